This design comes from an exercise in tuning for small area and a short achievable clock period on the open sky130 flow, not from production work.
Where RTL was checked, it was by simulation tests only, not by an equivalence proof against the original.
Runs are listed by start time; runs that overlapped did not see each other's results, and the first one shown may already differ from the original design.
The series may have gaps, and a smaller design here may also do less where the tests do not look.
The RTL of runs 1 to 5, 10 to 12, 14, 18, 21, 22, 25, 29 and 30 was laid out without a check of its function.
No activity file was given, so power comes from the tool's default toggle rates.

==> design/flow/design.v <==
module fp_multiplier(input [31:0] a, input [31:0] b, output [31:0] out, input clk,
	input rst, input in_valid, output out_valid);
	wire [7:0] ea = a[30:23], eb = b[30:23];
	wire za = ~|ea, zb = ~|eb, ia = &ea, ib = &eb;
	wire fn_s0 = (ia & zb) | (za & ib);         
	wire fo_s0 = ia | ib;                       
	wire fz_s0 = (za | zb) & ~fo_s0;            
	wire nz_s0 = ~(za | zb | fo_s0);            
	wire sg_s0 = (a[31] ^ b[31]) & ~fz_s0 & ~fn_s0;
	wire [7:0] es = ea + eb + 8'd129;           
	wire [7:0] es1 = ea + eb + 8'd130;
	wire [7:0] e_s0 = fo_s0 ? 8'hff : fz_s0 ? 8'h00 : es;     
	wire [7:0] e1_s0 = fo_s0 ? 8'hff : fz_s0 ? 8'h00 : es1;   
	reg b0_r1, a0_r1, b1_r1, a1_r1, n84_r1, a2_r1, a3_r1, a4_r1, a5_r1, a6_r1, a7_r1, a8_r1, a9_r1, a10_r1, a11_r1, a13_r1, a12_r1, a15_r1, a14_r1, a16_r1, a17_r1, n115_r1, n114_r1, n116_r1, a20_r1, a19_r1, a22_r1, n147_r1, n146_r1, n148_r1, a18_r1, a21_r1, n179_r1, n178_r1, n180_r1, n211_r1, n210_r1, n212_r1, n243_r1, n242_r1, n244_r1, n275_r1, n274_r1, n276_r1, n307_r1, n306_r1, n308_r1, n339_r1, n338_r1, n340_r1, n371_r1, n370_r1, n372_r1, n403_r1, n402_r1, n404_r1, n435_r1, n436_r1, n434_r1, n493_r2, n498_r2, n500_r2, n495_r2, n497_r2, n508_r2, n501_r2, n510_r2, n518_r2, n511_r2, n520_r2, n98_r1, n530_r2, n521_r2, n532_r2, n533_r2, n542_r2, n544_r2, n100_r1, n556_r2, n545_r2, n558_r2, n570_r2, n559_r2, n572_r2, n569_r2, n571_r2, n584_r2, n586_r2, n573_r2, n585_r2, n587_r2, n600_r2, n602_r2, n104_r1, n616_r2, n603_r2, n618_r2, n620_r2, n628_r1, n630_r1, n634_r2, n636_r2, n621_r2, n638_r2, n106_r1, n629_r1, n631_r1, n648_r1, n650_r1, n654_r2, n656_r2, n639_r2, n658_r2, n649_r1, n651_r1, n666_r1, n668_r1, n670_r1, n674_r2, n676_r2, n659_r2, n678_r2, n686_r1, n667_r1, n669_r1, n671_r1, n696_r2, n698_r2, n679_r2, n700_r2, n111_r1, n687_r1, n708_r1, n710_r1, n697_r2, n716_r2, n718_r2, n699_r2, n701_r2, n720_r2, n440_r1, n709_r1, n711_r1, n732_r1, n734_r1, n736_r1, n740_r2, n742_r2, n721_r2, n744_r2, n752_r1, n733_r1, n735_r1, n737_r1, n764_r2, n745_r2, n766_r2, n768_r2, n753_r1, n442_r1, n780_r1, n782_r1, n765_r2, n786_r2, n788_r2, n767_r2, n769_r2, n790_r2, n781_r1, n783_r1, n810_r2, n812_r2, n791_r2, n814_r2, n444_r1, n204_r1, n811_r2, n813_r2, n830_r2, n832_r2, n834_r2, n815_r2, n852_r2, n854_r2, n835_r2, n856_r2, n851_r2, n853_r2, n855_r2, n872_r2, n874_r2, n857_r2, n875_r2, n890_r2, n892_r2, n894_r2, n908_r2, n910_r2, n895_r2, n912_r2, n909_r2, n911_r2, n926_r2, n928_r2, n913_r2, n927_r2, n929_r2, n942_r2, n944_r2, n945_r2, n958_r2, n960_r2, n972_r2, n961_r2, n974_r2, n973_r2, n984_r2, n986_r2, n975_r2, n996_r2, n987_r2, n998_r2, n1006_r2, n997_r2, n1008_r2, n999_r2, n1016_r2, n1009_r2, n1018_r2, n1019_r2, n1028_r2, n1040_r2, n1042_r2, n1037_r2, n480_r2, n482_r2, n486_r2, n488_r2, n489_r2, n496_r2, n919_r3, n934_r3, n1038_r2, n1039_r2, n1050_r2, n1051_r2, n1054_r2, n1055_r2, n1058_r2, n1099_r3, n1096_r3, n1098_r3, n1097_r3, n1103_r3, n1101_r3, n1107_r3, n1105_r3, n1111_r3, n1109_r3, n1115_r3, n1113_r3, n1119_r3, n1116_r3, n1118_r3, n1117_r3, n1123_r3, n1120_r3, n1122_r3, n1121_r3, n1124_r3, n1125_r3, n1131_r3, n1129_r3, n1135_r3, n1133_r3, n1139_r3, n1137_r3, n1143_r3, n1141_r3, n1147_r3, n1145_r3, n1151_r3, n1149_r3, n1160_r2, n1161_r2, n1172_r3, n1173_r3, n1176_r3, n1104_r3, n1178_r3, n1180_r3, n1112_r3, n1182_r3, n1128_r3, n1190_r3, n1192_r3, n1136_r3, n1194_r3, n1196_r3, n1198_r3, n1153_r3, n1206_r2, n1132_r3, n1148_r3, n1200_r3, n1248_r3, n1267_r3, n1258_r3, n1266_r3, n1108_r3, n1140_r3, n1244_r3, n1155_r2, n1155_r3, e1_s00_r1, e1_s00_r2, e1_s00_r3, e_s00_r1, e_s00_r2, e_s00_r3, e1_s01_r1, e1_s01_r2, e1_s01_r3, e_s01_r1, e_s01_r2, e_s01_r3, e1_s02_r1, e1_s02_r2, e1_s02_r3, e_s02_r1, e_s02_r2, e_s02_r3, e1_s03_r1, e1_s03_r2, e1_s03_r3, e_s03_r1, e_s03_r2, e_s03_r3, e1_s04_r1, e1_s04_r2, e1_s04_r3, e_s04_r1, e_s04_r2, e_s04_r3, e1_s05_r1, e1_s05_r2, e1_s05_r3, e_s05_r1, e_s05_r2, e_s05_r3, e1_s06_r1, e1_s06_r2, e1_s06_r3, e_s06_r1, e_s06_r2, e_s06_r3, e1_s07_r1, e1_s07_r2, e1_s07_r3, e_s07_r1, e_s07_r2, e_s07_r3, nz_s0_r1, nz_s0_r2, nz_s0_r3, n1469_r4, fn_s0_r1, fn_s0_r2, fn_s0_r3, fn_s0_r4, n1471_r4, n1473_r4, n1475_r4, n1477_r4, n1479_r4, n1481_r4, n1483_r4, n1485_r4, n1487_r4, n1489_r4, n1491_r4, n1493_r4, n1495_r4, n1497_r4, n1499_r4, n1501_r4, n1503_r4, n1505_r4, n1507_r4, n1509_r4, n1511_r4, n1513_r4, n1460_r4, n1461_r4, n1462_r4, n1463_r4, n1464_r4, n1465_r4, n1466_r4, n1467_r4, sg_s0_r1, sg_s0_r2, sg_s0_r3, sg_s0_r4;
	always @(posedge clk) begin
		b0_r1 <= b[0];
		a0_r1 <= a[0];
		b1_r1 <= b[1];
		a1_r1 <= a[1];
		n84_r1 <= n84;
		a2_r1 <= a[2];
		a3_r1 <= a[3];
		a4_r1 <= a[4];
		a5_r1 <= a[5];
		a6_r1 <= a[6];
		a7_r1 <= a[7];
		a8_r1 <= a[8];
		a9_r1 <= a[9];
		a10_r1 <= a[10];
		a11_r1 <= a[11];
		a13_r1 <= a[13];
		a12_r1 <= a[12];
		a15_r1 <= a[15];
		a14_r1 <= a[14];
		a16_r1 <= a[16];
		a17_r1 <= a[17];
		n115_r1 <= n115;
		n114_r1 <= n114;
		n116_r1 <= n116;
		a20_r1 <= a[20];
		a19_r1 <= a[19];
		a22_r1 <= a[22];
		n147_r1 <= n147;
		n146_r1 <= n146;
		n148_r1 <= n148;
		a18_r1 <= a[18];
		a21_r1 <= a[21];
		n179_r1 <= n179;
		n178_r1 <= n178;
		n180_r1 <= n180;
		n211_r1 <= n211;
		n210_r1 <= n210;
		n212_r1 <= n212;
		n243_r1 <= n243;
		n242_r1 <= n242;
		n244_r1 <= n244;
		n275_r1 <= n275;
		n274_r1 <= n274;
		n276_r1 <= n276;
		n307_r1 <= n307;
		n306_r1 <= n306;
		n308_r1 <= n308;
		n339_r1 <= n339;
		n338_r1 <= n338;
		n340_r1 <= n340;
		n371_r1 <= n371;
		n370_r1 <= n370;
		n372_r1 <= n372;
		n403_r1 <= n403;
		n402_r1 <= n402;
		n404_r1 <= n404;
		n435_r1 <= n435;
		n436_r1 <= n436;
		n434_r1 <= n434;
		n493_r2 <= n493;
		n498_r2 <= n498;
		n500_r2 <= n500;
		n495_r2 <= n495;
		n497_r2 <= n497;
		n508_r2 <= n508;
		n501_r2 <= n501;
		n510_r2 <= n510;
		n518_r2 <= n518;
		n511_r2 <= n511;
		n520_r2 <= n520;
		n98_r1 <= n98;
		n530_r2 <= n530;
		n521_r2 <= n521;
		n532_r2 <= n532;
		n533_r2 <= n533;
		n542_r2 <= n542;
		n544_r2 <= n544;
		n100_r1 <= n100;
		n556_r2 <= n556;
		n545_r2 <= n545;
		n558_r2 <= n558;
		n570_r2 <= n570;
		n559_r2 <= n559;
		n572_r2 <= n572;
		n569_r2 <= n569;
		n571_r2 <= n571;
		n584_r2 <= n584;
		n586_r2 <= n586;
		n573_r2 <= n573;
		n585_r2 <= n585;
		n587_r2 <= n587;
		n600_r2 <= n600;
		n602_r2 <= n602;
		n104_r1 <= n104;
		n616_r2 <= n616;
		n603_r2 <= n603;
		n618_r2 <= n618;
		n620_r2 <= n620;
		n628_r1 <= n628;
		n630_r1 <= n630;
		n634_r2 <= n634;
		n636_r2 <= n636;
		n621_r2 <= n621;
		n638_r2 <= n638;
		n106_r1 <= n106;
		n629_r1 <= n629;
		n631_r1 <= n631;
		n648_r1 <= n648;
		n650_r1 <= n650;
		n654_r2 <= n654;
		n656_r2 <= n656;
		n639_r2 <= n639;
		n658_r2 <= n658;
		n649_r1 <= n649;
		n651_r1 <= n651;
		n666_r1 <= n666;
		n668_r1 <= n668;
		n670_r1 <= n670;
		n674_r2 <= n674;
		n676_r2 <= n676;
		n659_r2 <= n659;
		n678_r2 <= n678;
		n686_r1 <= n686;
		n667_r1 <= n667;
		n669_r1 <= n669;
		n671_r1 <= n671;
		n696_r2 <= n696;
		n698_r2 <= n698;
		n679_r2 <= n679;
		n700_r2 <= n700;
		n111_r1 <= n111;
		n687_r1 <= n687;
		n708_r1 <= n708;
		n710_r1 <= n710;
		n697_r2 <= n697;
		n716_r2 <= n716;
		n718_r2 <= n718;
		n699_r2 <= n699;
		n701_r2 <= n701;
		n720_r2 <= n720;
		n440_r1 <= n440;
		n709_r1 <= n709;
		n711_r1 <= n711;
		n732_r1 <= n732;
		n734_r1 <= n734;
		n736_r1 <= n736;
		n740_r2 <= n740;
		n742_r2 <= n742;
		n721_r2 <= n721;
		n744_r2 <= n744;
		n752_r1 <= n752;
		n733_r1 <= n733;
		n735_r1 <= n735;
		n737_r1 <= n737;
		n764_r2 <= n764;
		n745_r2 <= n745;
		n766_r2 <= n766;
		n768_r2 <= n768;
		n753_r1 <= n753;
		n442_r1 <= n442;
		n780_r1 <= n780;
		n782_r1 <= n782;
		n765_r2 <= n765;
		n786_r2 <= n786;
		n788_r2 <= n788;
		n767_r2 <= n767;
		n769_r2 <= n769;
		n790_r2 <= n790;
		n781_r1 <= n781;
		n783_r1 <= n783;
		n810_r2 <= n810;
		n812_r2 <= n812;
		n791_r2 <= n791;
		n814_r2 <= n814;
		n444_r1 <= n444;
		n204_r1 <= n204;
		n811_r2 <= n811;
		n813_r2 <= n813;
		n830_r2 <= n830;
		n832_r2 <= n832;
		n834_r2 <= n834;
		n815_r2 <= n815;
		n852_r2 <= n852;
		n854_r2 <= n854;
		n835_r2 <= n835;
		n856_r2 <= n856;
		n851_r2 <= n851;
		n853_r2 <= n853;
		n855_r2 <= n855;
		n872_r2 <= n872;
		n874_r2 <= n874;
		n857_r2 <= n857;
		n875_r2 <= n875;
		n890_r2 <= n890;
		n892_r2 <= n892;
		n894_r2 <= n894;
		n908_r2 <= n908;
		n910_r2 <= n910;
		n895_r2 <= n895;
		n912_r2 <= n912;
		n909_r2 <= n909;
		n911_r2 <= n911;
		n926_r2 <= n926;
		n928_r2 <= n928;
		n913_r2 <= n913;
		n927_r2 <= n927;
		n929_r2 <= n929;
		n942_r2 <= n942;
		n944_r2 <= n944;
		n945_r2 <= n945;
		n958_r2 <= n958;
		n960_r2 <= n960;
		n972_r2 <= n972;
		n961_r2 <= n961;
		n974_r2 <= n974;
		n973_r2 <= n973;
		n984_r2 <= n984;
		n986_r2 <= n986;
		n975_r2 <= n975;
		n996_r2 <= n996;
		n987_r2 <= n987;
		n998_r2 <= n998;
		n1006_r2 <= n1006;
		n997_r2 <= n997;
		n1008_r2 <= n1008;
		n999_r2 <= n999;
		n1016_r2 <= n1016;
		n1009_r2 <= n1009;
		n1018_r2 <= n1018;
		n1019_r2 <= n1019;
		n1028_r2 <= n1028;
		n1040_r2 <= n1040;
		n1042_r2 <= n1042;
		n1037_r2 <= n1037;
		n480_r2 <= n480;
		n482_r2 <= n482;
		n486_r2 <= n486;
		n488_r2 <= n488;
		n489_r2 <= n489;
		n496_r2 <= n496;
		n919_r3 <= n919;
		n934_r3 <= n934;
		n1038_r2 <= n1038;
		n1039_r2 <= n1039;
		n1050_r2 <= n1050;
		n1051_r2 <= n1051;
		n1054_r2 <= n1054;
		n1055_r2 <= n1055;
		n1058_r2 <= n1058;
		n1099_r3 <= n1099;
		n1096_r3 <= n1096;
		n1098_r3 <= n1098;
		n1097_r3 <= n1097;
		n1103_r3 <= n1103;
		n1101_r3 <= n1101;
		n1107_r3 <= n1107;
		n1105_r3 <= n1105;
		n1111_r3 <= n1111;
		n1109_r3 <= n1109;
		n1115_r3 <= n1115;
		n1113_r3 <= n1113;
		n1119_r3 <= n1119;
		n1116_r3 <= n1116;
		n1118_r3 <= n1118;
		n1117_r3 <= n1117;
		n1123_r3 <= n1123;
		n1120_r3 <= n1120;
		n1122_r3 <= n1122;
		n1121_r3 <= n1121;
		n1124_r3 <= n1124;
		n1125_r3 <= n1125;
		n1131_r3 <= n1131;
		n1129_r3 <= n1129;
		n1135_r3 <= n1135;
		n1133_r3 <= n1133;
		n1139_r3 <= n1139;
		n1137_r3 <= n1137;
		n1143_r3 <= n1143;
		n1141_r3 <= n1141;
		n1147_r3 <= n1147;
		n1145_r3 <= n1145;
		n1151_r3 <= n1151;
		n1149_r3 <= n1149;
		n1160_r2 <= n1160;
		n1161_r2 <= n1161;
		n1172_r3 <= n1172;
		n1173_r3 <= n1173;
		n1176_r3 <= n1176;
		n1104_r3 <= n1104;
		n1178_r3 <= n1178;
		n1180_r3 <= n1180;
		n1112_r3 <= n1112;
		n1182_r3 <= n1182;
		n1128_r3 <= n1128;
		n1190_r3 <= n1190;
		n1192_r3 <= n1192;
		n1136_r3 <= n1136;
		n1194_r3 <= n1194;
		n1196_r3 <= n1196;
		n1198_r3 <= n1198;
		n1153_r3 <= n1153;
		n1206_r2 <= n1206;
		n1132_r3 <= n1132;
		n1148_r3 <= n1148;
		n1200_r3 <= n1200;
		n1248_r3 <= n1248;
		n1267_r3 <= n1267;
		n1258_r3 <= n1258;
		n1266_r3 <= n1266;
		n1108_r3 <= n1108;
		n1140_r3 <= n1140;
		n1244_r3 <= n1244;
		n1155_r2 <= n1155;
		n1155_r3 <= n1155_r2;
		e1_s00_r1 <= e1_s0[0];
		e1_s00_r2 <= e1_s00_r1;
		e1_s00_r3 <= e1_s00_r2;
		e_s00_r1 <= e_s0[0];
		e_s00_r2 <= e_s00_r1;
		e_s00_r3 <= e_s00_r2;
		e1_s01_r1 <= e1_s0[1];
		e1_s01_r2 <= e1_s01_r1;
		e1_s01_r3 <= e1_s01_r2;
		e_s01_r1 <= e_s0[1];
		e_s01_r2 <= e_s01_r1;
		e_s01_r3 <= e_s01_r2;
		e1_s02_r1 <= e1_s0[2];
		e1_s02_r2 <= e1_s02_r1;
		e1_s02_r3 <= e1_s02_r2;
		e_s02_r1 <= e_s0[2];
		e_s02_r2 <= e_s02_r1;
		e_s02_r3 <= e_s02_r2;
		e1_s03_r1 <= e1_s0[3];
		e1_s03_r2 <= e1_s03_r1;
		e1_s03_r3 <= e1_s03_r2;
		e_s03_r1 <= e_s0[3];
		e_s03_r2 <= e_s03_r1;
		e_s03_r3 <= e_s03_r2;
		e1_s04_r1 <= e1_s0[4];
		e1_s04_r2 <= e1_s04_r1;
		e1_s04_r3 <= e1_s04_r2;
		e_s04_r1 <= e_s0[4];
		e_s04_r2 <= e_s04_r1;
		e_s04_r3 <= e_s04_r2;
		e1_s05_r1 <= e1_s0[5];
		e1_s05_r2 <= e1_s05_r1;
		e1_s05_r3 <= e1_s05_r2;
		e_s05_r1 <= e_s0[5];
		e_s05_r2 <= e_s05_r1;
		e_s05_r3 <= e_s05_r2;
		e1_s06_r1 <= e1_s0[6];
		e1_s06_r2 <= e1_s06_r1;
		e1_s06_r3 <= e1_s06_r2;
		e_s06_r1 <= e_s0[6];
		e_s06_r2 <= e_s06_r1;
		e_s06_r3 <= e_s06_r2;
		e1_s07_r1 <= e1_s0[7];
		e1_s07_r2 <= e1_s07_r1;
		e1_s07_r3 <= e1_s07_r2;
		e_s07_r1 <= e_s0[7];
		e_s07_r2 <= e_s07_r1;
		e_s07_r3 <= e_s07_r2;
		nz_s0_r1 <= nz_s0;
		nz_s0_r2 <= nz_s0_r1;
		nz_s0_r3 <= nz_s0_r2;
		n1469_r4 <= n1469;
		fn_s0_r1 <= fn_s0;
		fn_s0_r2 <= fn_s0_r1;
		fn_s0_r3 <= fn_s0_r2;
		fn_s0_r4 <= fn_s0_r3;
		n1471_r4 <= n1471;
		n1473_r4 <= n1473;
		n1475_r4 <= n1475;
		n1477_r4 <= n1477;
		n1479_r4 <= n1479;
		n1481_r4 <= n1481;
		n1483_r4 <= n1483;
		n1485_r4 <= n1485;
		n1487_r4 <= n1487;
		n1489_r4 <= n1489;
		n1491_r4 <= n1491;
		n1493_r4 <= n1493;
		n1495_r4 <= n1495;
		n1497_r4 <= n1497;
		n1499_r4 <= n1499;
		n1501_r4 <= n1501;
		n1503_r4 <= n1503;
		n1505_r4 <= n1505;
		n1507_r4 <= n1507;
		n1509_r4 <= n1509;
		n1511_r4 <= n1511;
		n1513_r4 <= n1513;
		n1460_r4 <= n1460;
		n1461_r4 <= n1461;
		n1462_r4 <= n1462;
		n1463_r4 <= n1463;
		n1464_r4 <= n1464;
		n1465_r4 <= n1465;
		n1466_r4 <= n1466;
		n1467_r4 <= n1467;
		sg_s0_r1 <= sg_s0;
		sg_s0_r2 <= sg_s0_r1;
		sg_s0_r3 <= sg_s0_r2;
		sg_s0_r4 <= sg_s0_r3;
	end
	wire n84, n85, n86, n87, n88, n89, n90, n91, n92, n93, n94, n95, n96, n97, n98, n99;
	wire n100, n101, n102, n103, n104, n105, n106, n107, n108, n109, n110, n111, n112, n113, n114, n115;
	wire n116, n117, n118, n119, n120, n121, n122, n123, n124, n125, n126, n127, n128, n129, n130, n131;
	wire n132, n133, n134, n135, n136, n137, n138, n139, n140, n141, n142, n143, n144, n145, n146, n147;
	wire n148, n149, n150, n151, n152, n153, n154, n155, n156, n157, n158, n159, n160, n161, n162, n163;
	wire n164, n165, n166, n167, n168, n169, n170, n171, n172, n173, n174, n175, n176, n177, n178, n179;
	wire n180, n181, n182, n183, n184, n185, n186, n187, n188, n189, n190, n191, n192, n193, n194, n195;
	wire n196, n197, n198, n199, n200, n201, n202, n203, n204, n205, n206, n207, n208, n209, n210, n211;
	wire n212, n213, n214, n215, n216, n217, n218, n219, n220, n221, n222, n223, n224, n225, n226, n227;
	wire n228, n229, n230, n231, n232, n233, n234, n235, n236, n237, n238, n239, n240, n241, n242, n243;
	wire n244, n245, n246, n247, n248, n249, n250, n251, n252, n253, n254, n255, n256, n257, n258, n259;
	wire n260, n261, n262, n263, n264, n265, n266, n267, n268, n269, n270, n271, n272, n273, n274, n275;
	wire n276, n277, n278, n279, n280, n281, n282, n283, n284, n285, n286, n287, n288, n289, n290, n291;
	wire n292, n293, n294, n295, n296, n297, n298, n299, n300, n301, n302, n303, n304, n305, n306, n307;
	wire n308, n309, n310, n311, n312, n313, n314, n315, n316, n317, n318, n319, n320, n321, n322, n323;
	wire n324, n325, n326, n327, n328, n329, n330, n331, n332, n333, n334, n335, n336, n337, n338, n339;
	wire n340, n341, n342, n343, n344, n345, n346, n347, n348, n349, n350, n351, n352, n353, n354, n355;
	wire n356, n357, n358, n359, n360, n361, n362, n363, n364, n365, n366, n367, n368, n369, n370, n371;
	wire n372, n373, n374, n375, n376, n377, n378, n379, n380, n381, n382, n383, n384, n385, n386, n387;
	wire n388, n389, n390, n391, n392, n393, n394, n395, n396, n397, n398, n399, n400, n401, n402, n403;
	wire n404, n405, n406, n407, n408, n409, n410, n411, n412, n413, n414, n415, n416, n417, n418, n419;
	wire n420, n421, n422, n423, n424, n425, n426, n427, n428, n429, n430, n431, n432, n433, n434, n435;
	wire n436, n437, n438, n439, n440, n441, n442, n443, n444, n445, n446, n447, n448, n449, n450, n451;
	wire n452, n453, n454, n455, n456, n457, n458, n459, n460, n461, n462, n463, n464, n465, n466, n467;
	wire n468, n469, n470, n471, n472, n473, n474, n475, n476, n477, n478, n479, n480, n481, n482, n483;
	wire n484, n485, n486, n487, n488, n489, n490, n491, n492, n493, n494, n495, n496, n497, n498, n499;
	wire n500, n501, n502, n503, n504, n505, n506, n507, n508, n509, n510, n511, n512, n513, n514, n515;
	wire n516, n517, n518, n519, n520, n521, n522, n523, n524, n525, n526, n527, n528, n529, n530, n531;
	wire n532, n533, n534, n535, n536, n537, n538, n539, n540, n541, n542, n543, n544, n545, n546, n547;
	wire n548, n549, n550, n551, n552, n553, n554, n555, n556, n557, n558, n559, n560, n561, n562, n563;
	wire n564, n565, n566, n567, n568, n569, n570, n571, n572, n573, n574, n575, n576, n577, n578, n579;
	wire n580, n581, n582, n583, n584, n585, n586, n587, n588, n589, n590, n591, n592, n593, n594, n595;
	wire n596, n597, n598, n599, n600, n601, n602, n603, n604, n605, n606, n607, n608, n609, n610, n611;
	wire n612, n613, n614, n615, n616, n617, n618, n619, n620, n621, n622, n623, n624, n625, n626, n627;
	wire n628, n629, n630, n631, n632, n633, n634, n635, n636, n637, n638, n639, n640, n641, n642, n643;
	wire n644, n645, n646, n647, n648, n649, n650, n651, n652, n653, n654, n655, n656, n657, n658, n659;
	wire n660, n661, n662, n663, n664, n665, n666, n667, n668, n669, n670, n671, n672, n673, n674, n675;
	wire n676, n677, n678, n679, n680, n681, n682, n683, n684, n685, n686, n687, n688, n689, n690, n691;
	wire n692, n693, n694, n695, n696, n697, n698, n699, n700, n701, n702, n703, n704, n705, n706, n707;
	wire n708, n709, n710, n711, n712, n713, n714, n715, n716, n717, n718, n719, n720, n721, n722, n723;
	wire n724, n725, n726, n727, n728, n729, n730, n731, n732, n733, n734, n735, n736, n737, n738, n739;
	wire n740, n741, n742, n743, n744, n745, n746, n747, n748, n749, n750, n751, n752, n753, n754, n755;
	wire n756, n757, n758, n759, n760, n761, n762, n763, n764, n765, n766, n767, n768, n769, n770, n771;
	wire n772, n773, n774, n775, n776, n777, n778, n779, n780, n781, n782, n783, n784, n785, n786, n787;
	wire n788, n789, n790, n791, n792, n793, n794, n795, n796, n797, n798, n799, n800, n801, n802, n803;
	wire n804, n805, n806, n807, n808, n809, n810, n811, n812, n813, n814, n815, n816, n817, n818, n819;
	wire n820, n821, n822, n823, n824, n825, n826, n827, n828, n829, n830, n831, n832, n833, n834, n835;
	wire n836, n837, n838, n839, n840, n841, n842, n843, n844, n845, n846, n847, n848, n849, n850, n851;
	wire n852, n853, n854, n855, n856, n857, n858, n859, n860, n861, n862, n863, n864, n865, n866, n867;
	wire n868, n869, n870, n871, n872, n873, n874, n875, n876, n877, n878, n879, n880, n881, n882, n883;
	wire n884, n885, n886, n887, n888, n889, n890, n891, n892, n893, n894, n895, n896, n897, n898, n899;
	wire n900, n901, n902, n903, n904, n905, n906, n907, n908, n909, n910, n911, n912, n913, n914, n915;
	wire n916, n917, n918, n919, n920, n921, n922, n923, n924, n925, n926, n927, n928, n929, n930, n931;
	wire n932, n933, n934, n935, n936, n937, n938, n939, n940, n941, n942, n943, n944, n945, n946, n947;
	wire n948, n949, n950, n951, n952, n953, n954, n955, n956, n957, n958, n959, n960, n961, n962, n963;
	wire n964, n965, n966, n967, n968, n969, n970, n971, n972, n973, n974, n975, n976, n977, n978, n979;
	wire n980, n981, n982, n983, n984, n985, n986, n987, n988, n989, n990, n991, n992, n993, n994, n995;
	wire n996, n997, n998, n999, n1000, n1001, n1002, n1003, n1004, n1005, n1006, n1007, n1008, n1009, n1010, n1011;
	wire n1012, n1013, n1014, n1015, n1016, n1017, n1018, n1019, n1020, n1021, n1022, n1023, n1024, n1025, n1026, n1027;
	wire n1028, n1029, n1030, n1031, n1032, n1033, n1034, n1035, n1036, n1037, n1038, n1039, n1040, n1041, n1042, n1043;
	wire n1044, n1045, n1046, n1047, n1048, n1049, n1050, n1051, n1052, n1053, n1054, n1055, n1056, n1057, n1058, n1059;
	wire n1060, n1062, n1064, n1065, n1066, n1067, n1068, n1069, n1070, n1071, n1072, n1073, n1074, n1075, n1076, n1077;
	wire n1078, n1079, n1080, n1081, n1082, n1083, n1084, n1085, n1086, n1087, n1088, n1089, n1090, n1091, n1092, n1093;
	wire n1094, n1095, n1096, n1097, n1098, n1099, n1100, n1101, n1102, n1103, n1104, n1105, n1106, n1107, n1108, n1109;
	wire n1110, n1111, n1112, n1113, n1114, n1115, n1116, n1117, n1118, n1119, n1120, n1121, n1122, n1123, n1124, n1125;
	wire n1126, n1127, n1128, n1129, n1130, n1131, n1132, n1133, n1134, n1135, n1136, n1137, n1138, n1139, n1140, n1141;
	wire n1142, n1143, n1144, n1145, n1146, n1147, n1148, n1149, n1150, n1151, n1152, n1153, n1155, n1156, n1158, n1159;
	wire n1160, n1161, n1162, n1163, n1164, n1165, n1166, n1167, n1168, n1169, n1170, n1171, n1172, n1173, n1174, n1175;
	wire n1176, n1177, n1178, n1179, n1180, n1181, n1182, n1183, n1184, n1185, n1186, n1187, n1188, n1189, n1190, n1191;
	wire n1192, n1193, n1194, n1195, n1196, n1197, n1198, n1199, n1200, n1201, n1206, n1210, n1211, n1214, n1215, n1218;
	wire n1219, n1222, n1223, n1224, n1225, n1226, n1227, n1228, n1229, n1230, n1231, n1232, n1233, n1234, n1235, n1236;
	wire n1237, n1238, n1239, n1240, n1241, n1242, n1243, n1244, n1245, n1246, n1247, n1248, n1249, n1258, n1266, n1267;
	wire n1272, n1273, n1274, n1275, n1276, n1277, n1278, n1279, n1280, n1281, n1282, n1283, n1284, n1285, n1286, n1287;
	wire n1288, n1289, n1290, n1291, n1292, n1293, n1294, n1295, n1296, n1297, n1314, n1316, n1317, n1318, n1319, n1320;
	wire n1321, n1322, n1323, n1324, n1325, n1326, n1327, n1328, n1329, n1330, n1331, n1332, n1333, n1334, n1335, n1336;
	wire n1337, n1338, n1339, n1340, n1341, n1342, n1343, n1344, n1345, n1360, n1362, n1364, n1366, n1368, n1370, n1372;
	wire n1374, n1376, n1378, n1380, n1382, n1384, n1386, n1388, n1390, n1392, n1394, n1396, n1398, n1400, n1402, n1404;
	wire n1406, n1408, n1412, n1413, n1414, n1415, n1416, n1417, n1418, n1419, n1420, n1421, n1422, n1423, n1424, n1425;
	wire n1426, n1427, n1428, n1429, n1430, n1431, n1432, n1433, n1434, n1435, n1436, n1437, n1438, n1439, n1440, n1441;
	wire n1442, n1443, n1444, n1445, n1446, n1447, n1448, n1449, n1450, n1451, n1452, n1453, n1454, n1455, n1456, n1457;
	wire n1458, n1459, n1460, n1461, n1462, n1463, n1464, n1465, n1466, n1467, n1469, n1470, n1471, n1472, n1473, n1474;
	wire n1475, n1476, n1477, n1478, n1479, n1480, n1481, n1482, n1483, n1484, n1485, n1486, n1487, n1488, n1489, n1490;
	wire n1491, n1492, n1493, n1494, n1495, n1496, n1497, n1498, n1499, n1500, n1501, n1502, n1503, n1504, n1505, n1506;
	wire n1507, n1508, n1509, n1510, n1511, n1512, n1513, n1514;
	assign n84 = b[1] & ~b[0];
	assign n85 = b0_r1 & a0_r1;
	assign n86 = n85 ^ b1_r1;
	assign n87 = ((b0_r1 & a1_r1) | (n84_r1 & a0_r1)) ^ b1_r1;
	assign n88 = ((b0_r1 & a2_r1) | (n84_r1 & a1_r1)) ^ b1_r1;
	assign n89 = ((b0_r1 & a3_r1) | (n84_r1 & a2_r1)) ^ b1_r1;
	assign n90 = ((b0_r1 & a4_r1) | (n84_r1 & a3_r1)) ^ b1_r1;
	assign n91 = ((b0_r1 & a5_r1) | (n84_r1 & a4_r1)) ^ b1_r1;
	assign n92 = ((b0_r1 & a6_r1) | (n84_r1 & a5_r1)) ^ b1_r1;
	assign n93 = ((b0_r1 & a7_r1) | (n84_r1 & a6_r1)) ^ b1_r1;
	assign n94 = ((b0_r1 & a8_r1) | (n84_r1 & a7_r1)) ^ b1_r1;
	assign n95 = ((b0_r1 & a9_r1) | (n84_r1 & a8_r1)) ^ b1_r1;
	assign n96 = ((b0_r1 & a10_r1) | (n84_r1 & a9_r1)) ^ b1_r1;
	assign n97 = ((b0_r1 & a11_r1) | (n84_r1 & a10_r1)) ^ b1_r1;
	assign n98 = ((b[0] & a[12]) | (n84 & a[11])) ^ b[1];
	assign n99 = ((b0_r1 & a13_r1) | (n84_r1 & a12_r1)) ^ b1_r1;
	assign n100 = ((b[0] & a[14]) | (n84 & a[13])) ^ b[1];
	assign n101 = ((b0_r1 & a15_r1) | (n84_r1 & a14_r1)) ^ b1_r1;
	assign n102 = ((b0_r1 & a16_r1) | (n84_r1 & a15_r1)) ^ b1_r1;
	assign n103 = ((b0_r1 & a17_r1) | (n84_r1 & a16_r1)) ^ b1_r1;
	assign n104 = ((b[0] & a[18]) | (n84 & a[17])) ^ b[1];
	assign n105 = ((b[0] & a[19]) | (n84 & a[18])) ^ b[1];
	assign n106 = ((b[0] & a[20]) | (n84 & a[19])) ^ b[1];
	assign n107 = ((b[0] & a[21]) | (n84 & a[20])) ^ b[1];
	assign n108 = ((b[0] & a[22]) | (n84 & a[21])) ^ b[1];
	assign n109 = n84 & a[22];
	assign n110 = b[0] | n109;
	assign n111 = n110 ^ b[1];
	assign n112 = n84_r1 ^ b1_r1;
	assign n113 = ~b[1];
	assign n114 = b[3] & ~(b[2] & b[1]);
	assign n115 = b[2] ^ b[1];
	assign n116 = (b[3] & ~b[2] & ~b[1]) | (~b[3] & b[2] & b[1]);
	assign n117 = n115_r1 & a0_r1;
	assign n118 = n117 ^ n114_r1;
	assign n119 = ((n115_r1 & a1_r1) | (n116_r1 & a0_r1)) ^ n114_r1;
	assign n120 = ((n115_r1 & a2_r1) | (n116_r1 & a1_r1)) ^ n114_r1;
	assign n121 = ((n115_r1 & a3_r1) | (n116_r1 & a2_r1)) ^ n114_r1;
	assign n122 = ((n115_r1 & a4_r1) | (n116_r1 & a3_r1)) ^ n114_r1;
	assign n123 = ((n115_r1 & a5_r1) | (n116_r1 & a4_r1)) ^ n114_r1;
	assign n124 = ((n115_r1 & a6_r1) | (n116_r1 & a5_r1)) ^ n114_r1;
	assign n125 = ((n115_r1 & a7_r1) | (n116_r1 & a6_r1)) ^ n114_r1;
	assign n126 = ((n115_r1 & a8_r1) | (n116_r1 & a7_r1)) ^ n114_r1;
	assign n127 = ((n115_r1 & a9_r1) | (n116_r1 & a8_r1)) ^ n114_r1;
	assign n128 = ((n115_r1 & a10_r1) | (n116_r1 & a9_r1)) ^ n114_r1;
	assign n129 = ((n115_r1 & a11_r1) | (n116_r1 & a10_r1)) ^ n114_r1;
	assign n130 = ((n115_r1 & a12_r1) | (n116_r1 & a11_r1)) ^ n114_r1;
	assign n131 = ((n115_r1 & a13_r1) | (n116_r1 & a12_r1)) ^ n114_r1;
	assign n132 = ((n115_r1 & a14_r1) | (n116_r1 & a13_r1)) ^ n114_r1;
	assign n133 = ((n115_r1 & a15_r1) | (n116_r1 & a14_r1)) ^ n114_r1;
	assign n134 = ((n115_r1 & a16_r1) | (n116_r1 & a15_r1)) ^ n114_r1;
	assign n135 = ((n115 & a[17]) | (n116 & a[16])) ^ n114;
	assign n136 = ((n115 & a[18]) | (n116 & a[17])) ^ n114;
	assign n137 = ((n115 & a[19]) | (n116 & a[18])) ^ n114;
	assign n138 = ((n115_r1 & a20_r1) | (n116_r1 & a19_r1)) ^ n114_r1;
	assign n139 = ((n115 & a[21]) | (n116 & a[20])) ^ n114;
	assign n140 = ((n115 & a[22]) | (n116 & a[21])) ^ n114;
	assign n141 = n116_r1 & a22_r1;
	assign n142 = n115_r1 | n141;
	assign n143 = n142 ^ n114_r1;
	assign n144 = n116_r1 ^ n114_r1;
	assign n145 = ~n114_r1;
	assign n146 = b[5] & ~(b[4] & b[3]);
	assign n147 = b[4] ^ b[3];
	assign n148 = (b[5] & ~b[4] & ~b[3]) | (~b[5] & b[4] & b[3]);
	assign n149 = n147_r1 & a0_r1;
	assign n150 = n149 ^ n146_r1;
	assign n151 = ((n147_r1 & a1_r1) | (n148_r1 & a0_r1)) ^ n146_r1;
	assign n152 = ((n147_r1 & a2_r1) | (n148_r1 & a1_r1)) ^ n146_r1;
	assign n153 = ((n147_r1 & a3_r1) | (n148_r1 & a2_r1)) ^ n146_r1;
	assign n154 = ((n147_r1 & a4_r1) | (n148_r1 & a3_r1)) ^ n146_r1;
	assign n155 = ((n147_r1 & a5_r1) | (n148_r1 & a4_r1)) ^ n146_r1;
	assign n156 = ((n147_r1 & a6_r1) | (n148_r1 & a5_r1)) ^ n146_r1;
	assign n157 = ((n147_r1 & a7_r1) | (n148_r1 & a6_r1)) ^ n146_r1;
	assign n158 = ((n147_r1 & a8_r1) | (n148_r1 & a7_r1)) ^ n146_r1;
	assign n159 = ((n147_r1 & a9_r1) | (n148_r1 & a8_r1)) ^ n146_r1;
	assign n160 = ((n147_r1 & a10_r1) | (n148_r1 & a9_r1)) ^ n146_r1;
	assign n161 = ((n147_r1 & a11_r1) | (n148_r1 & a10_r1)) ^ n146_r1;
	assign n162 = ((n147_r1 & a12_r1) | (n148_r1 & a11_r1)) ^ n146_r1;
	assign n163 = ((n147_r1 & a13_r1) | (n148_r1 & a12_r1)) ^ n146_r1;
	assign n164 = ((n147_r1 & a14_r1) | (n148_r1 & a13_r1)) ^ n146_r1;
	assign n165 = ((n147 & a[15]) | (n148 & a[14])) ^ n146;
	assign n166 = ((n147 & a[16]) | (n148 & a[15])) ^ n146;
	assign n167 = ((n147 & a[17]) | (n148 & a[16])) ^ n146;
	assign n168 = ((n147_r1 & a18_r1) | (n148_r1 & a17_r1)) ^ n146_r1;
	assign n169 = ((n147 & a[19]) | (n148 & a[18])) ^ n146;
	assign n170 = ((n147 & a[20]) | (n148 & a[19])) ^ n146;
	assign n171 = ((n147_r1 & a21_r1) | (n148_r1 & a20_r1)) ^ n146_r1;
	assign n172 = ((n147 & a[22]) | (n148 & a[21])) ^ n146;
	assign n173 = n148_r1 & a22_r1;
	assign n174 = n147_r1 | n173;
	assign n175 = n174 ^ n146_r1;
	assign n176 = n148_r1 ^ n146_r1;
	assign n177 = ~n146_r1;
	assign n178 = b[7] & ~(b[6] & b[5]);
	assign n179 = b[6] ^ b[5];
	assign n180 = (b[7] & ~b[6] & ~b[5]) | (~b[7] & b[6] & b[5]);
	assign n181 = n179_r1 & a0_r1;
	assign n182 = n181 ^ n178_r1;
	assign n183 = ((n179_r1 & a1_r1) | (n180_r1 & a0_r1)) ^ n178_r1;
	assign n184 = ((n179_r1 & a2_r1) | (n180_r1 & a1_r1)) ^ n178_r1;
	assign n185 = ((n179_r1 & a3_r1) | (n180_r1 & a2_r1)) ^ n178_r1;
	assign n186 = ((n179_r1 & a4_r1) | (n180_r1 & a3_r1)) ^ n178_r1;
	assign n187 = ((n179_r1 & a5_r1) | (n180_r1 & a4_r1)) ^ n178_r1;
	assign n188 = ((n179_r1 & a6_r1) | (n180_r1 & a5_r1)) ^ n178_r1;
	assign n189 = ((n179_r1 & a7_r1) | (n180_r1 & a6_r1)) ^ n178_r1;
	assign n190 = ((n179_r1 & a8_r1) | (n180_r1 & a7_r1)) ^ n178_r1;
	assign n191 = ((n179_r1 & a9_r1) | (n180_r1 & a8_r1)) ^ n178_r1;
	assign n192 = ((n179_r1 & a10_r1) | (n180_r1 & a9_r1)) ^ n178_r1;
	assign n193 = ((n179_r1 & a11_r1) | (n180_r1 & a10_r1)) ^ n178_r1;
	assign n194 = ((n179_r1 & a12_r1) | (n180_r1 & a11_r1)) ^ n178_r1;
	assign n195 = ((n179 & a[13]) | (n180 & a[12])) ^ n178;
	assign n196 = ((n179 & a[14]) | (n180 & a[13])) ^ n178;
	assign n197 = ((n179 & a[15]) | (n180 & a[14])) ^ n178;
	assign n198 = ((n179_r1 & a16_r1) | (n180_r1 & a15_r1)) ^ n178_r1;
	assign n199 = ((n179 & a[17]) | (n180 & a[16])) ^ n178;
	assign n200 = ((n179 & a[18]) | (n180 & a[17])) ^ n178;
	assign n201 = ((n179_r1 & a19_r1) | (n180_r1 & a18_r1)) ^ n178_r1;
	assign n202 = ((n179 & a[20]) | (n180 & a[19])) ^ n178;
	assign n203 = ((n179_r1 & a21_r1) | (n180_r1 & a20_r1)) ^ n178_r1;
	assign n204 = ((n179 & a[22]) | (n180 & a[21])) ^ n178;
	assign n205 = n180_r1 & a22_r1;
	assign n206 = n179_r1 | n205;
	assign n207 = n206 ^ n178_r1;
	assign n208 = n180_r1 ^ n178_r1;
	assign n209 = ~n178_r1;
	assign n210 = b[9] & ~(b[8] & b[7]);
	assign n211 = b[8] ^ b[7];
	assign n212 = (b[9] & ~b[8] & ~b[7]) | (~b[9] & b[8] & b[7]);
	assign n213 = n211_r1 & a0_r1;
	assign n214 = n213 ^ n210_r1;
	assign n215 = ((n211_r1 & a1_r1) | (n212_r1 & a0_r1)) ^ n210_r1;
	assign n216 = ((n211_r1 & a2_r1) | (n212_r1 & a1_r1)) ^ n210_r1;
	assign n217 = ((n211_r1 & a3_r1) | (n212_r1 & a2_r1)) ^ n210_r1;
	assign n218 = ((n211_r1 & a4_r1) | (n212_r1 & a3_r1)) ^ n210_r1;
	assign n219 = ((n211_r1 & a5_r1) | (n212_r1 & a4_r1)) ^ n210_r1;
	assign n220 = ((n211_r1 & a6_r1) | (n212_r1 & a5_r1)) ^ n210_r1;
	assign n221 = ((n211_r1 & a7_r1) | (n212_r1 & a6_r1)) ^ n210_r1;
	assign n222 = ((n211_r1 & a8_r1) | (n212_r1 & a7_r1)) ^ n210_r1;
	assign n223 = ((n211_r1 & a9_r1) | (n212_r1 & a8_r1)) ^ n210_r1;
	assign n224 = ((n211_r1 & a10_r1) | (n212_r1 & a9_r1)) ^ n210_r1;
	assign n225 = ((n211 & a[11]) | (n212 & a[10])) ^ n210;
	assign n226 = ((n211 & a[12]) | (n212 & a[11])) ^ n210;
	assign n227 = ((n211 & a[13]) | (n212 & a[12])) ^ n210;
	assign n228 = ((n211_r1 & a14_r1) | (n212_r1 & a13_r1)) ^ n210_r1;
	assign n229 = ((n211 & a[15]) | (n212 & a[14])) ^ n210;
	assign n230 = ((n211 & a[16]) | (n212 & a[15])) ^ n210;
	assign n231 = ((n211_r1 & a17_r1) | (n212_r1 & a16_r1)) ^ n210_r1;
	assign n232 = ((n211 & a[18]) | (n212 & a[17])) ^ n210;
	assign n233 = ((n211_r1 & a19_r1) | (n212_r1 & a18_r1)) ^ n210_r1;
	assign n234 = ((n211_r1 & a20_r1) | (n212_r1 & a19_r1)) ^ n210_r1;
	assign n235 = ((n211_r1 & a21_r1) | (n212_r1 & a20_r1)) ^ n210_r1;
	assign n236 = ((n211_r1 & a22_r1) | (n212_r1 & a21_r1)) ^ n210_r1;
	assign n237 = n212_r1 & a22_r1;
	assign n238 = n211_r1 | n237;
	assign n239 = n238 ^ n210_r1;
	assign n240 = n212_r1 ^ n210_r1;
	assign n241 = ~n210_r1;
	assign n242 = b[11] & ~(b[10] & b[9]);
	assign n243 = b[10] ^ b[9];
	assign n244 = (b[11] & ~b[10] & ~b[9]) | (~b[11] & b[10] & b[9]);
	assign n245 = n243_r1 & a0_r1;
	assign n246 = n245 ^ n242_r1;
	assign n247 = ((n243_r1 & a1_r1) | (n244_r1 & a0_r1)) ^ n242_r1;
	assign n248 = ((n243_r1 & a2_r1) | (n244_r1 & a1_r1)) ^ n242_r1;
	assign n249 = ((n243_r1 & a3_r1) | (n244_r1 & a2_r1)) ^ n242_r1;
	assign n250 = ((n243_r1 & a4_r1) | (n244_r1 & a3_r1)) ^ n242_r1;
	assign n251 = ((n243_r1 & a5_r1) | (n244_r1 & a4_r1)) ^ n242_r1;
	assign n252 = ((n243_r1 & a6_r1) | (n244_r1 & a5_r1)) ^ n242_r1;
	assign n253 = ((n243_r1 & a7_r1) | (n244_r1 & a6_r1)) ^ n242_r1;
	assign n254 = ((n243_r1 & a8_r1) | (n244_r1 & a7_r1)) ^ n242_r1;
	assign n255 = ((n243 & a[9]) | (n244 & a[8])) ^ n242;
	assign n256 = ((n243 & a[10]) | (n244 & a[9])) ^ n242;
	assign n257 = ((n243 & a[11]) | (n244 & a[10])) ^ n242;
	assign n258 = ((n243_r1 & a12_r1) | (n244_r1 & a11_r1)) ^ n242_r1;
	assign n259 = ((n243 & a[13]) | (n244 & a[12])) ^ n242;
	assign n260 = ((n243 & a[14]) | (n244 & a[13])) ^ n242;
	assign n261 = ((n243_r1 & a15_r1) | (n244_r1 & a14_r1)) ^ n242_r1;
	assign n262 = ((n243 & a[16]) | (n244 & a[15])) ^ n242;
	assign n263 = ((n243_r1 & a17_r1) | (n244_r1 & a16_r1)) ^ n242_r1;
	assign n264 = ((n243_r1 & a18_r1) | (n244_r1 & a17_r1)) ^ n242_r1;
	assign n265 = ((n243_r1 & a19_r1) | (n244_r1 & a18_r1)) ^ n242_r1;
	assign n266 = ((n243_r1 & a20_r1) | (n244_r1 & a19_r1)) ^ n242_r1;
	assign n267 = ((n243_r1 & a21_r1) | (n244_r1 & a20_r1)) ^ n242_r1;
	assign n268 = ((n243_r1 & a22_r1) | (n244_r1 & a21_r1)) ^ n242_r1;
	assign n269 = n244_r1 & a22_r1;
	assign n270 = n243_r1 | n269;
	assign n271 = n270 ^ n242_r1;
	assign n272 = n244_r1 ^ n242_r1;
	assign n273 = ~n242_r1;
	assign n274 = b[13] & ~(b[12] & b[11]);
	assign n275 = b[12] ^ b[11];
	assign n276 = (b[13] & ~b[12] & ~b[11]) | (~b[13] & b[12] & b[11]);
	assign n277 = n275_r1 & a0_r1;
	assign n278 = n277 ^ n274_r1;
	assign n279 = ((n275_r1 & a1_r1) | (n276_r1 & a0_r1)) ^ n274_r1;
	assign n280 = ((n275_r1 & a2_r1) | (n276_r1 & a1_r1)) ^ n274_r1;
	assign n281 = ((n275_r1 & a3_r1) | (n276_r1 & a2_r1)) ^ n274_r1;
	assign n282 = ((n275_r1 & a4_r1) | (n276_r1 & a3_r1)) ^ n274_r1;
	assign n283 = ((n275_r1 & a5_r1) | (n276_r1 & a4_r1)) ^ n274_r1;
	assign n284 = ((n275_r1 & a6_r1) | (n276_r1 & a5_r1)) ^ n274_r1;
	assign n285 = ((n275_r1 & a7_r1) | (n276_r1 & a6_r1)) ^ n274_r1;
	assign n286 = ((n275 & a[8]) | (n276 & a[7])) ^ n274;
	assign n287 = ((n275 & a[9]) | (n276 & a[8])) ^ n274;
	assign n288 = ((n275_r1 & a10_r1) | (n276_r1 & a9_r1)) ^ n274_r1;
	assign n289 = ((n275_r1 & a11_r1) | (n276_r1 & a10_r1)) ^ n274_r1;
	assign n290 = ((n275 & a[12]) | (n276 & a[11])) ^ n274;
	assign n291 = ((n275_r1 & a13_r1) | (n276_r1 & a12_r1)) ^ n274_r1;
	assign n292 = ((n275 & a[14]) | (n276 & a[13])) ^ n274;
	assign n293 = ((n275_r1 & a15_r1) | (n276_r1 & a14_r1)) ^ n274_r1;
	assign n294 = ((n275_r1 & a16_r1) | (n276_r1 & a15_r1)) ^ n274_r1;
	assign n295 = ((n275_r1 & a17_r1) | (n276_r1 & a16_r1)) ^ n274_r1;
	assign n296 = ((n275_r1 & a18_r1) | (n276_r1 & a17_r1)) ^ n274_r1;
	assign n297 = ((n275_r1 & a19_r1) | (n276_r1 & a18_r1)) ^ n274_r1;
	assign n298 = ((n275_r1 & a20_r1) | (n276_r1 & a19_r1)) ^ n274_r1;
	assign n299 = ((n275_r1 & a21_r1) | (n276_r1 & a20_r1)) ^ n274_r1;
	assign n300 = ((n275_r1 & a22_r1) | (n276_r1 & a21_r1)) ^ n274_r1;
	assign n301 = n276_r1 & a22_r1;
	assign n302 = n275_r1 | n301;
	assign n303 = n302 ^ n274_r1;
	assign n304 = n276_r1 ^ n274_r1;
	assign n305 = ~n274_r1;
	assign n306 = b[15] & ~(b[14] & b[13]);
	assign n307 = b[14] ^ b[13];
	assign n308 = (b[15] & ~b[14] & ~b[13]) | (~b[15] & b[14] & b[13]);
	assign n309 = n307_r1 & a0_r1;
	assign n310 = n309 ^ n306_r1;
	assign n311 = ((n307_r1 & a1_r1) | (n308_r1 & a0_r1)) ^ n306_r1;
	assign n312 = ((n307_r1 & a2_r1) | (n308_r1 & a1_r1)) ^ n306_r1;
	assign n313 = ((n307_r1 & a3_r1) | (n308_r1 & a2_r1)) ^ n306_r1;
	assign n314 = ((n307_r1 & a4_r1) | (n308_r1 & a3_r1)) ^ n306_r1;
	assign n315 = ((n307_r1 & a5_r1) | (n308_r1 & a4_r1)) ^ n306_r1;
	assign n316 = ((n307_r1 & a6_r1) | (n308_r1 & a5_r1)) ^ n306_r1;
	assign n317 = ((n307 & a[7]) | (n308 & a[6])) ^ n306;
	assign n318 = ((n307_r1 & a8_r1) | (n308_r1 & a7_r1)) ^ n306_r1;
	assign n319 = ((n307_r1 & a9_r1) | (n308_r1 & a8_r1)) ^ n306_r1;
	assign n320 = ((n307 & a[10]) | (n308 & a[9])) ^ n306;
	assign n321 = ((n307_r1 & a11_r1) | (n308_r1 & a10_r1)) ^ n306_r1;
	assign n322 = ((n307 & a[12]) | (n308 & a[11])) ^ n306;
	assign n323 = ((n307_r1 & a13_r1) | (n308_r1 & a12_r1)) ^ n306_r1;
	assign n324 = ((n307_r1 & a14_r1) | (n308_r1 & a13_r1)) ^ n306_r1;
	assign n325 = ((n307_r1 & a15_r1) | (n308_r1 & a14_r1)) ^ n306_r1;
	assign n326 = ((n307_r1 & a16_r1) | (n308_r1 & a15_r1)) ^ n306_r1;
	assign n327 = ((n307_r1 & a17_r1) | (n308_r1 & a16_r1)) ^ n306_r1;
	assign n328 = ((n307_r1 & a18_r1) | (n308_r1 & a17_r1)) ^ n306_r1;
	assign n329 = ((n307_r1 & a19_r1) | (n308_r1 & a18_r1)) ^ n306_r1;
	assign n330 = ((n307_r1 & a20_r1) | (n308_r1 & a19_r1)) ^ n306_r1;
	assign n331 = ((n307_r1 & a21_r1) | (n308_r1 & a20_r1)) ^ n306_r1;
	assign n332 = ((n307_r1 & a22_r1) | (n308_r1 & a21_r1)) ^ n306_r1;
	assign n333 = n308_r1 & a22_r1;
	assign n334 = n307_r1 | n333;
	assign n335 = n334 ^ n306_r1;
	assign n336 = n308_r1 ^ n306_r1;
	assign n337 = ~n306_r1;
	assign n338 = b[17] & ~(b[16] & b[15]);
	assign n339 = b[16] ^ b[15];
	assign n340 = (b[17] & ~b[16] & ~b[15]) | (~b[17] & b[16] & b[15]);
	assign n341 = n339_r1 & a0_r1;
	assign n342 = n341 ^ n338_r1;
	assign n343 = ((n339_r1 & a1_r1) | (n340_r1 & a0_r1)) ^ n338_r1;
	assign n344 = ((n339_r1 & a2_r1) | (n340_r1 & a1_r1)) ^ n338_r1;
	assign n345 = ((n339_r1 & a3_r1) | (n340_r1 & a2_r1)) ^ n338_r1;
	assign n346 = ((n339_r1 & a4_r1) | (n340_r1 & a3_r1)) ^ n338_r1;
	assign n347 = ((n339 & a[5]) | (n340 & a[4])) ^ n338;
	assign n348 = ((n339_r1 & a6_r1) | (n340_r1 & a5_r1)) ^ n338_r1;
	assign n349 = ((n339_r1 & a7_r1) | (n340_r1 & a6_r1)) ^ n338_r1;
	assign n350 = ((n339 & a[8]) | (n340 & a[7])) ^ n338;
	assign n351 = ((n339_r1 & a9_r1) | (n340_r1 & a8_r1)) ^ n338_r1;
	assign n352 = ((n339_r1 & a10_r1) | (n340_r1 & a9_r1)) ^ n338_r1;
	assign n353 = ((n339_r1 & a11_r1) | (n340_r1 & a10_r1)) ^ n338_r1;
	assign n354 = ((n339_r1 & a12_r1) | (n340_r1 & a11_r1)) ^ n338_r1;
	assign n355 = ((n339_r1 & a13_r1) | (n340_r1 & a12_r1)) ^ n338_r1;
	assign n356 = ((n339_r1 & a14_r1) | (n340_r1 & a13_r1)) ^ n338_r1;
	assign n357 = ((n339_r1 & a15_r1) | (n340_r1 & a14_r1)) ^ n338_r1;
	assign n358 = ((n339_r1 & a16_r1) | (n340_r1 & a15_r1)) ^ n338_r1;
	assign n359 = ((n339_r1 & a17_r1) | (n340_r1 & a16_r1)) ^ n338_r1;
	assign n360 = ((n339_r1 & a18_r1) | (n340_r1 & a17_r1)) ^ n338_r1;
	assign n361 = ((n339_r1 & a19_r1) | (n340_r1 & a18_r1)) ^ n338_r1;
	assign n362 = ((n339_r1 & a20_r1) | (n340_r1 & a19_r1)) ^ n338_r1;
	assign n363 = ((n339_r1 & a21_r1) | (n340_r1 & a20_r1)) ^ n338_r1;
	assign n364 = ((n339_r1 & a22_r1) | (n340_r1 & a21_r1)) ^ n338_r1;
	assign n365 = n340_r1 & a22_r1;
	assign n366 = n339_r1 | n365;
	assign n367 = n366 ^ n338_r1;
	assign n368 = n340_r1 ^ n338_r1;
	assign n369 = ~n338_r1;
	assign n370 = b[19] & ~(b[18] & b[17]);
	assign n371 = b[18] ^ b[17];
	assign n372 = (b[19] & ~b[18] & ~b[17]) | (~b[19] & b[18] & b[17]);
	assign n373 = n371_r1 & a0_r1;
	assign n374 = n373 ^ n370_r1;
	assign n375 = ((n371_r1 & a1_r1) | (n372_r1 & a0_r1)) ^ n370_r1;
	assign n376 = ((n371_r1 & a2_r1) | (n372_r1 & a1_r1)) ^ n370_r1;
	assign n377 = ((n371_r1 & a3_r1) | (n372_r1 & a2_r1)) ^ n370_r1;
	assign n378 = ((n371_r1 & a4_r1) | (n372_r1 & a3_r1)) ^ n370_r1;
	assign n379 = ((n371_r1 & a5_r1) | (n372_r1 & a4_r1)) ^ n370_r1;
	assign n380 = ((n371 & a[6]) | (n372 & a[5])) ^ n370;
	assign n381 = ((n371_r1 & a7_r1) | (n372_r1 & a6_r1)) ^ n370_r1;
	assign n382 = ((n371_r1 & a8_r1) | (n372_r1 & a7_r1)) ^ n370_r1;
	assign n383 = ((n371_r1 & a9_r1) | (n372_r1 & a8_r1)) ^ n370_r1;
	assign n384 = ((n371_r1 & a10_r1) | (n372_r1 & a9_r1)) ^ n370_r1;
	assign n385 = ((n371_r1 & a11_r1) | (n372_r1 & a10_r1)) ^ n370_r1;
	assign n386 = ((n371_r1 & a12_r1) | (n372_r1 & a11_r1)) ^ n370_r1;
	assign n387 = ((n371_r1 & a13_r1) | (n372_r1 & a12_r1)) ^ n370_r1;
	assign n388 = ((n371_r1 & a14_r1) | (n372_r1 & a13_r1)) ^ n370_r1;
	assign n389 = ((n371_r1 & a15_r1) | (n372_r1 & a14_r1)) ^ n370_r1;
	assign n390 = ((n371_r1 & a16_r1) | (n372_r1 & a15_r1)) ^ n370_r1;
	assign n391 = ((n371_r1 & a17_r1) | (n372_r1 & a16_r1)) ^ n370_r1;
	assign n392 = ((n371_r1 & a18_r1) | (n372_r1 & a17_r1)) ^ n370_r1;
	assign n393 = ((n371_r1 & a19_r1) | (n372_r1 & a18_r1)) ^ n370_r1;
	assign n394 = ((n371_r1 & a20_r1) | (n372_r1 & a19_r1)) ^ n370_r1;
	assign n395 = ((n371_r1 & a21_r1) | (n372_r1 & a20_r1)) ^ n370_r1;
	assign n396 = ((n371_r1 & a22_r1) | (n372_r1 & a21_r1)) ^ n370_r1;
	assign n397 = n372_r1 & a22_r1;
	assign n398 = n371_r1 | n397;
	assign n399 = n398 ^ n370_r1;
	assign n400 = n372_r1 ^ n370_r1;
	assign n401 = ~n370_r1;
	assign n402 = b[21] & ~(b[20] & b[19]);
	assign n403 = b[20] ^ b[19];
	assign n404 = (b[21] & ~b[20] & ~b[19]) | (~b[21] & b[20] & b[19]);
	assign n405 = n403_r1 & a0_r1;
	assign n406 = n405 ^ n402_r1;
	assign n407 = ((n403_r1 & a1_r1) | (n404_r1 & a0_r1)) ^ n402_r1;
	assign n408 = ((n403_r1 & a2_r1) | (n404_r1 & a1_r1)) ^ n402_r1;
	assign n409 = ((n403_r1 & a3_r1) | (n404_r1 & a2_r1)) ^ n402_r1;
	assign n410 = ((n403_r1 & a4_r1) | (n404_r1 & a3_r1)) ^ n402_r1;
	assign n411 = ((n403_r1 & a5_r1) | (n404_r1 & a4_r1)) ^ n402_r1;
	assign n412 = ((n403_r1 & a6_r1) | (n404_r1 & a5_r1)) ^ n402_r1;
	assign n413 = ((n403_r1 & a7_r1) | (n404_r1 & a6_r1)) ^ n402_r1;
	assign n414 = ((n403_r1 & a8_r1) | (n404_r1 & a7_r1)) ^ n402_r1;
	assign n415 = ((n403_r1 & a9_r1) | (n404_r1 & a8_r1)) ^ n402_r1;
	assign n416 = ((n403_r1 & a10_r1) | (n404_r1 & a9_r1)) ^ n402_r1;
	assign n417 = ((n403_r1 & a11_r1) | (n404_r1 & a10_r1)) ^ n402_r1;
	assign n418 = ((n403_r1 & a12_r1) | (n404_r1 & a11_r1)) ^ n402_r1;
	assign n419 = ((n403_r1 & a13_r1) | (n404_r1 & a12_r1)) ^ n402_r1;
	assign n420 = ((n403_r1 & a14_r1) | (n404_r1 & a13_r1)) ^ n402_r1;
	assign n421 = ((n403_r1 & a15_r1) | (n404_r1 & a14_r1)) ^ n402_r1;
	assign n422 = ((n403_r1 & a16_r1) | (n404_r1 & a15_r1)) ^ n402_r1;
	assign n423 = ((n403_r1 & a17_r1) | (n404_r1 & a16_r1)) ^ n402_r1;
	assign n424 = ((n403_r1 & a18_r1) | (n404_r1 & a17_r1)) ^ n402_r1;
	assign n425 = ((n403_r1 & a19_r1) | (n404_r1 & a18_r1)) ^ n402_r1;
	assign n426 = ((n403_r1 & a20_r1) | (n404_r1 & a19_r1)) ^ n402_r1;
	assign n427 = ((n403_r1 & a21_r1) | (n404_r1 & a20_r1)) ^ n402_r1;
	assign n428 = ((n403_r1 & a22_r1) | (n404_r1 & a21_r1)) ^ n402_r1;
	assign n429 = n404_r1 & a22_r1;
	assign n430 = n403_r1 | n429;
	assign n431 = n430 ^ n402_r1;
	assign n432 = n404_r1 ^ n402_r1;
	assign n433 = ~n402_r1;
	assign n434 = ~(b[22] & b[21]);
	assign n435 = b[22] ^ b[21];
	assign n436 = ~(b[22] | b[21]);
	assign n437 = n435 & a[0];
	assign n438 = n437 ^ n434;
	assign n439 = ((n435 & a[1]) | (n436 & a[0])) ^ n434;
	assign n440 = ((n435 & a[2]) | (n436 & a[1])) ^ n434;
	assign n441 = ((n435_r1 & a3_r1) | (n436_r1 & a2_r1)) ^ n434_r1;
	assign n442 = ((n435 & a[4]) | (n436 & a[3])) ^ n434;
	assign n443 = ((n435_r1 & a5_r1) | (n436_r1 & a4_r1)) ^ n434_r1;
	assign n444 = ((n435 & a[6]) | (n436 & a[5])) ^ n434;
	assign n445 = ((n435_r1 & a7_r1) | (n436_r1 & a6_r1)) ^ n434_r1;
	assign n446 = ((n435_r1 & a8_r1) | (n436_r1 & a7_r1)) ^ n434_r1;
	assign n447 = ((n435_r1 & a9_r1) | (n436_r1 & a8_r1)) ^ n434_r1;
	assign n448 = ((n435_r1 & a10_r1) | (n436_r1 & a9_r1)) ^ n434_r1;
	assign n449 = ((n435_r1 & a11_r1) | (n436_r1 & a10_r1)) ^ n434_r1;
	assign n450 = ((n435_r1 & a12_r1) | (n436_r1 & a11_r1)) ^ n434_r1;
	assign n451 = ((n435_r1 & a13_r1) | (n436_r1 & a12_r1)) ^ n434_r1;
	assign n452 = ((n435_r1 & a14_r1) | (n436_r1 & a13_r1)) ^ n434_r1;
	assign n453 = ((n435_r1 & a15_r1) | (n436_r1 & a14_r1)) ^ n434_r1;
	assign n454 = ((n435_r1 & a16_r1) | (n436_r1 & a15_r1)) ^ n434_r1;
	assign n455 = ((n435_r1 & a17_r1) | (n436_r1 & a16_r1)) ^ n434_r1;
	assign n456 = ((n435_r1 & a18_r1) | (n436_r1 & a17_r1)) ^ n434_r1;
	assign n457 = ((n435_r1 & a19_r1) | (n436_r1 & a18_r1)) ^ n434_r1;
	assign n458 = ((n435_r1 & a20_r1) | (n436_r1 & a19_r1)) ^ n434_r1;
	assign n459 = ((n435_r1 & a21_r1) | (n436_r1 & a20_r1)) ^ n434_r1;
	assign n460 = ((n435_r1 & a22_r1) | (n436_r1 & a21_r1)) ^ n434_r1;
	assign n461 = n436_r1 & a22_r1;
	assign n462 = n435_r1 | n461;
	assign n463 = n462 ^ n434_r1;
	assign n464 = n436_r1 ^ n434_r1;
	assign n465 = ~n434_r1;
	assign n466 = n114_r1 ^ n118;
	assign n467 = n114_r1 & n118;
	assign n468 = n89 ^ n119;
	assign n469 = n89 & n119;
	assign n470 = n146_r1 ^ n150 ^ n90;
	assign n471 = (n146_r1 & n150) | (n146_r1 & n90) | (n150 & n90);
	assign n472 = n120 ^ n469;
	assign n473 = n120 & n469;
	assign n474 = n91 ^ n121 ^ n151;
	assign n475 = (n91 & n121) | (n91 & n151) | (n121 & n151);
	assign n476 = n471 ^ n473;
	assign n477 = n471 & n473;
	assign n478 = n178_r1 ^ n182 ^ n92;
	assign n479 = (n178_r1 & n182) | (n178_r1 & n92) | (n182 & n92);
	assign n480 = n122 ^ n152 ^ n478;
	assign n481 = (n122 & n152) | (n122 & n478) | (n152 & n478);
	assign n482 = n475 ^ n477;
	assign n483 = n475 & n477;
	assign n484 = n93 ^ n123 ^ n153;
	assign n485 = (n93 & n123) | (n93 & n153) | (n123 & n153);
	assign n486 = n183 ^ n479 ^ n484;
	assign n487 = (n183 & n479) | (n183 & n484) | (n479 & n484);
	assign n488 = n481 ^ n483;
	assign n489 = n481 & n483;
	assign n490 = n210_r1 ^ n214 ^ n94;
	assign n491 = (n210_r1 & n214) | (n210_r1 & n94) | (n214 & n94);
	assign n492 = n124 ^ n154 ^ n184;
	assign n493 = (n124 & n154) | (n124 & n184) | (n154 & n184);
	assign n494 = n490 ^ n485 ^ n492;
	assign n495 = (n490 & n485) | (n490 & n492) | (n485 & n492);
	assign n496 = n487 ^ n494;
	assign n497 = n487 & n494;
	assign n498 = n95 ^ n125 ^ n155;
	assign n499 = (n95 & n125) | (n95 & n155) | (n125 & n155);
	assign n500 = n185 ^ n215 ^ n491;
	assign n501 = (n185 & n215) | (n185 & n491) | (n215 & n491);
	assign n502 = n493_r2 ^ n498_r2 ^ n500_r2;
	assign n503 = (n493_r2 & n498_r2) | (n493_r2 & n500_r2) | (n498_r2 & n500_r2);
	assign n504 = n495_r2 ^ n497_r2;
	assign n505 = n495_r2 & n497_r2;
	assign n506 = n242_r1 ^ n246 ^ n96;
	assign n507 = (n242_r1 & n246) | (n242_r1 & n96) | (n246 & n96);
	assign n508 = n126 ^ n156 ^ n186;
	assign n509 = (n126 & n156) | (n126 & n186) | (n156 & n186);
	assign n510 = n216 ^ n506 ^ n499;
	assign n511 = (n216 & n506) | (n216 & n499) | (n506 & n499);
	assign n512 = n508_r2 ^ n501_r2 ^ n510_r2;
	assign n513 = (n508_r2 & n501_r2) | (n508_r2 & n510_r2) | (n501_r2 & n510_r2);
	assign n514 = n503 ^ n512;
	assign n515 = n503 & n512;
	assign n516 = n97 ^ n127 ^ n157;
	assign n517 = (n97 & n127) | (n97 & n157) | (n127 & n157);
	assign n518 = n187 ^ n217 ^ n247;
	assign n519 = (n187 & n217) | (n187 & n247) | (n217 & n247);
	assign n520 = n507 ^ n509 ^ n516;
	assign n521 = (n507 & n509) | (n507 & n516) | (n509 & n516);
	assign n522 = n518_r2 ^ n511_r2 ^ n520_r2;
	assign n523 = (n518_r2 & n511_r2) | (n518_r2 & n520_r2) | (n511_r2 & n520_r2);
	assign n524 = n513 ^ n522;
	assign n525 = n513 & n522;
	assign n526 = n274_r1 ^ n278 ^ n98_r1;
	assign n527 = (n274_r1 & n278) | (n274_r1 & n98_r1) | (n278 & n98_r1);
	assign n528 = n128 ^ n158 ^ n188;
	assign n529 = (n128 & n158) | (n128 & n188) | (n158 & n188);
	assign n530 = n218 ^ n248 ^ n526;
	assign n531 = (n218 & n248) | (n218 & n526) | (n248 & n526);
	assign n532 = n517 ^ n519 ^ n528;
	assign n533 = (n517 & n519) | (n517 & n528) | (n519 & n528);
	assign n534 = n530_r2 ^ n521_r2 ^ n532_r2;
	assign n535 = (n530_r2 & n521_r2) | (n530_r2 & n532_r2) | (n521_r2 & n532_r2);
	assign n536 = n523 ^ n534;
	assign n537 = n523 & n534;
	assign n538 = n99 ^ n129 ^ n159;
	assign n539 = (n99 & n129) | (n99 & n159) | (n129 & n159);
	assign n540 = n189 ^ n219 ^ n249;
	assign n541 = (n189 & n219) | (n189 & n249) | (n219 & n249);
	assign n542 = n279 ^ n527 ^ n529;
	assign n543 = (n279 & n527) | (n279 & n529) | (n527 & n529);
	assign n544 = n538 ^ n540 ^ n531;
	assign n545 = (n538 & n540) | (n538 & n531) | (n540 & n531);
	assign n546 = n533_r2 ^ n542_r2 ^ n544_r2;
	assign n547 = (n533_r2 & n542_r2) | (n533_r2 & n544_r2) | (n542_r2 & n544_r2);
	assign n548 = n535 ^ n537;
	assign n549 = n535 & n537;
	assign n550 = n306_r1 ^ n310 ^ n100_r1;
	assign n551 = (n306_r1 & n310) | (n306_r1 & n100_r1) | (n310 & n100_r1);
	assign n552 = n130 ^ n160 ^ n190;
	assign n553 = (n130 & n160) | (n130 & n190) | (n160 & n190);
	assign n554 = n220 ^ n250 ^ n280;
	assign n555 = (n220 & n250) | (n220 & n280) | (n250 & n280);
	assign n556 = n550 ^ n539 ^ n541;
	assign n557 = (n550 & n539) | (n550 & n541) | (n539 & n541);
	assign n558 = n552 ^ n554 ^ n543;
	assign n559 = (n552 & n554) | (n552 & n543) | (n554 & n543);
	assign n560 = n556_r2 ^ n545_r2 ^ n558_r2;
	assign n561 = (n556_r2 & n545_r2) | (n556_r2 & n558_r2) | (n545_r2 & n558_r2);
	assign n562 = n547 ^ n560;
	assign n563 = n547 & n560;
	assign n564 = n101 ^ n131 ^ n161;
	assign n565 = (n101 & n131) | (n101 & n161) | (n131 & n161);
	assign n566 = n191 ^ n221 ^ n251;
	assign n567 = (n191 & n221) | (n191 & n251) | (n221 & n251);
	assign n568 = n281 ^ n311 ^ n551;
	assign n569 = (n281 & n311) | (n281 & n551) | (n311 & n551);
	assign n570 = n553 ^ n555 ^ n564;
	assign n571 = (n553 & n555) | (n553 & n564) | (n555 & n564);
	assign n572 = n566 ^ n568 ^ n557;
	assign n573 = (n566 & n568) | (n566 & n557) | (n568 & n557);
	assign n574 = n570_r2 ^ n559_r2 ^ n572_r2;
	assign n575 = (n570_r2 & n559_r2) | (n570_r2 & n572_r2) | (n559_r2 & n572_r2);
	assign n576 = n561 ^ n574;
	assign n577 = n561 & n574;
	assign n578 = n338_r1 ^ n342 ^ n102;
	assign n579 = (n338_r1 & n342) | (n338_r1 & n102) | (n342 & n102);
	assign n580 = n132 ^ n162 ^ n192;
	assign n581 = (n132 & n162) | (n132 & n192) | (n162 & n192);
	assign n582 = n222 ^ n252 ^ n282;
	assign n583 = (n222 & n252) | (n222 & n282) | (n252 & n282);
	assign n584 = n312 ^ n578 ^ n565;
	assign n585 = (n312 & n578) | (n312 & n565) | (n578 & n565);
	assign n586 = n567 ^ n580 ^ n582;
	assign n587 = (n567 & n580) | (n567 & n582) | (n580 & n582);
	assign n588 = n569_r2 ^ n571_r2 ^ n584_r2;
	assign n589 = (n569_r2 & n571_r2) | (n569_r2 & n584_r2) | (n571_r2 & n584_r2);
	assign n590 = n586_r2 ^ n573_r2 ^ n588;
	assign n591 = (n586_r2 & n573_r2) | (n586_r2 & n588) | (n573_r2 & n588);
	assign n592 = n575 ^ n590;
	assign n593 = n575 & n590;
	assign n594 = n103 ^ n133 ^ n163;
	assign n595 = (n103 & n133) | (n103 & n163) | (n133 & n163);
	assign n596 = n193 ^ n223 ^ n253;
	assign n597 = (n193 & n223) | (n193 & n253) | (n223 & n253);
	assign n598 = n283 ^ n313 ^ n343;
	assign n599 = (n283 & n313) | (n283 & n343) | (n313 & n343);
	assign n600 = n579 ^ n581 ^ n583;
	assign n601 = (n579 & n581) | (n579 & n583) | (n581 & n583);
	assign n602 = n594 ^ n596 ^ n598;
	assign n603 = (n594 & n596) | (n594 & n598) | (n596 & n598);
	assign n604 = n585_r2 ^ n587_r2 ^ n600_r2;
	assign n605 = (n585_r2 & n587_r2) | (n585_r2 & n600_r2) | (n587_r2 & n600_r2);
	assign n606 = n602_r2 ^ n589 ^ n604;
	assign n607 = (n602_r2 & n589) | (n602_r2 & n604) | (n589 & n604);
	assign n608 = n591 ^ n606;
	assign n609 = n591 & n606;
	assign n610 = n370_r1 ^ n374 ^ n104_r1;
	assign n611 = (n370_r1 & n374) | (n370_r1 & n104_r1) | (n374 & n104_r1);
	assign n612 = n134 ^ n164 ^ n194;
	assign n613 = (n134 & n164) | (n134 & n194) | (n164 & n194);
	assign n614 = n224 ^ n254 ^ n284;
	assign n615 = (n224 & n254) | (n224 & n284) | (n254 & n284);
	assign n616 = n314 ^ n344 ^ n610;
	assign n617 = (n314 & n344) | (n314 & n610) | (n344 & n610);
	assign n618 = n595 ^ n597 ^ n599;
	assign n619 = (n595 & n597) | (n595 & n599) | (n597 & n599);
	assign n620 = n612 ^ n614 ^ n601;
	assign n621 = (n612 & n614) | (n612 & n601) | (n614 & n601);
	assign n622 = n616_r2 ^ n603_r2 ^ n618_r2;
	assign n623 = (n616_r2 & n603_r2) | (n616_r2 & n618_r2) | (n603_r2 & n618_r2);
	assign n624 = n605 ^ n620_r2 ^ n622;
	assign n625 = (n605 & n620_r2) | (n605 & n622) | (n620_r2 & n622);
	assign n626 = n607 ^ n624;
	assign n627 = n607 & n624;
	assign n628 = n105 ^ n135 ^ n165;
	assign n629 = (n105 & n135) | (n105 & n165) | (n135 & n165);
	assign n630 = n195 ^ n225 ^ n255;
	assign n631 = (n195 & n225) | (n195 & n255) | (n225 & n255);
	assign n632 = n285 ^ n315 ^ n345;
	assign n633 = (n285 & n315) | (n285 & n345) | (n315 & n345);
	assign n634 = n375 ^ n611 ^ n613;
	assign n635 = (n375 & n611) | (n375 & n613) | (n611 & n613);
	assign n636 = n615 ^ n628_r1 ^ n630_r1;
	assign n637 = (n615 & n628_r1) | (n615 & n630_r1) | (n628_r1 & n630_r1);
	assign n638 = n632 ^ n617 ^ n619;
	assign n639 = (n632 & n617) | (n632 & n619) | (n617 & n619);
	assign n640 = n634_r2 ^ n636_r2 ^ n621_r2;
	assign n641 = (n634_r2 & n636_r2) | (n634_r2 & n621_r2) | (n636_r2 & n621_r2);
	assign n642 = n623 ^ n638_r2 ^ n640;
	assign n643 = (n623 & n638_r2) | (n623 & n640) | (n638_r2 & n640);
	assign n644 = n625 ^ n627;
	assign n645 = n625 & n627;
	assign n646 = n402_r1 ^ n406 ^ n106_r1;
	assign n647 = (n402_r1 & n406) | (n402_r1 & n106_r1) | (n406 & n106_r1);
	assign n648 = n136 ^ n166 ^ n196;
	assign n649 = (n136 & n166) | (n136 & n196) | (n166 & n196);
	assign n650 = n226 ^ n256 ^ n286;
	assign n651 = (n226 & n256) | (n226 & n286) | (n256 & n286);
	assign n652 = n316 ^ n346 ^ n376;
	assign n653 = (n316 & n346) | (n316 & n376) | (n346 & n376);
	assign n654 = n646 ^ n629_r1 ^ n631_r1;
	assign n655 = (n646 & n629_r1) | (n646 & n631_r1) | (n629_r1 & n631_r1);
	assign n656 = n633 ^ n648_r1 ^ n650_r1;
	assign n657 = (n633 & n648_r1) | (n633 & n650_r1) | (n648_r1 & n650_r1);
	assign n658 = n652 ^ n635 ^ n637;
	assign n659 = (n652 & n635) | (n652 & n637) | (n635 & n637);
	assign n660 = n654_r2 ^ n656_r2 ^ n639_r2;
	assign n661 = (n654_r2 & n656_r2) | (n654_r2 & n639_r2) | (n656_r2 & n639_r2);
	assign n662 = n658_r2 ^ n641 ^ n660;
	assign n663 = (n658_r2 & n641) | (n658_r2 & n660) | (n641 & n660);
	assign n664 = n643 ^ n662;
	assign n665 = n643 & n662;
	assign n666 = n107 ^ n137 ^ n167;
	assign n667 = (n107 & n137) | (n107 & n167) | (n137 & n167);
	assign n668 = n197 ^ n227 ^ n257;
	assign n669 = (n197 & n227) | (n197 & n257) | (n227 & n257);
	assign n670 = n287 ^ n317 ^ n347;
	assign n671 = (n287 & n317) | (n287 & n347) | (n317 & n347);
	assign n672 = n377 ^ n407 ^ n647;
	assign n673 = (n377 & n407) | (n377 & n647) | (n407 & n647);
	assign n674 = n649_r1 ^ n651_r1 ^ n653;
	assign n675 = (n649_r1 & n651_r1) | (n649_r1 & n653) | (n651_r1 & n653);
	assign n676 = n666_r1 ^ n668_r1 ^ n670_r1;
	assign n677 = (n666_r1 & n668_r1) | (n666_r1 & n670_r1) | (n668_r1 & n670_r1);
	assign n678 = n672 ^ n655 ^ n657;
	assign n679 = (n672 & n655) | (n672 & n657) | (n655 & n657);
	assign n680 = n674_r2 ^ n676_r2 ^ n659_r2;
	assign n681 = (n674_r2 & n676_r2) | (n674_r2 & n659_r2) | (n676_r2 & n659_r2);
	assign n682 = n678_r2 ^ n661 ^ n680;
	assign n683 = (n678_r2 & n661) | (n678_r2 & n680) | (n661 & n680);
	assign n684 = n663 ^ n682;
	assign n685 = n663 & n682;
	assign n686 = n434 ^ n438 ^ n108;
	assign n687 = (n434 & n438) | (n434 & n108) | (n438 & n108);
	assign n688 = n138 ^ n168 ^ n198;
	assign n689 = (n138 & n168) | (n138 & n198) | (n168 & n198);
	assign n690 = n228 ^ n258 ^ n288;
	assign n691 = (n228 & n258) | (n228 & n288) | (n258 & n288);
	assign n692 = n318 ^ n348 ^ n378;
	assign n693 = (n318 & n348) | (n318 & n378) | (n348 & n378);
	assign n694 = n408 ^ n686_r1 ^ n667_r1;
	assign n695 = (n408 & n686_r1) | (n408 & n667_r1) | (n686_r1 & n667_r1);
	assign n696 = n669_r1 ^ n671_r1 ^ n688;
	assign n697 = (n669_r1 & n671_r1) | (n669_r1 & n688) | (n671_r1 & n688);
	assign n698 = n690 ^ n692 ^ n673;
	assign n699 = (n690 & n692) | (n690 & n673) | (n692 & n673);
	assign n700 = n675 ^ n677 ^ n694;
	assign n701 = (n675 & n677) | (n675 & n694) | (n677 & n694);
	assign n702 = n696_r2 ^ n698_r2 ^ n679_r2;
	assign n703 = (n696_r2 & n698_r2) | (n696_r2 & n679_r2) | (n698_r2 & n679_r2);
	assign n704 = n700_r2 ^ n681 ^ n702;
	assign n705 = (n700_r2 & n681) | (n700_r2 & n702) | (n681 & n702);
	assign n706 = n683 ^ n704;
	assign n707 = n683 & n704;
	assign n708 = n439 ^ n139 ^ n169;
	assign n709 = (n439 & n139) | (n439 & n169) | (n139 & n169);
	assign n710 = n199 ^ n229 ^ n259;
	assign n711 = (n199 & n229) | (n199 & n259) | (n229 & n259);
	assign n712 = n289 ^ n319 ^ n349;
	assign n713 = (n289 & n319) | (n289 & n349) | (n319 & n349);
	assign n714 = n379 ^ n409 ^ n111_r1;
	assign n715 = (n379 & n409) | (n379 & n111_r1) | (n409 & n111_r1);
	assign n716 = n687_r1 ^ n689 ^ n691;
	assign n717 = (n687_r1 & n689) | (n687_r1 & n691) | (n689 & n691);
	assign n718 = n693 ^ n708_r1 ^ n710_r1;
	assign n719 = (n693 & n708_r1) | (n693 & n710_r1) | (n708_r1 & n710_r1);
	assign n720 = n712 ^ n714 ^ n695;
	assign n721 = (n712 & n714) | (n712 & n695) | (n714 & n695);
	assign n722 = n697_r2 ^ n716_r2 ^ n718_r2;
	assign n723 = (n697_r2 & n716_r2) | (n697_r2 & n718_r2) | (n716_r2 & n718_r2);
	assign n724 = n699_r2 ^ n701_r2 ^ n720_r2;
	assign n725 = (n699_r2 & n701_r2) | (n699_r2 & n720_r2) | (n701_r2 & n720_r2);
	assign n726 = n722 ^ n703 ^ n724;
	assign n727 = (n722 & n703) | (n722 & n724) | (n703 & n724);
	assign n728 = n705 ^ n726;
	assign n729 = n705 & n726;
	assign n730 = a0_r1 ^ n112 ^ n440_r1;
	assign n731 = (a0_r1 & n112) | (a0_r1 & n440_r1) | (n112 & n440_r1);
	assign n732 = n140 ^ n170 ^ n200;
	assign n733 = (n140 & n170) | (n140 & n200) | (n170 & n200);
	assign n734 = n230 ^ n260 ^ n290;
	assign n735 = (n230 & n260) | (n230 & n290) | (n260 & n290);
	assign n736 = n320 ^ n350 ^ n380;
	assign n737 = (n320 & n350) | (n320 & n380) | (n350 & n380);
	assign n738 = n410 ^ n709_r1 ^ n711_r1;
	assign n739 = (n410 & n709_r1) | (n410 & n711_r1) | (n709_r1 & n711_r1);
	assign n740 = n713 ^ n730 ^ n715;
	assign n741 = (n713 & n730) | (n713 & n715) | (n730 & n715);
	assign n742 = n732_r1 ^ n734_r1 ^ n736_r1;
	assign n743 = (n732_r1 & n734_r1) | (n732_r1 & n736_r1) | (n734_r1 & n736_r1);
	assign n744 = n717 ^ n719 ^ n738;
	assign n745 = (n717 & n719) | (n717 & n738) | (n719 & n738);
	assign n746 = n740_r2 ^ n742_r2 ^ n721_r2;
	assign n747 = (n740_r2 & n742_r2) | (n740_r2 & n721_r2) | (n742_r2 & n721_r2);
	assign n748 = n723 ^ n744_r2 ^ n725;
	assign n749 = (n723 & n744_r2) | (n723 & n725) | (n744_r2 & n725);
	assign n750 = n746 ^ n727 ^ n748;
	assign n751 = (n746 & n727) | (n746 & n748) | (n727 & n748);
	assign n752 = ~(a[1] ^ n113);
	assign n753 = a[1] | n113;
	assign n754 = n752_r1 ^ n441 ^ n171;
	assign n755 = (n752_r1 & n441) | (n752_r1 & n171) | (n441 & n171);
	assign n756 = n201 ^ n231 ^ n261;
	assign n757 = (n201 & n231) | (n201 & n261) | (n231 & n261);
	assign n758 = n291 ^ n321 ^ n351;
	assign n759 = (n291 & n321) | (n291 & n351) | (n321 & n351);
	assign n760 = n381 ^ n411 ^ n143;
	assign n761 = (n381 & n411) | (n381 & n143) | (n411 & n143);
	assign n762 = n731 ^ n733_r1 ^ n735_r1;
	assign n763 = (n731 & n733_r1) | (n731 & n735_r1) | (n733_r1 & n735_r1);
	assign n764 = n737_r1 ^ n754 ^ n756;
	assign n765 = (n737_r1 & n754) | (n737_r1 & n756) | (n754 & n756);
	assign n766 = n758 ^ n760 ^ n739;
	assign n767 = (n758 & n760) | (n758 & n739) | (n760 & n739);
	assign n768 = n741 ^ n743 ^ n762;
	assign n769 = (n741 & n743) | (n741 & n762) | (n743 & n762);
	assign n770 = n764_r2 ^ n745_r2 ^ n766_r2;
	assign n771 = (n764_r2 & n745_r2) | (n764_r2 & n766_r2) | (n745_r2 & n766_r2);
	assign n772 = n768_r2 ^ n747 ^ n770;
	assign n773 = (n768_r2 & n747) | (n768_r2 & n770) | (n747 & n770);
	assign n774 = n749 ^ n772;
	assign n775 = n749 & n772;
	assign n776 = ~(a2_r1 ^ n753_r1);
	assign n777 = a2_r1 | n753_r1;
	assign n778 = n144 ^ n776 ^ n442_r1;
	assign n779 = (n144 & n776) | (n144 & n442_r1) | (n776 & n442_r1);
	assign n780 = n172 ^ n202 ^ n232;
	assign n781 = (n172 & n202) | (n172 & n232) | (n202 & n232);
	assign n782 = n262 ^ n292 ^ n322;
	assign n783 = (n262 & n292) | (n262 & n322) | (n292 & n322);
	assign n784 = n352 ^ n382 ^ n412;
	assign n785 = (n352 & n382) | (n352 & n412) | (n382 & n412);
	assign n786 = n755 ^ n757 ^ n759;
	assign n787 = (n755 & n757) | (n755 & n759) | (n757 & n759);
	assign n788 = n778 ^ n780_r1 ^ n782_r1;
	assign n789 = (n778 & n780_r1) | (n778 & n782_r1) | (n780_r1 & n782_r1);
	assign n790 = n784 ^ n761 ^ n763;
	assign n791 = (n784 & n761) | (n784 & n763) | (n761 & n763);
	assign n792 = n765_r2 ^ n786_r2 ^ n788_r2;
	assign n793 = (n765_r2 & n786_r2) | (n765_r2 & n788_r2) | (n786_r2 & n788_r2);
	assign n794 = n767_r2 ^ n769_r2 ^ n790_r2;
	assign n795 = (n767_r2 & n769_r2) | (n767_r2 & n790_r2) | (n769_r2 & n790_r2);
	assign n796 = n792 ^ n771 ^ n794;
	assign n797 = (n792 & n771) | (n792 & n794) | (n771 & n794);
	assign n798 = n773 ^ n796;
	assign n799 = n773 & n796;
	assign n800 = a3_r1 ^ n145 ^ n777;
	assign n801 = (a3_r1 & n145) | (a3_r1 & n777) | (n145 & n777);
	assign n802 = n443 ^ n203 ^ n233;
	assign n803 = (n443 & n203) | (n443 & n233) | (n203 & n233);
	assign n804 = n263 ^ n293 ^ n323;
	assign n805 = (n263 & n293) | (n263 & n323) | (n293 & n323);
	assign n806 = n353 ^ n383 ^ n413;
	assign n807 = (n353 & n383) | (n353 & n413) | (n383 & n413);
	assign n808 = n175 ^ n800 ^ n779;
	assign n809 = (n175 & n800) | (n175 & n779) | (n800 & n779);
	assign n810 = n781_r1 ^ n783_r1 ^ n785;
	assign n811 = (n781_r1 & n783_r1) | (n781_r1 & n785) | (n783_r1 & n785);
	assign n812 = n802 ^ n804 ^ n806;
	assign n813 = (n802 & n804) | (n802 & n806) | (n804 & n806);
	assign n814 = n787 ^ n808 ^ n789;
	assign n815 = (n787 & n808) | (n787 & n789) | (n808 & n789);
	assign n816 = n810_r2 ^ n812_r2 ^ n791_r2;
	assign n817 = (n810_r2 & n812_r2) | (n810_r2 & n791_r2) | (n812_r2 & n791_r2);
	assign n818 = n793 ^ n814_r2 ^ n795;
	assign n819 = (n793 & n814_r2) | (n793 & n795) | (n814_r2 & n795);
	assign n820 = n816 ^ n797 ^ n818;
	assign n821 = (n816 & n797) | (n816 & n818) | (n797 & n818);
	assign n822 = ~(a4_r1 ^ n176);
	assign n823 = a4_r1 | n176;
	assign n824 = n822 ^ n444_r1 ^ n204_r1;
	assign n825 = (n822 & n444_r1) | (n822 & n204_r1) | (n444_r1 & n204_r1);
	assign n826 = n234 ^ n264 ^ n294;
	assign n827 = (n234 & n264) | (n234 & n294) | (n264 & n294);
	assign n828 = n324 ^ n354 ^ n384;
	assign n829 = (n324 & n354) | (n324 & n384) | (n354 & n384);
	assign n830 = n414 ^ n801 ^ n803;
	assign n831 = (n414 & n801) | (n414 & n803) | (n801 & n803);
	assign n832 = n805 ^ n807 ^ n824;
	assign n833 = (n805 & n807) | (n805 & n824) | (n807 & n824);
	assign n834 = n826 ^ n828 ^ n809;
	assign n835 = (n826 & n828) | (n826 & n809) | (n828 & n809);
	assign n836 = n811_r2 ^ n813_r2 ^ n830_r2;
	assign n837 = (n811_r2 & n813_r2) | (n811_r2 & n830_r2) | (n813_r2 & n830_r2);
	assign n838 = n832_r2 ^ n834_r2 ^ n815_r2;
	assign n839 = (n832_r2 & n834_r2) | (n832_r2 & n815_r2) | (n834_r2 & n815_r2);
	assign n840 = n836 ^ n817 ^ n838;
	assign n841 = (n836 & n817) | (n836 & n838) | (n817 & n838);
	assign n842 = n819 ^ n840;
	assign n843 = n819 & n840;
	assign n844 = a5_r1 ^ n177 ^ n823;
	assign n845 = (a5_r1 & n177) | (a5_r1 & n823) | (n177 & n823);
	assign n846 = n445 ^ n235 ^ n265;
	assign n847 = (n445 & n235) | (n445 & n265) | (n235 & n265);
	assign n848 = n295 ^ n325 ^ n355;
	assign n849 = (n295 & n325) | (n295 & n355) | (n325 & n355);
	assign n850 = n385 ^ n415 ^ n207;
	assign n851 = (n385 & n415) | (n385 & n207) | (n415 & n207);
	assign n852 = n825 ^ n827 ^ n829;
	assign n853 = (n825 & n827) | (n825 & n829) | (n827 & n829);
	assign n854 = n844 ^ n846 ^ n848;
	assign n855 = (n844 & n846) | (n844 & n848) | (n846 & n848);
	assign n856 = n850 ^ n831 ^ n833;
	assign n857 = (n850 & n831) | (n850 & n833) | (n831 & n833);
	assign n858 = n852_r2 ^ n854_r2 ^ n835_r2;
	assign n859 = (n852_r2 & n854_r2) | (n852_r2 & n835_r2) | (n854_r2 & n835_r2);
	assign n860 = n837 ^ n856_r2 ^ n858;
	assign n861 = (n837 & n856_r2) | (n837 & n858) | (n856_r2 & n858);
	assign n862 = n839 ^ n860 ^ n841;
	assign n863 = (n839 & n860) | (n839 & n841) | (n860 & n841);
	assign n864 = ~(a6_r1 ^ n208);
	assign n865 = a6_r1 | n208;
	assign n866 = n864 ^ n446 ^ n236;
	assign n867 = (n864 & n446) | (n864 & n236) | (n446 & n236);
	assign n868 = n266 ^ n296 ^ n326;
	assign n869 = (n266 & n296) | (n266 & n326) | (n296 & n326);
	assign n870 = n356 ^ n386 ^ n416;
	assign n871 = (n356 & n386) | (n356 & n416) | (n386 & n416);
	assign n872 = n845 ^ n847 ^ n849;
	assign n873 = (n845 & n847) | (n845 & n849) | (n847 & n849);
	assign n874 = n866 ^ n868 ^ n870;
	assign n875 = (n866 & n868) | (n866 & n870) | (n868 & n870);
	assign n876 = n851_r2 ^ n853_r2 ^ n855_r2;
	assign n877 = (n851_r2 & n853_r2) | (n851_r2 & n855_r2) | (n853_r2 & n855_r2);
	assign n878 = n872_r2 ^ n874_r2 ^ n857_r2;
	assign n879 = (n872_r2 & n874_r2) | (n872_r2 & n857_r2) | (n874_r2 & n857_r2);
	assign n880 = n876 ^ n859 ^ n878;
	assign n881 = (n876 & n859) | (n876 & n878) | (n859 & n878);
	assign n882 = n861 ^ n880;
	assign n883 = n861 & n880;
	assign n884 = a7_r1 ^ n209 ^ n865;
	assign n885 = (a7_r1 & n209) | (a7_r1 & n865) | (n209 & n865);
	assign n886 = n447 ^ n267 ^ n297;
	assign n887 = (n447 & n267) | (n447 & n297) | (n267 & n297);
	assign n888 = n327 ^ n357 ^ n387;
	assign n889 = (n327 & n357) | (n327 & n387) | (n357 & n387);
	assign n890 = n417 ^ n239 ^ n867;
	assign n891 = (n417 & n239) | (n417 & n867) | (n239 & n867);
	assign n892 = n869 ^ n871 ^ n884;
	assign n893 = (n869 & n871) | (n869 & n884) | (n871 & n884);
	assign n894 = n886 ^ n888 ^ n873;
	assign n895 = (n886 & n888) | (n886 & n873) | (n888 & n873);
	assign n896 = n875_r2 ^ n890_r2 ^ n892_r2;
	assign n897 = (n875_r2 & n890_r2) | (n875_r2 & n892_r2) | (n890_r2 & n892_r2);
	assign n898 = n877 ^ n894_r2 ^ n896;
	assign n899 = (n877 & n894_r2) | (n877 & n896) | (n894_r2 & n896);
	assign n900 = n879 ^ n898 ^ n881;
	assign n901 = (n879 & n898) | (n879 & n881) | (n898 & n881);
	assign n902 = ~(a8_r1 ^ n240);
	assign n903 = a8_r1 | n240;
	assign n904 = n902 ^ n448 ^ n268;
	assign n905 = (n902 & n448) | (n902 & n268) | (n448 & n268);
	assign n906 = n298 ^ n328 ^ n358;
	assign n907 = (n298 & n328) | (n298 & n358) | (n328 & n358);
	assign n908 = n388 ^ n418 ^ n885;
	assign n909 = (n388 & n418) | (n388 & n885) | (n418 & n885);
	assign n910 = n887 ^ n889 ^ n904;
	assign n911 = (n887 & n889) | (n887 & n904) | (n889 & n904);
	assign n912 = n906 ^ n891 ^ n893;
	assign n913 = (n906 & n891) | (n906 & n893) | (n891 & n893);
	assign n914 = n908_r2 ^ n910_r2 ^ n895_r2;
	assign n915 = (n908_r2 & n910_r2) | (n908_r2 & n895_r2) | (n910_r2 & n895_r2);
	assign n916 = n897 ^ n912_r2 ^ n914;
	assign n917 = (n897 & n912_r2) | (n897 & n914) | (n912_r2 & n914);
	assign n918 = n899 ^ n916;
	assign n919 = n899 & n916;
	assign n920 = a9_r1 ^ n241 ^ n903;
	assign n921 = (a9_r1 & n241) | (a9_r1 & n903) | (n241 & n903);
	assign n922 = n449 ^ n299 ^ n329;
	assign n923 = (n449 & n299) | (n449 & n329) | (n299 & n329);
	assign n924 = n359 ^ n389 ^ n419;
	assign n925 = (n359 & n389) | (n359 & n419) | (n389 & n419);
	assign n926 = n271 ^ n905 ^ n907;
	assign n927 = (n271 & n905) | (n271 & n907) | (n905 & n907);
	assign n928 = n920 ^ n922 ^ n924;
	assign n929 = (n920 & n922) | (n920 & n924) | (n922 & n924);
	assign n930 = n909_r2 ^ n911_r2 ^ n926_r2;
	assign n931 = (n909_r2 & n911_r2) | (n909_r2 & n926_r2) | (n911_r2 & n926_r2);
	assign n932 = n928_r2 ^ n913_r2 ^ n930;
	assign n933 = (n928_r2 & n913_r2) | (n928_r2 & n930) | (n913_r2 & n930);
	assign n934 = n915 ^ n932 ^ n917;
	assign n935 = (n915 & n932) | (n915 & n917) | (n932 & n917);
	assign n936 = ~(a10_r1 ^ n272);
	assign n937 = a10_r1 | n272;
	assign n938 = n936 ^ n450 ^ n300;
	assign n939 = (n936 & n450) | (n936 & n300) | (n450 & n300);
	assign n940 = n330 ^ n360 ^ n390;
	assign n941 = (n330 & n360) | (n330 & n390) | (n360 & n390);
	assign n942 = n420 ^ n921 ^ n923;
	assign n943 = (n420 & n921) | (n420 & n923) | (n921 & n923);
	assign n944 = n925 ^ n938 ^ n940;
	assign n945 = (n925 & n938) | (n925 & n940) | (n938 & n940);
	assign n946 = n927_r2 ^ n929_r2 ^ n942_r2;
	assign n947 = (n927_r2 & n929_r2) | (n927_r2 & n942_r2) | (n929_r2 & n942_r2);
	assign n948 = n944_r2 ^ n931 ^ n946;
	assign n949 = (n944_r2 & n931) | (n944_r2 & n946) | (n931 & n946);
	assign n950 = n933 ^ n948;
	assign n951 = n933 & n948;
	assign n952 = a11_r1 ^ n273 ^ n937;
	assign n953 = (a11_r1 & n273) | (a11_r1 & n937) | (n273 & n937);
	assign n954 = n451 ^ n331 ^ n361;
	assign n955 = (n451 & n331) | (n451 & n361) | (n331 & n361);
	assign n956 = n391 ^ n421 ^ n303;
	assign n957 = (n391 & n421) | (n391 & n303) | (n421 & n303);
	assign n958 = n939 ^ n941 ^ n952;
	assign n959 = (n939 & n941) | (n939 & n952) | (n941 & n952);
	assign n960 = n954 ^ n956 ^ n943;
	assign n961 = (n954 & n956) | (n954 & n943) | (n956 & n943);
	assign n962 = n945_r2 ^ n958_r2 ^ n947;
	assign n963 = (n945_r2 & n958_r2) | (n945_r2 & n947) | (n958_r2 & n947);
	assign n964 = n960_r2 ^ n949 ^ n962;
	assign n965 = (n960_r2 & n949) | (n960_r2 & n962) | (n949 & n962);
	assign n966 = ~(a12_r1 ^ n304);
	assign n967 = a12_r1 | n304;
	assign n968 = n966 ^ n452 ^ n332;
	assign n969 = (n966 & n452) | (n966 & n332) | (n452 & n332);
	assign n970 = n362 ^ n392 ^ n422;
	assign n971 = (n362 & n392) | (n362 & n422) | (n392 & n422);
	assign n972 = n953 ^ n955 ^ n968;
	assign n973 = (n953 & n955) | (n953 & n968) | (n955 & n968);
	assign n974 = n970 ^ n957 ^ n959;
	assign n975 = (n970 & n957) | (n970 & n959) | (n957 & n959);
	assign n976 = n972_r2 ^ n961_r2 ^ n974_r2;
	assign n977 = (n972_r2 & n961_r2) | (n972_r2 & n974_r2) | (n961_r2 & n974_r2);
	assign n978 = n963 ^ n976;
	assign n979 = n963 & n976;
	assign n980 = a13_r1 ^ n305 ^ n967;
	assign n981 = (a13_r1 & n305) | (a13_r1 & n967) | (n305 & n967);
	assign n982 = n453 ^ n363 ^ n393;
	assign n983 = (n453 & n363) | (n453 & n393) | (n363 & n393);
	assign n984 = n423 ^ n335 ^ n969;
	assign n985 = (n423 & n335) | (n423 & n969) | (n335 & n969);
	assign n986 = n971 ^ n980 ^ n982;
	assign n987 = (n971 & n980) | (n971 & n982) | (n980 & n982);
	assign n988 = n973_r2 ^ n984_r2 ^ n986_r2;
	assign n989 = (n973_r2 & n984_r2) | (n973_r2 & n986_r2) | (n984_r2 & n986_r2);
	assign n990 = n975_r2 ^ n988 ^ n977;
	assign n991 = (n975_r2 & n988) | (n975_r2 & n977) | (n988 & n977);
	assign n992 = ~(a14_r1 ^ n336);
	assign n993 = a14_r1 | n336;
	assign n994 = n992 ^ n454 ^ n364;
	assign n995 = (n992 & n454) | (n992 & n364) | (n454 & n364);
	assign n996 = n394 ^ n424 ^ n981;
	assign n997 = (n394 & n424) | (n394 & n981) | (n424 & n981);
	assign n998 = n983 ^ n994 ^ n985;
	assign n999 = (n983 & n994) | (n983 & n985) | (n994 & n985);
	assign n1000 = n996_r2 ^ n987_r2 ^ n998_r2;
	assign n1001 = (n996_r2 & n987_r2) | (n996_r2 & n998_r2) | (n987_r2 & n998_r2);
	assign n1002 = n989 ^ n1000;
	assign n1003 = n989 & n1000;
	assign n1004 = a15_r1 ^ n337 ^ n993;
	assign n1005 = (a15_r1 & n337) | (a15_r1 & n993) | (n337 & n993);
	assign n1006 = n455 ^ n395 ^ n425;
	assign n1007 = (n455 & n395) | (n455 & n425) | (n395 & n425);
	assign n1008 = n367 ^ n995 ^ n1004;
	assign n1009 = (n367 & n995) | (n367 & n1004) | (n995 & n1004);
	assign n1010 = n1006_r2 ^ n997_r2 ^ n1008_r2;
	assign n1011 = (n1006_r2 & n997_r2) | (n1006_r2 & n1008_r2) | (n997_r2 & n1008_r2);
	assign n1012 = n999_r2 ^ n1010 ^ n1001;
	assign n1013 = (n999_r2 & n1010) | (n999_r2 & n1001) | (n1010 & n1001);
	assign n1014 = ~(a16_r1 ^ n368);
	assign n1015 = a16_r1 | n368;
	assign n1016 = n1014 ^ n456 ^ n396;
	assign n1017 = (n1014 & n456) | (n1014 & n396) | (n456 & n396);
	assign n1018 = n426 ^ n1005 ^ n1007;
	assign n1019 = (n426 & n1005) | (n426 & n1007) | (n1005 & n1007);
	assign n1020 = n1016_r2 ^ n1009_r2 ^ n1018_r2;
	assign n1021 = (n1016_r2 & n1009_r2) | (n1016_r2 & n1018_r2) | (n1009_r2 & n1018_r2);
	assign n1022 = n1011 ^ n1020;
	assign n1023 = n1011 & n1020;
	assign n1024 = a17_r1 ^ n369 ^ n1015;
	assign n1025 = (a17_r1 & n369) | (a17_r1 & n1015) | (n369 & n1015);
	assign n1026 = n457 ^ n427 ^ n399;
	assign n1027 = (n457 & n427) | (n457 & n399) | (n427 & n399);
	assign n1028 = n1017 ^ n1024 ^ n1026;
	assign n1029 = (n1017 & n1024) | (n1017 & n1026) | (n1024 & n1026);
	assign n1030 = n1019_r2 ^ n1028_r2 ^ n1021;
	assign n1031 = (n1019_r2 & n1028_r2) | (n1019_r2 & n1021) | (n1028_r2 & n1021);
	assign n1032 = ~(a18_r1 ^ n400);
	assign n1033 = a18_r1 | n400;
	assign n1034 = n1032 ^ n458 ^ n428;
	assign n1035 = (n1032 & n458) | (n1032 & n428) | (n458 & n428);
	assign n1036 = n1025 ^ n1034 ^ n1027;
	assign n1037 = (n1025 & n1034) | (n1025 & n1027) | (n1034 & n1027);
	assign n1038 = n1029 ^ n1036;
	assign n1039 = n1029 & n1036;
	assign n1040 = a19_r1 ^ n401 ^ n1033;
	assign n1041 = (a19_r1 & n401) | (a19_r1 & n1033) | (n401 & n1033);
	assign n1042 = n459 ^ n431 ^ n1035;
	assign n1043 = (n459 & n431) | (n459 & n1035) | (n431 & n1035);
	assign n1044 = n1040_r2 ^ n1042_r2 ^ n1037_r2;
	assign n1045 = (n1040_r2 & n1042_r2) | (n1040_r2 & n1037_r2) | (n1042_r2 & n1037_r2);
	assign n1046 = ~(a20_r1 ^ n432);
	assign n1047 = a20_r1 | n432;
	assign n1048 = n1046 ^ n460 ^ n1041;
	assign n1049 = (n1046 & n460) | (n1046 & n1041) | (n460 & n1041);
	assign n1050 = n1043 ^ n1048;
	assign n1051 = n1043 & n1048;
	assign n1052 = a21_r1 ^ n433 ^ n1047;
	assign n1053 = (a21_r1 & n433) | (a21_r1 & n1047) | (n433 & n1047);
	assign n1054 = n463 ^ n1052 ^ n1049;
	assign n1055 = (n463 & n1052) | (n463 & n1049) | (n1052 & n1049);
	assign n1056 = ~(a22_r1 ^ n464);
	assign n1057 = a22_r1 | n464;
	assign n1058 = n1056 ^ n1053;
	assign n1059 = n1056 & n1053;
	assign n1060 = ~(n465 ^ n1057);
	assign n1062 = n86 & b1_r1;
	assign n1064 = n88 & n466;
	assign n1065 = n88 ^ n466;
	assign n1066 = n467 & n468;
	assign n1067 = n467 ^ n468;
	assign n1068 = n470 & n472;
	assign n1069 = n470 ^ n472;
	assign n1070 = n474 & n476;
	assign n1071 = n474 ^ n476;
	assign n1072 = n480_r2 & n482_r2;
	assign n1073 = n480_r2 ^ n482_r2;
	assign n1074 = n486_r2 & n488_r2;
	assign n1075 = n486_r2 ^ n488_r2;
	assign n1076 = n489_r2 & n496_r2;
	assign n1077 = n489_r2 ^ n496_r2;
	assign n1078 = n502 & n504;
	assign n1079 = n502 ^ n504;
	assign n1080 = n505 & n514;
	assign n1081 = n505 ^ n514;
	assign n1082 = n515 & n524;
	assign n1083 = n515 ^ n524;
	assign n1084 = n525 & n536;
	assign n1085 = n525 ^ n536;
	assign n1086 = n546 & n548;
	assign n1087 = n546 ^ n548;
	assign n1088 = n549 & n562;
	assign n1089 = n549 ^ n562;
	assign n1090 = n563 & n576;
	assign n1091 = n563 ^ n576;
	assign n1092 = n577 & n592;
	assign n1093 = n577 ^ n592;
	assign n1094 = n593 & n608;
	assign n1095 = n593 ^ n608;
	assign n1096 = n609 & n626;
	assign n1097 = n609 ^ n626;
	assign n1098 = n642 & n644;
	assign n1099 = n642 ^ n644;
	assign n1100 = n645 & n664;
	assign n1101 = n645 ^ n664;
	assign n1102 = n665 & n684;
	assign n1103 = n665 ^ n684;
	assign n1104 = n685 & n706;
	assign n1105 = n685 ^ n706;
	assign n1106 = n707 & n728;
	assign n1107 = n707 ^ n728;
	assign n1108 = n729 & n750;
	assign n1109 = n729 ^ n750;
	assign n1110 = n751 & n774;
	assign n1111 = n751 ^ n774;
	assign n1112 = n775 & n798;
	assign n1113 = n775 ^ n798;
	assign n1114 = n799 & n820;
	assign n1115 = n799 ^ n820;
	assign n1116 = n821 & n842;
	assign n1117 = n821 ^ n842;
	assign n1118 = n843 & n862;
	assign n1119 = n843 ^ n862;
	assign n1120 = n863 & n882;
	assign n1121 = n863 ^ n882;
	assign n1122 = n883 & n900;
	assign n1123 = n883 ^ n900;
	assign n1124 = n901 & n918;
	assign n1125 = n901 ^ n918;
	assign n1126 = n919_r3 & n934_r3;
	assign n1127 = n919_r3 ^ n934_r3;
	assign n1128 = n935 & n950;
	assign n1129 = n935 ^ n950;
	assign n1130 = n951 & n964;
	assign n1131 = n951 ^ n964;
	assign n1132 = n965 & n978;
	assign n1133 = n965 ^ n978;
	assign n1134 = n979 & n990;
	assign n1135 = n979 ^ n990;
	assign n1136 = n991 & n1002;
	assign n1137 = n991 ^ n1002;
	assign n1138 = n1003 & n1012;
	assign n1139 = n1003 ^ n1012;
	assign n1140 = n1013 & n1022;
	assign n1141 = n1013 ^ n1022;
	assign n1142 = n1023 & n1030;
	assign n1143 = n1023 ^ n1030;
	assign n1144 = n1031 & n1038_r2;
	assign n1145 = n1031 ^ n1038_r2;
	assign n1146 = n1039_r2 & n1044;
	assign n1147 = n1039_r2 ^ n1044;
	assign n1148 = n1045 & n1050_r2;
	assign n1149 = n1045 ^ n1050_r2;
	assign n1150 = n1051_r2 & n1054_r2;
	assign n1151 = n1051_r2 ^ n1054_r2;
	assign n1152 = n1055_r2 & n1058_r2;
	assign n1153 = n1055_r2 ^ n1058_r2;
	assign n1155 = n1059 ^ n1060;
	assign n1156 = n87 & n1062;
	assign n1158 = (n1067 & n1064) | n1066;
	assign n1159 = n1067 & n1065;
	assign n1160 = (n1071 & n1068) | n1070;
	assign n1161 = n1071 & n1069;
	assign n1162 = (n1075 & n1072) | n1074;
	assign n1163 = n1075 & n1073;
	assign n1164 = (n1079 & n1076) | n1078;
	assign n1165 = n1079 & n1077;
	assign n1166 = (n1083 & n1080) | n1082;
	assign n1167 = n1083 & n1081;
	assign n1168 = (n1087 & n1084) | n1086;
	assign n1169 = n1087 & n1085;
	assign n1170 = (n1091 & n1088) | n1090;
	assign n1171 = n1091 & n1089;
	assign n1172 = (n1095 & n1092) | n1094;
	assign n1173 = n1095 & n1093;
	assign n1174 = (n1099_r3 & n1096_r3) | n1098_r3;
	assign n1175 = n1099_r3 & n1097_r3;
	assign n1176 = (n1103 & n1100) | n1102;
	assign n1177 = n1103_r3 & n1101_r3;
	assign n1178 = (n1107 & n1104) | n1106;
	assign n1179 = n1107_r3 & n1105_r3;
	assign n1180 = (n1111 & n1108) | n1110;
	assign n1181 = n1111_r3 & n1109_r3;
	assign n1182 = (n1115 & n1112) | n1114;
	assign n1183 = n1115_r3 & n1113_r3;
	assign n1184 = (n1119_r3 & n1116_r3) | n1118_r3;
	assign n1185 = n1119_r3 & n1117_r3;
	assign n1186 = (n1123_r3 & n1120_r3) | n1122_r3;
	assign n1187 = n1123_r3 & n1121_r3;
	assign n1188 = (n1127 & n1124_r3) | n1126;
	assign n1189 = n1127 & n1125_r3;
	assign n1190 = (n1131 & n1128) | n1130;
	assign n1191 = n1131_r3 & n1129_r3;
	assign n1192 = (n1135 & n1132) | n1134;
	assign n1193 = n1135_r3 & n1133_r3;
	assign n1194 = (n1139 & n1136) | n1138;
	assign n1195 = n1139_r3 & n1137_r3;
	assign n1196 = (n1143 & n1140) | n1142;
	assign n1197 = n1143_r3 & n1141_r3;
	assign n1198 = (n1147 & n1144) | n1146;
	assign n1199 = n1147_r3 & n1145_r3;
	assign n1200 = (n1151 & n1148) | n1150;
	assign n1201 = n1151_r3 & n1149_r3;
	assign n1206 = (n1159 & n1156) | n1158;
	assign n1210 = (n1163 & n1160_r2) | n1162;
	assign n1211 = n1163 & n1161_r2;
	assign n1214 = (n1167 & n1164) | n1166;
	assign n1215 = n1167 & n1165;
	assign n1218 = (n1171 & n1168) | n1170;
	assign n1219 = n1171 & n1169;
	assign n1222 = (n1175 & n1172_r3) | n1174;
	assign n1223 = n1175 & n1173_r3;
	assign n1224 = (n1105_r3 & n1176_r3) | n1104_r3;
	assign n1225 = n1105_r3 & n1177;
	assign n1226 = (n1179 & n1176_r3) | n1178_r3;
	assign n1227 = n1179 & n1177;
	assign n1228 = (n1113_r3 & n1180_r3) | n1112_r3;
	assign n1229 = n1113_r3 & n1181;
	assign n1230 = (n1183 & n1180_r3) | n1182_r3;
	assign n1231 = n1183 & n1181;
	assign n1232 = (n1121_r3 & n1184) | n1120_r3;
	assign n1233 = n1121_r3 & n1185;
	assign n1234 = (n1187 & n1184) | n1186;
	assign n1235 = n1187 & n1185;
	assign n1236 = (n1129_r3 & n1188) | n1128_r3;
	assign n1237 = n1129_r3 & n1189;
	assign n1238 = (n1191 & n1188) | n1190_r3;
	assign n1239 = n1191 & n1189;
	assign n1240 = (n1137_r3 & n1192_r3) | n1136_r3;
	assign n1241 = n1137_r3 & n1193;
	assign n1242 = (n1195 & n1192_r3) | n1194_r3;
	assign n1243 = n1195 & n1193;
	assign n1244 = (n1145 & n1196) | n1144;
	assign n1245 = n1145_r3 & n1197;
	assign n1246 = (n1199 & n1196_r3) | n1198_r3;
	assign n1247 = n1199 & n1197;
	assign n1248 = (n1153 & n1200) | n1152;
	assign n1249 = n1153_r3 & n1201;
	assign n1258 = (n1211 & n1206_r2) | n1210;
	assign n1266 = (n1219 & n1214) | n1218;
	assign n1267 = n1219 & n1215;
	assign n1272 = (n1225 & n1222) | n1224;
	assign n1273 = n1225 & n1223;
	assign n1274 = (n1227 & n1222) | n1226;
	assign n1275 = n1227 & n1223;
	assign n1276 = (n1117_r3 & n1230) | n1116_r3;
	assign n1277 = n1117_r3 & n1231;
	assign n1278 = (n1185 & n1230) | n1184;
	assign n1279 = n1185 & n1231;
	assign n1280 = (n1233 & n1230) | n1232;
	assign n1281 = n1233 & n1231;
	assign n1282 = (n1235 & n1230) | n1234;
	assign n1283 = n1235 & n1231;
	assign n1284 = (n1133_r3 & n1238) | n1132_r3;
	assign n1285 = n1133_r3 & n1239;
	assign n1286 = (n1193 & n1238) | n1192_r3;
	assign n1287 = n1193 & n1239;
	assign n1288 = (n1241 & n1238) | n1240;
	assign n1289 = n1241 & n1239;
	assign n1290 = (n1243 & n1238) | n1242;
	assign n1291 = n1243 & n1239;
	assign n1292 = (n1149_r3 & n1246) | n1148_r3;
	assign n1293 = n1149_r3 & n1247;
	assign n1294 = (n1201 & n1246) | n1200_r3;
	assign n1295 = n1201 & n1247;
	assign n1296 = (n1249 & n1246) | n1248_r3;
	assign n1297 = n1249 & n1247;
	assign n1314 = (n1267_r3 & n1258_r3) | n1266_r3;
	assign n1316 = (n1109_r3 & n1274) | n1108_r3;
	assign n1317 = n1109_r3 & n1275;
	assign n1318 = (n1181 & n1274) | n1180_r3;
	assign n1319 = n1181 & n1275;
	assign n1320 = (n1229 & n1274) | n1228;
	assign n1321 = n1229 & n1275;
	assign n1322 = (n1231 & n1274) | n1230;
	assign n1323 = n1231 & n1275;
	assign n1324 = (n1277 & n1274) | n1276;
	assign n1325 = n1277 & n1275;
	assign n1326 = (n1279 & n1274) | n1278;
	assign n1327 = n1279 & n1275;
	assign n1328 = (n1281 & n1274) | n1280;
	assign n1329 = n1281 & n1275;
	assign n1330 = (n1283 & n1274) | n1282;
	assign n1331 = n1283 & n1275;
	assign n1332 = (n1141_r3 & n1290) | n1140_r3;
	assign n1333 = n1141_r3 & n1291;
	assign n1334 = (n1197 & n1290) | n1196_r3;
	assign n1335 = n1197 & n1291;
	assign n1336 = (n1245 & n1290) | n1244_r3;
	assign n1337 = n1245 & n1291;
	assign n1338 = (n1247 & n1290) | n1246;
	assign n1339 = n1247 & n1291;
	assign n1340 = (n1293 & n1290) | n1292;
	assign n1341 = n1293 & n1291;
	assign n1342 = (n1295 & n1290) | n1294;
	assign n1343 = n1295 & n1291;
	assign n1344 = (n1297 & n1290) | n1296;
	assign n1345 = n1297 & n1291;
	assign n1360 = (n1273 & n1314) | n1272;
	assign n1362 = (n1275 & n1314) | n1274;
	assign n1364 = (n1317 & n1314) | n1316;
	assign n1366 = (n1319 & n1314) | n1318;
	assign n1368 = (n1321 & n1314) | n1320;
	assign n1370 = (n1323 & n1314) | n1322;
	assign n1372 = (n1325 & n1314) | n1324;
	assign n1374 = (n1327 & n1314) | n1326;
	assign n1376 = (n1329 & n1314) | n1328;
	assign n1378 = (n1331 & n1314) | n1330;
	assign n1380 = (n1125_r3 & n1378) | n1124_r3;
	assign n1382 = (n1189 & n1378) | n1188;
	assign n1384 = (n1237 & n1378) | n1236;
	assign n1386 = (n1239 & n1378) | n1238;
	assign n1388 = (n1285 & n1378) | n1284;
	assign n1390 = (n1287 & n1378) | n1286;
	assign n1392 = (n1289 & n1378) | n1288;
	assign n1394 = (n1291 & n1378) | n1290;
	assign n1396 = (n1333 & n1378) | n1332;
	assign n1398 = (n1335 & n1378) | n1334;
	assign n1400 = (n1337 & n1378) | n1336;
	assign n1402 = (n1339 & n1378) | n1338;
	assign n1404 = (n1341 & n1378) | n1340;
	assign n1406 = (n1343 & n1378) | n1342;
	assign n1408 = (n1345 & n1378) | n1344;
	assign n1412 = n1107_r3 ^ n1360;
	assign n1413 = n1109_r3 ^ n1362;
	assign n1414 = n1111_r3 ^ n1364;
	assign n1415 = n1113_r3 ^ n1366;
	assign n1416 = n1115_r3 ^ n1368;
	assign n1417 = n1117_r3 ^ n1370;
	assign n1418 = n1119_r3 ^ n1372;
	assign n1419 = n1121_r3 ^ n1374;
	assign n1420 = n1123_r3 ^ n1376;
	assign n1421 = n1125_r3 ^ n1378;
	assign n1422 = n1127 ^ n1380;
	assign n1423 = n1129_r3 ^ n1382;
	assign n1424 = n1131_r3 ^ n1384;
	assign n1425 = n1133_r3 ^ n1386;
	assign n1426 = n1135_r3 ^ n1388;
	assign n1427 = n1137_r3 ^ n1390;
	assign n1428 = n1139_r3 ^ n1392;
	assign n1429 = n1141_r3 ^ n1394;
	assign n1430 = n1143_r3 ^ n1396;
	assign n1431 = n1145_r3 ^ n1398;
	assign n1432 = n1147_r3 ^ n1400;
	assign n1433 = n1149_r3 ^ n1402;
	assign n1434 = n1151_r3 ^ n1404;
	assign n1435 = n1153_r3 ^ n1406;
	assign n1436 = n1155_r3 ^ n1408;
	assign n1437 = n1436 ? n1413 : n1412;
	assign n1438 = n1436 ? n1414 : n1413;
	assign n1439 = n1436 ? n1415 : n1414;
	assign n1440 = n1436 ? n1416 : n1415;
	assign n1441 = n1436 ? n1417 : n1416;
	assign n1442 = n1436 ? n1418 : n1417;
	assign n1443 = n1436 ? n1419 : n1418;
	assign n1444 = n1436 ? n1420 : n1419;
	assign n1445 = n1436 ? n1421 : n1420;
	assign n1446 = n1436 ? n1422 : n1421;
	assign n1447 = n1436 ? n1423 : n1422;
	assign n1448 = n1436 ? n1424 : n1423;
	assign n1449 = n1436 ? n1425 : n1424;
	assign n1450 = n1436 ? n1426 : n1425;
	assign n1451 = n1436 ? n1427 : n1426;
	assign n1452 = n1436 ? n1428 : n1427;
	assign n1453 = n1436 ? n1429 : n1428;
	assign n1454 = n1436 ? n1430 : n1429;
	assign n1455 = n1436 ? n1431 : n1430;
	assign n1456 = n1436 ? n1432 : n1431;
	assign n1457 = n1436 ? n1433 : n1432;
	assign n1458 = n1436 ? n1434 : n1433;
	assign n1459 = n1436 ? n1435 : n1434;
	assign n1460 = n1436 ? e1_s00_r3 : e_s00_r3;
	assign n1461 = n1436 ? e1_s01_r3 : e_s01_r3;
	assign n1462 = n1436 ? e1_s02_r3 : e_s02_r3;
	assign n1463 = n1436 ? e1_s03_r3 : e_s03_r3;
	assign n1464 = n1436 ? e1_s04_r3 : e_s04_r3;
	assign n1465 = n1436 ? e1_s05_r3 : e_s05_r3;
	assign n1466 = n1436 ? e1_s06_r3 : e_s06_r3;
	assign n1467 = n1436 ? e1_s07_r3 : e_s07_r3;
	assign n1469 = n1437 & nz_s0_r3;
	assign n1470 = n1469_r4 | fn_s0_r4;
	assign n1471 = n1438 & nz_s0_r3;
	assign n1472 = n1471_r4 | fn_s0_r4;
	assign n1473 = n1439 & nz_s0_r3;
	assign n1474 = n1473_r4 | fn_s0_r4;
	assign n1475 = n1440 & nz_s0_r3;
	assign n1476 = n1475_r4 | fn_s0_r4;
	assign n1477 = n1441 & nz_s0_r3;
	assign n1478 = n1477_r4 | fn_s0_r4;
	assign n1479 = n1442 & nz_s0_r3;
	assign n1480 = n1479_r4 | fn_s0_r4;
	assign n1481 = n1443 & nz_s0_r3;
	assign n1482 = n1481_r4 | fn_s0_r4;
	assign n1483 = n1444 & nz_s0_r3;
	assign n1484 = n1483_r4 | fn_s0_r4;
	assign n1485 = n1445 & nz_s0_r3;
	assign n1486 = n1485_r4 | fn_s0_r4;
	assign n1487 = n1446 & nz_s0_r3;
	assign n1488 = n1487_r4 | fn_s0_r4;
	assign n1489 = n1447 & nz_s0_r3;
	assign n1490 = n1489_r4 | fn_s0_r4;
	assign n1491 = n1448 & nz_s0_r3;
	assign n1492 = n1491_r4 | fn_s0_r4;
	assign n1493 = n1449 & nz_s0_r3;
	assign n1494 = n1493_r4 | fn_s0_r4;
	assign n1495 = n1450 & nz_s0_r3;
	assign n1496 = n1495_r4 | fn_s0_r4;
	assign n1497 = n1451 & nz_s0_r3;
	assign n1498 = n1497_r4 | fn_s0_r4;
	assign n1499 = n1452 & nz_s0_r3;
	assign n1500 = n1499_r4 | fn_s0_r4;
	assign n1501 = n1453 & nz_s0_r3;
	assign n1502 = n1501_r4 | fn_s0_r4;
	assign n1503 = n1454 & nz_s0_r3;
	assign n1504 = n1503_r4 | fn_s0_r4;
	assign n1505 = n1455 & nz_s0_r3;
	assign n1506 = n1505_r4 | fn_s0_r4;
	assign n1507 = n1456 & nz_s0_r3;
	assign n1508 = n1507_r4 | fn_s0_r4;
	assign n1509 = n1457 & nz_s0_r3;
	assign n1510 = n1509_r4 | fn_s0_r4;
	assign n1511 = n1458 & nz_s0_r3;
	assign n1512 = n1511_r4 | fn_s0_r4;
	assign n1513 = n1459 & nz_s0_r3;
	assign n1514 = n1513_r4 | fn_s0_r4;
	reg [3:0] valid;
	always @(posedge clk)
		if (rst) valid <= 4'b0;
		else valid <= {valid[2:0], in_valid};
	assign out_valid = valid[3];
	assign out = {sg_s0_r4, n1467_r4, n1466_r4, n1465_r4, n1464_r4, n1463_r4, n1462_r4, n1461_r4, n1460_r4, n1514, n1512, n1510, n1508, n1506, n1504, n1502, n1500, n1498, n1496, n1494, n1492, n1490, n1488, n1486, n1484, n1482, n1480, n1478, n1476, n1474, n1472, n1470};
endmodule
==> design/flow/run.sh <==
#!/bin/bash
# synth_recipe.tcl (not shown) runs the flow's synth.tcl, then flattens the netlist and writes it again
# the make line also repeats each setting of config.mk as NAME=value (left out here)
make -C /OpenROAD-flow-scripts/flow DESIGN_CONFIG=/design/flow/config.mk WORK_HOME=/design/flow/orfs CLKGATE_MAP_FILE= SYNTH_SCRIPT=/design/flow/synth_recipe.tcl finish
==> design/flow/config.mk <==
export PLATFORM = sky130hd
export DESIGN_NAME = fp_multiplier
export DESIGN_NICKNAME = fp_multiplier
export VERILOG_FILES = /design/flow/design.v
export SDC_FILE = /design/flow/constraint.sdc
export NUM_CORES = 4
export LEC_CHECK = 0
export CAP_MARGIN = 20
export CORE_MARGIN = 2
export CORE_UTILIZATION = 40
export SLEW_MARGIN = 20
==> design/flow/constraint.sdc <==
create_clock -name core_clock -period 2.5 [get_ports {clk}]
set_input_delay 0.5000 -clock core_clock [delete_from_list [all_inputs] [get_ports {clk}]]
set_output_delay 0.5000 -clock core_clock [all_outputs]
set_load 0.01 [all_outputs]
==> impl_metrics.json, run 1 <==
{
  "r2r_slack_ns": -0.12,
  "hold_depth": 0,
  "critPathBufInv": 1,
  "finalSetupTns_ns": -1.58,
  "cts-buffers-inserted": 45,
  "portBuffers": 99,
  "rsz0062_at_grt": "true",
  "synthDominantCellAreaShare_pct": 34.6,
  "dieWidth_um": 247,
  "switching_share_pct": 39.1,
  "grt_pass1_vias": 17100,
  "synth_fp_nets": 2635,
  "startpoint": "n919_r3$_DFF_P_",
  "utilization_pct": 48.7,
  "synth_cells": 2215,
  "crit_path_max_incr_delay_ns": 0.34,
  "cp-start-kind": "register",
  "ys_async_sr_fraction_pct": 0,
  "synth_cell_type_count": 64,
  "drc": 0,
  "clk_pin_slew_ns": 0.06,
  "synth.largest_area_cell": "dfxtp_1",
  "post-route-min-period_ns": 2.62,
  "min_path_type": "reg -> reg",
  "via_count": 16300,
  "rows": 89,
  "ys.flop_type": "dfxtp_1",
  "synth-seq-area-share_pct": 34.6,
  "slew_viol_final": 0,
  "hpwl_um": 49100,
  "regArea_um2": 8180,
  "ctsHoldBuffers": 0,
  "cts.sinks": 408,
  "max_slew_margin_pct": 48.3,
  "chipHeight_um": 247,
  "drt_iter0_markers": 1140,
  "cp.required_ns": 3.00,
  "p_sw_mw": 14.6,
  "grt_pass1_wl_um": 99300,
  "antenna_found_initial": 0,
  "cp_top_family": "compound AO/OA/AOI/OAI gates",
  "setup_viol": 31,
  "comb_power_share_pct": 53.8,
  "syn_area_um2": 23600,
  "r2r-end": "n1479_r4$_DFF_P_",
  "preCtsSetupSlack_ns": -0.472,
  "yosys_warnings": 1,
  "nets": 2813,
  "drtAntennaViolNets": 0,
  "fin_crit_sh_pct": 105,
  "diodes": 0,
  "p_seq_share_pct": 28.5,
  "largest_register_ffs": 4,
  "drv_cap": 0,
  "firstDrtPassIters": 5,
  "viasPerCell": 5.09,
  "drive_gt1_share_pct": 15.5,
  "clk_latency_ns": 0.59,
  "regMostFlops": "valid",
  "crit_path_end_kind": "register",
  "crit_end": "n1479_r4$_DFF_P_",
  "synth_edf_count": 0,
  "fp.dieArea_um2": 61000,
  "max_freq_mhz": 382,
  "intPower_mw": 22.7,
  "cp_max_fo": 6,
  "cts_tree": "yes",
  "critical_path_class": "reg -> reg",
  "pwr-share-clk_pct": 17.7,
  "status": "failed layout checks",
  "synthTopCellsByArea": "dfxtp_1 35%, fa_1 21%, xnor2_1 11%",
  "cp.depth": 11,
  "start_util_pct": 40.2,
  "ys_ff_latch": 408,
  "multi_input_area_um2": 13800,
  "syn_area_per_cell_um2": 10.7,
  "regToRegStartpoint": "n919_r3$_DFF_P_",
  "fillers": 5252,
  "avgRoutedWirePerCell_um": 20.0,
  "rr_worst_depth": 11,
  "core-area_um2": 58700,
  "htreeDepth": 2,
  "skew_ns": 0.0166,
  "track_usage_pct": 21.4,
  "grt_overflow_total": 0,
  "p_leak_nw": 12.4,
  "drt_wl_total_um": 63900,
  "powerDensity_nw_per_um2": 1300,
  "io_pins": 100,
  "finalHoldViolCount": 0,
  "failed_checks": "setup timing",
  "tightest_slew_ns": 0.770,
  "ir_drop_mv": 1.01,
  "crit_arrival_ns": 3.12,
  "area_growth_pct": 21.1,
  "crit_chain": "ha_4 > nand2_2 > nor3_2 > o211ai_1 > a31oi_4 > o21ai_2 > a21o_1 > a221oi_4 > buf_12 > mux2_2 > a311oi_2",
  "gp_congestion": 0.878,
  "cts.path.max_buffers": 3,
  "cp_slowest_cell": "mux2_2",
  "layout_setup_ws_ns": -0.119,
  "grt_max_degree": 25,
  "root_buffer": "clkbuf_16"
}
repair_timing:
action / CTS / global route
cloned: 1 / 0
resized for setup: 26 / 36
setup buffers: 5 / 0
pin swaps: 2 / 15
setup endpoints to repair: 75 / 51
layout by cell type, fill, tap and decap left out, types with 11 or more instances in the layout:
cell,Yosys,final
a22oi_1,256,253
nand3_1,11,11
clkbuf_16,0,45
inv_2,12,13
a21oi_1,39,36
ha_1,111,104
buf_4,33,147
o21ai_0,29,27
nand2_1,48,47
inv_1,285,284
buf_12,0,44
or2_2,26,26
dfxtp_1,408,397
mux2i_1,21,20
xor2_1,44,44
clkdlybuf4s50_1,0,99
fa_1,242,234
clkbuf_1,103,12
xnor2_1,291,290
nand2b_1,25,25
nor2_1,52,51
nor2b_1,14,13
a21o_1,20,20
worst min path at each step:
stage,start,slack [ns],endpoint
global route,fn_s0_r1$_DFF_P_,0.33,fn_s0_r2$_DFF_P_
global placement,e1_s01_r2$_DFF_P_,0.31,e1_s01_r3$_DFF_P_
finish,e1_s00_r1$_SDFF_PP1_,0.32,e1_s00_r2$_DFF_P_
detailed placement,e_s01_r1$_SDFF_PP1_,0.31,e_s01_r2$_DFF_P_
floorplan,e1_s00_r1$_SDFF_PP1_,0.31,e1_s00_r2$_DFF_P_
CTS,e1_s00_r1$_SDFF_PP1_,0.32,e1_s00_r2$_DFF_P_
area by class of cell:
class                      count  share of cell area (%)
multi-input combinational   1343                    48.2
clock buffer                  62                    4.34
sequential                   408                    28.6
tap                          773                    3.38
timing repair buffer         296                    10.7
inverter                     299                    3.92
clock inverter                18                   0.871
synthesized netlist by cell type (20+ instances only):
| master | n |
|---|---|
| xnor2_1 | 291 |
| dfxtp_1 | 408 |
| nand2_1 | 48 |
| fa_1 | 242 |
| nand2b_1 | 25 |
| clkbuf_1 | 103 |
| a22oi_1 | 256 |
| buf_1 | 26 |
| inv_1 | 285 |
| a21o_1 | 20 |
| ha_1 | 111 |
| nor2_1 | 52 |
| mux2i_1 | 21 |
| xor2_1 | 44 |
| buf_4 | 33 |
| o21ai_0 | 29 |
| or2_2 | 26 |
| a21oi_1 | 39 |
through the flow:
step                      total power [mW]  area, um2  hold WS, ns  instances
after floorplan                       22.8      23700        0.310       2215
after global placement                29.5      26800        0.310       3114
after detailed placement              30.0      26800        0.312       3114
after CTS                             37.3      28500        0.322       3200
after global routing                  41.0      28600        0.330       3199
final                                 37.3      28600        0.320       3199
per-layer routing:
layer	track usage, %	share of wire [%]
met4	7.69	3.4
met1	28.0	43
met2	35.4	47
met5	0	0
met3	3.54	6.2
cells by family after synthesis:
family	Yosys count	synth area share [%]
AOI/OAI and AO/OA	394	12.0
xor gates and xnor gates	335	12.4
adders and majority gates	353	26.4
buffers and inverters	464	7.99
DFF	408	34.6
muxes	39	1.75
and+or+nand+nor	222	4.85
power groups by stage:
stage,Clock (mW),Combinational [mW],Sequential (mW)
finish,6.59,20.1,10.6
floorplan,0,12.4,10.4
global placement,0,18.8,10.7
CTS,6.75,19.8,10.7
global route,7.03,23.0,10.9
detailed placement,0,19.2,10.8
--- run 2: outline of the changes from run 1 ---
design/flow/design.v: 1847 -> 1509 lines; modules unchanged: 0
  fp_multiplier: edited, 1847 -> 1485 lines, shown in part
  booth8: new, 24 lines, not shown
==> module fp_multiplier as of run 2, first 22 of 1485 lines <==
module fp_multiplier(input [31:0] a, input [31:0] b, output [31:0] out, input clk,
	input rst, input in_valid, output out_valid);
	wire [7:0] ea = a[30:23], eb = b[30:23];
	wire za = ~|ea, zb = ~|eb, ia = &ea, ib = &eb;
	wire fn_s0 = (ia & zb) | (za & ib);         
	wire fo_s0 = ia | ib;                       
	wire fz_s0 = (za | zb) & ~fo_s0;            
	wire nz_s0 = ~(za | zb | fo_s0);            
	wire sg_s0 = (a[31] ^ b[31]) & ~fz_s0 & ~fn_s0;
	wire [7:0] es = ea + eb + 8'd129;           
	wire [7:0] es1 = ea + eb + 8'd130;
	wire [7:0] e_s0 = fo_s0 ? 8'hff : fz_s0 ? 8'h00 : es;     
	wire [7:0] e1_s0 = fo_s0 ? 8'hff : fz_s0 ? 8'h00 : es1;   
	wire [25:0] t3_s0 = {2'b01, a[22:0]} + {1'b1, a[22:0], 1'b0};   
	wire [26:0] bx = {3'b001, b[22:0], 1'b0};
	wire [4:0] enc0_s0;
	booth8 be0 (bx[3:0], enc0_s0);
	wire [4:0] enc1_s0;
	booth8 be1 (bx[6:3], enc1_s0);
	wire [4:0] enc2_s0;
	booth8 be2 (bx[9:6], enc2_s0);
	wire [4:0] enc3_s0;
==> impl_metrics.json, run 2 <==
{
  "status": "timing/DRC/antenna clean",
  "min_path_type": "in -> reg",
  "via_count": 17100,
  "syn_area_um2": 22800,
  "synth_fp_nets": 2528,
  "drtAntennaViolNets": 0,
  "cp.required_ns": 2.94,
  "drv_cap": 0,
  "cts.sinks": 398,
  "post-route-min-period_ns": 2.49,
  "track_usage_pct": 21.4,
  "nets": 2680,
  "crit_path_end_kind": "register",
  "grt_pass1_vias": 17200,
  "area_growth_pct": 22.5,
  "ys_ff_latch": 398,
  "synth.largest_area_cell": "dfxtp_1",
  "cts_tree": "yes",
  "synth_edf_count": 0,
  "fin_crit_sh_pct": 99.5,
  "tightest_slew_ns": 0.715,
  "synth-seq-area-share_pct": 35.0,
  "fillers": 5102,
  "fp.dieArea_um2": 58800,
  "crit_arrival_ns": 2.93,
  "syn_area_per_cell_um2": 10.5,
  "crit_path_max_incr_delay_ns": 0.78,
  "top_layer": "met5",
  "synth_cell_type_count": 63,
  "antenna_found_initial": 3,
  "ys_async_sr_fraction_pct": 0,
  "gp_congestion": 0.968,
  "grt_overflow_total": 0,
  "setup_viol": 0,
  "synthDominantCellAreaShare_pct": 35.0,
  "drive_gt1_share_pct": 17.5,
  "viasPerCell": 5.50,
  "clk_latency_ns": 0.59,
  "ir_drop_mv": 0.717,
  "grt_pass1_wl_um": 99000,
  "synth-compound-area-share_pct": 19.7,
  "routed-wl-met3_um": 5560,
  "regArea_um2": 7990,
  "synth_top_family_by_area": "adder cells",
  "crit_chain": "a22o_1 > a221oi_1 > xor2_1 > fa_1 > inv_1 > fa_1",
  "drt_wl_total_um": 64000,
  "cts-buffers-inserted": 44,
  "layout.cells.non_filler": 3111,
  "max_freq_mhz": 402,
  "max_slew_margin_pct": 52.3,
  "core-area_um2": 56300,
  "rows": 87,
  "synthMuxAreaShare_pct": 2.18,
  "cp_slowest_cell": "dfxtp_1",
  "synth_cells": 2168,
  "drc": 0,
  "rsz0062_at_grt": "true",
  "finalHoldViolCount": 0,
  "largest_register_ffs": 4,
  "ys.flop_type": "dfxtp_1",
  "yosys_warnings": 2,
  "portBuffers": 99,
  "hpwl_um": 47500,
  "firstDrtPassIters": 8,
  "p_leak_nw": 11.9,
  "cts.path.max_buffers": 3,
  "avgRoutedWirePerCell_um": 20.6,
  "regMostFlops": "valid",
  "synth_common_cells": "398 x dfxtp_1, 225 x xnor2_1, 176 x a221oi_1, 176 x inv_1, 175 x clkbuf_1",
  "root_buffer": "clkbuf_16",
  "multi_input_area_um2": 13400,
  "start_util_pct": 40.4,
  "grt_max_degree": 29,
  "critPathBufInv": 1,
  "dieWidth_um": 243,
  "diodes": 0,
  "powerDensity_nw_per_um2": 1090,
  "synth_xor_area_share_pct": 10.9,
  "htreeDepth": 2,
  "ctsHoldBuffers": 0,
  "chipHeight_um": 243,
  "final_cell_mix": "385 x dfxtp_1, 225 x xnor2_1, 183 x buf_4",
  "cp-start-kind": "register",
  "worst_path_most_repeated_cell": "fa_1",
  "skew_ns": 0.0323,
  "slew_viol_final": 0,
  "synthSimpleGateAreaFrac_pct": 4.02,
  "route.met2.wl_um": 28900,
  "layout_commonest_cell": "dfxtp_1",
  "synth-adder-area-share_pct": 21.0,
  "critical_path_class": "reg -> reg",
  "clk_pin_slew_ns": 0.06,
  "placed_cells": 3023,
  "whs_ns": 0.0587,
  "io_pins": 100,
  "drt_iter0_markers": 1513,
  "yosysMostFrequentCell": "dfxtp_1",
  "wl_met1_um": 27200,
  "synthTopCellsByArea": "dfxtp_1 35%, fa_1 13%, xnor2_1 8.7%",
  "cp_top_family": "adder cells",
  "cp_max_fo": 8
}
-- run 2: changes by cell type in the layout (fill, tap and decap cells not counted), moves of 36 or more --
cell	change
xnor2_1	-65
mux2_2	+36
a22o_1	+165
clkdlybuf4s50_1	-36
a221oi_1	+155
ha_1	+38
a22oi_1	-244
buf_4	+36
inv_1	-108
fa_1	-86
-- run 2: cells by family after synthesis --
group                      Yosys count
AOI/OAI and AO/OA                  567
buffers and inverters              403
DFF                                398
adders and majority gates          293
xor gates and xnor gates           282
and+or+nand+nor                    181
muxes                               44
-- run 2: through the flow --
stage | worst slack, ns | total power, mW | utilization [%] | TNS [ns] | cell area, um2
3_3_place_gp | -0.697 | 23.5 | 46.2 | -10.86 | 26000
3_5_place_dp | -0.789 | 23.9 | 46.2 | -12.63 | 26000
4_1_cts | -0.00600 | 30.7 | 49.2 | -0.00919 | 27700
5_1_grt | -0.00939 | 33.2 | 49.6 | -0.0148 | 27900
6_report | 0.0132 | 30.4 | 49.6 | 0 | 27900
2_1_floorplan | -0.0943 | 19.2 | - | -0.0943 | 22800
-- run 2: what timing repair did --
item,in CTS,in global routing
setup buffers,3,2
resized for setup,56,54
gates cloned,2,0
pin swaps,4,17
setup endpoints to repair,46,57
-- run 2: path summary, 6_finish.rpt --
kind	start	to	slack (ns)	depth (start not counted)
min reg2reg	fn_s0_r2$_DFF_P_	fn_s0_r3$_DFF_P_	0.32	0
max reg2reg	t3_s015_r1$_DFF_P_	n461_r2$_DFF_P_	0.01	6
min	a[0]	a0_r1$_DFF_P_	0.06	1
max	t3_s015_r1$_DFF_P_	n461_r2$_DFF_P_	0.01	6
-- run 2: layout make-up --
type / instances / area share, %
Tap cell: 756 / 3.39
Inverter: 177 / 2.38
Timing Repair Buffer: 332 / 12.1
Multi-Input combinational cell: 1367 / 48.0
Clock buffer: 58 / 4.39
Sequential cell: 398 / 28.6
Clock inverter: 23 / 1.19
-- run 2: where the power goes --
part	leakage, nW	switching (mW)	total [mW]	internal [mW]
logic	7.81	6.80	13.5	6.73
clock network	0.761	2.68	6.72	4.03
registers	3.35	1.29	10.1	8.85
-- run 2: routing by layer --
metal  vias to the layer above  global-route usage [%]
li1                       7917                       -
met5                         -                       0
met3                       183                    4.71
met4                         6                    8.19
met2                       781                    34.5
met1                      8217                    28.1
==> run 3: changes to the inputs <==
--- a/design/flow/config.mk
+++ b/design/flow/config.mk
@@ -8,4 +8,7 @@
 export CAP_MARGIN = 20
 export CORE_MARGIN = 2
 export CORE_UTILIZATION = 40
+export CTS_BUF_LIST = sky130_fd_sc_hd__clkbuf_8
+export CTS_CLUSTER_DIAMETER = 100
+export CTS_CLUSTER_SIZE = 16
 export SLEW_MARGIN = 20
==> impl_metrics.json, run 3 <==
{
  "synth_cells": 2168,
  "antenna_found_initial": 3,
  "drive_gt1_share_pct": 17.5,
  "gp_congestion": 0.968,
  "synthDominantCellAreaShare_pct": 35.0,
  "p_sw_mw": 10.1,
  "htreeDepth": 1,
  "ys.flop_type": "dfxtp_1",
  "yosysMostFrequentCell": "dfxtp_1",
  "total_power_mw": 26.7,
  "grt_pass1_wl_um": 98200,
  "drt_iter0_markers": 1514,
  "grt_pass1_vias": 17000,
  "setup_viol": 0,
  "crit_path_max_incr_delay_ns": 0.54,
  "synth_common_cells": "398 x dfxtp_1, 225 x xnor2_1, 176 x a221oi_1, 176 x inv_1, 175 x clkbuf_1",
  "regMostFlops": "valid",
  "finalHoldViolCount": 0,
  "ys_ff_latch": 398,
  "fp.dieArea_um2": 58800,
  "grt_max_degree": 29,
  "crit_end": "n657_r2$_DFF_P_",
  "via_count": 17000,
  "cts-buffers-inserted": 30,
  "synth-seq-area-share_pct": 35.0,
  "p_leak_nw": 11.4,
  "nets": 2667,
  "viasPerCell": 5.52,
  "io_pins": 100,
  "switching_share_pct": 37.8,
  "critical_path_class": "reg -> reg",
  "avgRoutedWirePerCell_um": 20.8,
  "r2r-end": "n657_r2$_DFF_P_",
  "p_seq_share_pct": 37.9,
  "dieWidth_um": 243,
  "cp_max_fo": 6,
  "cp-start-kind": "register",
  "drt_wl_total_um": 63800,
  "synth_cell_type_count": 63,
  "drc": 0,
  "layout_commonest_cell": "dfxtp_1",
  "rr_worst_depth": 6,
  "crit_path_end_kind": "register",
  "cts.path.max_buffers": 3,
  "rows": 87,
  "status": "timing/DRC/antenna clean",
  "hpwl_um": 47500,
  "drtAntennaViolNets": 0,
  "synth.largest_area_cell": "dfxtp_1",
  "yosys_warnings": 2,
  "cp_slowest_cell": "dfxtp_1",
  "r2r_slack_ns": 0.03,
  "start_util_pct": 40.4,
  "clk_latency_ns": 0.65,
  "tightest_slew_ns": 0.674,
  "core-area_um2": 56300,
  "ir_drop_mv": 0.406,
  "comb_power_share_pct": 50.0,
  "ys_async_sr_fraction_pct": 0,
  "firstDrtPassIters": 8,
  "slew_viol_final": 0,
  "synthTopCellsByArea": "dfxtp_1 35%, fa_1 13%, xnor2_1 8.7%",
  "post-route-min-period_ns": 2.47,
  "root_buffer": "clkbuf_8",
  "max_slew_margin_pct": 55.0,
  "crit_chain": "buf_4 > a22o_1 > a221oi_1 > xnor2_1 > fa_1 > fa_1",
  "syn_area_um2": 22800,
  "grt_overflow_total": 0,
  "placed_cells": 3023,
  "powerDensity_nw_per_um2": 1000,
  "fillers": 5209,
  "intPower_mw": 16.6,
  "area_growth_pct": 17.4,
  "max_freq_mhz": 405,
  "regToRegStartpoint": "t3_s016_r1$_DFF_P_",
  "crit_arrival_ns": 2.98,
  "synth_fp_nets": 2528,
  "startpoint": "t3_s016_r1$_DFF_P_",
  "clk_pin_slew_ns": 0.10,
  "synth_edf_count": 0,
  "track_usage_pct": 21.1,
  "pwr-share-clk_pct": 12.1,
  "syn_area_per_cell_um2": 10.5,
  "fin_crit_sh_pct": 98.7,
  "cts_tree": "yes",
  "layout.cells.non_filler": 3070,
  "regArea_um2": 7990,
  "final_cell_mix": "383 x dfxtp_1, 225 x xnor2_1, 183 x buf_4",
  "cp.required_ns": 3.02,
  "cts.sinks": 398,
  "multi_input_area_um2": 13400,
  "largest_register_ffs": 4,
  "worst_path_most_repeated_cell": "fa_1",
  "drv_cap": 0,
  "min_path_type": "in -> reg",
  "portBuffers": 99,
  "skew_ns": 0.0258,
  "chipHeight_um": 243
}
## run 3: worst min path at each step
stage                              start                end  slack (ns)  depth (start not counted)
floorplan           e1_s00_r1$_SDFF_PP1_  e1_s00_r2$_DFF_P_        0.31                          0
detailed placement  e1_s00_r1$_SDFF_PP1_  e1_s00_r2$_DFF_P_        0.31                          0
global route                        a[2]      a2_r1$_DFF_P_        0.05                          1
finish                              a[2]      a2_r1$_DFF_P_        0.07                          1
CTS                                 a[1]      a1_r1$_DFF_P_        0.15                          1
global placement        e_s03_r3$_DFF_P_   e_s03_r4$_DFF_P_        0.31                          0
## run 3: stage by stage
step | setup WS (ns) | util, % | area [um2] | hold slack (ns) | setup TNS, ns
2_1_floorplan | -0.0943 | - | 22800 | 0.310 | -0.0943
3_3_place_gp | -0.697 | 46.2 | 26000 | 0.310 | -10.86
3_5_place_dp | -0.789 | 46.2 | 26000 | 0.312 | -12.63
4_1_cts | -0.0548 | 47.1 | 26500 | 0.146 | -0.0918
5_1_grt | -0.0176 | 47.5 | 26700 | 0.0474 | -0.0176
6_report | 0.0336 | 47.5 | 26700 | 0.0653 | 0
## run 3: timing repair
action	CTS	global route
hold endpoints to repair	0	1
pin swaps	2	14
cloned	1	1
hold buffers	0	1
endpoints found under the setup margin	43	52
setup buffers	3	2
resized for setup	91	76
## run 3: per-layer routing
metal	vias up	share of wire (%)	global-route usage, %
li1	7853	-	-
met1	8157	43	28.4
met2	760	45	34.2
met3	184	7.9	3.74
met4	4	4.0	7.55
met5	-	0.041	0
## run 3: power by group through the flow
stage	clock network, mW	registers (mW)	logic [mW]
after floorplan	0	9.65	9.57
after global placement	0	10.2	13.3
after detailed placement	0	10.2	13.6
after CTS	3.41	10.1	13.5
after global routing	3.62	10.4	15.5
final	3.23	10.1	13.4
## run 3: cells by family (layout without fill, tap and decap cells)
family | count (synthesis) | count (layout) | share of synthesized area (%)
AOI/OAI and AO/OA | 567 | 567 | 19.7
buffers and inverters | 403 | 548 | 7.19
DFF | 398 | 398 | 35.0
adders and majority gates | 293 | 293 | 21.0
xor gates and xnor gates | 282 | 282 | 10.9
and+or+nand+nor | 181 | 181 | 4.02
muxes | 44 | 44 | 2.18
other | 0 | 1 | 0
## run 3: cell type report
cell class                      instances  share of cell area [%]
Antenna cell                            1                 0.00936
Clock buffer                           30                    1.54
Clock inverter                          8                   0.351
Inverter                              177                    2.49
Multi-Input combinational cell       1367                    50.0
Sequential cell                       398                    29.9
Tap cell                              756                    3.54
Timing Repair Buffer                  333                    12.2
## run 3: worst max-delay path, delay by kind of cell, from the launching register on
kind	cells	cell delay [ns]
buffers and inverters	1	0.26
AOI/OAI and AO/OA	2	0.50
adders and majority gates	2	0.89
DFF	1	0.54
xor gates and xnor gates	1	0.15
==> run 4: too many edits to list; what changed since run 3 <==
design/flow/design.v: 1509 -> 1917 lines; modules unchanged: 0
  fp_multiplier: edited, 1485 -> 1917 lines, shown in part
  removed: booth8
==> module fp_multiplier as of run 4, first 9 of 1917 lines <==
module fp_multiplier(input [31:0] a, input [31:0] b, output [31:0] out, input clk,
	input rst, input in_valid, output out_valid);
	wire [7:0] ea = a[30:23], eb = b[30:23];
	wire za = ~|ea, zb = ~|eb, ia = &ea, ib = &eb;
	wire fn_s0 = (ia & zb) | (za & ib);         
	wire fo_s0 = ia | ib;                       
	wire fz_s0 = (za | zb) & ~fo_s0;            
	wire sg_s0 = (a[31] ^ b[31]) & ~fz_s0 & ~fn_s0;
	wire [7:0] e_s0 = ea + eb + 8'd129;         
--- a/design/flow/config.mk
+++ b/design/flow/config.mk
@@ -8,7 +8,4 @@
 export CAP_MARGIN = 20
 export CORE_MARGIN = 2
 export CORE_UTILIZATION = 40
-export CTS_BUF_LIST = sky130_fd_sc_hd__clkbuf_8
-export CTS_CLUSTER_DIAMETER = 100
-export CTS_CLUSTER_SIZE = 16
 export SLEW_MARGIN = 20
==> impl_metrics.json, run 4 <==
{
  "drtAntennaViolNets": 0,
  "placed_cells": 2962,
  "via_count": 16900,
  "synthMuxAreaShare_pct": 1.55,
  "wl_met1_um": 26800,
  "rows": 86,
  "core-area_um2": 55000,
  "finalHoldViolCount": 0,
  "drc": 0,
  "hpwl_um": 49600,
  "synthTopCellsByArea": "dfxtp_1 38%, fa_1 20%, a222oi_1 9.3%",
  "top_layer": "met4",
  "setup_viol": 25,
  "root_buffer": "clkbuf_16",
  "ir_drop_mv": 0.678,
  "startpoint": "n998_r3$_DFF_P_",
  "cp_slowest_cell": "dfxtp_2",
  "route.met2.wl_um": 31000,
  "powerDensity_nw_per_um2": 1140,
  "ys_ff_latch": 417,
  "crit_path_end_kind": "register",
  "synth_common_cells": "417 x dfxtp_1, 338 x inv_1, 224 x fa_1",
  "drt_wl_total_um": 66900,
  "drt_iter0_markers": 3000,
  "clk_pin_slew_ns": 0.06,
  "cts.path.max_buffers": 3,
  "routed-wl-met3_um": 6000,
  "cts_tree": "yes",
  "fillers": 4872,
  "syn_area_um2": 22200,
  "cp-start-kind": "register",
  "total_power_mw": 31.4,
  "synth-adder-area-share_pct": 26.2,
  "hp-start": "a[1]",
  "yosys_warnings": 1,
  "ys.flop_type": "dfxtp_1",
  "ys_async_sr_fraction_pct": 0,
  "portBuffers": 99,
  "area_growth_pct": 24.3,
  "synth-seq-area-share_pct": 37.6,
  "nets": 2675,
  "max_freq_mhz": 368,
  "cp.required_ns": 2.98,
  "yosysMostFrequentCell": "dfxtp_1",
  "ctsHoldBuffers": 0,
  "largest_register_ffs": 4,
  "critical_path_class": "reg -> reg",
  "grt_overflow_total": 0,
  "crit_chain": "ha_4 > a21o_1 > a21oi_4 > o211ai_1 > a22o_1 > a21o_4 > a41oi_4 > xnor2_4 > buf_6 > mux2_4 > o211a_1",
  "cts-buffers-inserted": 45,
  "synthSimpleGateAreaFrac_pct": 4.89,
  "chipHeight_um": 240,
  "fp.dieArea_um2": 57400,
  "min_path_type": "in -> reg",
  "layout_setup_ws_ns": -0.220,
  "cp_max_fo": 6,
  "regToRegStartpoint": "n998_r3$_DFF_P_",
  "firstDrtPassIters": 13,
  "synth_cells": 2051,
  "max_slew_margin_pct": 44.2,
  "fin_crit_sh_pct": 109,
  "synth-compound-area-share_pct": 18.5,
  "rsz0062_at_grt": "true",
  "final_cell_mix": "409 x dfxtp_1, 334 x inv_1, 237 x buf_4",
  "track_usage_pct": 23.5,
  "cts.sinks": 417,
  "placed_cell_area_um2": 25600,
  "p_leak_nw": 13.0,
  "drv_cap": 0,
  "layout_commonest_cell": "dfxtp_1",
  "slew_viol_final": 0,
  "grt_pass1_vias": 17600,
  "layout.cells.non_filler": 3059,
  "synth.largest_area_cell": "dfxtp_1",
  "clk_latency_ns": 0.63,
  "grt_max_degree": 24,
  "failed_checks": "setup timing",
  "htreeDepth": 2,
  "skew_ns": 0.0428,
  "gp_congestion": 0.955,
  "synth_cell_type_count": 63,
  "dieWidth_um": 240,
  "viasPerCell": 5.51,
  "syn_area_per_cell_um2": 10.8,
  "tightest_slew_ns": 0.837,
  "drive_gt1_share_pct": 19.0,
  "status": "failed layout checks",
  "synthDominantCellAreaShare_pct": 37.6,
  "io_pins": 100,
  "synth_edf_count": 0,
  "final_area_um2": 27600,
  "crit_arrival_ns": 3.20,
  "avgRoutedWirePerCell_um": 21.9,
  "regMostFlops": "valid",
  "synth_fp_nets": 2449,
  "grt_pass1_wl_um": 103000,
  "synth_top_family_by_area": "adder cells",
  "synth_xor_area_share_pct": 1.73,
  "antenna_found_initial": 0,
  "post-route-min-period_ns": 2.72,
  "start_util_pct": 40.4,
  "crit_path_max_incr_delay_ns": 0.32,
  "diodes": 0
}
run 4: cell types whose count changed in the layout (fill, tap and decap cells not counted), sizes merged, moves of 19 or more:
| cell | before | now |
|---|---|---|
| a222oi | 7 | 206 |
| xnor2 | 225 | 29 |
| a221oi | 176 | 9 |
| inv | 179 | 341 |
| a22o | 167 | 39 |
| fa | 149 | 224 |
| xor2 | 57 | 14 |
| ha | 144 | 107 |
| buf | 247 | 276 |
| mux2 | 44 | 19 |
| clkdlybuf4s50 | 63 | 85 |
| nor2b | 13 | 35 |
| dfxtp | 398 | 417 |
run 4: logic make-up (layout without fill, tap and decap cells):
| family | count (synthesis) | after routing |
|---|---|---|
| mux | 32 | 32 |
| fa+ha+maj | 331 | 331 |
| simple gates | 211 | 211 |
| xor+xnor | 43 | 43 |
| flops | 417 | 417 |
| buf+inv | 530 | 790 |
| compound gates | 487 | 487 |
run 4: where the power goes:
part           total (mW)  internal, mW  switching [mW]
Clock                7.00          4.07            2.93
Combinational        14.1          6.77            7.35
Sequential           10.2          8.91            1.33
Total                31.4          19.8            11.6
run 4: through the flow:
stage	setup TNS (ns)	worst slack (ns)	hold slack, ns	util (%)
5_1_grt	-6.23	-0.310	0.181	50.2
4_1_cts	-4.09	-0.224	0.175	49.9
2_1_floorplan	-0.966	-0.297	0.310	-
3_3_place_gp	-49.52	-1.12	0.311	46.5
3_5_place_dp	-48.88	-1.16	0.312	46.5
6_report	-2.98	-0.220	0.199	50.2
run 4: final timing paths:
path / endpoint / slack, ns / cells after the start
worst max-delay path: n1479_r4$_DFF_P_ / -0.22 / 11
worst max register to register: n1479_r4$_DFF_P_ / -0.22 / 11
worst min-delay path: n77_r1$_DFF_P_ / 0.20 / 2
worst min register to register: n1286_r3$_DFF_P_ / 0.33 / 0
run 4: timing repair:
action	4_1_cts	5_1_grt
hold endpoints to repair	0	0
setup buffers	10	8
resized for setup	69	48
setup endpoints to repair	82	61
cloned	1	0
pin swaps	19	21
run 4: final cells by class:
cell class | instances | area, um2 | area share, %
multi-input combinational | 1104 | 12100 | 43.8
sequential | 417 | 8370 | 30.3
timing repair buffer | 371 | 3370 | 12.2
inverter | 338 | 1270 | 4.59
clock buffer | 56 | 1230 | 4.44
tap | 748 | 936 | 3.39
clock inverter | 25 | 353 | 1.28
run 4: layer usage:
metal	global-route usage, %	vias up
met2	38.2	984
met4	10.2	0
met5	0	-
met1	29.7	8073
li1	-	7596
met3	5.53	217
run 4: critical path, delay by kind of cell, from the launching register on:
| family | cells | cell delay, ns |
|---|---|---|
| fa+ha+maj | 1 | 0.23 |
| mux | 1 | 0.30 |
| flops | 1 | 0.32 |
| compound gates | 7 | 1.40 |
| buf+inv | 1 | 0.15 |
| xor+xnor | 1 | 0.17 |
## Run 5: large edit since run 4, in outline
design/flow/design.v: 1917 -> 1800 lines; modules unchanged: 0
  fp_multiplier: edited, 1917 -> 1800 lines, shown in part
==> module fp_multiplier as of run 5, first 9 of 1800 lines <==
module fp_multiplier(input [31:0] a, input [31:0] b, output [31:0] out, input clk,
	input rst, input in_valid, output out_valid);
	wire [7:0] ea = a[30:23], eb = b[30:23];
	wire za = ~|ea, zb = ~|eb, ia = &ea, ib = &eb;
	wire fn_s0 = (ia & zb) | (za & ib);         
	wire fo_s0 = ia | ib;                       
	wire fz_s0 = (za | zb) & ~fo_s0;            
	wire sg_s0 = (a[31] ^ b[31]) & ~fz_s0 & ~fn_s0;
	wire [7:0] e_s0 = ea + eb + 8'd129;         
==> impl_metrics.json, run 5 <==
{
  "clk_latency_ns": 0.58,
  "r2r_slack_ns": -0.03,
  "layout_setup_ws_ns": -0.0260,
  "grt_pass1_vias": 17200,
  "placed_cells": 3002,
  "p_seq_share_pct": 30.5,
  "drc": 0,
  "utilization_pct": 49.7,
  "pwr-share-clk_pct": 19.4,
  "cp_top_family": "compound AO/OA/AOI/OAI gates",
  "portBuffers": 99,
  "yosysMostFrequentCell": "dfxtp_1",
  "whs_ns": 0.306,
  "synth_common_cells": "369 x dfxtp_1, 200 x xnor2_1, 175 x a221oi_1",
  "grt_overflow_total": 0,
  "rows": 86,
  "firstDrtPassIters": 6,
  "ys_async_sr_fraction_pct": 0,
  "root_buffer": "clkbuf_16",
  "ys.flop_type": "dfxtp_1",
  "tightest_slew_ns": 0.718,
  "cts-buffers-inserted": 42,
  "drtAntennaViolNets": 0,
  "hp-start": "a[1]",
  "total_power_mw": 31.5,
  "crit_path_max_incr_delay_ns": 0.36,
  "comb_power_share_pct": 50.1,
  "p_sw_mw": 11.8,
  "worst_path_most_repeated_cell": "buf_4",
  "hpwl_um": 47000,
  "cp.required_ns": 2.97,
  "max_freq_mhz": 396,
  "min_path_type": "in -> reg",
  "critPathBufInv": 2,
  "cts_tree": "yes",
  "skew_ns": 0.0124,
  "grt_max_degree": 28,
  "syn_area_um2": 22300,
  "drt_wl_total_um": 62100,
  "synthTopCellsByArea": "dfxtp_1 33%, fa_1 14%, ha_1 8.2%",
  "htreeDepth": 2,
  "via_count": 16900,
  "synth-seq-area-share_pct": 33.1,
  "finalHoldViolCount": 0,
  "layout.cells.non_filler": 3087,
  "hold_depth": 2,
  "cts.sinks": 369,
  "ir_drop_mv": 0.547,
  "status": "failed layout checks",
  "start_util_pct": 40.5,
  "critical_path_class": "reg -> reg",
  "synthDominantCellAreaShare_pct": 33.1,
  "cp_max_fo": 3,
  "ys_ff_latch": 369,
  "fp.dieArea_um2": 57700,
  "p_leak_nw": 11.8,
  "syn_area_per_cell_um2": 10.4,
  "clk_pin_slew_ns": 0.06,
  "preCtsSetupSlack_ns": -0.891,
  "gp_congestion": 0.943,
  "failed_checks": "setup timing",
  "largest_register_ffs": 4,
  "slew_viol_final": 0,
  "track_usage_pct": 21.7,
  "crit_arrival_ns": 2.99,
  "synth_cell_type_count": 66,
  "regMostFlops": "valid",
  "rr_worst_depth": 10,
  "fin_crit_sh_pct": 101,
  "max_slew_margin_pct": 51.7,
  "grt_pass1_wl_um": 97300,
  "intPower_mw": 19.7,
  "final_cell_mix": "360 x dfxtp_1, 198 x xnor2_1, 190 x buf_4",
  "area_growth_pct": 22.7,
  "drv_cap": 0,
  "io_pins": 100,
  "yosys_warnings": 1,
  "crit_chain": "a211o_4 > a2111oi_4 > buf_4 > nor4b_4 > buf_4 > o21ai_4 > a21oi_2 > a21o_1 > mux2_4 > o211a_1",
  "cts.path.max_buffers": 3,
  "crit_path_end_kind": "register",
  "r2r-end": "n1420_r4$_DFF_P_",
  "setup_viol": 7,
  "drive_gt1_share_pct": 17.3,
  "cp-start-kind": "register",
  "layout_commonest_cell": "dfxtp_1",
  "synth_cells": 2148,
  "synth_edf_count": 0,
  "chipHeight_um": 240,
  "drt_iter0_markers": 1274,
  "powerDensity_nw_per_um2": 1150,
  "nets": 2674,
  "viasPerCell": 5.46,
  "rsz0062_at_grt": "true",
  "hold_end": "a1_r1$_DFF_P_",
  "dieWidth_um": 240,
  "post-route-min-period_ns": 2.53,
  "avgRoutedWirePerCell_um": 20.1,
  "synth.largest_area_cell": "dfxtp_1",
  "synth_fp_nets": 2516,
  "core-area_um2": 55100,
  "regToRegStartpoint": "n1222_r3$_DFF_P_",
  "cp_slowest_cell": "a211o_4",
  "antenna_found_initial": 1,
  "switching_share_pct": 37.4
}
-- run 5: cell types whose count changed in the layout (fill, tap and decap cells not counted), sizes merged, moves of 39 or more --
cell / previous run / this run
a222oi: 206 / 7
xnor2: 29 / 200
a221oi: 9 / 177
inv: 341 / 180
a22o: 39 / 167
fa: 224 / 155
xor2: 14 / 65
dfxtp: 417 / 369
ha: 107 / 146
-- run 5: power groups by stage --
stage	clock (mW)	combinational (mW)	sequential, mW
CTS	6.30	15.4	9.58
detailed placement	0	15.2	9.69
finish	6.10	15.8	9.60
floorplan	0	10.4	9.14
global route	6.51	18.1	9.80
global placement	0	14.9	9.64
-- run 5: layout make-up --
type | count | area [um2]
diodes | 1 | 2.50
clock buffers | 56 | 1180
clock inverters | 20 | 209
fillers | 5074 | 27700
inverters | 175 | 657
multi-input cells | 1379 | 13600
flip-flops and latches | 369 | 7400
well taps | 748 | 936
repair buffers | 339 | 3380
-- run 5: how the worst max path moves through the flow --
stage	from	to	slack [ns]	cells past startpoint
after floorplan	a[1]	n224_r1$_DFF_P_	-0.06	9
after global placement	a[2]	n247_r1$_DFF_P_	-0.88	11
after detailed placement	a[3]	n247_r1$_DFF_P_	-0.89	11
after CTS	n1231_r3$_DFF_P_	n1416_r4$_DFF_P_	-0.03	10
after global routing	n1222_r3$_DFF_P_	n1422_r4$_DFF_P_	-0.13	10
final	n1222_r3$_DFF_P_	n1420_r4$_DFF_P_	-0.03	10
-- run 5: what timing repair did --
item | CTS | global route
gates cloned | 0 | 2
hold buffers | 0 | 0
gates resized for setup | 21 | 70
pin swaps | 10 | 36
setup buffers | 4 | 2
setup endpoints to repair | 38 | 68
-- run 5: layer usage --
layer / GRT usage, % / share of wire, % / vias to the layer above
li1: - / - / 7883
met1: 28.1 / 43 / 8088
met2: 34.7 / 45 / 700
met3: 5.20 / 8.2 / 182
met4: 8.47 / 4.1 / 0
met5: 0 / 0 / -
-- run 5: logic make-up (layout without fill, tap and decap cells) --
family | after synthesis | count (layout) | share of synthesized area, %
compound gates | 578 | 578 | 20.8
xor+xnor | 265 | 265 | 10.4
fa+ha+maj | 301 | 301 | 22.1
buf+inv | 400 | 590 | 7.41
flops | 369 | 369 | 33.1
mux | 24 | 24 | 1.15
other cells | 0 | 1 | 0
simple gates | 211 | 211 | 5.07
-- run 5: through the flow --
stage,setup TNS [ns],area [um2]
after floorplan,-0.0555,22300
after detailed placement,-13.04,25500
after CTS,-0.128,27000
after global routing,-2.22,27400
after global placement,-12.57,25500
final,-0.107,27400
==> run 6: too many edits to list; what changed since run 5 <==
design/flow/design.v: 1800 -> 1787 lines; modules unchanged: 0
  fp_multiplier: edited, 1800 -> 1787 lines, shown in part
==> module fp_multiplier, changes in run 6, first 14 of 3449 lines <==
@@ -2,306 +2,321 @@
 	input rst, input in_valid, output out_valid);
 	wire [7:0] ea = a[30:23], eb = b[30:23];
 	wire za = ~|ea, zb = ~|eb, ia = &ea, ib = &eb;
-	wire fn_s0 = (ia & zb) | (za & ib);         
-	wire fo_s0 = ia | ib;                       
-	wire fz_s0 = (za | zb) & ~fo_s0;            
-	wire sg_s0 = (a[31] ^ b[31]) & ~fz_s0 & ~fn_s0;
+	wire fn = (ia & zb) | (za & ib);            
+	wire fo = ia | ib;                          
+	wire fz = (za | zb) & ~fo;                  
+	wire [1:0] cl_s0 = {fo, fz | fn};           
+	wire sg_s0 = (a[31] ^ b[31]) & ~fz & ~fn;
 	wire [7:0] e_s0 = ea + eb + 8'd129;         
--- a/design/flow/config.mk
+++ b/design/flow/config.mk
@@ -8,4 +8,8 @@
 export CAP_MARGIN = 20
 export CORE_MARGIN = 2
 export CORE_UTILIZATION = 40
+export CTS_BUF_LIST = sky130_fd_sc_hd__clkbuf_8
+export CTS_CLUSTER_DIAMETER = 100
+export CTS_CLUSTER_SIZE = 16
+export GPL_TIMING_DRIVEN = 0
 export SLEW_MARGIN = 20
==> impl_metrics.json, run 6 <==
{
  "status": "failed layout checks",
  "failed_checks": "setup timing",
  "io_pins": 100,
  "yosysMostFrequentCell": "dfxtp_1",
  "drc": 0,
  "synthMuxAreaShare_pct": 2.16,
  "r2r_slack_ns": -0.05,
  "grt_max_degree": 17,
  "final_area_um2": 27600,
  "area_growth_pct": 23.9,
  "syn_area_um2": 22200,
  "nets": 2657,
  "hold_end": "a3_r1$_DFF_P_",
  "grt_pass1_vias": 17900,
  "synth.largest_area_cell": "dfxtp_1",
  "synth_top_family_by_area": "adder cells",
  "tightest_slew_ns": 1.03,
  "viasPerCell": 5.78,
  "cts_tree": "yes",
  "finalHoldViolCount": 0,
  "cp_max_fo": 10,
  "cts.path.max_buffers": 3,
  "skew_ns": 0.0313,
  "yosys_warnings": 1,
  "cts-buffers-inserted": 27,
  "cp.required_ns": 3.03,
  "dieWidth_um": 240,
  "layout_commonest_cell": "dfxtp_1",
  "fp.dieArea_um2": 57500,
  "ys_ff_latch": 363,
  "p_leak_nw": 11.9,
  "setup_viol": 7,
  "drtAntennaViolNets": 0,
  "synth_cells": 2146,
  "p_sw_mw": 11.9,
  "min_path_type": "in -> reg",
  "fin_crit_sh_pct": 102,
  "layout_setup_ws_ns": -0.0510,
  "portBuffers": 99,
  "firstDrtPassIters": 5,
  "ys.flop_type": "dfxtp_1",
  "core-area_um2": 55000,
  "drv_cap": 0,
  "cp_slowest_cell": "fa_2",
  "synth_xor_area_share_pct": 10.4,
  "synth_common_cells": "363 x dfxtp_1, 197 x inv_1, 197 x xnor2_1",
  "antenna_found_initial": 3,
  "crit_chain": "clkbuf_8 > a22o_1 > a221oi_4 > xnor2_2 > fa_2 > fa_2",
  "switching_share_pct": 40.4,
  "drt_iter0_markers": 1421,
  "rsz0062_at_grt": "true",
  "clk_latency_ns": 0.66,
  "powerDensity_nw_per_um2": 1070,
  "largest_register_ffs": 4,
  "root_buffer": "clkbuf_8",
  "crit_path_end_kind": "register",
  "crit_path_max_incr_delay_ns": 0.65,
  "clk_pin_slew_ns": 0.10,
  "synth-adder-area-share_pct": 22.3,
  "synth_edf_count": 0,
  "avgRoutedWirePerCell_um": 29.5,
  "track_usage_pct": 31.4,
  "chipHeight_um": 240,
  "crit_arrival_ns": 3.08,
  "preCtsSetupSlack_ns": -1.39,
  "synth-compound-area-share_pct": 20.6,
  "regToRegStartpoint": "n491_r1$_DFF_P_",
  "drive_gt1_share_pct": 25.2,
  "synthSimpleGateAreaFrac_pct": 4.22,
  "critical_path_class": "reg -> reg",
  "synth_fp_nets": 2516,
  "synthDominantCellAreaShare_pct": 32.7,
  "synthTopCellsByArea": "dfxtp_1 33%, fa_1 14%, ha_1 8.3%",
  "cp_top_family": "adder cells",
  "drt_wl_total_um": 89800,
  "cp-start-kind": "register",
  "synth_cell_type_count": 70,
  "max_freq_mhz": 392,
  "slew_viol_final": 0,
  "comb_power_share_pct": 57.1,
  "regMostFlops": "valid",
  "htreeDepth": 1,
  "hp-start": "a[3]",
  "final_cell_mix": "302 x dfxtp_1, 187 x inv_1, 175 x xnor2_1",
  "post-route-min-period_ns": 2.55,
  "hpwl_um": 69700,
  "grt_overflow_total": 0,
  "via_count": 17600,
  "intPower_mw": 17.5,
  "rr_worst_depth": 6,
  "syn_area_per_cell_um2": 10.4,
  "p_seq_share_pct": 32.8,
  "r2r-end": "n756_r2$_DFF_P_",
  "ys_async_sr_fraction_pct": 0,
  "finalSetupTns_ns": -0.111,
  "rows": 86,
  "critPathBufInv": 1,
  "cts.sinks": 363,
  "start_util_pct": 40.4,
  "grt_pass1_wl_um": 128000,
  "worst_path_most_repeated_cell": "fa_2",
  "max_slew_margin_pct": 30.6,
  "pwr-share-clk_pct": 10.1,
  "hold_depth": 1,
  "synth-seq-area-share_pct": 32.7,
  "ir_drop_mv": 0.586,
  "placed_cell_area_um2": 24200,
  "gp_congestion": 1.01
}
run 6: cell count changes after synthesis, moves of 13 or more:
cell     before  now
mux2_2       13   39
inv_1       172  197
o21ai_0      41   28
nor2_1       42   29
a21o_1       50   63
a21oi_1      53   66
run 6: how the worst max path moves through the flow:
stage | start | end | slack (ns) | depth (start not counted)
floorplan | a[1] | n591_r1$_DFF_P_ | -0.14 | 13
finish | n491_r1$_DFF_P_ | n756_r2$_DFF_P_ | -0.05 | 6
detailed placement | a2_r1$_DFF_P_ | n694_r2$_DFF_P_ | -1.39 | 8
CTS | n1305_r4$_DFF_P_ | out[7] | -0.15 | 7
global placement | a2_r1$_DFF_P_ | n694_r2$_DFF_P_ | -1.42 | 8
global route | a[2] | n591_r1$_DFF_P_ | -0.14 | 14
run 6: repair_timing:
action,in CTS,in global routing
hold buffers,0,1
endpoints found under the setup margin,162,88
endpoints found under the hold margin,0,1
cloned,3,0
resized for setup,747,146
setup buffers,55,26
pin swaps,57,61
run 6: through the flow:
step	power (mW)	std cells	utilization [%]	hold slack (ns)
2_1_floorplan	19.5	2146	-	0.310
3_3_place_gp	25.0	2993	44.0	0.310
3_5_place_dp	25.2	2993	44.0	0.312
4_1_cts	29.5	3027	49.1	0.0319
5_1_grt	32.2	3040	50.1	0.0386
6_report	29.4	3040	50.1	0.0816
run 6: power by group through the flow:
stage               Combinational (mW)  Clock (mW)  Sequential [mW]
floorplan                         10.5           0             8.99
global route                      19.0        3.35             9.84
CTS                               16.8        3.12             9.61
detailed placement                15.9           0             9.34
finish                            16.8        2.96             9.64
global placement                  15.7           0             9.26
run 6: routing by layer:
layer	vias to the layer above	part of all wire, %	global-route usage [%]	routed length, um
met3	209	6.7	5.64	6010
met1	8852	42	40.5	38000
met2	733	46	51.8	41300
met4	2	5.0	12.8	4490
met5	-	0.014	0	13
li1	7778	-	-	-
run 6: logic make-up (layout without fill, tap and decap cells):
group / count (synthesis) / in the layout
other: 0 / 1
AOI/OAI and AO/OA: 576 / 576
muxes: 43 / 43
adders and majority gates: 303 / 303
and+or+nand+nor: 172 / 172
xor gates and xnor gates: 263 / 263
DFF: 363 / 363
buffers and inverters: 426 / 571
run 6: final cells by class:
| type | count | area [um2] |
|---|---|---|
| Tap cell | 748 | 936 |
| Antenna cell | 1 | 2.50 |
| Inverter | 200 | 771 |
| Timing Repair Buffer | 179 | 1790 |
| Multi-Input combinational cell | 1357 | 14600 |
| Clock inverter | 3 | 31.3 |
| Buffer | 159 | 1650 |
| Sequential cell | 363 | 7390 |
| Fill cell | 4992 | 27400 |
| Clock buffer | 30 | 413 |
==> run 7: changes to the inputs <==
--- a/design/flow/config.mk
+++ b/design/flow/config.mk
@@ -11,5 +11,4 @@
 export CTS_BUF_LIST = sky130_fd_sc_hd__clkbuf_8
 export CTS_CLUSTER_DIAMETER = 100
 export CTS_CLUSTER_SIZE = 16
-export GPL_TIMING_DRIVEN = 0
 export SLEW_MARGIN = 20
==> impl_metrics.json, run 7 <==
{
  "track_usage_pct": 21.7,
  "utilization_pct": 47.3,
  "area_growth_pct": 16.9,
  "post-route-min-period_ns": 2.45,
  "critical_path_class": "reg -> reg",
  "wl_met1_um": 26600,
  "top_layer": "met5",
  "routed-wl-met3_um": 4840,
  "fillers": 5144,
  "ir_drop_mv": 0.454,
  "htreeDepth": 1,
  "drc": 0,
  "synth_common_cells": "363 x dfxtp_1, 197 x inv_1, 197 x xnor2_1",
  "crit_arrival_ns": 3.02,
  "intPower_mw": 16.4,
  "p_sw_mw": 10.5,
  "placed_cell_area_um2": 25200,
  "skew_ns": 0.0519,
  "grt_pass1_vias": 17000,
  "synth-seq-area-share_pct": 32.7,
  "cts.sinks": 363,
  "portBuffers": 99,
  "p_leak_nw": 11.3,
  "layout_setup_ws_ns": 0.0534,
  "root_buffer": "clkbuf_8",
  "via_count": 16600,
  "start_util_pct": 40.4,
  "drtAntennaViolNets": 0,
  "grt_overflow_total": 0,
  "ys.flop_type": "dfxtp_1",
  "chipHeight_um": 240,
  "switching_share_pct": 39.1,
  "layout_commonest_cell": "dfxtp_1",
  "regMostFlops": "valid",
  "final_cell_mix": "343 x dfxtp_1, 196 x inv_1, 196 x xnor2_1",
  "tightest_slew_ns": 0.597,
  "cts.path.max_buffers": 3,
  "crit_path_max_incr_delay_ns": 0.58,
  "firstDrtPassIters": 5,
  "setup_viol": 0,
  "yosysMostFrequentCell": "dfxtp_1",
  "core-area_um2": 55000,
  "nets": 2636,
  "hp-start": "a[4]",
  "synth_fp_nets": 2516,
  "drt_wl_total_um": 62100,
  "synthTopCellsByArea": "dfxtp_1 33%, fa_1 14%, ha_1 8.3%",
  "synth_cells": 2146,
  "ys_async_sr_fraction_pct": 0,
  "drv_cap": 0,
  "startpoint": "n490_r1$_DFF_P_",
  "multi_input_area_um2": 13600,
  "ys_ff_latch": 363,
  "status": "timing/DRC/antenna clean",
  "avgRoutedWirePerCell_um": 20.6,
  "rows": 86,
  "cts-buffers-inserted": 28,
  "cp-start-kind": "register",
  "max_freq_mhz": 409,
  "cp.required_ns": 3.07,
  "r2r_slack_ns": 0.05,
  "synth_cell_type_count": 70,
  "finalHoldViolCount": 0,
  "regToRegStartpoint": "n490_r1$_DFF_P_",
  "regArea_um2": 7290,
  "io_pins": 100,
  "fin_crit_sh_pct": 97.9,
  "synth_edf_count": 0,
  "grt_max_degree": 29,
  "grt_pass1_wl_um": 97400,
  "crit_end": "n784_r2$_DFF_P_",
  "comb_power_share_pct": 54.3,
  "drive_gt1_share_pct": 18.3,
  "yosys_warnings": 1,
  "crit_chain": "buf_12 > a22o_1 > a221oi_1 > xnor2_1 > fa_1 > inv_1 > fa_2",
  "fp.dieArea_um2": 57500,
  "crit_path_end_kind": "register",
  "p_seq_share_pct": 34.8,
  "r2r-end": "n784_r2$_DFF_P_",
  "antenna_found_initial": 2,
  "preCtsSetupSlack_ns": -0.876,
  "whs_ns": 0.179,
  "viasPerCell": 5.51,
  "syn_area_um2": 22200,
  "dieWidth_um": 240,
  "gp_congestion": 0.935,
  "max_slew_margin_pct": 59.8,
  "final_area_um2": 26000,
  "cp_max_fo": 19,
  "clk_latency_ns": 0.67,
  "synthDominantCellAreaShare_pct": 32.7,
  "pwr-share-clk_pct": 10.9,
  "min_path_type": "in -> reg",
  "cp_slowest_cell": "fa_2",
  "synth.largest_area_cell": "dfxtp_1",
  "largest_register_ffs": 4,
  "clk_pin_slew_ns": 0.10,
  "powerDensity_nw_per_um2": 1040,
  "cts_tree": "yes",
  "rr_worst_depth": 7,
  "drt_iter0_markers": 1299,
  "hpwl_um": 46600,
  "syn_area_per_cell_um2": 10.4,
  "rsz0062_at_grt": "true",
  "ctsHoldBuffers": 0,
  "slew_viol_final": 0,
  "route.met2.wl_um": 28200
}
-- run 7: per-stage QoR --
stage | std cells | setup TNS, ns | power (mW)
6_report | 3018 | 0 | 27.0
3_3_place_gp | 2974 | -7.05 | 23.8
4_1_cts | 3018 | -0.164 | 27.4
3_5_place_dp | 2974 | -8.26 | 24.2
5_1_grt | 3018 | -0.0191 | 29.8
2_1_floorplan | 2146 | -0.135 | 19.5
-- run 7: timing repair --
| action | in CTS | in global routing |
|---|---|---|
| resized for setup | 164 | 62 |
| gates cloned | 2 | 0 |
| pin swaps | 20 | 15 |
| endpoints found under the setup margin | 47 | 60 |
| setup buffers | 9 | 1 |
-- run 7: worst min path at each step --
stage / endpoint / slack (ns) / depth (start not counted)
global route: a4_r1$_DFF_P_ / 0.15 / 2
floorplan: cl_s00_r2$_DFF_P_ / 0.31 / 0
detailed placement: e_s04_r3$_DFF_P_ / 0.31 / 0
CTS: a1_r1$_DFF_P_ / 0.22 / 2
global placement: cl_s01_r2$_DFF_P_ / 0.31 / 0
finish: a4_r1$_DFF_P_ / 0.18 / 2
-- run 7: layer usage --
layer / vias up / track usage, %
met1: 8028 / 28.3
met5: - / 0
met2: 694 / 35.6
met3: 174 / 3.94
li1: 7718 / -
met4: 2 / 8.71
-- run 7: cell families (layout without fill, tap and decap cells) --
family                     count (synthesis)  in the layout  share of synthesized area (%)
xor gates and xnor gates                 263            263                           10.4
other                                      0              1                              0
DFF                                      363            363                           32.7
buffers and inverters                    426            549                           7.73
AOI/OAI and AO/OA                        576            576                           20.6
and+or+nand+nor                          172            172                           4.22
adders and majority gates                303            303                           22.3
muxes                                     43             43                           2.16
-- run 7: power by group through the flow --
stage / Clock [mW] / Combinational, mW / Sequential [mW]
after floorplan: 0 / 10.5 / 8.99
after global placement: 0 / 14.4 / 9.44
after detailed placement: 0 / 14.7 / 9.49
after CTS: 3.09 / 14.9 / 9.39
after global routing: 3.30 / 16.9 / 9.60
final: 2.94 / 14.6 / 9.38
-- run 7: critical path: cells and delay by family (launching register included) --
kind / cells / cell delay (ns)
buffers and inverters: 2 / 0.23
adder cells (fa/ha/maj): 2 / 1.13
AO/OA/AOI/OAI: 2 / 0.49
flip-flops: 1 / 0.34
XOR/XNOR: 1 / 0.14
-- run 7: area by class of cell --
| cell class | instances | area share [%] |
|---|---|---|
| sequential | 363 | 28.1 |
| multi-input combinational | 1357 | 52.2 |
| clock buffer | 28 | 1.48 |
| clock inverter | 5 | 0.245 |
| tap | 748 | 3.60 |
| antenna | 1 | 0.00963 |
| inverter | 200 | 2.90 |
| timing repair buffer | 316 | 11.5 |
==> run 8: changes to the inputs <==
--- a/design/flow/config.mk
+++ b/design/flow/config.mk
@@ -5,6 +5,7 @@
 export SDC_FILE = /design/flow/constraint.sdc
 export NUM_CORES = 4
 export LEC_CHECK = 0
+export ABC_CLOCK_PERIOD_IN_PS = 3500
 export CAP_MARGIN = 20
 export CORE_MARGIN = 2
 export CORE_UTILIZATION = 40
==> impl_metrics.json, run 8 <==
{
  "yosysMostFrequentCell": "dfxtp_1",
  "start_util_pct": 40.4,
  "wl_met1_um": 26600,
  "routed-wl-met3_um": 4840,
  "total_power_mw": 27.0,
  "dieWidth_um": 240,
  "synth.largest_area_cell": "dfxtp_1",
  "htreeDepth": 1,
  "max_freq_mhz": 409,
  "skew_ns": 0.0519,
  "firstDrtPassIters": 5,
  "root_buffer": "clkbuf_8",
  "cts_tree": "yes",
  "placed_cells": 2974,
  "r2r-end": "n784_r2$_DFF_P_",
  "nets": 2636,
  "synth-seq-area-share_pct": 32.7,
  "powerDensity_nw_per_um2": 1040,
  "synth_fp_nets": 2516,
  "grt_max_degree": 29,
  "hold_depth": 2,
  "via_count": 16600,
  "layout.cells.non_filler": 3018,
  "p_leak_nw": 11.3,
  "antenna_found_initial": 2,
  "min_path_type": "in -> reg",
  "drt_iter0_markers": 1299,
  "r2r_slack_ns": 0.05,
  "syn_area_per_cell_um2": 10.4,
  "cp-start-kind": "register",
  "io_pins": 100,
  "ys_async_sr_fraction_pct": 0,
  "rows": 86,
  "synth_cell_type_count": 70,
  "drtAntennaViolNets": 0,
  "max_slew_margin_pct": 59.8,
  "yosys_warnings": 1,
  "fp.dieArea_um2": 57500,
  "grt_pass1_vias": 17000,
  "cp_max_fo": 19,
  "post-route-min-period_ns": 2.45,
  "slew_viol_final": 0,
  "syn_area_um2": 22200,
  "hold_end": "a4_r1$_DFF_P_",
  "core-area_um2": 55000,
  "critical_path_class": "reg -> reg",
  "crit_path_end_kind": "register",
  "chipHeight_um": 240,
  "route.met2.wl_um": 28200,
  "ctsHoldBuffers": 0,
  "rsz0062_at_grt": "true",
  "finalHoldViolCount": 0,
  "clk_latency_ns": 0.67,
  "cp.required_ns": 3.07,
  "ys_ff_latch": 363,
  "cts-buffers-inserted": 28,
  "gp_congestion": 0.935,
  "grt_overflow_total": 0,
  "synthDominantCellAreaShare_pct": 32.7,
  "status": "timing/DRC/antenna clean",
  "avgRoutedWirePerCell_um": 20.6,
  "cts.sinks": 363,
  "fillers": 5144,
  "tightest_slew_ns": 0.597,
  "clk_pin_slew_ns": 0.10,
  "drt_wl_total_um": 62100,
  "synth_edf_count": 0,
  "rr_worst_depth": 7,
  "area_growth_pct": 16.9,
  "track_usage_pct": 21.7,
  "grt_pass1_wl_um": 97400,
  "fin_crit_sh_pct": 97.9,
  "regMostFlops": "valid",
  "largest_register_ffs": 4,
  "setup_viol": 0,
  "cts.path.max_buffers": 3,
  "regToRegStartpoint": "n490_r1$_DFF_P_",
  "synth_cells": 2146,
  "top_layer": "met5",
  "drive_gt1_share_pct": 18.3,
  "portBuffers": 99,
  "drv_cap": 0,
  "hp-start": "a[4]",
  "synth_common_cells": "363 x dfxtp_1, 197 x inv_1, 197 x xnor2_1",
  "drc": 0,
  "crit_arrival_ns": 3.02,
  "ys.flop_type": "dfxtp_1",
  "final_cell_mix": "343 x dfxtp_1, 196 x inv_1, 196 x xnor2_1",
  "synthTopCellsByArea": "dfxtp_1 33%, fa_1 14%, ha_1 8.3%",
  "viasPerCell": 5.51,
  "hpwl_um": 46600,
  "layout_commonest_cell": "dfxtp_1",
  "ir_drop_mv": 0.454
}
run 8: cell counts after synthesis:
No cell type changed its count.
run 8: area by class of cell:
class / instances / area (um2) / share of cell area [%]
multi-input combinational: 1357 / 13600 / 52.2
sequential: 363 / 7290 / 28.1
clock buffer: 28 / 385 / 1.48
tap: 748 / 936 / 3.60
clock inverter: 5 / 63.8 / 0.245
timing repair buffer: 316 / 2990 / 11.5
inverter: 200 / 754 / 2.90
antenna: 1 / 2.50 / 0.00963
run 8: timing repair:
action / in CTS / in global routing
pin swaps: 20 / 15
setup endpoints to repair: 47 / 60
resized for setup: 164 / 62
cloned: 2 / 0
setup buffers: 9 / 1
run 8: logic make-up (layout without fill, tap and decap cells):
kind of cell	Yosys count	in the layout	share of synthesized area [%]
and+or+nand+nor	172	172	4.22
other	0	1	0
muxes	43	43	2.16
adders and majority gates	303	303	22.3
DFF	363	363	32.7
buffers and inverters	426	549	7.73
AOI/OAI and AO/OA	576	576	20.6
xor gates and xnor gates	263	263	10.4
run 8: power breakdown:
part | internal [mW] | switching, mW
sequential | 8.13 | 1.25
combinational | 7.23 | 7.42
clock | 1.06 | 1.88
total | 16.4 | 10.5
run 8: worst max-delay path by stage:
stage	from	cells past startpoint	to	slack, ns
finish	n490_r1$_DFF_P_	7	n784_r2$_DFF_P_	0.05
CTS	n1305_r4$_DFF_P_	5	out[22]	-0.03
floorplan	a[1]	13	n591_r1$_DFF_P_	-0.14
global placement	a[2]	14	n591_r1$_DFF_P_	-0.80
detailed placement	a[2]	14	n591_r1$_DFF_P_	-0.88
global route	a[2]	14	n591_r1$_DFF_P_	-0.01
run 8: routing by layer:
layer	track usage [%]	vias up
met2	35.6	694
met4	8.71	2
met5	0	-
met1	28.3	8028
met3	3.94	174
li1	-	7718
run 8: worst max-delay path, stage by stage (launching register included):
cell	delay (ns)
dfxtp_1	0.34
buf_12	0.16
a22o_1	0.23
a221oi_1	0.26
xnor2_1	0.14
fa_1	0.55
inv_1	0.07
fa_2	0.58
run 8: stage by stage:
stage | setup WS (ns) | instance area (um2) | hold slack [ns] | utilization, % | TNS, ns
global placement | -0.795 | 25200 | 0.312 | 45.8 | -7.05
detailed placement | -0.876 | 25200 | 0.312 | 45.8 | -8.26
global route | -0.0136 | 26000 | 0.150 | 47.3 | -0.0191
CTS | -0.0339 | 25800 | 0.216 | 46.9 | -0.164
floorplan | -0.135 | 22300 | 0.310 | - | -0.135
finish | 0.0534 | 26000 | 0.179 | 47.3 | 0
==> run 9: changes to the inputs <==
==> design/flow/config.mk (replaced) <==
export PLATFORM = sky130hd
export DESIGN_NAME = fp_multiplier
export DESIGN_NICKNAME = fp_multiplier
export VERILOG_FILES = /design/flow/design.v
export SDC_FILE = /design/flow/constraint.sdc
export NUM_CORES = 4
export LEC_CHECK = 0
export CAP_MARGIN = 20
export CORE_MARGIN = 2
export CORE_UTILIZATION = 60
export CTS_BUF_LIST = sky130_fd_sc_hd__clkbuf_8
export CTS_CLUSTER_DIAMETER = 100
export CTS_CLUSTER_SIZE = 16
export PLACE_DENSITY = 0.75
export SLEW_MARGIN = 20
==> impl_metrics.json, run 9 <==
{
  "status": "timing/DRC/antenna clean",
  "regMostFlops": "valid",
  "yosysMostFrequentCell": "dfxtp_1",
  "fp.dieArea_um2": 38600,
  "startpoint": "a6_r1$_DFF_P_",
  "placed_cells": 2696,
  "finalHoldViolCount": 0,
  "rows": 70,
  "p_leak_nw": 11.3,
  "crit_path_end_kind": "register",
  "drt_iter0_markers": 1603,
  "utilization_pct": 70.3,
  "syn_area_per_cell_um2": 10.4,
  "regArea_um2": 7290,
  "rr_worst_depth": 6,
  "antenna_found_initial": 0,
  "whs_ns": 0.258,
  "synth_fp_nets": 2516,
  "tightest_slew_ns": 0.703,
  "cp_slowest_cell": "fa_1",
  "synth_common_cells": "363 x dfxtp_1, 197 x inv_1, 197 x xnor2_1",
  "portBuffers": 99,
  "regToRegStartpoint": "a6_r1$_DFF_P_",
  "nets": 2643,
  "htreeDepth": 1,
  "max_slew_margin_pct": 53.1,
  "drv_cap": 0,
  "cts.path.max_buffers": 3,
  "syn_area_um2": 22200,
  "crit_chain": "inv_1 > fa_1 > ha_1 > inv_1 > fa_1 > fa_1",
  "fillers": 2762,
  "start_util_pct": 60.9,
  "r2r-end": "n888_r2$_DFF_P_",
  "yosys_warnings": 1,
  "chipHeight_um": 197,
  "ys.flop_type": "dfxtp_1",
  "synth_edf_count": 0,
  "synthDominantCellAreaShare_pct": 32.7,
  "cts_tree": "yes",
  "ctsHoldBuffers": 0,
  "track_usage_pct": 31.9,
  "io_pins": 100,
  "fin_crit_sh_pct": 98.1,
  "largest_register_ffs": 4,
  "via_count": 17100,
  "r2r_slack_ns": 0.05,
  "firstDrtPassIters": 9,
  "diodes": 0,
  "setup_viol": 0,
  "max_freq_mhz": 408,
  "drive_gt1_share_pct": 17.8,
  "min_path_type": "in -> reg",
  "synth_cell_type_count": 70,
  "cp_max_fo": 2,
  "root_buffer": "clkbuf_8",
  "clk_pin_slew_ns": 0.10,
  "viasPerCell": 6.22,
  "crit_end": "n888_r2$_DFF_P_",
  "powerDensity_nw_per_um2": 1060,
  "intPower_mw": 16.5,
  "synth.largest_area_cell": "dfxtp_1",
  "comb_power_share_pct": 55.2,
  "hold_depth": 2,
  "synthTopCellsByArea": "dfxtp_1 33%, fa_1 14%, ha_1 8.3%",
  "critical_path_class": "reg -> reg",
  "gp_congestion": 0.989,
  "cp-start-kind": "register",
  "crit_path_max_incr_delay_ns": 0.58,
  "drtAntennaViolNets": 0,
  "pwr-share-clk_pct": 10.3,
  "cts-buffers-inserted": 27,
  "cts.sinks": 363,
  "skew_ns": 0.0148,
  "layout.cells.non_filler": 2743,
  "dieWidth_um": 197,
  "grt_overflow_total": 0,
  "grt_pass1_vias": 17500,
  "ys_ff_latch": 363,
  "grt_max_degree": 29,
  "synth-seq-area-share_pct": 32.7,
  "avgRoutedWirePerCell_um": 22.5,
  "clk_latency_ns": 0.63,
  "core-area_um2": 36500,
  "synth_cells": 2146,
  "post-route-min-period_ns": 2.45,
  "p_sw_mw": 10.8,
  "area_growth_pct": 15.5,
  "hpwl_um": 45700,
  "worst_path_most_repeated_cell": "fa_1",
  "drc": 0,
  "rsz0062_at_grt": "true",
  "layout_commonest_cell": "dfxtp_1",
  "ys_async_sr_fraction_pct": 0,
  "cp.required_ns": 2.99,
  "grt_pass1_wl_um": 96500,
  "drt_wl_total_um": 61600,
  "crit_arrival_ns": 2.94,
  "ir_drop_mv": 0.512,
  "switching_share_pct": 39.7,
  "p_seq_share_pct": 34.5,
  "multi_input_area_um2": 13600,
  "finalSetupTns_ns": 0,
  "slew_viol_final": 0,
  "final_cell_mix": "347 x dfxtp_1, 197 x inv_1, 197 x xnor2_1"
}
## run 9: cell counts after synthesis
Identical to the previous run, type by type.
## run 9: worst max-delay path, delay by kind of cell (launching register included)
family | cells | cell delay, ns
buffers and inverters | 2 | 0.12
flip-flops | 1 | 0.37
adder cells (fa/ha/maj) | 4 | 1.82
## run 9: metal layers
layer / up-vias / part of all wire, % / track usage, %
li1: 7715 / - / -
met1: 8222 / 41 / 41.8
met2: 933 / 45 / 52.5
met3: 194 / 10 / 6.54
met4: 0 / 3.8 / 11.5
met5: - / 0 / 0
## run 9: kinds of logic (layout without fill, tap and decap cells)
logic type | count (synthesis) | in the layout | synth area share [%]
AOI/OAI and AO/OA | 576 | 576 | 20.6
xor gates and xnor gates | 263 | 263 | 10.4
adders and majority gates | 303 | 303 | 22.3
buffers and inverters | 426 | 555 | 7.73
DFF | 363 | 363 | 32.7
muxes | 43 | 43 | 2.16
and+or+nand+nor | 172 | 172 | 4.22
## run 9: through the flow
step / cell area (um2) / setup WS, ns / power [mW]
floorplan: 22300 / -0.135 / 19.5
global placement: 24900 / -0.795 / 23.5
detailed placement: 24900 / -0.899 / 24.5
CTS: 25400 / -0.116 / 27.4
global route: 25700 / -0.0478 / 29.8
finish: 25700 / 0.0464 / 27.3
## run 9: worst min path at each step
stage | start | end
3_5_place_dp | e_s05_r1$_DFF_P_ | e_s05_r2$_DFF_P_
4_1_cts | a[1] | a1_r1$_DFF_P_
5_1_grt | a[1] | a1_r1$_DFF_P_
6_report | a[1] | a1_r1$_DFF_P_
3_3_place_gp | sg_s0_r1$_DFF_P_ | sg_s0_r2$_DFF_P_
2_1_floorplan | cl_s00_r1$_DFF_P_ | cl_s00_r2$_DFF_P_
## run 9: power groups by stage
stage               sequential, mW  combinational [mW]  clock, mW
finish                        9.41                15.1       2.82
global route                  9.60                17.1       3.09
CTS                           9.39                15.1       2.92
detailed placement            9.52                14.9          0
global placement              9.41                14.1          0
floorplan                     8.99                10.5          0
## run 9: area by class of cell
| type | instances | share of cell area, % |
|---|---|---|
| Tap cell | 468 | 2.28 |
| Timing Repair Buffer | 324 | 11.9 |
| Sequential cell | 363 | 28.4 |
| Clock inverter | 4 | 0.156 |
| Multi-Input combinational cell | 1357 | 52.8 |
| Clock buffer | 27 | 1.45 |
| Inverter | 200 | 2.94 |
## run 9: timing repair
item,CTS,global route
cloned,2,0
endpoints found under the setup margin,53,61
hold endpoints to repair,0,0
gates resized for setup,85,84
pin swaps,13,16
buffers inserted,6,9
--- run 10: outline of the changes from run 9 ---
design/flow/design.v: 1787 -> 1774 lines; modules unchanged: 0
  fp_multiplier: edited, 1787 -> 1774 lines, shown in part
==> module fp_multiplier, changes in run 10, first 4 of 941 lines <==
@@ -8,14 +8,15 @@
 	wire [1:0] cl_s0 = {fo, fz | fn};           
 	wire sg_s0 = (a[31] ^ b[31]) & ~fz & ~fn;
 	wire [7:0] e_s0 = ea + eb + 8'd129;         
--- a/design/flow/config.mk
+++ b/design/flow/config.mk
@@ -7,9 +7,8 @@
 export LEC_CHECK = 0
 export CAP_MARGIN = 20
 export CORE_MARGIN = 2
-export CORE_UTILIZATION = 60
+export CORE_UTILIZATION = 40
 export CTS_BUF_LIST = sky130_fd_sc_hd__clkbuf_8
 export CTS_CLUSTER_DIAMETER = 100
 export CTS_CLUSTER_SIZE = 16
-export PLACE_DENSITY = 0.75
 export SLEW_MARGIN = 20
==> impl_metrics.json, run 10 <==
{
  "status": "failed layout checks",
  "failed_checks": "setup timing",
  "final_area_um2": 25900,
  "rr_worst_depth": 8,
  "synth_common_cells": "350 x dfxtp_1, 220 x xnor2_1, 184 x clkbuf_1",
  "cts.path.max_buffers": 3,
  "ys_async_sr_fraction_pct": 0,
  "yosysMostFrequentCell": "dfxtp_1",
  "skew_ns": 0.0303,
  "crit_path_end_kind": "register",
  "preCtsSetupSlack_ns": -0.836,
  "max_slew_margin_pct": 60.4,
  "tightest_slew_ns": 0.593,
  "final_cell_mix": "329 x dfxtp_1, 219 x xnor2_1, 210 x buf_4",
  "rsz0062_at_grt": "true",
  "drt_wl_total_um": 63400,
  "crit_path_max_incr_delay_ns": 0.56,
  "grt_pass1_vias": 17500,
  "drv_cap": 0,
  "gp_congestion": 0.968,
  "ctsHoldBuffers": 0,
  "viasPerCell": 5.68,
  "crit_chain": "and4_1 > a221o_1 > a311oi_2 > a21oi_2 > or4b_4 > and3_4 > o22a_1 > o221a_2",
  "synth_cells": 2126,
  "rows": 85,
  "portBuffers": 99,
  "max_freq_mhz": 370,
  "placed_cells": 2918,
  "dieWidth_um": 238,
  "p_leak_nw": 11.1,
  "slew_viol_final": 0,
  "io_pins": 100,
  "ir_drop_mv": 0.513,
  "critical_path_class": "reg -> reg",
  "cts_tree": "yes",
  "synth_cell_type_count": 64,
  "r2r-end": "n1326_r4$_DFF_P_",
  "ys.flop_type": "dfxtp_1",
  "post-route-min-period_ns": 2.70,
  "cp-start-kind": "register",
  "yosys_warnings": 1,
  "via_count": 16800,
  "regMostFlops": "valid",
  "layout_setup_ws_ns": -0.203,
  "regToRegStartpoint": "n1083_r3$_DFF_P_",
  "grt_pass1_wl_um": 98800,
  "clk_latency_ns": 0.63,
  "cp_slowest_cell": "or4b_4",
  "start_util_pct": 40.6,
  "fp.dieArea_um2": 56800,
  "synth.largest_area_cell": "dfxtp_1",
  "hp-start": "a[7]",
  "total_power_mw": 28.4,
  "synthDominantCellAreaShare_pct": 31.9,
  "finalHoldViolCount": 0,
  "ys_ff_latch": 350,
  "nets": 2636,
  "area_growth_pct": 18.1,
  "synthTopCellsByArea": "dfxtp_1 32%, fa_1 14%, xnor2_1 8.8%",
  "chipHeight_um": 238,
  "clk_pin_slew_ns": 0.10,
  "min_path_type": "in -> reg",
  "layout.cells.non_filler": 2963,
  "crit_arrival_ns": 3.23,
  "cp_max_fo": 7,
  "avgRoutedWirePerCell_um": 21.4,
  "fin_crit_sh_pct": 108,
  "drt_iter0_markers": 1308,
  "cp.required_ns": 3.03,
  "drive_gt1_share_pct": 17.7,
  "drc": 0,
  "setup_viol": 29,
  "cts.sinks": 350,
  "hpwl_um": 47100,
  "core-area_um2": 54000,
  "grt_overflow_total": 0,
  "r2r_slack_ns": -0.20,
  "syn_area_per_cell_um2": 10.3,
  "antenna_found_initial": 2,
  "synth_edf_count": 0,
  "finalSetupTns_ns": -3.10,
  "track_usage_pct": 22.1,
  "root_buffer": "clkbuf_8",
  "firstDrtPassIters": 7,
  "hold_end": "a7_r1$_DFF_P_",
  "synth-seq-area-share_pct": 31.9,
  "whs_ns": 0.132,
  "grt_max_degree": 28,
  "hold_depth": 1,
  "htreeDepth": 1,
  "cts-buffers-inserted": 26,
  "drtAntennaViolNets": 0,
  "synth_fp_nets": 2498,
  "layout_commonest_cell": "dfxtp_1",
  "utilization_pct": 48.0,
  "syn_area_um2": 22000,
  "fillers": 5082,
  "placed_cell_area_um2": 25000,
  "largest_register_ffs": 4,
  "powerDensity_nw_per_um2": 1090
}
-- run 10: layout make-up --
cell class,instances,area [um2],area share (%)
multi-input cells,1377,13700,52.6
diodes,1,2.50,0.00965
clock inverters,3,30.0,0.116
inverters,155,582,2.24
repair buffers,354,3390,13.1
flip-flops and latches,350,7040,27.1
clock buffers,27,372,1.43
well taps,696,871,3.36
-- run 10: cells by family after synthesis --
logic type,count (synthesis),synth area share (%)
AO/OA/AOI/OAI,595,21.6
buffers and inverters,400,7.53
flip-flops,350,31.9
adder cells (fa/ha/maj),305,22.6
XOR/XNOR,263,10.5
AND/OR/NAND/NOR,189,4.62
multiplexers,24,1.16
-- run 10: routing by layer --
layer | share of wire, % | GRT usage, %
met1 | 43 | 28.5
met2 | 45 | 36.2
met3 | 8.2 | 4.79
met4 | 3.8 | 8.47
met5 | 0.014 | 0
-- run 10: how the worst max path moves through the flow --
stage               slack (ns)               end             start
floorplan                -0.23  n1318_r4$_DFF_P_  n1083_r3$_DFF_P_
detailed placement       -0.84   n223_r1$_DFF_P_              a[1]
finish                   -0.20  n1326_r4$_DFF_P_  n1083_r3$_DFF_P_
global route             -0.26  n1311_r4$_DFF_P_  n1079_r3$_DFF_P_
CTS                      -0.15  n1326_r4$_DFF_P_  n1153_r3$_DFF_P_
global placement         -0.81   n223_r1$_DFF_P_              a[1]
-- run 10: timing repair --
action | 4_1_cts | 5_1_grt
cloned | 5 | 0
pin swaps | 14 | 17
buffers inserted | 7 | 2
endpoints found under the hold margin | 0 | 0
endpoints found under the setup margin | 76 | 79
resized for setup | 67 | 59
-- run 10: power breakdown --
part           internal (mW)  switching (mW)
clock                  0.986            1.78
combinational           8.22            8.21
sequential              7.86            1.31
-- run 10: worst max-delay path: cells and delay by family, from the launching register on --
kind / cells / cell delay, ns
AOI/OAI and AO/OA: 5 / 1.24
and+or+nand+nor: 3 / 1.04
DFF: 1 / 0.34
--- run 11: outline of the changes from run 10 ---
design/flow/design.v: 1774 -> 1821 lines; modules unchanged: 0
  fp_multiplier: edited, 1774 -> 1821 lines, shown in part
==> module fp_multiplier, changes in run 11, first 4 of 1119 lines <==
@@ -8,7 +8,7 @@
 	wire [1:0] cl_s0 = {fo, fz | fn};           
 	wire sg_s0 = (a[31] ^ b[31]) & ~fz & ~fn;
 	wire [7:0] e_s0 = ea + eb + 8'd129;         
==> impl_metrics.json, run 11 <==
{
  "io_pins": 100,
  "yosysMostFrequentCell": "dfxtp_1",
  "p_leak_nw": 10.9,
  "synth_fp_nets": 2464,
  "nets": 2566,
  "status": "timing/DRC/antenna clean",
  "via_count": 16100,
  "drtAntennaViolNets": 0,
  "finalHoldViolCount": 0,
  "grt_max_degree": 28,
  "max_slew_margin_pct": 57.9,
  "hpwl_um": 44900,
  "core-area_um2": 55200,
  "synthTopCellsByArea": "dfxtp_1 36%, fa_1 14%, xnor2_1 8.4%",
  "slew_viol_final": 0,
  "dieWidth_um": 240,
  "ys_ff_latch": 398,
  "cts.path.max_buffers": 3,
  "htreeDepth": 1,
  "synth-seq-area-share_pct": 35.7,
  "chipHeight_um": 240,
  "crit_arrival_ns": 2.95,
  "critical_path_class": "reg -> reg",
  "final_area_um2": 26100,
  "fillers": 5105,
  "cp_slowest_cell": "fa_1",
  "cts.sinks": 398,
  "drive_gt1_share_pct": 14.7,
  "ys_async_sr_fraction_pct": 0,
  "cts_tree": "yes",
  "finalSetupTns_ns": 0,
  "start_util_pct": 40.5,
  "skew_ns": 0.0625,
  "critPathBufInv": 2,
  "synthDominantCellAreaShare_pct": 35.7,
  "placed_cell_area_um2": 25300,
  "cp.depth": 7,
  "area_growth_pct": 16.8,
  "max_freq_mhz": 412,
  "yosys_warnings": 1,
  "synth_cell_type_count": 62,
  "ctsHoldBuffers": 0,
  "clk_latency_ns": 0.68,
  "synth_cells": 2096,
  "rows": 86,
  "whs_ns": 0.325,
  "cp_max_fo": 8,
  "track_usage_pct": 21.2,
  "largest_register_ffs": 5,
  "firstDrtPassIters": 7,
  "crit_path_end_kind": "register",
  "synth.largest_area_cell": "dfxtp_1",
  "viasPerCell": 5.46,
  "crit_chain": "buf_4 > a22o_1 > a221oi_1 > xnor2_1 > fa_1 > inv_1 > fa_1",
  "regMostFlops": "valid",
  "cts-buffers-inserted": 30,
  "powerDensity_nw_per_um2": 1010,
  "final_cell_mix": "378 x dfxtp_1, 214 x xnor2_1, 168 x a22o_1",
  "hold_depth": 1,
  "worst_path_most_repeated_cell": "fa_1",
  "cp-start-kind": "register",
  "layout_commonest_cell": "dfxtp_1",
  "drc": 0,
  "antenna_found_initial": 1,
  "rsz0062_at_grt": "true",
  "rr_worst_depth": 7,
  "layout_setup_ws_ns": 0.0743,
  "tightest_slew_ns": 0.631,
  "drv_cap": 0,
  "gp_congestion": 0.911,
  "fin_crit_sh_pct": 97.0,
  "synth_edf_count": 0,
  "portBuffers": 99,
  "preCtsSetupSlack_ns": -0.611,
  "grt_overflow_total": 0,
  "setup_viol": 0,
  "root_buffer": "clkbuf_8",
  "syn_area_um2": 22300,
  "avgRoutedWirePerCell_um": 20.5,
  "cp.required_ns": 3.03,
  "drt_wl_total_um": 60300,
  "crit_path_max_incr_delay_ns": 0.49,
  "drt_iter0_markers": 1257,
  "synth_common_cells": "398 x dfxtp_1, 215 x xnor2_1, 176 x a221oi_1",
  "fp.dieArea_um2": 57800,
  "syn_area_per_cell_um2": 10.7,
  "min_path_type": "in -> reg",
  "ir_drop_mv": 0.406,
  "cp_top_family": "adder cells",
  "post-route-min-period_ns": 2.43,
  "grt_pass1_vias": 16700,
  "ys.flop_type": "dfxtp_1",
  "grt_pass1_wl_um": 95500,
  "clk_pin_slew_ns": 0.10
}
[run 11: cell count changes in the layout (fill, tap and decap cells not counted), sizes merged, moves of 15 or more]
cell           previous run  this run
dfxtp                   350       398
buf                     254       197
a21o                     52        19
o21ai                    35        51
a21oi                    66        48
mux2i                    13        28
clkdlybuf4s50            69        99
dlygate4sd2              26         0
inv                     155       171
[run 11: final timing paths]
path | slack (ns) | endpoint | from
worst min register to register | 0.33 | e_s04_r4$_DFF_P_ | e_s04_r3$_DFF_P_
worst max register to register | 0.07 | n844_r2$_DFF_P_ | a8_r1$_DFF_P_
worst max-delay path | 0.07 | n844_r2$_DFF_P_ | a8_r1$_DFF_P_
worst min-delay path | 0.33 | a17_r1$_DFF_P_ | a[17]
[run 11: kinds of logic after synthesis]
family | after synthesis | synth area share [%]
compound gates | 532 | 19.1
flops | 398 | 35.7
buf+inv | 394 | 7.16
fa+ha+maj | 301 | 22.0
xor+xnor | 267 | 10.5
simple gates | 168 | 3.96
mux | 36 | 1.66
[run 11: metrics by stage]
stage	util (%)	std cells	power, mW
CTS	46.7	2947	26.6
global route	47.3	2950	29.2
detailed placement	45.8	2912	23.4
floorplan	-	2096	18.9
finish	47.3	2950	26.4
global placement	45.8	2912	23.1
[run 11: repair_timing]
action                     CTS  global route
setup endpoints to repair   22            49
hold endpoints to repair     0             0
gates resized for setup      6            60
setup buffers                0             2
pin swaps                    3            14
[run 11: layout make-up]
class | instances | area, um2 | share of cell area [%]
Multi-Input combinational cell | 1304 | 13100 | 50.1
Sequential cell | 398 | 7990 | 30.6
Timing Repair Buffer | 296 | 2980 | 11.4
Tap cell | 748 | 936 | 3.59
Inverter | 168 | 631 | 2.42
Clock buffer | 30 | 413 | 1.58
Clock inverter | 5 | 61.3 | 0.235
Antenna cell | 1 | 2.50 | 0.00959
[run 11: routing by layer]
layer  wire length (um)  GRT usage, %  vias up  share of wire (%)
li1                   -             -     7506                  -
met1              26500          28.5     7765                 44
met2              26900          33.6      664                 45
met3               4590          3.71      163                7.6
met4               2370          8.96        0                3.9
met5                  0             0        -                  0
[run 11: report_power, final]
part	internal (mW)	switching (mW)
clock network	1.12	2.00
registers	8.92	1.35
logic	6.36	6.64
total	16.4	9.98
## Run 12: large edit since run 11, in outline
design/flow/design.v: 1821 -> 1892 lines; modules unchanged: 0
  fp_multiplier: edited, 1821 -> 1892 lines, shown in part
==> module fp_multiplier as of run 12, first 10 of 1892 lines <==
module fp_multiplier(input [31:0] a, input [31:0] b, output [31:0] out, input clk,
	input rst, input in_valid, output out_valid);
	wire [7:0] ea = a[30:23], eb = b[30:23];
	wire za = ~|ea, zb = ~|eb, ia = &ea, ib = &eb;
	wire fn = (ia & zb) | (za & ib);            
	wire fo = ia | ib;                          
	wire fz = (za | zb) & ~fo;                  
	wire [1:0] cl_s0 = {fo, fz | fn};           
	wire sg_s0 = (a[31] ^ b[31]) & ~fz & ~fn;
	wire [7:0] e_s0 = ea + eb + 8'd129;         
==> impl_metrics.json, run 12 <==
{
  "cp_top_family": "adder cells",
  "io_pins": 100,
  "antenna_found_initial": 3,
  "crit_path_end_kind": "register",
  "via_count": 17200,
  "post-route-min-period_ns": 2.42,
  "synthDominantCellAreaShare_pct": 38.6,
  "crit_chain": "inv_1 > ha_1 > ha_1 > fa_1 > inv_1 > fa_1",
  "yosys_warnings": 1,
  "root_buffer": "clkbuf_8",
  "drt_iter0_markers": 1299,
  "tightest_slew_ns": 0.620,
  "crit_arrival_ns": 2.91,
  "slew_viol_final": 0,
  "syn_area_um2": 24300,
  "firstDrtPassIters": 5,
  "regMostFlops": "valid",
  "p_sw_mw": 11.2,
  "drc": 0,
  "drt_wl_total_um": 65200,
  "drive_gt1_share_pct": 11.4,
  "preCtsSetupSlack_ns": -0.895,
  "grt_max_degree": 27,
  "grt_pass1_vias": 17600,
  "grt_pass1_wl_um": 103000,
  "synth.largest_area_cell": "dfxtp_1",
  "switching_share_pct": 37.8,
  "synth_edf_count": 0,
  "cts_tree": "yes",
  "fp.dieArea_um2": 62700,
  "cp_slowest_cell": "dfxtp_1",
  "intPower_mw": 18.4,
  "viasPerCell": 5.46,
  "chipHeight_um": 250,
  "synth_cells": 2257,
  "pwr-share-clk_pct": 12.3,
  "largest_register_ffs": 5,
  "min_path_type": "in -> reg",
  "ys_ff_latch": 469,
  "p_leak_nw": 12.0,
  "rows": 90,
  "synth-seq-area-share_pct": 38.6,
  "nets": 2731,
  "syn_area_per_cell_um2": 10.8,
  "drv_cap": 0,
  "cts.path.max_buffers": 3,
  "ctsHoldBuffers": 0,
  "gp_congestion": 0.922,
  "drtAntennaViolNets": 0,
  "crit_path_max_incr_delay_ns": 0.62,
  "clk_latency_ns": 0.63,
  "comb_power_share_pct": 47.4,
  "synthTopCellsByArea": "dfxtp_1 39%, fa_1 13%, xnor2_1 8.6%",
  "status": "timing/DRC/antenna clean",
  "rsz0062_at_grt": "true",
  "area_growth_pct": 13.1,
  "start_util_pct": 40.3,
  "total_power_mw": 29.6,
  "htreeDepth": 2,
  "critPathBufInv": 2,
  "avgRoutedWirePerCell_um": 20.7,
  "critical_path_class": "reg -> reg",
  "cts-buffers-inserted": 35,
  "setup_viol": 0,
  "ys_async_sr_fraction_pct": 0,
  "synth_fp_nets": 2631,
  "max_freq_mhz": 414,
  "max_slew_margin_pct": 58.2,
  "fin_crit_sh_pct": 96.7,
  "yosysMostFrequentCell": "dfxtp_1",
  "clk_pin_slew_ns": 0.10,
  "ir_drop_mv": 0.401,
  "finalHoldViolCount": 0,
  "final_cell_mix": "466 x dfxtp_1, 239 x xnor2_1, 209 x inv_1",
  "synth_common_cells": "469 x dfxtp_1, 239 x xnor2_1, 208 x inv_1",
  "grt_overflow_total": 0,
  "cp_max_fo": 9,
  "hpwl_um": 50000,
  "powerDensity_nw_per_um2": 1080,
  "layout_setup_ws_ns": 0.0825,
  "p_seq_share_pct": 40.2,
  "layout_commonest_cell": "dfxtp_1",
  "cts.sinks": 469,
  "dieWidth_um": 250,
  "core-area_um2": 60200,
  "synth_cell_type_count": 64,
  "skew_ns": 0.0403,
  "track_usage_pct": 20.9,
  "cp.required_ns": 3.00,
  "cp-start-kind": "register",
  "ys.flop_type": "dfxtp_1",
  "portBuffers": 99
}
[run 12: final timing paths]
| path | slack (ns) | end | cells past startpoint | startpoint |
|---|---|---|---|---|
| setup / recovery | 0.08 | n858_r2$_DFF_P_ | 6 | a4_r1$_DFF_P_ |
| hold / removal | 0.09 | a1_r1$_DFF_P_ | 1 | a[1] |
| setup reg to reg | 0.08 | n858_r2$_DFF_P_ | 6 | a4_r1$_DFF_P_ |
| hold reg to reg | 0.33 | cl_s01_r3$_DFF_P_ | 0 | cl_s01_r2$_DFF_P_ |
[run 12: final cells by class]
cell class	count	area [um2]
antenna	1	2.50
clock buffer	35	482
clock inverter	5	43.8
tap	782	978
multi-input combinational	1362	13300
sequential	469	9390
fill	5652	32800
timing repair buffer	281	2500
inverter	208	781
[run 12: per-stage QoR]
step	instance area, um2	hold slack (ns)	utilization [%]	cells	setup TNS (ns)
3_3_place_gp	26700	0.310	44.4	3096	-10.55
5_1_grt	27500	0.0527	45.6	3143	-0.0270
3_5_place_dp	26700	0.312	44.4	3096	-12.13
4_1_cts	27300	0.205	45.3	3138	0
6_report	27500	0.0879	45.6	3143	0
2_1_floorplan	24400	0.310	-	2257	-0.112
[run 12: layer usage]
metal	global-route usage, %	vias to the layer above	share of wire, %
met5	0	-	0.015
met4	7.80	2	3.8
met3	3.25	151	6.1
met2	35.1	675	47
met1	27.1	8327	43
li1	-	8010	-
[run 12: cell families (layout without fill, tap and decap cells)]
kind of cell | Yosys count | in the layout | synth area share (%)
compound gates | 575 | 575 | 18.9
xor+xnor | 267 | 267 | 9.73
fa+ha+maj | 307 | 307 | 20.6
buf+inv | 426 | 529 | 7.14
flops | 469 | 469 | 38.6
mux | 18 | 18 | 0.788
other cells | 0 | 1 | 0
simple gates | 195 | 195 | 4.18
[run 12: what timing repair did]
item	CTS	global route
cloned	0	2
pin swaps	4	3
resized for setup	15	46
buffers inserted	2	2
endpoints found under the setup margin	32	32
[run 12: power groups by stage]
stage	Sequential, mW	Clock [mW]	Combinational, mW
finish	11.9	3.66	14.1
global route	12.2	4.13	16.3
CTS	12.0	3.88	14.3
detailed placement	12.1	0	14.2
global placement	12.1	0	13.9
floorplan	11.5	0	9.90
--- run 13: outline of the changes from run 12 ---
design/flow/design.v: 1892 -> 1602 lines; modules unchanged: 0
  fp_multiplier: edited, 1892 -> 1594 lines, shown in part
  fa3: new, 4 lines
  ha2: new, 4 lines
==> module fp_multiplier as of run 13, first 10 of 1594 lines <==
module fp_multiplier(input [31:0] a, input [31:0] b, output [31:0] out, input clk,
	input rst, input in_valid, output out_valid);
	wire [7:0] ea = a[30:23], eb = b[30:23];
	wire za = ~|ea, zb = ~|eb, ia = &ea, ib = &eb;
	wire fn = (ia & zb) | (za & ib);            
	wire fo = ia | ib;                          
	wire fz = (za | zb) & ~fo;                  
	wire [1:0] cl_s0 = {fo, fz | fn};           
	wire sg_s0 = (a[31] ^ b[31]) & ~fz & ~fn;
	wire [7:0] e_s0 = ea + eb + 8'd129;         
==> module fa3 as of run 13 <==
module fa3(input a, input b, input c, output s, output co);
	assign s = a ^ b ^ c;
	assign co = (a & b) | (a & c) | (b & c);
endmodule
==> module ha2 as of run 13 <==
module ha2(input a, input b, output s, output co);
	assign s = a ^ b;
	assign co = a & b;
endmodule
--- a/design/flow/config.mk
+++ b/design/flow/config.mk
@@ -12,3 +12,4 @@
 export CTS_CLUSTER_DIAMETER = 100
 export CTS_CLUSTER_SIZE = 16
 export SLEW_MARGIN = 20
+export SYNTH_HIERARCHICAL = 1
==> impl_metrics.json, run 13 <==
{
  "ys_async_sr_fraction_pct": 0,
  "ir_drop_mv": 0.489,
  "regMostFlops": "valid",
  "via_count": 15800,
  "clk_pin_slew_ns": 0.09,
  "ys.flop_type": "dfxtp_1",
  "synthTopCellsByArea": "dfxtp_1 34%, fa_1 15%, xnor2_1 9.7%",
  "drv_cap": 0,
  "cts.path.max_buffers": 3,
  "avgRoutedWirePerCell_um": 21.7,
  "cp.depth": 5,
  "tightest_slew_ns": 0.690,
  "grt.busiest_layer": "met2",
  "synth-seq-area-share_pct": 33.7,
  "crit_chain": "a22o_1 > a221oi_1 > xnor2_1 > fa_1 > fa_1",
  "min_path_type": "in -> reg",
  "synth_common_cells": "363 x dfxtp_1, 239 x xnor2_1, 174 x a221oi_1",
  "drt_iter0_markers": 1797,
  "syn_area_per_cell_um2": 10.9,
  "root_buffer": "clkbuf_8",
  "largest_register_ffs": 4,
  "p_leak_nw": 10.2,
  "cts.sinks": 363,
  "worst_path_most_repeated_cell": "fa_1",
  "r2r_slack_ns": 0.06,
  "r2r-end": "n844_r2$_DFF_P_",
  "hpwl_um": 41900,
  "ctsHoldBuffers": 0,
  "final_cell_mix": "353 x dfxtp_1, 239 x xnor2_1, 171 x a221oi_1",
  "skew_ns": 0.0364,
  "drive_gt1_share_pct": 14.9,
  "preCtsSetupSlack_ns": -0.825,
  "cts-buffers-inserted": 26,
  "cts_tree": "yes",
  "rr_worst_depth": 5,
  "htreeDepth": 1,
  "firstDrtPassIters": 8,
  "synth.largest_area_cell": "dfxtp_1",
  "cp-start-kind": "register",
  "drtAntennaViolNets": 0,
  "cp_top_family": "adder cells",
  "yosysMostFrequentCell": "dfxtp_1",
  "diodes": 0,
  "chipHeight_um": 236,
  "rows": 85,
  "total_power_mw": 26.1,
  "drt_wl_total_um": 59500,
  "grtUsageMet2_pct": 33.4,
  "synth_fp_nets": 2347,
  "crit_arrival_ns": 2.93,
  "synth_cell_type_count": 60,
  "core-area_um2": 53500,
  "antenna_found_initial": 0,
  "regToRegStartpoint": "n236_r1$_DFF_P_",
  "gp_congestion": 0.925,
  "setup_viol": 0,
  "yosys_warnings": 7,
  "dieWidth_um": 236,
  "fin_crit_sh_pct": 97.7,
  "clk_latency_ns": 0.64,
  "use_met3_pct": 4.27,
  "cp_slowest_cell": "dfxtp_1",
  "drc": 0,
  "slew_viol_final": 0,
  "post-route-min-period_ns": 2.44,
  "crit_path_max_incr_delay_ns": 0.77,
  "track_usage_pct": 21.1,
  "ys_ff_latch": 363,
  "grt_pass1_vias": 16000,
  "portBuffers": 99,
  "viasPerCell": 5.78,
  "fp.dieArea_um2": 55700,
  "grtUsageMet1_pct": 28.8,
  "rsz0062_at_grt": "true",
  "crit_path_end_kind": "register",
  "critPathBufInv": 0,
  "max_freq_mhz": 409,
  "utilization_pct": 46.5,
  "startpoint": "n236_r1$_DFF_P_",
  "finalHoldViolCount": 0,
  "grt_max_degree": 28,
  "start_util_pct": 40.3,
  "layout_commonest_cell": "dfxtp_1",
  "whs_ns": 0.0825,
  "status": "timing/DRC/antenna clean",
  "crit_end": "n844_r2$_DFF_P_",
  "nets": 2420,
  "synth_edf_count": 0,
  "cp.required_ns": 2.99,
  "powerDensity_nw_per_um2": 1050,
  "io_pins": 100,
  "area_growth_pct": 15.4,
  "cp_max_fo": 8,
  "grt_overflow_total": 0,
  "critical_path_class": "reg -> reg",
  "synthDominantCellAreaShare_pct": 33.7,
  "synth_cells": 1973,
  "syn_area_um2": 21500,
  "grt_pass1_wl_um": 93300,
  "layout_setup_ws_ns": 0.0576,
  "max_slew_margin_pct": 54.0
}
==> run 13: cell types whose count changed after synthesis, sizes merged, moves of 11 or more <==
cell,previous run,this run
mux2,9,33
nand2,62,36
inv,208,71
dfxtp,469,363
a222oi,11,0
==> run 13: power breakdown <==
part           internal [mW]  total, mW  leakage (nW)  switching (mW)
Combinational           7.14       13.9          6.90            6.78
Sequential              8.14       9.44          3.05            1.30
Clock                  0.974       2.74         0.203            1.77
Total                   16.3       26.1          10.2            9.85
==> run 13: cells by family after synthesis <==
kind of cell	share of synthesized area [%]
adders and majority gates	23.5
muxes	1.72
AOI/OAI and AO/OA	20.6
DFF	33.7
xor gates and xnor gates	10.4
and+or+nand+nor	4.27
buffers and inverters	5.65
==> run 13: timing repair <==
action,4_1_cts,5_1_grt
cloned,3,0
buffers inserted,6,10
pin swaps,7,15
gates resized for setup,120,44
setup endpoints to repair,37,37
==> run 13: per-stage QoR <==
step / instance area [um2] / setup TNS, ns / instances
after floorplan: 21600 / -0.0459 / 1973
after global placement: 24200 / -6.49 / 2696
after detailed placement: 24200 / -7.83 / 2696
after CTS: 24700 / -0.162 / 2734
after global routing: 24900 / -0.0316 / 2743
final: 24900 / 0 / 2743
==> run 13: cell type report <==
| type | count | area (um2) |
|---|---|---|
| clock inverters | 2 | 13.8 |
| inverters | 71 | 274 |
| flip-flops and latches | 363 | 7280 |
| well taps | 696 | 871 |
| repair buffers | 266 | 2800 |
| multi-input cells | 1318 | 13300 |
| fillers | 4986 | 28600 |
| clock buffers | 27 | 372 |
==> run 13: layer usage <==
metal / routed length, um / vias to the layer above
met2: 26500 / 796
li1: - / 7182
met4: 2190 / 0
met1: 25600 / 7715
met5: 0 / -
met3: 5150 / 148
==> run 13: how the worst min path moves through the flow <==
stage	from	endpoint	slack [ns]	depth (start not counted)
2_1_floorplan	cl_s00_r1$_DFF_P_	cl_s00_r2$_DFF_P_	0.31	0
3_3_place_gp	e_s07_r1$_DFF_P_	e_s07_r2$_DFF_P_	0.31	0
3_5_place_dp	cl_s01_r2$_DFF_P_	cl_s01_r3$_DFF_P_	0.31	0
4_1_cts	a[2]	a2_r1$_DFF_P_	0.16	1
5_1_grt	a[9]	a9_r1$_DFF_P_	0.04	1
6_report	a[9]	a9_r1$_DFF_P_	0.08	1
==> run 13: per-module statistics from Yosys, one instance, submodules excluded <==
module         copies in the design  cell area (um2)
fp_multiplier                     1            17900
fa3                             159             20.0
ha2                              36             12.5
## Run 14: large edit since run 13, in outline
design/flow/design.v: 1602 -> 1728 lines; modules unchanged: 2
  fp_multiplier: edited, 1594 -> 1720 lines, shown in part
==> module fp_multiplier as of run 14, first 10 of 1720 lines <==
module fp_multiplier(input [31:0] a, input [31:0] b, output [31:0] out, input clk,
	input rst, input in_valid, output out_valid);
	wire [7:0] ea = a[30:23], eb = b[30:23];
	wire za = ~|ea, zb = ~|eb, ia = &ea, ib = &eb;
	wire fn = (ia & zb) | (za & ib);            
	wire fo = ia | ib;                          
	wire fz = (za | zb) & ~fo;                  
	wire [1:0] cl_s0 = {fo, fz | fn};           
	wire sg_s0 = (a[31] ^ b[31]) & ~fz & ~fn;
	wire [7:0] e_s0 = ea + eb + 8'd129;         
==> impl_metrics.json, run 14 <==
{
  "crit_path_end_kind": "register",
  "p_sw_mw": 10.8,
  "cts.path.max_buffers": 3,
  "cp.required_ns": 3.03,
  "fp.dieArea_um2": 62400,
  "syn_area_um2": 24200,
  "synth_edf_count": 0,
  "synthSimpleGateAreaFrac_pct": 5.54,
  "finalHoldViolCount": 0,
  "comb_power_share_pct": 43.7,
  "grt_max_degree": 29,
  "drt_wl_total_um": 64500,
  "root_buffer": "clkbuf_8",
  "synth_cell_type_count": 65,
  "tightest_slew_ns": 0.903,
  "track_usage_pct": 20.6,
  "nets": 2610,
  "synth_cells": 2171,
  "synth_xor_area_share_pct": 9.75,
  "min_path_type": "reg -> reg",
  "crit_chain": "o21ai_0 > xnor2_1 > ha_1 > ha_1 > nand2_1 > a21oi_1 > a41o_1 > a21o_1",
  "startpoint": "n301_r1$_DFF_P_",
  "drt_iter0_markers": 1741,
  "ys_ff_latch": 490,
  "chipHeight_um": 250,
  "ys.flop_type": "dfxtp_1",
  "final_cell_mix": "489 x dfxtp_1, 227 x xnor2_1, 164 x fa_1",
  "cts-buffers-inserted": 37,
  "htreeDepth": 2,
  "cp_top_family": "flip-flops",
  "rr_worst_depth": 8,
  "crit_path_max_incr_delay_ns": 0.81,
  "r2r-end": "n1123_r2$_DFF_P_",
  "layout_commonest_cell": "dfxtp_1",
  "utilization_pct": 44.9,
  "max_freq_mhz": 422,
  "setup_viol": 0,
  "powerDensity_nw_per_um2": 1090,
  "rsz0062_at_grt": "false",
  "cp_max_fo": 14,
  "preCtsSetupSlack_ns": -0.506,
  "yosysMostFrequentCell": "dfxtp_1",
  "placed_cell_area_um2": 26300,
  "ctsHoldBuffers": 0,
  "synth-compound-area-share_pct": 17.3,
  "postCtsSetupRepairBufs": 0,
  "drv_cap": 0,
  "area_growth_pct": 11.6,
  "worst_path_most_repeated_cell": "ha_1",
  "gp_congestion": 0.930,
  "viasPerCell": 5.53,
  "switching_share_pct": 36.8,
  "crit_end": "n1123_r2$_DFF_P_",
  "regToRegStartpoint": "n301_r1$_DFF_P_",
  "firstDrtPassIters": 10,
  "synthTopCellsByArea": "dfxtp_1 41%, fa_1 14%, xnor2_1 8.2%",
  "via_count": 16700,
  "largest_register_ffs": 5,
  "crit_arrival_ns": 2.90,
  "post-route-min-period_ns": 2.37,
  "cp.depth": 8,
  "cp_slowest_cell": "dfxtp_1",
  "hpwl_um": 48200,
  "clk_pin_slew_ns": 0.09,
  "status": "timing/DRC/antenna clean",
  "regMostFlops": "valid",
  "ys_async_sr_fraction_pct": 0,
  "ir_drop_mv": 0.491,
  "max_slew_margin_pct": 39.3,
  "synth_common_cells": "490 x dfxtp_1, 227 x xnor2_1, 172 x clkbuf_1",
  "final_area_um2": 27000,
  "synth_fp_nets": 2546,
  "synth-adder-area-share_pct": 21.0,
  "synthMuxAreaShare_pct": 0.528,
  "core-area_um2": 60000,
  "avgRoutedWirePerCell_um": 21.3,
  "dieWidth_um": 250,
  "cts_tree": "yes",
  "critical_path_class": "reg -> reg",
  "syn_area_per_cell_um2": 11.1,
  "critPathBufInv": 0,
  "clk_latency_ns": 0.66,
  "pwr-share-clk_pct": 13.8,
  "cts.sinks": 490,
  "p_leak_nw": 11.2,
  "post_cts_resized": 6,
  "yosys_warnings": 7,
  "io_pins": 100,
  "drc": 0,
  "drive_gt1_share_pct": 9.63,
  "synth_top_family_by_area": "adder cells",
  "skew_ns": 0.0460,
  "synth-seq-area-share_pct": 40.6,
  "grt_pass1_vias": 17000,
  "finalSetupTns_ns": 0,
  "intPower_mw": 18.5,
  "antenna_found_initial": 1,
  "rows": 90,
  "cp-start-kind": "register",
  "synth.largest_area_cell": "dfxtp_1",
  "fin_crit_sh_pct": 94.7,
  "hold_depth": 0,
  "layout_setup_ws_ns": 0.132,
  "start_util_pct": 40.2,
  "grt_pass1_wl_um": 100000,
  "r2r_slack_ns": 0.13,
  "slew_viol_final": 0,
  "p_seq_share_pct": 42.6,
  "grt_overflow_total": 0,
  "portBuffers": 99,
  "drtAntennaViolNets": 0,
  "fillers": 5584,
  "synthDominantCellAreaShare_pct": 40.6
}
-- run 14: worst min-delay path by stage --
stage	startpoint	end	slack, ns
after floorplan	cl_s00_r1$_DFF_P_	cl_s00_r2$_DFF_P_	0.31
after global placement	sg_s0_r3$_DFF_P_	sg_s0_r4$_DFF_P_	0.31
after detailed placement	e_s03_r2$_DFF_P_	e_s03_r3$_DFF_P_	0.31
after CTS	a[9]	a9_r1$_DFF_P_	0.30
after global routing	a[10]	a10_r1$_DFF_P_	0.31
final	sg_s0_r4$_DFF_P_	sg_s0_r5$_DFF_P_	0.32
-- run 14: power groups by stage --
stage | sequential, mW | clock, mW | combinational [mW]
2_1_floorplan | 12.0 | 0 | 8.99
3_3_place_gp | 12.6 | 0 | 12.7
4_1_cts | 12.5 | 4.25 | 13.0
3_5_place_dp | 12.7 | 0 | 12.9
5_1_grt | 12.8 | 4.51 | 14.6
6_report | 12.5 | 4.03 | 12.8
-- run 14: logic make-up (layout without fill, tap and decap cells) --
family                     count (synthesis)  in the layout
and+or+nand+nor                          274            274
other                                      0              1
DFF                                      490            490
AOI/OAI and AO/OA                        515            515
buffers and inverters                    303            374
muxes                                     12             12
xor gates and xnor gates                 269            269
adders and majority gates                308            308
-- run 14: cell type report --
type | count | area, um2 | area share [%]
multi-input combinational | 1378 | 13100 | 48.5
tap | 782 | 978 | 3.63
antenna | 1 | 2.50 | 0.00928
timing repair buffer | 241 | 2160 | 8.03
sequential | 490 | 9810 | 36.4
clock buffer | 37 | 509 | 1.89
clock inverter | 9 | 97.6 | 0.362
inverter | 87 | 327 | 1.21
-- run 14: per-layer routing --
| layer | GRT usage [%] | wire, um |
|---|---|---|
| met1 | 28.1 | 28800 |
| met2 | 31.7 | 27900 |
| met3 | 4.30 | 5330 |
| met4 | 8.49 | 2510 |
| met5 | 0 | 0 |
-- run 14: per-module statistics from Yosys (local to each module, per instance) --
module | flops+latches | area [um2]
ha2 | 0 | 12.5
fp_multiplier | 490 | 20500
fa3 | 0 | 20.0
-- run 14: per-stage QoR --
stage	std cells	power [mW]	hold WS (ns)
finish	3025	29.3	0.321
CTS	3024	29.7	0.303
detailed placement	2978	25.6	0.312
floorplan	2171	21.0	0.310
global route	3025	31.9	0.315
global placement	2978	25.3	0.312
-- run 14: worst register-to-register path: cells and delay by family, from the launching register on --
family / cells / cell delay [ns]
simple gates: 1 / 0.06
xor+xnor: 1 / 0.18
fa+ha+maj: 2 / 0.58
flops: 1 / 0.81
compound gates: 4 / 0.64
==> run 15: changes to the inputs <==
==> design/flow/design.v: back to that of run 13 <==
--- a/design/flow/config.mk
+++ b/design/flow/config.mk
@@ -11,5 +11,6 @@
 export CTS_BUF_LIST = sky130_fd_sc_hd__clkbuf_8
 export CTS_CLUSTER_DIAMETER = 100
 export CTS_CLUSTER_SIZE = 16
+export SETUP_SLACK_MARGIN = 0.4
 export SLEW_MARGIN = 20
 export SYNTH_HIERARCHICAL = 1
==> impl_metrics.json, run 15 <==
{
  "status": "timing/DRC/antenna clean",
  "drv_cap": 0,
  "synthDominantCellAreaShare_pct": 33.7,
  "synth_cells": 1973,
  "critical_path_class": "reg -> out",
  "layout_commonest_cell": "dfxtp_1",
  "root_buffer": "clkbuf_8",
  "rsz0062_at_grt": "true",
  "synth_cell_type_count": 60,
  "nets": 2522,
  "r2r_slack_ns": 0.09,
  "drive_gt1_share_pct": 38.4,
  "grt_pass1_wl_um": 102000,
  "synth_edf_count": 0,
  "max_slew_margin_pct": 61.4,
  "finalHoldViolCount": 0,
  "syn_area_um2": 21500,
  "cp.required_ns": 2.00,
  "placed_cells": 2715,
  "skew_ns": 0.0138,
  "utilization_pct": 53.2,
  "regMostFlops": "valid",
  "synth.largest_area_cell": "dfxtp_1",
  "antenna_found_initial": 1,
  "ir_drop_mv": 0.550,
  "tightest_slew_ns": 0.578,
  "drt_iter0_markers": 1509,
  "layout_setup_ws_ns": 0.0355,
  "track_usage_pct": 23.6,
  "post-route-min-period_ns": 2.46,
  "synth_fp_nets": 2347,
  "cts.path.max_buffers": 3,
  "crit_path_end_kind": "output pin",
  "core-area_um2": 53500,
  "syn_area_per_cell_um2": 10.9,
  "powerDensity_nw_per_um2": 1030,
  "whs_ns": 0.0470,
  "portBuffers": 99,
  "max_freq_mhz": 406,
  "drt_wl_total_um": 68100,
  "ys_async_sr_fraction_pct": 0,
  "area_growth_pct": 32.1,
  "grt_overflow_total": 0,
  "hp-start": "a[13]",
  "clk_pin_slew_ns": 0.10,
  "via_count": 16600,
  "drc": 0,
  "hpwl_um": 44900,
  "synth_common_cells": "363 x dfxtp_1, 239 x xnor2_1, 174 x a221oi_1",
  "yosysMostFrequentCell": "dfxtp_1",
  "viasPerCell": 5.83,
  "min_path_type": "in -> reg",
  "drtAntennaViolNets": 0,
  "ys_ff_latch": 363,
  "avgRoutedWirePerCell_um": 23.9,
  "hold_depth": 1,
  "hold_end": "a13_r1$_DFF_P_",
  "largest_register_ffs": 4,
  "crit_arrival_ns": 1.96,
  "yosys_warnings": 7,
  "gp_congestion": 0.903,
  "ys.flop_type": "dfxtp_1",
  "grt_max_degree": 28,
  "slew_viol_final": 0,
  "fp.dieArea_um2": 55700,
  "p_leak_nw": 11.4,
  "io_pins": 100,
  "preCtsSetupSlack_ns": -0.825,
  "grt_pass1_vias": 17000,
  "cp-start-kind": "register",
  "cp_max_fo": 8,
  "synthTopCellsByArea": "dfxtp_1 34%, fa_1 15%, xnor2_1 9.7%",
  "layout.cells.non_filler": 2846,
  "dieWidth_um": 236,
  "cts-buffers-inserted": 26,
  "cts_tree": "yes",
  "final_cell_mix": "300 x dfxtp_1, 205 x xnor2_1, 164 x a22o_1",
  "rr_worst_depth": 7,
  "synth-seq-area-share_pct": 33.7,
  "chipHeight_um": 236,
  "rows": 85,
  "start_util_pct": 40.3,
  "fin_crit_sh_pct": 98.6,
  "setup_viol": 0,
  "total_power_mw": 29.3,
  "clk_latency_ns": 0.62,
  "regToRegStartpoint": "a11_r1$_DFF_P_",
  "htreeDepth": 1,
  "firstDrtPassIters": 6,
  "r2r-end": "n800_r2$_DFF_P_",
  "cts.sinks": 363
}
==> run 15: cell types whose count changed in the layout (fill, tap and decap cells not counted), moves of 35 or more <==
cell and delta:
nand2_1 -119, fa_2 +83, dfxtp_1 -189, buf_12 +44, buf_6 +54, a221oi_2 +113, a222oi_1 -55, fa_1 -83
inv_1 -35, clkdlybuf4s50_1 -46, a22o_1 +45, dfxtp_2 +38, ha_1 -37, a221oi_1 -81
==> run 15: stage by stage <==
stage          cell area, um2  TNS, ns
6_report                28500        0
5_1_grt                 28500   -0.351
4_1_cts                 27000  -0.0384
3_5_place_dp            24900    -7.78
3_3_place_gp            24900    -6.71
2_1_floorplan           22800  -0.0440
==> run 15: cell families after synthesis <==
group / count (synthesis) / share of synthesized area (%)
flip-flops: 363 / 33.7
AO/OA/AOI/OAI: 552 / 20.6
AND/OR/NAND/NOR: 169 / 4.27
adder cells (fa/ha/maj): 307 / 23.5
buffers and inverters: 292 / 5.65
multiplexers: 33 / 1.72
XOR/XNOR: 257 / 10.4
==> run 15: final cells by class <==
class,instances,area (um2)
multi-input combinational,1318,15400
clock buffer,28,385
fill,4469,25000
inverter,71,300
sequential,363,7410
antenna,1,2.50
tap,696,871
timing repair buffer,368,4050
clock inverter,1,5.00
==> run 15: repair_timing <==
| action | in CTS | in global routing |
|---|---|---|
| hold buffers | 1 | 0 |
| buffers inserted | 59 | 25 |
| cloned | 12 | 4 |
| endpoints found under the setup margin | 157 | 156 |
| resized for setup | 424 | 233 |
| pin swaps | 177 | 162 |
| endpoints found under the hold margin | 1 | 0 |
==> run 15: how the worst max path moves through the flow <==
stage | end | slack, ns | startpoint | depth (start not counted)
2_1_floorplan | n223_r1$_DFF_P_ | -0.04 | a[1] | 9
6_report | out[18] | 0.04 | n1305_r4$_DFF_P_ | 6
3_3_place_gp | n223_r1$_DFF_P_ | -0.76 | a[2] | 10
4_1_cts | out[17] | -0.008 | n1305_r4$_DFF_P_ | 6
3_5_place_dp | n223_r1$_DFF_P_ | -0.83 | a[2] | 10
5_1_grt | out[18] | -0.03 | n1305_r4$_DFF_P_ | 6
==> run 15: report_power, final <==
part | switching (mW) | internal [mW] | leakage [nW]
Sequential | 1.44 | 8.17 | 3.06
Clock | 1.78 | 0.999 | 0.205
Combinational | 7.92 | 8.99 | 8.11
Total | 11.1 | 18.2 | 11.4
==> run 15: worst max-delay path, stage by stage (launching register included) <==
cell and delay (ns):
dfxtp_4 0.37, buf_6 0.12, buf_12 0.12, buf_16 0.14, mux2_4 0.29, a21o_1 0.16
buf_2 0.14
==> run 15: modules after synthesis, one instance, submodules excluded <==
module | flops+latches | cells | times used
ha2 | 0 | 1 | 36
fp_multiplier | 363 | 1778 | 1
fa3 | 0 | 1 | 159
==> run 15: metal layers <==
metal | GRT usage, % | part of all wire [%]
met2 | 37.5 | 44
met1 | 30.5 | 41
met3 | 4.86 | 8.9
met5 | 0 | 0
met4 | 11.6 | 5.6
==> run 16: changes to the inputs <==
--- a/design/flow/config.mk
+++ b/design/flow/config.mk
@@ -11,6 +11,6 @@
 export CTS_BUF_LIST = sky130_fd_sc_hd__clkbuf_8
 export CTS_CLUSTER_DIAMETER = 100
 export CTS_CLUSTER_SIZE = 16
-export SETUP_SLACK_MARGIN = 0.4
+export SETUP_SLACK_MARGIN = 0.2
 export SLEW_MARGIN = 20
 export SYNTH_HIERARCHICAL = 1
==> impl_metrics.json, run 16 <==
{
  "status": "timing/DRC/antenna clean",
  "cp_slowest_cell": "fa_2",
  "clk_latency_ns": 0.62,
  "hp-start": "a[1]",
  "dieWidth_um": 236,
  "skew_ns": 0.0139,
  "yosysMostFrequentCell": "dfxtp_1",
  "root_buffer": "clkbuf_8",
  "avgRoutedWirePerCell_um": 21.9,
  "hold_depth": 2,
  "synth.largest_area_cell": "dfxtp_1",
  "finalSetupTns_ns": 0,
  "htreeDepth": 1,
  "preCtsSetupSlack_ns": -0.846,
  "grtUsageMet1_pct": 28.7,
  "hpwl_um": 42000,
  "ys.flop_type": "dfxtp_1",
  "grt.busiest_layer": "met2",
  "gp_congestion": 0.919,
  "p_seq_share_pct": 35.0,
  "placed_cell_area_um2": 24400,
  "crit_arrival_ns": 2.94,
  "track_usage_pct": 21.3,
  "rr_worst_depth": 6,
  "drv_cap": 0,
  "critical_path_class": "reg -> reg",
  "worst_path_most_repeated_cell": "fa_2",
  "p_leak_nw": 10.6,
  "min_path_type": "in -> reg",
  "fp.dieArea_um2": 55700,
  "drtAntennaViolNets": 0,
  "tightest_slew_ns": 0.612,
  "post-route-min-period_ns": 2.38,
  "layout_commonest_cell": "dfxtp_1",
  "drt_wl_total_um": 60500,
  "regToRegStartpoint": "n581_r1$_DFF_P_",
  "cts.path.max_buffers": 3,
  "regMostFlops": "valid",
  "via_count": 16000,
  "grt_max_degree": 28,
  "finalHoldViolCount": 0,
  "ctsHoldBuffers": 0,
  "cts-buffers-inserted": 26,
  "cp-start-kind": "register",
  "cts_tree": "yes",
  "grt_overflow_total": 0,
  "hold_end": "a1_r1$_DFF_P_",
  "synthTopCellsByArea": "dfxtp_1 34%, fa_1 15%, xnor2_1 9.7%",
  "cp_top_family": "adder cells",
  "slew_viol_final": 0,
  "switching_share_pct": 37.5,
  "cp.required_ns": 3.06,
  "start_util_pct": 40.3,
  "syn_area_um2": 21500,
  "critPathBufInv": 1,
  "drive_gt1_share_pct": 23.3,
  "pwr-share-clk_pct": 10.3,
  "crit_chain": "buf_12 > a22o_1 > a221oi_2 > xnor2_2 > fa_2 > fa_2",
  "grtUsageMet2_pct": 32.9,
  "ys_async_sr_fraction_pct": 0,
  "synth_fp_nets": 2347,
  "final_cell_mix": "329 x dfxtp_1, 233 x xnor2_1, 165 x a22o_1",
  "rows": 85,
  "chipHeight_um": 236,
  "crit_path_max_incr_delay_ns": 0.57,
  "setup_viol": 0,
  "yosys_warnings": 7,
  "grt_pass1_vias": 16400,
  "r2r-end": "n814_r2$_DFF_P_",
  "synth_common_cells": "363 x dfxtp_1, 239 x xnor2_1, 174 x a221oi_1",
  "comb_power_share_pct": 54.7,
  "synth-seq-area-share_pct": 33.7,
  "antenna_found_initial": 2,
  "whs_ns": 0.105,
  "ir_drop_mv": 0.439,
  "viasPerCell": 5.77,
  "area_growth_pct": 20.8,
  "crit_path_end_kind": "register",
  "firstDrtPassIters": 5,
  "largest_register_ffs": 4,
  "nets": 2438,
  "powerDensity_nw_per_um2": 1040,
  "p_sw_mw": 10.2,
  "synth_cells": 1973,
  "io_pins": 100,
  "max_slew_margin_pct": 59.1,
  "synthDominantCellAreaShare_pct": 33.7,
  "ys_ff_latch": 363,
  "fin_crit_sh_pct": 95.3,
  "clk_pin_slew_ns": 0.10,
  "syn_area_per_cell_um2": 10.9,
  "core-area_um2": 53500,
  "rsz0062_at_grt": "true",
  "r2r_slack_ns": 0.12,
  "intPower_mw": 16.9,
  "synth_edf_count": 0,
  "cts.sinks": 363,
  "drt_iter0_markers": 1328,
  "max_freq_mhz": 420,
  "grt_pass1_wl_um": 94000,
  "cp_max_fo": 26,
  "use_met3_pct": 4.34,
  "portBuffers": 99,
  "synth_cell_type_count": 60,
  "final_area_um2": 26000,
  "fillers": 4769,
  "drc": 0,
  "layout_setup_ws_ns": 0.119
}
==> run 16: cell counts after synthesis <==
No cell type changed its count.
==> run 16: what timing repair did <==
action,4_1_cts,5_1_grt
gates cloned,2,0
pin swaps,53,57
setup buffers,8,24
endpoints found under the setup margin,97,103
resized for setup,241,156
==> run 16: area by class of cell <==
cell class / count / area (um2) / share of cell area, %
Inverter: 71 / 275 / 1.06
Multi-Input combinational cell: 1318 / 14100 / 54.2
Antenna cell: 2 / 5.00 / 0.0192
Clock buffer: 29 / 399 / 1.53
Tap cell: 696 / 871 / 3.34
Sequential cell: 363 / 7320 / 28.1
Clock inverter: 1 / 3.75 / 0.0144
Timing Repair Buffer: 284 / 3050 / 11.7
==> run 16: routing by layer <==
layer | vias to the layer above | part of all wire, %
met2 | 747 | 44
met3 | 194 | 8.7
met5 | - | 0.018
met1 | 7788 | 43
met4 | 2 | 4.3
li1 | 7225 | -
==> run 16: worst max-delay path by stage <==
stage / startpoint / to / depth (start not counted)
6_report: n581_r1$_DFF_P_ / n814_r2$_DFF_P_ / 6
5_1_grt: n1305_r4$_DFF_P_ / out[10] / 5
4_1_cts: n1305_r4$_DFF_P_ / out[10] / 5
3_5_place_dp: a[2] / n223_r1$_DFF_P_ / 10
3_3_place_gp: a[2] / n223_r1$_DFF_P_ / 10
2_1_floorplan: a[1] / n223_r1$_DFF_P_ / 9
==> run 16: stage by stage <==
stage	power, mW	utilization, %	instances
after floorplan	18.9	-	1973
after global placement	23.1	45.6	2698
after global routing	29.9	48.7	2762
after detailed placement	23.4	45.6	2698
after CTS	26.9	47.1	2738
final	27.1	48.7	2764
==> run 16: cells by family after synthesis <==
family | count (synthesis) | share of synthesized area (%)
adders and majority gates | 307 | 23.5
buffers and inverters | 292 | 5.65
DFF | 363 | 33.7
AOI/OAI and AO/OA | 552 | 20.6
and+or+nand+nor | 169 | 4.27
xor gates and xnor gates | 257 | 10.4
muxes | 33 | 1.72
==> run 16: worst register-to-register path: stages (launching register included) <==
cell,delay (ns)
dfxtp_2,0.34
buf_12,0.16
a22o_1,0.26
a221oi_2,0.28
xnor2_2,0.20
fa_2,0.52
fa_2,0.57
==> run 16: power groups by stage <==
stage	combinational [mW]	sequential, mW	clock, mW
after floorplan	9.83	9.03	0
after global placement	13.6	9.50	0
after detailed placement	13.9	9.57	0
after CTS	14.5	9.50	2.95
after global routing	17.0	9.74	3.17
final	14.8	9.50	2.78
==> run 16: Yosys stat by module (local to each module, per instance) <==
module | copies in the design | cells | cell area, um2
fa3 | 159 | 1 | 20.0
ha2 | 36 | 1 | 12.5
fp_multiplier | 1 | 1778 | 17900
==> run 17: changes to the inputs <==
--- a/design/flow/config.mk
+++ b/design/flow/config.mk
@@ -11,6 +11,6 @@
 export CTS_BUF_LIST = sky130_fd_sc_hd__clkbuf_8
 export CTS_CLUSTER_DIAMETER = 100
 export CTS_CLUSTER_SIZE = 16
-export SETUP_SLACK_MARGIN = 0.2
+export GPL_TIMING_DRIVEN = 0
 export SLEW_MARGIN = 20
 export SYNTH_HIERARCHICAL = 1
==> impl_metrics.json, run 17 <==
{
  "status": "failed layout checks",
  "failed_checks": "setup timing",
  "drtAntennaViolNets": 0,
  "ctsHoldBuffers": 0,
  "cp.required_ns": 3.02,
  "powerDensity_nw_per_um2": 1070,
  "preCtsSetupSlack_ns": -1.03,
  "cts.path.max_buffers": 3,
  "whs_ns": 0.0601,
  "yosys_warnings": 7,
  "slew_viol_final": 0,
  "synthDominantCellAreaShare_pct": 33.7,
  "setup_viol": 4,
  "placed_cells": 2767,
  "synth_fp_nets": 2347,
  "grtUsageMet1_pct": 36.8,
  "track_usage_pct": 27.2,
  "synth_common_cells": "363 x dfxtp_1, 239 x xnor2_1, 174 x a221oi_1",
  "p_leak_nw": 10.5,
  "firstDrtPassIters": 5,
  "crit_chain": "buf_4 > a221oi_1 > xnor2_1 > fa_1 > fa_1",
  "htreeDepth": 1,
  "layout_commonest_cell": "dfxtp_1",
  "grtUsageMet2_pct": 43.4,
  "cp_slowest_cell": "fa_1",
  "root_buffer": "clkbuf_8",
  "tightest_slew_ns": 0.752,
  "core-area_um2": 53500,
  "cts_tree": "yes",
  "io_pins": 100,
  "skew_ns": 0.0194,
  "synth.largest_area_cell": "dfxtp_1",
  "crit_path_max_incr_delay_ns": 0.55,
  "r2r_slack_ns": -0.04,
  "grt_pass1_vias": 16700,
  "drt_wl_total_um": 76900,
  "avgRoutedWirePerCell_um": 27.6,
  "nets": 2462,
  "synth_cell_type_count": 60,
  "fp.dieArea_um2": 55700,
  "grt_overflow_total": 0,
  "drc": 0,
  "fillers": 4956,
  "use_met3_pct": 3.83,
  "syn_area_per_cell_um2": 10.9,
  "synth-seq-area-share_pct": 33.7,
  "finalHoldViolCount": 0,
  "cts-buffers-inserted": 27,
  "layout_setup_ws_ns": -0.0385,
  "ys.flop_type": "dfxtp_1",
  "syn_area_um2": 21500,
  "ys_async_sr_fraction_pct": 0,
  "hpwl_um": 59800,
  "rows": 85,
  "fin_crit_sh_pct": 102,
  "yosysMostFrequentCell": "dfxtp_1",
  "crit_path_end_kind": "register",
  "grt_pass1_wl_um": 112000,
  "dieWidth_um": 236,
  "largest_register_ffs": 4,
  "rsz0062_at_grt": "true",
  "via_count": 16200,
  "critical_path_class": "reg -> reg",
  "critPathBufInv": 1,
  "antenna_found_initial": 1,
  "cp_max_fo": 10,
  "synthTopCellsByArea": "dfxtp_1 34%, fa_1 15%, xnor2_1 9.7%",
  "cts.sinks": 363,
  "clk_latency_ns": 0.64,
  "layout.cells.non_filler": 2787,
  "max_freq_mhz": 394,
  "grt.busiest_layer": "met2",
  "start_util_pct": 40.3,
  "drt_iter0_markers": 1149,
  "grt_max_degree": 17,
  "gp_congestion": 1.04,
  "cp_top_family": "adder cells",
  "drv_cap": 0,
  "viasPerCell": 5.82,
  "drive_gt1_share_pct": 23.8,
  "min_path_type": "in -> reg",
  "cp-start-kind": "register",
  "synth_edf_count": 0,
  "worst_path_most_repeated_cell": "fa_1",
  "area_growth_pct": 18.6,
  "final_cell_mix": "316 x dfxtp_1, 221 x xnor2_1, 166 x a22o_1",
  "max_slew_margin_pct": 49.8,
  "crit_arrival_ns": 3.06,
  "regMostFlops": "valid",
  "post-route-min-period_ns": 2.54,
  "synth_cells": 1973,
  "utilization_pct": 47.8,
  "chipHeight_um": 236,
  "finalSetupTns_ns": -0.0798,
  "clk_pin_slew_ns": 0.09,
  "ys_ff_latch": 363,
  "portBuffers": 98,
  "ir_drop_mv": 0.448
}
## run 17: cell types whose count changed in the layout (fill, tap and decap cells not counted), sizes merged, moves of 2 or more
cell      delta
clkbuf      +95
clkinvlp     +6
buf         -73
clkinv       +2
inv          -6
## run 17: through the flow
step	area [um2]	total power [mW]
floorplan	21600	18.8
finish	25500	27.4
global placement	23500	23.4
CTS	25100	27.7
detailed placement	23500	23.8
global route	25500	30.0
## run 17: cell families (layout without fill, tap and decap cells)
logic type / count (synthesis) / count (layout) / share of synthesized area (%)
AND/OR/NAND/NOR: 169 / 169 / 4.27
multiplexers: 33 / 33 / 1.72
other: 0 / 1 / 0
AO/OA/AOI/OAI: 552 / 552 / 20.6
flip-flops: 363 / 363 / 33.7
buffers and inverters: 292 / 409 / 5.65
XOR/XNOR: 257 / 257 / 10.4
adder cells (fa/ha/maj): 307 / 307 / 23.5
## run 17: modules after synthesis, one instance, submodules excluded
module         times used  cell area, um2
fa3                   159            20.0
fp_multiplier           1           17900
ha2                    36            12.5
## run 17: per-layer routing
layer	share of wire, %	vias up
met4	4.9	0
met3	6.8	173
met2	45	649
met1	44	8095
li1	-	7301
met5	0	-
## run 17: power breakdown
group / switching (mW) / internal (mW)
clock: 1.82 / 1.02
sequential: 1.49 / 8.15
combinational: 7.30 / 7.60
total: 10.6 / 16.8
## run 17: area by class of cell
| cell class | instances | area [um2] | area share (%) |
|---|---|---|---|
| Sequential cell | 363 | 7360 | 28.8 |
| Inverter | 71 | 299 | 1.17 |
| Multi-Input combinational cell | 1318 | 14100 | 55.1 |
| Antenna cell | 1 | 2.50 | 0.00980 |
| Buffer | 165 | 1130 | 4.42 |
| Tap cell | 696 | 871 | 3.41 |
| Clock buffer | 28 | 385 | 1.51 |
| Timing Repair Buffer | 142 | 1400 | 5.46 |
| Clock inverter | 3 | 32.5 | 0.127 |
## run 17: worst paths after layout
kind,start,to,cells after the start
worst min-delay path,a[1],a1_r1$_DFF_P_,1
worst max register to register,a9_r1$_DFF_P_,n800_r2$_DFF_P_,5
worst max-delay path,a9_r1$_DFF_P_,n800_r2$_DFF_P_,5
worst min register to register,e_s02_r2$_DFF_P_,e_s02_r3$_DFF_P_,0
## run 17: what timing repair did
action,in CTS,in global routing
endpoints found under the setup margin,171,96
cloned,2,0
pin swaps,49,39
setup buffers,38,8
resized for setup,533,188
hold endpoints to repair,0,0
==> run 18: changes to the inputs <==
--- a/design/flow/design.v
+++ b/design/flow/design.v
@@ -8,14 +8,15 @@
 	wire [1:0] cl_s0 = {fo, fz | fn};           
 	wire sg_s0 = (a[31] ^ b[31]) & ~fz & ~fn;
 	wire [7:0] e_s0 = ea + eb + 8'd129;         
-	reg a1_r1, a0_r1, n255_r1, n260_r1, b2_r1, n259_r1, a2_r1, n225_r1, n261_r1, a3_r1, n226_r1, a4_r1, n227_r1, a5_r1, n228_r1, a6_r1, n229_r1, a7_r1, n230_r1, a8_r1, n231_r1, a9_r1, n232_r1, a10_r1, n233_r1, a11_r1, n234_r1, a12_r1, n235_r1, a13_r1, n236_r1, a14_r1, n237_r1, a15_r1, n238_r1, a16_r1, n239_r1, a17_r1, n240_r1, a18_r1, n241_r1, a19_r1, n242_r1, a20_r1, n243_r1, a21_r1, n244_r1, a22_r1, n245_r1, n246_r1, n247_r1, n223_r1, n301_r1, n306_r1, n292_r1, n305_r1, n307_r1, n347_r1, n352_r1, n338_r1, n351_r1, n353_r1, n393_r1, n398_r1, n384_r1, n397_r1, n399_r1, n439_r1, n444_r1, n430_r1, n443_r1, n445_r1, n485_r1, n490_r1, n476_r1, n489_r1, n491_r1, n531_r1, n536_r1, n522_r1, n535_r1, n537_r1, n576_r1, n581_r1, n567_r1, n580_r1, n582_r1, n625_r2, n627_r2, n631_r2, n637_r2, n642_r2, n643_r2, n650_r2, n654_r2, n649_r2, n656_r2, n651_r2, n662_r2, n657_r2, n664_r2, n672_r2, n665_r2, n674_r2, n682_r2, n675_r2, n684_r2, n692_r2, n685_r2, n694_r2, n704_r2, n695_r2, n706_r2, n703_r2, n714_r2, n705_r2, n716_r2, n707_r2, n715_r2, n726_r2, n717_r2, n728_r2, n727_r2, n740_r2, n729_r2, n742_r2, n741_r2, n754_r2, n743_r2, n756_r2, n764_r2, n753_r2, n755_r2, n766_r2, n768_r2, n757_r2, n767_r2, n769_r2, n782_r2, n784_r2, n798_r2, n785_r2, n800_r2, n799_r2, n812_r2, n801_r2, n814_r2, n820_r1, n811_r2, n826_r2, n813_r2, n828_r2, n815_r2, n821_r1, n827_r2, n842_r2, n829_r2, n844_r2, n852_r1, n591_r1, n858_r2, n843_r2, n845_r2, n860_r2, n853_r1, n874_r2, n861_r2, n876_r2, n873_r2, n886_r2, n875_r2, n888_r2, n877_r2, n887_r2, n900_r2, n889_r2, n902_r2, n897_r1, n914_r2, n903_r2, n916_r2, n926_r2, n917_r2, n928_r2, n938_r2, n929_r2, n940_r2, n948_r2, n939_r2, n950_r2, n941_r2, n958_r2, n951_r2, n960_r2, n968_r2, n961_r2, n970_r2, n967_r1, n971_r2, n980_r2, n981_r2, n988_r2, n989_r2, n996_r2, n995_r2, n1002_r2, n997_r2, n616_r2, n618_r2, n623_r2, n626_r2, n630_r2, n636_r2, n735_r3, n748_r3, n777_r3, n790_r3, n791_r3, n804_r3, n867_r3, n880_r3, n975_r3, n982_r3, n983_r3, n990_r3, n991_r3, n998_r3, n999_r3, n1004_r3, n1005_r3, n1010_r2, n1010_r3, n1011_r2, n1011_r3, n1016_r2, n1016_r3, n1017_r2, n1020_r2, n1021_r2, n1024_r2, n1124_r2, n1039_r2, n1038_r2, n1141_r3, n1139_r3, n1140_r3, n1142_r3, n1143_r3, n1069_r3, n1068_r3, n1070_r3, n1071_r3, n1077_r3, n1076_r3, n1081_r3, n1079_r3, n1082_r3, n1083_r3, n1089_r3, n1087_r3, n1093_r3, n1090_r3, n1092_r3, n1091_r3, n1097_r3, n1095_r3, n1101_r3, n1099_r3, n1117_r3, n1115_r3, n1153_r3, n1157_r3, n1161_r3, n1163_r3, n1114_r3, n1171_r3, n1078_r3, n1094_r3, n1185_r3, n1086_r3, n1119_r2, n1119_r3, n1305_r4, n1259_r4, n1257_r4, n1261_r4, n1263_r4, n1265_r4, n1267_r4, n1269_r4, n1271_r4, n1273_r4, n1275_r4, n1277_r4, n1279_r4, n1281_r4, n1283_r4, n1285_r4, n1287_r4, n1289_r4, n1291_r4, n1293_r4, n1295_r4, n1297_r4, n1299_r4, n1301_r4, n1303_r4, e_s00_r1, e_s00_r2, e_s00_r3, e_s01_r1, e_s01_r2, e_s01_r3, e_s02_r1, e_s02_r2, e_s02_r3, e_s03_r1, e_s03_r2, e_s03_r3, e_s04_r1, e_s04_r2, e_s04_r3, e_s05_r1, e_s05_r2, e_s05_r3, e_s06_r1, e_s06_r2, e_s06_r3, e_s07_r1, e_s07_r2, e_s07_r3, cl_s01_r1, cl_s01_r2, cl_s01_r3, cl_s00_r1, cl_s00_r2, cl_s00_r3, n1362_r4, n1346_r4, n1364_r4, n1348_r4, n1366_r4, n1350_r4, n1368_r4, n1352_r4, n1370_r4, n1354_r4, n1372_r4, n1356_r4, n1374_r4, n1358_r4, n1376_r4, n1360_r4, n1385_r4, n1386_r4, sg_s0_r1, sg_s0_r2, sg_s0_r3, sg_s0_r4;
+	reg n255_r1, a0_r1, n260_r1, b2_r1, a1_r1, n259_r1, n76_r1, a2_r1, n225_r1, n261_r1, a3_r1, n226_r1, a4_r1, n227_r1, a5_r1, n228_r1, a6_r1, n229_r1, a7_r1, n230_r1, a8_r1, n231_r1, a9_r1, n232_r1, a10_r1, n233_r1, a11_r1, n234_r1, a12_r1, n235_r1, a13_r1, n236_r1, a14_r1, n237_r1, a15_r1, n238_r1, a16_r1, n239_r1, a17_r1, n240_r1, a18_r1, n241_r1, a19_r1, n242_r1, a20_r1, n243_r1, a21_r1, n244_r1, a22_r1, n245_r1, n246_r1, n247_r1, n223_r1, n301_r1, n306_r1, n292_r1, n305_r1, n307_r1, n347_r1, n352_r1, n338_r1, n351_r1, n353_r1, n393_r1, n398_r1, n384_r1, n397_r1, n399_r1, n439_r1, n444_r1, n430_r1, n443_r1, n445_r1, n485_r1, n490_r1, n476_r1, n489_r1, n491_r1, n531_r1, n536_r1, n522_r1, n535_r1, n537_r1, n576_r1, n581_r1, n567_r1, n580_r1, n582_r1, n631_r2, n633_r2, n637_r2, n642_r2, n643_r2, n650_r2, n654_r2, n649_r2, n656_r2, n651_r2, n662_r2, n657_r2, n664_r2, n672_r2, n665_r2, n674_r2, n682_r2, n675_r2, n684_r2, n692_r2, n685_r2, n694_r2, n704_r2, n695_r2, n706_r2, n703_r2, n714_r2, n705_r2, n716_r2, n707_r2, n715_r2, n726_r2, n717_r2, n728_r2, n727_r2, n740_r2, n729_r2, n742_r2, n741_r2, n754_r2, n743_r2, n756_r2, n764_r2, n753_r2, n755_r2, n766_r2, n768_r2, n757_r2, n767_r2, n782_r2, n769_r2, n784_r2, n785_r2, n798_r2, n800_r2, n799_r2, n812_r2, n801_r2, n814_r2, n820_r1, n811_r2, n826_r2, n813_r2, n828_r2, n815_r2, n821_r1, n827_r2, n842_r2, n829_r2, n844_r2, n837_r1, n591_r1, n858_r2, n843_r2, n845_r2, n860_r2, n868_r1, n874_r2, n861_r2, n876_r2, n869_r1, n873_r2, n886_r2, n875_r2, n888_r2, n877_r2, n887_r2, n900_r2, n889_r2, n902_r2, n910_r1, n914_r2, n903_r2, n916_r2, n911_r1, n926_r2, n917_r2, n928_r2, n938_r2, n929_r2, n940_r2, n935_r1, n948_r2, n939_r2, n950_r2, n941_r2, n958_r2, n951_r2, n960_r2, n968_r2, n961_r2, n970_r2, n976_r1, n971_r2, n980_r2, n977_r1, n981_r2, n988_r2, n989_r2, n996_r2, n993_r1, n995_r2, n1002_r2, n997_r2, n616_r2, n618_r2, n630_r2, n632_r2, n636_r2, n749_r3, n762_r3, n1010_r2, n1011_r2, n1016_r2, n1017_r2, n1020_r2, n1021_r2, n1024_r2, n1124_r2, n1039_r2, n1038_r2, n1041_r2, n1040_r2, n1065_r3, n1062_r3, n1064_r3, n1141_r3, n1139_r3, n1140_r3, n1067_r3, n1066_r3, n1143_r3, n1073_r3, n1070_r3, n1072_r3, n1071_r3, n1077_r3, n1074_r3, n1076_r3, n1075_r3, n1081_r3, n1078_r3, n1080_r3, n1079_r3, n1085_r3, n1082_r3, n1084_r3, n1083_r3, n1089_r3, n1086_r3, n1088_r3, n1087_r3, n1093_r3, n1090_r3, n1092_r3, n1091_r3, n1097_r3, n1095_r3, n1101_r3, n1099_r3, n1105_r3, n1103_r3, n1109_r3, n1107_r3, n1113_r3, n1111_r3, n1117_r3, n1115_r3, n1161_r3, n1163_r3, n1165_r3, n1106_r3, n1167_r3, n1169_r3, n1114_r3, n1171_r3, n1094_r3, n1185_r3, n1110_r3, n1102_r3, n1119_r2, n1119_r3, n1305_r4, n1259_r4, n1257_r4, n1261_r4, n1263_r4, n1265_r4, n1267_r4, n1269_r4, n1271_r4, n1273_r4, n1275_r4, n1277_r4, n1279_r4, n1281_r4, n1283_r4, n1285_r4, n1287_r4, n1289_r4, n1291_r4, n1293_r4, n1295_r4, n1297_r4, n1299_r4, n1301_r4, n1303_r4, e_s00_r1, e_s00_r2, e_s00_r3, e_s01_r1, e_s01_r2, e_s01_r3, e_s02_r1, e_s02_r2, e_s02_r3, e_s03_r1, e_s03_r2, e_s03_r3, e_s04_r1, e_s04_r2, e_s04_r3, e_s05_r1, e_s05_r2, e_s05_r3, e_s06_r1, e_s06_r2, e_s06_r3, e_s07_r1, e_s07_r2, e_s07_r3, cl_s01_r1, cl_s01_r2, cl_s01_r3, cl_s00_r1, cl_s00_r2, cl_s00_r3, n1362_r4, n1346_r4, n1364_r4, n1348_r4, n1366_r4, n1350_r4, n1368_r4, n1352_r4, n1370_r4, n1354_r4, n1372_r4, n1356_r4, n1374_r4, n1358_r4, n1376_r4, n1360_r4, cl_s01_r4, cl_s00_r4, sg_s0_r1, sg_s0_r2, sg_s0_r3, sg_s0_r4;
 	always @(posedge clk) begin
-		a1_r1 <= a[1];
-		a0_r1 <= a[0];
 		n255_r1 <= n255;
+		a0_r1 <= a[0];
 		n260_r1 <= n260;
 		b2_r1 <= b[2];
+		a1_r1 <= a[1];
 		n259_r1 <= n259;
+		n76_r1 <= n76;
 		a2_r1 <= a[2];
 		n225_r1 <= n225;
 		n261_r1 <= n261;
@@ -97,9 +98,8 @@
 		n567_r1 <= n567;
 		n580_r1 <= n580;
 		n582_r1 <= n582;
-		n625_r2 <= n625;
-		n627_r2 <= n627;
 		n631_r2 <= n631;
+		n633_r2 <= n633;
 		n637_r2 <= n637;
 		n642_r2 <= n642;
 		n643_r2 <= n643;
@@ -147,11 +147,11 @@
 		n768_r2 <= n768;
 		n757_r2 <= n757;
 		n767_r2 <= n767;
-		n769_r2 <= n769;
 		n782_r2 <= n782;
+		n769_r2 <= n769;
 		n784_r2 <= n784;
-		n798_r2 <= n798;
 		n785_r2 <= n785;
+		n798_r2 <= n798;
 		n800_r2 <= n800;
 		n799_r2 <= n799;
 		n812_r2 <= n812;
@@ -168,16 +168,17 @@
 		n842_r2 <= n842;
 		n829_r2 <= n829;
 		n844_r2 <= n844;
-		n852_r1 <= n852;
+		n837_r1 <= n837;
 		n591_r1 <= n591;
 		n858_r2 <= n858;
 		n843_r2 <= n843;
 		n845_r2 <= n845;
 		n860_r2 <= n860;
-		n853_r1 <= n853;
+		n868_r1 <= n868;
 		n874_r2 <= n874;
 		n861_r2 <= n861;
 		n876_r2 <= n876;
+		n869_r1 <= n869;
 		n873_r2 <= n873;
 		n886_r2 <= n886;
 		n875_r2 <= n875;
@@ -187,16 +188,18 @@
 		n900_r2 <= n900;
 		n889_r2 <= n889;
 		n902_r2 <= n902;
-		n897_r1 <= n897;
+		n910_r1 <= n910;
 		n914_r2 <= n914;
 		n903_r2 <= n903;
 		n916_r2 <= n916;
+		n911_r1 <= n911;
 		n926_r2 <= n926;
 		n917_r2 <= n917;
 		n928_r2 <= n928;
 		n938_r2 <= n938;
 		n929_r2 <= n929;
 		n940_r2 <= n940;
+		n935_r1 <= n935;
 		n948_r2 <= n948;
 		n939_r2 <= n939;
 		n950_r2 <= n950;
@@ -207,45 +210,28 @@
 		n968_r2 <= n968;
 		n961_r2 <= n961;
 		n970_r2 <= n970;
-		n967_r1 <= n967;
+		n976_r1 <= n976;
 		n971_r2 <= n971;
 		n980_r2 <= n980;
+		n977_r1 <= n977;
 		n981_r2 <= n981;
 		n988_r2 <= n988;
 		n989_r2 <= n989;
 		n996_r2 <= n996;
+		n993_r1 <= n993;
 		n995_r2 <= n995;
 		n1002_r2 <= n1002;
 		n997_r2 <= n997;
 		n616_r2 <= n616;
 		n618_r2 <= n618;
-		n623_r2 <= n623;
-		n626_r2 <= n626;
 		n630_r2 <= n630;
+		n632_r2 <= n632;
 		n636_r2 <= n636;
-		n735_r3 <= n735;
-		n748_r3 <= n748;
-		n777_r3 <= n777;
-		n790_r3 <= n790;
-		n791_r3 <= n791;
-		n804_r3 <= n804;
-		n867_r3 <= n867;
-		n880_r3 <= n880;
-		n975_r3 <= n975;
-		n982_r3 <= n982;
-		n983_r3 <= n983;
-		n990_r3 <= n990;
-		n991_r3 <= n991;
-		n998_r3 <= n998;
-		n999_r3 <= n999;
-		n1004_r3 <= n1004;
-		n1005_r3 <= n1005;
+		n749_r3 <= n749;
+		n762_r3 <= n762;
 		n1010_r2 <= n1010;
-		n1010_r3 <= n1010_r2;
 		n1011_r2 <= n1011;
-		n1011_r3 <= n1011_r2;
 		n1016_r2 <= n1016;
-		n1016_r3 <= n1016_r2;
 		n1017_r2 <= n1017;
 		n1020_r2 <= n1020;
 		n1021_r2 <= n1021;
@@ -253,22 +239,36 @@
 		n1124_r2 <= n1124;
 		n1039_r2 <= n1039;
 		n1038_r2 <= n1038;
+		n1041_r2 <= n1041;
+		n1040_r2 <= n1040;
+		n1065_r3 <= n1065;
+		n1062_r3 <= n1062;
+		n1064_r3 <= n1064;
 		n1141_r3 <= n1141;
 		n1139_r3 <= n1139;
 		n1140_r3 <= n1140;
-		n1142_r3 <= n1142;
+		n1067_r3 <= n1067;
+		n1066_r3 <= n1066;
 		n1143_r3 <= n1143;
-		n1069_r3 <= n1069;
-		n1068_r3 <= n1068;
+		n1073_r3 <= n1073;
 		n1070_r3 <= n1070;
+		n1072_r3 <= n1072;
 		n1071_r3 <= n1071;
 		n1077_r3 <= n1077;
+		n1074_r3 <= n1074;
 		n1076_r3 <= n1076;
+		n1075_r3 <= n1075;
 		n1081_r3 <= n1081;
+		n1078_r3 <= n1078;
+		n1080_r3 <= n1080;
 		n1079_r3 <= n1079;
+		n1085_r3 <= n1085;
 		n1082_r3 <= n1082;
+		n1084_r3 <= n1084;
 		n1083_r3 <= n1083;
 		n1089_r3 <= n1089;
+		n1086_r3 <= n1086;
+		n1088_r3 <= n1088;
 		n1087_r3 <= n1087;
 		n1093_r3 <= n1093;
 		n1090_r3 <= n1090;
@@ -278,18 +278,26 @@
 		n1095_r3 <= n1095;
 		n1101_r3 <= n1101;
 		n1099_r3 <= n1099;
+		n1105_r3 <= n1105;
+		n1103_r3 <= n1103;
+		n1109_r3 <= n1109;
+		n1107_r3 <= n1107;
+		n1113_r3 <= n1113;
+		n1111_r3 <= n1111;
 		n1117_r3 <= n1117;
 		n1115_r3 <= n1115;
-		n1153_r3 <= n1153;
-		n1157_r3 <= n1157;
 		n1161_r3 <= n1161;
 		n1163_r3 <= n1163;
+		n1165_r3 <= n1165;
+		n1106_r3 <= n1106;
+		n1167_r3 <= n1167;
+		n1169_r3 <= n1169;
 		n1114_r3 <= n1114;
 		n1171_r3 <= n1171;
-		n1078_r3 <= n1078;
 		n1094_r3 <= n1094;
 		n1185_r3 <= n1185;
-		n1086_r3 <= n1086;
+		n1110_r3 <= n1110;
+		n1102_r3 <= n1102;
 		n1119_r2 <= n1119;
 		n1119_r3 <= n1119_r2;
 		n1305_r4 <= n1305;
@@ -363,8 +371,8 @@
 		n1358_r4 <= n1358;
 		n1376_r4 <= n1376;
 		n1360_r4 <= n1360;
-		n1385_r4 <= n1385;
-		n1386_r4 <= n1386;
+		cl_s01_r4 <= cl_s01_r3;
+		cl_s00_r4 <= cl_s00_r3;
 		sg_s0_r1 <= sg_s0;
 		sg_s0_r2 <= sg_s0_r1;
 		sg_s0_r3 <= sg_s0_r2;
@@ -455,7 +463,7 @@
 	wire n1420, n1421, n1422, n1423, n1424, n1425, n1426, n1427, n1428, n1429, n1430, n1431, n1432;
 	wire n1026_nc;    
 	assign n75 = a[1] & a[0];
-	assign n76 = a1_r1 ^ a0_r1;
+	assign n76 = a[1] ^ a[0];
 	assign n77 = a[2] & a[1];
 	assign n78 = a[2] ^ a[1];
 	assign n79 = a[3] & a[2];
@@ -618,7 +626,7 @@
 	assign n260 = n248 & n250;
 	assign n261 = n248 & n251;
 	assign n262 = ((n255_r1 & a0_r1) | (n260_r1 & a0_r1)) ^ b2_r1;
-	assign n263 = ((n255_r1 & a1_r1) | (n259_r1 & a0_r1) | (n260_r1 & n76)) ^ b2_r1;
+	assign n263 = ((n255_r1 & a1_r1) | (n259_r1 & a0_r1) | (n260_r1 & n76_r1)) ^ b2_r1;
 	assign n264 = ((n255_r1 & a2_r1) | (n259_r1 & a1_r1) | (n260_r1 & n225_r1) | (n261_r1 & a0_r1)) ^ b2_r1;
 	assign n265 = ((n255_r1 & a3_r1) | (n259_r1 & a2_r1) | (n260_r1 & n226_r1) | (n261_r1 & a1_r1)) ^ b2_r1;
 	assign n266 = ((n255_r1 & a4_r1) | (n259_r1 & a3_r1) | (n260_r1 & n227_r1) | (n261_r1 & a2_r1)) ^ b2_r1;
@@ -664,7 +672,7 @@
 	assign n306 = n293 & n296;
 	assign n307 = n293 & n297;
 	assign n308 = ((n301_r1 & a0_r1) | (n306_r1 & a0_r1)) ^ n292_r1;
-	assign n309 = ((n301_r1 & a1_r1) | (n305_r1 & a0_r1) | (n306_r1 & n76)) ^ n292_r1;
+	assign n309 = ((n301_r1 & a1_r1) | (n305_r1 & a0_r1) | (n306_r1 & n76_r1)) ^ n292_r1;
 	assign n310 = ((n301_r1 & a2_r1) | (n305_r1 & a1_r1) | (n306_r1 & n225_r1) | (n307_r1 & a0_r1)) ^ n292_r1;
 	assign n311 = ((n301_r1 & a3_r1) | (n305_r1 & a2_r1) | (n306_r1 & n226_r1) | (n307_r1 & a1_r1)) ^ n292_r1;
 	assign n312 = ((n301_r1 & a4_r1) | (n305_r1 & a3_r1) | (n306_r1 & n227_r1) | (n307_r1 & a2_r1)) ^ n292_r1;
@@ -689,7 +697,7 @@
 	assign n331 = (n301_r1 | (n305_r1 & a22_r1) | (n306_r1 & n246_r1) | (n307_r1 & a21_r1)) ^ n292_r1;
 	assign n332 = (n305_r1 | (n306_r1 & n247_r1) | (n307_r1 & a22_r1)) ^ n292_r1;
 	assign n333 = ((n306_r1 & n223_r1) | n307_r1) ^ n292_r1;
-	assign n334 = ~n292_r1;
+	assign n334 = ~n292;
 	assign n335 = b[6] & b[5];
 	assign n336 = b[7] & n335;
 	assign n337 = ~n336;
@@ -710,7 +718,7 @@
 	assign n352 = n339 & n342;
 	assign n353 = n339 & n343;
 	assign n354 = ((n347_r1 & a0_r1) | (n352_r1 & a0_r1)) ^ n338_r1;
-	assign n355 = ((n347_r1 & a1_r1) | (n351_r1 & a0_r1) | (n352_r1 & n76)) ^ n338_r1;
+	assign n355 = ((n347_r1 & a1_r1) | (n351_r1 & a0_r1) | (n352_r1 & n76_r1)) ^ n338_r1;
 	assign n356 = ((n347_r1 & a2_r1) | (n351_r1 & a1_r1) | (n352_r1 & n225_r1) | (n353_r1 & a0_r1)) ^ n338_r1;
 	assign n357 = ((n347_r1 & a3_r1) | (n351_r1 & a2_r1) | (n352_r1 & n226_r1) | (n353_r1 & a1_r1)) ^ n338_r1;
 	assign n358 = ((n347_r1 & a4_r1) | (n351_r1 & a3_r1) | (n352_r1 & n227_r1) | (n353_r1 & a2_r1)) ^ n338_r1;
@@ -735,7 +743,7 @@
 	assign n377 = (n347_r1 | (n351_r1 & a22_r1) | (n352_r1 & n246_r1) | (n353_r1 & a21_r1)) ^ n338_r1;
 	assign n378 = (n351_r1 | (n352_r1 & n247_r1) | (n353_r1 & a22_r1)) ^ n338_r1;
 	assign n379 = ((n352_r1 & n223_r1) | n353_r1) ^ n338_r1;
-	assign n380 = ~n338_r1;
+	assign n380 = ~n338;
 	assign n381 = b[9] & b[8];
 	assign n382 = b[10] & n381;
 	assign n383 = ~n382;
@@ -756,7 +764,7 @@
 	assign n398 = n385 & n388;
 	assign n399 = n385 & n389;
 	assign n400 = ((n393_r1 & a0_r1) | (n398_r1 & a0_r1)) ^ n384_r1;
-	assign n401 = ((n393_r1 & a1_r1) | (n397_r1 & a0_r1) | (n398_r1 & n76)) ^ n384_r1;
+	assign n401 = ((n393_r1 & a1_r1) | (n397_r1 & a0_r1) | (n398_r1 & n76_r1)) ^ n384_r1;
 	assign n402 = ((n393_r1 & a2_r1) | (n397_r1 & a1_r1) | (n398_r1 & n225_r1) | (n399_r1 & a0_r1)) ^ n384_r1;
 	assign n403 = ((n393_r1 & a3_r1) | (n397_r1 & a2_r1) | (n398_r1 & n226_r1) | (n399_r1 & a1_r1)) ^ n384_r1;
 	assign n404 = ((n393_r1 & a4_r1) | (n397_r1 & a3_r1) | (n398_r1 & n227_r1) | (n399_r1 & a2_r1)) ^ n384_r1;
@@ -802,7 +810,7 @@
 	assign n444 = n431 & n434;
 	assign n445 = n431 & n435;
 	assign n446 = ((n439_r1 & a0_r1) | (n444_r1 & a0_r1)) ^ n430_r1;
-	assign n447 = ((n439_r1 & a1_r1) | (n443_r1 & a0_r1) | (n444_r1 & n76)) ^ n430_r1;
+	assign n447 = ((n439_r1 & a1_r1) | (n443_r1 & a0_r1) | (n444_r1 & n76_r1)) ^ n430_r1;
 	assign n448 = ((n439_r1 & a2_r1) | (n443_r1 & a1_r1) | (n444_r1 & n225_r1) | (n445_r1 & a0_r1)) ^ n430_r1;
 	assign n449 = ((n439_r1 & a3_r1) | (n443_r1 & a2_r1) | (n444_r1 & n226_r1) | (n445_r1 & a1_r1)) ^ n430_r1;
 	assign n450 = ((n439_r1 & a4_r1) | (n443_r1 & a3_r1) | (n444_r1 & n227_r1) | (n445_r1 & a2_r1)) ^ n430_r1;
@@ -827,7 +835,7 @@
 	assign n469 = (n439_r1 | (n443_r1 & a22_r1) | (n444_r1 & n246_r1) | (n445_r1 & a21_r1)) ^ n430_r1;
 	assign n470 = (n443_r1 | (n444_r1 & n247_r1) | (n445_r1 & a22_r1)) ^ n430_r1;
 	assign n471 = ((n444_r1 & n223_r1) | n445_r1) ^ n430_r1;
-	assign n472 = ~n430_r1;
+	assign n472 = ~n430;
 	assign n473 = b[15] & b[14];
 	assign n474 = b[16] & n473;
 	assign n475 = ~n474;
@@ -848,7 +856,7 @@
 	assign n490 = n477 & n480;
 	assign n491 = n477 & n481;
 	assign n492 = ((n485_r1 & a0_r1) | (n490_r1 & a0_r1)) ^ n476_r1;
-	assign n493 = ((n485_r1 & a1_r1) | (n489_r1 & a0_r1) | (n490_r1 & n76)) ^ n476_r1;
+	assign n493 = ((n485_r1 & a1_r1) | (n489_r1 & a0_r1) | (n490_r1 & n76_r1)) ^ n476_r1;
 	assign n494 = ((n485_r1 & a2_r1) | (n489_r1 & a1_r1) | (n490_r1 & n225_r1) | (n491_r1 & a0_r1)) ^ n476_r1;
 	assign n495 = ((n485_r1 & a3_r1) | (n489_r1 & a2_r1) | (n490_r1 & n226_r1) | (n491_r1 & a1_r1)) ^ n476_r1;
 	assign n496 = ((n485_r1 & a4_r1) | (n489_r1 & a3_r1) | (n490_r1 & n227_r1) | (n491_r1 & a2_r1)) ^ n476_r1;
@@ -894,7 +902,7 @@
 	assign n536 = n523 & n526;
 	assign n537 = n523 & n527;
 	assign n538 = ((n531_r1 & a0_r1) | (n536_r1 & a0_r1)) ^ n522_r1;
-	assign n539 = ((n531_r1 & a1_r1) | (n535_r1 & a0_r1) | (n536_r1 & n76)) ^ n522_r1;
+	assign n539 = ((n531_r1 & a1_r1) | (n535_r1 & a0_r1) | (n536_r1 & n76_r1)) ^ n522_r1;
 	assign n540 = ((n531_r1 & a2_r1) | (n535_r1 & a1_r1) | (n536_r1 & n225_r1) | (n537_r1 & a0_r1)) ^ n522_r1;
 	assign n541 = ((n531_r1 & a3_r1) | (n535_r1 & a2_r1) | (n536_r1 & n226_r1) | (n537_r1 & a1_r1)) ^ n522_r1;
 	assign n542 = ((n531_r1 & a4_r1) | (n535_r1 & a3_r1) | (n536_r1 & n227_r1) | (n537_r1 & a2_r1)) ^ n522_r1;
@@ -939,7 +947,7 @@
 	assign n581 = n568 & n571;
 	assign n582 = n568 & n572;
 	assign n583 = ((n576_r1 & a0_r1) | (n581_r1 & a0_r1)) ^ n567_r1;
-	assign n584 = ((n576_r1 & a1_r1) | (n580_r1 & a0_r1) | (n581_r1 & n76)) ^ n567_r1;
+	assign n584 = ((n576_r1 & a1_r1) | (n580_r1 & a0_r1) | (n581_r1 & n76_r1)) ^ n567_r1;
 	assign n585 = ((n576_r1 & a2_r1) | (n580_r1 & a1_r1) | (n581_r1 & n225_r1) | (n582_r1 & a0_r1)) ^ n567_r1;
 	assign n586 = ((n576_r1 & a3_r1) | (n580_r1 & a2_r1) | (n581_r1 & n226_r1) | (n582_r1 & a1_r1)) ^ n567_r1;
 	assign n587 = ((n576_r1 & a4_r1) | (n580_r1 & a3_r1) | (n581_r1 & n227_r1) | (n582_r1 & a2_r1)) ^ n567_r1;
@@ -975,10 +983,10 @@
 	ha2 u_n626 (n621, n624, n626, n627);
 	fa3 u_n628 (n384_r1, n400, n357, n628, n629);
 	fa3 u_n630 (n314, n271, n628, n630, n631);
-	ha2 u_n632 (n625_r2, n627_r2, n632, n633);
+	ha2 u_n632 (n625, n627, n632, n633);
 	fa3 u_n634 (n358, n401, n315, n634, n635);
 	fa3 u_n636 (n272, n629, n634, n636, n637);
-	ha2 u_n638 (n631_r2, n633, n638, n639);
+	ha2 u_n638 (n631_r2, n633_r2, n638, n639);
 	fa3 u_n640 (n402, n316, n359, n640, n641);
 	fa3 u_n642 (n273, n635, n640, n642, n643);
 	ha2 u_n644 (n637_r2, n642_r2, n644, n645);
@@ -1052,7 +1060,7 @@
 	fa3 u_n780 (n415, n458, n501, n780, n781);
 	fa3 u_n782 (n286, n329, n372, n782, n783);
 	fa3 u_n784 (n765, n778, n780, n784, n785);
-	fa3 u_n786 (n767_r2, n769_r2, n782_r2, n786, n787);
+	fa3 u_n786 (n767_r2, n782_r2, n769_r2, n786, n787);
 	fa3 u_n788 (n784_r2, n771, n786, n788, n789);
 	fa3 u_n790 (n773, n788, n775, n790, n791);
 	fa3 u_n792 (a1_r1, n587, n545, n792, n793);
@@ -1060,7 +1068,7 @@
 	fa3 u_n796 (n502, n330, n373, n796, n797);
 	fa3 u_n798 (n779, n792, n781, n798, n799);
 	fa3 u_n800 (n794, n783, n796, n800, n801);
-	fa3 u_n802 (n798_r2, n785_r2, n787, n802, n803);
+	fa3 u_n802 (n785_r2, n798_r2, n787, n802, n803);
 	fa3 u_n804 (n800_r2, n789, n802, n804, n805);
 	fa3 u_n806 (b2_r1, a2_r1, n546, n806, n807);
 	fa3 u_n808 (n588, n460, n503, n808, n809);
@@ -1087,24 +1095,24 @@
 	fa3 u_n846 (n827_r2, n842_r2, n829_r2, n846, n847);
 	fa3 u_n848 (n844_r2, n831, n846, n848, n849);
 	ha2 u_n850 (n833, n848, n850, n851);
-	assign n852 = ~(a[5] ^ n837);
+	assign n852 = ~(a5_r1 ^ n837_r1);
 	assign n853 = a[5] | n837;
-	fa3 u_n854 (n292_r1, n852_r1, n591_r1, n854, n855);
+	fa3 u_n854 (n292_r1, n852, n591_r1, n854, n855);
 	fa3 u_n856 (n506, n549, n377, n856, n857);
 	fa3 u_n858 (n420, n463, n854, n858, n859);
 	fa3 u_n860 (n839, n841, n856, n860, n861);
 	fa3 u_n862 (n858_r2, n843_r2, n845_r2, n862, n863);
 	fa3 u_n864 (n860_r2, n847, n862, n864, n865);
 	ha2 u_n866 (n849, n864, n866, n867);
-	fa3 u_n868 (a6_r1, n853_r1, n334, n868, n869);
-	fa3 u_n870 (n868, n507, n550, n870, n871);
+	fa3 u_n868 (a[6], n853, n334, n868, n869);
+	fa3 u_n870 (n868_r1, n507, n550, n870, n871);
 	fa3 u_n872 (n592, n378, n421, n872, n873);
 	fa3 u_n874 (n464, n855, n870, n874, n875);
 	fa3 u_n876 (n857, n872, n859, n876, n877);
 	fa3 u_n878 (n874_r2, n861_r2, n876_r2, n878, n879);
 	fa3 u_n880 (n863, n878, n865, n880, n881);
-	assign n882 = ~(a7_r1 ^ n869);
-	assign n883 = a7_r1 | n869;
+	assign n882 = ~(a7_r1 ^ n869_r1);
+	assign n883 = a7_r1 | n869_r1;
 	fa3 u_n884 (n882, n379, n508, n884, n885);
 	fa3 u_n886 (n551, n593, n422, n886, n887);
 	fa3 u_n888 (n465, n871, n884, n888, n889);
@@ -1119,27 +1127,27 @@
 	fa3 u_n904 (n887_r2, n900_r2, n889_r2, n904, n905);
 	fa3 u_n906 (n902_r2, n891, n904, n906, n907);
 	ha2 u_n908 (n893, n906, n908, n909);
-	fa3 u_n910 (a9_r1, n380, n897_r1, n910, n911);
-	fa3 u_n912 (n910, n553, n595, n912, n913);
+	fa3 u_n910 (a[9], n380, n897, n910, n911);
+	fa3 u_n912 (n910_r1, n553, n595, n912, n913);
 	fa3 u_n914 (n424, n467, n510, n914, n915);
 	fa3 u_n916 (n899, n912, n901, n916, n917);
 	fa3 u_n918 (n914_r2, n903_r2, n916_r2, n918, n919);
 	fa3 u_n920 (n905, n918, n907, n920, n921);
-	assign n922 = ~(a10_r1 ^ n911);
-	assign n923 = a10_r1 | n911;
+	assign n922 = ~(a10_r1 ^ n911_r1);
+	assign n923 = a10_r1 | n911_r1;
 	fa3 u_n924 (n922, n425, n554, n924, n925);
 	fa3 u_n926 (n596, n468, n511, n926, n927);
 	fa3 u_n928 (n913, n924, n915, n928, n929);
 	fa3 u_n930 (n926_r2, n917_r2, n928_r2, n930, n931);
 	ha2 u_n932 (n919, n930, n932, n933);
 	assign n934 = ~(a11_r1 ^ n384_r1);
-	assign n935 = a11_r1 | n384_r1;
+	assign n935 = a[11] | n384;
 	fa3 u_n936 (n934, n923, n597, n936, n937);
 	fa3 u_n938 (n469, n512, n555, n938, n939);
 	fa3 u_n940 (n925, n936, n927, n940, n941);
 	fa3 u_n942 (n938_r2, n929_r2, n940_r2, n942, n943);
 	ha2 u_n944 (n931, n942, n944, n945);
-	fa3 u_n946 (a12_r1, n426, n935, n946, n947);
+	fa3 u_n946 (a12_r1, n426, n935_r1, n946, n947);
 	fa3 u_n948 (n946, n598, n470, n948, n949);
 	fa3 u_n950 (n513, n556, n937, n950, n951);
 	fa3 u_n952 (n948_r2, n939_r2, n950_r2, n952, n953);
@@ -1156,21 +1164,21 @@
 	fa3 u_n970 (n558, n600, n959, n970, n971);
 	fa3 u_n972 (n968_r2, n961_r2, n970_r2, n972, n973);
 	ha2 u_n974 (n963, n972, n974, n975);
-	fa3 u_n976 (a15_r1, n472, n967_r1, n976, n977);
-	fa3 u_n978 (n976, n516, n559, n978, n979);
+	fa3 u_n976 (a[15], n472, n967, n976, n977);
+	fa3 u_n978 (n976_r1, n516, n559, n978, n979);
 	fa3 u_n980 (n601, n969, n978, n980, n981);
 	fa3 u_n982 (n971_r2, n980_r2, n973, n982, n983);
-	assign n984 = ~(a16_r1 ^ n977);
-	assign n985 = a16_r1 | n977;
+	assign n984 = ~(a16_r1 ^ n977_r1);
+	assign n985 = a16_r1 | n977_r1;
 	fa3 u_n986 (n984, n517, n560, n986, n987);
 	fa3 u_n988 (n602, n979, n986, n988, n989);
 	ha2 u_n990 (n981_r2, n988_r2, n990, n991);
 	assign n992 = ~(a17_r1 ^ n476_r1);
-	assign n993 = a17_r1 | n476_r1;
+	assign n993 = a[17] | n476;
 	fa3 u_n994 (n992, n985, n561, n994, n995);
 	fa3 u_n996 (n603, n987, n994, n996, n997);
 	ha2 u_n998 (n989_r2, n996_r2, n998, n999);
-	fa3 u_n1000 (a18_r1, n518, n993, n1000, n1001);
+	fa3 u_n1000 (a18_r1, n518, n993_r1, n1000, n1001);
 	fa3 u_n1002 (n1000, n562, n604, n1002, n1003);
 	fa3 u_n1004 (n995_r2, n1002_r2, n997_r2, n1004, n1005);
 	assign n1006 = ~(a19_r1 ^ n1001);
@@ -1198,10 +1206,10 @@
 	assign n1037 = n616_r2 ^ n618_r2;
 	assign n1038 = n620 & n622;
 	assign n1039 = n620 ^ n622;
-	assign n1040 = n623_r2 & n626_r2;
-	assign n1041 = n623_r2 ^ n626_r2;
-	assign n1042 = n630_r2 & n632;
-	assign n1043 = n630_r2 ^ n632;
+	assign n1040 = n623 & n626;
+	assign n1041 = n623 ^ n626;
+	assign n1042 = n630_r2 & n632_r2;
+	assign n1043 = n630_r2 ^ n632_r2;
 	assign n1044 = n636_r2 & n638;
 	assign n1045 = n636_r2 ^ n638;
 	assign n1046 = n639 & n644;
@@ -1224,16 +1232,16 @@
 	assign n1063 = n711 ^ n722;
 	assign n1064 = n723 & n734;
 	assign n1065 = n723 ^ n734;
-	assign n1066 = n735_r3 & n748_r3;
-	assign n1067 = n735_r3 ^ n748_r3;
-	assign n1068 = n749 & n762;
-	assign n1069 = n749 ^ n762;
+	assign n1066 = n735 & n748;
+	assign n1067 = n735 ^ n748;
+	assign n1068 = n749_r3 & n762_r3;
+	assign n1069 = n749_r3 ^ n762_r3;
 	assign n1070 = n763 & n776;
 	assign n1071 = n763 ^ n776;
-	assign n1072 = n777_r3 & n790_r3;
-	assign n1073 = n777_r3 ^ n790_r3;
-	assign n1074 = n791_r3 & n804_r3;
-	assign n1075 = n791_r3 ^ n804_r3;
+	assign n1072 = n777 & n790;
+	assign n1073 = n777 ^ n790;
+	assign n1074 = n791 & n804;
+	assign n1075 = n791 ^ n804;
 	assign n1076 = n805 & n818;
 	assign n1077 = n805 ^ n818;
 	assign n1078 = n819 & n834;
@@ -1242,8 +1250,8 @@
 	assign n1081 = n835 ^ n850;
 	assign n1082 = n851 & n866;
 	assign n1083 = n851 ^ n866;
-	assign n1084 = n867_r3 & n880_r3;
-	assign n1085 = n867_r3 ^ n880_r3;
+	assign n1084 = n867 & n880;
+	assign n1085 = n867 ^ n880;
 	assign n1086 = n881 & n894;
 	assign n1087 = n881 ^ n894;
 	assign n1088 = n895 & n908;
@@ -1260,18 +1268,18 @@
 	assign n1099 = n955 ^ n964;
 	assign n1100 = n965 & n974;
 	assign n1101 = n965 ^ n974;
-	assign n1102 = n975_r3 & n982_r3;
-	assign n1103 = n975_r3 ^ n982_r3;
-	assign n1104 = n983_r3 & n990_r3;
-	assign n1105 = n983_r3 ^ n990_r3;
-	assign n1106 = n991_r3 & n998_r3;
-	assign n1107 = n991_r3 ^ n998_r3;
-	assign n1108 = n999_r3 & n1004_r3;
-	assign n1109 = n999_r3 ^ n1004_r3;
-	assign n1110 = n1005_r3 & n1010_r3;
-	assign n1111 = n1005_r3 ^ n1010_r3;
-	assign n1112 = n1011_r3 & n1016_r3;
-	assign n1113 = n1011_r3 ^ n1016_r3;
+	assign n1102 = n975 & n982;
+	assign n1103 = n975 ^ n982;
+	assign n1104 = n983 & n990;
+	assign n1105 = n983 ^ n990;
+	assign n1106 = n991 & n998;
+	assign n1107 = n991 ^ n998;
+	assign n1108 = n999 & n1004;
+	assign n1109 = n999 ^ n1004;
+	assign n1110 = n1005 & n1010_r2;
+	assign n1111 = n1005 ^ n1010_r2;
+	assign n1112 = n1011_r2 & n1016_r2;
+	assign n1113 = n1011_r2 ^ n1016_r2;
 	assign n1114 = n1017_r2 & n1020_r2;
 	assign n1115 = n1017_r2 ^ n1020_r2;
 	assign n1116 = n1021_r2 & n1024_r2;
@@ -1284,7 +1292,7 @@
 	assign n1124 = (n1035 & n1123) | n1034;
 	assign n1125 = (n1037 & n1124_r2) | n1036;
 	assign n1126 = (n1039_r2 & n1125) | n1038_r2;
-	assign n1127 = (n1041 & n1126) | n1040;
+	assign n1127 = (n1041_r2 & n1126) | n1040_r2;
 	assign n1128 = (n1043 & n1127) | n1042;
 	assign n1129 = (n1047 & n1044) | n1046;
 	assign n1130 = n1047 & n1045;
@@ -1299,22 +1307,22 @@
 	assign n1139 = (n1138 & n1136) | n1137;
 	assign n1140 = (n1061 & n1058) | n1060;
 	assign n1141 = n1061 & n1059;
-	assign n1142 = (n1065 & n1062) | n1064;
+	assign n1142 = (n1065_r3 & n1062_r3) | n1064_r3;
 	assign n1143 = n1065 & n1063;
 	assign n1144 = (n1141_r3 & n1139_r3) | n1140_r3;
-	assign n1145 = (n1067 & n1142_r3) | n1066;
-	assign n1146 = n1067 & n1143_r3;
+	assign n1145 = (n1067_r3 & n1142) | n1066_r3;
+	assign n1146 = n1067_r3 & n1143_r3;
 	assign n1147 = (n1146 & n1144) | n1145;
-	assign n1148 = (n1069_r3 & n1147) | n1068_r3;
-	assign n1149 = (n1073 & n1070_r3) | n1072;
-	assign n1150 = n1073 & n1071_r3;
-	assign n1151 = (n1077_r3 & n1074) | n1076_r3;
-	assign n1152 = n1077_r3 & n1075;
-	assign n1153 = (n1081 & n1078) | n1080;
+	assign n1148 = (n1069 & n1147) | n1068;
+	assign n1149 = (n1073_r3 & n1070_r3) | n1072_r3;
+	assign n1150 = n1073_r3 & n1071_r3;
+	assign n1151 = (n1077_r3 & n1074_r3) | n1076_r3;
+	assign n1152 = n1077_r3 & n1075_r3;
+	assign n1153 = (n1081_r3 & n1078_r3) | n1080_r3;
 	assign n1154 = n1081_r3 & n1079_r3;
-	assign n1155 = (n1085 & n1082_r3) | n1084;
-	assign n1156 = n1085 & n1083_r3;
-	assign n1157 = (n1089 & n1086) | n1088;
+	assign n1155 = (n1085_r3 & n1082_r3) | n1084_r3;
+	assign n1156 = n1085_r3 & n1083_r3;
+	assign n1157 = (n1089_r3 & n1086_r3) | n1088_r3;
 	assign n1158 = n1089_r3 & n1087_r3;
 	assign n1159 = (n1093_r3 & n1090_r3) | n1092_r3;
 	assign n1160 = n1093_r3 & n1091_r3;
@@ -1323,40 +1331,40 @@
 	assign n1163 = (n1101 & n1098) | n1100;
 	assign n1164 = n1101_r3 & n1099_r3;
 	assign n1165 = (n1105 & n1102) | n1104;
-	assign n1166 = n1105 & n1103;
+	assign n1166 = n1105_r3 & n1103_r3;
 	assign n1167 = (n1109 & n1106) | n1108;
-	assign n1168 = n1109 & n1107;
+	assign n1168 = n1109_r3 & n1107_r3;
 	assign n1169 = (n1113 & n1110) | n1112;
-	assign n1170 = n1113 & n1111;
+	assign n1170 = n1113_r3 & n1111_r3;
 	assign n1171 = (n1117 & n1114) | n1116;
 	assign n1172 = n1117_r3 & n1115_r3;
-	assign n1173 = (n1075 & n1149) | n1074;
-	assign n1174 = n1075 & n1150;
+	assign n1173 = (n1075_r3 & n1149) | n1074_r3;
+	assign n1174 = n1075_r3 & n1150;
 	assign n1175 = (n1152 & n1149) | n1151;
 	assign n1176 = n1152 & n1150;
-	assign n1177 = (n1083_r3 & n1153_r3) | n1082_r3;
+	assign n1177 = (n1083_r3 & n1153) | n1082_r3;
 	assign n1178 = n1083_r3 & n1154;
-	assign n1179 = (n1156 & n1153_r3) | n1155;
+	assign n1179 = (n1156 & n1153) | n1155;
 	assign n1180 = n1156 & n1154;
-	assign n1181 = (n1091_r3 & n1157_r3) | n1090_r3;
+	assign n1181 = (n1091_r3 & n1157) | n1090_r3;
 	assign n1182 = n1091_r3 & n1158;
-	assign n1183 = (n1160 & n1157_r3) | n1159;
+	assign n1183 = (n1160 & n1157) | n1159;
 	assign n1184 = n1160 & n1158;
 	assign n1185 = (n1099 & n1161) | n1098;
 	assign n1186 = n1099_r3 & n1162;
 	assign n1187 = (n1164 & n1161_r3) | n1163_r3;
 	assign n1188 = n1164 & n1162;
-	assign n1189 = (n1107 & n1165) | n1106;
-	assign n1190 = n1107 & n1166;
-	assign n1191 = (n1168 & n1165) | n1167;
+	assign n1189 = (n1107_r3 & n1165_r3) | n1106_r3;
+	assign n1190 = n1107_r3 & n1166;
+	assign n1191 = (n1168 & n1165_r3) | n1167_r3;
 	assign n1192 = n1168 & n1166;
-	assign n1193 = (n1115_r3 & n1169) | n1114_r3;
+	assign n1193 = (n1115_r3 & n1169_r3) | n1114_r3;
 	assign n1194 = n1115_r3 & n1170;
-	assign n1195 = (n1172 & n1169) | n1171_r3;
+	assign n1195 = (n1172 & n1169_r3) | n1171_r3;
 	assign n1196 = n1172 & n1170;
 	assign n1197 = (n1079_r3 & n1175) | n1078_r3;
 	assign n1198 = n1079_r3 & n1176;
-	assign n1199 = (n1154 & n1175) | n1153_r3;
+	assign n1199 = (n1154 & n1175) | n1153;
 	assign n1200 = n1154 & n1176;
 	assign n1201 = (n1178 & n1175) | n1177;
 	assign n1202 = n1178 & n1176;
@@ -1370,9 +1378,9 @@
 	assign n1210 = n1186 & n1184;
 	assign n1211 = (n1188 & n1183) | n1187;
 	assign n1212 = n1188 & n1184;
-	assign n1213 = (n1111 & n1191) | n1110;
-	assign n1214 = n1111 & n1192;
-	assign n1215 = (n1170 & n1191) | n1169;
+	assign n1213 = (n1111_r3 & n1191) | n1110_r3;
+	assign n1214 = n1111_r3 & n1192;
+	assign n1215 = (n1170 & n1191) | n1169_r3;
 	assign n1216 = n1170 & n1192;
 	assign n1217 = (n1194 & n1191) | n1193;
 	assign n1218 = n1194 & n1192;
@@ -1380,7 +1388,7 @@
 	assign n1220 = n1196 & n1192;
 	assign n1221 = (n1087_r3 & n1203) | n1086_r3;
 	assign n1222 = n1087_r3 & n1204;
-	assign n1223 = (n1158 & n1203) | n1157_r3;
+	assign n1223 = (n1158 & n1203) | n1157;
 	assign n1224 = n1158 & n1204;
 	assign n1225 = (n1182 & n1203) | n1181;
 	assign n1226 = n1182 & n1204;
@@ -1394,9 +1402,9 @@
 	assign n1234 = n1210 & n1204;
 	assign n1235 = (n1212 & n1203) | n1211;
 	assign n1236 = n1212 & n1204;
-	assign n1239 = (n1103 & n1235) | n1102;
-	assign n1240 = n1103 & n1236;
-	assign n1241 = (n1166 & n1235) | n1165;
+	assign n1239 = (n1103_r3 & n1235) | n1102_r3;
+	assign n1240 = n1103_r3 & n1236;
+	assign n1241 = (n1166 & n1235) | n1165_r3;
 	assign n1242 = n1166 & n1236;
 	assign n1243 = (n1190 & n1235) | n1189;
 	assign n1244 = n1190 & n1236;
@@ -1412,9 +1420,9 @@
 	assign n1254 = n1220 & n1236;
 	assign n1257 = n1071_r3 ^ n1148;
 	assign n1258 = (n1071_r3 & n1148) | n1070_r3;
-	assign n1259 = n1073 ^ n1258;
+	assign n1259 = n1073_r3 ^ n1258;
 	assign n1260 = (n1150 & n1148) | n1149;
-	assign n1261 = n1075 ^ n1260;
+	assign n1261 = n1075_r3 ^ n1260;
 	assign n1262 = (n1174 & n1148) | n1173;
 	assign n1263 = n1077_r3 ^ n1262;
 	assign n1264 = (n1176 & n1148) | n1175;
@@ -1424,7 +1432,7 @@
 	assign n1268 = (n1200 & n1148) | n1199;
 	assign n1269 = n1083_r3 ^ n1268;
 	assign n1270 = (n1202 & n1148) | n1201;
-	assign n1271 = n1085 ^ n1270;
+	assign n1271 = n1085_r3 ^ n1270;
 	assign n1272 = (n1204 & n1148) | n1203;
 	assign n1273 = n1087_r3 ^ n1272;
 	assign n1274 = (n1222 & n1148) | n1221;
@@ -1442,17 +1450,17 @@
 	assign n1286 = (n1234 & n1148) | n1233;
 	assign n1287 = n1101_r3 ^ n1286;
 	assign n1288 = (n1236 & n1148) | n1235;
-	assign n1289 = n1103 ^ n1288;
+	assign n1289 = n1103_r3 ^ n1288;
 	assign n1290 = (n1240 & n1148) | n1239;
-	assign n1291 = n1105 ^ n1290;
+	assign n1291 = n1105_r3 ^ n1290;
 	assign n1292 = (n1242 & n1148) | n1241;
-	assign n1293 = n1107 ^ n1292;
+	assign n1293 = n1107_r3 ^ n1292;
 	assign n1294 = (n1244 & n1148) | n1243;
-	assign n1295 = n1109 ^ n1294;
+	assign n1295 = n1109_r3 ^ n1294;
 	assign n1296 = (n1246 & n1148) | n1245;
-	assign n1297 = n1111 ^ n1296;
+	assign n1297 = n1111_r3 ^ n1296;
 	assign n1298 = (n1248 & n1148) | n1247;
-	assign n1299 = n1113 ^ n1298;
+	assign n1299 = n1113_r3 ^ n1298;
 	assign n1300 = (n1250 & n1148) | n1249;
 	assign n1301 = n1115_r3 ^ n1300;
 	assign n1302 = (n1252 & n1148) | n1251;
@@ -1537,54 +1545,54 @@
 	assign n1382 = n1305_r4 ? n1372_r4 : n1356_r4;
 	assign n1383 = n1305_r4 ? n1374_r4 : n1358_r4;
 	assign n1384 = n1305_r4 ? n1376_r4 : n1360_r4;
-	assign n1385 = ~(cl_s01_r3 | cl_s00_r3);
-	assign n1386 = cl_s01_r3 & cl_s00_r3;
-	assign n1387 = n1306 & n1385_r4;
-	assign n1388 = n1387 | n1386_r4;
-	assign n1389 = n1307 & n1385_r4;
-	assign n1390 = n1389 | n1386_r4;
-	assign n1391 = n1308 & n1385_r4;
-	assign n1392 = n1391 | n1386_r4;
-	assign n1393 = n1309 & n1385_r4;
-	assign n1394 = n1393 | n1386_r4;
-	assign n1395 = n1310 & n1385_r4;
-	assign n1396 = n1395 | n1386_r4;
-	assign n1397 = n1311 & n1385_r4;
-	assign n1398 = n1397 | n1386_r4;
-	assign n1399 = n1312 & n1385_r4;
-	assign n1400 = n1399 | n1386_r4;
-	assign n1401 = n1313 & n1385_r4;
-	assign n1402 = n1401 | n1386_r4;
-	assign n1403 = n1314 & n1385_r4;
-	assign n1404 = n1403 | n1386_r4;
-	assign n1405 = n1315 & n1385_r4;
-	assign n1406 = n1405 | n1386_r4;
-	assign n1407 = n1316 & n1385_r4;
-	assign n1408 = n1407 | n1386_r4;
-	assign n1409 = n1317 & n1385_r4;
-	assign n1410 = n1409 | n1386_r4;
-	assign n1411 = n1318 & n1385_r4;
-	assign n1412 = n1411 | n1386_r4;
-	assign n1413 = n1319 & n1385_r4;
-	assign n1414 = n1413 | n1386_r4;
-	assign n1415 = n1320 & n1385_r4;
-	assign n1416 = n1415 | n1386_r4;
-	assign n1417 = n1321 & n1385_r4;
-	assign n1418 = n1417 | n1386_r4;
-	assign n1419 = n1322 & n1385_r4;
-	assign n1420 = n1419 | n1386_r4;
-	assign n1421 = n1323 & n1385_r4;
-	assign n1422 = n1421 | n1386_r4;
-	assign n1423 = n1324 & n1385_r4;
-	assign n1424 = n1423 | n1386_r4;
-	assign n1425 = n1325 & n1385_r4;
-	assign n1426 = n1425 | n1386_r4;
-	assign n1427 = n1326 & n1385_r4;
-	assign n1428 = n1427 | n1386_r4;
-	assign n1429 = n1327 & n1385_r4;
-	assign n1430 = n1429 | n1386_r4;
-	assign n1431 = n1328 & n1385_r4;
-	assign n1432 = n1431 | n1386_r4;
+	assign n1385 = ~(cl_s01_r4 | cl_s00_r4);
+	assign n1386 = cl_s01_r4 & cl_s00_r4;
+	assign n1387 = n1306 & n1385;
+	assign n1388 = n1387 | n1386;
+	assign n1389 = n1307 & n1385;
+	assign n1390 = n1389 | n1386;
+	assign n1391 = n1308 & n1385;
+	assign n1392 = n1391 | n1386;
+	assign n1393 = n1309 & n1385;
+	assign n1394 = n1393 | n1386;
+	assign n1395 = n1310 & n1385;
+	assign n1396 = n1395 | n1386;
+	assign n1397 = n1311 & n1385;
+	assign n1398 = n1397 | n1386;
+	assign n1399 = n1312 & n1385;
+	assign n1400 = n1399 | n1386;
+	assign n1401 = n1313 & n1385;
+	assign n1402 = n1401 | n1386;
+	assign n1403 = n1314 & n1385;
+	assign n1404 = n1403 | n1386;
+	assign n1405 = n1315 & n1385;
+	assign n1406 = n1405 | n1386;
+	assign n1407 = n1316 & n1385;
+	assign n1408 = n1407 | n1386;
+	assign n1409 = n1317 & n1385;
+	assign n1410 = n1409 | n1386;
+	assign n1411 = n1318 & n1385;
+	assign n1412 = n1411 | n1386;
+	assign n1413 = n1319 & n1385;
+	assign n1414 = n1413 | n1386;
+	assign n1415 = n1320 & n1385;
+	assign n1416 = n1415 | n1386;
+	assign n1417 = n1321 & n1385;
+	assign n1418 = n1417 | n1386;
+	assign n1419 = n1322 & n1385;
+	assign n1420 = n1419 | n1386;
+	assign n1421 = n1323 & n1385;
+	assign n1422 = n1421 | n1386;
+	assign n1423 = n1324 & n1385;
+	assign n1424 = n1423 | n1386;
+	assign n1425 = n1325 & n1385;
+	assign n1426 = n1425 | n1386;
+	assign n1427 = n1326 & n1385;
+	assign n1428 = n1427 | n1386;
+	assign n1429 = n1327 & n1385;
+	assign n1430 = n1429 | n1386;
+	assign n1431 = n1328 & n1385;
+	assign n1432 = n1431 | n1386;
 	reg [3:0] valid;
 	always @(posedge clk)
 		if (rst) valid <= 4'b0;
--- a/design/flow/config.mk
+++ b/design/flow/config.mk
@@ -11,6 +11,5 @@
 export CTS_BUF_LIST = sky130_fd_sc_hd__clkbuf_8
 export CTS_CLUSTER_DIAMETER = 100
 export CTS_CLUSTER_SIZE = 16
-export GPL_TIMING_DRIVEN = 0
 export SLEW_MARGIN = 20
 export SYNTH_HIERARCHICAL = 1
==> impl_metrics.json, run 18 <==
{
  "status": "timing/DRC/antenna clean",
  "antenna_found_initial": 1,
  "route.met2.wl_um": 27200,
  "synthTopCellsByArea": "dfxtp_1 34%, fa_1 15%, xnor2_1 9.8%",
  "syn_area_per_cell_um2": 10.9,
  "crit_path_end_kind": "output pin",
  "grt_overflow_total": 0,
  "setup_viol": 0,
  "cp_max_fo": 5,
  "drv_cap": 0,
  "fp.dieArea_um2": 55900,
  "finalHoldViolCount": 0,
  "rsz0062_at_grt": "true",
  "largest_register_ffs": 4,
  "synthDominantCellAreaShare_pct": 34.4,
  "post-route-min-period_ns": 2.46,
  "slew_viol_final": 0,
  "firstDrtPassIters": 6,
  "clk_pin_slew_ns": 0.10,
  "via_count": 15700,
  "track_usage_pct": 20.8,
  "ys_async_sr_fraction_pct": 0,
  "top_layer": "met4",
  "final_cell_mix": "367 x dfxtp_1, 242 x xnor2_1, 168 x a221oi_1",
  "finalSetupTns_ns": 0,
  "hold_depth": 2,
  "crit_arrival_ns": 1.96,
  "ir_drop_mv": 0.512,
  "area_growth_pct": 16.6,
  "hpwl_um": 42800,
  "synth-seq-area-share_pct": 34.4,
  "drt_wl_total_um": 59100,
  "grt_pass1_vias": 16300,
  "powerDensity_nw_per_um2": 1030,
  "cts.path.max_buffers": 3,
  "syn_area_um2": 21600,
  "min_path_type": "in -> reg",
  "avgRoutedWirePerCell_um": 21.4,
  "max_freq_mhz": 407,
  "synth_cells": 1976,
  "synth.largest_area_cell": "dfxtp_1",
  "synth_cell_type_count": 56,
  "max_slew_margin_pct": 51.4,
  "wl_met1_um": 25400,
  "layout_setup_ws_ns": 0.0406,
  "io_pins": 100,
  "p_leak_nw": 10.3,
  "synth_edf_count": 0,
  "total_power_mw": 26.0,
  "cts_tree": "yes",
  "cp.required_ns": 2.00,
  "viasPerCell": 5.68,
  "routed-wl-met3_um": 4570,
  "rr_worst_depth": 7,
  "tightest_slew_ns": 0.728,
  "gp_congestion": 0.958,
  "ys_ff_latch": 371,
  "nets": 2438,
  "clk_latency_ns": 0.66,
  "grt_max_degree": 32,
  "regMostFlops": "valid",
  "fin_crit_sh_pct": 98.4,
  "chipHeight_um": 236,
  "synth_fp_nets": 2348,
  "skew_ns": 0.0250,
  "root_buffer": "clkbuf_8",
  "htreeDepth": 1,
  "portBuffers": 99,
  "yosys_warnings": 7,
  "start_util_pct": 40.3,
  "ys.flop_type": "dfxtp_1",
  "dieWidth_um": 236,
  "grt_pass1_wl_um": 92200,
  "drive_gt1_share_pct": 14.1,
  "cp-start-kind": "register",
  "synth_common_cells": "371 x dfxtp_1, 242 x xnor2_1, 175 x clkbuf_1",
  "yosysMostFrequentCell": "dfxtp_1",
  "cts-buffers-inserted": 29,
  "drc": 0,
  "drt_iter0_markers": 1630,
  "rows": 85,
  "cts.sinks": 371,
  "preCtsSetupSlack_ns": -0.880,
  "critical_path_class": "reg -> out",
  "drtAntennaViolNets": 0,
  "core-area_um2": 53600,
  "layout_commonest_cell": "dfxtp_1"
}
-- run 18: changes by cell type in the layout (fill, tap and decap cells not counted), sizes merged, moves of 19 or more --
cell / delta
clkbuf: -91
mux2i: +26
o21ai: +23
a21oi: -19
buf: +36
mux2: -23
-- run 18: worst max-delay path, stage by stage (launching register included) --
cell	delay, ns
dfxtp_1	0.36
or2_4	0.30
buf_12	0.14
o21ai_0	0.22
clkdlybuf4s15_1	0.30
-- run 18: timing repair --
item	4_1_cts	5_1_grt
gates cloned	0	2
hold endpoints to repair	0	1
setup endpoints to repair	33	30
buffers inserted	3	10
pin swaps	7	21
hold buffers	0	1
gates resized for setup	46	60
-- run 18: cell type report --
class	count	area [um2]
clock inverters	6	91.3
clock buffers	29	399
inverters	63	236
well taps	696	871
repair buffers	282	2960
diodes	1	2.50
fillers	5009	28400
multi-input cells	1319	13200
flip-flops and latches	371	7430
-- run 18: logic make-up (layout without fill, tap and decap cells) --
family | Yosys count | after routing | synth area share [%]
XOR/XNOR | 263 | 263 | 10.7
AND/OR/NAND/NOR | 177 | 178 | 4.42
AO/OA/AOI/OAI | 537 | 537 | 19.9
flip-flops | 371 | 371 | 34.4
adder cells (fa/ha/maj) | 305 | 305 | 23.4
buffers and inverters | 287 | 380 | 5.55
other | 0 | 1 | 0
multiplexers | 36 | 36 | 1.73
-- run 18: report_power, final --
group	switching (mW)	leakage, nW	internal [mW]
combinational	6.55	6.95	6.64
clock	1.91	0.252	1.19
sequential	1.41	3.12	8.29
total	9.87	10.3	16.1
-- run 18: metrics by stage --
stage	instances	hold WS [ns]	utilization, %	cell area (um2)
final	2767	0.123	47.0	25200
after CTS	2753	0.135	46.4	24900
after global routing	2767	0.109	47.0	25200
after floorplan	1976	0.310	-	21700
after global placement	2715	0.312	45.5	24400
after detailed placement	2715	0.312	45.5	24400
-- run 18: metal layers --
layer  up-vias  global-route usage, %
li1       7221                      -
met1      7606                   27.4
met2       755                   33.9
met3       145                   4.07
met4         0                   7.88
met5         -                      0
-- run 18: final timing paths --
kind | slack, ns | start | end
min | 0.12 | a[1] | a1_r1$_DFF_P_
max | 0.04 | cl_s00_r4$_DFF_P_ | out[18]
min reg2reg | 0.33 | e_s05_r2$_DFF_P_ | e_s05_r3$_DFF_P_
max reg2reg | 0.06 | n398_r1$_DFF_P_ | n800_r2$_DFF_P_
-- run 18: Yosys stat by module, one instance, submodules excluded --
module | times used | cells inside | cell area, um2
ha2 | 36 | 1 | 12.5
fa3 | 159 | 1 | 20.0
fp_multiplier | 1 | 1781 | 18000
==> run 19: changes to the inputs <==
==> design/flow/design.v: back to that of run 13 <==
--- a/design/flow/config.mk
+++ b/design/flow/config.mk
@@ -8,7 +8,7 @@
 export CAP_MARGIN = 20
 export CORE_MARGIN = 2
 export CORE_UTILIZATION = 40
-export CTS_BUF_LIST = sky130_fd_sc_hd__clkbuf_8
+export CTS_BUF_LIST = sky130_fd_sc_hd__clkbuf_4 sky130_fd_sc_hd__clkbuf_8
 export CTS_CLUSTER_DIAMETER = 100
 export CTS_CLUSTER_SIZE = 16
 export SLEW_MARGIN = 20
==> impl_metrics.json, run 19 <==
{
  "r2r_slack_ns": 0.06,
  "hp-start": "a[9]",
  "drv_cap": 0,
  "synth_common_cells": "363 x dfxtp_1, 239 x xnor2_1, 174 x a221oi_1",
  "min_path_type": "in -> reg",
  "synthDominantCellAreaShare_pct": 33.7,
  "via_count": 15800,
  "area_growth_pct": 15.4,
  "avgRoutedWirePerCell_um": 21.7,
  "critical_path_class": "reg -> reg",
  "final_area_um2": 24900,
  "diodes": 0,
  "final_cell_mix": "353 x dfxtp_1, 239 x xnor2_1, 171 x a221oi_1",
  "drt_iter0_markers": 1797,
  "rows": 85,
  "synth_fp_nets": 2347,
  "regMostFlops": "valid",
  "cts.path.max_buffers": 3,
  "hold_end": "a9_r1$_DFF_P_",
  "tightest_slew_ns": 0.690,
  "cp.required_ns": 2.99,
  "ir_drop_mv": 0.489,
  "grt_pass1_vias": 16000,
  "core-area_um2": 53500,
  "rsz0062_at_grt": "true",
  "fin_crit_sh_pct": 97.7,
  "ys_ff_latch": 363,
  "drtAntennaViolNets": 0,
  "yosys_warnings": 7,
  "p_leak_nw": 10.2,
  "synthTopCellsByArea": "dfxtp_1 34%, fa_1 15%, xnor2_1 9.7%",
  "synth-seq-area-share_pct": 33.7,
  "portBuffers": 99,
  "clk_latency_ns": 0.64,
  "cp_max_fo": 8,
  "ys_async_sr_fraction_pct": 0,
  "hpwl_um": 41900,
  "drc": 0,
  "cp-start-kind": "register",
  "cts.sinks": 363,
  "antenna_found_initial": 0,
  "skew_ns": 0.0364,
  "hold_depth": 1,
  "synth_edf_count": 0,
  "preCtsSetupSlack_ns": -0.825,
  "crit_arrival_ns": 2.93,
  "max_slew_margin_pct": 54.0,
  "grt_max_degree": 28,
  "dieWidth_um": 236,
  "synth_cells": 1973,
  "placed_cell_area_um2": 24200,
  "grt_overflow_total": 0,
  "syn_area_um2": 21500,
  "drive_gt1_share_pct": 14.9,
  "drt_wl_total_um": 59500,
  "synth_cell_type_count": 60,
  "root_buffer": "clkbuf_8",
  "post-route-min-period_ns": 2.44,
  "start_util_pct": 40.3,
  "status": "timing/DRC/antenna clean",
  "r2r-end": "n844_r2$_DFF_P_",
  "whs_ns": 0.0825,
  "yosysMostFrequentCell": "dfxtp_1",
  "crit_path_end_kind": "register",
  "ys.flop_type": "dfxtp_1",
  "setup_viol": 0,
  "synth.largest_area_cell": "dfxtp_1",
  "max_freq_mhz": 409,
  "cts-buffers-inserted": 26,
  "fp.dieArea_um2": 55700,
  "slew_viol_final": 0,
  "io_pins": 100,
  "placed_cells": 2696,
  "htreeDepth": 1,
  "layout_setup_ws_ns": 0.0576,
  "nets": 2420,
  "track_usage_pct": 21.1,
  "layout.cells.non_filler": 2743,
  "layout_commonest_cell": "dfxtp_1",
  "firstDrtPassIters": 8,
  "clk_pin_slew_ns": 0.09,
  "gp_congestion": 0.925,
  "syn_area_per_cell_um2": 10.9,
  "largest_register_ffs": 4,
  "grt_pass1_wl_um": 93300,
  "cts_tree": "yes",
  "viasPerCell": 5.78,
  "finalHoldViolCount": 0,
  "regToRegStartpoint": "n236_r1$_DFF_P_",
  "chipHeight_um": 236,
  "rr_worst_depth": 5,
  "powerDensity_nw_per_um2": 1050,
  "total_power_mw": 26.1
}
==> run 19: cell count changes in the layout (fill, tap and decap cells not counted), moves of 16 or more <==
cell,before,now
mux2i_1,25,0
buf_2,0,21
a21oi_1,34,54
buf_4,132,114
mux2_2,10,27
a21o_1,44,60
==> run 19: per-stage QoR <==
step,utilization (%),TNS (ns)
after floorplan,-,-0.0459
after global placement,45.2,-6.49
after detailed placement,45.2,-7.83
after CTS,46.1,-0.162
after global routing,46.5,-0.0316
final,46.5,0
==> run 19: cells by family after synthesis <==
kind of cell               after synthesis  share of synthesized area, %
AOI/OAI and AO/OA                      552                          20.6
DFF                                    363                          33.7
adders and majority gates              307                          23.5
buffers and inverters                  292                          5.65
xor gates and xnor gates               257                          10.4
and+or+nand+nor                        169                          4.27
muxes                                   33                          1.72
==> run 19: worst max path at each step <==
stage,endpoint,cells past startpoint,start,slack (ns)
CTS,out[14],5,n1305_r4$_DFF_P_,-0.07
global placement,n223_r1$_DFF_P_,10,a[2],-0.77
detailed placement,n223_r1$_DFF_P_,10,a[2],-0.83
finish,n844_r2$_DFF_P_,5,n236_r1$_DFF_P_,0.06
global route,n716_r2$_DFF_P_,6,a1_r1$_DFF_P_,-0.02
floorplan,n223_r1$_DFF_P_,9,a[1],-0.05
==> run 19: area by class of cell <==
type                       instances  area [um2]
sequential                       363        7280
tap                              696         871
clock buffer                      27         372
inverter                          71         274
clock inverter                     2        13.8
timing repair buffer             266        2800
multi-input combinational       1318       13300
fill                            4986       28600
==> run 19: per-layer routing <==
metal / vias to the layer above / routed length (um) / GRT usage, %
met5: - / 0 / 0
met4: 0 / 2190 / 7.39
li1: 7182 / - / -
met2: 796 / 26500 / 33.4
met1: 7715 / 25600 / 28.8
met3: 148 / 5150 / 4.27
==> run 19: power breakdown <==
group,internal [mW],switching (mW)
combinational,7.14,6.78
clock,0.974,1.77
sequential,8.14,1.30
==> run 19: worst max-delay path, stage by stage, from the launching register on <==
cell	delay [ns]
dfxtp_1	0.77
a22o_1	0.26
a221oi_1	0.06
xnor2_1	0.22
fa_1	0.47
fa_1	0.51
==> run 19: Yosys stat by module, one instance, submodules excluded <==
module / cells inside / copies in the design / cell area, um2
fa3: 1 / 159 / 20.0
fp_multiplier: 1778 / 1 / 17900
ha2: 1 / 36 / 12.5
==> run 19: timing repair <==
item / 4_1_cts / 5_1_grt
setup endpoints to repair: 37 / 37
gates cloned: 3 / 0
hold endpoints to repair: 0 / 0
pin swaps: 7 / 15
setup buffers: 6 / 10
hold buffers: 0 / 0
resized for setup: 120 / 44
==> run 20: changes to the inputs <==
--- a/design/flow/design.v
+++ b/design/flow/design.v
@@ -8,7 +8,7 @@
 	wire [1:0] cl_s0 = {fo, fz | fn};           
 	wire sg_s0 = (a[31] ^ b[31]) & ~fz & ~fn;
 	wire [7:0] e_s0 = ea + eb + 8'd129;         
-	reg a1_r1, a0_r1, n255_r1, n260_r1, b2_r1, n259_r1, a2_r1, n225_r1, n261_r1, a3_r1, n226_r1, a4_r1, n227_r1, a5_r1, n228_r1, a6_r1, n229_r1, a7_r1, n230_r1, a8_r1, n231_r1, a9_r1, n232_r1, a10_r1, n233_r1, a11_r1, n234_r1, a12_r1, n235_r1, a13_r1, n236_r1, a14_r1, n237_r1, a15_r1, n238_r1, a16_r1, n239_r1, a17_r1, n240_r1, a18_r1, n241_r1, a19_r1, n242_r1, a20_r1, n243_r1, a21_r1, n244_r1, a22_r1, n245_r1, n246_r1, n247_r1, n223_r1, n301_r1, n306_r1, n292_r1, n305_r1, n307_r1, n347_r1, n352_r1, n338_r1, n351_r1, n353_r1, n393_r1, n398_r1, n384_r1, n397_r1, n399_r1, n439_r1, n444_r1, n430_r1, n443_r1, n445_r1, n485_r1, n490_r1, n476_r1, n489_r1, n491_r1, n531_r1, n536_r1, n522_r1, n535_r1, n537_r1, n576_r1, n581_r1, n567_r1, n580_r1, n582_r1, n625_r2, n627_r2, n631_r2, n637_r2, n642_r2, n643_r2, n650_r2, n654_r2, n649_r2, n656_r2, n651_r2, n662_r2, n657_r2, n664_r2, n672_r2, n665_r2, n674_r2, n682_r2, n675_r2, n684_r2, n692_r2, n685_r2, n694_r2, n704_r2, n695_r2, n706_r2, n703_r2, n714_r2, n705_r2, n716_r2, n707_r2, n715_r2, n726_r2, n717_r2, n728_r2, n727_r2, n740_r2, n729_r2, n742_r2, n741_r2, n754_r2, n743_r2, n756_r2, n764_r2, n753_r2, n755_r2, n766_r2, n768_r2, n757_r2, n767_r2, n769_r2, n782_r2, n784_r2, n798_r2, n785_r2, n800_r2, n799_r2, n812_r2, n801_r2, n814_r2, n820_r1, n811_r2, n826_r2, n813_r2, n828_r2, n815_r2, n821_r1, n827_r2, n842_r2, n829_r2, n844_r2, n852_r1, n591_r1, n858_r2, n843_r2, n845_r2, n860_r2, n853_r1, n874_r2, n861_r2, n876_r2, n873_r2, n886_r2, n875_r2, n888_r2, n877_r2, n887_r2, n900_r2, n889_r2, n902_r2, n897_r1, n914_r2, n903_r2, n916_r2, n926_r2, n917_r2, n928_r2, n938_r2, n929_r2, n940_r2, n948_r2, n939_r2, n950_r2, n941_r2, n958_r2, n951_r2, n960_r2, n968_r2, n961_r2, n970_r2, n967_r1, n971_r2, n980_r2, n981_r2, n988_r2, n989_r2, n996_r2, n995_r2, n1002_r2, n997_r2, n616_r2, n618_r2, n623_r2, n626_r2, n630_r2, n636_r2, n735_r3, n748_r3, n777_r3, n790_r3, n791_r3, n804_r3, n867_r3, n880_r3, n975_r3, n982_r3, n983_r3, n990_r3, n991_r3, n998_r3, n999_r3, n1004_r3, n1005_r3, n1010_r2, n1010_r3, n1011_r2, n1011_r3, n1016_r2, n1016_r3, n1017_r2, n1020_r2, n1021_r2, n1024_r2, n1124_r2, n1039_r2, n1038_r2, n1141_r3, n1139_r3, n1140_r3, n1142_r3, n1143_r3, n1069_r3, n1068_r3, n1070_r3, n1071_r3, n1077_r3, n1076_r3, n1081_r3, n1079_r3, n1082_r3, n1083_r3, n1089_r3, n1087_r3, n1093_r3, n1090_r3, n1092_r3, n1091_r3, n1097_r3, n1095_r3, n1101_r3, n1099_r3, n1117_r3, n1115_r3, n1153_r3, n1157_r3, n1161_r3, n1163_r3, n1114_r3, n1171_r3, n1078_r3, n1094_r3, n1185_r3, n1086_r3, n1119_r2, n1119_r3, n1305_r4, n1259_r4, n1257_r4, n1261_r4, n1263_r4, n1265_r4, n1267_r4, n1269_r4, n1271_r4, n1273_r4, n1275_r4, n1277_r4, n1279_r4, n1281_r4, n1283_r4, n1285_r4, n1287_r4, n1289_r4, n1291_r4, n1293_r4, n1295_r4, n1297_r4, n1299_r4, n1301_r4, n1303_r4, e_s00_r1, e_s00_r2, e_s00_r3, e_s01_r1, e_s01_r2, e_s01_r3, e_s02_r1, e_s02_r2, e_s02_r3, e_s03_r1, e_s03_r2, e_s03_r3, e_s04_r1, e_s04_r2, e_s04_r3, e_s05_r1, e_s05_r2, e_s05_r3, e_s06_r1, e_s06_r2, e_s06_r3, e_s07_r1, e_s07_r2, e_s07_r3, cl_s01_r1, cl_s01_r2, cl_s01_r3, cl_s00_r1, cl_s00_r2, cl_s00_r3, n1362_r4, n1346_r4, n1364_r4, n1348_r4, n1366_r4, n1350_r4, n1368_r4, n1352_r4, n1370_r4, n1354_r4, n1372_r4, n1356_r4, n1374_r4, n1358_r4, n1376_r4, n1360_r4, n1385_r4, n1386_r4, sg_s0_r1, sg_s0_r2, sg_s0_r3, sg_s0_r4;
+	reg a1_r1, a0_r1, n255_r1, n260_r1, b2_r1, n259_r1, a2_r1, n225_r1, n261_r1, a3_r1, n226_r1, a4_r1, n227_r1, a5_r1, n228_r1, a6_r1, n229_r1, a7_r1, n230_r1, a8_r1, n231_r1, a9_r1, n232_r1, a10_r1, n233_r1, a11_r1, n234_r1, a12_r1, n235_r1, a13_r1, n236_r1, a14_r1, n237_r1, a15_r1, n238_r1, a16_r1, n239_r1, a17_r1, n240_r1, a18_r1, n241_r1, a19_r1, n242_r1, a20_r1, n243_r1, a21_r1, n244_r1, a22_r1, n245_r1, n246_r1, n247_r1, n223_r1, n301_r1, n306_r1, n292_r1, n305_r1, n307_r1, n347_r1, n352_r1, n338_r1, n351_r1, n353_r1, n393_r1, n398_r1, n384_r1, n397_r1, n399_r1, n439_r1, n444_r1, n430_r1, n443_r1, n445_r1, n485_r1, n490_r1, n476_r1, n489_r1, n491_r1, n531_r1, n536_r1, n522_r1, n535_r1, n537_r1, n576_r1, n581_r1, n567_r1, n580_r1, n582_r1, n625_r2, n627_r2, n631_r2, n637_r2, n642_r2, n643_r2, n650_r2, n654_r2, n649_r2, n656_r2, n651_r2, n662_r2, n657_r2, n664_r2, n672_r2, n665_r2, n674_r2, n682_r2, n675_r2, n684_r2, n692_r2, n685_r2, n694_r2, n704_r2, n695_r2, n706_r2, n703_r2, n714_r2, n705_r2, n716_r2, n707_r2, n715_r2, n726_r2, n717_r2, n728_r2, n727_r2, n740_r2, n729_r2, n742_r2, n741_r2, n754_r2, n743_r2, n756_r2, n764_r2, n753_r2, n755_r2, n766_r2, n768_r2, n757_r2, n767_r2, n769_r2, n782_r2, n784_r2, n798_r2, n785_r2, n800_r2, n799_r2, n812_r2, n801_r2, n814_r2, n288_r1, n811_r2, n826_r2, n813_r2, n828_r2, n815_r2, n821_r1, n827_r2, n842_r2, n829_r2, n844_r2, n837_r1, n591_r1, n858_r2, n843_r2, n845_r2, n860_r2, n853_r1, n874_r2, n861_r2, n876_r2, n873_r2, n886_r2, n875_r2, n888_r2, n877_r2, n887_r2, n900_r2, n889_r2, n902_r2, n897_r1, n914_r2, n903_r2, n916_r2, n926_r2, n917_r2, n928_r2, n938_r2, n929_r2, n940_r2, n948_r2, n939_r2, n950_r2, n941_r2, n958_r2, n951_r2, n960_r2, n968_r2, n961_r2, n970_r2, n967_r1, n971_r2, n980_r2, n981_r2, n988_r2, n989_r2, n996_r2, n995_r2, n1002_r2, n997_r2, n623_r2, n626_r2, n630_r2, n636_r2, n735_r3, n748_r3, n749_r3, n762_r3, n983_r3, n990_r3, n1005_r3, n1010_r2, n1010_r3, n1011_r2, n1011_r3, n1016_r2, n1016_r3, n1017_r2, n1020_r2, n1021_r2, n1024_r2, n1037_r2, n1124_r2, n1036_r2, n1039_r2, n1038_r2, n1141_r3, n1139_r3, n1140_r3, n1142_r3, n1143_r3, n1073_r3, n1070_r3, n1072_r3, n1071_r3, n1077_r3, n1074_r3, n1076_r3, n1075_r3, n1081_r3, n1079_r3, n1085_r3, n1082_r3, n1084_r3, n1083_r3, n1089_r3, n1087_r3, n1093_r3, n1090_r3, n1092_r3, n1091_r3, n1097_r3, n1095_r3, n1101_r3, n1099_r3, n1102_r3, n1103_r3, n1109_r3, n1107_r3, n1117_r3, n1115_r3, n1153_r3, n1157_r3, n1161_r3, n1163_r3, n1167_r3, n1171_r3, n1078_r3, n1086_r3, n1094_r3, n1098_r3, n1106_r3, n1114_r3, n1119_r2, n1119_r3, n1281_r4, n1235_r4, n1233_r4, n1237_r4, n1239_r4, n1241_r4, n1243_r4, n1245_r4, n1247_r4, n1249_r4, n1251_r4, n1253_r4, n1255_r4, n1257_r4, n1259_r4, n1261_r4, n1263_r4, n1265_r4, n1267_r4, n1269_r4, n1271_r4, n1273_r4, n1275_r4, n1277_r4, n1279_r4, e_s01_r1, e_s01_r2, e_s01_r3, e_s00_r1, e_s00_r2, e_s00_r3, e_s03_r1, e_s03_r2, e_s03_r3, e_s02_r1, e_s02_r2, e_s02_r3, e_s05_r1, e_s05_r2, e_s05_r3, e_s04_r1, e_s04_r2, e_s04_r3, e_s06_r1, e_s06_r2, e_s06_r3, e_s07_r1, e_s07_r2, e_s07_r3, cl_s01_r1, cl_s01_r2, cl_s01_r3, cl_s00_r1, cl_s00_r2, cl_s00_r3, n1343_r4, n1327_r4, n1345_r4, n1329_r4, n1347_r4, n1331_r4, n1349_r4, n1333_r4, n1351_r4, n1335_r4, n1353_r4, n1337_r4, n1355_r4, n1339_r4, n1357_r4, n1341_r4, cl_s01_r4, cl_s00_r4, sg_s0_r1, sg_s0_r2, sg_s0_r3, sg_s0_r4;
 	always @(posedge clk) begin
 		a1_r1 <= a[1];
 		a0_r1 <= a[0];
@@ -157,7 +157,7 @@
 		n812_r2 <= n812;
 		n801_r2 <= n801;
 		n814_r2 <= n814;
-		n820_r1 <= n820;
+		n288_r1 <= n288;
 		n811_r2 <= n811;
 		n826_r2 <= n826;
 		n813_r2 <= n813;
@@ -168,7 +168,7 @@
 		n842_r2 <= n842;
 		n829_r2 <= n829;
 		n844_r2 <= n844;
-		n852_r1 <= n852;
+		n837_r1 <= n837;
 		n591_r1 <= n591;
 		n858_r2 <= n858;
 		n843_r2 <= n843;
@@ -217,28 +217,16 @@
 		n995_r2 <= n995;
 		n1002_r2 <= n1002;
 		n997_r2 <= n997;
-		n616_r2 <= n616;
-		n618_r2 <= n618;
 		n623_r2 <= n623;
 		n626_r2 <= n626;
 		n630_r2 <= n630;
 		n636_r2 <= n636;
 		n735_r3 <= n735;
 		n748_r3 <= n748;
-		n777_r3 <= n777;
-		n790_r3 <= n790;
-		n791_r3 <= n791;
-		n804_r3 <= n804;
-		n867_r3 <= n867;
-		n880_r3 <= n880;
-		n975_r3 <= n975;
-		n982_r3 <= n982;
+		n749_r3 <= n749;
+		n762_r3 <= n762;
 		n983_r3 <= n983;
 		n990_r3 <= n990;
-		n991_r3 <= n991;
-		n998_r3 <= n998;
-		n999_r3 <= n999;
-		n1004_r3 <= n1004;
 		n1005_r3 <= n1005;
 		n1010_r2 <= n1010;
 		n1010_r3 <= n1010_r2;
@@ -250,7 +238,9 @@
 		n1020_r2 <= n1020;
 		n1021_r2 <= n1021;
 		n1024_r2 <= n1024;
+		n1037_r2 <= n1037;
 		n1124_r2 <= n1124;
+		n1036_r2 <= n1036;
 		n1039_r2 <= n1039;
 		n1038_r2 <= n1038;
 		n1141_r3 <= n1141;
@@ -258,15 +248,19 @@
 		n1140_r3 <= n1140;
 		n1142_r3 <= n1142;
 		n1143_r3 <= n1143;
-		n1069_r3 <= n1069;
-		n1068_r3 <= n1068;
+		n1073_r3 <= n1073;
 		n1070_r3 <= n1070;
+		n1072_r3 <= n1072;
 		n1071_r3 <= n1071;
 		n1077_r3 <= n1077;
+		n1074_r3 <= n1074;
 		n1076_r3 <= n1076;
+		n1075_r3 <= n1075;
 		n1081_r3 <= n1081;
 		n1079_r3 <= n1079;
+		n1085_r3 <= n1085;
 		n1082_r3 <= n1082;
+		n1084_r3 <= n1084;
 		n1083_r3 <= n1083;
 		n1089_r3 <= n1089;
 		n1087_r3 <= n1087;
@@ -278,23 +272,41 @@
 		n1095_r3 <= n1095;
 		n1101_r3 <= n1101;
 		n1099_r3 <= n1099;
+		n1102_r3 <= n1102;
+		n1103_r3 <= n1103;
+		n1109_r3 <= n1109;
+		n1107_r3 <= n1107;
 		n1117_r3 <= n1117;
 		n1115_r3 <= n1115;
 		n1153_r3 <= n1153;
 		n1157_r3 <= n1157;
 		n1161_r3 <= n1161;
 		n1163_r3 <= n1163;
-		n1114_r3 <= n1114;
+		n1167_r3 <= n1167;
 		n1171_r3 <= n1171;
 		n1078_r3 <= n1078;
-		n1094_r3 <= n1094;
-		n1185_r3 <= n1185;
 		n1086_r3 <= n1086;
+		n1094_r3 <= n1094;
+		n1098_r3 <= n1098;
+		n1106_r3 <= n1106;
+		n1114_r3 <= n1114;
 		n1119_r2 <= n1119;
 		n1119_r3 <= n1119_r2;
-		n1305_r4 <= n1305;
-		n1259_r4 <= n1259;
+		n1281_r4 <= n1281;
+		n1235_r4 <= n1235;
+		n1233_r4 <= n1233;
+		n1237_r4 <= n1237;
+		n1239_r4 <= n1239;
+		n1241_r4 <= n1241;
+		n1243_r4 <= n1243;
+		n1245_r4 <= n1245;
+		n1247_r4 <= n1247;
+		n1249_r4 <= n1249;
+		n1251_r4 <= n1251;
+		n1253_r4 <= n1253;
+		n1255_r4 <= n1255;
 		n1257_r4 <= n1257;
+		n1259_r4 <= n1259;
 		n1261_r4 <= n1261;
 		n1263_r4 <= n1263;
 		n1265_r4 <= n1265;
@@ -305,36 +317,24 @@
 		n1275_r4 <= n1275;
 		n1277_r4 <= n1277;
 		n1279_r4 <= n1279;
-		n1281_r4 <= n1281;
-		n1283_r4 <= n1283;
-		n1285_r4 <= n1285;
-		n1287_r4 <= n1287;
-		n1289_r4 <= n1289;
-		n1291_r4 <= n1291;
-		n1293_r4 <= n1293;
-		n1295_r4 <= n1295;
-		n1297_r4 <= n1297;
-		n1299_r4 <= n1299;
-		n1301_r4 <= n1301;
-		n1303_r4 <= n1303;
-		e_s00_r1 <= e_s0[0];
-		e_s00_r2 <= e_s00_r1;
-		e_s00_r3 <= e_s00_r2;
 		e_s01_r1 <= e_s0[1];
 		e_s01_r2 <= e_s01_r1;
 		e_s01_r3 <= e_s01_r2;
-		e_s02_r1 <= e_s0[2];
-		e_s02_r2 <= e_s02_r1;
-		e_s02_r3 <= e_s02_r2;
+		e_s00_r1 <= e_s0[0];
+		e_s00_r2 <= e_s00_r1;
+		e_s00_r3 <= e_s00_r2;
 		e_s03_r1 <= e_s0[3];
 		e_s03_r2 <= e_s03_r1;
 		e_s03_r3 <= e_s03_r2;
-		e_s04_r1 <= e_s0[4];
-		e_s04_r2 <= e_s04_r1;
-		e_s04_r3 <= e_s04_r2;
+		e_s02_r1 <= e_s0[2];
+		e_s02_r2 <= e_s02_r1;
+		e_s02_r3 <= e_s02_r2;
 		e_s05_r1 <= e_s0[5];
 		e_s05_r2 <= e_s05_r1;
 		e_s05_r3 <= e_s05_r2;
+		e_s04_r1 <= e_s0[4];
+		e_s04_r2 <= e_s04_r1;
+		e_s04_r3 <= e_s04_r2;
 		e_s06_r1 <= e_s0[6];
 		e_s06_r2 <= e_s06_r1;
 		e_s06_r3 <= e_s06_r2;
@@ -347,24 +347,24 @@
 		cl_s00_r1 <= cl_s0[0];
 		cl_s00_r2 <= cl_s00_r1;
 		cl_s00_r3 <= cl_s00_r2;
-		n1362_r4 <= n1362;
-		n1346_r4 <= n1346;
-		n1364_r4 <= n1364;
-		n1348_r4 <= n1348;
-		n1366_r4 <= n1366;
-		n1350_r4 <= n1350;
-		n1368_r4 <= n1368;
-		n1352_r4 <= n1352;
-		n1370_r4 <= n1370;
-		n1354_r4 <= n1354;
-		n1372_r4 <= n1372;
-		n1356_r4 <= n1356;
-		n1374_r4 <= n1374;
-		n1358_r4 <= n1358;
-		n1376_r4 <= n1376;
-		n1360_r4 <= n1360;
-		n1385_r4 <= n1385;
-		n1386_r4 <= n1386;
+		n1343_r4 <= n1343;
+		n1327_r4 <= n1327;
+		n1345_r4 <= n1345;
+		n1329_r4 <= n1329;
+		n1347_r4 <= n1347;
+		n1331_r4 <= n1331;
+		n1349_r4 <= n1349;
+		n1333_r4 <= n1333;
+		n1351_r4 <= n1351;
+		n1335_r4 <= n1335;
+		n1353_r4 <= n1353;
+		n1337_r4 <= n1337;
+		n1355_r4 <= n1355;
+		n1339_r4 <= n1339;
+		n1357_r4 <= n1357;
+		n1341_r4 <= n1341;
+		cl_s01_r4 <= cl_s01_r3;
+		cl_s00_r4 <= cl_s00_r3;
 		sg_s0_r1 <= sg_s0;
 		sg_s0_r2 <= sg_s0_r1;
 		sg_s0_r3 <= sg_s0_r2;
@@ -440,19 +440,18 @@
 	wire n1175, n1176, n1177, n1178, n1179, n1180, n1181, n1182, n1183, n1184, n1185, n1186, n1187, n1188, n1189, n1190;
 	wire n1191, n1192, n1193, n1194, n1195, n1196, n1197, n1198, n1199, n1200, n1201, n1202, n1203, n1204, n1205, n1206;
 	wire n1207, n1208, n1209, n1210, n1211, n1212, n1213, n1214, n1215, n1216, n1217, n1218, n1219, n1220, n1221, n1222;
-	wire n1223, n1224, n1225, n1226, n1227, n1228, n1229, n1230, n1231, n1232, n1233, n1234, n1235, n1236, n1239, n1240;
-	wire n1241, n1242, n1243, n1244, n1245, n1246, n1247, n1248, n1249, n1250, n1251, n1252, n1253, n1254, n1257, n1258;
-	wire n1259, n1260, n1261, n1262, n1263, n1264, n1265, n1266, n1267, n1268, n1269, n1270, n1271, n1272, n1273, n1274;
-	wire n1275, n1276, n1277, n1278, n1279, n1280, n1281, n1282, n1283, n1284, n1285, n1286, n1287, n1288, n1289, n1290;
-	wire n1291, n1292, n1293, n1294, n1295, n1296, n1297, n1298, n1299, n1300, n1301, n1302, n1303, n1304, n1305, n1306;
-	wire n1307, n1308, n1309, n1310, n1311, n1312, n1313, n1314, n1315, n1316, n1317, n1318, n1319, n1320, n1321, n1322;
-	wire n1323, n1324, n1325, n1326, n1327, n1328, n1329, n1330, n1331, n1332, n1333, n1334, n1335, n1336, n1337, n1338;
-	wire n1339, n1340, n1341, n1342, n1344, n1345, n1346, n1347, n1348, n1349, n1350, n1351, n1352, n1353, n1354, n1355;
+	wire n1223, n1224, n1225, n1226, n1227, n1228, n1229, n1230, n1233, n1234, n1235, n1236, n1237, n1238, n1239, n1240;
+	wire n1241, n1242, n1243, n1244, n1245, n1246, n1247, n1248, n1249, n1250, n1251, n1252, n1253, n1254, n1255, n1256;
+	wire n1257, n1258, n1259, n1260, n1261, n1262, n1263, n1264, n1265, n1266, n1267, n1268, n1269, n1270, n1271, n1272;
+	wire n1273, n1274, n1275, n1276, n1277, n1278, n1279, n1280, n1281, n1282, n1283, n1284, n1285, n1286, n1287, n1288;
+	wire n1289, n1290, n1291, n1292, n1293, n1294, n1295, n1296, n1297, n1298, n1299, n1300, n1301, n1302, n1303, n1304;
+	wire n1305, n1306, n1307, n1309, n1310, n1311, n1313, n1314, n1315, n1317, n1318, n1319, n1320, n1321, n1322, n1323;
+	wire n1324, n1325, n1326, n1327, n1328, n1329, n1330, n1331, n1332, n1333, n1334, n1335, n1336, n1337, n1338, n1339;
+	wire n1340, n1341, n1342, n1343, n1344, n1345, n1346, n1347, n1348, n1349, n1350, n1351, n1352, n1353, n1354, n1355;
 	wire n1356, n1357, n1358, n1359, n1360, n1361, n1362, n1363, n1364, n1365, n1366, n1367, n1368, n1369, n1370, n1371;
 	wire n1372, n1373, n1374, n1375, n1376, n1377, n1378, n1379, n1380, n1381, n1382, n1383, n1384, n1385, n1386, n1387;
 	wire n1388, n1389, n1390, n1391, n1392, n1393, n1394, n1395, n1396, n1397, n1398, n1399, n1400, n1401, n1402, n1403;
-	wire n1404, n1405, n1406, n1407, n1408, n1409, n1410, n1411, n1412, n1413, n1414, n1415, n1416, n1417, n1418, n1419;
-	wire n1420, n1421, n1422, n1423, n1424, n1425, n1426, n1427, n1428, n1429, n1430, n1431, n1432;
+	wire n1404, n1405, n1406, n1407, n1408, n1409, n1410, n1411, n1412, n1413;
 	wire n1026_nc;    
 	assign n75 = a[1] & a[0];
 	assign n76 = a1_r1 ^ a0_r1;
@@ -1069,9 +1068,9 @@
 	fa3 u_n814 (n808, n797, n810, n814, n815);
 	fa3 u_n816 (n799_r2, n812_r2, n801_r2, n816, n817);
 	fa3 u_n818 (n814_r2, n803, n816, n818, n819);
-	assign n820 = ~(a[3] ^ n288);
+	assign n820 = ~(a3_r1 ^ n288_r1);
 	assign n821 = a[3] | n288;
-	fa3 u_n822 (n820_r1, n589, n461, n822, n823);
+	fa3 u_n822 (n820, n589, n461, n822, n823);
 	fa3 u_n824 (n504, n547, n332, n824, n825);
 	fa3 u_n826 (n375, n418, n807, n826, n827);
 	fa3 u_n828 (n809, n822, n824, n828, n829);
@@ -1087,9 +1086,9 @@
 	fa3 u_n846 (n827_r2, n842_r2, n829_r2, n846, n847);
 	fa3 u_n848 (n844_r2, n831, n846, n848, n849);
 	ha2 u_n850 (n833, n848, n850, n851);
-	assign n852 = ~(a[5] ^ n837);
+	assign n852 = ~(a5_r1 ^ n837_r1);
 	assign n853 = a[5] | n837;
-	fa3 u_n854 (n292_r1, n852_r1, n591_r1, n854, n855);
+	fa3 u_n854 (n292_r1, n852, n591_r1, n854, n855);
 	fa3 u_n856 (n506, n549, n377, n856, n857);
 	fa3 u_n858 (n420, n463, n854, n858, n859);
 	fa3 u_n860 (n839, n841, n856, n860, n861);
@@ -1194,8 +1193,8 @@
 	assign n1033 = n611 ^ n612;
 	assign n1034 = n613 & n614;
 	assign n1035 = n613 ^ n614;
-	assign n1036 = n616_r2 & n618_r2;
-	assign n1037 = n616_r2 ^ n618_r2;
+	assign n1036 = n616 & n618;
+	assign n1037 = n616 ^ n618;
 	assign n1038 = n620 & n622;
 	assign n1039 = n620 ^ n622;
 	assign n1040 = n623_r2 & n626_r2;
@@ -1226,14 +1225,14 @@
 	assign n1065 = n723 ^ n734;
 	assign n1066 = n735_r3 & n748_r3;
 	assign n1067 = n735_r3 ^ n748_r3;
-	assign n1068 = n749 & n762;
-	assign n1069 = n749 ^ n762;
+	assign n1068 = n749_r3 & n762_r3;
+	assign n1069 = n749_r3 ^ n762_r3;
 	assign n1070 = n763 & n776;
 	assign n1071 = n763 ^ n776;
-	assign n1072 = n777_r3 & n790_r3;
-	assign n1073 = n777_r3 ^ n790_r3;
-	assign n1074 = n791_r3 & n804_r3;
-	assign n1075 = n791_r3 ^ n804_r3;
+	assign n1072 = n777 & n790;
+	assign n1073 = n777 ^ n790;
+	assign n1074 = n791 & n804;
+	assign n1075 = n791 ^ n804;
 	assign n1076 = n805 & n818;
 	assign n1077 = n805 ^ n818;
 	assign n1078 = n819 & n834;
@@ -1242,8 +1241,8 @@
 	assign n1081 = n835 ^ n850;
 	assign n1082 = n851 & n866;
 	assign n1083 = n851 ^ n866;
-	assign n1084 = n867_r3 & n880_r3;
-	assign n1085 = n867_r3 ^ n880_r3;
+	assign n1084 = n867 & n880;
+	assign n1085 = n867 ^ n880;
 	assign n1086 = n881 & n894;
 	assign n1087 = n881 ^ n894;
 	assign n1088 = n895 & n908;
@@ -1260,14 +1259,14 @@
 	assign n1099 = n955 ^ n964;
 	assign n1100 = n965 & n974;
 	assign n1101 = n965 ^ n974;
-	assign n1102 = n975_r3 & n982_r3;
-	assign n1103 = n975_r3 ^ n982_r3;
+	assign n1102 = n975 & n982;
+	assign n1103 = n975 ^ n982;
 	assign n1104 = n983_r3 & n990_r3;
 	assign n1105 = n983_r3 ^ n990_r3;
-	assign n1106 = n991_r3 & n998_r3;
-	assign n1107 = n991_r3 ^ n998_r3;
-	assign n1108 = n999_r3 & n1004_r3;
-	assign n1109 = n999_r3 ^ n1004_r3;
+	assign n1106 = n991 & n998;
+	assign n1107 = n991 ^ n998;
+	assign n1108 = n999 & n1004;
+	assign n1109 = n999 ^ n1004;
 	assign n1110 = n1005_r3 & n1010_r3;
 	assign n1111 = n1005_r3 ^ n1010_r3;
 	assign n1112 = n1011_r3 & n1016_r3;
@@ -1282,7 +1281,7 @@
 	assign n1122 = (n1031 & n1121) | n1030;
 	assign n1123 = (n1033 & n1122) | n1032;
 	assign n1124 = (n1035 & n1123) | n1034;
-	assign n1125 = (n1037 & n1124_r2) | n1036;
+	assign n1125 = (n1037_r2 & n1124_r2) | n1036_r2;
 	assign n1126 = (n1039_r2 & n1125) | n1038_r2;
 	assign n1127 = (n1041 & n1126) | n1040;
 	assign n1128 = (n1043 & n1127) | n1042;
@@ -1305,15 +1304,15 @@
 	assign n1145 = (n1067 & n1142_r3) | n1066;
 	assign n1146 = n1067 & n1143_r3;
 	assign n1147 = (n1146 & n1144) | n1145;
-	assign n1148 = (n1069_r3 & n1147) | n1068_r3;
-	assign n1149 = (n1073 & n1070_r3) | n1072;
-	assign n1150 = n1073 & n1071_r3;
-	assign n1151 = (n1077_r3 & n1074) | n1076_r3;
-	assign n1152 = n1077_r3 & n1075;
+	assign n1148 = (n1069 & n1147) | n1068;
+	assign n1149 = (n1073_r3 & n1070_r3) | n1072_r3;
+	assign n1150 = n1073_r3 & n1071_r3;
+	assign n1151 = (n1077_r3 & n1074_r3) | n1076_r3;
+	assign n1152 = n1077_r3 & n1075_r3;
 	assign n1153 = (n1081 & n1078) | n1080;
 	assign n1154 = n1081_r3 & n1079_r3;
-	assign n1155 = (n1085 & n1082_r3) | n1084;
-	assign n1156 = n1085 & n1083_r3;
+	assign n1155 = (n1085_r3 & n1082_r3) | n1084_r3;
+	assign n1156 = n1085_r3 & n1083_r3;
 	assign n1157 = (n1089 & n1086) | n1088;
 	assign n1158 = n1089_r3 & n1087_r3;
 	assign n1159 = (n1093_r3 & n1090_r3) | n1092_r3;
@@ -1322,275 +1321,256 @@
 	assign n1162 = n1097_r3 & n1095_r3;
 	assign n1163 = (n1101 & n1098) | n1100;
 	assign n1164 = n1101_r3 & n1099_r3;
-	assign n1165 = (n1105 & n1102) | n1104;
-	assign n1166 = n1105 & n1103;
+	assign n1165 = (n1105 & n1102_r3) | n1104;
+	assign n1166 = n1105 & n1103_r3;
 	assign n1167 = (n1109 & n1106) | n1108;
-	assign n1168 = n1109 & n1107;
+	assign n1168 = n1109_r3 & n1107_r3;
 	assign n1169 = (n1113 & n1110) | n1112;
 	assign n1170 = n1113 & n1111;
 	assign n1171 = (n1117 & n1114) | n1116;
 	assign n1172 = n1117_r3 & n1115_r3;
-	assign n1173 = (n1075 & n1149) | n1074;
-	assign n1174 = n1075 & n1150;
-	assign n1175 = (n1152 & n1149) | n1151;
-	assign n1176 = n1152 & n1150;
-	assign n1177 = (n1083_r3 & n1153_r3) | n1082_r3;
-	assign n1178 = n1083_r3 & n1154;
-	assign n1179 = (n1156 & n1153_r3) | n1155;
-	assign n1180 = n1156 & n1154;
-	assign n1181 = (n1091_r3 & n1157_r3) | n1090_r3;
-	assign n1182 = n1091_r3 & n1158;
-	assign n1183 = (n1160 & n1157_r3) | n1159;
-	assign n1184 = n1160 & n1158;
-	assign n1185 = (n1099 & n1161) | n1098;
-	assign n1186 = n1099_r3 & n1162;
-	assign n1187 = (n1164 & n1161_r3) | n1163_r3;
-	assign n1188 = n1164 & n1162;
-	assign n1189 = (n1107 & n1165) | n1106;
-	assign n1190 = n1107 & n1166;
-	assign n1191 = (n1168 & n1165) | n1167;
-	assign n1192 = n1168 & n1166;
-	assign n1193 = (n1115_r3 & n1169) | n1114_r3;
-	assign n1194 = n1115_r3 & n1170;
-	assign n1195 = (n1172 & n1169) | n1171_r3;
-	assign n1196 = n1172 & n1170;
-	assign n1197 = (n1079_r3 & n1175) | n1078_r3;
-	assign n1198 = n1079_r3 & n1176;
-	assign n1199 = (n1154 & n1175) | n1153_r3;
-	assign n1200 = n1154 & n1176;
-	assign n1201 = (n1178 & n1175) | n1177;
-	assign n1202 = n1178 & n1176;
-	assign n1203 = (n1180 & n1175) | n1179;
-	assign n1204 = n1180 & n1176;
-	assign n1205 = (n1095_r3 & n1183) | n1094_r3;
-	assign n1206 = n1095_r3 & n1184;
-	assign n1207 = (n1162 & n1183) | n1161_r3;
-	assign n1208 = n1162 & n1184;
-	assign n1209 = (n1186 & n1183) | n1185_r3;
-	assign n1210 = n1186 & n1184;
-	assign n1211 = (n1188 & n1183) | n1187;
-	assign n1212 = n1188 & n1184;
-	assign n1213 = (n1111 & n1191) | n1110;
-	assign n1214 = n1111 & n1192;
-	assign n1215 = (n1170 & n1191) | n1169;
-	assign n1216 = n1170 & n1192;
-	assign n1217 = (n1194 & n1191) | n1193;
-	assign n1218 = n1194 & n1192;
-	assign n1219 = (n1196 & n1191) | n1195;
-	assign n1220 = n1196 & n1192;
-	assign n1221 = (n1087_r3 & n1203) | n1086_r3;
-	assign n1222 = n1087_r3 & n1204;
-	assign n1223 = (n1158 & n1203) | n1157_r3;
-	assign n1224 = n1158 & n1204;
-	assign n1225 = (n1182 & n1203) | n1181;
-	assign n1226 = n1182 & n1204;
-	assign n1227 = (n1184 & n1203) | n1183;
-	assign n1228 = n1184 & n1204;
-	assign n1229 = (n1206 & n1203) | n1205;
-	assign n1230 = n1206 & n1204;
-	assign n1231 = (n1208 & n1203) | n1207;
-	assign n1232 = n1208 & n1204;
-	assign n1233 = (n1210 & n1203) | n1209;
-	assign n1234 = n1210 & n1204;
-	assign n1235 = (n1212 & n1203) | n1211;
-	assign n1236 = n1212 & n1204;
-	assign n1239 = (n1103 & n1235) | n1102;
-	assign n1240 = n1103 & n1236;
-	assign n1241 = (n1166 & n1235) | n1165;
-	assign n1242 = n1166 & n1236;
-	assign n1243 = (n1190 & n1235) | n1189;
-	assign n1244 = n1190 & n1236;
-	assign n1245 = (n1192 & n1235) | n1191;
-	assign n1246 = n1192 & n1236;
-	assign n1247 = (n1214 & n1235) | n1213;
-	assign n1248 = n1214 & n1236;
-	assign n1249 = (n1216 & n1235) | n1215;
-	assign n1250 = n1216 & n1236;
-	assign n1251 = (n1218 & n1235) | n1217;
-	assign n1252 = n1218 & n1236;
-	assign n1253 = (n1220 & n1235) | n1219;
-	assign n1254 = n1220 & n1236;
-	assign n1257 = n1071_r3 ^ n1148;
-	assign n1258 = (n1071_r3 & n1148) | n1070_r3;
-	assign n1259 = n1073 ^ n1258;
-	assign n1260 = (n1150 & n1148) | n1149;
-	assign n1261 = n1075 ^ n1260;
-	assign n1262 = (n1174 & n1148) | n1173;
-	assign n1263 = n1077_r3 ^ n1262;
-	assign n1264 = (n1176 & n1148) | n1175;
-	assign n1265 = n1079_r3 ^ n1264;
-	assign n1266 = (n1198 & n1148) | n1197;
-	assign n1267 = n1081_r3 ^ n1266;
-	assign n1268 = (n1200 & n1148) | n1199;
-	assign n1269 = n1083_r3 ^ n1268;
-	assign n1270 = (n1202 & n1148) | n1201;
-	assign n1271 = n1085 ^ n1270;
-	assign n1272 = (n1204 & n1148) | n1203;
-	assign n1273 = n1087_r3 ^ n1272;
-	assign n1274 = (n1222 & n1148) | n1221;
-	assign n1275 = n1089_r3 ^ n1274;
-	assign n1276 = (n1224 & n1148) | n1223;
-	assign n1277 = n1091_r3 ^ n1276;
-	assign n1278 = (n1226 & n1148) | n1225;
-	assign n1279 = n1093_r3 ^ n1278;
-	assign n1280 = (n1228 & n1148) | n1227;
-	assign n1281 = n1095_r3 ^ n1280;
-	assign n1282 = (n1230 & n1148) | n1229;
-	assign n1283 = n1097_r3 ^ n1282;
-	assign n1284 = (n1232 & n1148) | n1231;
-	assign n1285 = n1099_r3 ^ n1284;
-	assign n1286 = (n1234 & n1148) | n1233;
-	assign n1287 = n1101_r3 ^ n1286;
-	assign n1288 = (n1236 & n1148) | n1235;
-	assign n1289 = n1103 ^ n1288;
-	assign n1290 = (n1240 & n1148) | n1239;
-	assign n1291 = n1105 ^ n1290;
-	assign n1292 = (n1242 & n1148) | n1241;
-	assign n1293 = n1107 ^ n1292;
-	assign n1294 = (n1244 & n1148) | n1243;
-	assign n1295 = n1109 ^ n1294;
-	assign n1296 = (n1246 & n1148) | n1245;
-	assign n1297 = n1111 ^ n1296;
-	assign n1298 = (n1248 & n1148) | n1247;
-	assign n1299 = n1113 ^ n1298;
-	assign n1300 = (n1250 & n1148) | n1249;
-	assign n1301 = n1115_r3 ^ n1300;
-	assign n1302 = (n1252 & n1148) | n1251;
-	assign n1303 = n1117_r3 ^ n1302;
-	assign n1304 = (n1254 & n1148) | n1253;
-	assign n1305 = n1119_r3 ^ n1304;
-	assign n1306 = n1305_r4 ? n1259_r4 : n1257_r4;
-	assign n1307 = n1305_r4 ? n1261_r4 : n1259_r4;
-	assign n1308 = n1305_r4 ? n1263_r4 : n1261_r4;
-	assign n1309 = n1305_r4 ? n1265_r4 : n1263_r4;
-	assign n1310 = n1305_r4 ? n1267_r4 : n1265_r4;
-	assign n1311 = n1305_r4 ? n1269_r4 : n1267_r4;
-	assign n1312 = n1305_r4 ? n1271_r4 : n1269_r4;
-	assign n1313 = n1305_r4 ? n1273_r4 : n1271_r4;
-	assign n1314 = n1305_r4 ? n1275_r4 : n1273_r4;
-	assign n1315 = n1305_r4 ? n1277_r4 : n1275_r4;
-	assign n1316 = n1305_r4 ? n1279_r4 : n1277_r4;
-	assign n1317 = n1305_r4 ? n1281_r4 : n1279_r4;
-	assign n1318 = n1305_r4 ? n1283_r4 : n1281_r4;
-	assign n1319 = n1305_r4 ? n1285_r4 : n1283_r4;
-	assign n1320 = n1305_r4 ? n1287_r4 : n1285_r4;
-	assign n1321 = n1305_r4 ? n1289_r4 : n1287_r4;
-	assign n1322 = n1305_r4 ? n1291_r4 : n1289_r4;
-	assign n1323 = n1305_r4 ? n1293_r4 : n1291_r4;
-	assign n1324 = n1305_r4 ? n1295_r4 : n1293_r4;
-	assign n1325 = n1305_r4 ? n1297_r4 : n1295_r4;
-	assign n1326 = n1305_r4 ? n1299_r4 : n1297_r4;
-	assign n1327 = n1305_r4 ? n1301_r4 : n1299_r4;
-	assign n1328 = n1305_r4 ? n1303_r4 : n1301_r4;
-	assign n1329 = ~e_s00_r3;
-	assign n1330 = e_s01_r3 ^ e_s00_r3;
-	assign n1331 = e_s01_r3 & e_s00_r3;
-	assign n1332 = e_s02_r3 ^ n1331;
-	assign n1333 = e_s02_r3 & n1331;
-	assign n1334 = e_s03_r3 ^ n1333;
-	assign n1335 = e_s03_r3 & n1333;
-	assign n1336 = e_s04_r3 ^ n1335;
-	assign n1337 = e_s04_r3 & n1335;
-	assign n1338 = e_s05_r3 ^ n1337;
-	assign n1339 = e_s05_r3 & n1337;
-	assign n1340 = e_s06_r3 ^ n1339;
-	assign n1341 = e_s06_r3 & n1339;
-	assign n1342 = e_s07_r3 ^ n1341;
-	assign n1344 = cl_s01_r3 | ~cl_s00_r3;
-	assign n1345 = e_s00_r3 & n1344;
-	assign n1346 = n1345 | cl_s01_r3;
-	assign n1347 = e_s01_r3 & n1344;
-	assign n1348 = n1347 | cl_s01_r3;
-	assign n1349 = e_s02_r3 & n1344;
-	assign n1350 = n1349 | cl_s01_r3;
-	assign n1351 = e_s03_r3 & n1344;
-	assign n1352 = n1351 | cl_s01_r3;
-	assign n1353 = e_s04_r3 & n1344;
-	assign n1354 = n1353 | cl_s01_r3;
-	assign n1355 = e_s05_r3 & n1344;
-	assign n1356 = n1355 | cl_s01_r3;
-	assign n1357 = e_s06_r3 & n1344;
-	assign n1358 = n1357 | cl_s01_r3;
-	assign n1359 = e_s07_r3 & n1344;
-	assign n1360 = n1359 | cl_s01_r3;
-	assign n1361 = n1329 & n1344;
-	assign n1362 = n1361 | cl_s01_r3;
-	assign n1363 = n1330 & n1344;
-	assign n1364 = n1363 | cl_s01_r3;
-	assign n1365 = n1332 & n1344;
-	assign n1366 = n1365 | cl_s01_r3;
-	assign n1367 = n1334 & n1344;
-	assign n1368 = n1367 | cl_s01_r3;
-	assign n1369 = n1336 & n1344;
-	assign n1370 = n1369 | cl_s01_r3;
-	assign n1371 = n1338 & n1344;
-	assign n1372 = n1371 | cl_s01_r3;
-	assign n1373 = n1340 & n1344;
-	assign n1374 = n1373 | cl_s01_r3;
-	assign n1375 = n1342 & n1344;
-	assign n1376 = n1375 | cl_s01_r3;
-	assign n1377 = n1305_r4 ? n1362_r4 : n1346_r4;
-	assign n1378 = n1305_r4 ? n1364_r4 : n1348_r4;
-	assign n1379 = n1305_r4 ? n1366_r4 : n1350_r4;
-	assign n1380 = n1305_r4 ? n1368_r4 : n1352_r4;
-	assign n1381 = n1305_r4 ? n1370_r4 : n1354_r4;
-	assign n1382 = n1305_r4 ? n1372_r4 : n1356_r4;
-	assign n1383 = n1305_r4 ? n1374_r4 : n1358_r4;
-	assign n1384 = n1305_r4 ? n1376_r4 : n1360_r4;
-	assign n1385 = ~(cl_s01_r3 | cl_s00_r3);
-	assign n1386 = cl_s01_r3 & cl_s00_r3;
-	assign n1387 = n1306 & n1385_r4;
-	assign n1388 = n1387 | n1386_r4;
-	assign n1389 = n1307 & n1385_r4;
-	assign n1390 = n1389 | n1386_r4;
-	assign n1391 = n1308 & n1385_r4;
-	assign n1392 = n1391 | n1386_r4;
-	assign n1393 = n1309 & n1385_r4;
-	assign n1394 = n1393 | n1386_r4;
-	assign n1395 = n1310 & n1385_r4;
-	assign n1396 = n1395 | n1386_r4;
-	assign n1397 = n1311 & n1385_r4;
-	assign n1398 = n1397 | n1386_r4;
-	assign n1399 = n1312 & n1385_r4;
-	assign n1400 = n1399 | n1386_r4;
-	assign n1401 = n1313 & n1385_r4;
-	assign n1402 = n1401 | n1386_r4;
-	assign n1403 = n1314 & n1385_r4;
-	assign n1404 = n1403 | n1386_r4;
-	assign n1405 = n1315 & n1385_r4;
-	assign n1406 = n1405 | n1386_r4;
-	assign n1407 = n1316 & n1385_r4;
-	assign n1408 = n1407 | n1386_r4;
-	assign n1409 = n1317 & n1385_r4;
-	assign n1410 = n1409 | n1386_r4;
-	assign n1411 = n1318 & n1385_r4;
-	assign n1412 = n1411 | n1386_r4;
-	assign n1413 = n1319 & n1385_r4;
-	assign n1414 = n1413 | n1386_r4;
-	assign n1415 = n1320 & n1385_r4;
-	assign n1416 = n1415 | n1386_r4;
-	assign n1417 = n1321 & n1385_r4;
-	assign n1418 = n1417 | n1386_r4;
-	assign n1419 = n1322 & n1385_r4;
-	assign n1420 = n1419 | n1386_r4;
-	assign n1421 = n1323 & n1385_r4;
-	assign n1422 = n1421 | n1386_r4;
-	assign n1423 = n1324 & n1385_r4;
-	assign n1424 = n1423 | n1386_r4;
-	assign n1425 = n1325 & n1385_r4;
-	assign n1426 = n1425 | n1386_r4;
-	assign n1427 = n1326 & n1385_r4;
-	assign n1428 = n1427 | n1386_r4;
-	assign n1429 = n1327 & n1385_r4;
-	assign n1430 = n1429 | n1386_r4;
-	assign n1431 = n1328 & n1385_r4;
-	assign n1432 = n1431 | n1386_r4;
+	assign n1173 = (n1152 & n1149) | n1151;
+	assign n1174 = n1152 & n1150;
+	assign n1175 = (n1156 & n1153_r3) | n1155;
+	assign n1176 = n1156 & n1154;
+	assign n1177 = (n1160 & n1157_r3) | n1159;
+	assign n1178 = n1160 & n1158;
+	assign n1179 = (n1164 & n1161_r3) | n1163_r3;
+	assign n1180 = n1164 & n1162;
+	assign n1181 = (n1168 & n1165) | n1167_r3;
+	assign n1182 = n1168 & n1166;
+	assign n1183 = (n1172 & n1169) | n1171_r3;
+	assign n1184 = n1172 & n1170;
+	assign n1185 = (n1176 & n1173) | n1175;
+	assign n1186 = n1176 & n1174;
+	assign n1187 = (n1180 & n1177) | n1179;
+	assign n1188 = n1180 & n1178;
+	assign n1189 = (n1184 & n1181) | n1183;
+	assign n1190 = n1184 & n1182;
+	assign n1191 = (n1188 & n1185) | n1187;
+	assign n1192 = n1188 & n1186;
+	assign n1193 = (n1190 & n1191) | n1189;
+	assign n1194 = n1190 & n1192;
+	assign n1195 = (n1178 & n1185) | n1177;
+	assign n1196 = n1178 & n1186;
+	assign n1197 = (n1182 & n1191) | n1181;
+	assign n1198 = n1182 & n1192;
+	assign n1199 = (n1154 & n1173) | n1153_r3;
+	assign n1200 = n1154 & n1174;
+	assign n1201 = (n1158 & n1185) | n1157_r3;
+	assign n1202 = n1158 & n1186;
+	assign n1203 = (n1162 & n1195) | n1161_r3;
+	assign n1204 = n1162 & n1196;
+	assign n1205 = (n1166 & n1191) | n1165;
+	assign n1206 = n1166 & n1192;
+	assign n1207 = (n1170 & n1197) | n1169;
+	assign n1208 = n1170 & n1198;
+	assign n1209 = (n1075_r3 & n1149) | n1074_r3;
+	assign n1210 = n1075_r3 & n1150;
+	assign n1211 = (n1079_r3 & n1173) | n1078_r3;
+	assign n1212 = n1079_r3 & n1174;
+	assign n1213 = (n1083_r3 & n1199) | n1082_r3;
+	assign n1214 = n1083_r3 & n1200;
+	assign n1215 = (n1087_r3 & n1185) | n1086_r3;
+	assign n1216 = n1087_r3 & n1186;
+	assign n1217 = (n1091_r3 & n1201) | n1090_r3;
+	assign n1218 = n1091_r3 & n1202;
+	assign n1219 = (n1095_r3 & n1195) | n1094_r3;
+	assign n1220 = n1095_r3 & n1196;
+	assign n1221 = (n1099_r3 & n1203) | n1098_r3;
+	assign n1222 = n1099_r3 & n1204;
+	assign n1223 = (n1103_r3 & n1191) | n1102_r3;
+	assign n1224 = n1103_r3 & n1192;
+	assign n1225 = (n1107_r3 & n1205) | n1106_r3;
+	assign n1226 = n1107_r3 & n1206;
+	assign n1227 = (n1111 & n1197) | n1110;
+	assign n1228 = n1111 & n1198;
+	assign n1229 = (n1115_r3 & n1207) | n1114_r3;
+	assign n1230 = n1115_r3 & n1208;
+	assign n1233 = n1071_r3 ^ n1148;
+	assign n1234 = (n1071_r3 & n1148) | n1070_r3;
+	assign n1235 = n1073_r3 ^ n1234;
+	assign n1236 = (n1150 & n1148) | n1149;
+	assign n1237 = n1075_r3 ^ n1236;
+	assign n1238 = (n1210 & n1148) | n1209;
+	assign n1239 = n1077_r3 ^ n1238;
+	assign n1240 = (n1174 & n1148) | n1173;
+	assign n1241 = n1079_r3 ^ n1240;
+	assign n1242 = (n1212 & n1148) | n1211;
+	assign n1243 = n1081_r3 ^ n1242;
+	assign n1244 = (n1200 & n1148) | n1199;
+	assign n1245 = n1083_r3 ^ n1244;
+	assign n1246 = (n1214 & n1148) | n1213;
+	assign n1247 = n1085_r3 ^ n1246;
+	assign n1248 = (n1186 & n1148) | n1185;
+	assign n1249 = n1087_r3 ^ n1248;
+	assign n1250 = (n1216 & n1148) | n1215;
+	assign n1251 = n1089_r3 ^ n1250;
+	assign n1252 = (n1202 & n1148) | n1201;
+	assign n1253 = n1091_r3 ^ n1252;
+	assign n1254 = (n1218 & n1148) | n1217;
+	assign n1255 = n1093_r3 ^ n1254;
+	assign n1256 = (n1196 & n1148) | n1195;
+	assign n1257 = n1095_r3 ^ n1256;
+	assign n1258 = (n1220 & n1148) | n1219;
+	assign n1259 = n1097_r3 ^ n1258;
+	assign n1260 = (n1204 & n1148) | n1203;
+	assign n1261 = n1099_r3 ^ n1260;
+	assign n1262 = (n1222 & n1148) | n1221;
+	assign n1263 = n1101_r3 ^ n1262;
+	assign n1264 = (n1192 & n1148) | n1191;
+	assign n1265 = n1103_r3 ^ n1264;
+	assign n1266 = (n1224 & n1148) | n1223;
+	assign n1267 = n1105 ^ n1266;
+	assign n1268 = (n1206 & n1148) | n1205;
+	assign n1269 = n1107_r3 ^ n1268;
+	assign n1270 = (n1226 & n1148) | n1225;
+	assign n1271 = n1109_r3 ^ n1270;
+	assign n1272 = (n1198 & n1148) | n1197;
+	assign n1273 = n1111 ^ n1272;
+	assign n1274 = (n1228 & n1148) | n1227;
+	assign n1275 = n1113 ^ n1274;
+	assign n1276 = (n1208 & n1148) | n1207;
+	assign n1277 = n1115_r3 ^ n1276;
+	assign n1278 = (n1230 & n1148) | n1229;
+	assign n1279 = n1117_r3 ^ n1278;
+	assign n1280 = (n1194 & n1148) | n1193;
+	assign n1281 = n1119_r3 ^ n1280;
+	assign n1282 = n1281_r4 ? n1235_r4 : n1233_r4;
+	assign n1283 = n1281_r4 ? n1237_r4 : n1235_r4;
+	assign n1284 = n1281_r4 ? n1239_r4 : n1237_r4;
+	assign n1285 = n1281_r4 ? n1241_r4 : n1239_r4;
+	assign n1286 = n1281_r4 ? n1243_r4 : n1241_r4;
+	assign n1287 = n1281_r4 ? n1245_r4 : n1243_r4;
+	assign n1288 = n1281_r4 ? n1247_r4 : n1245_r4;
+	assign n1289 = n1281_r4 ? n1249_r4 : n1247_r4;
+	assign n1290 = n1281_r4 ? n1251_r4 : n1249_r4;
+	assign n1291 = n1281_r4 ? n1253_r4 : n1251_r4;
+	assign n1292 = n1281_r4 ? n1255_r4 : n1253_r4;
+	assign n1293 = n1281_r4 ? n1257_r4 : n1255_r4;
+	assign n1294 = n1281_r4 ? n1259_r4 : n1257_r4;
+	assign n1295 = n1281_r4 ? n1261_r4 : n1259_r4;
+	assign n1296 = n1281_r4 ? n1263_r4 : n1261_r4;
+	assign n1297 = n1281_r4 ? n1265_r4 : n1263_r4;
+	assign n1298 = n1281_r4 ? n1267_r4 : n1265_r4;
+	assign n1299 = n1281_r4 ? n1269_r4 : n1267_r4;
+	assign n1300 = n1281_r4 ? n1271_r4 : n1269_r4;
+	assign n1301 = n1281_r4 ? n1273_r4 : n1271_r4;
+	assign n1302 = n1281_r4 ? n1275_r4 : n1273_r4;
+	assign n1303 = n1281_r4 ? n1277_r4 : n1275_r4;
+	assign n1304 = n1281_r4 ? n1279_r4 : n1277_r4;
+	assign n1305 = e_s01_r3 & e_s00_r3;
+	assign n1306 = e_s03_r3 & e_s02_r3;
+	assign n1307 = e_s05_r3 & e_s04_r3;
+	assign n1309 = e_s02_r3 & n1305;
+	assign n1310 = n1306 & n1305;
+	assign n1311 = e_s06_r3 & n1307;
+	assign n1313 = e_s04_r3 & n1310;
+	assign n1314 = n1307 & n1310;
+	assign n1315 = n1311 & n1310;
+	assign n1317 = ~e_s00_r3;
+	assign n1318 = e_s01_r3 ^ e_s00_r3;
+	assign n1319 = e_s02_r3 ^ n1305;
+	assign n1320 = e_s03_r3 ^ n1309;
+	assign n1321 = e_s04_r3 ^ n1310;
+	assign n1322 = e_s05_r3 ^ n1313;
+	assign n1323 = e_s06_r3 ^ n1314;
+	assign n1324 = e_s07_r3 ^ n1315;
+	assign n1325 = cl_s01_r3 | ~cl_s00_r3;
+	assign n1326 = e_s00_r3 & n1325;
+	assign n1327 = n1326 | cl_s01_r3;
+	assign n1328 = e_s01_r3 & n1325;
+	assign n1329 = n1328 | cl_s01_r3;
+	assign n1330 = e_s02_r3 & n1325;
+	assign n1331 = n1330 | cl_s01_r3;
+	assign n1332 = e_s03_r3 & n1325;
+	assign n1333 = n1332 | cl_s01_r3;
+	assign n1334 = e_s04_r3 & n1325;
+	assign n1335 = n1334 | cl_s01_r3;
+	assign n1336 = e_s05_r3 & n1325;
+	assign n1337 = n1336 | cl_s01_r3;
+	assign n1338 = e_s06_r3 & n1325;
+	assign n1339 = n1338 | cl_s01_r3;
+	assign n1340 = e_s07_r3 & n1325;
+	assign n1341 = n1340 | cl_s01_r3;
+	assign n1342 = n1317 & n1325;
+	assign n1343 = n1342 | cl_s01_r3;
+	assign n1344 = n1318 & n1325;
+	assign n1345 = n1344 | cl_s01_r3;
+	assign n1346 = n1319 & n1325;
+	assign n1347 = n1346 | cl_s01_r3;
+	assign n1348 = n1320 & n1325;
+	assign n1349 = n1348 | cl_s01_r3;
+	assign n1350 = n1321 & n1325;
+	assign n1351 = n1350 | cl_s01_r3;
+	assign n1352 = n1322 & n1325;
+	assign n1353 = n1352 | cl_s01_r3;
+	assign n1354 = n1323 & n1325;
+	assign n1355 = n1354 | cl_s01_r3;
+	assign n1356 = n1324 & n1325;
+	assign n1357 = n1356 | cl_s01_r3;
+	assign n1358 = n1281_r4 ? n1343_r4 : n1327_r4;
+	assign n1359 = n1281_r4 ? n1345_r4 : n1329_r4;
+	assign n1360 = n1281_r4 ? n1347_r4 : n1331_r4;
+	assign n1361 = n1281_r4 ? n1349_r4 : n1333_r4;
+	assign n1362 = n1281_r4 ? n1351_r4 : n1335_r4;
+	assign n1363 = n1281_r4 ? n1353_r4 : n1337_r4;
+	assign n1364 = n1281_r4 ? n1355_r4 : n1339_r4;
+	assign n1365 = n1281_r4 ? n1357_r4 : n1341_r4;
+	assign n1366 = ~(cl_s01_r4 | cl_s00_r4);
+	assign n1367 = cl_s01_r4 & cl_s00_r4;
+	assign n1368 = n1282 & n1366;
+	assign n1369 = n1368 | n1367;
+	assign n1370 = n1283 & n1366;
+	assign n1371 = n1370 | n1367;
+	assign n1372 = n1284 & n1366;
+	assign n1373 = n1372 | n1367;
+	assign n1374 = n1285 & n1366;
+	assign n1375 = n1374 | n1367;
+	assign n1376 = n1286 & n1366;
+	assign n1377 = n1376 | n1367;
+	assign n1378 = n1287 & n1366;
+	assign n1379 = n1378 | n1367;
+	assign n1380 = n1288 & n1366;
+	assign n1381 = n1380 | n1367;
+	assign n1382 = n1289 & n1366;
+	assign n1383 = n1382 | n1367;
+	assign n1384 = n1290 & n1366;
+	assign n1385 = n1384 | n1367;
+	assign n1386 = n1291 & n1366;
+	assign n1387 = n1386 | n1367;
+	assign n1388 = n1292 & n1366;
+	assign n1389 = n1388 | n1367;
+	assign n1390 = n1293 & n1366;
+	assign n1391 = n1390 | n1367;
+	assign n1392 = n1294 & n1366;
+	assign n1393 = n1392 | n1367;
+	assign n1394 = n1295 & n1366;
+	assign n1395 = n1394 | n1367;
+	assign n1396 = n1296 & n1366;
+	assign n1397 = n1396 | n1367;
+	assign n1398 = n1297 & n1366;
+	assign n1399 = n1398 | n1367;
+	assign n1400 = n1298 & n1366;
+	assign n1401 = n1400 | n1367;
+	assign n1402 = n1299 & n1366;
+	assign n1403 = n1402 | n1367;
+	assign n1404 = n1300 & n1366;
+	assign n1405 = n1404 | n1367;
+	assign n1406 = n1301 & n1366;
+	assign n1407 = n1406 | n1367;
+	assign n1408 = n1302 & n1366;
+	assign n1409 = n1408 | n1367;
+	assign n1410 = n1303 & n1366;
+	assign n1411 = n1410 | n1367;
+	assign n1412 = n1304 & n1366;
+	assign n1413 = n1412 | n1367;
 	reg [3:0] valid;
 	always @(posedge clk)
 		if (rst) valid <= 4'b0;
 		else valid <= {valid[2:0], in_valid};
 	assign out_valid = valid[3];
-	assign out = {sg_s0_r4, n1384, n1383, n1382, n1381, n1380, n1379, n1378, n1377, n1432, n1430, n1428, n1426, n1424, n1422, n1420, n1418, n1416, n1414, n1412, n1410, n1408, n1406, n1404, n1402, n1400, n1398, n1396, n1394, n1392, n1390, n1388};
+	assign out = {sg_s0_r4, n1365, n1364, n1363, n1362, n1361, n1360, n1359, n1358, n1413, n1411, n1409, n1407, n1405, n1403, n1401, n1399, n1397, n1395, n1393, n1391, n1389, n1387, n1385, n1383, n1381, n1379, n1377, n1375, n1373, n1371, n1369};
 endmodule
 module fa3(input a, input b, input c, output s, output co);
 	assign s = a ^ b ^ c;
--- a/design/flow/config.mk
+++ b/design/flow/config.mk
@@ -8,7 +8,7 @@
 export CAP_MARGIN = 20
 export CORE_MARGIN = 2
 export CORE_UTILIZATION = 40
-export CTS_BUF_LIST = sky130_fd_sc_hd__clkbuf_4 sky130_fd_sc_hd__clkbuf_8
+export CTS_BUF_LIST = sky130_fd_sc_hd__clkbuf_8
 export CTS_CLUSTER_DIAMETER = 100
 export CTS_CLUSTER_SIZE = 16
 export SLEW_MARGIN = 20
==> impl_metrics.json, run 20 <==
{
  "status": "failed layout checks",
  "failed_checks": "setup timing",
  "core-area_um2": 52800,
  "fp.dieArea_um2": 55500,
  "cp.required_ns": 2.00,
  "max_freq_mhz": 390,
  "synth-compound-area-share_pct": 20.4,
  "regMostFlops": "valid",
  "synthDominantCellAreaShare_pct": 33.9,
  "synth-seq-area-share_pct": 33.9,
  "chipHeight_um": 236,
  "regToRegStartpoint": "n490_r1$_DFF_P_",
  "dieWidth_um": 236,
  "io_pins": 100,
  "yosys_warnings": 7,
  "synth_cells": 1977,
  "area_growth_pct": 14.8,
  "root_buffer": "clkbuf_8",
  "yosysMostFrequentCell": "dfxtp_1",
  "crit_arrival_ns": 2.07,
  "synth_top_family_by_area": "adder cells",
  "clk_pin_slew_ns": 0.09,
  "synthMuxAreaShare_pct": 1.69,
  "gp_congestion": 0.937,
  "startpoint": "cl_s00_r4$_DFF_P_",
  "hpwl_um": 42200,
  "drc": 0,
  "skew_ns": 0.0256,
  "ys_ff_latch": 363,
  "tightest_slew_ns": 0.692,
  "synth.largest_area_cell": "dfxtp_1",
  "synth-adder-area-share_pct": 23.4,
  "ys.flop_type": "dfxtp_1",
  "cp-start-kind": "register",
  "synth_fp_nets": 2346,
  "crit_path_end_kind": "output pin",
  "fillers": 4837,
  "via_count": 15800,
  "cts-buffers-inserted": 28,
  "synthSimpleGateAreaFrac_pct": 3.96,
  "drtAntennaViolNets": 0,
  "min_path_type": "in -> reg",
  "start_util_pct": 40.7,
  "synth_xor_area_share_pct": 10.9,
  "antenna_found_initial": 1,
  "ys_async_sr_fraction_pct": 0,
  "grt_pass1_wl_um": 92900,
  "avgRoutedWirePerCell_um": 21.9,
  "cp_max_fo": 13,
  "post-route-min-period_ns": 2.57,
  "htreeDepth": 1,
  "clk_latency_ns": 0.65,
  "layout_setup_ws_ns": -0.0670,
  "layout_commonest_cell": "dfxtp_1",
  "cts.path.max_buffers": 3,
  "largest_register_ffs": 4,
  "syn_area_um2": 21500,
  "grt_overflow_total": 0,
  "drive_gt1_share_pct": 12.0,
  "synth_edf_count": 0,
  "synth_cell_type_count": 61,
  "p_leak_nw": 9.96,
  "slew_viol_final": 0,
  "track_usage_pct": 21.2,
  "grt_max_degree": 28,
  "hp-start": "a[1]",
  "finalSetupTns_ns": -0.0691,
  "max_slew_margin_pct": 53.8,
  "nets": 2406,
  "rows": 84,
  "syn_area_per_cell_um2": 10.9,
  "portBuffers": 99,
  "cts_tree": "yes",
  "synthTopCellsByArea": "dfxtp_1 34%, fa_1 15%, xnor2_1 9.8%",
  "fin_crit_sh_pct": 103,
  "powerDensity_nw_per_um2": 1040,
  "drt_wl_total_um": 59700,
  "drt_iter0_markers": 1474,
  "viasPerCell": 5.78,
  "grt_pass1_vias": 16000,
  "firstDrtPassIters": 6,
  "ir_drop_mv": 0.467,
  "drv_cap": 0,
  "critical_path_class": "reg -> out",
  "setup_viol": 2,
  "rsz0062_at_grt": "true",
  "synth_common_cells": "363 x dfxtp_1, 240 x xnor2_1, 174 x a221oi_1",
  "final_cell_mix": "359 x dfxtp_1, 239 x xnor2_1, 171 x a221oi_1",
  "finalHoldViolCount": 0,
  "cts.sinks": 363,
  "preCtsSetupSlack_ns": -0.730
}
-- run 20: changes by cell type after synthesis, sizes merged, moves of 6 or more --
| cell | delta |
|---|---|
| mux2i | +25 |
| nor2 | -15 |
| o21ai | +22 |
| inv | +6 |
| xor2 | +8 |
| a21oi | +8 |
| a21o | -27 |
| mux2 | -23 |
| o21bai | +7 |
-- run 20: worst paths after layout --
kind                      endpoint  cells past startpoint  slack (ns)
setup / recovery           out[13]                      3       -0.07
hold / removal       a1_r1$_DFF_P_                      1        0.09
setup reg to reg   n814_r2$_DFF_P_                      6        0.07
hold reg to reg   sg_s0_r3$_DFF_P_                      0        0.32
-- run 20: metal layers --
metal	GRT usage, %	vias up	routed length [um]
met5	0	-	0
met4	9.28	0	2720
met3	3.96	196	5070
met2	34.0	816	26400
met1	28.0	7585	25500
li1	-	7177	-
-- run 20: logic make-up after synthesis --
family / count (synthesis)
AO/OA/AOI/OAI: 559
flip-flops: 363
adder cells (fa/ha/maj): 302
buffers and inverters: 300
XOR/XNOR: 266
AND/OR/NAND/NOR: 152
multiplexers: 35
-- run 20: critical path: stages (launching register included) --
cell,delay [ns]
dfxtp_1,0.33
or2_4,0.31
o21ai_1,0.21
clkdlybuf4s50_1,0.57
-- run 20: per-module statistics from Yosys, one instance, submodules excluded --
module	times used	flip-flops and latches	cells inside
fa3	159	0	1
fp_multiplier	1	363	1782
ha2	36	0	1
-- run 20: through the flow --
step	total power, mW	cells	utilization [%]	hold WS [ns]	cell area [um2]
after CTS	26.0	2721	46.4	0.162	24500
after detailed placement	23.1	2687	45.6	0.312	24000
after global routing	28.2	2729	46.7	0.0573	24600
after global placement	22.8	2687	45.6	0.310	24000
after floorplan	18.6	1977	-	0.310	21500
final	25.7	2729	46.7	0.0885	24600
-- run 20: report_power, final --
| group | total, mW | leakage, nW | internal [mW] | switching [mW] |
|---|---|---|---|---|
| sequential | 9.51 | 3.05 | 8.13 | 1.38 |
| combinational | 13.2 | 6.68 | 6.58 | 6.64 |
| clock | 2.94 | 0.232 | 1.06 | 1.88 |
| total | 25.7 | 9.96 | 15.8 | 9.89 |
-- run 20: repair_timing --
action	4_1_cts	5_1_grt
endpoints found under the setup margin	33	38
buffers inserted	1	7
hold buffers	0	0
pin swaps	1	7
resized for setup	51	45
-- run 20: area by class of cell --
class,instances,area (um2),area share [%]
multi-input cells,1314,13000,53.0
flip-flops and latches,363,7270,29.5
repair buffers,253,2700,11.0
well taps,688,861,3.50
clock buffers,28,385,1.56
inverters,77,297,1.20
clock inverters,5,63.8,0.259
diodes,1,2.50,0.0102
## Run 21: large edit since run 20, in outline
design/flow/design.v: 1582 -> 1707 lines; modules unchanged: 2
  fp_multiplier: edited, 1574 -> 1699 lines, shown in part
==> module fp_multiplier as of run 21, first 10 of 1699 lines <==
module fp_multiplier(input [31:0] a, input [31:0] b, output [31:0] out, input clk,
	input rst, input in_valid, output out_valid);
	wire [7:0] ea = a[30:23], eb = b[30:23];
	wire za = ~|ea, zb = ~|eb, ia = &ea, ib = &eb;
	wire fn = (ia & zb) | (za & ib);            
	wire fo = ia | ib;                          
	wire fz = (za | zb) & ~fo;                  
	wire [1:0] cl_s0 = {fo, fz | fn};           
	wire sg_s0 = (a[31] ^ b[31]) & ~fz & ~fn;
	wire [7:0] e_s0 = ea + eb + 8'd129;         
==> impl_metrics.json, run 21 <==
{
  "synth-adder-area-share_pct": 21.5,
  "crit_path_end_kind": "register",
  "skew_ns": 0.0403,
  "synthMuxAreaShare_pct": 1.16,
  "rows": 89,
  "layout_setup_ws_ns": -0.0696,
  "core-area_um2": 58800,
  "max_freq_mhz": 389,
  "synth_cells": 2101,
  "syn_area_per_cell_um2": 11.3,
  "synth.largest_area_cell": "dfxtp_1",
  "max_slew_margin_pct": 19.4,
  "drt_wl_total_um": 63700,
  "track_usage_pct": 20.9,
  "regMostFlops": "valid",
  "dieWidth_um": 247,
  "yosys_warnings": 7,
  "placed_cells": 2900,
  "synthSimpleGateAreaFrac_pct": 4.43,
  "p_sw_mw": 11.3,
  "ir_drop_mv": 0.601,
  "synth_top_family_by_area": "adder cells",
  "drtAntennaViolNets": 0,
  "avgRoutedWirePerCell_um": 21.6,
  "powerDensity_nw_per_um2": 1140,
  "cp.required_ns": 3.02,
  "io_pins": 100,
  "antenna_found_initial": 5,
  "syn_area_um2": 23700,
  "chipHeight_um": 247,
  "p_seq_share_pct": 39.5,
  "fin_crit_sh_pct": 103,
  "final_cell_mix": "465 x dfxtp_1, 247 x xnor2_1, 178 x a221oi_1",
  "via_count": 16500,
  "layout_commonest_cell": "dfxtp_1",
  "comb_power_share_pct": 47.8,
  "synth_edf_count": 0,
  "cts.path.max_buffers": 3,
  "slew_viol_final": 0,
  "cp-start-kind": "register",
  "crit_path_max_incr_delay_ns": 0.57,
  "setup_viol": 7,
  "status": "failed layout checks",
  "synth_common_cells": "467 x dfxtp_1, 247 x xnor2_1, 178 x a221oi_1",
  "post-route-min-period_ns": 2.57,
  "grt_max_degree": 30,
  "drive_gt1_share_pct": 11.7,
  "fp.dieArea_um2": 61100,
  "nets": 2544,
  "grt_pass1_vias": 17300,
  "critical_path_class": "reg -> reg",
  "ys_async_sr_fraction_pct": 0,
  "cts-buffers-inserted": 37,
  "root_buffer": "clkbuf_8",
  "failed_checks": "setup timing",
  "finalHoldViolCount": 0,
  "switching_share_pct": 37.2,
  "synth_fp_nets": 2475,
  "drv_cap": 0,
  "ys_ff_latch": 467,
  "layout.cells.non_filler": 2950,
  "whs_ns": 0.206,
  "synth-compound-area-share_pct": 18.0,
  "viasPerCell": 5.61,
  "synth_xor_area_share_pct": 10.1,
  "synth-seq-area-share_pct": 39.5,
  "ctsHoldBuffers": 0,
  "total_power_mw": 30.4,
  "tightest_slew_ns": 1.21,
  "gp_congestion": 0.938,
  "pwr-share-clk_pct": 12.7,
  "start_util_pct": 40.2,
  "clk_pin_slew_ns": 0.09,
  "synthDominantCellAreaShare_pct": 39.5,
  "rsz0062_at_grt": "true",
  "cp_max_fo": 6,
  "synth_cell_type_count": 58,
  "crit_chain": "fa_1 > ha_4 > a21o_1 > a21o_1 > a21o_1 > a221o_1 > a21oi_4 > nor3_1 > or2_4",
  "yosysMostFrequentCell": "dfxtp_1",
  "htreeDepth": 2,
  "synthTopCellsByArea": "dfxtp_1 40%, fa_1 14%, xnor2_1 9.1%",
  "portBuffers": 99,
  "intPower_mw": 19.1,
  "clk_latency_ns": 0.65,
  "drt_iter0_markers": 1648,
  "fillers": 5483,
  "p_leak_nw": 10.9,
  "grt_pass1_wl_um": 99000,
  "cp_slowest_cell": "fa_1",
  "crit_arrival_ns": 3.09,
  "min_path_type": "in -> reg",
  "largest_register_ffs": 5,
  "drc": 0,
  "ys.flop_type": "dfxtp_1",
  "hpwl_um": 45400,
  "cts_tree": "yes",
  "worst_path_most_repeated_cell": "a21o_1",
  "grt_overflow_total": 0,
  "cts.sinks": 467,
  "area_growth_pct": 12.6,
  "firstDrtPassIters": 6
}
-- run 21: path summary, 6_finish.rpt --
path,start,endpoint,slack (ns),depth (start not counted)
worst max-delay path,n775_r3$_DFF_P_,n1283_r4$_DFF_P_,-0.07,9
worst min-delay path,a[2],a2_r1$_DFF_P_,0.21,2
worst max register to register,n775_r3$_DFF_P_,n1283_r4$_DFF_P_,-0.07,9
worst min register to register,e_s07_r1$_DFF_P_,e_s07_r2$_DFF_P_,0.33,0
-- run 21: cells by family (layout without fill, tap and decap cells) --
logic type	after synthesis	count (layout)
fa+ha+maj	307	307
mux	27	27
flops	467	467
other cells	0	1
compound gates	534	534
simple gates	193	193
buf+inv	302	377
xor+xnor	271	271
-- run 21: through the flow --
step | setup slack (ns) | TNS (ns) | utilization [%] | instance area, um2
3_3_place_gp | -0.641 | -8.83 | 44.1 | 25900
6_report | -0.0696 | -0.304 | 45.3 | 26600
2_1_floorplan | -0.0893 | -0.178 | - | 23700
3_5_place_dp | -0.693 | -9.81 | 44.1 | 25900
5_1_grt | -0.143 | -1.06 | 45.3 | 26600
4_1_cts | -0.124 | -0.558 | 45.2 | 26600
-- run 21: area by class of cell --
class / count / area [um2] / area share [%]
multi-input combinational: 1332 / 13100 / 49.3
tap: 773 / 967 / 3.63
antenna: 1 / 2.50 / 0.00939
clock buffer: 37 / 509 / 1.91
clock inverter: 8 / 80.1 / 0.301
inverter: 75 / 282 / 1.06
timing repair buffer: 257 / 2300 / 8.64
sequential: 467 / 9350 / 35.1
-- run 21: metal layers --
layer,vias up,track usage (%),wire length [um]
met4,6,9.63,2780
li1,7537,-,-
met5,-,0,38
met2,805,32.2,27700
met1,8015,28.1,28300
met3,175,4.20,4940
-- run 21: per-module statistics from Yosys (local to each module, per instance) --
module | cells | times used | cell area, um2
fp_multiplier | 1906 | 1 | 20000
fa3 | 1 | 159 | 20.0
ha2 | 1 | 36 | 12.5
-- run 21: timing repair --
| action | 4_1_cts | 5_1_grt |
|---|---|---|
| gates resized for setup | 10 | 11 |
| endpoints found under the setup margin | 34 | 20 |
| gates cloned | 0 | 0 |
| buffers inserted | 3 | 1 |
| pin swaps | 10 | 2 |
-- run 21: worst max-delay path, delay by kind of cell, from the launching register on --
kind	cells	cell delay [ns]
compound gates	5	1.08
fa+ha+maj	2	0.78
flops	1	0.33
simple gates	2	0.29
-- run 21: power groups by stage --
| stage | Clock [mW] | Combinational (mW) | Sequential [mW] |
|---|---|---|---|
| 2_1_floorplan | 0 | 9.97 | 11.4 |
| 3_3_place_gp | 0 | 13.8 | 12.1 |
| 3_5_place_dp | 0 | 14.1 | 12.2 |
| 4_1_cts | 4.07 | 14.5 | 12.0 |
| 5_1_grt | 4.34 | 16.5 | 12.3 |
| 6_report | 3.87 | 14.5 | 12.0 |
--- run 22: outline of the changes from run 21 ---
design/flow/design.v: 1707 -> 1562 lines; modules unchanged: 2
  fp_multiplier: edited, 1699 -> 1554 lines, shown in part
==> module fp_multiplier as of run 22, first 10 of 1554 lines <==
module fp_multiplier(input [31:0] a, input [31:0] b, output [31:0] out, input clk,
	input rst, input in_valid, output out_valid);
	wire [7:0] ea = a[30:23], eb = b[30:23];
	wire za = ~|ea, zb = ~|eb, ia = &ea, ib = &eb;
	wire fn = (ia & zb) | (za & ib);            
	wire fo = ia | ib;                          
	wire fz = (za | zb) & ~fo;                  
	wire [1:0] cl_s0 = {fo, fz | fn};           
	wire sg_s0 = (a[31] ^ b[31]) & ~fz & ~fn;
	wire [7:0] e_s0 = ea + eb + 8'd129;         
--- a/design/flow/config.mk
+++ b/design/flow/config.mk
@@ -11,5 +11,6 @@
 export CTS_BUF_LIST = sky130_fd_sc_hd__clkbuf_8
 export CTS_CLUSTER_DIAMETER = 100
 export CTS_CLUSTER_SIZE = 16
+export SETUP_SLACK_MARGIN = 0.05
 export SLEW_MARGIN = 20
 export SYNTH_HIERARCHICAL = 1
==> impl_metrics.json, run 22 <==
{
  "status": "timing/DRC/antenna clean",
  "utilization_pct": 47.3,
  "hold_end": "a6_r1$_DFF_P_",
  "diodes": 0,
  "area_growth_pct": 16.5,
  "ys_ff_latch": 367,
  "cts.sinks": 367,
  "crit_arrival_ns": 2.91,
  "grt_pass1_wl_um": 90400,
  "yosysMostFrequentCell": "dfxtp_1",
  "synth_fp_nets": 2317,
  "cp.required_ns": 2.99,
  "cp-start-kind": "register",
  "post-route-min-period_ns": 2.42,
  "finalSetupTns_ns": 0,
  "viasPerCell": 5.72,
  "avgRoutedWirePerCell_um": 21.7,
  "skew_ns": 0.0860,
  "critical_path_class": "reg -> reg",
  "syn_area_per_cell_um2": 11.1,
  "firstDrtPassIters": 8,
  "grt_overflow_total": 0,
  "drc": 0,
  "chipHeight_um": 236,
  "regMostFlops": "valid",
  "drt_wl_total_um": 58600,
  "ir_drop_mv": 0.520,
  "powerDensity_nw_per_um2": 1030,
  "root_buffer": "clkbuf_8",
  "drt_iter0_markers": 1225,
  "nets": 2389,
  "start_util_pct": 40.6,
  "cts-buffers-inserted": 26,
  "fillers": 4840,
  "max_freq_mhz": 413,
  "synth_common_cells": "367 x dfxtp_1, 235 x xnor2_1, 176 x a221oi_1",
  "synth.largest_area_cell": "dfxtp_1",
  "synth_cell_type_count": 56,
  "ys.flop_type": "dfxtp_1",
  "hold_depth": 1,
  "min_path_type": "in -> reg",
  "portBuffers": 99,
  "hpwl_um": 41700,
  "via_count": 15400,
  "core-area_um2": 52800,
  "tightest_slew_ns": 0.611,
  "ys_async_sr_fraction_pct": 0,
  "preCtsSetupSlack_ns": -0.891,
  "yosys_warnings": 7,
  "r2r-end": "n804_r2$_DFF_P_",
  "multi_input_area_um2": 13300,
  "synth_edf_count": 0,
  "synth-seq-area-share_pct": 34.3,
  "clk_pin_slew_ns": 0.10,
  "regToRegStartpoint": "n466_r1$_DFF_P_",
  "drv_cap": 0,
  "setup_viol": 0,
  "crit_path_end_kind": "register",
  "rows": 84,
  "dieWidth_um": 236,
  "gp_congestion": 0.920,
  "fp.dieArea_um2": 55500,
  "max_slew_margin_pct": 59.2,
  "fin_crit_sh_pct": 96.9,
  "grt_max_degree": 32,
  "ctsHoldBuffers": 0,
  "rsz0062_at_grt": "true",
  "cts.path.max_buffers": 3,
  "slew_viol_final": 0,
  "track_usage_pct": 20.5,
  "antenna_found_initial": 1,
  "synth_cells": 1940,
  "r2r_slack_ns": 0.08,
  "grt_pass1_vias": 15600,
  "finalHoldViolCount": 0,
  "layout_setup_ws_ns": 0.0764,
  "cp_max_fo": 26,
  "final_cell_mix": "348 x dfxtp_1, 234 x xnor2_1, 168 x a22o_1",
  "cts_tree": "yes",
  "layout_commonest_cell": "dfxtp_1",
  "p_leak_nw": 10.2,
  "regArea_um2": 7380,
  "drtAntennaViolNets": 0,
  "clk_latency_ns": 0.69,
  "synthDominantCellAreaShare_pct": 34.3,
  "hp-start": "a[6]",
  "htreeDepth": 1,
  "syn_area_um2": 21400,
  "io_pins": 100,
  "synthTopCellsByArea": "dfxtp_1 34%, fa_1 16%, xnor2_1 9.6%",
  "drive_gt1_share_pct": 15.2,
  "largest_register_ffs": 4,
  "rr_worst_depth": 6
}
run 22: layer usage:
metal / GRT usage [%] / vias up / wire length (um)
li1: - / 7074 / -
met1: 27.6 / 7498 / 25200
met2: 32.3 / 716 / 26200
met3: 4.70 / 153 / 4980
met4: 7.64 / 2 / 2210
met5: 0 / - / 13
run 22: cell type report:
| class | instances | area share, % |
|---|---|---|
| clock inverters | 2 | 0.0501 |
| well taps | 688 | 3.45 |
| flip-flops and latches | 367 | 29.6 |
| repair inverters | 1 | 0.0200 |
| multi-input cells | 1287 | 53.2 |
| repair buffers | 259 | 11.3 |
| clock buffers | 26 | 1.43 |
| inverters | 70 | 1.08 |
run 22: how the worst max path moves through the flow:
stage	startpoint	end	slack (ns)	depth (start not counted)
global placement	a[4]	n218_r1$_DFF_P_	-0.84	12
detailed placement	a[4]	n221_r1$_DFF_P_	-0.89	11
finish	n466_r1$_DFF_P_	n804_r2$_DFF_P_	0.08	6
CTS	cl_s00_r4$_DFF_P_	out[16]	-0.16	3
floorplan	a[1]	n218_r1$_DFF_P_	-0.04	11
global route	n328_r1$_DFF_P_	n804_r2$_DFF_P_	0.002	7
run 22: modules after synthesis, one instance, submodules excluded:
module,area (um2),flops+latches
fp_multiplier,17800,367
ha2,12.5,0
fa3,20.0,0
run 22: repair_timing:
item	CTS	global route
pin swaps	9	29
setup endpoints to repair	56	52
setup buffers	3	4
resized for setup	59	85
cloned	1	5
run 22: report_power, final:
| group | leakage [nW] | total, mW | switching, mW | internal (mW) |
|---|---|---|---|---|
| logic | 6.93 | 13.5 | 6.77 | 6.72 |
| registers | 3.09 | 9.54 | 1.34 | 8.20 |
| clock network | 0.197 | 2.77 | 1.83 | 0.940 |
run 22: per-stage QoR:
stage	area, um2	instances	power (mW)	hold WS, ns
2_1_floorplan	21500	1940	18.6	0.310
3_3_place_gp	24100	2660	22.9	0.310
3_5_place_dp	24100	2660	23.3	0.313
4_1_cts	24500	2692	26.0	0.226
5_1_grt	25000	2700	28.4	0.00747
6_report	25000	2700	25.8	0.0326
run 22: worst max-delay path, stage by stage (launching register included):
cell	delay [ns]
dfxtp_1	0.34
buf_12	0.16
a22o_1	0.24
a221oi_2	0.21
xnor2_1	0.16
fa_2	0.67
fa_1	0.44
run 22: kinds of logic (layout without fill, tap and decap cells):
group | count (synthesis) | after routing | share of synthesized area (%)
compound gates | 538 | 538 | 19.9
xor+xnor | 260 | 260 | 10.6
fa+ha+maj | 310 | 310 | 24.1
buf+inv | 288 | 358 | 5.60
flops | 367 | 367 | 34.3
mux | 36 | 36 | 1.74
simple gates | 141 | 143 | 3.83
==> run 23: changes to the inputs <==
==> design/flow/design.v: back to that of run 20 <==
==> impl_metrics.json, run 23 <==
{
  "max_freq_mhz": 417,
  "drtAntennaViolNets": 0,
  "cts.sinks": 363,
  "area_growth_pct": 15.4,
  "avgRoutedWirePerCell_um": 21.4,
  "startpoint": "n581_r1$_DFF_P_",
  "clk_latency_ns": 0.67,
  "drc": 0,
  "min_path_type": "in -> reg",
  "hp-start": "a[1]",
  "fp.dieArea_um2": 55500,
  "nets": 2408,
  "via_count": 15800,
  "regMostFlops": "valid",
  "crit_path_max_incr_delay_ns": 0.63,
  "synth_fp_nets": 2346,
  "clk_pin_slew_ns": 0.10,
  "regToRegStartpoint": "n581_r1$_DFF_P_",
  "p_sw_mw": 10.0,
  "comb_power_share_pct": 51.9,
  "crit_path_end_kind": "register",
  "synth_cells": 1977,
  "largest_register_ffs": 4,
  "drt_iter0_markers": 1427,
  "finalHoldViolCount": 0,
  "antenna_found_initial": 2,
  "cts-buffers-inserted": 28,
  "root_buffer": "clkbuf_8",
  "synth.largest_area_cell": "dfxtp_1",
  "yosysMostFrequentCell": "dfxtp_1",
  "critPathBufInv": 1,
  "syn_area_um2": 21500,
  "critical_path_class": "reg -> reg",
  "track_usage_pct": 20.8,
  "drt_wl_total_um": 58500,
  "r2r-end": "n844_r2$_DFF_P_",
  "ys.flop_type": "dfxtp_1",
  "setup_viol": 0,
  "syn_area_per_cell_um2": 10.9,
  "synth_edf_count": 0,
  "grt_max_degree": 28,
  "chipHeight_um": 236,
  "final_area_um2": 24800,
  "start_util_pct": 40.7,
  "viasPerCell": 5.77,
  "ys_ff_latch": 363,
  "ctsHoldBuffers": 0,
  "gp_congestion": 0.892,
  "synthDominantCellAreaShare_pct": 33.9,
  "cts_tree": "yes",
  "skew_ns": 0.0399,
  "grt_pass1_vias": 16300,
  "status": "timing/DRC/antenna clean",
  "cp.required_ns": 3.08,
  "crit_arrival_ns": 2.98,
  "pwr-share-clk_pct": 11.5,
  "tightest_slew_ns": 0.709,
  "drive_gt1_share_pct": 13.9,
  "rr_worst_depth": 6,
  "grt_overflow_total": 0,
  "cp_max_fo": 26,
  "htreeDepth": 1,
  "powerDensity_nw_per_um2": 1050,
  "cp-start-kind": "register",
  "hpwl_um": 41600,
  "synth-seq-area-share_pct": 33.9,
  "portBuffers": 99,
  "p_seq_share_pct": 36.6,
  "drv_cap": 0,
  "rows": 84,
  "r2r_slack_ns": 0.1,
  "rsz0062_at_grt": "true",
  "cts.path.max_buffers": 3,
  "grt_pass1_wl_um": 91800,
  "final_cell_mix": "349 x dfxtp_1, 240 x xnor2_1, 166 x a22o_1",
  "cp_top_family": "adder cells",
  "fin_crit_sh_pct": 96.0,
  "switching_share_pct": 38.6,
  "crit_chain": "buf_12 > a22o_1 > a221oi_1 > xnor2_1 > fa_1 > fa_1",
  "yosys_warnings": 7,
  "hold_depth": 1,
  "synth_cell_type_count": 61,
  "fillers": 4899,
  "synth_common_cells": "363 x dfxtp_1, 240 x xnor2_1, 174 x a221oi_1",
  "slew_viol_final": 0,
  "synthTopCellsByArea": "dfxtp_1 34%, fa_1 15%, xnor2_1 9.8%",
  "firstDrtPassIters": 6,
  "cp_slowest_cell": "fa_1",
  "ys_async_sr_fraction_pct": 0,
  "layout_commonest_cell": "dfxtp_1",
  "io_pins": 100,
  "worst_path_most_repeated_cell": "fa_1",
  "intPower_mw": 15.9,
  "hold_end": "a1_r1$_DFF_P_",
  "ir_drop_mv": 0.511,
  "core-area_um2": 52800,
  "dieWidth_um": 236,
  "utilization_pct": 46.9,
  "post-route-min-period_ns": 2.40,
  "p_leak_nw": 9.98,
  "cp.depth": 6,
  "max_slew_margin_pct": 52.6,
  "placed_cell_area_um2": 24000
}
-- run 23: changes by cell type after synthesis, moves of 4 or more --
cell,before,now
a221o_1,9,1
a21o_1,43,34
nand2_1,28,41
a22oi_1,1,9
fa_1,171,164
o21ai_0,41,50
a211oi_1,1,5
dfxtp_1,367,363
inv_1,70,77
buf_1,24,29
xnor2_1,235,240
a21oi_1,60,67
-- run 23: cells by family (layout without fill, tap and decap cells) --
logic type / Yosys count / after routing / synth area share (%)
multiplexers: 35 / 35 / 1.69
adder cells (fa/ha/maj): 302 / 302 / 23.4
XOR/XNOR: 266 / 266 / 10.9
AND/OR/NAND/NOR: 152 / 153 / 3.96
flip-flops: 363 / 363 / 33.9
AO/OA/AOI/OAI: 559 / 559 / 20.4
buffers and inverters: 300 / 364 / 5.82
other: 0 / 1 / 0
-- run 23: how the worst max path moves through the flow --
stage                           end  slack, ns
finish              n844_r2$_DFF_P_        0.1
global route                 out[8]      0.003
CTS                          out[7]       0.02
detailed placement  n591_r1$_DFF_P_      -0.74
global placement    n591_r1$_DFF_P_      -0.66
floorplan           n591_r1$_DFF_P_     -0.003
-- run 23: Yosys stat by module (local to each module, per instance) --
module         cells inside  copies in the design  area (um2)
fp_multiplier          1782                     1       17800
fa3                       1                   159        20.0
ha2                       1                    36        12.5
-- run 23: metal layers --
metal	share of wire [%]	wire length, um	global-route usage, %
met2	44	26000	33.0
met1	43	25100	27.1
met4	4.1	2410	9.52
met5	0	0	0
met3	8.7	5080	4.35
-- run 23: metrics by stage --
stage | power, mW | cells | TNS, ns | setup slack, ns | hold WS (ns)
after global placement | 22.7 | 2685 | -5.83 | -0.656 | 0.311
after CTS | 26.1 | 2724 | 0 | 0.0238 | 0.243
after detailed placement | 23.0 | 2685 | -7.52 | -0.737 | 0.312
after global routing | 28.5 | 2731 | 0 | 0.00250 | 0.0446
after floorplan | 18.6 | 1977 | -0.00311 | -0.00311 | 0.310
final | 25.9 | 2731 | 0 | 0.100 | 0.0891
-- run 23: power groups by stage --
stage	logic, mW	clock network (mW)	registers [mW]
floorplan	9.54	0	9.07
global placement	13.2	0	9.56
detailed placement	13.4	0	9.64
CTS	13.5	3.14	9.48
global route	15.5	3.34	9.72
finish	13.4	2.97	9.48
-- run 23: timing repair --
| item | in CTS | in global routing |
|---|---|---|
| endpoints found under the setup margin | 33 | 46 |
| hold endpoints to repair | 0 | 0 |
| resized for setup | 92 | 56 |
| buffers inserted | 5 | 4 |
| pin swaps | 3 | 7 |
| cloned | 1 | 2 |
-- run 23: area by class of cell --
type / count / area (um2) / area share, %
multi-input combinational: 1315 / 13200 / 53.2
inverter: 77 / 293 / 1.18
antenna: 1 / 2.50 / 0.0101
tap: 688 / 861 / 3.48
clock buffer: 29 / 399 / 1.61
sequential: 363 / 7290 / 29.4
timing repair buffer: 254 / 2690 / 10.9
clock inverter: 4 / 60.1 / 0.243
==> run 24: changes to the inputs <==
==> design/flow/design.v: back to that of run 13 <==
==> impl_metrics.json, run 24 <==
{
  "root_buffer": "clkbuf_8",
  "whs_ns": 0.0397,
  "cp_slowest_cell": "fa_1",
  "drt_wl_total_um": 59500,
  "synth_cell_type_count": 60,
  "drive_gt1_share_pct": 16.7,
  "critPathBufInv": 2,
  "antenna_found_initial": 0,
  "rows": 85,
  "drt_iter0_markers": 1338,
  "cts.path.max_buffers": 3,
  "total_power_mw": 26.4,
  "regArea_um2": 7290,
  "via_count": 15800,
  "cp_top_family": "adder cells",
  "placed_cell_area_um2": 24300,
  "drv_cap": 0,
  "utilization_pct": 46.9,
  "chipHeight_um": 236,
  "cp.required_ns": 3.03,
  "critical_path_class": "reg -> reg",
  "ys_ff_latch": 363,
  "synth-seq-area-share_pct": 33.7,
  "crit_chain": "clkinvlp_4 > buf_2 > a21oi_1 > o22ai_2 > xnor2_2 > fa_1 > fa_1",
  "firstDrtPassIters": 6,
  "powerDensity_nw_per_um2": 1050,
  "finalHoldViolCount": 0,
  "drtAntennaViolNets": 0,
  "start_util_pct": 40.3,
  "core-area_um2": 53500,
  "r2r_slack_ns": 0.06,
  "hpwl_um": 42300,
  "grt_max_degree": 28,
  "layout_setup_ws_ns": 0.0563,
  "grt_pass1_wl_um": 93200,
  "status": "timing/DRC/antenna clean",
  "fp.dieArea_um2": 55700,
  "layout_commonest_cell": "dfxtp_1",
  "track_usage_pct": 21.0,
  "worst_path_most_repeated_cell": "fa_1",
  "io_pins": 100,
  "synthSimpleGateAreaFrac_pct": 4.27,
  "synth_fp_nets": 2347,
  "placed_cells": 2701,
  "regMostFlops": "valid",
  "hp-start": "a[10]",
  "synth_edf_count": 0,
  "synth_cells": 1973,
  "fillers": 4896,
  "max_slew_margin_pct": 51.1,
  "synth_top_family_by_area": "adder cells",
  "skew_ns": 0.0433,
  "gp_congestion": 0.914,
  "grt_pass1_vias": 16200,
  "rr_worst_depth": 7,
  "hold_depth": 1,
  "multi_input_area_um2": 13400,
  "cts_tree": "yes",
  "min_path_type": "in -> reg",
  "synth-adder-area-share_pct": 23.5,
  "slew_viol_final": 0,
  "synth-compound-area-share_pct": 20.6,
  "final_area_um2": 25100,
  "rsz0062_at_grt": "true",
  "ir_drop_mv": 0.500,
  "diodes": 0,
  "max_freq_mhz": 409,
  "yosysMostFrequentCell": "dfxtp_1",
  "synthDominantCellAreaShare_pct": 33.7,
  "clk_pin_slew_ns": 0.10,
  "viasPerCell": 5.75,
  "tightest_slew_ns": 0.732,
  "portBuffers": 99,
  "r2r-end": "n684_r2$_DFF_P_",
  "htreeDepth": 1,
  "synthMuxAreaShare_pct": 1.72,
  "yosys_warnings": 7,
  "grt_overflow_total": 0,
  "layout.cells.non_filler": 2746,
  "syn_area_um2": 21500,
  "cp_max_fo": 6,
  "synth.largest_area_cell": "dfxtp_1",
  "crit_path_max_incr_delay_ns": 0.49,
  "clk_latency_ns": 0.65,
  "ys.flop_type": "dfxtp_1",
  "area_growth_pct": 16.3,
  "synth_common_cells": "363 x dfxtp_1, 239 x xnor2_1, 174 x a221oi_1",
  "crit_arrival_ns": 2.97,
  "regToRegStartpoint": "a0_r1$_DFF_P_",
  "setup_viol": 0,
  "fin_crit_sh_pct": 97.7,
  "largest_register_ffs": 4,
  "cp-start-kind": "register",
  "synthTopCellsByArea": "dfxtp_1 34%, fa_1 15%, xnor2_1 9.7%",
  "post-route-min-period_ns": 2.44,
  "finalSetupTns_ns": 0,
  "syn_area_per_cell_um2": 10.9,
  "nets": 2423,
  "drc": 0,
  "ys_async_sr_fraction_pct": 0,
  "crit_path_end_kind": "register",
  "preCtsSetupSlack_ns": -0.821,
  "dieWidth_um": 236,
  "avgRoutedWirePerCell_um": 21.7,
  "p_leak_nw": 10.3,
  "cts.sinks": 363,
  "final_cell_mix": "345 x dfxtp_1, 237 x xnor2_1, 166 x a22o_1",
  "hold_end": "a10_r1$_DFF_P_",
  "cts-buffers-inserted": 26,
  "synth_xor_area_share_pct": 10.4
}
## run 24: power breakdown
part | internal [mW] | switching (mW) | leakage (nW)
combinational | 7.27 | 6.85 | 7.05
clock | 1.05 | 1.76 | 0.211
sequential | 8.15 | 1.34 | 3.05
total | 16.5 | 9.95 | 10.3
## run 24: area by class of cell
type / instances / area share, %
clock buffer: 26 / 1.43
clock inverter: 3 / 0.170
inverter: 71 / 1.09
multi-input combinational: 1318 / 53.5
sequential: 363 / 29.1
tap: 696 / 3.47
timing repair buffer: 269 / 11.3
## run 24: timing repair
| action | 4_1_cts | 5_1_grt |
|---|---|---|
| gates cloned | 2 | 0 |
| hold buffers | 0 | 0 |
| buffers inserted | 4 | 11 |
| resized for setup | 163 | 65 |
| pin swaps | 18 | 24 |
| endpoints found under the setup margin | 47 | 56 |
## run 24: worst max path at each step
stage | from | endpoint | slack [ns] | cells after the start
CTS | n1305_r4$_DFF_P_ | out[21] | 0.001 | 5
global route | n867_r3$_DFF_P_ | n1305_r4$_DFF_P_ | -0.02 | 9
global placement | a[2] | n223_r1$_DFF_P_ | -0.73 | 10
detailed placement | a[2] | n223_r1$_DFF_P_ | -0.82 | 10
floorplan | a[1] | n223_r1$_DFF_P_ | -0.05 | 9
finish | a0_r1$_DFF_P_ | n684_r2$_DFF_P_ | 0.06 | 7
## run 24: logic make-up (layout without fill, tap and decap cells)
logic type | after synthesis | count (layout)
mux | 33 | 33
simple gates | 169 | 169
xor+xnor | 257 | 257
flops | 363 | 363
buf+inv | 292 | 369
fa+ha+maj | 307 | 307
compound gates | 552 | 552
## run 24: layer usage
layer	share of wire, %	vias up	track usage, %
li1	-	7194	-
met1	43	7664	27.5
met2	44	740	33.5
met3	9.1	183	5.25
met4	4.1	0	8.20
met5	0	-	0
## run 24: per-module statistics from Yosys (local to each module, per instance)
module / cells inside / times used / area (um2) / flip-flops and latches
fa3: 1 / 159 / 20.0 / 0
fp_multiplier: 1778 / 1 / 17900 / 363
ha2: 1 / 36 / 12.5 / 0
--- run 25: outline of the changes from run 24 ---
design/flow/design.v: 1602 -> 1566 lines; modules unchanged: 2
  fp_multiplier: edited, 1594 -> 1558 lines, shown in part
==> module fp_multiplier, changes in run 25, first 4 of 1165 lines <==
@@ -8,14 +8,15 @@
 	wire [1:0] cl_s0 = {fo, fz | fn};           
 	wire sg_s0 = (a[31] ^ b[31]) & ~fz & ~fn;
 	wire [7:0] e_s0 = ea + eb + 8'd129;         
--- a/design/flow/config.mk
+++ b/design/flow/config.mk
@@ -11,6 +11,6 @@
 export CTS_BUF_LIST = sky130_fd_sc_hd__clkbuf_8
 export CTS_CLUSTER_DIAMETER = 100
 export CTS_CLUSTER_SIZE = 16
-export SETUP_SLACK_MARGIN = 0.05
+export SETUP_SLACK_MARGIN = 0.1
 export SLEW_MARGIN = 20
 export SYNTH_HIERARCHICAL = 1
==> impl_metrics.json, run 25 <==
{
  "status": "timing/DRC/antenna clean",
  "grt_overflow_total": 0,
  "drt_iter0_markers": 1424,
  "clk_pin_slew_ns": 0.10,
  "min_path_type": "in -> reg",
  "via_count": 15800,
  "synth_fp_nets": 2324,
  "drc": 0,
  "total_power_mw": 26.4,
  "synth-seq-area-share_pct": 32.9,
  "switching_share_pct": 39.1,
  "cts_tree": "yes",
  "viasPerCell": 5.70,
  "clk_latency_ns": 0.64,
  "regToRegStartpoint": "a3_r1$_DFF_P_",
  "ys_ff_latch": 347,
  "cp-start-kind": "input pin",
  "syn_area_um2": 21100,
  "fp.dieArea_um2": 54600,
  "avgRoutedWirePerCell_um": 22.2,
  "synthTopCellsByArea": "dfxtp_1 33%, fa_1 16%, xnor2_1 9.8%",
  "fin_crit_sh_pct": 97.2,
  "cts.path.max_buffers": 3,
  "pwr-share-clk_pct": 10.3,
  "placed_cell_area_um2": 24000,
  "setup_viol": 0,
  "drive_gt1_share_pct": 22.4,
  "cp_max_fo": 4,
  "hp-start": "a[1]",
  "synthDominantCellAreaShare_pct": 32.9,
  "synth_edf_count": 0,
  "yosys_warnings": 7,
  "critical_path_class": "in -> reg",
  "rows": 84,
  "slew_viol_final": 0,
  "skew_ns": 0.0308,
  "finalHoldViolCount": 0,
  "ir_drop_mv": 0.454,
  "crit_path_end_kind": "register",
  "area_growth_pct": 21.6,
  "antenna_found_initial": 0,
  "yosysMostFrequentCell": "dfxtp_1",
  "tightest_slew_ns": 0.618,
  "intPower_mw": 16.1,
  "grtUsageMet2_pct": 35.5,
  "grt_pass1_wl_um": 95500,
  "grt_max_degree": 28,
  "final_cell_mix": "303 x dfxtp_1, 227 x xnor2_1, 169 x buf_4",
  "syn_area_per_cell_um2": 10.8,
  "r2r_slack_ns": 0.07,
  "grt_pass1_vias": 16300,
  "dieWidth_um": 234,
  "hold_depth": 2,
  "core-area_um2": 52300,
  "synth_cell_type_count": 62,
  "grt.busiest_layer": "met2",
  "post-route-min-period_ns": 2.43,
  "max_slew_margin_pct": 58.7,
  "ys.flop_type": "dfxtp_1",
  "final_area_um2": 25700,
  "drtAntennaViolNets": 0,
  "diodes": 0,
  "p_leak_nw": 10.4,
  "powerDensity_nw_per_um2": 1030,
  "synth.largest_area_cell": "dfxtp_1",
  "chipHeight_um": 234,
  "regMostFlops": "valid",
  "p_seq_share_pct": 34.9,
  "drv_cap": 0,
  "track_usage_pct": 22.5,
  "utilization_pct": 49.0,
  "gp_congestion": 0.931,
  "r2r-end": "n652_r2$_DFF_P_",
  "layout_commonest_cell": "dfxtp_1",
  "io_pins": 100,
  "synth_common_cells": "347 x dfxtp_1, 235 x xnor2_1, 174 x a221oi_1",
  "startpoint": "a[2]",
  "synth_cells": 1950,
  "firstDrtPassIters": 5,
  "cts-buffers-inserted": 25,
  "rsz0062_at_grt": "true",
  "cts.sinks": 347,
  "max_freq_mhz": 411,
  "nets": 2460,
  "htreeDepth": 1,
  "ys_async_sr_fraction_pct": 0,
  "root_buffer": "clkbuf_8",
  "rr_worst_depth": 6,
  "grtUsageMet1_pct": 31.1,
  "start_util_pct": 40.3,
  "comb_power_share_pct": 54.8,
  "portBuffers": 99,
  "use_met3_pct": 3.52,
  "p_sw_mw": 10.3,
  "hold_end": "a1_r1$_DFF_P_",
  "crit_arrival_ns": 3.01,
  "hpwl_um": 45600,
  "cp.required_ns": 3.08,
  "largest_register_ffs": 4,
  "drt_wl_total_um": 61700
}
==> run 25: cell count changes after synthesis, sizes merged, moves of 13 or more <==
cell,before,now
buf,64,49
clkbuf,157,170
mux2,33,3
o21ai,30,50
a21o,61,28
mux2i,0,25
a21oi,61,42
dfxtp,363,347
==> run 25: through the flow <==
stage	setup TNS (ns)	hold slack [ns]	std cells	setup WS, ns
floorplan	-0.334	0.310	1950	-0.334
global placement	-8.89	0.310	2720	-1.07
detailed placement	-10.90	0.312	2720	-1.09
CTS	-0.104	0.194	2762	-0.104
global route	-0.0806	0.0553	2775	-0.0725
finish	0	0.0876	2775	0.0692
==> run 25: repair_timing <==
| action | 4_1_cts | 5_1_grt |
|---|---|---|
| pin swaps | 34 | 86 |
| hold buffers | 0 | 2 |
| endpoints found under the hold margin | 0 | 2 |
| endpoints found under the setup margin | 90 | 90 |
| buffers inserted | 13 | 11 |
| cloned | 1 | 2 |
| resized for setup | 106 | 174 |
==> run 25: how the worst max path moves through the flow <==
stage | end | cells past startpoint
after floorplan | n591_r1$_DFF_P_ | 12
after global placement | n591_r1$_DFF_P_ | 13
after detailed placement | n591_r1$_DFF_P_ | 13
after CTS | n591_r1$_DFF_P_ | 13
after global routing | n591_r1$_DFF_P_ | 13
final | n591_r1$_DFF_P_ | 13
==> run 25: area by class of cell <==
type	count	area, um2
Timing Repair Buffer	328	3240
Tap cell	688	861
Inverter	83	319
Sequential cell	347	7030
Fill cell	4843	26700
Multi-Input combinational cell	1301	13800
Clock inverter	3	45.0
Clock buffer	25	344
==> run 25: power groups by stage <==
stage / clock network [mW] / logic [mW] / registers (mW)
2_1_floorplan: 0 / 9.87 / 8.75
3_3_place_gp: 0 / 13.9 / 9.24
3_5_place_dp: 0 / 14.1 / 9.32
4_1_cts: 2.89 / 14.3 / 9.20
5_1_grt: 3.06 / 16.7 / 9.44
6_report: 2.73 / 14.5 / 9.20
==> run 25: logic make-up (layout without fill, tap and decap cells) <==
family,Yosys count,count (layout),synth area share [%]
DFF,347,347,32.9
muxes,28,28,1.35
buffers and inverters,302,439,5.95
AOI/OAI and AO/OA,549,549,20.9
xor gates and xnor gates,257,257,10.7
and+or+nand+nor,160,160,4.21
adders and majority gates,307,307,24.0
==> run 25: critical path, cell delays in order <==
cell and delay [ns]:
buf_8 0.11, ha_4 0.23, a211o_1 0.28, a221o_1 0.36, a21o_1 0.19, a21oi_2 0.16, fa_1 0.44, o21ai_1 0.15
nand2_1 0.08, inv_1 0.07, o21ai_1 0.07, a311o_1 0.27, a21oi_2 0.10
==> run 25: per-module statistics from Yosys (local to each module, per instance) <==
module	times used	cell area, um2	flops+latches	cells
fp_multiplier	1	17500	347	1755
fa3	159	20.0	0	1
ha2	36	12.5	0	1
==> run 25: routing by layer <==
layer | vias up | wire [um]
li1 | 7284 | -
met4 | 0 | 2250
met1 | 7723 | 27300
met5 | - | 0
met3 | 147 | 4660
met2 | 672 | 27500
==> run 26: changes to the inputs <==
==> design/flow/design.v: back to that of run 20 <==
--- a/design/flow/config.mk
+++ b/design/flow/config.mk
@@ -11,6 +11,6 @@
 export CTS_BUF_LIST = sky130_fd_sc_hd__clkbuf_8
 export CTS_CLUSTER_DIAMETER = 100
 export CTS_CLUSTER_SIZE = 16
-export SETUP_SLACK_MARGIN = 0.1
+export SETUP_SLACK_MARGIN = 0.075
 export SLEW_MARGIN = 20
 export SYNTH_HIERARCHICAL = 1
==> impl_metrics.json, run 26 <==
{
  "grt_pass1_wl_um": 91800,
  "finalSetupTns_ns": 0,
  "synth_fp_nets": 2346,
  "cts_tree": "yes",
  "track_usage_pct": 20.8,
  "cp.required_ns": 3.08,
  "via_count": 15800,
  "max_slew_margin_pct": 57.0,
  "drc": 0,
  "start_util_pct": 40.7,
  "diodes": 0,
  "top_layer": "met4",
  "hold_end": "a1_r1$_DFF_P_",
  "core-area_um2": 52800,
  "htreeDepth": 1,
  "finalHoldViolCount": 0,
  "gp_congestion": 0.924,
  "skew_ns": 0.0442,
  "slew_viol_final": 0,
  "chipHeight_um": 236,
  "synthDominantCellAreaShare_pct": 33.9,
  "max_freq_mhz": 415,
  "drtAntennaViolNets": 0,
  "nets": 2410,
  "ctsHoldBuffers": 0,
  "cp-start-kind": "register",
  "clk_pin_slew_ns": 0.10,
  "fin_crit_sh_pct": 96.4,
  "fillers": 4896,
  "clk_latency_ns": 0.68,
  "largest_register_ffs": 4,
  "wl_met1_um": 25000,
  "synth_edf_count": 0,
  "r2r_slack_ns": 0.09,
  "grt_overflow_total": 0,
  "cts-buffers-inserted": 28,
  "regMostFlops": "valid",
  "dieWidth_um": 236,
  "drv_cap": 0,
  "synth-seq-area-share_pct": 33.9,
  "hpwl_um": 41400,
  "drt_wl_total_um": 58600,
  "hp-start": "a[1]",
  "routed-wl-met3_um": 4960,
  "layout_commonest_cell": "dfxtp_1",
  "crit_path_end_kind": "register",
  "route.met2.wl_um": 25800,
  "grt_pass1_vias": 16100,
  "root_buffer": "clkbuf_8",
  "ys_ff_latch": 363,
  "placed_cell_area_um2": 24000,
  "final_cell_mix": "349 x dfxtp_1, 239 x xnor2_1, 166 x a22o_1",
  "cts.path.max_buffers": 3,
  "ys_async_sr_fraction_pct": 0,
  "final_area_um2": 24800,
  "rsz0062_at_grt": "true",
  "io_pins": 100,
  "synthTopCellsByArea": "dfxtp_1 34%, fa_1 15%, xnor2_1 9.8%",
  "drt_iter0_markers": 1415,
  "crit_arrival_ns": 2.99,
  "synth_cell_type_count": 61,
  "cts.sinks": 363,
  "portBuffers": 99,
  "syn_area_um2": 21500,
  "status": "timing/DRC/antenna clean",
  "post-route-min-period_ns": 2.41,
  "rr_worst_depth": 6,
  "regToRegStartpoint": "n581_r1$_DFF_P_",
  "ys.flop_type": "dfxtp_1",
  "powerDensity_nw_per_um2": 1050,
  "critical_path_class": "reg -> reg",
  "setup_viol": 0,
  "rows": 84,
  "cp_max_fo": 26,
  "syn_area_per_cell_um2": 10.9,
  "viasPerCell": 5.77,
  "p_leak_nw": 10.0,
  "area_growth_pct": 15.5,
  "antenna_found_initial": 0,
  "synth.largest_area_cell": "dfxtp_1",
  "firstDrtPassIters": 6,
  "fp.dieArea_um2": 55500,
  "min_path_type": "in -> reg",
  "synth_cells": 1977,
  "grt_max_degree": 28,
  "synth_common_cells": "363 x dfxtp_1, 240 x xnor2_1, 174 x a221oi_1",
  "yosys_warnings": 7,
  "r2r-end": "n828_r2$_DFF_P_",
  "hold_depth": 1,
  "drive_gt1_share_pct": 14.3,
  "yosysMostFrequentCell": "dfxtp_1",
  "avgRoutedWirePerCell_um": 21.4,
  "tightest_slew_ns": 0.645,
  "ir_drop_mv": 0.529
}
[run 26: repair_timing]
action                                  in CTS  in global routing
gates resized for setup                     63                 94
setup buffers                                5                 11
endpoints found under the setup margin      50                 69
gates cloned                                 1                  0
pin swaps                                    2                 10
[run 26: critical path, cell delays in order (launching register included)]
cell and delay (ns):
dfxtp_1 0.34, buf_12 0.17, a22o_1 0.24, a221oi_1 0.30, xnor2_1 0.15, fa_1 0.48
fa_2 0.63
[run 26: kinds of logic after synthesis]
family,count (synthesis),synth area share (%)
compound gates,559,20.4
flops,363,33.9
fa+ha+maj,302,23.4
buf+inv,300,5.82
xor+xnor,266,10.9
simple gates,152,3.96
mux,35,1.69
[run 26: layout make-up]
| class | count | area [um2] | area share [%] |
|---|---|---|---|
| Clock buffer | 28 | 385 | 1.56 |
| Clock inverter | 5 | 90.1 | 0.364 |
| Inverter | 77 | 293 | 1.18 |
| Multi-Input combinational cell | 1315 | 13200 | 53.2 |
| Sequential cell | 363 | 7290 | 29.4 |
| Tap cell | 688 | 861 | 3.48 |
| Timing Repair Buffer | 256 | 2670 | 10.8 |
[run 26: layer usage]
layer	global-route usage, %	vias up
met3	4.14	190
met2	32.9	808
met5	0	-
met4	9.25	0
met1	27.5	7595
li1	-	7181
[run 26: worst max-delay path by stage]
stage / to / cells after the start / startpoint
finish: n828_r2$_DFF_P_ / 6 / n581_r1$_DFF_P_
global route: n1261_r4$_DFF_P_ / 9 / n735_r3$_DFF_P_
detailed placement: n591_r1$_DFF_P_ / 12 / a[2]
floorplan: n591_r1$_DFF_P_ / 10 / a[6]
global placement: n591_r1$_DFF_P_ / 12 / a[5]
CTS: out[18] / 3 / cl_s00_r4$_DFF_P_
[run 26: per-stage QoR]
| step | utilization [%] | power, mW | instances | hold slack (ns) | setup slack, ns |
|---|---|---|---|---|---|
| 2_1_floorplan | - | 18.6 | 1977 | 0.310 | -0.00311 |
| 3_3_place_gp | 45.6 | 22.8 | 2682 | 0.310 | -0.682 |
| 3_5_place_dp | 45.6 | 23.1 | 2682 | 0.312 | -0.722 |
| 4_1_cts | 46.5 | 26.2 | 2721 | 0.132 | -0.193 |
| 5_1_grt | 47.0 | 28.7 | 2732 | 0.157 | 0.0358 |
| 6_report | 47.0 | 26.0 | 2732 | 0.177 | 0.0895 |
[run 26: per-module statistics from Yosys (local to each module, per instance)]
module	flops+latches	cells inside	area, um2
fp_multiplier	363	1782	17800
fa3	0	1	20.0
ha2	0	1	12.5
[run 26: where the power goes]
group | internal, mW | switching (mW) | total, mW
Combinational | 6.68 | 6.74 | 13.4
Clock | 1.15 | 1.91 | 3.06
Sequential | 8.14 | 1.37 | 9.50
Total | 16.0 | 10.0 | 26.0
==> run 27: changes to the inputs <==
--- a/design/flow/config.mk
+++ b/design/flow/config.mk
@@ -11,6 +11,6 @@
 export CTS_BUF_LIST = sky130_fd_sc_hd__clkbuf_8
 export CTS_CLUSTER_DIAMETER = 100
 export CTS_CLUSTER_SIZE = 16
-export SETUP_SLACK_MARGIN = 0.075
+export SETUP_SLACK_MARGIN = 0.15
 export SLEW_MARGIN = 20
 export SYNTH_HIERARCHICAL = 1
==> impl_metrics.json, run 27 <==
{
  "setup_viol": 0,
  "drv_cap": 0,
  "p_leak_nw": 10.2,
  "critical_path_class": "reg -> reg",
  "largest_register_ffs": 4,
  "powerDensity_nw_per_um2": 1040,
  "root_buffer": "clkbuf_8",
  "pwr-share-clk_pct": 11.2,
  "cp_slowest_cell": "fa_2",
  "r2r-end": "n784_r2$_DFF_P_",
  "synth_cell_type_count": 61,
  "synth_common_cells": "363 x dfxtp_1, 240 x xnor2_1, 174 x a221oi_1",
  "p_seq_share_pct": 35.8,
  "slew_viol_final": 0,
  "ys_ff_latch": 363,
  "nets": 2432,
  "crit_path_end_kind": "register",
  "multi_input_area_um2": 13700,
  "regArea_um2": 7310,
  "yosysMostFrequentCell": "dfxtp_1",
  "ys_async_sr_fraction_pct": 0,
  "fin_crit_sh_pct": 94.9,
  "min_path_type": "in -> reg",
  "synthTopCellsByArea": "dfxtp_1 34%, fa_1 15%, xnor2_1 9.8%",
  "firstDrtPassIters": 7,
  "whs_ns": 0.105,
  "ctsHoldBuffers": 0,
  "crit_end": "n784_r2$_DFF_P_",
  "start_util_pct": 40.7,
  "fillers": 4768,
  "drtAntennaViolNets": 0,
  "critPathBufInv": 2,
  "cts.sinks": 363,
  "cp.depth": 7,
  "grt_pass1_wl_um": 93200,
  "grt_max_degree": 28,
  "crit_chain": "buf_12 > clkbuf_16 > a22o_1 > a221oi_2 > xnor2_1 > fa_1 > fa_2",
  "drt_iter0_markers": 1384,
  "chipHeight_um": 236,
  "viasPerCell": 5.80,
  "cts-buffers-inserted": 28,
  "area_growth_pct": 19.0,
  "avgRoutedWirePerCell_um": 22.0,
  "rows": 84,
  "p_sw_mw": 10.4,
  "drt_wl_total_um": 60600,
  "drive_gt1_share_pct": 20.7,
  "cp_max_fo": 13,
  "synth_edf_count": 0,
  "grt_overflow_total": 0,
  "tightest_slew_ns": 0.586,
  "hpwl_um": 42600,
  "max_slew_margin_pct": 60.9,
  "total_power_mw": 26.7,
  "comb_power_share_pct": 53.0,
  "syn_area_um2": 21500,
  "gp_congestion": 0.925,
  "hp-start": "a[1]",
  "core-area_um2": 52800,
  "ys.flop_type": "dfxtp_1",
  "crit_arrival_ns": 2.98,
  "dieWidth_um": 236,
  "drc": 0,
  "regToRegStartpoint": "n536_r1$_DFF_P_",
  "via_count": 16000,
  "yosys_warnings": 7,
  "grtUsageMet2_pct": 34.5,
  "rr_worst_depth": 7,
  "track_usage_pct": 21.3,
  "cp-start-kind": "register",
  "placed_cells": 2691,
  "portBuffers": 99,
  "antenna_found_initial": 1,
  "syn_area_per_cell_um2": 10.9,
  "htreeDepth": 1,
  "r2r_slack_ns": 0.13,
  "synth_cells": 1977,
  "synthDominantCellAreaShare_pct": 33.9,
  "layout_commonest_cell": "dfxtp_1",
  "finalSetupTns_ns": 0,
  "intPower_mw": 16.3,
  "crit_path_max_incr_delay_ns": 0.58,
  "synth-seq-area-share_pct": 33.9,
  "cp.required_ns": 3.10,
  "io_pins": 100,
  "preCtsSetupSlack_ns": -0.742,
  "synth.largest_area_cell": "dfxtp_1",
  "grtUsageMet1_pct": 27.9,
  "clk_pin_slew_ns": 0.10,
  "synth_fp_nets": 2346,
  "layout.cells.non_filler": 2755,
  "rsz0062_at_grt": "true",
  "grt.busiest_layer": "met2",
  "skew_ns": 0.0243,
  "use_met3_pct": 3.82,
  "post-route-min-period_ns": 2.37,
  "max_freq_mhz": 421,
  "cp_top_family": "adder cells",
  "final_cell_mix": "339 x dfxtp_1, 233 x xnor2_1, 166 x a22o_1",
  "clk_latency_ns": 0.67,
  "finalHoldViolCount": 0,
  "status": "timing/DRC/antenna clean",
  "layout_setup_ws_ns": 0.127,
  "grt_pass1_vias": 16100,
  "fp.dieArea_um2": 55500,
  "startpoint": "n536_r1$_DFF_P_",
  "ir_drop_mv": 0.437,
  "cts.path.max_buffers": 3,
  "switching_share_pct": 38.9,
  "cts_tree": "yes",
  "regMostFlops": "valid"
}
==> run 27: cell counts after synthesis <==
Identical to the previous run, type by type.
==> run 27: kinds of logic after synthesis <==
kind of cell	count (synthesis)	share of synthesized area [%]
compound gates	559	20.4
flops	363	33.9
fa+ha+maj	302	23.4
buf+inv	300	5.82
xor+xnor	266	10.9
simple gates	152	3.96
mux	35	1.69
==> run 27: final cells by class <==
type / count / area share, %
clock buffer: 29 / 1.56
timing repair buffer: 277 / 11.3
clock inverter: 4 / 0.235
inverter: 77 / 1.16
antenna: 1 / 0.00980
sequential: 363 / 28.6
timing repair inverter: 2 / 0.0392
multi-input combinational: 1314 / 53.7
tap: 688 / 3.37
==> run 27: through the flow <==
stage | util, % | instance area [um2]
2_1_floorplan | - | 21500
3_3_place_gp | 45.6 | 24100
3_5_place_dp | 45.6 | 24100
4_1_cts | 46.9 | 24800
5_1_grt | 48.4 | 25500
6_report | 48.4 | 25500
==> run 27: worst min path at each step <==
stage	to	slack [ns]	cells after the start
after floorplan	cl_s00_r2$_DFF_P_	0.31	0
after global placement	sg_s0_r4$_DFF_P_	0.31	0
after detailed placement	e_s03_r2$_DFF_P_	0.31	0
after CTS	a2_r1$_DFF_P_	0.25	2
after global routing	a2_r1$_DFF_P_	0.08	2
final	a1_r1$_DFF_P_	0.11	2
==> run 27: power by group through the flow <==
stage          sequential, mW  clock (mW)  combinational [mW]
6_report                 9.56        2.99                14.1
5_1_grt                  9.79        3.36                16.2
4_1_cts                  9.48        3.16                13.8
3_5_place_dp             9.66           0                13.6
3_3_place_gp             9.57           0                13.3
2_1_floorplan            9.07           0                9.55
==> run 27: per-module statistics from Yosys, one instance, submodules excluded <==
module | copies in the design | area [um2]
fp_multiplier | 1 | 17800
ha2 | 36 | 12.5
fa3 | 159 | 20.0
==> run 27: metal layers <==
| metal | routed length [um] | part of all wire (%) |
|---|---|---|
| met1 | 25900 | 43 |
| met2 | 27100 | 45 |
| met3 | 4980 | 8.2 |
| met4 | 2720 | 4.5 |
| met5 | 13 | 0.021 |
==> run 27: what timing repair did <==
item / CTS / global route
pin swaps: 7 / 52
buffers inserted: 11 / 13
gates resized for setup: 170 / 164
setup endpoints to repair: 65 / 86
endpoints found under the hold margin: 0 / 0
gates cloned: 0 / 6
==> run 28: changes to the inputs <==
--- a/design/flow/config.mk
+++ b/design/flow/config.mk
@@ -11,6 +11,6 @@
 export CTS_BUF_LIST = sky130_fd_sc_hd__clkbuf_8
 export CTS_CLUSTER_DIAMETER = 100
 export CTS_CLUSTER_SIZE = 16
-export SETUP_SLACK_MARGIN = 0.15
+export SETUP_SLACK_MARGIN = 0.1
 export SLEW_MARGIN = 20
 export SYNTH_HIERARCHICAL = 1
==> impl_metrics.json, run 28 <==
{
  "crit_path_max_incr_delay_ns": 0.48,
  "max_slew_margin_pct": 60.0,
  "setup_viol": 0,
  "drt_iter0_markers": 1416,
  "preCtsSetupSlack_ns": -0.703,
  "grt_overflow_total": 0,
  "cp.required_ns": 3.01,
  "drive_gt1_share_pct": 15.7,
  "fillers": 4876,
  "comb_power_share_pct": 52.1,
  "synth_cells": 1977,
  "switching_share_pct": 38.6,
  "cp-start-kind": "register",
  "worst_path_most_repeated_cell": "fa_1",
  "root_buffer": "clkbuf_8",
  "placed_cells": 2686,
  "skew_ns": 0.0321,
  "layout_setup_ws_ns": 0.140,
  "regArea_um2": 7300,
  "synthMuxAreaShare_pct": 1.69,
  "finalHoldViolCount": 0,
  "core-area_um2": 52800,
  "cp_top_family": "adder cells",
  "cp_max_fo": 5,
  "avgRoutedWirePerCell_um": 21.4,
  "regMostFlops": "valid",
  "cts_tree": "yes",
  "whs_ns": 0.148,
  "post-route-min-period_ns": 2.36,
  "slew_viol_final": 0,
  "hpwl_um": 41700,
  "critPathBufInv": 0,
  "final_cell_mix": "346 x dfxtp_1, 239 x xnor2_1, 166 x a22o_1",
  "ctsHoldBuffers": 0,
  "p_leak_nw": 10.0,
  "drt_wl_total_um": 58600,
  "synth_edf_count": 0,
  "drv_cap": 0,
  "intPower_mw": 15.9,
  "powerDensity_nw_per_um2": 1040,
  "drc": 0,
  "crit_arrival_ns": 2.87,
  "synth-seq-area-share_pct": 33.9,
  "portBuffers": 99,
  "gp_congestion": 0.913,
  "cp_slowest_cell": "dfxtp_1",
  "pwr-share-clk_pct": 11.2,
  "synthDominantCellAreaShare_pct": 33.9,
  "clk_pin_slew_ns": 0.10,
  "synth_common_cells": "363 x dfxtp_1, 240 x xnor2_1, 174 x a221oi_1",
  "largest_register_ffs": 4,
  "layout.cells.non_filler": 2740,
  "start_util_pct": 40.7,
  "area_growth_pct": 16.2,
  "synth_fp_nets": 2346,
  "status": "timing/DRC/antenna clean",
  "cts-buffers-inserted": 28,
  "critical_path_class": "reg -> reg",
  "syn_area_per_cell_um2": 10.9,
  "p_sw_mw": 10.0,
  "crit_chain": "a22o_1 > a221oi_1 > xnor2_1 > fa_1 > fa_1",
  "rsz0062_at_grt": "true",
  "viasPerCell": 5.77,
  "track_usage_pct": 20.9,
  "syn_area_um2": 21500,
  "multi_input_area_um2": 13300,
  "drtAntennaViolNets": 0,
  "grt_max_degree": 28,
  "clk_latency_ns": 0.65,
  "tightest_slew_ns": 0.600,
  "chipHeight_um": 236,
  "grt_pass1_vias": 16300,
  "layout_commonest_cell": "dfxtp_1",
  "ys_async_sr_fraction_pct": 0,
  "synth-adder-area-share_pct": 23.4,
  "synth.largest_area_cell": "dfxtp_1",
  "grt_pass1_wl_um": 92300,
  "synth_top_family_by_area": "adder cells",
  "nets": 2415,
  "synthTopCellsByArea": "dfxtp_1 34%, fa_1 15%, xnor2_1 9.8%",
  "synth_xor_area_share_pct": 10.9,
  "max_freq_mhz": 424,
  "rows": 84,
  "ys_ff_latch": 363,
  "io_pins": 100,
  "yosys_warnings": 7,
  "cts.path.max_buffers": 3,
  "ir_drop_mv": 0.474,
  "firstDrtPassIters": 5,
  "yosysMostFrequentCell": "dfxtp_1",
  "synth-compound-area-share_pct": 20.4,
  "htreeDepth": 1,
  "fin_crit_sh_pct": 94.4,
  "cts.sinks": 363,
  "dieWidth_um": 236,
  "ys.flop_type": "dfxtp_1",
  "p_seq_share_pct": 36.7,
  "antenna_found_initial": 1,
  "crit_path_end_kind": "register",
  "synth_cell_type_count": 61,
  "synthSimpleGateAreaFrac_pct": 3.96,
  "fp.dieArea_um2": 55500,
  "min_path_type": "in -> reg",
  "total_power_mw": 25.9,
  "via_count": 15800
}
run 28: final cells by class:
class | instances | share of cell area, %
inverter | 77 | 1.17
antenna | 2 | 0.0201
clock buffer | 28 | 1.55
timing repair buffer | 261 | 11.0
sequential | 363 | 29.3
tap | 688 | 3.45
clock inverter | 6 | 0.281
multi-input combinational | 1315 | 53.3
run 28: Yosys stat by module, one instance, submodules excluded:
module,cell area [um2],flip-flops and latches,cells inside,times used
ha2,12.5,0,1,36
fa3,20.0,0,1,159
fp_multiplier,17800,363,1782,1
run 28: logic make-up after synthesis:
logic type	after synthesis
buf+inv	300
xor+xnor	266
simple gates	152
fa+ha+maj	302
flops	363
compound gates	559
mux	35
run 28: power groups by stage:
stage,combinational (mW),clock [mW],sequential [mW]
detailed placement,13.5,0,9.64
finish,13.5,2.92,9.51
floorplan,9.54,0,9.07
global route,15.6,3.28,9.73
global placement,13.2,0,9.57
CTS,13.5,3.07,9.50
run 28: metrics by stage:
| step | setup TNS, ns | util (%) | instance area, um2 |
|---|---|---|---|
| 5_1_grt | 0 | 47.2 | 24900 |
| 3_5_place_dp | -7.07 | 45.6 | 24100 |
| 6_report | 0 | 47.2 | 24900 |
| 3_3_place_gp | -6.02 | 45.6 | 24100 |
| 2_1_floorplan | -0.00311 | - | 21500 |
| 4_1_cts | -0.0309 | 46.6 | 24600 |
run 28: per-layer routing:
layer | vias to the layer above | global-route usage (%) | share of wire, %
met4 | 0 | 9.38 | 4.5
li1 | 7191 | - | -
met1 | 7582 | 27.1 | 42
met3 | 193 | 3.96 | 8.9
met2 | 845 | 33.8 | 45
met5 | - | 0 | 0
run 28: final timing paths:
path	end	cells past startpoint	from	slack, ns
max	n756_r2$_DFF_P_	5	n233_r1$_DFF_P_	0.14
min	a1_r1$_DFF_P_	2	a[1]	0.15
max reg2reg	n756_r2$_DFF_P_	5	n233_r1$_DFF_P_	0.14
min reg2reg	e_s00_r3$_DFF_P_	0	e_s00_r2$_DFF_P_	0.33
run 28: what timing repair did:
item / CTS / global route
setup buffers: 3 / 13
gates resized for setup: 105 / 96
pin swaps: 5 / 16
endpoints found under the hold margin: 0 / 0
setup endpoints to repair: 41 / 69
cloned: 0 / 2
==> run 29: too many edits to list; what changed since run 28 <==
design/flow/design.v: 1582 -> 1598 lines; modules unchanged: 2
  fp_multiplier: edited, 1574 -> 1590 lines, shown in part
==> module fp_multiplier as of run 29, first 10 of 1590 lines <==
module fp_multiplier(input [31:0] a, input [31:0] b, output [31:0] out, input clk,
	input rst, input in_valid, output out_valid);
	wire [7:0] ea = a[30:23], eb = b[30:23];
	wire za = ~|ea, zb = ~|eb, ia = &ea, ib = &eb;
	wire fn = (ia & zb) | (za & ib);            
	wire fo = ia | ib;                          
	wire fz = (za | zb) & ~fo;                  
	wire [1:0] cl_s0 = {fo, fz | fn};           
	wire sg_s0 = (a[31] ^ b[31]) & ~fz & ~fn;
	wire [7:0] e_s0 = ea + eb + 8'd129;         
==> impl_metrics.json, run 29 <==
{
  "r2r_slack_ns": -0.16,
  "grt_pass1_wl_um": 93400,
  "powerDensity_nw_per_um2": 1130,
  "nets": 2610,
  "layout_commonest_cell": "dfxtp_1",
  "cts.sinks": 416,
  "final_cell_mix": "412 x dfxtp_1, 298 x xnor2_1, 243 x fa_1",
  "rows": 87,
  "root_buffer": "clkbuf_8",
  "synth_fp_nets": 2373,
  "total_power_mw": 31.4,
  "avgRoutedWirePerCell_um": 20.7,
  "critical_path_class": "reg -> reg",
  "clk_pin_slew_ns": 0.10,
  "portBuffers": 99,
  "synth-seq-area-share_pct": 36.7,
  "hold_end": "e_s03_r2$_DFF_P_",
  "largest_register_ffs": 4,
  "cts_tree": "yes",
  "syn_area_per_cell_um2": 11.7,
  "regToRegStartpoint": "n671_r2$_DFF_P_",
  "synth_edf_count": 0,
  "synthTopCellsByArea": "dfxtp_1 37%, fa_1 22%, xnor2_1 12%",
  "p_leak_nw": 11.5,
  "crit_path_end_kind": "register",
  "tightest_slew_ns": 0.451,
  "hpwl_um": 45400,
  "hp-start": "e_s03_r1$_DFF_P_",
  "synth_cell_type_count": 55,
  "firstDrtPassIters": 6,
  "hold_depth": 0,
  "drive_gt1_share_pct": 19.6,
  "area_growth_pct": 22.0,
  "cp.required_ns": 3.06,
  "synthDominantCellAreaShare_pct": 36.7,
  "synth.largest_area_cell": "dfxtp_1",
  "yosysMostFrequentCell": "dfxtp_1",
  "cp-start-kind": "register",
  "fp.dieArea_um2": 58600,
  "drv_cap": 0,
  "ctsHoldBuffers": 0,
  "ys.flop_type": "dfxtp_1",
  "fin_crit_sh_pct": 106,
  "rr_worst_depth": 11,
  "synth_common_cells": "416 x dfxtp_1, 298 x xnor2_1, 253 x fa_1",
  "failed_checks": "setup timing",
  "whs_ns": 0.324,
  "chipHeight_um": 242,
  "track_usage_pct": 20.7,
  "gp_congestion": 0.877,
  "min_path_type": "reg -> reg",
  "setup_viol": 1,
  "r2r-end": "n1260_r3$_DFF_P_",
  "ir_drop_mv": 0.611,
  "cts-buffers-inserted": 34,
  "via_count": 15100,
  "cts.path.max_buffers": 3,
  "synth_cells": 1934,
  "grt_overflow_total": 0,
  "finalHoldViolCount": 0,
  "skew_ns": 0.0293,
  "ys_ff_latch": 416,
  "yosys_warnings": 7,
  "drt_wl_total_um": 60800,
  "antenna_found_initial": 1,
  "status": "failed layout checks",
  "drc": 0,
  "crit_arrival_ns": 3.22,
  "dieWidth_um": 242,
  "drt_iter0_markers": 1092,
  "start_util_pct": 40.3,
  "finalSetupTns_ns": -0.159,
  "startpoint": "n671_r2$_DFF_P_",
  "ys_async_sr_fraction_pct": 0,
  "htreeDepth": 2,
  "layout_setup_ws_ns": -0.159,
  "max_freq_mhz": 376,
  "grt_max_degree": 26,
  "clk_latency_ns": 0.63,
  "slew_viol_final": 0,
  "grt_pass1_vias": 16100,
  "syn_area_um2": 22700,
  "post-route-min-period_ns": 2.66,
  "preCtsSetupSlack_ns": -0.584,
  "drtAntennaViolNets": 0,
  "regMostFlops": "valid",
  "cp_max_fo": 2,
  "rsz0062_at_grt": "true",
  "io_pins": 100,
  "max_slew_margin_pct": 69.9,
  "viasPerCell": 5.16,
  "core-area_um2": 56200
}
[run 29: cell types whose count changed after synthesis, moves of 13 or more]
cell | previous run | this run
xnor2_1 | 240 | 298
mux2i_1 | 25 | 1
a22o_1 | 166 | 1
dfxtp_1 | 363 | 416
mux2_2 | 10 | 23
clkbuf_1 | 161 | 114
a21o_1 | 34 | 52
o21ai_0 | 50 | 14
a22oi_1 | 9 | 241
ha_1 | 138 | 119
a221oi_1 | 174 | 0
fa_1 | 164 | 253
[run 29: kinds of logic after synthesis]
| logic type | Yosys count | synth area share, % |
|---|---|---|
| buf+inv | 251 | 4.73 |
| mux | 24 | 1.19 |
| compound gates | 406 | 12.6 |
| fa+ha+maj | 372 | 28.9 |
| simple gates | 141 | 3.25 |
| xor+xnor | 324 | 12.5 |
| flops | 416 | 36.7 |
[run 29: layer usage]
layer	track usage, %	up-vias	wire, um	share of wire [%]
li1	-	6950	-	-
met2	34.1	606	28000	46
met5	0	-	0	0
met3	3.38	126	4180	6.9
met4	7.44	0	1970	3.2
met1	27.5	7458	26700	44
[run 29: what timing repair did]
action | 4_1_cts | 5_1_grt
gates resized for setup | 114 | 40
setup endpoints to repair | 28 | 42
pin swaps | 10 | 19
cloned | 3 | 1
setup buffers | 7 | 6
[run 29: worst max path at each step]
stage | endpoint | slack [ns]
after floorplan | n1260_r3$_DFF_P_ | -0.04
after global placement | n501_r1$_DFF_P_ | -0.56
after detailed placement | n501_r1$_DFF_P_ | -0.58
after CTS | n1260_r3$_DFF_P_ | -0.24
after global routing | n1260_r3$_DFF_P_ | -0.27
final | n1260_r3$_DFF_P_ | -0.16
[run 29: critical path, stage by stage (launching register included)]
cell       delay [ns]
dfxtp_2          0.33
fa_1             0.58
ha_4             0.22
ha_4             0.21
inv_2            0.06
o21ai_2          0.06
a2111oi_4        0.30
o2111ai_1        0.16
buf_4            0.17
nand2_4          0.06
fa_1             0.40
inv_1            0.06
[run 29: Yosys stat by module (local to each module, per instance)]
module | area (um2) | flip-flops and latches | copies in the design | cells
fp_multiplier | 17200 | 416 | 1 | 1649
fa3 | 20.0 | 0 | 251 | 1
ha2 | 12.5 | 0 | 34 | 1
[run 29: per-stage QoR]
stage | instance area (um2) | instances | utilization [%]
6_report | 27600 | 2934 | 49.2
2_1_floorplan | 23000 | 1934 | -
5_1_grt | 27600 | 2934 | 49.2
3_5_place_dp | 26700 | 2876 | 47.5
4_1_cts | 27400 | 2927 | 48.7
3_3_place_gp | 26700 | 2876 | 47.5
[run 29: layout make-up]
class,instances,area [um2]
Clock buffer,34,468
Fill cell,5075,28500
Multi-Input combinational cell,1267,13600
Clock inverter,8,116
Sequential cell,416,8340
Timing Repair Buffer,376,3900
Tap cell,756,946
Inverter,76,320
Antenna cell,1,2.50
[run 29: power by group]
part	leakage [nW]	switching, mW	total [mW]	internal [mW]
clock	0.299	2.28	3.70	1.42
combinational	7.70	8.14	16.3	8.15
sequential	3.50	1.49	11.4	9.88
--- run 30: outline of the changes from run 29 ---
design/flow/design.v: 1598 -> 1544 lines; modules unchanged: 2
  fp_multiplier: edited, 1590 -> 1536 lines, shown in part
==> module fp_multiplier as of run 30, first 10 of 1536 lines <==
module fp_multiplier(input [31:0] a, input [31:0] b, output [31:0] out, input clk,
	input rst, input in_valid, output out_valid);
	wire [7:0] ea = a[30:23], eb = b[30:23];
	wire za = ~|ea, zb = ~|eb, ia = &ea, ib = &eb;
	wire fn = (ia & zb) | (za & ib);            
	wire fo = ia | ib;                          
	wire fz = (za | zb) & ~fo;                  
	wire [1:0] cl_s0 = {fo, fz | fn};           
	wire sg_s0 = (a[31] ^ b[31]) & ~fz & ~fn;
	wire [7:0] e_s0 = ea + eb + 8'd129;         
==> impl_metrics.json, run 30 <==
{
  "status": "timing/DRC/antenna clean",
  "nets": 2590,
  "setup_viol": 0,
  "min_path_type": "reg -> reg",
  "synth_edf_count": 0,
  "portBuffers": 99,
  "diodes": 0,
  "synth-seq-area-share_pct": 33.4,
  "crit_chain": "clkdlybuf4s50_1 > buf_6 > ha_4 > buf_4 > a22oi_2 > xnor2_1 > fa_1 > fa_1",
  "max_slew_margin_pct": 46.0,
  "final_cell_mix": "360 x dfxtp_1, 296 x xnor2_1, 244 x fa_1",
  "gp_congestion": 0.887,
  "start_util_pct": 40.4,
  "layout_commonest_cell": "dfxtp_1",
  "hp-start": "e_s06_r2$_DFF_P_",
  "drt_wl_total_um": 60300,
  "crit_path_max_incr_delay_ns": 0.55,
  "powerDensity_nw_per_um2": 1100,
  "root_buffer": "clkbuf_8",
  "ys_async_sr_fraction_pct": 0,
  "utilization_pct": 50.0,
  "syn_area_per_cell_um2": 11.2,
  "grt_pass1_vias": 15700,
  "grt_max_degree": 26,
  "clk_latency_ns": 0.66,
  "fin_crit_sh_pct": 94.7,
  "p_leak_nw": 10.9,
  "cts_tree": "yes",
  "hold_end": "e_s06_r3$_DFF_P_",
  "worst_path_most_repeated_cell": "fa_1",
  "firstDrtPassIters": 6,
  "finalHoldViolCount": 0,
  "critical_path_class": "in -> reg",
  "fillers": 4731,
  "via_count": 15300,
  "synth_fp_nets": 2374,
  "r2r-end": "n1277_r3$_DFF_P_",
  "drv_cap": 0,
  "core-area_um2": 53700,
  "cts-buffers-inserted": 28,
  "regToRegStartpoint": "n716_r2$_DFF_P_",
  "yosys_warnings": 7,
  "ctsHoldBuffers": 0,
  "rows": 85,
  "crit_arrival_ns": 2.89,
  "post-route-min-period_ns": 2.37,
  "syn_area_um2": 21700,
  "drc": 0,
  "crit_path_end_kind": "register",
  "hpwl_um": 44300,
  "skew_ns": 0.0461,
  "cp.required_ns": 3.02,
  "cts.path.max_buffers": 3,
  "antenna_found_initial": 0,
  "rr_worst_depth": 8,
  "tightest_slew_ns": 0.807,
  "ir_drop_mv": 0.700,
  "drt_iter0_markers": 1261,
  "cts.sinks": 362,
  "synth_cells": 1936,
  "synthDominantCellAreaShare_pct": 33.4,
  "area_growth_pct": 23.6,
  "drtAntennaViolNets": 0,
  "io_pins": 100,
  "hold_depth": 0,
  "drive_gt1_share_pct": 19.0,
  "whs_ns": 0.324,
  "cp_max_fo": 6,
  "clk_pin_slew_ns": 0.10,
  "max_freq_mhz": 423,
  "viasPerCell": 5.36,
  "r2r_slack_ns": 0.14,
  "track_usage_pct": 20.8,
  "htreeDepth": 1,
  "cp_top_family": "adder cells",
  "chipHeight_um": 237,
  "synth_cell_type_count": 53,
  "slew_viol_final": 0,
  "synth.largest_area_cell": "dfxtp_1",
  "ys.flop_type": "dfxtp_1",
  "critPathBufInv": 3,
  "ys_ff_latch": 362,
  "grt_overflow_total": 0,
  "dieWidth_um": 237,
  "avgRoutedWirePerCell_um": 21.1,
  "final_area_um2": 26800,
  "preCtsSetupSlack_ns": -0.644,
  "cp.depth": 8,
  "layout_setup_ws_ns": 0.134,
  "rsz0062_at_grt": "true",
  "fp.dieArea_um2": 56200,
  "yosysMostFrequentCell": "dfxtp_1",
  "cp-start-kind": "input pin",
  "synthTopCellsByArea": "dfxtp_1 33%, fa_1 23%, xnor2_1 12%",
  "synth_common_cells": "362 x dfxtp_1, 304 x xnor2_1, 252 x fa_1",
  "placed_cell_area_um2": 25800,
  "largest_register_ffs": 4,
  "grt_pass1_wl_um": 90600,
  "cp_slowest_cell": "fa_1",
  "regMostFlops": "valid"
}
-- run 30: what timing repair did --
| action | CTS | global route |
|---|---|---|
| setup buffers | 0 | 11 |
| endpoints found under the setup margin | 33 | 54 |
| resized for setup | 31 | 51 |
| pin swaps | 10 | 35 |
| cloned | 0 | 9 |
-- run 30: how the worst max path moves through the flow --
stage                    start  slack (ns)          endpoint
2_1_floorplan            b[21]        0.04   n709_r1$_DFF_P_
3_3_place_gp              b[3]       -0.64   n823_r1$_DFF_P_
3_5_place_dp              b[7]       -0.64   n901_r1$_DFF_P_
4_1_cts        n718_r2$_DFF_P_        0.06  n1276_r3$_DFF_P_
5_1_grt        n716_r2$_DFF_P_        0.06  n1276_r3$_DFF_P_
6_report                 b[13]        0.13   n823_r1$_DFF_P_
-- run 30: through the flow --
step	total power, mW	instances	TNS [ns]
floorplan	20.8	1936	0
global placement	25.8	2798	-63.00
detailed placement	26.4	2798	-66.92
CTS	29.6	2833	0
global route	32.5	2853	0
finish	29.5	2853	0
-- run 30: layout make-up --
class | instances | area [um2] | area share [%]
clock inverter | 6 | 92.6 | 0.345
multi-input combinational | 1322 | 13900 | 51.7
tap | 696 | 871 | 3.24
sequential | 362 | 7250 | 27.0
timing repair buffer | 363 | 4040 | 15.0
inverter | 75 | 319 | 1.19
clock buffer | 29 | 399 | 1.49
-- run 30: cell families (layout without fill, tap and decap cells) --
family | count (synthesis) | after routing | share of synthesized area (%)
multiplexers | 1 | 1 | 0.0461
flip-flops | 362 | 362 | 33.4
AND/OR/NAND/NOR | 182 | 182 | 4.58
adder cells (fa/ha/maj) | 371 | 371 | 30.1
buffers and inverters | 252 | 473 | 4.99
XOR/XNOR | 326 | 326 | 13.1
AO/OA/AOI/OAI | 442 | 442 | 13.8
-- run 30: where the power goes --
part           internal (mW)  switching (mW)
Sequential              8.72            1.27
Combinational           7.92            8.45
Clock                   1.19            1.95
Total                   17.8            11.7
-- run 30: modules after synthesis (local to each module, per instance) --
module	cells	area [um2]
ha2	1	12.5
fa3	1	20.0
fp_multiplier	1651	16300
-- run 30: metal layers --
layer  track usage (%)  up-vias  wire (um)
li1                  -     6962          -
met4              5.70        0       2020
met2              34.4      630      27900
met5                 0        -          0
met1              28.1     7556      25600
met3              3.39      131       4700

[port drivers added, routing unchanged]
Ports are ideal in the flow. The routed layouts listed here were re-timed in OpenROAD. Step 1: set_driving_cell puts a clkbuf_16 on clk and a buf_2 on each other input, an assumption about the parent block. Step 2 also shifts input and output timing later by t, the mid clock arrival at the registers, as if the neighbouring blocks saw the same clock. Three values: ideal ports, drivers, drivers and shift; two values: the first two.
run | shift t [ns] | setup WS [ns] | hold WS [ns] | worst register clock-pin slew, ns | cell pins on the clock port's net
run 1 | 0.641 | -0.119 / -0.119 / -0.419 | 0.320 / 0.320 / 0.320 | 0.06 / 0.06 | 1
run 2 | 0.639 | 0.013 / 0.001 / -0.515 | 0.059 / 0.018 / 0.316 | 0.06 / 0.06 | 1
run 3 | 0.691 | 0.034 / 0.034 / -0.606 | 0.065 / 0.030 / 0.325 | 0.11 / 0.11 | 1
run 4 | 0.669 | -0.220 / -0.220 / -0.578 | 0.199 / 0.170 / 0.326 | 0.07 / 0.07 | 1
run 5 | 0.627 | -0.026 / -0.026 / -0.517 | 0.306 / 0.273 / 0.322 | 0.06 / 0.06 | 1
run 6 | 0.695 | -0.051 / -0.058 / -0.583 | 0.082 / 0.045 / 0.327 | 0.10 / 0.10 | 1
run 7 | 0.704 | 0.053 / 0.042 / -0.587 | 0.179 / 0.148 / 0.319 | 0.11 / 0.11 | 1
run 8 | 0.704 | 0.053 / 0.042 / -0.587 | 0.179 / 0.148 / 0.319 | 0.11 / 0.11 | 1
run 9 | 0.673 | 0.046 / 0.046 / -0.563 | 0.258 / 0.226 / 0.330 | 0.10 / 0.10 | 1
run 10 | 0.674 | -0.203 / -0.203 / -0.594 | 0.132 / 0.096 / 0.333 | 0.11 / 0.11 | 1
run 11 | 0.705 | 0.074 / 0.074 / -0.484 | 0.325 / 0.299 / 0.329 | 0.10 / 0.10 | 1
run 12 | 0.669 | 0.083 / 0.083 / -0.500 | 0.088 / 0.068 / 0.326 | 0.11 / 0.11 | 1
run 13 | 0.677 | 0.058 / 0.029 / -0.548 | 0.082 / 0.052 / 0.325 | 0.11 / 0.11 | 1
run 14 | 0.700 | 0.132 / 0.074 / -0.483 | 0.321 / 0.315 / 0.321 | 0.12 / 0.12 | 1
run 15 | 0.665 | 0.036 / -0.019 / -0.245 | 0.047 / 0.020 / 0.320 | 0.11 / 0.11 | 1
run 16 | 0.662 | 0.119 / 0.078 / -0.398 | 0.105 / 0.091 / 0.321 | 0.10 / 0.10 | 1
run 17 | 0.692 | -0.039 / -0.039 / -0.554 | 0.060 / 0.022 / 0.329 | 0.10 / 0.10 | 1
run 18 | 0.700 | 0.041 / -0.019 / -0.554 | 0.123 / 0.087 / 0.332 | 0.10 / 0.10 | 1
run 19 | 0.677 | 0.058 / 0.029 / -0.548 | 0.082 / 0.052 / 0.325 | 0.11 / 0.11 | 1
run 20 | 0.692 | -0.067 / -0.121 / -0.519 | 0.088 / 0.056 / 0.321 | 0.11 / 0.11 | 1
run 21 | 0.676 | -0.070 / -0.070 / -0.546 | 0.206 / 0.173 / 0.332 | 0.10 / 0.10 | 1
run 22 | 0.702 | 0.076 / 0.076 / -0.545 | 0.033 / -0.003 / 0.335 | 0.12 / 0.12 | 1
run 23 | 0.702 | 0.100 / 0.079 / -0.517 | 0.089 / 0.054 / 0.326 | 0.10 / 0.10 | 1
run 24 | 0.680 | 0.056 / 0.056 / -0.567 | 0.040 / 0.008 / 0.334 | 0.10 / 0.10 | 1
run 25 | 0.675 | 0.069 / 0.073 / -0.592 | 0.088 / 0.073 / 0.331 | 0.11 / 0.11 | 1
run 26 | 0.710 | 0.090 / 0.090 / -0.466 | 0.177 / 0.141 / 0.324 | 0.11 / 0.11 | 1
run 27 | 0.708 | 0.127 / 0.127 / -0.455 | 0.105 / 0.074 / 0.331 | 0.11 / 0.11 | 1
run 28 | 0.685 | 0.140 / 0.104 / -0.470 | 0.148 / 0.115 / 0.333 | 0.11 / 0.11 | 1
run 29 | 0.666 | -0.159 / -0.159 / -0.522 | 0.324 / 0.324 / 0.324 | 0.11 / 0.11 | 1
run 30 | 0.696 | 0.134 / 0.140 / -0.529 | 0.324 / 0.324 / 0.324 | 0.11 / 0.11 | 1
With both steps, setup timing fails in 21 of these runs, where it was met with ideal ports. The setup slack of run 30, which loses most, moves by +0.006 ns with the drivers and by -0.663 ns with both steps.
